This design comes from an exercise in tuning for small area and a short achievable clock period on the open sky130 flow, not from production work.
At most, simulation tests tie the RTL to the original design; equivalence was not proved.
The runs stand in the order in which they began. Some may have run side by side, so a run need not build on the results above it, and the first need not be the original design.
Not every run is shown, and edits may drop behaviour that the tests do not exercise.
Only the layout flow was run in runs 1, 4 to 6, 8, 10, 13, 15 and 17; the RTL was not checked for function there.
No activity file was given, so power comes from the tool's default toggle rates.

`design.v`:
```
package defines;
localparam  XLEN                    = 32;
localparam  FLEN                    = 32;
localparam  NUM_REGS                = XLEN;
localparam  REG_WIDTH               = $clog2(NUM_REGS);
localparam  NUM_EXE_PIPES           = 4;  
localparam  NUM_IO_CORES            = 4;  
localparam  EXE_PIPE_ID_ALU         = 0;
localparam  EXE_PIPE_ID_LSU         = 1;
localparam  EXE_PIPE_ID_MUL         = 2;
localparam  EXE_PIPE_ID_DIV         = 3;
localparam  ICACHE_NUM_WAYS         = 4;
localparam  ICACHE_NUM_SETS         = 64;
localparam  ICACHE_CL_SIZE          = 64;  
localparam  ICACHE_NUM_BLOCK_BITS   = $clog2(ICACHE_CL_SIZE);
localparam  ICACHE_NUM_SET_BITS     = $clog2(ICACHE_NUM_SETS);
localparam  ICACHE_NUM_TAG_BITS     = 32 - (ICACHE_NUM_BLOCK_BITS + ICACHE_NUM_SET_BITS);
localparam  ICACHE_NUM_WAY_BITS     = $clog2(ICACHE_NUM_WAYS);
localparam  DCACHE_NUM_WAYS         = 4;
localparam  DCACHE_NUM_SETS         = 128;
localparam  DCACHE_CL_SIZE          = 64;  
localparam  DCACHE_NUM_BLOCK_BITS   = $clog2(DCACHE_CL_SIZE);
localparam  DCACHE_NUM_SET_BITS     = $clog2(DCACHE_NUM_SETS);
localparam  DCACHE_NUM_TAG_BITS     = 32 - (DCACHE_NUM_BLOCK_BITS + DCACHE_NUM_SET_BITS);
localparam  DCACHE_NUM_WAY_BITS     = $clog2(DCACHE_NUM_WAYS);
typedef struct packed {
    logic[ICACHE_NUM_TAG_BITS-1:0]      tag_idx;
    logic[ICACHE_NUM_SET_BITS-1:0]      set_idx;
    logic[ICACHE_NUM_BLOCK_BITS-1:0]    block_idx;
} ifu_address_t;
typedef struct packed {
    logic[DCACHE_NUM_TAG_BITS-1:0]      tag_idx;
    logic[DCACHE_NUM_SET_BITS-1:0]      set_idx;
    logic[DCACHE_NUM_BLOCK_BITS-1:0]    block_idx;
} lsu_address_t;
typedef logic[ICACHE_NUM_TAG_BITS-1:0]  icache_tag_t;
typedef logic[DCACHE_NUM_TAG_BITS-1:0]  dcache_tag_t;
typedef enum logic[NUM_EXE_PIPES-1:0] {
    EXE_PIPE_INVALID    = 0,
    EXE_PIPE_ALU        = 1 << EXE_PIPE_ID_ALU,
    EXE_PIPE_LSU        = 1 << EXE_PIPE_ID_LSU,
    EXE_PIPE_MUL        = 1 << EXE_PIPE_ID_MUL,
    EXE_PIPE_DIV        = 1 << EXE_PIPE_ID_DIV
} exe_pipe_e;
typedef enum logic[6:0] {
    INSTR_OPCODE_ALU_MUL_DIV_R  = 7'b0110011,    
    INSTR_OPCODE_ALU_BRANCH     = 7'b1100011,    
    INSTR_OPCODE_ALU_I          = 7'b0010011,    
    INSTR_OPCODE_ALU_JALR       = 7'b1100111,    
    INSTR_OPCODE_ALU_JAL        = 7'b1101111,    
    INSTR_OPCODE_ALU_LUI        = 7'b0110111,    
    INSTR_OPCODE_ALU_AUIPC      = 7'b0010111,    
    INSTR_OPCODE_LSU_LOAD       = 7'b0000011,    
    INSTR_OPCODE_LSU_STORE      = 7'b0100011,    
    INSTR_OPCODE_FENCE          = 7'b0001111,    
    INSTR_OPCODE_CSR            = 7'b1110011     
} instr_opcode_e;
typedef enum logic[3:0] {
    ALU_OP_ADD      = 4'b0000,
    ALU_OP_SUB      = 4'b1000,
    ALU_OP_SLL      = 4'b0001,
    ALU_OP_LT       = 4'b0010,
    ALU_OP_LTU      = 4'b0011,
    ALU_OP_XOR      = 4'b0100,
    ALU_OP_SRL      = 4'b0101,
    ALU_OP_SRA      = 4'b1101,
    ALU_OP_OR       = 4'b0110,
    ALU_OP_AND      = 4'b0111,
    ALU_OP_LUI      = 4'b1111,
    ALU_OP_AUIPC    = 4'b1110
} alu_op_e;
typedef enum logic[1:0] {
    MUL_OP_MUL      = 2'b00,
    MUL_OP_MULH     = 2'b01,
    MUL_OP_MULHSU   = 2'b10,
    MUL_OP_MULHU    = 2'b11
} mul_op_e;
typedef enum logic[1:0] {
    DIV_OP_DIV  = 2'b00,
    DIV_OP_DIVU = 2'b01,
    DIV_OP_REM  = 2'b10,
    DIV_OP_REMU = 2'b11
} div_op_e;
typedef enum logic[2:0] {
    IMM_TYPE_I  = 3'b000,
    IMM_TYPE_S  = 3'b001,
    IMM_TYPE_B  = 3'b010,
    IMM_TYPE_J  = 3'b011,
    IMM_TYPE_SH = 3'b100,
    IMM_TYPE_U  = 3'b101
} imm_type_e;
typedef enum logic[2:0] {
    BRANCH_OP_BEQ   = 3'b000,
    BRANCH_OP_BNE   = 3'b001,
    BRANCH_OP_BLT   = 3'b100,
    BRANCH_OP_BGE   = 3'b101,
    BRANCH_OP_BLTU  = 3'b110,
    BRANCH_OP_BGEU  = 3'b111
} branch_op_e;
typedef enum logic[2:0] {
    LOAD_OP_LB  = 3'b000,
    LOAD_OP_LH  = 3'b001,
    LOAD_OP_LW  = 3'b010,
    LOAD_OP_LBU = 3'b100,
    LOAD_OP_LHU = 3'b101
} load_op_e;
typedef enum logic[1:0] {
    STORE_OP_SB = 2'b00,
    STORE_OP_SH = 2'b01,
    STORE_OP_SW = 2'b10
} store_op_e;
typedef enum logic[2:0] {
    CSR_OP_RW   = 3'b001,
    CSR_OP_RS   = 3'b010,
    CSR_OP_RC   = 3'b011,
    CSR_OP_RWI  = 3'b101,
    CSR_OP_RSI  = 3'b110,
    CSR_OP_RCI  = 3'b111
} csr_op_e;
typedef enum logic[11:0] {
    CSR_REG_DCACHE_FLUSH    = 12'h3a0
} csr_reg_e;
typedef struct packed {
    logic       branch_taken;
    logic[29:0] branch_target;
} btp_info_t;
typedef struct packed {
    ifu_address_t                       fetched_pc;
    logic[ICACHE_NUM_WAYS-1:0]          valid_bits;
    icache_tag_t[ICACHE_NUM_WAYS-1:0]   tags_read;
} ift_ifd_inf_t;
typedef struct packed {
    logic                           cache_miss;
    logic                           resume_fetch;
    logic[ICACHE_NUM_WAYS-1:0]      update_tag_en;
    logic[ICACHE_NUM_SET_BITS-1:0]  update_tag_set;
    icache_tag_t                    update_tag;
} ifd_ift_inf_t;
typedef struct packed {
    logic[31:0] pc;
    logic[31:0] pc_inc;
    logic[31:0] instr;
} ifd_id_inf_t;
typedef struct packed {
    logic[REG_WIDTH-1:0]    a1;
    logic[REG_WIDTH-1:0]    a2;
    logic[REG_WIDTH-1:0]    rd;
    logic[31:0]             pc;
    logic[31:0]             pc_inc;
    logic[31:0]             imm_ext;
    logic                   register_write;
    logic                   branch, jal, jalr;
    branch_op_e             branch_op;
    btp_info_t              btp_info;
    logic                   result_src;
    logic                   mem_store;
    logic                   mem_load;
    logic                   icache_invalidate;
    logic                   dcache_flush;
    alu_op_e                alu_control;
    mul_op_e                mul_control;
    div_op_e                div_control;
    logic[2:0]              lsu_control;
    logic                   alu_src;
    exe_pipe_e              exe_pipe;
} id_ix_inf_t;
typedef struct packed {
    logic                   icache_invalidate;
    logic                   register_write;
    logic                   branch, jump;
    btp_info_t              btp_info;
    branch_op_e             branch_op;
    logic                   result_src;
    alu_op_e                alu_control;
    logic[REG_WIDTH-1:0]    rd;
    logic[31:0]             pc;
    logic[31:0]             pc_inc;
    logic[31:0]             pc_base;
    logic[31:0]             rs1;
    logic[31:0]             rs2;
    logic[31:0]             imm_ext;
} ix_alu_inf_t;
typedef struct packed {
    logic[REG_WIDTH-1:0]    rd;
    logic                   register_write;
    logic                   mem_store;
    logic                   mem_load;
    logic                   dcache_flush;
    logic[2:0]              lsu_control;
    logic[31:0]             write_data;
    logic[31:0]             rs1;
    logic[31:0]             imm_ext;
    logic[31:0]             pc;
} ix_lst_inf_t;
typedef struct packed {
    logic                               register_write;
    logic                               mem_store;
    logic                               mem_load;
    logic                               dcache_flush;
    logic                               cacheable_mem_access;
    logic                               unaligned_mem_access;
    logic[REG_WIDTH-1:0]                rd;
    lsu_address_t                       mem_addr;
    load_op_e                           mem_load_op;
    logic[3:0]                          write_strobe;
    logic[31:0]                         write_data;
    logic[31:0]                         pc;
    logic[31:0]                         dcache_flush_start_addr;
    logic[31:0]                         dcache_flush_end_addr;
    logic[DCACHE_NUM_WAYS-1:0]          valid_bits;
    dcache_tag_t[DCACHE_NUM_WAYS-1:0]   tags_read;
    logic                               io_rd_en;
    logic                               io_wr_en;
    logic[NUM_IO_CORES-1:0]             io_cs;
} lst_lsd_inf_t;
typedef struct packed {
    logic[DCACHE_NUM_WAYS-1:0]      update_tag_en;
    logic[DCACHE_NUM_SET_BITS-1:0]  update_tag_set;
    logic[DCACHE_NUM_SET_BITS-1:0]  evict_set;
    dcache_tag_t                    update_tag;
} lsd_lst_inf_t;
typedef struct packed {
    logic[REG_WIDTH-1:0]    rd;
    logic[31:0]             rs1;
    logic[31:0]             rs2;
    mul_op_e                mul_control;
} ix_mul_inf_t;
typedef struct packed {
    logic[REG_WIDTH-1:0]    rd;
    logic[31:0]             rs1;
    logic[31:0]             rs2;
    div_op_e                div_control;
} ix_div_inf_t;
typedef struct packed {
    logic                   do_branch;
    logic                   icache_invalidate;
    logic[31:0]             branch_target;
    logic[31:0]             control_flow_pc;
    logic                   register_write;
    logic[REG_WIDTH-1:0]    rd;
    logic[31:0]             exe_result;
} alu_wb_inf_t;
typedef struct packed {
    logic                   do_branch;
    logic[31:0]             control_flow_pc;
    logic                   register_write;
    logic                   unaligned_mem_access;
    logic[1:0]              load_selector;
    load_op_e               load_control;
    logic[REG_WIDTH-1:0]    rd;
    logic[31:0]             load_result;
    logic[31:0]             branch_target;
} lsd_wb_inf_t;
typedef struct packed {
    logic[4:0]  rd;
    logic[31:0] result;
} mul_wb_inf_t;
typedef struct packed {
    logic[4:0]  rd;
    logic[31:0] result;
} div_wb_inf_t;
typedef struct packed {
    logic                   wr_en;
    logic[REG_WIDTH-1:0]    rd;
    logic[31:0]             wr_data;
} wb_ix_inf_t;
endpackage
module shift_register
#
(
    parameter WIDTH         = 1,     
    parameter DELAY_COUNT   = 3      
)
(
    input logic             clk,
    input logic[WIDTH-1:0]  d,
    output logic[WIDTH-1:0] q 
);
    logic[WIDTH-1:0]   q_reg[DELAY_COUNT-1:0];
    always_ff @(posedge clk) begin
        for (integer i = 0; i < DELAY_COUNT-1; i=i+1)
            q_reg[i + 1] <= q_reg[i];
        q_reg[0] <= d;
    end
    assign q = q_reg[DELAY_COUNT-1];
endmodule
module pipelined_divider
(
    input logic         aclk,
    input logic         s_axis_divisor_tvalid,
    input logic[31:0]   s_axis_divisor_tdata,
    input logic         s_axis_dividend_tvalid,
    input logic[31:0]   s_axis_dividend_tdata,
    output logic        m_axis_dout_tvalid,
    output logic[63:0]  m_axis_dout_tdata
);
    localparam NUM_STAGES = 14;
    logic           valid_reg[NUM_STAGES];
    logic[31:0]     rem_reg[NUM_STAGES];
    logic[31:0]     nq_reg[NUM_STAGES];      
    logic[31:0]     divisor_reg[NUM_STAGES];
    function automatic integer stage_bits(input integer s);
        stage_bits = (s < 4) ? 3 : 2;
    endfunction
    genvar s;
    generate
        for (s = 0; s < NUM_STAGES; s = s + 1) begin : stage
            logic       v_in;
            logic[31:0] r_in, nq_in, d_in;
            logic[31:0] r_out, nq_out;
            if (s == 0) begin : first
                assign v_in = s_axis_divisor_tvalid & s_axis_dividend_tvalid;
                assign r_in = 32'd0;
                assign nq_in = s_axis_dividend_tdata;
                assign d_in = s_axis_divisor_tdata;
            end else begin : rest
                assign v_in = valid_reg[s-1];
                assign r_in = rem_reg[s-1];
                assign nq_in = nq_reg[s-1];
                assign d_in = divisor_reg[s-1];
            end
            always_comb begin
                logic[32:0] tmp;
                logic[31:0] r, nq;
                r = r_in;
                nq = nq_in;
                for (integer b = 0; b < stage_bits(s); b = b + 1) begin
                    tmp = {r, nq[31]};
                    nq = {nq[30:0], 1'b0};
                    if (tmp >= {1'b0, d_in}) begin
                        r = tmp[31:0] - d_in;
                        nq[0] = 1'b1;
                    end else begin
                        r = tmp[31:0];
                    end
                end
                r_out = r;
                nq_out = nq;
            end
            always_ff @(posedge aclk) begin
                valid_reg[s] <= v_in;
                rem_reg[s] <= r_out;
                nq_reg[s] <= nq_out;
                divisor_reg[s] <= d_in;
            end
        end
    endgenerate
    assign m_axis_dout_tvalid = valid_reg[NUM_STAGES-1];
    assign m_axis_dout_tdata = {nq_reg[NUM_STAGES-1], rem_reg[NUM_STAGES-1]};
endmodule
module exe_mul
(
    input logic         clk, rst,
    input logic         wb_do_branch,
    input logic         ix_mul_valid,
    input defines::ix_mul_inf_t  ix_mul_inf,
    output logic        mul_valid,
    output defines::mul_wb_inf_t mul_wb_inf
);
    logic       s1_valid_reg;
    logic       s1_output_lower_reg;
    logic[4:0]  s1_rd_reg;
    logic[32:0] s1_a_reg, s1_b_reg;
    logic       s2_valid_reg;
    logic       s2_output_lower_reg;
    logic[4:0]  s2_rd_reg;
    logic[65:0] s2_result_reg;
    always_ff @(posedge clk) begin
        if (rst || wb_do_branch)
            s1_valid_reg <= 1'b0;
        else
            s1_valid_reg <= ix_mul_valid;
    end
    always_ff @(posedge clk) begin
        s1_output_lower_reg <= ix_mul_inf.mul_control == defines::MUL_OP_MUL;
        s1_a_reg <= {((ix_mul_inf.mul_control == defines::MUL_OP_MUL) || (ix_mul_inf.mul_control == defines::MUL_OP_MULHU)) ? 1'b0 : ix_mul_inf.rs1[31], ix_mul_inf.rs1};;
        s1_b_reg <= {(ix_mul_inf.mul_control == defines::MUL_OP_MULH) ? ix_mul_inf.rs2[31] : 1'b0, ix_mul_inf.rs2};
        s1_rd_reg <= ix_mul_inf.rd[4:0];  
    end
    always_ff @(posedge clk) begin
        s2_valid_reg <= s1_valid_reg;
        s2_output_lower_reg <= s1_output_lower_reg;
        s2_rd_reg <= s1_rd_reg;
        s2_result_reg <= $signed(s1_a_reg) * $signed(s1_b_reg);
    end
    always_ff @(posedge clk) begin
        mul_valid <= s2_valid_reg;
        mul_wb_inf.rd <= s2_rd_reg;
        mul_wb_inf.result <= s2_output_lower_reg ? s2_result_reg[31:0] : s2_result_reg[63:32];
    end
endmodule
module exe_div
(
    input logic         clk, rst,
    input logic         wb_do_branch,
    input logic         ix_div_valid,
    input defines::ix_div_inf_t  ix_div_inf,
    output logic        div_valid,
    output defines::div_wb_inf_t div_wb_inf
);
    localparam  PIPE_DIV_LATENCY = 14;
    logic           flip_sign_rem, flip_sign_qout;
    logic           div_valid_tmp;
    logic[4:0]      rd_dly;
    logic[63:0]     div_result_tmp;
    logic           flip_quot_sign_dly, flip_rem_sign_dly, div_op_dly;
    logic           div_input_valid_reg, div_valid_reg;
    logic[4:0]      rd_reg;
    logic[31:0]     divisor_reg, dividend_reg, div_output_reg;
    always_ff @(posedge clk) begin
        div_input_valid_reg <= ix_div_valid && !wb_do_branch && !rst;
        divisor_reg <= {((~ix_div_inf.div_control[0]) & ix_div_inf.rs2[31]) ? -$signed(ix_div_inf.rs2) : ix_div_inf.rs2};
        dividend_reg <= {((~ix_div_inf.div_control[0]) & ix_div_inf.rs1[31]) ? -$signed(ix_div_inf.rs1) : ix_div_inf.rs1};
    end
    pipelined_divider divider(
        .aclk(clk),
        .s_axis_divisor_tvalid(div_input_valid_reg),
        .s_axis_divisor_tdata(divisor_reg),
        .s_axis_dividend_tvalid(div_input_valid_reg),
        .s_axis_dividend_tdata(dividend_reg),
        .m_axis_dout_tvalid(div_valid_tmp),
        .m_axis_dout_tdata(div_result_tmp));
    always_ff @(posedge clk) begin
        div_valid_reg <= div_valid_tmp;
        rd_reg <= rd_dly;
        div_output_reg <= div_op_dly ? (flip_quot_sign_dly ? -$signed(div_result_tmp[63:32]) : div_result_tmp[63:32]) :
                          (flip_rem_sign_dly ? -$signed(div_result_tmp[31:0]) : div_result_tmp[31:0]);
    end
    shift_register #(.WIDTH(5), .DELAY_COUNT(PIPE_DIV_LATENCY+1)) dly_rd(
    	.clk(clk),
        .d(ix_div_inf.rd),
        .q(rd_dly));
    shift_register #(.WIDTH(1), .DELAY_COUNT(PIPE_DIV_LATENCY+1)) dly_flip_sign_rem(
        .clk(clk),
        .d(flip_sign_rem),
        .q(flip_rem_sign_dly));
    shift_register #(.WIDTH(1), .DELAY_COUNT(PIPE_DIV_LATENCY+1)) dly_flip_sign_qout(
        .clk(clk),
        .d(flip_sign_qout),
        .q(flip_quot_sign_dly));
    shift_register #(.WIDTH(1), .DELAY_COUNT(PIPE_DIV_LATENCY+1)) dly_div_op(
        .clk(clk),
        .d(~ix_div_inf.div_control[1]),  
        .q(div_op_dly));
    assign flip_sign_qout = (ix_div_inf.rs1[31] ^ ix_div_inf.rs2[31]) &
                            (~ix_div_inf.div_control[0]) &  
                            (|ix_div_inf.rs2);  
    assign flip_sign_rem = ix_div_inf.rs1[31] &
                           (~ix_div_inf.div_control[0]);  
    assign div_valid = div_valid_reg;
    assign div_wb_inf.rd = rd_reg;
    assign div_wb_inf.result = div_output_reg;
endmodule
module exe_muldiv
(
    input logic         clk, rst,
    input logic         wb_do_branch,
    input logic         ix_mul_valid,
    input logic[4:0]    ix_mul_rd,
    input logic[31:0]   ix_mul_rs1,
    input logic[31:0]   ix_mul_rs2,
    input logic[1:0]    ix_mul_op,
    input logic         ix_div_valid,
    input logic[4:0]    ix_div_rd,
    input logic[31:0]   ix_div_rs1,
    input logic[31:0]   ix_div_rs2,
    input logic[1:0]    ix_div_op,
    output logic        mul_valid,
    output logic[4:0]   mul_rd,
    output logic[31:0]  mul_result,
    output logic        div_valid,
    output logic[4:0]   div_rd,
    output logic[31:0]  div_result
);
    defines::ix_mul_inf_t    ix_mul_inf;
    defines::ix_div_inf_t    ix_div_inf;
    defines::mul_wb_inf_t    mul_wb_inf;
    defines::div_wb_inf_t    div_wb_inf;
    assign ix_mul_inf.rd = ix_mul_rd;
    assign ix_mul_inf.rs1 = ix_mul_rs1;
    assign ix_mul_inf.rs2 = ix_mul_rs2;
    assign ix_mul_inf.mul_control = defines::mul_op_e'(ix_mul_op);
    assign ix_div_inf.rd = ix_div_rd;
    assign ix_div_inf.rs1 = ix_div_rs1;
    assign ix_div_inf.rs2 = ix_div_rs2;
    assign ix_div_inf.div_control = defines::div_op_e'(ix_div_op);
    exe_mul mul(
        .clk(clk),
        .rst(rst),
        .wb_do_branch(wb_do_branch),
        .ix_mul_valid(ix_mul_valid),
        .ix_mul_inf(ix_mul_inf),
        .mul_valid(mul_valid),
        .mul_wb_inf(mul_wb_inf));
    exe_div div(
        .clk(clk),
        .rst(rst),
        .wb_do_branch(wb_do_branch),
        .ix_div_valid(ix_div_valid),
        .ix_div_inf(ix_div_inf),
        .div_valid(div_valid),
        .div_wb_inf(div_wb_inf));
    assign mul_rd = mul_wb_inf.rd;
    assign mul_result = mul_wb_inf.result;
    assign div_rd = div_wb_inf.rd;
    assign div_result = div_wb_inf.result;
endmodule
```
`run.sh`:
```
#!/bin/bash
# synth_recipe.tcl (not shown) runs the flow's synth.tcl, then flattens the netlist and writes it again
# the make line also repeats each setting of config.mk as NAME=value (left out here)
make -C /OpenROAD-flow-scripts/flow DESIGN_CONFIG=/design/flow/config.mk WORK_HOME=/design/flow/orfs CLKGATE_MAP_FILE= SYNTH_SCRIPT=/design/flow/synth_recipe.tcl finish
```
`config.mk`:
```
export PLATFORM = sky130hd
export DESIGN_NAME = exe_muldiv
export DESIGN_NICKNAME = exe_muldiv
export VERILOG_FILES = /design/flow/design.v
export SDC_FILE = /design/flow/constraint.sdc
export NUM_CORES = 4
export LEC_CHECK = 0
export CAP_MARGIN = 20
export CORE_MARGIN = 2
export CORE_UTILIZATION = 40
export SLEW_MARGIN = 20
```
`constraint.sdc`:
```
create_clock -name core_clock -period 9.5 [get_ports {clk}]
set_input_delay 1.9000 -clock core_clock [delete_from_list [all_inputs] [get_ports {clk}]]
set_output_delay 1.9000 -clock core_clock [all_outputs]
set_load 0.01 [all_outputs]
```
==> flow_summary.yaml, run 1 <==
outcome:
  status: "complete, no violations"
route:
  drt-total-wl_um: 390000
  num_vias: 105485
  postRouteAntennaNets: 0
  drc: 0
  wl_per_cell_um: 19.8
  dr.pass1.iters: 6
  drt_iter0_drc: 7087
  post_drt_via_cell_ratio: 5.34
clock_network:
  cts_hold_buf: 0
  cts_inserted_buffers: 199
  cts_tree: "yes"
  clk_latency_ps: 910
  h-tree-depth: 4
  clk_pin_slew_ps: 60
  cts_sinks: 1731
  cts.root.buffer_cell: "clkbuf_16"
  cts_max_path_buffers: 4
synthesis:
  yosysTopAreaCell: "dfxtp_1"
  synth_area_um2: 135000
  ys.flop_type: "dfxtp_1"
  synth_cell_types: 100
  synth_area_leaders: "dfxtp_1 (26%), fa_1 (17%), ha_1 (11%), inv_1 (5.0%), nand2_1 (4.3%)"
  syn_avg_cell_area_um2: 9.01
  synth-async-reset-ratio: 0
  yosysMostFrequentCell: "inv_1"
  yosysWarningCount: 11
  syn_nets: 17468
  netlist_instances: 14953
  synth_top_area_frac: 0.257
  ys_ff_latch: 1731
  synth-edff-count: 0
  synth-seq-area-share: 0.257
  synth_commonest_cells: "inv_1 (1,802), dfxtp_1 (1,731), nand2_1 (1,539), ha_1 (1,212), fa_1 (1,156)"
timing:
  relSlewSlack: 0.247
  fin_crit_ps: 9120
  setup_viol: 0
  finClkSkew_ps: 111
  finalCritPeriodShare: 0.960
  worstMarginPinSlew_ps: 1120
  slew_viol_final: 0
  max_freq_ghz: 0.110
  timing_hold_violations_final: 0
floorplanning:
  die-height_um: 584
  die_w_um: 584
  num_rows: 213
  core_region_area_um2: 336000
  start_util: 0.401
  io_pins: 223
  die_area_um2: 341000
global_routing:
  grt_util_all_layers: 0.224
  grt_pass1_vias: 103132
  grt_antenna_before_repair: 21
  grt_pass1_wl_um: 602000
  overflow: 0
  met2_usage: 0.366
  gr-usage-met1: 0.304
  grt-busiest-layer: "met2"
  grt_max_degree: 65
  grtUsageMet3: 0.0286
setup_path:
  crit_arrival_ps: 9890
  crit_top_cell: "a21oi_1"
  start_kind: "register"
  cp_max_fo: 21
  slowest_delay_ps: 490
  critPathCaptureType: "register"
  required_ps: 10270
  slowest_stage: "a2111o_1"
  crit_type: "register to register"
  rrSetupSlack_ps: 380
layout:
  drive_gt1_frac: 0.0784
  fill_cells: 32747
  area_delta_synth_final_pct: 11.1
  final_area_um2: 150000
  finalNetCount: 17694
place:
  gp_congestion: 0.956
  place_hpwl_um: 323000
  place_area_um2: 143000
  portBuffers: 222
run:
  maxCapViolations: 0
min_path:
  hp-class: "register to register"
## worst max-delay path: cells and delay by family, from the launching register on
family                     cells  cell delay, ps
muxes                          3             960
DFF                            1             450
and+or+nand+nor                6             800
buffers and inverters          5             920
xor gates and xnor gates       1              80
AOI/OAI and AO/OA             20            4670
adders and majority gates      3            1160
## final timing paths
kind,startpoint,endpoint,depth (start not counted)
max,div.divider.divisor_reg[2][2]$_DFF_P_,div.divider.rem_reg[3][30]$_DFF_P_,38
min,div.divider.divisor_reg[7][12]$_DFF_P_,div.divider.divisor_reg[8][12]$_DFF_P_,0
max reg2reg,div.divider.divisor_reg[2][2]$_DFF_P_,div.divider.rem_reg[3][30]$_DFF_P_,38
min reg2reg,div.divider.divisor_reg[7][12]$_DFF_P_,div.divider.divisor_reg[8][12]$_DFF_P_,0
## area by class of cell
type	instances	area (um^2)	area share
diodes	13	32.5	0.000217
clock inverters	102	1210	0.00811
flip-flops and latches	1731	34700	0.232
well taps	4407	5510	0.0369
multi-input cells	10962	91700	0.613
inverters	1812	6800	0.0455
repair buffers	473	4210	0.0281
clock buffers	256	5430	0.0363
## layout by cell type (no fill, tap or decap), drive strengths merged, types with 30 or more instances in the layout
| cell | count |
|---|---|
| a21oi | 965 |
| and3 | 101 |
| or3 | 63 |
| o21a | 188 |
| inv | 1822 |
| buf | 251 |
| nand3 | 246 |
| clkbuf | 256 |
| o211ai | 54 |
| and2 | 341 |
| o21bai | 138 |
| dfxtp | 1731 |
| nand2b | 175 |
| nor4 | 67 |
| or2 | 38 |
| nor2b | 134 |
| clkinv | 61 |
| o21ai | 814 |
| o41ai | 30 |
| a21boi | 36 |
| xor2 | 338 |
| clkdlybuf4s50 | 222 |
| nand4 | 145 |
| a21o | 419 |
| xnor2 | 649 |
| o31ai | 96 |
| mux2i | 49 |
| o31a | 34 |
| and4 | 36 |
| ha | 1212 |
| a31oi | 94 |
| nor2 | 671 |
| nand2 | 1540 |
| a211oi | 85 |
| a211o | 34 |
| fa | 1156 |
| mux2 | 473 |
| nor3 | 172 |
| a2111oi | 43 |
## stage by stage
stage	setup WS [ps]	TNS [ps]	cells	hold slack [ps]	util
finish	385	0	19756	283	0.446
global route	-63.9	-119	19748	291	0.446
detailed placement	-48.7	-778	19381	312	0.425
floorplan	524	0	14953	310	-
CTS	9.86	0	19739	282	0.445
global placement	-191	-2010	19381	310	0.425
## per-layer routing
layer / routed length (um) / part of all wire
met5: 13 / 0.000033
met4: 15200 / 0.039
met3: 20400 / 0.052
met2: 178000 / 0.46
met1: 176000 / 0.45
## what timing repair did
item | 4_1_cts | 5_1_grt
resized for setup | 2 | 56
setup endpoints to repair | 29 | 105
cloned | 0 | 0
pin swaps | 0 | 4
buffers inserted | 0 | 4
## cell families after synthesis
group                      count (synthesis)  synth area share
and+or+nand+nor                         3822             0.135
DFF                                     1731             0.257
xor gates and xnor gates                 987            0.0642
AOI/OAI and AO/OA                       3263             0.153
muxes                                    522            0.0432
buffers and inverters                   2260            0.0634
adders and majority gates               2368             0.284
Power of run 1 is not shown: default switching activity piles up to over one toggle a cycle in this logic, so the estimate is an artifact.
==> run 2: too many edits to list; what changed since run 1 <==
design.v: 507 -> 2203 lines; modules unchanged: 0
  exe_mul: edited, 41 -> 1814 lines, shown in part
  exe_div: edited, 62 -> 357 lines
  exe_muldiv: edited, 54 -> 32 lines
  removed: shift_register, pipelined_divider
  code outside the modules changed too, not shown
==> module exe_mul, changes in run 2, first 41 of 1836 lines <==
@@ -3,39 +3,1812 @@
     input logic         clk, rst,
     input logic         wb_do_branch,
     input logic         ix_mul_valid,
-    input defines::ix_mul_inf_t  ix_mul_inf,
+    input logic[4:0]    ix_mul_rd,
+    input logic[31:0]   ix_mul_rs1,
+    input logic[31:0]   ix_mul_rs2,
+    input logic[1:0]    ix_mul_op,
     output logic        mul_valid,
-    output defines::mul_wb_inf_t mul_wb_inf
+    output logic[4:0]   mul_rd,
+    output logic[31:0]  mul_result
 );
-    logic       s1_valid_reg;
-    logic       s1_output_lower_reg;
+    wire sa_in = (ix_mul_op == 2'b01) || (ix_mul_op == 2'b10);
+    wire sb_in = (ix_mul_op == 2'b01);
+    wire[32:0] a_in = {sa_in & ix_mul_rs1[31], ix_mul_rs1};
+    wire[33:0] b_in = {{2{sb_in & ix_mul_rs2[31]}}, ix_mul_rs2};
+    logic       s1_valid_reg, s1_lo_reg;
     logic[4:0]  s1_rd_reg;
-    logic[32:0] s1_a_reg, s1_b_reg;
-    logic       s2_valid_reg;
-    logic       s2_output_lower_reg;
-    logic[4:0]  s2_rd_reg;
-    logic[65:0] s2_result_reg;
-    always_ff @(posedge clk) begin
-        if (rst || wb_do_branch)
-            s1_valid_reg <= 1'b0;
-        else
-            s1_valid_reg <= ix_mul_valid;
-    end
+    logic[32:0] s1_a_reg;
+    logic[16:0] s1_one_reg, s1_two_reg, s1_neg_reg;
     always_ff @(posedge clk) begin
-        s1_output_lower_reg <= ix_mul_inf.mul_control == defines::MUL_OP_MUL;
-        s1_a_reg <= {((ix_mul_inf.mul_control == defines::MUL_OP_MUL) || (ix_mul_inf.mul_control == defines::MUL_OP_MULHU)) ? 1'b0 : ix_mul_inf.rs1[31], ix_mul_inf.rs1};;
-        s1_b_reg <= {(ix_mul_inf.mul_control == defines::MUL_OP_MULH) ? ix_mul_inf.rs2[31] : 1'b0, ix_mul_inf.rs2};
-        s1_rd_reg <= ix_mul_inf.rd[4:0];  
+        s1_valid_reg <= ix_mul_valid && !wb_do_branch && !rst;
==> module exe_div as of run 2 <==
module exe_div
(
    input logic         clk, rst,
    input logic         wb_do_branch,
    input logic         ix_div_valid,
    input logic[4:0]    ix_div_rd,
    input logic[31:0]   ix_div_rs1,
    input logic[31:0]   ix_div_rs2,
    input logic[1:0]    ix_div_op,
    output logic        div_valid,
    output logic[4:0]   div_rd,
    output logic[31:0]  div_result
);
    wire sgn_in = ~ix_div_op[0];
    wire rem_in = ix_div_op[1];
    wire neg_in = sgn_in & (rem_in ? ix_div_rs1[31] : ((ix_div_rs1[31] ^ ix_div_rs2[31]) & (|ix_div_rs2)));
    logic       v0_reg, rem0_reg, neg0_reg;
    logic[4:0]  rd0_reg;
    logic[31:0] d0_reg;
    logic[31:0] rn0_reg;    
    logic       v1_reg, rem1_reg, neg1_reg;
    logic[4:0]  rd1_reg;
    logic[31:0] d1_reg;
    logic[31:0] rn1_reg;    
    logic[3:0] q1_reg;
    logic       v2_reg, rem2_reg, neg2_reg;
    logic[4:0]  rd2_reg;
    logic[31:0] d2_reg;
    logic[31:0] rn2_reg;    
    logic[6:0] q2_reg;
    logic       v3_reg, rem3_reg, neg3_reg;
    logic[4:0]  rd3_reg;
    logic[31:0] d3_reg;
    logic[31:0] rn3_reg;    
    logic[9:0] q3_reg;
    logic       v4_reg, rem4_reg, neg4_reg;
    logic[4:0]  rd4_reg;
    logic[31:0] d4_reg;
    logic[31:0] rn4_reg;    
    logic[12:0] q4_reg;
    logic       v5_reg, rem5_reg, neg5_reg;
    logic[4:0]  rd5_reg;
    logic[31:0] d5_reg;
    logic[31:0] rn5_reg;    
    logic[14:0] q5_reg;
    logic       v6_reg, rem6_reg, neg6_reg;
    logic[4:0]  rd6_reg;
    logic[31:0] d6_reg;
    logic[31:0] rn6_reg;    
    logic[16:0] q6_reg;
    logic       v7_reg, rem7_reg, neg7_reg;
    logic[4:0]  rd7_reg;
    logic[31:0] d7_reg;
    logic[31:0] rn7_reg;    
    logic[18:0] q7_reg;
    logic       v8_reg, rem8_reg, neg8_reg;
    logic[4:0]  rd8_reg;
    logic[31:0] d8_reg;
    logic[31:0] rn8_reg;    
    logic[20:0] q8_reg;
    logic       v9_reg, rem9_reg, neg9_reg;
    logic[4:0]  rd9_reg;
    logic[31:0] d9_reg;
    logic[31:0] rn9_reg;    
    logic[22:0] q9_reg;
    logic       v10_reg, rem10_reg, neg10_reg;
    logic[4:0]  rd10_reg;
    logic[31:0] d10_reg;
    logic[31:0] rn10_reg;    
    logic[24:0] q10_reg;
    logic       v11_reg, rem11_reg, neg11_reg;
    logic[4:0]  rd11_reg;
    logic[31:0] d11_reg;
    logic[31:0] rn11_reg;    
    logic[26:0] q11_reg;
    logic       v12_reg, rem12_reg, neg12_reg;
    logic[4:0]  rd12_reg;
    logic[31:0] d12_reg;
    logic[31:0] rn12_reg;    
    logic[28:0] q12_reg;
    logic       v13_reg, rem13_reg, neg13_reg;
    logic[4:0]  rd13_reg;
    logic[31:0] d13_reg;
    logic[31:0] rn13_reg;    
    logic[30:0] q13_reg;
    logic       v14_reg, rem14_reg, neg14_reg;
    logic[4:0]  rd14_reg;
    logic[31:0] x14_reg;     
    wire[31:0] ua_in = (sgn_in & ix_div_rs1[31]) ? -ix_div_rs1 : ix_div_rs1;
    wire[31:0] ud_in = (sgn_in & ix_div_rs2[31]) ? -ix_div_rs2 : ix_div_rs2;
    always_ff @(posedge clk) begin
        v0_reg <= ix_div_valid && !wb_do_branch && !rst;
        rem0_reg <= rem_in;
        neg0_reg <= neg_in;
        rd0_reg <= ix_div_rd;
        d0_reg <= ud_in;
        rn0_reg <= ua_in;
    end
    wire[0:0] s1_t = rn0_reg[31];
    wire[1:0] s1_diff = {1'b0, s1_t} - {1'b0, d0_reg[0:0]};
    wire s1_ge = ~s1_diff[1] & ~|d0_reg[31:1];
    wire[0:0] s1_r = s1_ge ? s1_diff[0:0] : s1_t;
    wire[1:0] s2_t = {s1_r, rn0_reg[30]};
    wire[2:0] s2_diff = {1'b0, s2_t} - {1'b0, d0_reg[1:0]};
    wire s2_ge = ~s2_diff[2] & ~|d0_reg[31:2];
    wire[1:0] s2_r = s2_ge ? s2_diff[1:0] : s2_t;
    wire[2:0] s3_t = {s2_r, rn0_reg[29]};
    wire[3:0] s3_diff = {1'b0, s3_t} - {1'b0, d0_reg[2:0]};
    wire s3_ge = ~s3_diff[3] & ~|d0_reg[31:3];
    wire[2:0] s3_r = s3_ge ? s3_diff[2:0] : s3_t;
    wire[3:0] s4_t = {s3_r, rn0_reg[28]};
    wire[4:0] s4_diff = {1'b0, s4_t} - {1'b0, d0_reg[3:0]};
    wire s4_ge = ~s4_diff[4] & ~|d0_reg[31:4];
    wire[3:0] s4_r = s4_ge ? s4_diff[3:0] : s4_t;
    always_ff @(posedge clk) begin
        v1_reg <= v0_reg;
        rem1_reg <= rem0_reg;
        neg1_reg <= neg0_reg;
        rd1_reg <= rd0_reg;
        d1_reg <= d0_reg;
        rn1_reg <= {s4_r, rn0_reg[27:0]};
        q1_reg <= {s1_ge, s2_ge, s3_ge, s4_ge};
    end
    wire[4:0] s5_t = {rn1_reg[31:28], rn1_reg[27]};
    wire[5:0] s5_diff = {1'b0, s5_t} - {1'b0, d1_reg[4:0]};
    wire s5_ge = ~s5_diff[5] & ~|d1_reg[31:5];
    wire[4:0] s5_r = s5_ge ? s5_diff[4:0] : s5_t;
    wire[5:0] s6_t = {s5_r, rn1_reg[26]};
    wire[6:0] s6_diff = {1'b0, s6_t} - {1'b0, d1_reg[5:0]};
    wire s6_ge = ~s6_diff[6] & ~|d1_reg[31:6];
    wire[5:0] s6_r = s6_ge ? s6_diff[5:0] : s6_t;
    wire[6:0] s7_t = {s6_r, rn1_reg[25]};
    wire[7:0] s7_diff = {1'b0, s7_t} - {1'b0, d1_reg[6:0]};
    wire s7_ge = ~s7_diff[7] & ~|d1_reg[31:7];
    wire[6:0] s7_r = s7_ge ? s7_diff[6:0] : s7_t;
    always_ff @(posedge clk) begin
        v2_reg <= v1_reg;
        rem2_reg <= rem1_reg;
        neg2_reg <= neg1_reg;
        rd2_reg <= rd1_reg;
        d2_reg <= d1_reg;
        rn2_reg <= {s7_r, rn1_reg[24:0]};
        q2_reg <= {q1_reg, s5_ge, s6_ge, s7_ge};
    end
    wire[7:0] s8_t = {rn2_reg[31:25], rn2_reg[24]};
    wire[8:0] s8_diff = {1'b0, s8_t} - {1'b0, d2_reg[7:0]};
    wire s8_ge = ~s8_diff[8] & ~|d2_reg[31:8];
    wire[7:0] s8_r = s8_ge ? s8_diff[7:0] : s8_t;
    wire[8:0] s9_t = {s8_r, rn2_reg[23]};
    wire[9:0] s9_diff = {1'b0, s9_t} - {1'b0, d2_reg[8:0]};
    wire s9_ge = ~s9_diff[9] & ~|d2_reg[31:9];
    wire[8:0] s9_r = s9_ge ? s9_diff[8:0] : s9_t;
    wire[9:0] s10_t = {s9_r, rn2_reg[22]};
    wire[10:0] s10_diff = {1'b0, s10_t} - {1'b0, d2_reg[9:0]};
    wire s10_ge = ~s10_diff[10] & ~|d2_reg[31:10];
    wire[9:0] s10_r = s10_ge ? s10_diff[9:0] : s10_t;
    always_ff @(posedge clk) begin
        v3_reg <= v2_reg;
        rem3_reg <= rem2_reg;
        neg3_reg <= neg2_reg;
        rd3_reg <= rd2_reg;
        d3_reg <= d2_reg;
        rn3_reg <= {s10_r, rn2_reg[21:0]};
        q3_reg <= {q2_reg, s8_ge, s9_ge, s10_ge};
    end
    wire[10:0] s11_t = {rn3_reg[31:22], rn3_reg[21]};
    wire[11:0] s11_diff = {1'b0, s11_t} - {1'b0, d3_reg[10:0]};
    wire s11_ge = ~s11_diff[11] & ~|d3_reg[31:11];
    wire[10:0] s11_r = s11_ge ? s11_diff[10:0] : s11_t;
    wire[11:0] s12_t = {s11_r, rn3_reg[20]};
    wire[12:0] s12_diff = {1'b0, s12_t} - {1'b0, d3_reg[11:0]};
    wire s12_ge = ~s12_diff[12] & ~|d3_reg[31:12];
    wire[11:0] s12_r = s12_ge ? s12_diff[11:0] : s12_t;
    wire[12:0] s13_t = {s12_r, rn3_reg[19]};
    wire[13:0] s13_diff = {1'b0, s13_t} - {1'b0, d3_reg[12:0]};
    wire s13_ge = ~s13_diff[13] & ~|d3_reg[31:13];
    wire[12:0] s13_r = s13_ge ? s13_diff[12:0] : s13_t;
    always_ff @(posedge clk) begin
        v4_reg <= v3_reg;
        rem4_reg <= rem3_reg;
        neg4_reg <= neg3_reg;
        rd4_reg <= rd3_reg;
        d4_reg <= d3_reg;
        rn4_reg <= {s13_r, rn3_reg[18:0]};
        q4_reg <= {q3_reg, s11_ge, s12_ge, s13_ge};
    end
    wire[13:0] s14_t = {rn4_reg[31:19], rn4_reg[18]};
    wire[14:0] s14_diff = {1'b0, s14_t} - {1'b0, d4_reg[13:0]};
    wire s14_ge = ~s14_diff[14] & ~|d4_reg[31:14];
    wire[13:0] s14_r = s14_ge ? s14_diff[13:0] : s14_t;
    wire[14:0] s15_t = {s14_r, rn4_reg[17]};
    wire[15:0] s15_diff = {1'b0, s15_t} - {1'b0, d4_reg[14:0]};
    wire s15_ge = ~s15_diff[15] & ~|d4_reg[31:15];
    wire[14:0] s15_r = s15_ge ? s15_diff[14:0] : s15_t;
    always_ff @(posedge clk) begin
        v5_reg <= v4_reg;
        rem5_reg <= rem4_reg;
        neg5_reg <= neg4_reg;
        rd5_reg <= rd4_reg;
        d5_reg <= d4_reg;
        rn5_reg <= {s15_r, rn4_reg[16:0]};
        q5_reg <= {q4_reg, s14_ge, s15_ge};
    end
    wire[15:0] s16_t = {rn5_reg[31:17], rn5_reg[16]};
    wire[16:0] s16_diff = {1'b0, s16_t} - {1'b0, d5_reg[15:0]};
    wire s16_ge = ~s16_diff[16] & ~|d5_reg[31:16];
    wire[15:0] s16_r = s16_ge ? s16_diff[15:0] : s16_t;
    wire[16:0] s17_t = {s16_r, rn5_reg[15]};
    wire[17:0] s17_diff = {1'b0, s17_t} - {1'b0, d5_reg[16:0]};
    wire s17_ge = ~s17_diff[17] & ~|d5_reg[31:17];
    wire[16:0] s17_r = s17_ge ? s17_diff[16:0] : s17_t;
    always_ff @(posedge clk) begin
        v6_reg <= v5_reg;
        rem6_reg <= rem5_reg;
        neg6_reg <= neg5_reg;
        rd6_reg <= rd5_reg;
        d6_reg <= d5_reg;
        rn6_reg <= {s17_r, rn5_reg[14:0]};
        q6_reg <= {q5_reg, s16_ge, s17_ge};
    end
    wire[17:0] s18_t = {rn6_reg[31:15], rn6_reg[14]};
    wire[18:0] s18_diff = {1'b0, s18_t} - {1'b0, d6_reg[17:0]};
    wire s18_ge = ~s18_diff[18] & ~|d6_reg[31:18];
    wire[17:0] s18_r = s18_ge ? s18_diff[17:0] : s18_t;
    wire[18:0] s19_t = {s18_r, rn6_reg[13]};
    wire[19:0] s19_diff = {1'b0, s19_t} - {1'b0, d6_reg[18:0]};
    wire s19_ge = ~s19_diff[19] & ~|d6_reg[31:19];
    wire[18:0] s19_r = s19_ge ? s19_diff[18:0] : s19_t;
    always_ff @(posedge clk) begin
        v7_reg <= v6_reg;
        rem7_reg <= rem6_reg;
        neg7_reg <= neg6_reg;
        rd7_reg <= rd6_reg;
        d7_reg <= d6_reg;
        rn7_reg <= {s19_r, rn6_reg[12:0]};
        q7_reg <= {q6_reg, s18_ge, s19_ge};
    end
    wire[19:0] s20_t = {rn7_reg[31:13], rn7_reg[12]};
    wire[20:0] s20_diff = {1'b0, s20_t} - {1'b0, d7_reg[19:0]};
    wire s20_ge = ~s20_diff[20] & ~|d7_reg[31:20];
    wire[19:0] s20_r = s20_ge ? s20_diff[19:0] : s20_t;
    wire[20:0] s21_t = {s20_r, rn7_reg[11]};
    wire[21:0] s21_diff = {1'b0, s21_t} - {1'b0, d7_reg[20:0]};
    wire s21_ge = ~s21_diff[21] & ~|d7_reg[31:21];
    wire[20:0] s21_r = s21_ge ? s21_diff[20:0] : s21_t;
    always_ff @(posedge clk) begin
        v8_reg <= v7_reg;
        rem8_reg <= rem7_reg;
        neg8_reg <= neg7_reg;
        rd8_reg <= rd7_reg;
        d8_reg <= d7_reg;
        rn8_reg <= {s21_r, rn7_reg[10:0]};
        q8_reg <= {q7_reg, s20_ge, s21_ge};
    end
    wire[21:0] s22_t = {rn8_reg[31:11], rn8_reg[10]};
    wire[22:0] s22_diff = {1'b0, s22_t} - {1'b0, d8_reg[21:0]};
    wire s22_ge = ~s22_diff[22] & ~|d8_reg[31:22];
    wire[21:0] s22_r = s22_ge ? s22_diff[21:0] : s22_t;
    wire[22:0] s23_t = {s22_r, rn8_reg[9]};
    wire[23:0] s23_diff = {1'b0, s23_t} - {1'b0, d8_reg[22:0]};
    wire s23_ge = ~s23_diff[23] & ~|d8_reg[31:23];
    wire[22:0] s23_r = s23_ge ? s23_diff[22:0] : s23_t;
    always_ff @(posedge clk) begin
        v9_reg <= v8_reg;
        rem9_reg <= rem8_reg;
        neg9_reg <= neg8_reg;
        rd9_reg <= rd8_reg;
        d9_reg <= d8_reg;
        rn9_reg <= {s23_r, rn8_reg[8:0]};
        q9_reg <= {q8_reg, s22_ge, s23_ge};
    end
    wire[23:0] s24_t = {rn9_reg[31:9], rn9_reg[8]};
    wire[24:0] s24_diff = {1'b0, s24_t} - {1'b0, d9_reg[23:0]};
    wire s24_ge = ~s24_diff[24] & ~|d9_reg[31:24];
    wire[23:0] s24_r = s24_ge ? s24_diff[23:0] : s24_t;
    wire[24:0] s25_t = {s24_r, rn9_reg[7]};
    wire[25:0] s25_diff = {1'b0, s25_t} - {1'b0, d9_reg[24:0]};
    wire s25_ge = ~s25_diff[25] & ~|d9_reg[31:25];
    wire[24:0] s25_r = s25_ge ? s25_diff[24:0] : s25_t;
    always_ff @(posedge clk) begin
        v10_reg <= v9_reg;
        rem10_reg <= rem9_reg;
        neg10_reg <= neg9_reg;
        rd10_reg <= rd9_reg;
        d10_reg <= d9_reg;
        rn10_reg <= {s25_r, rn9_reg[6:0]};
        q10_reg <= {q9_reg, s24_ge, s25_ge};
    end
    wire[25:0] s26_t = {rn10_reg[31:7], rn10_reg[6]};
    wire[26:0] s26_diff = {1'b0, s26_t} - {1'b0, d10_reg[25:0]};
    wire s26_ge = ~s26_diff[26] & ~|d10_reg[31:26];
    wire[25:0] s26_r = s26_ge ? s26_diff[25:0] : s26_t;
    wire[26:0] s27_t = {s26_r, rn10_reg[5]};
    wire[27:0] s27_diff = {1'b0, s27_t} - {1'b0, d10_reg[26:0]};
    wire s27_ge = ~s27_diff[27] & ~|d10_reg[31:27];
    wire[26:0] s27_r = s27_ge ? s27_diff[26:0] : s27_t;
    always_ff @(posedge clk) begin
        v11_reg <= v10_reg;
        rem11_reg <= rem10_reg;
        neg11_reg <= neg10_reg;
        rd11_reg <= rd10_reg;
        d11_reg <= d10_reg;
        rn11_reg <= {s27_r, rn10_reg[4:0]};
        q11_reg <= {q10_reg, s26_ge, s27_ge};
    end
    wire[27:0] s28_t = {rn11_reg[31:5], rn11_reg[4]};
    wire[28:0] s28_diff = {1'b0, s28_t} - {1'b0, d11_reg[27:0]};
    wire s28_ge = ~s28_diff[28] & ~|d11_reg[31:28];
    wire[27:0] s28_r = s28_ge ? s28_diff[27:0] : s28_t;
    wire[28:0] s29_t = {s28_r, rn11_reg[3]};
    wire[29:0] s29_diff = {1'b0, s29_t} - {1'b0, d11_reg[28:0]};
    wire s29_ge = ~s29_diff[29] & ~|d11_reg[31:29];
    wire[28:0] s29_r = s29_ge ? s29_diff[28:0] : s29_t;
    always_ff @(posedge clk) begin
        v12_reg <= v11_reg;
        rem12_reg <= rem11_reg;
        neg12_reg <= neg11_reg;
        rd12_reg <= rd11_reg;
        d12_reg <= d11_reg;
        rn12_reg <= {s29_r, rn11_reg[2:0]};
        q12_reg <= {q11_reg, s28_ge, s29_ge};
    end
    wire[29:0] s30_t = {rn12_reg[31:3], rn12_reg[2]};
    wire[30:0] s30_diff = {1'b0, s30_t} - {1'b0, d12_reg[29:0]};
    wire s30_ge = ~s30_diff[30] & ~|d12_reg[31:30];
    wire[29:0] s30_r = s30_ge ? s30_diff[29:0] : s30_t;
    wire[30:0] s31_t = {s30_r, rn12_reg[1]};
    wire[31:0] s31_diff = {1'b0, s31_t} - {1'b0, d12_reg[30:0]};
    wire s31_ge = ~s31_diff[31] & ~|d12_reg[31:31];
    wire[30:0] s31_r = s31_ge ? s31_diff[30:0] : s31_t;
    always_ff @(posedge clk) begin
        v13_reg <= v12_reg;
        rem13_reg <= rem12_reg;
        neg13_reg <= neg12_reg;
        rd13_reg <= rd12_reg;
        d13_reg <= d12_reg;
        rn13_reg <= {s31_r, rn12_reg[0:0]};
        q13_reg <= {q12_reg, s30_ge, s31_ge};
    end
    wire[31:0] s32_t = {rn13_reg[31:1], rn13_reg[0]};
    wire[32:0] s32_diff = {1'b0, s32_t} - {1'b0, d13_reg[31:0]};
    wire s32_ge = ~s32_diff[32];
    wire[31:0] s32_r = s32_ge ? s32_diff[31:0] : s32_t;
    always_ff @(posedge clk) begin
        v14_reg <= v13_reg;
        rem14_reg <= rem13_reg;
        neg14_reg <= neg13_reg;
        rd14_reg <= rd13_reg;
        x14_reg <= (rem13_reg ? s32_r : {q13_reg, s32_ge});
    end
    wire[31:0] xo = x14_reg;
    always_ff @(posedge clk) begin
        div_valid <= v14_reg;
        div_rd <= rd14_reg;
        div_result <= neg14_reg ? -xo : xo;
    end
endmodule
==> module exe_muldiv as of run 2 <==
module exe_muldiv
(
    input logic         clk, rst,
    input logic         wb_do_branch,
    input logic         ix_mul_valid,
    input logic[4:0]    ix_mul_rd,
    input logic[31:0]   ix_mul_rs1,
    input logic[31:0]   ix_mul_rs2,
    input logic[1:0]    ix_mul_op,
    input logic         ix_div_valid,
    input logic[4:0]    ix_div_rd,
    input logic[31:0]   ix_div_rs1,
    input logic[31:0]   ix_div_rs2,
    input logic[1:0]    ix_div_op,
    output logic        mul_valid,
    output logic[4:0]   mul_rd,
    output logic[31:0]  mul_result,
    output logic        div_valid,
    output logic[4:0]   div_rd,
    output logic[31:0]  div_result
);
    exe_mul mul(
        .clk(clk), .rst(rst), .wb_do_branch(wb_do_branch),
        .ix_mul_valid(ix_mul_valid), .ix_mul_rd(ix_mul_rd),
        .ix_mul_rs1(ix_mul_rs1), .ix_mul_rs2(ix_mul_rs2), .ix_mul_op(ix_mul_op),
        .mul_valid(mul_valid), .mul_rd(mul_rd), .mul_result(mul_result));
    exe_div div(
        .clk(clk), .rst(rst), .wb_do_branch(wb_do_branch),
        .ix_div_valid(ix_div_valid), .ix_div_rd(ix_div_rd),
        .ix_div_rs1(ix_div_rs1), .ix_div_rs2(ix_div_rs2), .ix_div_op(ix_div_op),
        .div_valid(div_valid), .div_rd(div_rd), .div_result(div_result));
endmodule
--- a/config.mk
+++ b/config.mk
@@ -5,6 +5,7 @@
 export SDC_FILE = /design/flow/constraint.sdc
 export NUM_CORES = 4
 export LEC_CHECK = 0
+export ABC_AREA = 1
 export CAP_MARGIN = 20
 export CORE_MARGIN = 2
 export CORE_UTILIZATION = 40
==> run 2 against run 1 <==
  * Wire length fell by 14%
  * Register-to-register slack improved by 2300 ps
  * Utilization is 0.31 points higher
  * First-iteration DRC count is 4.5% higher
  * Area after synthesis decreased by 23%
  * Critical path depth fell by 7
  * Die area down 23%
  * Sequential share of layout area grew 4.4 points
  * Critical path type unchanged
  * Highest routed layer unchanged
==> flow_summary.yaml, run 2 <==
clock_network:
  post-cts-setup-buffers: 0
  cts.root.buffer_cell: "clkbuf_16"
  cts_max_path_buffers: 4
  clk_latency_ps: 880
  clk_pin_slew_ps: 70
  cts_inserted_buffers: 182
  cts_tree: "yes"
  cts_sinks: 1588
  h-tree-depth: 4
  cts_hold_buf: 0
  cts_resized: 0
layout:
  fin_util: 0.449
  largest_reg_flops: 127
  area_delta_synth_final_pct: 11.6
  final_area_um2: 115000
  finalNetCount: 15483
  final_cell_mix: "nand2_1 (3,737), inv_1 (2,362), dfxtp_1 (1,585)"
  fill_cells: 26365
  register_area_um2: 31800
  final_common_cell: "nand2_1"
  multiInputGateArea_um2: 60900
  drive_gt1_frac: 0.0372
route:
  dr.pass1.iters: 6
  drt-total-wl_um: 335000
  postRouteAntennaNets: 0
  wl_per_cell_um: 18.9
  drc: 0
  drt_iter0_drc: 7403
  num_vias: 88899
  post_drt_via_cell_ratio: 5.01
synthesis:
  synth_area_leaders: "dfxtp_1 (31%), nand2_1 (14%), fa_1 (9.5%), inv_1 (8.6%), ha_1 (7.9%)"
  synth_compound_area_frac: 0.0886
  syn_nets: 15341
  ys.flop_type: "dfxtp_1"
  synth-simple-area-share: 0.243
  synth_cell_types: 60
  synth_top_area_frac: 0.308
  yosysWarningCount: 2
  synth_commonest_cells: "nand2_1 (3,737), inv_1 (2,368), dfxtp_1 (1,588), nor2_1 (811), xor2_1 (797)"
  synthMuxAreaShare: 0.00153
  yosysMostFrequentCell: "nand2_1"
  synth_top_family_by_area: "simple AND/OR/NAND/NOR gates"
  synth-seq-area-share: 0.308
  synth-edff-count: 0
  syn_avg_cell_area_um2: 7.35
  yosysTopAreaCell: "dfxtp_1"
  synth_area_um2: 103000
  synth-async-reset-ratio: 0
  ys_ff_latch: 1588
  synthXorXnorAreaFrac: 0.0820
  netlist_instances: 14051
  synthAdderAreaFrac: 0.174
global_routing:
  grt_max_degree: 42
  overflow: 0
  grt_util_all_layers: 0.250
  grt_pass1_wl_um: 510000
  grt_pass1_vias: 86260
  grt_antenna_before_repair: 19
setup_path:
  crit_arrival_ps: 7570
  crit_type: "register to register"
  slowest_delay_ps: 480
  cp_num_buf_inv: 5
  crit_top_cell: "nand2_1"
  critPathCaptureType: "register"
  required_ps: 10260
  rrSetupSlack_ps: 2690
  crit_family: "simple AND/OR/NAND/NOR gates"
  start_kind: "register"
  cp_max_fo: 16
  slowest_stage: "fa_1"
timing:
  finalCritPeriodShare: 0.717
  setup_viol: 0
  fin_crit_ps: 6810
  relSlewSlack: 0.216
  worst_slack_ps: 2690
  slew_viol_final: 0
  timing_hold_violations_final: 0
  fin_tns_setup_ps: 0
  worstMarginPinSlew_ps: 1180
  max_freq_ghz: 0.147
  finClkSkew_ps: 107
  rsz0062_at_grt: "false"
power:
  p_total_mw: 35.4
  power.leakage_nw: 59.0
  peakVddDrop_uv: 302
  power_density_nw_per_um2: 307
floorplanning:
  core_region_area_um2: 257000
  start_util: 0.402
  num_rows: 186
  io_pins: 223
  die_area_um2: 262000
  die-height_um: 512
  die_w_um: 512
min_path:
  hp-class: "register to register"
place:
  place_area_um2: 109000
  portBuffers: 222
  place_hpwl_um: 266000
  gp_congestion: 0.976
  pre_cts_ws_ps: 2660
run:
  maxCapViolations: 0
outcome:
  status: "complete, no violations"
==> run 2: logic make-up (layout without fill, tap and decap cells) <==
group,Yosys count,count (layout)
multiplexers,14,14
flip-flops,1588,1588
other,0,9
buffers and inverters,2756,3042
AND/OR/NAND/NOR,5983,5983
XOR/XNOR,968,968
adder cells (fa/ha/maj),1143,1143
AO/OA/AOI/OAI,1599,1599
==> run 2: metrics by stage <==
stage	instances	hold slack [ps]
after floorplan	14051	310
final	17730	301
after detailed placement	17393	312
after global routing	17722	301
after CTS	17721	291
after global placement	17393	310
==> run 2: where the power goes <==
part           switching (mW)  internal [mW]
Combinational            12.5           6.84
Clock                    2.90           4.45
Sequential              0.781           7.93
Total                    16.2           19.2
==> run 2: final cells by class <==
type,count,area share
clock buffers,232,0.0438
repair buffers,317,0.0255
inverters,2397,0.0781
clock inverters,96,0.0115
diodes,9,0.000195
flip-flops and latches,1588,0.276
well taps,3384,0.0367
multi-input cells,9707,0.529
==> run 2: worst reg2reg max path, delay by kind of cell (launching register included) <==
kind / cells / cell delay, ps
fa+ha+maj: 3 / 1150
buf+inv: 5 / 1440
compound gates: 3 / 690
simple gates: 20 / 3060
flops: 1 / 360
==> run 2: layer usage <==
layer | GRT usage | wire length [um]
met3 | 0.0487 | 26600
met5 | 0 | 27
met2 | 0.396 | 146000
met1 | 0.339 | 150000
met4 | 0.0804 | 12300
==> run 2: path summary, 6_finish.rpt <==
path,cells after the start,startpoint,end
hold reg to reg,0,div.rn11_reg[2]$_DFF_P_,div.rn12_reg[2]$_DFF_P_
setup / recovery,31,div.d3_reg[1]$_DFF_P_,div.rn4_reg[28]$_DFF_P_
hold / removal,0,div.rn11_reg[2]$_DFF_P_,div.rn12_reg[2]$_DFF_P_
setup reg to reg,31,div.d3_reg[1]$_DFF_P_,div.rn4_reg[28]$_DFF_P_
==> run 3, diff against run 2 <==
--- a/config.mk
+++ b/config.mk
@@ -9,4 +9,5 @@
 export CAP_MARGIN = 20
 export CORE_MARGIN = 2
 export CORE_UTILIZATION = 40
+export SETUP_SLACK_MARGIN = 5
 export SLEW_MARGIN = 20
==> run 3 against run 2 <==
  * Maximum frequency grew 51%
  * Sequential power is essentially flat
  * Combinational power grew 3%
  * Synthesized cell count is the same
  * Final area grew 3.8%
  * Global-route usage grew 0.41 points
  * Critical path depth is the same
  * Utilization grew 1.7 points
  * Wire length grew 3.1%
  * Critical endpoint is now div.rn4_reg[30]$_DFF_P_
  * Largest cell class unchanged
==> flow_summary.yaml, run 3 <==
outcome:
  status: "complete, no violations"
place:
  dp_cells: 17392
  portBuffers: 222
  gp_congestion: 0.972
  place_hpwl_um: 266000
  pre_cts_ws_ps: 3020
floorplanning:
  die-height_um: 512
  die_w_um: 512
  num_rows: 186
  start_util: 0.402
  io_pins: 223
  core_region_area_um2: 257000
  die_area_um2: 262000
setup_path:
  slowest_stage: "fa_2"
  critPathCaptureType: "register"
  crit_type: "register to register"
  start_kind: "register"
  reg2regPathDepth: 31
  cp_max_fo: 8
  required_ps: 10230
  crit_arrival_ps: 5240
  slowest_delay_ps: 440
  reg2reg_to: "div.rn4_reg[30]$_DFF_P_"
  rrSetupSlack_ps: 4990
  r2r-start: "div.rn3_reg[21]$_DFF_P_"
  crit_top_cell: "nand2_2"
power:
  power.leakage_nw: 60.3
  peakVddDrop_uv: 356
  seqPwrFrac: 0.243
  power_frac_comb: 0.553
  power_density_nw_per_um2: 300
  switching_share: 0.458
  p_total_mw: 35.9
  p_int_mw: 19.5
  switching_power_mw: 16.4
  clkPwrFrac: 0.204
clock_network:
  cts_inserted_buffers: 182
  cts_sinks: 1588
  clk_pin_slew_ps: 60
  h-tree-depth: 4
  cts_hold_buf: 0
  cts_tree: "yes"
  cts_max_path_buffers: 4
  clk_latency_ps: 860
  cts.root.buffer_cell: "clkbuf_16"
layout:
  final_common_cell: "nand2_1"
  final_cell_mix: "nand2_1 (3,636), inv_1 (2,307), dfxtp_1 (1,541)"
  drive_gt1_frac: 0.0802
  largest_reg_flops: 127
  finalNetCount: 15660
  area_delta_synth_final_pct: 15.8
  instances_no_fill: 17896
synthesis:
  synth-edff-count: 0
  yosysTopAreaCell: "dfxtp_1"
  synth_cell_types: 60
  yosysWarningCount: 2
  syn_avg_cell_area_um2: 7.35
  ys_ff_latch: 1588
  synth_commonest_cells: "nand2_1 (3,737), inv_1 (2,368), dfxtp_1 (1,588), nor2_1 (811), xor2_1 (797)"
  yosysMostFrequentCell: "nand2_1"
  synth-seq-area-share: 0.308
  synth_area_um2: 103000
  ys.flop_type: "dfxtp_1"
  synth_area_leaders: "dfxtp_1 (31%), nand2_1 (14%), fa_1 (9.5%), inv_1 (8.6%), ha_1 (7.9%)"
  syn_nets: 15341
  synth-async-reset-ratio: 0
  netlist_instances: 14051
  synth_top_area_frac: 0.308
route:
  postRouteAntennaNets: 0
  drt_iter0_drc: 7904
  drt-total-wl_um: 346000
  num_vias: 90872
  post_drt_via_cell_ratio: 5.08
  drc: 0
  dr.pass1.iters: 6
  wl_per_cell_um: 19.3
global_routing:
  grt_pass1_vias: 87254
  grt_antenna_before_repair: 20
  grt_pass1_wl_um: 517000
  grt_util_all_layers: 0.254
  overflow: 0
  grt_max_degree: 39
timing:
  fin_tns_setup_ps: 0
  hold_ws_ps: 281
  finClkSkew_ps: 78.9
  slew_viol_final: 0
  worst_slack_ps: 4990
  max_freq_ghz: 0.222
  worstMarginPinSlew_ps: 1430
  fin_crit_ps: 4510
  timing_hold_violations_final: 0
  rsz0062_at_grt: "true"
  finalCritPeriodShare: 0.475
  setup_viol: 0
  relSlewSlack: 0.0389
min_path:
  holdPathEnd: "div.q4_reg[10]$_DFF_P_"
  hp-class: "register to register"
  min_path_cells: 0
  hold_start: "div.q3_reg[7]$_DFF_P_"
run:
  maxCapViolations: 0
## run 3: cell counts after synthesis
No cell type changed its count.
## run 3: power by group through the flow
stage / Combinational (mW) / Clock [mW] / Sequential, mW
2_1_floorplan: 12.3 / 0 / 8.45
3_3_place_gp: 18.7 / 0 / 8.84
3_5_place_dp: 18.8 / 0 / 8.83
4_1_cts: 19.2 / 7.52 / 8.70
5_1_grt: 22.3 / 7.77 / 8.78
6_report: 19.9 / 7.33 / 8.71
## run 3: repair_timing
item,CTS,global route
pin swaps,36,124
setup buffers,62,80
cloned,19,16
setup endpoints to repair,302,291
resized for setup,284,468
## run 3: area by class of cell
type / count / area [um^2]
antenna: 5 / 12.5
clock buffer: 230 / 5030
clock inverter: 91 / 1240
fill: 25956 / 137000
inverter: 2397 / 9210
multi-input combinational: 9729 / 63500
sequential: 1588 / 31900
tap: 3384 / 4230
timing repair buffer: 465 / 4510
timing repair inverter: 7 / 58.8
## run 3: logic make-up (layout without fill, tap and decap cells)
| group | after synthesis | count (layout) | share of synthesized area |
|---|---|---|---|
| other | 0 | 5 | 0 |
| AO/OA/AOI/OAI | 1599 | 1601 | 0.0886 |
| multiplexers | 14 | 14 | 0.00153 |
| AND/OR/NAND/NOR | 5983 | 6003 | 0.243 |
| adder cells (fa/ha/maj) | 1143 | 1143 | 0.174 |
| flip-flops | 1588 | 1588 | 0.308 |
| buffers and inverters | 2756 | 3190 | 0.103 |
| XOR/XNOR | 968 | 968 | 0.0820 |
## run 3: critical path: cells and delay by family (launching register included)
family                   cells  cell delay (ps)
AND/OR/NAND/NOR             12             1180
adder cells (fa/ha/maj)      4             1120
AO/OA/AOI/OAI                6              860
buffers and inverters        8              760
flip-flops                   1              310
XOR/XNOR                     1              140
## run 3: through the flow
stage / area [um^2] / utilization
after global placement: 109000 / 0.424
after global routing: 120000 / 0.466
after detailed placement: 109000 / 0.424
final: 120000 / 0.466
after floorplan: 103000 / -
after CTS: 117000 / 0.455
## run 3: how the worst max path moves through the flow
| stage | from | end | slack (ps) | cells past startpoint |
|---|---|---|---|---|
| floorplan | mul.s1_neg_reg[7]$_DFF_P_ | mul.s2_t_reg[66]$_DFF_P_ | 5040 | 13 |
| global placement | div.d3_reg[2]$_DFF_P_ | div.rn4_reg[29]$_DFF_P_ | 3080 | 31 |
| detailed placement | div.d3_reg[2]$_DFF_P_ | div.rn4_reg[29]$_DFF_P_ | 3020 | 31 |
| CTS | div.d3_reg[5]$_DFF_P_ | div.rn4_reg[29]$_DFF_P_ | 4970 | 35 |
| global route | div.rn3_reg[21]$_DFF_P_ | div.rn4_reg[30]$_DFF_P_ | 4770 | 33 |
| finish | div.rn3_reg[21]$_DFF_P_ | div.rn4_reg[30]$_DFF_P_ | 4990 | 31 |
## run 3: layer usage
layer  routed length [um]  share of wire  up-vias  global-route usage
met4                12800          0.037       10              0.0818
met3                27100          0.078      645              0.0471
met5                   90        0.00026        -             0.00110
li1                     -              -    44765                   -
met1               153000           0.44    41926               0.346
met2               153000           0.44     3526               0.403
==> run 4, diff against run 3 <==
--- a/design.v
+++ b/design.v
@@ -1544,133 +1544,133 @@
     assign t_c463 = (t_c405 & ~pp[14][33]) | (t_c405 & pp[15][31]) | (~pp[14][33] & pp[15][31]);
     assign t_s464 = pp[15][32] ^ pp[16][30];
     assign t_c464 = pp[15][32] & pp[16][30];
-    assign t_s465 = pp[0][2] ^ pp[1][0];
-    assign t_c465 = pp[0][2] & pp[1][0];
-    assign t_s466 = pp[0][3] ^ pp[1][1];
-    assign t_c466 = pp[0][3] & pp[1][1];
-    assign t_s467 = t_s406 ^ pp[2][0] ^ neg[2];
-    assign t_c467 = (t_s406 & pp[2][0]) | (t_s406 & neg[2]) | (pp[2][0] & neg[2]);
-    assign t_s468 = t_c406 ^ t_s407 ^ pp[2][1];
-    assign t_c468 = (t_c406 & t_s407) | (t_c406 & pp[2][1]) | (t_s407 & pp[2][1]);
-    assign t_s469 = t_c407 ^ t_s408 ^ neg[3];
-    assign t_c469 = (t_c407 & t_s408) | (t_c407 & neg[3]) | (t_s408 & neg[3]);
-    assign t_s470 = t_c408 ^ t_s409 ^ pp[3][1];
-    assign t_c470 = (t_c408 & t_s409) | (t_c408 & pp[3][1]) | (t_s409 & pp[3][1]);
-    assign t_s471 = t_c409 ^ t_s410 ^ neg[4];
-    assign t_c471 = (t_c409 & t_s410) | (t_c409 & neg[4]) | (t_s410 & neg[4]);
-    assign t_s472 = t_c410 ^ t_s411 ^ t_s305;
-    assign t_c472 = (t_c410 & t_s411) | (t_c410 & t_s305) | (t_s411 & t_s305);
-    assign t_s473 = t_c411 ^ t_s412 ^ t_s307;
-    assign t_c473 = (t_c411 & t_s412) | (t_c411 & t_s307) | (t_s412 & t_s307);
-    assign t_s474 = t_c412 ^ t_s413 ^ t_s309;
-    assign t_c474 = (t_c412 & t_s413) | (t_c412 & t_s309) | (t_s413 & t_s309);
-    assign t_s475 = t_c413 ^ t_s414 ^ t_s311;
-    assign t_c475 = (t_c413 & t_s414) | (t_c413 & t_s311) | (t_s414 & t_s311);
-    assign t_s476 = t_c414 ^ t_s415 ^ t_s313;
-    assign t_c476 = (t_c414 & t_s415) | (t_c414 & t_s313) | (t_s415 & t_s313);
-    assign t_s477 = t_c415 ^ t_s416 ^ t_s315;
-    assign t_c477 = (t_c415 & t_s416) | (t_c415 & t_s315) | (t_s416 & t_s315);
-    assign t_s478 = t_c416 ^ t_s417 ^ t_s317;
-    assign t_c478 = (t_c416 & t_s417) | (t_c416 & t_s317) | (t_s417 & t_s317);
-    assign t_s479 = t_c417 ^ t_s418 ^ t_s319;
-    assign t_c479 = (t_c417 & t_s418) | (t_c417 & t_s319) | (t_s418 & t_s319);
-    assign t_s480 = t_c418 ^ t_s419 ^ t_s321;
-    assign t_c480 = (t_c418 & t_s419) | (t_c418 & t_s321) | (t_s419 & t_s321);
-    assign t_s481 = t_c419 ^ t_s420 ^ t_s323;
-    assign t_c481 = (t_c419 & t_s420) | (t_c419 & t_s323) | (t_s420 & t_s323);
-    assign t_s482 = t_c420 ^ t_s421 ^ t_s325;
-    assign t_c482 = (t_c420 & t_s421) | (t_c420 & t_s325) | (t_s421 & t_s325);
-    assign t_s483 = t_c421 ^ t_s422 ^ t_s327;
-    assign t_c483 = (t_c421 & t_s422) | (t_c421 & t_s327) | (t_s422 & t_s327);
-    assign t_s484 = t_c422 ^ t_s423 ^ t_s329;
-    assign t_c484 = (t_c422 & t_s423) | (t_c422 & t_s329) | (t_s423 & t_s329);
-    assign t_s485 = t_c423 ^ t_s424 ^ t_s331;
-    assign t_c485 = (t_c423 & t_s424) | (t_c423 & t_s331) | (t_s424 & t_s331);
-    assign t_s486 = t_c424 ^ t_s425 ^ t_s333;
-    assign t_c486 = (t_c424 & t_s425) | (t_c424 & t_s333) | (t_s425 & t_s333);
-    assign t_s487 = t_c425 ^ t_s426 ^ t_s335;
-    assign t_c487 = (t_c425 & t_s426) | (t_c425 & t_s335) | (t_s426 & t_s335);
-    assign t_s488 = t_c426 ^ t_s427 ^ t_s337;
-    assign t_c488 = (t_c426 & t_s427) | (t_c426 & t_s337) | (t_s427 & t_s337);
-    assign t_s489 = t_c427 ^ t_s428 ^ t_s339;
-    assign t_c489 = (t_c427 & t_s428) | (t_c427 & t_s339) | (t_s428 & t_s339);
-    assign t_s490 = t_c428 ^ t_s429 ^ t_s341;
-    assign t_c490 = (t_c428 & t_s429) | (t_c428 & t_s341) | (t_s429 & t_s341);
-    assign t_s491 = t_c429 ^ t_s430 ^ t_s343;
-    assign t_c491 = (t_c429 & t_s430) | (t_c429 & t_s343) | (t_s430 & t_s343);
-    assign t_s492 = t_c430 ^ t_s431 ^ t_s345;
-    assign t_c492 = (t_c430 & t_s431) | (t_c430 & t_s345) | (t_s431 & t_s345);
-    assign t_s493 = t_c431 ^ t_s432 ^ t_s347;
-    assign t_c493 = (t_c431 & t_s432) | (t_c431 & t_s347) | (t_s432 & t_s347);
-    assign t_s494 = t_c432 ^ t_s433 ^ t_s349;
-    assign t_c494 = (t_c432 & t_s433) | (t_c432 & t_s349) | (t_s433 & t_s349);
-    assign t_s495 = t_c433 ^ t_s434 ^ t_s351;
-    assign t_c495 = (t_c433 & t_s434) | (t_c433 & t_s351) | (t_s434 & t_s351);
-    assign t_s496 = t_c434 ^ t_s435 ^ t_s353;
-    assign t_c496 = (t_c434 & t_s435) | (t_c434 & t_s353) | (t_s435 & t_s353);
-    assign t_s497 = t_c435 ^ t_s436 ^ t_s355;
-    assign t_c497 = (t_c435 & t_s436) | (t_c435 & t_s355) | (t_s436 & t_s355);
-    assign t_s498 = t_c436 ^ t_s437 ^ t_s357;
-    assign t_c498 = (t_c436 & t_s437) | (t_c436 & t_s357) | (t_s437 & t_s357);
-    assign t_s499 = t_c437 ^ t_s438 ^ t_s359;
-    assign t_c499 = (t_c437 & t_s438) | (t_c437 & t_s359) | (t_s438 & t_s359);
-    assign t_s500 = t_c438 ^ t_s439 ^ t_s361;
-    assign t_c500 = (t_c438 & t_s439) | (t_c438 & t_s361) | (t_s439 & t_s361);
-    assign t_s501 = t_c439 ^ t_s440 ^ t_s363;
-    assign t_c501 = (t_c439 & t_s440) | (t_c439 & t_s363) | (t_s440 & t_s363);
-    assign t_s502 = t_c440 ^ t_s441 ^ t_s365;
-    assign t_c502 = (t_c440 & t_s441) | (t_c440 & t_s365) | (t_s441 & t_s365);
-    assign t_s503 = t_c441 ^ t_s442 ^ t_s367;
-    assign t_c503 = (t_c441 & t_s442) | (t_c441 & t_s367) | (t_s442 & t_s367);
-    assign t_s504 = t_c442 ^ t_s443 ^ t_s369;
-    assign t_c504 = (t_c442 & t_s443) | (t_c442 & t_s369) | (t_s443 & t_s369);
-    assign t_s505 = t_c443 ^ t_s444 ^ t_s371;
-    assign t_c505 = (t_c443 & t_s444) | (t_c443 & t_s371) | (t_s444 & t_s371);
-    assign t_s506 = t_c444 ^ t_s445 ^ t_s373;
-    assign t_c506 = (t_c444 & t_s445) | (t_c444 & t_s373) | (t_s445 & t_s373);
-    assign t_s507 = t_c445 ^ t_s446 ^ t_s375;
-    assign t_c507 = (t_c445 & t_s446) | (t_c445 & t_s375) | (t_s446 & t_s375);
-    assign t_s508 = t_c446 ^ t_s447 ^ t_s377;
-    assign t_c508 = (t_c446 & t_s447) | (t_c446 & t_s377) | (t_s447 & t_s377);
-    assign t_s509 = t_c447 ^ t_s448 ^ t_s379;
-    assign t_c509 = (t_c447 & t_s448) | (t_c447 & t_s379) | (t_s448 & t_s379);
-    assign t_s510 = t_c448 ^ t_s449 ^ t_s381;
-    assign t_c510 = (t_c448 & t_s449) | (t_c448 & t_s381) | (t_s449 & t_s381);
-    assign t_s511 = t_c449 ^ t_s450 ^ t_s383;
-    assign t_c511 = (t_c449 & t_s450) | (t_c449 & t_s383) | (t_s450 & t_s383);
-    assign t_s512 = t_c450 ^ t_s451 ^ t_s385;
-    assign t_c512 = (t_c450 & t_s451) | (t_c450 & t_s385) | (t_s451 & t_s385);
-    assign t_s513 = t_c451 ^ t_s452 ^ t_s387;
-    assign t_c513 = (t_c451 & t_s452) | (t_c451 & t_s387) | (t_s452 & t_s387);
-    assign t_s514 = t_c452 ^ t_s453 ^ t_s389;
-    assign t_c514 = (t_c452 & t_s453) | (t_c452 & t_s389) | (t_s453 & t_s389);
-    assign t_s515 = t_c453 ^ t_s454 ^ t_s391;
-    assign t_c515 = (t_c453 & t_s454) | (t_c453 & t_s391) | (t_s454 & t_s391);
-    assign t_s516 = t_c454 ^ t_s455 ^ t_s393;
-    assign t_c516 = (t_c454 & t_s455) | (t_c454 & t_s393) | (t_s455 & t_s393);
-    assign t_s517 = t_c455 ^ t_s456 ^ t_s395;
-    assign t_c517 = (t_c455 & t_s456) | (t_c455 & t_s395) | (t_s456 & t_s395);
-    assign t_s518 = t_c456 ^ t_s457 ^ t_s397;
-    assign t_c518 = (t_c456 & t_s457) | (t_c456 & t_s397) | (t_s457 & t_s397);
-    assign t_s519 = t_c457 ^ t_s458 ^ t_s399;
-    assign t_c519 = (t_c457 & t_s458) | (t_c457 & t_s399) | (t_s458 & t_s399);
-    assign t_s520 = t_c458 ^ t_s459 ^ t_s401;
-    assign t_c520 = (t_c458 & t_s459) | (t_c458 & t_s401) | (t_s459 & t_s401);
-    assign t_s521 = t_c459 ^ t_s460 ^ t_s403;
-    assign t_c521 = (t_c459 & t_s460) | (t_c459 & t_s403) | (t_s460 & t_s403);
-    assign t_s522 = t_c460 ^ t_s461 ^ pp[16][27];
-    assign t_c522 = (t_c460 & t_s461) | (t_c460 & pp[16][27]) | (t_s461 & pp[16][27]);
-    assign t_s523 = t_c461 ^ t_s462 ^ 1'b1;
-    assign t_c523 = (t_c461 & t_s462) | (t_c461 & 1'b1) | (t_s462 & 1'b1);
-    assign t_s524 = t_c462 ^ t_s463 ^ pp[16][29];
-    assign t_c524 = (t_c462 & t_s463) | (t_c462 & pp[16][29]) | (t_s463 & pp[16][29]);
-    assign t_s525 = t_c463 ^ t_s464 ^ 1'b1;
-    assign t_c525 = (t_c463 & t_s464) | (t_c463 & 1'b1) | (t_s464 & 1'b1);
-    assign t_s526 = t_c464 ^ ~pp[15][33] ^ pp[16][31];
-    assign t_c526 = (t_c464 & ~pp[15][33]) | (t_c464 & pp[16][31]) | (~pp[15][33] & pp[16][31]);
+    assign t_s465 = s2_t_reg[3] ^ s2_t_reg[4];
+    assign t_c465 = s2_t_reg[3] & s2_t_reg[4];
+    assign t_s466 = s2_t_reg[6] ^ s2_t_reg[7];
+    assign t_c466 = s2_t_reg[6] & s2_t_reg[7];
+    assign t_s467 = s2_t_reg[8] ^ s2_t_reg[9] ^ s2_t_reg[10];
+    assign t_c467 = (s2_t_reg[8] & s2_t_reg[9]) | (s2_t_reg[8] & s2_t_reg[10]) | (s2_t_reg[9] & s2_t_reg[10]);
+    assign t_s468 = s2_t_reg[11] ^ s2_t_reg[12] ^ s2_t_reg[13];
+    assign t_c468 = (s2_t_reg[11] & s2_t_reg[12]) | (s2_t_reg[11] & s2_t_reg[13]) | (s2_t_reg[12] & s2_t_reg[13]);
+    assign t_s469 = s2_t_reg[14] ^ s2_t_reg[15] ^ s2_t_reg[16];
+    assign t_c469 = (s2_t_reg[14] & s2_t_reg[15]) | (s2_t_reg[14] & s2_t_reg[16]) | (s2_t_reg[15] & s2_t_reg[16]);
+    assign t_s470 = s2_t_reg[17] ^ s2_t_reg[18] ^ s2_t_reg[19];
+    assign t_c470 = (s2_t_reg[17] & s2_t_reg[18]) | (s2_t_reg[17] & s2_t_reg[19]) | (s2_t_reg[18] & s2_t_reg[19]);
+    assign t_s471 = s2_t_reg[20] ^ s2_t_reg[21] ^ s2_t_reg[22];
+    assign t_c471 = (s2_t_reg[20] & s2_t_reg[21]) | (s2_t_reg[20] & s2_t_reg[22]) | (s2_t_reg[21] & s2_t_reg[22]);
+    assign t_s472 = s2_t_reg[23] ^ s2_t_reg[24] ^ s2_t_reg[25];
+    assign t_c472 = (s2_t_reg[23] & s2_t_reg[24]) | (s2_t_reg[23] & s2_t_reg[25]) | (s2_t_reg[24] & s2_t_reg[25]);
+    assign t_s473 = s2_t_reg[26] ^ s2_t_reg[27] ^ s2_t_reg[28];
+    assign t_c473 = (s2_t_reg[26] & s2_t_reg[27]) | (s2_t_reg[26] & s2_t_reg[28]) | (s2_t_reg[27] & s2_t_reg[28]);
+    assign t_s474 = s2_t_reg[29] ^ s2_t_reg[30] ^ s2_t_reg[31];
+    assign t_c474 = (s2_t_reg[29] & s2_t_reg[30]) | (s2_t_reg[29] & s2_t_reg[31]) | (s2_t_reg[30] & s2_t_reg[31]);
+    assign t_s475 = s2_t_reg[32] ^ s2_t_reg[33] ^ s2_t_reg[34];
+    assign t_c475 = (s2_t_reg[32] & s2_t_reg[33]) | (s2_t_reg[32] & s2_t_reg[34]) | (s2_t_reg[33] & s2_t_reg[34]);
+    assign t_s476 = s2_t_reg[35] ^ s2_t_reg[36] ^ s2_t_reg[37];
+    assign t_c476 = (s2_t_reg[35] & s2_t_reg[36]) | (s2_t_reg[35] & s2_t_reg[37]) | (s2_t_reg[36] & s2_t_reg[37]);
+    assign t_s477 = s2_t_reg[38] ^ s2_t_reg[39] ^ s2_t_reg[40];
+    assign t_c477 = (s2_t_reg[38] & s2_t_reg[39]) | (s2_t_reg[38] & s2_t_reg[40]) | (s2_t_reg[39] & s2_t_reg[40]);
+    assign t_s478 = s2_t_reg[41] ^ s2_t_reg[42] ^ s2_t_reg[43];
+    assign t_c478 = (s2_t_reg[41] & s2_t_reg[42]) | (s2_t_reg[41] & s2_t_reg[43]) | (s2_t_reg[42] & s2_t_reg[43]);
+    assign t_s479 = s2_t_reg[44] ^ s2_t_reg[45] ^ s2_t_reg[46];
+    assign t_c479 = (s2_t_reg[44] & s2_t_reg[45]) | (s2_t_reg[44] & s2_t_reg[46]) | (s2_t_reg[45] & s2_t_reg[46]);
+    assign t_s480 = s2_t_reg[47] ^ s2_t_reg[48] ^ s2_t_reg[49];
+    assign t_c480 = (s2_t_reg[47] & s2_t_reg[48]) | (s2_t_reg[47] & s2_t_reg[49]) | (s2_t_reg[48] & s2_t_reg[49]);
+    assign t_s481 = s2_t_reg[50] ^ s2_t_reg[51] ^ s2_t_reg[52];
+    assign t_c481 = (s2_t_reg[50] & s2_t_reg[51]) | (s2_t_reg[50] & s2_t_reg[52]) | (s2_t_reg[51] & s2_t_reg[52]);
+    assign t_s482 = s2_t_reg[53] ^ s2_t_reg[54] ^ s2_t_reg[55];
+    assign t_c482 = (s2_t_reg[53] & s2_t_reg[54]) | (s2_t_reg[53] & s2_t_reg[55]) | (s2_t_reg[54] & s2_t_reg[55]);
+    assign t_s483 = s2_t_reg[56] ^ s2_t_reg[57] ^ s2_t_reg[58];
+    assign t_c483 = (s2_t_reg[56] & s2_t_reg[57]) | (s2_t_reg[56] & s2_t_reg[58]) | (s2_t_reg[57] & s2_t_reg[58]);
+    assign t_s484 = s2_t_reg[59] ^ s2_t_reg[60] ^ s2_t_reg[61];
+    assign t_c484 = (s2_t_reg[59] & s2_t_reg[60]) | (s2_t_reg[59] & s2_t_reg[61]) | (s2_t_reg[60] & s2_t_reg[61]);
+    assign t_s485 = s2_t_reg[62] ^ s2_t_reg[63] ^ s2_t_reg[64];
+    assign t_c485 = (s2_t_reg[62] & s2_t_reg[63]) | (s2_t_reg[62] & s2_t_reg[64]) | (s2_t_reg[63] & s2_t_reg[64]);
+    assign t_s486 = s2_t_reg[65] ^ s2_t_reg[66] ^ s2_t_reg[67];
+    assign t_c486 = (s2_t_reg[65] & s2_t_reg[66]) | (s2_t_reg[65] & s2_t_reg[67]) | (s2_t_reg[66] & s2_t_reg[67]);
+    assign t_s487 = s2_t_reg[68] ^ s2_t_reg[69] ^ s2_t_reg[70];
+    assign t_c487 = (s2_t_reg[68] & s2_t_reg[69]) | (s2_t_reg[68] & s2_t_reg[70]) | (s2_t_reg[69] & s2_t_reg[70]);
+    assign t_s488 = s2_t_reg[71] ^ s2_t_reg[72] ^ s2_t_reg[73];
+    assign t_c488 = (s2_t_reg[71] & s2_t_reg[72]) | (s2_t_reg[71] & s2_t_reg[73]) | (s2_t_reg[72] & s2_t_reg[73]);
+    assign t_s489 = s2_t_reg[74] ^ s2_t_reg[75] ^ s2_t_reg[76];
+    assign t_c489 = (s2_t_reg[74] & s2_t_reg[75]) | (s2_t_reg[74] & s2_t_reg[76]) | (s2_t_reg[75] & s2_t_reg[76]);
+    assign t_s490 = s2_t_reg[77] ^ s2_t_reg[78] ^ s2_t_reg[79];
+    assign t_c490 = (s2_t_reg[77] & s2_t_reg[78]) | (s2_t_reg[77] & s2_t_reg[79]) | (s2_t_reg[78] & s2_t_reg[79]);
+    assign t_s491 = s2_t_reg[80] ^ s2_t_reg[81] ^ s2_t_reg[82];
+    assign t_c491 = (s2_t_reg[80] & s2_t_reg[81]) | (s2_t_reg[80] & s2_t_reg[82]) | (s2_t_reg[81] & s2_t_reg[82]);
+    assign t_s492 = s2_t_reg[83] ^ s2_t_reg[84] ^ s2_t_reg[85];
+    assign t_c492 = (s2_t_reg[83] & s2_t_reg[84]) | (s2_t_reg[83] & s2_t_reg[85]) | (s2_t_reg[84] & s2_t_reg[85]);
+    assign t_s493 = s2_t_reg[86] ^ s2_t_reg[87] ^ s2_t_reg[88];
+    assign t_c493 = (s2_t_reg[86] & s2_t_reg[87]) | (s2_t_reg[86] & s2_t_reg[88]) | (s2_t_reg[87] & s2_t_reg[88]);
+    assign t_s494 = s2_t_reg[89] ^ s2_t_reg[90] ^ s2_t_reg[91];
+    assign t_c494 = (s2_t_reg[89] & s2_t_reg[90]) | (s2_t_reg[89] & s2_t_reg[91]) | (s2_t_reg[90] & s2_t_reg[91]);
+    assign t_s495 = s2_t_reg[92] ^ s2_t_reg[93] ^ s2_t_reg[94];
+    assign t_c495 = (s2_t_reg[92] & s2_t_reg[93]) | (s2_t_reg[92] & s2_t_reg[94]) | (s2_t_reg[93] & s2_t_reg[94]);
+    assign t_s496 = s2_t_reg[95] ^ s2_t_reg[96] ^ s2_t_reg[97];
+    assign t_c496 = (s2_t_reg[95] & s2_t_reg[96]) | (s2_t_reg[95] & s2_t_reg[97]) | (s2_t_reg[96] & s2_t_reg[97]);
+    assign t_s497 = s2_t_reg[98] ^ s2_t_reg[99] ^ s2_t_reg[100];
+    assign t_c497 = (s2_t_reg[98] & s2_t_reg[99]) | (s2_t_reg[98] & s2_t_reg[100]) | (s2_t_reg[99] & s2_t_reg[100]);
+    assign t_s498 = s2_t_reg[101] ^ s2_t_reg[102] ^ s2_t_reg[103];
+    assign t_c498 = (s2_t_reg[101] & s2_t_reg[102]) | (s2_t_reg[101] & s2_t_reg[103]) | (s2_t_reg[102] & s2_t_reg[103]);
+    assign t_s499 = s2_t_reg[104] ^ s2_t_reg[105] ^ s2_t_reg[106];
+    assign t_c499 = (s2_t_reg[104] & s2_t_reg[105]) | (s2_t_reg[104] & s2_t_reg[106]) | (s2_t_reg[105] & s2_t_reg[106]);
+    assign t_s500 = s2_t_reg[107] ^ s2_t_reg[108] ^ s2_t_reg[109];
+    assign t_c500 = (s2_t_reg[107] & s2_t_reg[108]) | (s2_t_reg[107] & s2_t_reg[109]) | (s2_t_reg[108] & s2_t_reg[109]);
+    assign t_s501 = s2_t_reg[110] ^ s2_t_reg[111] ^ s2_t_reg[112];
+    assign t_c501 = (s2_t_reg[110] & s2_t_reg[111]) | (s2_t_reg[110] & s2_t_reg[112]) | (s2_t_reg[111] & s2_t_reg[112]);
+    assign t_s502 = s2_t_reg[113] ^ s2_t_reg[114] ^ s2_t_reg[115];
+    assign t_c502 = (s2_t_reg[113] & s2_t_reg[114]) | (s2_t_reg[113] & s2_t_reg[115]) | (s2_t_reg[114] & s2_t_reg[115]);
+    assign t_s503 = s2_t_reg[116] ^ s2_t_reg[117] ^ s2_t_reg[118];
+    assign t_c503 = (s2_t_reg[116] & s2_t_reg[117]) | (s2_t_reg[116] & s2_t_reg[118]) | (s2_t_reg[117] & s2_t_reg[118]);
+    assign t_s504 = s2_t_reg[119] ^ s2_t_reg[120] ^ s2_t_reg[121];
+    assign t_c504 = (s2_t_reg[119] & s2_t_reg[120]) | (s2_t_reg[119] & s2_t_reg[121]) | (s2_t_reg[120] & s2_t_reg[121]);
+    assign t_s505 = s2_t_reg[122] ^ s2_t_reg[123] ^ s2_t_reg[124];
+    assign t_c505 = (s2_t_reg[122] & s2_t_reg[123]) | (s2_t_reg[122] & s2_t_reg[124]) | (s2_t_reg[123] & s2_t_reg[124]);
+    assign t_s506 = s2_t_reg[125] ^ s2_t_reg[126] ^ s2_t_reg[127];
+    assign t_c506 = (s2_t_reg[125] & s2_t_reg[126]) | (s2_t_reg[125] & s2_t_reg[127]) | (s2_t_reg[126] & s2_t_reg[127]);
+    assign t_s507 = s2_t_reg[128] ^ s2_t_reg[129] ^ s2_t_reg[130];
+    assign t_c507 = (s2_t_reg[128] & s2_t_reg[129]) | (s2_t_reg[128] & s2_t_reg[130]) | (s2_t_reg[129] & s2_t_reg[130]);
+    assign t_s508 = s2_t_reg[131] ^ s2_t_reg[132] ^ s2_t_reg[133];
+    assign t_c508 = (s2_t_reg[131] & s2_t_reg[132]) | (s2_t_reg[131] & s2_t_reg[133]) | (s2_t_reg[132] & s2_t_reg[133]);
+    assign t_s509 = s2_t_reg[134] ^ s2_t_reg[135] ^ s2_t_reg[136];
+    assign t_c509 = (s2_t_reg[134] & s2_t_reg[135]) | (s2_t_reg[134] & s2_t_reg[136]) | (s2_t_reg[135] & s2_t_reg[136]);
+    assign t_s510 = s2_t_reg[137] ^ s2_t_reg[138] ^ s2_t_reg[139];
+    assign t_c510 = (s2_t_reg[137] & s2_t_reg[138]) | (s2_t_reg[137] & s2_t_reg[139]) | (s2_t_reg[138] & s2_t_reg[139]);
+    assign t_s511 = s2_t_reg[140] ^ s2_t_reg[141] ^ s2_t_reg[142];
+    assign t_c511 = (s2_t_reg[140] & s2_t_reg[141]) | (s2_t_reg[140] & s2_t_reg[142]) | (s2_t_reg[141] & s2_t_reg[142]);
+    assign t_s512 = s2_t_reg[143] ^ s2_t_reg[144] ^ s2_t_reg[145];
+    assign t_c512 = (s2_t_reg[143] & s2_t_reg[144]) | (s2_t_reg[143] & s2_t_reg[145]) | (s2_t_reg[144] & s2_t_reg[145]);
+    assign t_s513 = s2_t_reg[146] ^ s2_t_reg[147] ^ s2_t_reg[148];
+    assign t_c513 = (s2_t_reg[146] & s2_t_reg[147]) | (s2_t_reg[146] & s2_t_reg[148]) | (s2_t_reg[147] & s2_t_reg[148]);
+    assign t_s514 = s2_t_reg[149] ^ s2_t_reg[150] ^ s2_t_reg[151];
+    assign t_c514 = (s2_t_reg[149] & s2_t_reg[150]) | (s2_t_reg[149] & s2_t_reg[151]) | (s2_t_reg[150] & s2_t_reg[151]);
+    assign t_s515 = s2_t_reg[152] ^ s2_t_reg[153] ^ s2_t_reg[154];
+    assign t_c515 = (s2_t_reg[152] & s2_t_reg[153]) | (s2_t_reg[152] & s2_t_reg[154]) | (s2_t_reg[153] & s2_t_reg[154]);
+    assign t_s516 = s2_t_reg[155] ^ s2_t_reg[156] ^ s2_t_reg[157];
+    assign t_c516 = (s2_t_reg[155] & s2_t_reg[156]) | (s2_t_reg[155] & s2_t_reg[157]) | (s2_t_reg[156] & s2_t_reg[157]);
+    assign t_s517 = s2_t_reg[158] ^ s2_t_reg[159] ^ s2_t_reg[160];
+    assign t_c517 = (s2_t_reg[158] & s2_t_reg[159]) | (s2_t_reg[158] & s2_t_reg[160]) | (s2_t_reg[159] & s2_t_reg[160]);
+    assign t_s518 = s2_t_reg[161] ^ s2_t_reg[162] ^ s2_t_reg[163];
+    assign t_c518 = (s2_t_reg[161] & s2_t_reg[162]) | (s2_t_reg[161] & s2_t_reg[163]) | (s2_t_reg[162] & s2_t_reg[163]);
+    assign t_s519 = s2_t_reg[164] ^ s2_t_reg[165] ^ s2_t_reg[166];
+    assign t_c519 = (s2_t_reg[164] & s2_t_reg[165]) | (s2_t_reg[164] & s2_t_reg[166]) | (s2_t_reg[165] & s2_t_reg[166]);
+    assign t_s520 = s2_t_reg[167] ^ s2_t_reg[168] ^ s2_t_reg[169];
+    assign t_c520 = (s2_t_reg[167] & s2_t_reg[168]) | (s2_t_reg[167] & s2_t_reg[169]) | (s2_t_reg[168] & s2_t_reg[169]);
+    assign t_s521 = s2_t_reg[170] ^ s2_t_reg[171] ^ s2_t_reg[172];
+    assign t_c521 = (s2_t_reg[170] & s2_t_reg[171]) | (s2_t_reg[170] & s2_t_reg[172]) | (s2_t_reg[171] & s2_t_reg[172]);
+    assign t_s522 = s2_t_reg[173] ^ s2_t_reg[174] ^ s2_t_reg[175];
+    assign t_c522 = (s2_t_reg[173] & s2_t_reg[174]) | (s2_t_reg[173] & s2_t_reg[175]) | (s2_t_reg[174] & s2_t_reg[175]);
+    assign t_s523 = s2_t_reg[176] ^ s2_t_reg[177] ^ 1'b1;
+    assign t_c523 = (s2_t_reg[176] & s2_t_reg[177]) | (s2_t_reg[176] & 1'b1) | (s2_t_reg[177] & 1'b1);
+    assign t_s524 = s2_t_reg[178] ^ s2_t_reg[179] ^ s2_t_reg[180];
+    assign t_c524 = (s2_t_reg[178] & s2_t_reg[179]) | (s2_t_reg[178] & s2_t_reg[180]) | (s2_t_reg[179] & s2_t_reg[180]);
+    assign t_s525 = s2_t_reg[181] ^ s2_t_reg[182] ^ 1'b1;
+    assign t_c525 = (s2_t_reg[181] & s2_t_reg[182]) | (s2_t_reg[181] & 1'b1) | (s2_t_reg[182] & 1'b1);
+    assign t_s526 = s2_t_reg[183] ^ s2_t_reg[184] ^ s2_t_reg[185];
+    assign t_c526 = (s2_t_reg[183] & s2_t_reg[184]) | (s2_t_reg[183] & s2_t_reg[185]) | (s2_t_reg[184] & s2_t_reg[185]);
     logic       s2_valid_reg, s2_lo_reg;
     logic[4:0]  s2_rd_reg;
-    logic[126:0] s2_t_reg;
+    logic[185:0] s2_t_reg;
     always_ff @(posedge clk) begin
         s2_valid_reg <= s1_valid_reg;
         s2_lo_reg <= s1_lo_reg;
@@ -1678,133 +1678,192 @@
         s2_t_reg[0] <= pp[0][0];
         s2_t_reg[1] <= neg[0];
         s2_t_reg[2] <= pp[0][1];
-        s2_t_reg[3] <= t_s465;
-        s2_t_reg[4] <= neg[1];
-        s2_t_reg[5] <= t_c465;
-        s2_t_reg[6] <= t_s466;
-        s2_t_reg[7] <= t_c466;
-        s2_t_reg[8] <= t_s467;
-        s2_t_reg[9] <= t_c467;
-        s2_t_reg[10] <= t_s468;
-        s2_t_reg[11] <= t_c468;
-        s2_t_reg[12] <= t_s469;
-        s2_t_reg[13] <= t_c469;
-        s2_t_reg[14] <= t_s470;
-        s2_t_reg[15] <= t_c470;
-        s2_t_reg[16] <= t_s471;
-        s2_t_reg[17] <= t_c471;
-        s2_t_reg[18] <= t_s472;
-        s2_t_reg[19] <= t_c472;
-        s2_t_reg[20] <= t_s473;
-        s2_t_reg[21] <= t_c473;
-        s2_t_reg[22] <= t_s474;
-        s2_t_reg[23] <= t_c474;
-        s2_t_reg[24] <= t_s475;
-        s2_t_reg[25] <= t_c475;
-        s2_t_reg[26] <= t_s476;
-        s2_t_reg[27] <= t_c476;
-        s2_t_reg[28] <= t_s477;
-        s2_t_reg[29] <= t_c477;
-        s2_t_reg[30] <= t_s478;
-        s2_t_reg[31] <= t_c478;
-        s2_t_reg[32] <= t_s479;
-        s2_t_reg[33] <= t_c479;
-        s2_t_reg[34] <= t_s480;
-        s2_t_reg[35] <= t_c480;
-        s2_t_reg[36] <= t_s481;
-        s2_t_reg[37] <= t_c481;
-        s2_t_reg[38] <= t_s482;
-        s2_t_reg[39] <= t_c482;
-        s2_t_reg[40] <= t_s483;
-        s2_t_reg[41] <= t_c483;
-        s2_t_reg[42] <= t_s484;
-        s2_t_reg[43] <= t_c484;
-        s2_t_reg[44] <= t_s485;
-        s2_t_reg[45] <= t_c485;
-        s2_t_reg[46] <= t_s486;
-        s2_t_reg[47] <= t_c486;
-        s2_t_reg[48] <= t_s487;
-        s2_t_reg[49] <= t_c487;
-        s2_t_reg[50] <= t_s488;
-        s2_t_reg[51] <= t_c488;
-        s2_t_reg[52] <= t_s489;
-        s2_t_reg[53] <= t_c489;
-        s2_t_reg[54] <= t_s490;
-        s2_t_reg[55] <= t_c490;
-        s2_t_reg[56] <= t_s491;
-        s2_t_reg[57] <= t_c491;
-        s2_t_reg[58] <= t_s492;
-        s2_t_reg[59] <= t_c492;
-        s2_t_reg[60] <= t_s493;
-        s2_t_reg[61] <= t_c493;
-        s2_t_reg[62] <= t_s494;
-        s2_t_reg[63] <= t_c494;
-        s2_t_reg[64] <= t_s495;
-        s2_t_reg[65] <= t_c495;
-        s2_t_reg[66] <= t_s496;
-        s2_t_reg[67] <= t_c496;
-        s2_t_reg[68] <= t_s497;
-        s2_t_reg[69] <= t_c497;
-        s2_t_reg[70] <= t_s498;
-        s2_t_reg[71] <= t_c498;
-        s2_t_reg[72] <= t_s499;
-        s2_t_reg[73] <= t_c499;
-        s2_t_reg[74] <= t_s500;
-        s2_t_reg[75] <= t_c500;
-        s2_t_reg[76] <= t_s501;
-        s2_t_reg[77] <= t_c501;
-        s2_t_reg[78] <= t_s502;
-        s2_t_reg[79] <= t_c502;
-        s2_t_reg[80] <= t_s503;
-        s2_t_reg[81] <= t_c503;
-        s2_t_reg[82] <= t_s504;
-        s2_t_reg[83] <= t_c504;
-        s2_t_reg[84] <= t_s505;
-        s2_t_reg[85] <= t_c505;
-        s2_t_reg[86] <= t_s506;
-        s2_t_reg[87] <= t_c506;
-        s2_t_reg[88] <= t_s507;
-        s2_t_reg[89] <= t_c507;
-        s2_t_reg[90] <= t_s508;
-        s2_t_reg[91] <= t_c508;
-        s2_t_reg[92] <= t_s509;
-        s2_t_reg[93] <= t_c509;
-        s2_t_reg[94] <= t_s510;
-        s2_t_reg[95] <= t_c510;
-        s2_t_reg[96] <= t_s511;
-        s2_t_reg[97] <= t_c511;
-        s2_t_reg[98] <= t_s512;
-        s2_t_reg[99] <= t_c512;
-        s2_t_reg[100] <= t_s513;
-        s2_t_reg[101] <= t_c513;
-        s2_t_reg[102] <= t_s514;
-        s2_t_reg[103] <= t_c514;
-        s2_t_reg[104] <= t_s515;
-        s2_t_reg[105] <= t_c515;
-        s2_t_reg[106] <= t_s516;
-        s2_t_reg[107] <= t_c516;
-        s2_t_reg[108] <= t_s517;
-        s2_t_reg[109] <= t_c517;
-        s2_t_reg[110] <= t_s518;
-        s2_t_reg[111] <= t_c518;
-        s2_t_reg[112] <= t_s519;
-        s2_t_reg[113] <= t_c519;
-        s2_t_reg[114] <= t_s520;
-        s2_t_reg[115] <= t_c520;
-        s2_t_reg[116] <= t_s521;
-        s2_t_reg[117] <= t_c521;
-        s2_t_reg[118] <= t_s522;
-        s2_t_reg[119] <= t_c522;
-        s2_t_reg[120] <= t_s523;
-        s2_t_reg[121] <= t_c523;
-        s2_t_reg[122] <= t_s524;
-        s2_t_reg[123] <= t_c524;
-        s2_t_reg[124] <= t_s525;
-        s2_t_reg[125] <= t_c525;
-        s2_t_reg[126] <= t_s526;
+        s2_t_reg[3] <= pp[0][2];
+        s2_t_reg[4] <= pp[1][0];
+        s2_t_reg[5] <= neg[1];
+        s2_t_reg[6] <= pp[0][3];
+        s2_t_reg[7] <= pp[1][1];
+        s2_t_reg[8] <= t_s406;
+        s2_t_reg[9] <= pp[2][0];
+        s2_t_reg[10] <= neg[2];
+        s2_t_reg[11] <= t_c406;
+        s2_t_reg[12] <= t_s407;
+        s2_t_reg[13] <= pp[2][1];
+        s2_t_reg[14] <= t_c407;
+        s2_t_reg[15] <= t_s408;
+        s2_t_reg[16] <= neg[3];
+        s2_t_reg[17] <= t_c408;
+        s2_t_reg[18] <= t_s409;
+        s2_t_reg[19] <= pp[3][1];
+        s2_t_reg[20] <= t_c409;
+        s2_t_reg[21] <= t_s410;
+        s2_t_reg[22] <= neg[4];
+        s2_t_reg[23] <= t_c410;
+        s2_t_reg[24] <= t_s411;
+        s2_t_reg[25] <= t_s305;
+        s2_t_reg[26] <= t_c411;
+        s2_t_reg[27] <= t_s412;
+        s2_t_reg[28] <= t_s307;
+        s2_t_reg[29] <= t_c412;
+        s2_t_reg[30] <= t_s413;
+        s2_t_reg[31] <= t_s309;
+        s2_t_reg[32] <= t_c413;
+        s2_t_reg[33] <= t_s414;
+        s2_t_reg[34] <= t_s311;
+        s2_t_reg[35] <= t_c414;
+        s2_t_reg[36] <= t_s415;
+        s2_t_reg[37] <= t_s313;
+        s2_t_reg[38] <= t_c415;
+        s2_t_reg[39] <= t_s416;
+        s2_t_reg[40] <= t_s315;
+        s2_t_reg[41] <= t_c416;
+        s2_t_reg[42] <= t_s417;
+        s2_t_reg[43] <= t_s317;
+        s2_t_reg[44] <= t_c417;
+        s2_t_reg[45] <= t_s418;
+        s2_t_reg[46] <= t_s319;
+        s2_t_reg[47] <= t_c418;
+        s2_t_reg[48] <= t_s419;
+        s2_t_reg[49] <= t_s321;
+        s2_t_reg[50] <= t_c419;
+        s2_t_reg[51] <= t_s420;
+        s2_t_reg[52] <= t_s323;
+        s2_t_reg[53] <= t_c420;
+        s2_t_reg[54] <= t_s421;
+        s2_t_reg[55] <= t_s325;
+        s2_t_reg[56] <= t_c421;
+        s2_t_reg[57] <= t_s422;
+        s2_t_reg[58] <= t_s327;
+        s2_t_reg[59] <= t_c422;
+        s2_t_reg[60] <= t_s423;
+        s2_t_reg[61] <= t_s329;
+        s2_t_reg[62] <= t_c423;
+        s2_t_reg[63] <= t_s424;
+        s2_t_reg[64] <= t_s331;
+        s2_t_reg[65] <= t_c424;
+        s2_t_reg[66] <= t_s425;
+        s2_t_reg[67] <= t_s333;
+        s2_t_reg[68] <= t_c425;
+        s2_t_reg[69] <= t_s426;
+        s2_t_reg[70] <= t_s335;
+        s2_t_reg[71] <= t_c426;
+        s2_t_reg[72] <= t_s427;
+        s2_t_reg[73] <= t_s337;
+        s2_t_reg[74] <= t_c427;
+        s2_t_reg[75] <= t_s428;
+        s2_t_reg[76] <= t_s339;
+        s2_t_reg[77] <= t_c428;
+        s2_t_reg[78] <= t_s429;
+        s2_t_reg[79] <= t_s341;
+        s2_t_reg[80] <= t_c429;
+        s2_t_reg[81] <= t_s430;
+        s2_t_reg[82] <= t_s343;
+        s2_t_reg[83] <= t_c430;
+        s2_t_reg[84] <= t_s431;
+        s2_t_reg[85] <= t_s345;
+        s2_t_reg[86] <= t_c431;
+        s2_t_reg[87] <= t_s432;
+        s2_t_reg[88] <= t_s347;
+        s2_t_reg[89] <= t_c432;
+        s2_t_reg[90] <= t_s433;
+        s2_t_reg[91] <= t_s349;
+        s2_t_reg[92] <= t_c433;
+        s2_t_reg[93] <= t_s434;
+        s2_t_reg[94] <= t_s351;
+        s2_t_reg[95] <= t_c434;
+        s2_t_reg[96] <= t_s435;
+        s2_t_reg[97] <= t_s353;
+        s2_t_reg[98] <= t_c435;
+        s2_t_reg[99] <= t_s436;
+        s2_t_reg[100] <= t_s355;
+        s2_t_reg[101] <= t_c436;
+        s2_t_reg[102] <= t_s437;
+        s2_t_reg[103] <= t_s357;
+        s2_t_reg[104] <= t_c437;
+        s2_t_reg[105] <= t_s438;
+        s2_t_reg[106] <= t_s359;
+        s2_t_reg[107] <= t_c438;
+        s2_t_reg[108] <= t_s439;
+        s2_t_reg[109] <= t_s361;
+        s2_t_reg[110] <= t_c439;
+        s2_t_reg[111] <= t_s440;
+        s2_t_reg[112] <= t_s363;
+        s2_t_reg[113] <= t_c440;
+        s2_t_reg[114] <= t_s441;
+        s2_t_reg[115] <= t_s365;
+        s2_t_reg[116] <= t_c441;
+        s2_t_reg[117] <= t_s442;
+        s2_t_reg[118] <= t_s367;
+        s2_t_reg[119] <= t_c442;
+        s2_t_reg[120] <= t_s443;
+        s2_t_reg[121] <= t_s369;
+        s2_t_reg[122] <= t_c443;
+        s2_t_reg[123] <= t_s444;
+        s2_t_reg[124] <= t_s371;
+        s2_t_reg[125] <= t_c444;
+        s2_t_reg[126] <= t_s445;
+        s2_t_reg[127] <= t_s373;
+        s2_t_reg[128] <= t_c445;
+        s2_t_reg[129] <= t_s446;
+        s2_t_reg[130] <= t_s375;
+        s2_t_reg[131] <= t_c446;
+        s2_t_reg[132] <= t_s447;
+        s2_t_reg[133] <= t_s377;
+        s2_t_reg[134] <= t_c447;
+        s2_t_reg[135] <= t_s448;
+        s2_t_reg[136] <= t_s379;
+        s2_t_reg[137] <= t_c448;
+        s2_t_reg[138] <= t_s449;
+        s2_t_reg[139] <= t_s381;
+        s2_t_reg[140] <= t_c449;
+        s2_t_reg[141] <= t_s450;
+        s2_t_reg[142] <= t_s383;
+        s2_t_reg[143] <= t_c450;
+        s2_t_reg[144] <= t_s451;
+        s2_t_reg[145] <= t_s385;
+        s2_t_reg[146] <= t_c451;
+        s2_t_reg[147] <= t_s452;
+        s2_t_reg[148] <= t_s387;
+        s2_t_reg[149] <= t_c452;
+        s2_t_reg[150] <= t_s453;
+        s2_t_reg[151] <= t_s389;
+        s2_t_reg[152] <= t_c453;
+        s2_t_reg[153] <= t_s454;
+        s2_t_reg[154] <= t_s391;
+        s2_t_reg[155] <= t_c454;
+        s2_t_reg[156] <= t_s455;
+        s2_t_reg[157] <= t_s393;
+        s2_t_reg[158] <= t_c455;
+        s2_t_reg[159] <= t_s456;
+        s2_t_reg[160] <= t_s395;
+        s2_t_reg[161] <= t_c456;
+        s2_t_reg[162] <= t_s457;
+        s2_t_reg[163] <= t_s397;
+        s2_t_reg[164] <= t_c457;
+        s2_t_reg[165] <= t_s458;
+        s2_t_reg[166] <= t_s399;
+        s2_t_reg[167] <= t_c458;
+        s2_t_reg[168] <= t_s459;
+        s2_t_reg[169] <= t_s401;
+        s2_t_reg[170] <= t_c459;
+        s2_t_reg[171] <= t_s460;
+        s2_t_reg[172] <= t_s403;
+        s2_t_reg[173] <= t_c460;
+        s2_t_reg[174] <= t_s461;
+        s2_t_reg[175] <= pp[16][27];
+        s2_t_reg[176] <= t_c461;
+        s2_t_reg[177] <= t_s462;
+        s2_t_reg[178] <= t_c462;
+        s2_t_reg[179] <= t_s463;
+        s2_t_reg[180] <= pp[16][29];
+        s2_t_reg[181] <= t_c463;
+        s2_t_reg[182] <= t_s464;
+        s2_t_reg[183] <= t_c464;
+        s2_t_reg[184] <= ~pp[15][33];
+        s2_t_reg[185] <= pp[16][31];
     end
-    wire[63:0] row0 = {s2_t_reg[125], s2_t_reg[123], s2_t_reg[121], s2_t_reg[119], s2_t_reg[117], s2_t_reg[115], s2_t_reg[113], s2_t_reg[111], s2_t_reg[109], s2_t_reg[107], s2_t_reg[105], s2_t_reg[103], s2_t_reg[101], s2_t_reg[99], s2_t_reg[97], s2_t_reg[95], s2_t_reg[93], s2_t_reg[91], s2_t_reg[89], s2_t_reg[87], s2_t_reg[85], s2_t_reg[83], s2_t_reg[81], s2_t_reg[79], s2_t_reg[77], s2_t_reg[75], s2_t_reg[73], s2_t_reg[71], s2_t_reg[69], s2_t_reg[67], s2_t_reg[65], s2_t_reg[63], s2_t_reg[61], s2_t_reg[59], s2_t_reg[57], s2_t_reg[55], s2_t_reg[53], s2_t_reg[51], s2_t_reg[49], s2_t_reg[47], s2_t_reg[45], s2_t_reg[43], s2_t_reg[41], s2_t_reg[39], s2_t_reg[37], s2_t_reg[35], s2_t_reg[33], s2_t_reg[31], s2_t_reg[29], s2_t_reg[27], s2_t_reg[25], s2_t_reg[23], s2_t_reg[21], s2_t_reg[19], s2_t_reg[17], s2_t_reg[15], s2_t_reg[13], s2_t_reg[11], s2_t_reg[9], s2_t_reg[7], s2_t_reg[5], s2_t_reg[3], s2_t_reg[2], s2_t_reg[0]};
-    wire[63:0] row1 = {s2_t_reg[126], s2_t_reg[124], s2_t_reg[122], s2_t_reg[120], s2_t_reg[118], s2_t_reg[116], s2_t_reg[114], s2_t_reg[112], s2_t_reg[110], s2_t_reg[108], s2_t_reg[106], s2_t_reg[104], s2_t_reg[102], s2_t_reg[100], s2_t_reg[98], s2_t_reg[96], s2_t_reg[94], s2_t_reg[92], s2_t_reg[90], s2_t_reg[88], s2_t_reg[86], s2_t_reg[84], s2_t_reg[82], s2_t_reg[80], s2_t_reg[78], s2_t_reg[76], s2_t_reg[74], s2_t_reg[72], s2_t_reg[70], s2_t_reg[68], s2_t_reg[66], s2_t_reg[64], s2_t_reg[62], s2_t_reg[60], s2_t_reg[58], s2_t_reg[56], s2_t_reg[54], s2_t_reg[52], s2_t_reg[50], s2_t_reg[48], s2_t_reg[46], s2_t_reg[44], s2_t_reg[42], s2_t_reg[40], s2_t_reg[38], s2_t_reg[36], s2_t_reg[34], s2_t_reg[32], s2_t_reg[30], s2_t_reg[28], s2_t_reg[26], s2_t_reg[24], s2_t_reg[22], s2_t_reg[20], s2_t_reg[18], s2_t_reg[16], s2_t_reg[14], s2_t_reg[12], s2_t_reg[10], s2_t_reg[8], s2_t_reg[6], s2_t_reg[4], 1'b0, s2_t_reg[1]};
+    wire[63:0] row0 = {t_c525, t_c524, t_c523, t_c522, t_c521, t_c520, t_c519, t_c518, t_c517, t_c516, t_c515, t_c514, t_c513, t_c512, t_c511, t_c510, t_c509, t_c508, t_c507, t_c506, t_c505, t_c504, t_c503, t_c502, t_c501, t_c500, t_c499, t_c498, t_c497, t_c496, t_c495, t_c494, t_c493, t_c492, t_c491, t_c490, t_c489, t_c488, t_c487, t_c486, t_c485, t_c484, t_c483, t_c482, t_c481, t_c480, t_c479, t_c478, t_c477, t_c476, t_c475, t_c474, t_c473, t_c472, t_c471, t_c470, t_c469, t_c468, t_c467, t_c466, t_c465, t_s465, s2_t_reg[2], s2_t_reg[0]};
+    wire[63:0] row1 = {t_s526, t_s525, t_s524, t_s523, t_s522, t_s521, t_s520, t_s519, t_s518, t_s517, t_s516, t_s515, t_s514, t_s513, t_s512, t_s511, t_s510, t_s509, t_s508, t_s507, t_s506, t_s505, t_s504, t_s503, t_s502, t_s501, t_s500, t_s499, t_s498, t_s497, t_s496, t_s495, t_s494, t_s493, t_s492, t_s491, t_s490, t_s489, t_s488, t_s487, t_s486, t_s485, t_s484, t_s483, t_s482, t_s481, t_s480, t_s479, t_s478, t_s477, t_s476, t_s475, t_s474, t_s473, t_s472, t_s471, t_s470, t_s469, t_s468, t_s467, t_s466, s2_t_reg[5], 1'b0, s2_t_reg[1]};
     wire[63:0] prod = row0 + row1;
     always_ff @(posedge clk) begin
         mul_valid <= s2_valid_reg;
@@ -1836,70 +1895,72 @@
     logic[4:0]  rd1_reg;
     logic[31:0] d1_reg;
     logic[31:0] rn1_reg;    
-    logic[3:0] q1_reg;
+    logic[2:0] q1_reg;
     logic       v2_reg, rem2_reg, neg2_reg;
     logic[4:0]  rd2_reg;
     logic[31:0] d2_reg;
     logic[31:0] rn2_reg;    
-    logic[6:0] q2_reg;
+    logic[5:0] q2_reg;
     logic       v3_reg, rem3_reg, neg3_reg;
     logic[4:0]  rd3_reg;
     logic[31:0] d3_reg;
     logic[31:0] rn3_reg;    
-    logic[9:0] q3_reg;
+    logic[8:0] q3_reg;
     logic       v4_reg, rem4_reg, neg4_reg;
     logic[4:0]  rd4_reg;
     logic[31:0] d4_reg;
     logic[31:0] rn4_reg;    
-    logic[12:0] q4_reg;
+    logic[10:0] q4_reg;
     logic       v5_reg, rem5_reg, neg5_reg;
     logic[4:0]  rd5_reg;
     logic[31:0] d5_reg;
     logic[31:0] rn5_reg;    
-    logic[14:0] q5_reg;
+    logic[12:0] q5_reg;
     logic       v6_reg, rem6_reg, neg6_reg;
     logic[4:0]  rd6_reg;
     logic[31:0] d6_reg;
     logic[31:0] rn6_reg;    
-    logic[16:0] q6_reg;
+    logic[14:0] q6_reg;
     logic       v7_reg, rem7_reg, neg7_reg;
     logic[4:0]  rd7_reg;
     logic[31:0] d7_reg;
     logic[31:0] rn7_reg;    
-    logic[18:0] q7_reg;
+    logic[16:0] q7_reg;
     logic       v8_reg, rem8_reg, neg8_reg;
     logic[4:0]  rd8_reg;
     logic[31:0] d8_reg;
     logic[31:0] rn8_reg;    
-    logic[20:0] q8_reg;
+    logic[18:0] q8_reg;
     logic       v9_reg, rem9_reg, neg9_reg;
     logic[4:0]  rd9_reg;
     logic[31:0] d9_reg;
     logic[31:0] rn9_reg;    
-    logic[22:0] q9_reg;
+    logic[20:0] q9_reg;
     logic       v10_reg, rem10_reg, neg10_reg;
     logic[4:0]  rd10_reg;
     logic[31:0] d10_reg;
     logic[31:0] rn10_reg;    
-    logic[24:0] q10_reg;
+    logic[22:0] q10_reg;
     logic       v11_reg, rem11_reg, neg11_reg;
     logic[4:0]  rd11_reg;
     logic[31:0] d11_reg;
     logic[31:0] rn11_reg;    
-    logic[26:0] q11_reg;
+    logic[24:0] q11_reg;
     logic       v12_reg, rem12_reg, neg12_reg;
     logic[4:0]  rd12_reg;
     logic[31:0] d12_reg;
     logic[31:0] rn12_reg;    
-    logic[28:0] q12_reg;
+    logic[26:0] q12_reg;
     logic       v13_reg, rem13_reg, neg13_reg;
     logic[4:0]  rd13_reg;
     logic[31:0] d13_reg;
     logic[31:0] rn13_reg;    
-    logic[30:0] q13_reg;
+    logic[28:0] q13_reg;
     logic       v14_reg, rem14_reg, neg14_reg;
     logic[4:0]  rd14_reg;
-    logic[31:0] x14_reg;     
+    logic[31:0] d14_reg;
+    logic[31:0] rn14_reg;    
+    logic[30:0] q14_reg;
     wire[31:0] ua_in = (sgn_in & ix_div_rs1[31]) ? -ix_div_rs1 : ix_div_rs1;
     wire[31:0] ud_in = (sgn_in & ix_div_rs2[31]) ? -ix_div_rs2 : ix_div_rs2;
     always_ff @(posedge clk) begin
@@ -1922,20 +1983,20 @@
     wire[3:0] s3_diff = {1'b0, s3_t} - {1'b0, d0_reg[2:0]};
     wire s3_ge = ~s3_diff[3] & ~|d0_reg[31:3];
     wire[2:0] s3_r = s3_ge ? s3_diff[2:0] : s3_t;
-    wire[3:0] s4_t = {s3_r, rn0_reg[28]};
-    wire[4:0] s4_diff = {1'b0, s4_t} - {1'b0, d0_reg[3:0]};
-    wire s4_ge = ~s4_diff[4] & ~|d0_reg[31:4];
-    wire[3:0] s4_r = s4_ge ? s4_diff[3:0] : s4_t;
     always_ff @(posedge clk) begin
         v1_reg <= v0_reg;
         rem1_reg <= rem0_reg;
         neg1_reg <= neg0_reg;
         rd1_reg <= rd0_reg;
         d1_reg <= d0_reg;
-        rn1_reg <= {s4_r, rn0_reg[27:0]};
-        q1_reg <= {s1_ge, s2_ge, s3_ge, s4_ge};
+        rn1_reg <= {s3_r, rn0_reg[28:0]};
+        q1_reg <= {s1_ge, s2_ge, s3_ge};
     end
-    wire[4:0] s5_t = {rn1_reg[31:28], rn1_reg[27]};
+    wire[3:0] s4_t = {rn1_reg[31:29], rn1_reg[28]};
+    wire[4:0] s4_diff = {1'b0, s4_t} - {1'b0, d1_reg[3:0]};
+    wire s4_ge = ~s4_diff[4] & ~|d1_reg[31:4];
+    wire[3:0] s4_r = s4_ge ? s4_diff[3:0] : s4_t;
+    wire[4:0] s5_t = {s4_r, rn1_reg[27]};
     wire[5:0] s5_diff = {1'b0, s5_t} - {1'b0, d1_reg[4:0]};
     wire s5_ge = ~s5_diff[5] & ~|d1_reg[31:5];
     wire[4:0] s5_r = s5_ge ? s5_diff[4:0] : s5_t;
@@ -1943,20 +2004,20 @@
     wire[6:0] s6_diff = {1'b0, s6_t} - {1'b0, d1_reg[5:0]};
     wire s6_ge = ~s6_diff[6] & ~|d1_reg[31:6];
     wire[5:0] s6_r = s6_ge ? s6_diff[5:0] : s6_t;
-    wire[6:0] s7_t = {s6_r, rn1_reg[25]};
-    wire[7:0] s7_diff = {1'b0, s7_t} - {1'b0, d1_reg[6:0]};
-    wire s7_ge = ~s7_diff[7] & ~|d1_reg[31:7];
-    wire[6:0] s7_r = s7_ge ? s7_diff[6:0] : s7_t;
     always_ff @(posedge clk) begin
         v2_reg <= v1_reg;
         rem2_reg <= rem1_reg;
         neg2_reg <= neg1_reg;
         rd2_reg <= rd1_reg;
         d2_reg <= d1_reg;
-        rn2_reg <= {s7_r, rn1_reg[24:0]};
-        q2_reg <= {q1_reg, s5_ge, s6_ge, s7_ge};
+        rn2_reg <= {s6_r, rn1_reg[25:0]};
+        q2_reg <= {q1_reg, s4_ge, s5_ge, s6_ge};
     end
-    wire[7:0] s8_t = {rn2_reg[31:25], rn2_reg[24]};
+    wire[6:0] s7_t = {rn2_reg[31:26], rn2_reg[25]};
+    wire[7:0] s7_diff = {1'b0, s7_t} - {1'b0, d2_reg[6:0]};
+    wire s7_ge = ~s7_diff[7] & ~|d2_reg[31:7];
+    wire[6:0] s7_r = s7_ge ? s7_diff[6:0] : s7_t;
+    wire[7:0] s8_t = {s7_r, rn2_reg[24]};
     wire[8:0] s8_diff = {1'b0, s8_t} - {1'b0, d2_reg[7:0]};
     wire s8_ge = ~s8_diff[8] & ~|d2_reg[31:8];
     wire[7:0] s8_r = s8_ge ? s8_diff[7:0] : s8_t;
@@ -1964,205 +2025,207 @@
     wire[9:0] s9_diff = {1'b0, s9_t} - {1'b0, d2_reg[8:0]};
     wire s9_ge = ~s9_diff[9] & ~|d2_reg[31:9];
     wire[8:0] s9_r = s9_ge ? s9_diff[8:0] : s9_t;
-    wire[9:0] s10_t = {s9_r, rn2_reg[22]};
-    wire[10:0] s10_diff = {1'b0, s10_t} - {1'b0, d2_reg[9:0]};
-    wire s10_ge = ~s10_diff[10] & ~|d2_reg[31:10];
-    wire[9:0] s10_r = s10_ge ? s10_diff[9:0] : s10_t;
     always_ff @(posedge clk) begin
         v3_reg <= v2_reg;
         rem3_reg <= rem2_reg;
         neg3_reg <= neg2_reg;
         rd3_reg <= rd2_reg;
         d3_reg <= d2_reg;
-        rn3_reg <= {s10_r, rn2_reg[21:0]};
-        q3_reg <= {q2_reg, s8_ge, s9_ge, s10_ge};
+        rn3_reg <= {s9_r, rn2_reg[22:0]};
+        q3_reg <= {q2_reg, s7_ge, s8_ge, s9_ge};
     end
-    wire[10:0] s11_t = {rn3_reg[31:22], rn3_reg[21]};
+    wire[9:0] s10_t = {rn3_reg[31:23], rn3_reg[22]};
+    wire[10:0] s10_diff = {1'b0, s10_t} - {1'b0, d3_reg[9:0]};
+    wire s10_ge = ~s10_diff[10] & ~|d3_reg[31:10];
+    wire[9:0] s10_r = s10_ge ? s10_diff[9:0] : s10_t;
+    wire[10:0] s11_t = {s10_r, rn3_reg[21]};
     wire[11:0] s11_diff = {1'b0, s11_t} - {1'b0, d3_reg[10:0]};
     wire s11_ge = ~s11_diff[11] & ~|d3_reg[31:11];
     wire[10:0] s11_r = s11_ge ? s11_diff[10:0] : s11_t;
-    wire[11:0] s12_t = {s11_r, rn3_reg[20]};
-    wire[12:0] s12_diff = {1'b0, s12_t} - {1'b0, d3_reg[11:0]};
-    wire s12_ge = ~s12_diff[12] & ~|d3_reg[31:12];
-    wire[11:0] s12_r = s12_ge ? s12_diff[11:0] : s12_t;
-    wire[12:0] s13_t = {s12_r, rn3_reg[19]};
-    wire[13:0] s13_diff = {1'b0, s13_t} - {1'b0, d3_reg[12:0]};
-    wire s13_ge = ~s13_diff[13] & ~|d3_reg[31:13];
-    wire[12:0] s13_r = s13_ge ? s13_diff[12:0] : s13_t;
     always_ff @(posedge clk) begin
         v4_reg <= v3_reg;
         rem4_reg <= rem3_reg;
         neg4_reg <= neg3_reg;
         rd4_reg <= rd3_reg;
         d4_reg <= d3_reg;
-        rn4_reg <= {s13_r, rn3_reg[18:0]};
-        q4_reg <= {q3_reg, s11_ge, s12_ge, s13_ge};
+        rn4_reg <= {s11_r, rn3_reg[20:0]};
+        q4_reg <= {q3_reg, s10_ge, s11_ge};
     end
-    wire[13:0] s14_t = {rn4_reg[31:19], rn4_reg[18]};
-    wire[14:0] s14_diff = {1'b0, s14_t} - {1'b0, d4_reg[13:0]};
-    wire s14_ge = ~s14_diff[14] & ~|d4_reg[31:14];
-    wire[13:0] s14_r = s14_ge ? s14_diff[13:0] : s14_t;
-    wire[14:0] s15_t = {s14_r, rn4_reg[17]};
-    wire[15:0] s15_diff = {1'b0, s15_t} - {1'b0, d4_reg[14:0]};
-    wire s15_ge = ~s15_diff[15] & ~|d4_reg[31:15];
-    wire[14:0] s15_r = s15_ge ? s15_diff[14:0] : s15_t;
+    wire[11:0] s12_t = {rn4_reg[31:21], rn4_reg[20]};
+    wire[12:0] s12_diff = {1'b0, s12_t} - {1'b0, d4_reg[11:0]};
+    wire s12_ge = ~s12_diff[12] & ~|d4_reg[31:12];
+    wire[11:0] s12_r = s12_ge ? s12_diff[11:0] : s12_t;
+    wire[12:0] s13_t = {s12_r, rn4_reg[19]};
+    wire[13:0] s13_diff = {1'b0, s13_t} - {1'b0, d4_reg[12:0]};
+    wire s13_ge = ~s13_diff[13] & ~|d4_reg[31:13];
+    wire[12:0] s13_r = s13_ge ? s13_diff[12:0] : s13_t;
     always_ff @(posedge clk) begin
         v5_reg <= v4_reg;
         rem5_reg <= rem4_reg;
         neg5_reg <= neg4_reg;
         rd5_reg <= rd4_reg;
         d5_reg <= d4_reg;
-        rn5_reg <= {s15_r, rn4_reg[16:0]};
-        q5_reg <= {q4_reg, s14_ge, s15_ge};
+        rn5_reg <= {s13_r, rn4_reg[18:0]};
+        q5_reg <= {q4_reg, s12_ge, s13_ge};
     end
-    wire[15:0] s16_t = {rn5_reg[31:17], rn5_reg[16]};
-    wire[16:0] s16_diff = {1'b0, s16_t} - {1'b0, d5_reg[15:0]};
-    wire s16_ge = ~s16_diff[16] & ~|d5_reg[31:16];
-    wire[15:0] s16_r = s16_ge ? s16_diff[15:0] : s16_t;
-    wire[16:0] s17_t = {s16_r, rn5_reg[15]};
-    wire[17:0] s17_diff = {1'b0, s17_t} - {1'b0, d5_reg[16:0]};
-    wire s17_ge = ~s17_diff[17] & ~|d5_reg[31:17];
-    wire[16:0] s17_r = s17_ge ? s17_diff[16:0] : s17_t;
+    wire[13:0] s14_t = {rn5_reg[31:19], rn5_reg[18]};
+    wire[14:0] s14_diff = {1'b0, s14_t} - {1'b0, d5_reg[13:0]};
+    wire s14_ge = ~s14_diff[14] & ~|d5_reg[31:14];
+    wire[13:0] s14_r = s14_ge ? s14_diff[13:0] : s14_t;
+    wire[14:0] s15_t = {s14_r, rn5_reg[17]};
+    wire[15:0] s15_diff = {1'b0, s15_t} - {1'b0, d5_reg[14:0]};
+    wire s15_ge = ~s15_diff[15] & ~|d5_reg[31:15];
+    wire[14:0] s15_r = s15_ge ? s15_diff[14:0] : s15_t;
     always_ff @(posedge clk) begin
         v6_reg <= v5_reg;
         rem6_reg <= rem5_reg;
         neg6_reg <= neg5_reg;
         rd6_reg <= rd5_reg;
         d6_reg <= d5_reg;
-        rn6_reg <= {s17_r, rn5_reg[14:0]};
-        q6_reg <= {q5_reg, s16_ge, s17_ge};
+        rn6_reg <= {s15_r, rn5_reg[16:0]};
+        q6_reg <= {q5_reg, s14_ge, s15_ge};
     end
-    wire[17:0] s18_t = {rn6_reg[31:15], rn6_reg[14]};
-    wire[18:0] s18_diff = {1'b0, s18_t} - {1'b0, d6_reg[17:0]};
-    wire s18_ge = ~s18_diff[18] & ~|d6_reg[31:18];
-    wire[17:0] s18_r = s18_ge ? s18_diff[17:0] : s18_t;
-    wire[18:0] s19_t = {s18_r, rn6_reg[13]};
-    wire[19:0] s19_diff = {1'b0, s19_t} - {1'b0, d6_reg[18:0]};
-    wire s19_ge = ~s19_diff[19] & ~|d6_reg[31:19];
-    wire[18:0] s19_r = s19_ge ? s19_diff[18:0] : s19_t;
+    wire[15:0] s16_t = {rn6_reg[31:17], rn6_reg[16]};
+    wire[16:0] s16_diff = {1'b0, s16_t} - {1'b0, d6_reg[15:0]};
+    wire s16_ge = ~s16_diff[16] & ~|d6_reg[31:16];
+    wire[15:0] s16_r = s16_ge ? s16_diff[15:0] : s16_t;
+    wire[16:0] s17_t = {s16_r, rn6_reg[15]};
+    wire[17:0] s17_diff = {1'b0, s17_t} - {1'b0, d6_reg[16:0]};
+    wire s17_ge = ~s17_diff[17] & ~|d6_reg[31:17];
+    wire[16:0] s17_r = s17_ge ? s17_diff[16:0] : s17_t;
     always_ff @(posedge clk) begin
         v7_reg <= v6_reg;
         rem7_reg <= rem6_reg;
         neg7_reg <= neg6_reg;
         rd7_reg <= rd6_reg;
         d7_reg <= d6_reg;
-        rn7_reg <= {s19_r, rn6_reg[12:0]};
-        q7_reg <= {q6_reg, s18_ge, s19_ge};
+        rn7_reg <= {s17_r, rn6_reg[14:0]};
+        q7_reg <= {q6_reg, s16_ge, s17_ge};
     end
-    wire[19:0] s20_t = {rn7_reg[31:13], rn7_reg[12]};
-    wire[20:0] s20_diff = {1'b0, s20_t} - {1'b0, d7_reg[19:0]};
-    wire s20_ge = ~s20_diff[20] & ~|d7_reg[31:20];
-    wire[19:0] s20_r = s20_ge ? s20_diff[19:0] : s20_t;
-    wire[20:0] s21_t = {s20_r, rn7_reg[11]};
-    wire[21:0] s21_diff = {1'b0, s21_t} - {1'b0, d7_reg[20:0]};
-    wire s21_ge = ~s21_diff[21] & ~|d7_reg[31:21];
-    wire[20:0] s21_r = s21_ge ? s21_diff[20:0] : s21_t;
+    wire[17:0] s18_t = {rn7_reg[31:15], rn7_reg[14]};
+    wire[18:0] s18_diff = {1'b0, s18_t} - {1'b0, d7_reg[17:0]};
+    wire s18_ge = ~s18_diff[18] & ~|d7_reg[31:18];
+    wire[17:0] s18_r = s18_ge ? s18_diff[17:0] : s18_t;
+    wire[18:0] s19_t = {s18_r, rn7_reg[13]};
+    wire[19:0] s19_diff = {1'b0, s19_t} - {1'b0, d7_reg[18:0]};
+    wire s19_ge = ~s19_diff[19] & ~|d7_reg[31:19];
+    wire[18:0] s19_r = s19_ge ? s19_diff[18:0] : s19_t;
     always_ff @(posedge clk) begin
         v8_reg <= v7_reg;
         rem8_reg <= rem7_reg;
         neg8_reg <= neg7_reg;
         rd8_reg <= rd7_reg;
         d8_reg <= d7_reg;
-        rn8_reg <= {s21_r, rn7_reg[10:0]};
-        q8_reg <= {q7_reg, s20_ge, s21_ge};
+        rn8_reg <= {s19_r, rn7_reg[12:0]};
+        q8_reg <= {q7_reg, s18_ge, s19_ge};
     end
-    wire[21:0] s22_t = {rn8_reg[31:11], rn8_reg[10]};
-    wire[22:0] s22_diff = {1'b0, s22_t} - {1'b0, d8_reg[21:0]};
-    wire s22_ge = ~s22_diff[22] & ~|d8_reg[31:22];
-    wire[21:0] s22_r = s22_ge ? s22_diff[21:0] : s22_t;
-    wire[22:0] s23_t = {s22_r, rn8_reg[9]};
-    wire[23:0] s23_diff = {1'b0, s23_t} - {1'b0, d8_reg[22:0]};
-    wire s23_ge = ~s23_diff[23] & ~|d8_reg[31:23];
-    wire[22:0] s23_r = s23_ge ? s23_diff[22:0] : s23_t;
+    wire[19:0] s20_t = {rn8_reg[31:13], rn8_reg[12]};
+    wire[20:0] s20_diff = {1'b0, s20_t} - {1'b0, d8_reg[19:0]};
+    wire s20_ge = ~s20_diff[20] & ~|d8_reg[31:20];
+    wire[19:0] s20_r = s20_ge ? s20_diff[19:0] : s20_t;
+    wire[20:0] s21_t = {s20_r, rn8_reg[11]};
+    wire[21:0] s21_diff = {1'b0, s21_t} - {1'b0, d8_reg[20:0]};
+    wire s21_ge = ~s21_diff[21] & ~|d8_reg[31:21];
+    wire[20:0] s21_r = s21_ge ? s21_diff[20:0] : s21_t;
     always_ff @(posedge clk) begin
         v9_reg <= v8_reg;
         rem9_reg <= rem8_reg;
         neg9_reg <= neg8_reg;
         rd9_reg <= rd8_reg;
         d9_reg <= d8_reg;
-        rn9_reg <= {s23_r, rn8_reg[8:0]};
-        q9_reg <= {q8_reg, s22_ge, s23_ge};
+        rn9_reg <= {s21_r, rn8_reg[10:0]};
+        q9_reg <= {q8_reg, s20_ge, s21_ge};
     end
-    wire[23:0] s24_t = {rn9_reg[31:9], rn9_reg[8]};
-    wire[24:0] s24_diff = {1'b0, s24_t} - {1'b0, d9_reg[23:0]};
-    wire s24_ge = ~s24_diff[24] & ~|d9_reg[31:24];
-    wire[23:0] s24_r = s24_ge ? s24_diff[23:0] : s24_t;
-    wire[24:0] s25_t = {s24_r, rn9_reg[7]};
-    wire[25:0] s25_diff = {1'b0, s25_t} - {1'b0, d9_reg[24:0]};
-    wire s25_ge = ~s25_diff[25] & ~|d9_reg[31:25];
-    wire[24:0] s25_r = s25_ge ? s25_diff[24:0] : s25_t;
+    wire[21:0] s22_t = {rn9_reg[31:11], rn9_reg[10]};
+    wire[22:0] s22_diff = {1'b0, s22_t} - {1'b0, d9_reg[21:0]};
+    wire s22_ge = ~s22_diff[22] & ~|d9_reg[31:22];
+    wire[21:0] s22_r = s22_ge ? s22_diff[21:0] : s22_t;
+    wire[22:0] s23_t = {s22_r, rn9_reg[9]};
+    wire[23:0] s23_diff = {1'b0, s23_t} - {1'b0, d9_reg[22:0]};
+    wire s23_ge = ~s23_diff[23] & ~|d9_reg[31:23];
+    wire[22:0] s23_r = s23_ge ? s23_diff[22:0] : s23_t;
     always_ff @(posedge clk) begin
         v10_reg <= v9_reg;
         rem10_reg <= rem9_reg;
         neg10_reg <= neg9_reg;
         rd10_reg <= rd9_reg;
         d10_reg <= d9_reg;
-        rn10_reg <= {s25_r, rn9_reg[6:0]};
-        q10_reg <= {q9_reg, s24_ge, s25_ge};
+        rn10_reg <= {s23_r, rn9_reg[8:0]};
+        q10_reg <= {q9_reg, s22_ge, s23_ge};
     end
-    wire[25:0] s26_t = {rn10_reg[31:7], rn10_reg[6]};
-    wire[26:0] s26_diff = {1'b0, s26_t} - {1'b0, d10_reg[25:0]};
-    wire s26_ge = ~s26_diff[26] & ~|d10_reg[31:26];
-    wire[25:0] s26_r = s26_ge ? s26_diff[25:0] : s26_t;
-    wire[26:0] s27_t = {s26_r, rn10_reg[5]};
-    wire[27:0] s27_diff = {1'b0, s27_t} - {1'b0, d10_reg[26:0]};
-    wire s27_ge = ~s27_diff[27] & ~|d10_reg[31:27];
-    wire[26:0] s27_r = s27_ge ? s27_diff[26:0] : s27_t;
+    wire[23:0] s24_t = {rn10_reg[31:9], rn10_reg[8]};
+    wire[24:0] s24_diff = {1'b0, s24_t} - {1'b0, d10_reg[23:0]};
+    wire s24_ge = ~s24_diff[24] & ~|d10_reg[31:24];
+    wire[23:0] s24_r = s24_ge ? s24_diff[23:0] : s24_t;
+    wire[24:0] s25_t = {s24_r, rn10_reg[7]};
+    wire[25:0] s25_diff = {1'b0, s25_t} - {1'b0, d10_reg[24:0]};
+    wire s25_ge = ~s25_diff[25] & ~|d10_reg[31:25];
+    wire[24:0] s25_r = s25_ge ? s25_diff[24:0] : s25_t;
     always_ff @(posedge clk) begin
         v11_reg <= v10_reg;
         rem11_reg <= rem10_reg;
         neg11_reg <= neg10_reg;
         rd11_reg <= rd10_reg;
         d11_reg <= d10_reg;
-        rn11_reg <= {s27_r, rn10_reg[4:0]};
-        q11_reg <= {q10_reg, s26_ge, s27_ge};
+        rn11_reg <= {s25_r, rn10_reg[6:0]};
+        q11_reg <= {q10_reg, s24_ge, s25_ge};
     end
-    wire[27:0] s28_t = {rn11_reg[31:5], rn11_reg[4]};
-    wire[28:0] s28_diff = {1'b0, s28_t} - {1'b0, d11_reg[27:0]};
-    wire s28_ge = ~s28_diff[28] & ~|d11_reg[31:28];
-    wire[27:0] s28_r = s28_ge ? s28_diff[27:0] : s28_t;
-    wire[28:0] s29_t = {s28_r, rn11_reg[3]};
-    wire[29:0] s29_diff = {1'b0, s29_t} - {1'b0, d11_reg[28:0]};
-    wire s29_ge = ~s29_diff[29] & ~|d11_reg[31:29];
-    wire[28:0] s29_r = s29_ge ? s29_diff[28:0] : s29_t;
+    wire[25:0] s26_t = {rn11_reg[31:7], rn11_reg[6]};
+    wire[26:0] s26_diff = {1'b0, s26_t} - {1'b0, d11_reg[25:0]};
+    wire s26_ge = ~s26_diff[26] & ~|d11_reg[31:26];
+    wire[25:0] s26_r = s26_ge ? s26_diff[25:0] : s26_t;
+    wire[26:0] s27_t = {s26_r, rn11_reg[5]};
+    wire[27:0] s27_diff = {1'b0, s27_t} - {1'b0, d11_reg[26:0]};
+    wire s27_ge = ~s27_diff[27] & ~|d11_reg[31:27];
+    wire[26:0] s27_r = s27_ge ? s27_diff[26:0] : s27_t;
     always_ff @(posedge clk) begin
         v12_reg <= v11_reg;
         rem12_reg <= rem11_reg;
         neg12_reg <= neg11_reg;
         rd12_reg <= rd11_reg;
         d12_reg <= d11_reg;
-        rn12_reg <= {s29_r, rn11_reg[2:0]};
-        q12_reg <= {q11_reg, s28_ge, s29_ge};
+        rn12_reg <= {s27_r, rn11_reg[4:0]};
+        q12_reg <= {q11_reg, s26_ge, s27_ge};
     end
-    wire[29:0] s30_t = {rn12_reg[31:3], rn12_reg[2]};
-    wire[30:0] s30_diff = {1'b0, s30_t} - {1'b0, d12_reg[29:0]};
-    wire s30_ge = ~s30_diff[30] & ~|d12_reg[31:30];
-    wire[29:0] s30_r = s30_ge ? s30_diff[29:0] : s30_t;
-    wire[30:0] s31_t = {s30_r, rn12_reg[1]};
-    wire[31:0] s31_diff = {1'b0, s31_t} - {1'b0, d12_reg[30:0]};
-    wire s31_ge = ~s31_diff[31] & ~|d12_reg[31:31];
-    wire[30:0] s31_r = s31_ge ? s31_diff[30:0] : s31_t;
+    wire[27:0] s28_t = {rn12_reg[31:5], rn12_reg[4]};
+    wire[28:0] s28_diff = {1'b0, s28_t} - {1'b0, d12_reg[27:0]};
+    wire s28_ge = ~s28_diff[28] & ~|d12_reg[31:28];
+    wire[27:0] s28_r = s28_ge ? s28_diff[27:0] : s28_t;
+    wire[28:0] s29_t = {s28_r, rn12_reg[3]};
+    wire[29:0] s29_diff = {1'b0, s29_t} - {1'b0, d12_reg[28:0]};
+    wire s29_ge = ~s29_diff[29] & ~|d12_reg[31:29];
+    wire[28:0] s29_r = s29_ge ? s29_diff[28:0] : s29_t;
     always_ff @(posedge clk) begin
         v13_reg <= v12_reg;
         rem13_reg <= rem12_reg;
         neg13_reg <= neg12_reg;
         rd13_reg <= rd12_reg;
         d13_reg <= d12_reg;
-        rn13_reg <= {s31_r, rn12_reg[0:0]};
-        q13_reg <= {q12_reg, s30_ge, s31_ge};
+        rn13_reg <= {s29_r, rn12_reg[2:0]};
+        q13_reg <= {q12_reg, s28_ge, s29_ge};
     end
-    wire[31:0] s32_t = {rn13_reg[31:1], rn13_reg[0]};
-    wire[32:0] s32_diff = {1'b0, s32_t} - {1'b0, d13_reg[31:0]};
-    wire s32_ge = ~s32_diff[32];
-    wire[31:0] s32_r = s32_ge ? s32_diff[31:0] : s32_t;
+    wire[29:0] s30_t = {rn13_reg[31:3], rn13_reg[2]};
+    wire[30:0] s30_diff = {1'b0, s30_t} - {1'b0, d13_reg[29:0]};
+    wire s30_ge = ~s30_diff[30] & ~|d13_reg[31:30];
+    wire[29:0] s30_r = s30_ge ? s30_diff[29:0] : s30_t;
+    wire[30:0] s31_t = {s30_r, rn13_reg[1]};
+    wire[31:0] s31_diff = {1'b0, s31_t} - {1'b0, d13_reg[30:0]};
+    wire s31_ge = ~s31_diff[31] & ~|d13_reg[31:31];
+    wire[30:0] s31_r = s31_ge ? s31_diff[30:0] : s31_t;
     always_ff @(posedge clk) begin
         v14_reg <= v13_reg;
         rem14_reg <= rem13_reg;
         neg14_reg <= neg13_reg;
         rd14_reg <= rd13_reg;
-        x14_reg <= (rem13_reg ? s32_r : {q13_reg, s32_ge});
+        d14_reg <= d13_reg;
+        rn14_reg <= {s31_r, rn13_reg[0:0]};
+        q14_reg <= {q13_reg, s30_ge, s31_ge};
     end
-    wire[31:0] xo = x14_reg;
+    wire[31:0] s32_t = {rn14_reg[31:1], rn14_reg[0]};
+    wire[32:0] s32_diff = {1'b0, s32_t} - {1'b0, d14_reg[31:0]};
+    wire s32_ge = ~s32_diff[32];
+    wire[31:0] s32_r = s32_ge ? s32_diff[31:0] : s32_t;
+    wire[31:0] xo = (rem14_reg ? s32_r : {q14_reg, s32_ge});
     always_ff @(posedge clk) begin
         div_valid <= v14_reg;
         div_rd <= rd14_reg;
==> run 4 against run 3 <==
  * Non-clock buffer count is 261 higher
  * Count of clock-buffer cells in the layout is 14 higher
  * Synthesized cell count is 20% lower
  * Critical endpoint is now div.rn3_reg[28]$_DFF_P_
  * Highest routed layer unchanged
  * Worst setup slack worse by 350 ps
  * Critical path type unchanged
  * Sequential share of layout area is 2.6 points higher
  * Combinational power is 5% higher
==> flow_summary.yaml, run 4 <==
timing:
  finClkSkew_ps: 58.8
  finalCritPeriodShare: 0.511
  timing_hold_violations_final: 0
  max_freq_ghz: 0.206
  relSlewSlack: 0.296
  rsz0062_at_grt: "true"
  fin_crit_ps: 4860
  setup_viol: 0
  slew_viol_final: 0
  worstMarginPinSlew_ps: 1060
  fin_tns_setup_ps: 0
floorplanning:
  start_util: 0.401
  io_pins: 223
  num_rows: 178
  core_region_area_um2: 235000
  die_w_um: 489
  die_area_um2: 239000
  die-height_um: 489
clock_network:
  cts_tree: "yes"
  cts_sinks: 1688
  cts_max_path_buffers: 3
  h-tree-depth: 4
  cts.root.buffer_cell: "clkbuf_16"
  cts_inserted_buffers: 184
  clk_latency_ps: 860
  clk_pin_slew_ps: 60
  cts_hold_buf: 0
global_routing:
  grt_util_all_layers: 0.259
  grt_pass1_wl_um: 473000
  grt_max_degree: 42
  overflow: 0
  grt_antenna_before_repair: 23
  grt_pass1_vias: 80304
layout:
  multiInputGateArea_um2: 58500
  finalNetCount: 13034
  largest_reg_flops: 186
  instances_no_fill: 15061
  fill_cells: 21881
  area_delta_synth_final_pct: 23.0
  final_cell_mix: "nand2_1 (1,784), dfxtp_1 (1,625), inv_1 (1,396)"
  register_area_um2: 33900
  final_common_cell: "nand2_1"
  drive_gt1_frac: 0.160
place:
  portBuffers: 222
  gp_congestion: 0.981
  place_hpwl_um: 235000
  dp_cells: 14296
route:
  postRouteAntennaNets: 0
  num_vias: 79826
  wl_per_cell_um: 21.7
  drc: 0
  dr.pass1.iters: 6
  drt-total-wl_um: 327000
  post_drt_via_cell_ratio: 5.30
  drt_iter0_drc: 6820
synthesis:
  ys.flop_type: "dfxtp_1"
  synth-async-reset-ratio: 0
  synth_top_family_by_area: "adder cells"
  synth-seq-area-share: 0.359
  syn_avg_cell_area_um2: 8.43
  yosysWarningCount: 2
  yosysMostFrequentCell: "nand2_1"
  synth-edff-count: 0
  syn_nets: 12475
  synth_top_area_frac: 0.359
  synth_cell_types: 63
  yosysTopAreaCell: "dfxtp_1"
  synth_area_leaders: "dfxtp_1 (36%), fa_1 (10%), ha_1 (8.7%), xor2_1 (8.2%), nand2_1 (7.8%)"
  netlist_instances: 11184
  synth-simple-area-share: 0.137
  ys_ff_latch: 1688
  synthMuxAreaShare: 0.00178
  synthXorXnorAreaFrac: 0.102
  synthAdderAreaFrac: 0.191
  synth_commonest_cells: "nand2_1 (1,970), dfxtp_1 (1,688), inv_1 (1,507), xor2_1 (877), o21ai_0 (721)"
  synth_area_um2: 94200
  synth_compound_area_frac: 0.133
setup_path:
  start_kind: "register"
  crit_type: "register to register"
  crit_top_cell: "nand2_1"
  required_ps: 10230
  critPathCaptureType: "register"
  slowest_stage: "dfxtp_4"
  crit_arrival_ps: 5590
  cp_max_fo: 8
  slowest_delay_ps: 360
power:
  p_total_mw: 37.4
  peakVddDrop_uv: 245
  power_density_nw_per_um2: 323
  power.leakage_nw: 53.5
run:
  maxCapViolations: 0
outcome:
  status: "complete, no violations"
min_path:
  hp-class: "register to register"
==> run 4: per-layer routing <==
layer  vias to the layer above  global-route usage  wire length [um]  part of all wire
li1                      37595                   -                 -                 -
met1                     37838               0.320            132000              0.40
met2                      3414               0.411            145000              0.45
met3                       959              0.0752             29800             0.091
met4                        20               0.128             18900             0.058
met5                         -             0.00483               285           0.00087
==> run 4: repair_timing <==
action / CTS / global route
setup buffers: 156 / 207
pin swaps: 140 / 291
endpoints found under the setup margin: 295 / 291
cloned: 30 / 18
gates resized for setup: 586 / 923
==> run 4: final timing paths <==
kind | depth (start not counted) | slack [ps] | start | end
max | 36 | 4640 | div.d2_reg[2]$_DFF_P_ | div.rn3_reg[28]$_DFF_P_
min | 0 | 290 | div.rn0_reg[9]$_DFF_P_ | div.rn1_reg[9]$_DFF_P_
max reg2reg | 36 | 4640 | div.d2_reg[2]$_DFF_P_ | div.rn3_reg[28]$_DFF_P_
min reg2reg | 0 | 290 | div.rn0_reg[9]$_DFF_P_ | div.rn1_reg[9]$_DFF_P_
==> run 4: worst max-delay path: cells and delay by family, from the launching register on <==
family / cells / cell delay (ps)
DFF: 1 / 360
buffers and inverters: 4 / 520
AOI/OAI and AO/OA: 14 / 1840
and+or+nand+nor: 15 / 1240
adders and majority gates: 3 / 790
==> run 4: layout make-up <==
class                   instances  share of cell area
repair buffers                726              0.0617
clock inverters               101              0.0117
inverters                    1535              0.0507
flip-flops and latches       1688               0.292
repair inverters                3            0.000184
multi-input cells            7605               0.504
diodes                          9            0.000194
well taps                    3150              0.0340
clock buffers                 244              0.0446
==> run 4: report_power, final <==
group / leakage (nW) / switching [mW] / internal [mW] / total (mW)
combinational: 36.2 / 13.3 / 7.59 / 20.9
sequential: 14.1 / 0.690 / 8.33 / 9.02
clock: 3.17 / 3.12 / 4.39 / 7.50
==> run 4: logic make-up after synthesis <==
logic type,count (synthesis)
compound gates,2219
xor+xnor,1100
fa+ha+maj,1144
buf+inv,1902
flops,1688
mux,15
simple gates,3116
==> run 4: stage by stage <==
| step | instance area (um^2) | util | setup WS, ps | hold slack [ps] |
|---|---|---|---|---|
| 3_5_place_dp | 99900 | 0.425 | 3040 | 312 |
| 2_1_floorplan | 94300 | - | 4990 | 310 |
| 3_3_place_gp | 99900 | 0.425 | 3180 | 309 |
| 6_report | 116000 | 0.494 | 4640 | 292 |
| 5_1_grt | 116000 | 0.494 | 4300 | 304 |
| 4_1_cts | 110000 | 0.470 | 4830 | 291 |
==> run 5, diff against run 4 <==
--- a/design.v
+++ b/design.v
@@ -1895,12 +1895,12 @@
     logic[4:0]  rd1_reg;
     logic[31:0] d1_reg;
     logic[31:0] rn1_reg;    
-    logic[2:0] q1_reg;
+    logic[3:0] q1_reg;
     logic       v2_reg, rem2_reg, neg2_reg;
     logic[4:0]  rd2_reg;
     logic[31:0] d2_reg;
     logic[31:0] rn2_reg;    
-    logic[5:0] q2_reg;
+    logic[6:0] q2_reg;
     logic       v3_reg, rem3_reg, neg3_reg;
     logic[4:0]  rd3_reg;
     logic[31:0] d3_reg;
@@ -1983,20 +1983,20 @@
     wire[3:0] s3_diff = {1'b0, s3_t} - {1'b0, d0_reg[2:0]};
     wire s3_ge = ~s3_diff[3] & ~|d0_reg[31:3];
     wire[2:0] s3_r = s3_ge ? s3_diff[2:0] : s3_t;
+    wire[3:0] s4_t = {s3_r, rn0_reg[28]};
+    wire[4:0] s4_diff = {1'b0, s4_t} - {1'b0, d0_reg[3:0]};
+    wire s4_ge = ~s4_diff[4] & ~|d0_reg[31:4];
+    wire[3:0] s4_r = s4_ge ? s4_diff[3:0] : s4_t;
     always_ff @(posedge clk) begin
         v1_reg <= v0_reg;
         rem1_reg <= rem0_reg;
         neg1_reg <= neg0_reg;
         rd1_reg <= rd0_reg;
         d1_reg <= d0_reg;
-        rn1_reg <= {s3_r, rn0_reg[28:0]};
-        q1_reg <= {s1_ge, s2_ge, s3_ge};
+        rn1_reg <= {s4_r, rn0_reg[27:0]};
+        q1_reg <= {s1_ge, s2_ge, s3_ge, s4_ge};
     end
-    wire[3:0] s4_t = {rn1_reg[31:29], rn1_reg[28]};
-    wire[4:0] s4_diff = {1'b0, s4_t} - {1'b0, d1_reg[3:0]};
-    wire s4_ge = ~s4_diff[4] & ~|d1_reg[31:4];
-    wire[3:0] s4_r = s4_ge ? s4_diff[3:0] : s4_t;
-    wire[4:0] s5_t = {s4_r, rn1_reg[27]};
+    wire[4:0] s5_t = {rn1_reg[31:28], rn1_reg[27]};
     wire[5:0] s5_diff = {1'b0, s5_t} - {1'b0, d1_reg[4:0]};
     wire s5_ge = ~s5_diff[5] & ~|d1_reg[31:5];
     wire[4:0] s5_r = s5_ge ? s5_diff[4:0] : s5_t;
@@ -2004,20 +2004,20 @@
     wire[6:0] s6_diff = {1'b0, s6_t} - {1'b0, d1_reg[5:0]};
     wire s6_ge = ~s6_diff[6] & ~|d1_reg[31:6];
     wire[5:0] s6_r = s6_ge ? s6_diff[5:0] : s6_t;
+    wire[6:0] s7_t = {s6_r, rn1_reg[25]};
+    wire[7:0] s7_diff = {1'b0, s7_t} - {1'b0, d1_reg[6:0]};
+    wire s7_ge = ~s7_diff[7] & ~|d1_reg[31:7];
+    wire[6:0] s7_r = s7_ge ? s7_diff[6:0] : s7_t;
     always_ff @(posedge clk) begin
         v2_reg <= v1_reg;
         rem2_reg <= rem1_reg;
         neg2_reg <= neg1_reg;
         rd2_reg <= rd1_reg;
         d2_reg <= d1_reg;
-        rn2_reg <= {s6_r, rn1_reg[25:0]};
-        q2_reg <= {q1_reg, s4_ge, s5_ge, s6_ge};
+        rn2_reg <= {s7_r, rn1_reg[24:0]};
+        q2_reg <= {q1_reg, s5_ge, s6_ge, s7_ge};
     end
-    wire[6:0] s7_t = {rn2_reg[31:26], rn2_reg[25]};
-    wire[7:0] s7_diff = {1'b0, s7_t} - {1'b0, d2_reg[6:0]};
-    wire s7_ge = ~s7_diff[7] & ~|d2_reg[31:7];
-    wire[6:0] s7_r = s7_ge ? s7_diff[6:0] : s7_t;
-    wire[7:0] s8_t = {s7_r, rn2_reg[24]};
+    wire[7:0] s8_t = {rn2_reg[31:25], rn2_reg[24]};
     wire[8:0] s8_diff = {1'b0, s8_t} - {1'b0, d2_reg[7:0]};
     wire s8_ge = ~s8_diff[8] & ~|d2_reg[31:8];
     wire[7:0] s8_r = s8_ge ? s8_diff[7:0] : s8_t;
@@ -2032,7 +2032,7 @@
         rd3_reg <= rd2_reg;
         d3_reg <= d2_reg;
         rn3_reg <= {s9_r, rn2_reg[22:0]};
-        q3_reg <= {q2_reg, s7_ge, s8_ge, s9_ge};
+        q3_reg <= {q2_reg, s8_ge, s9_ge};
     end
     wire[9:0] s10_t = {rn3_reg[31:23], rn3_reg[22]};
     wire[10:0] s10_diff = {1'b0, s10_t} - {1'b0, d3_reg[9:0]};
--- a/config.mk
+++ b/config.mk
@@ -8,6 +8,6 @@
 export ABC_AREA = 1
 export CAP_MARGIN = 20
 export CORE_MARGIN = 2
-export CORE_UTILIZATION = 40
+export CORE_UTILIZATION = 50
 export SETUP_SLACK_MARGIN = 5
 export SLEW_MARGIN = 20
==> run 5 against run 4 <==
  * Still clean
  * Global-route usage up 6.2 points
  * First-iteration DRC count up 0.29%
  * Utilization up 13 points
  * Flip-flop and latch count up 2
  * Synthesized cell count up 0.56%
  * Clock skew up 16 ps
  * Area after synthesis up 0.49%
  * Sequential share of layout area down 0.17 points
  * Via count up 0.85%
  * Final cell count down 3.7%
==> flow_summary.yaml, run 5 <==
outcome:
  status: "complete, no violations"
route:
  postRouteAntennaNets: 0
  drc: 0
  dr.pass1.iters: 8
  num_vias: 80507
  wl_per_cell_um: 22.3
  post_drt_via_cell_ratio: 5.55
  drt-total-wl_um: 323000
  drt_iter0_drc: 6840
setup_path:
  required_ps: 10190
  crit_type: "register to register"
  start_kind: "register"
  cp_max_fo: 8
  slowest_stage: "ha_1"
  crit_top_cell: "nand2_1"
  critPathCaptureType: "register"
  slowest_delay_ps: 360
  crit_arrival_ps: 5470
  cp_num_buf_inv: 7
  crit_family: "compound AO/OA/AOI/OAI gates"
layout:
  final_cell_mix: "nand2_1 (1,719), dfxtp_1 (1,596), inv_1 (1,483)"
  largest_reg_flops: 186
  drive_gt1_frac: 0.169
  instances_no_fill: 14510
  final_common_cell: "nand2_1"
  area_delta_synth_final_pct: 23.5
  multiInputGateArea_um2: 59100
  register_area_um2: 34000
  fill_cells: 15984
  finalNetCount: 13145
power:
  power.leakage_nw: 54.1
  peakVddDrop_uv: 231
  power_density_nw_per_um2: 315
synthesis:
  synthAdderAreaFrac: 0.190
  yosysTopAreaCell: "dfxtp_1"
  synth-seq-area-share: 0.357
  synth_area_leaders: "dfxtp_1 (36%), fa_1 (10%), ha_1 (8.6%), xor2_1 (7.9%), nand2_1 (7.6%)"
  synth_commonest_cells: "nand2_1 (1,929), dfxtp_1 (1,690), inv_1 (1,568), xor2_1 (854), o21ai_0 (701)"
  syn_avg_cell_area_um2: 8.42
  synth_cell_types: 62
  ys.flop_type: "dfxtp_1"
  yosysMostFrequentCell: "nand2_1"
  syn_nets: 12538
  synth_area_um2: 94700
  synthMuxAreaShare: 0.00166
  synth-async-reset-ratio: 0
  ys_ff_latch: 1690
  yosysWarningCount: 2
  synthXorXnorAreaFrac: 0.102
  synth-edff-count: 0
  synth_top_family_by_area: "adder cells"
  synth-simple-area-share: 0.136
  synth_compound_area_frac: 0.135
  synth_top_area_frac: 0.357
  netlist_instances: 11247
global_routing:
  grt_util_all_layers: 0.321
  grt_antenna_before_repair: 7
  grt_pass1_vias: 80751
  grt_max_degree: 65
  overflow: 0
  grt_pass1_wl_um: 478000
place:
  gp_congestion: 0.995
  portBuffers: 222
  dp_cells: 13699
  place_hpwl_um: 232000
clock_network:
  cts_sinks: 1690
  cts.root.buffer_cell: "clkbuf_16"
  cts_hold_buf: 0
  clk_latency_ps: 860
  cts_tree: "yes"
  clk_pin_slew_ps: 70
  cts_inserted_buffers: 180
  cts_max_path_buffers: 3
  h-tree-depth: 4
timing:
  relSlewSlack: 0.206
  finalCritPeriodShare: 0.503
  max_freq_ghz: 0.209
  timing_hold_violations_final: 0
  worstMarginPinSlew_ps: 1180
  finClkSkew_ps: 75.2
  slew_viol_final: 0
  fin_crit_ps: 4780
  rsz0062_at_grt: "true"
  setup_viol: 0
  fin_tns_setup_ps: 0
floorplanning:
  die_w_um: 439
  num_rows: 159
  die-height_um: 439
  die_area_um2: 193000
  io_pins: 223
  core_region_area_um2: 188000
  start_util: 0.504
run:
  maxCapViolations: 0
min_path:
  hp-class: "register to register"
==> run 5: repair_timing <==
| action | 4_1_cts | 5_1_grt |
|---|---|---|
| cloned | 44 | 26 |
| endpoints found under the setup margin | 271 | 302 |
| setup buffers | 222 | 176 |
| pin swaps | 223 | 316 |
| resized for setup | 833 | 882 |
==> run 5: metrics by stage <==
step / worst slack, ps / instance area [um^2] / utilization / power (mW) / hold WS, ps
floorplan: 5000 / 94700 / - / 20.9 / 310
global placement: 2810 / 99400 / 0.529 / 27.1 / 309
detailed placement: 2770 / 99400 / 0.529 / 27.3 / 312
CTS: 4860 / 112000 / 0.594 / 35.7 / 268
global route: 4430 / 117000 / 0.622 / 39.4 / 267
finish: 4720 / 117000 / 0.622 / 36.9 / 269
==> run 5: worst paths after layout <==
| check | slack, ps | end | cells past startpoint | startpoint |
|---|---|---|---|---|
| min | 270 | div.rn5_reg[8]$_DFF_P_ | 0 | div.rn4_reg[8]$_DFF_P_ |
| max reg2reg | 4720 | div.rn14_reg[22]$_DFF_P_ | 33 | div.rn13_reg[2]$_DFF_P_ |
| min reg2reg | 270 | div.rn5_reg[8]$_DFF_P_ | 0 | div.rn4_reg[8]$_DFF_P_ |
| max | 4720 | div.rn14_reg[22]$_DFF_P_ | 33 | div.rn13_reg[2]$_DFF_P_ |
==> run 5: cells by family (layout without fill, tap and decap cells) <==
| logic type | after synthesis | count (layout) |
|---|---|---|
| mux | 14 | 14 |
| fa+ha+maj | 1144 | 1144 |
| flops | 1690 | 1690 |
| simple gates | 3095 | 3110 |
| other cells | 0 | 6 |
| xor+xnor | 1098 | 1098 |
| compound gates | 2242 | 2243 |
| buf+inv | 1964 | 2710 |
==> run 5: area by class of cell <==
class,count,area share
Multi-Input combinational cell,7609,0.506
Sequential cell,1690,0.291
Timing Repair Buffer,776,0.0676
Inverter,1594,0.0523
Clock buffer,237,0.0432
Tap cell,2495,0.0267
Clock inverter,100,0.0131
Timing Repair inverter,3,0.000460
Antenna cell,6,0.000128
==> run 5: per-layer routing <==
| metal | up-vias | wire [um] | GRT usage |
|---|---|---|---|
| li1 | 37884 | - | - |
| met2 | 3256 | 149000 | 0.532 |
| met1 | 38407 | 132000 | 0.402 |
| met4 | 6 | 18100 | 0.149 |
| met5 | - | 42 | 0 |
| met3 | 954 | 23700 | 0.0644 |
==> run 5: power breakdown <==
group,leakage [nW],internal [mW],total [mW],switching (mW)
logic,36.8,7.48,20.2,12.8
registers,14.2,8.34,9.07,0.729
clock network,3.15,4.44,7.56,3.11
total,54.1,20.3,36.9,16.6
--- run 6: outline of the changes from run 5 ---
design.v: 2266 -> 1785 lines; modules unchanged: 2
  exe_mul: edited, 1873 -> 1392 lines, shown in part
==> module exe_mul, changes in run 6, first 27 of 1538 lines <==
@@ -618,1056 +618,575 @@
     assign t_c0 = pp[0][24] & pp[1][22];
     assign t_s1 = pp[0][25] ^ pp[1][23];
     assign t_c1 = pp[0][25] & pp[1][23];
-    assign t_s2 = pp[0][26] ^ pp[1][24] ^ pp[2][22];
-    assign t_c2 = (pp[0][26] & pp[1][24]) | (pp[0][26] & pp[2][22]) | (pp[1][24] & pp[2][22]);
+    assign {t_c2, t_s2} = {1'b0, pp[0][26]} + {1'b0, pp[1][24]} + {1'b0, pp[2][22]};
     assign t_s3 = pp[3][20] ^ pp[4][18];
     assign t_c3 = pp[3][20] & pp[4][18];
-    assign t_s4 = pp[0][27] ^ pp[1][25] ^ pp[2][23];
-    assign t_c4 = (pp[0][27] & pp[1][25]) | (pp[0][27] & pp[2][23]) | (pp[1][25] & pp[2][23]);
+    assign {t_c4, t_s4} = {1'b0, pp[0][27]} + {1'b0, pp[1][25]} + {1'b0, pp[2][23]};
     assign t_s5 = pp[3][21] ^ pp[4][19];
     assign t_c5 = pp[3][21] & pp[4][19];
-    assign t_s6 = pp[0][28] ^ pp[1][26] ^ pp[2][24];
-    assign t_c6 = (pp[0][28] & pp[1][26]) | (pp[0][28] & pp[2][24]) | (pp[1][26] & pp[2][24]);
-    assign t_s7 = pp[3][22] ^ pp[4][20] ^ pp[5][18];
-    assign t_c7 = (pp[3][22] & pp[4][20]) | (pp[3][22] & pp[5][18]) | (pp[4][20] & pp[5][18]);
+    assign {t_c6, t_s6} = {1'b0, pp[0][28]} + {1'b0, pp[1][26]} + {1'b0, pp[2][24]};
+    assign {t_c7, t_s7} = {1'b0, pp[3][22]} + {1'b0, pp[4][20]} + {1'b0, pp[5][18]};
     assign t_s8 = pp[6][16] ^ pp[7][14];
     assign t_c8 = pp[6][16] & pp[7][14];
-    assign t_s9 = pp[0][29] ^ pp[1][27] ^ pp[2][25];
-    assign t_c9 = (pp[0][29] & pp[1][27]) | (pp[0][29] & pp[2][25]) | (pp[1][27] & pp[2][25]);
-    assign t_s10 = pp[3][23] ^ pp[4][21] ^ pp[5][19];
-    assign t_c10 = (pp[3][23] & pp[4][21]) | (pp[3][23] & pp[5][19]) | (pp[4][21] & pp[5][19]);
+    assign {t_c9, t_s9} = {1'b0, pp[0][29]} + {1'b0, pp[1][27]} + {1'b0, pp[2][25]};
==> run 6 against run 5 <==
  * Power is 0.58% higher
  * Final area is 0.73% lower
  * Worst setup slack better by 32 ps
  * Final cell count is 0.16% lower
  * Worst hold slack worse by 6.9 ps
  * Sequential share of layout area is 0.21 points higher
  * Largest cell class unchanged
==> flow_summary.yaml, run 6 <==
floorplanning:
  die-height_um: 439
  num_rows: 159
  core_region_area_um2: 188000
  io_pins: 223
  die_area_um2: 193000
  die_w_um: 439
  start_util: 0.504
global_routing:
  grt_pass1_vias: 79394
  grt_max_degree: 65
  overflow: 0
  grt_util_all_layers: 0.315
  grt_pass1_wl_um: 468000
  grt_antenna_before_repair: 17
synthesis:
  synth_commonest_cells: "nand2_1 (1,946), dfxtp_1 (1,690), inv_1 (1,562), xor2_1 (840), o21ai_0 (704)"
  syn_nets: 12533
  synth_area_um2: 94700
  yosysTopAreaCell: "dfxtp_1"
  synth-seq-area-share: 0.357
  synth_area_leaders: "dfxtp_1 (36%), fa_1 (10%), ha_1 (8.6%), xor2_1 (7.8%), nand2_1 (7.7%)"
  syn_avg_cell_area_um2: 8.42
  ys.flop_type: "dfxtp_1"
  synth-edff-count: 0
  synth_cell_types: 58
  netlist_instances: 11242
  yosysWarningCount: 2
  yosysMostFrequentCell: "nand2_1"
  ys_ff_latch: 1690
  synth_top_area_frac: 0.357
  synth-async-reset-ratio: 0
setup_path:
  slowest_stage: "dfxtp_2"
  critPathCaptureType: "register"
  required_ps: 10210
  crit_top_cell: "nand2_2"
  rrSetupSlack_ps: 4750
  crit_arrival_ps: 5460
  crit_type: "register to register"
  r2r-start: "div.d11_reg[3]$_DFF_P_"
  slowest_delay_ps: 430
  reg2regPathDepth: 31
  reg2reg_to: "div.rn12_reg[5]$_DFF_P_"
  cp_max_fo: 7
  start_kind: "register"
power:
  clkPwrFrac: 0.202
  power_frac_comb: 0.553
  power.leakage_nw: 53.9
  power_density_nw_per_um2: 320
  switching_share: 0.448
  seqPwrFrac: 0.245
  switching_power_mw: 16.6
  peakVddDrop_uv: 255
  p_int_mw: 20.5
clock_network:
  cts.root.buffer_cell: "clkbuf_16"
  clk_latency_ps: 870
  h-tree-depth: 4
  cts_hold_buf: 0
  cts_sinks: 1690
  cts_tree: "yes"
  clk_pin_slew_ps: 60
  cts_inserted_buffers: 178
  cts_max_path_buffers: 3
layout:
  drive_gt1_frac: 0.166
  fill_cells: 15959
  final_cell_mix: "nand2_1 (1,767), dfxtp_1 (1,612), inv_1 (1,436)"
  final_common_cell: "nand2_1"
  finalNetCount: 13128
  largest_reg_flops: 186
  register_area_um2: 34000
  area_delta_synth_final_pct: 22.6
  multiInputGateArea_um2: 58800
timing:
  max_freq_ghz: 0.211
  worst_slack_ps: 4750
  slew_viol_final: 0
  relSlewSlack: 0.150
  fin_tns_setup_ps: 0
  timing_hold_violations_final: 0
  finalCritPeriodShare: 0.500
  setup_viol: 0
  finClkSkew_ps: 70.5
  worstMarginPinSlew_ps: 1270
  rsz0062_at_grt: "true"
  fin_crit_ps: 4750
place:
  portBuffers: 222
  gp_congestion: 0.969
  pre_cts_ws_ps: 3010
  place_hpwl_um: 223000
min_path:
  hp-class: "register to register"
  min_path_cells: 0
  holdPathEnd: "div.q4_reg[6]$_DFF_P_"
  hold_start: "div.q3_reg[4]$_DFF_P_"
route:
  drt-total-wl_um: 318000
  drc: 0
  dr.pass1.iters: 18
  post_drt_via_cell_ratio: 5.56
  postRouteAntennaNets: 0
  drt_iter0_drc: 6994
  wl_per_cell_um: 21.9
  num_vias: 80486
run:
  maxCapViolations: 0
outcome:
  status: "complete, no violations"
-- run 6: cell type report --
type                    instances  share of cell area
inverters                    1591              0.0531
repair buffers                764              0.0643
multi-input cells            7608               0.506
clock inverters               103              0.0135
flip-flops and latches       1690               0.293
repair inverters                4            0.000442
clock buffers                 229              0.0426
well taps                    2495              0.0269
diodes                          3           0.0000647
-- run 6: worst max-delay path, delay by kind of cell, from the launching register on --
kind | cells | cell delay [ps]
AO/OA/AOI/OAI | 7 | 990
adder cells (fa/ha/maj) | 2 | 630
AND/OR/NAND/NOR | 13 | 1330
buffers and inverters | 9 | 1220
flip-flops | 1 | 430
-- run 6: cells by family after synthesis --
kind of cell,Yosys count,share of synthesized area
simple gates,3129,0.139
compound gates,2207,0.132
fa+ha+maj,1144,0.190
xor+xnor,1098,0.102
mux,15,0.00178
buf+inv,1959,0.0784
flops,1690,0.357
-- run 6: worst max path at each step --
stage | startpoint | to | slack, ps | cells past startpoint
final | div.d11_reg[3]$_DFF_P_ | div.rn12_reg[5]$_DFF_P_ | 4750 | 31
after floorplan | div.d1_reg[2]$_DFF_P_ | div.rn2_reg[29]$_DFF_P_ | 5010 | 30
after CTS | div.rn11_reg[6]$_DFF_P_ | div.rn12_reg[26]$_DFF_P_ | 4860 | 33
after detailed placement | div.d13_reg[0]$_DFF_P_ | div.rn14_reg[3]$_DFF_P_ | 3010 | 32
after global placement | div.d13_reg[0]$_DFF_P_ | div.rn14_reg[3]$_DFF_P_ | 3220 | 32
after global routing | div.d11_reg[3]$_DFF_P_ | div.rn12_reg[5]$_DFF_P_ | 4670 | 22
-- run 6: timing repair --
| item | 4_1_cts | 5_1_grt |
|---|---|---|
| endpoints found under the hold margin | 0 | 0 |
| cloned | 38 | 15 |
| pin swaps | 158 | 300 |
| buffers inserted | 206 | 210 |
| setup endpoints to repair | 317 | 277 |
| resized for setup | 742 | 878 |
-- run 6: metrics by stage --
step | util | std cells | total power [mW] | hold WS [ps] | cell area [um^2]
after global placement | 0.528 | 13683 | 27.3 | 310 | 99300
after detailed placement | 0.528 | 13683 | 27.5 | 312 | 99300
after global routing | 0.617 | 14486 | 39.8 | 255 | 116000
final | 0.617 | 14487 | 37.1 | 262 | 116000
after CTS | 0.590 | 14259 | 35.8 | 251 | 111000
after floorplan | - | 11242 | 21.2 | 310 | 94700
-- run 6: power groups by stage --
stage | Sequential [mW] | Combinational [mW] | Clock [mW]
2_1_floorplan | 8.95 | 12.3 | 0
3_3_place_gp | 9.19 | 18.1 | 0
3_5_place_dp | 9.21 | 18.2 | 0
4_1_cts | 9.08 | 19.1 | 7.64
5_1_grt | 9.18 | 22.7 | 7.92
6_report | 9.08 | 20.5 | 7.49
-- run 6: per-layer routing --
| metal | share of wire | GRT usage | vias to the layer above |
|---|---|---|---|
| li1 | - | - | 37789 |
| met1 | 0.41 | 0.402 | 37925 |
| met2 | 0.44 | 0.498 | 3729 |
| met3 | 0.088 | 0.0752 | 1027 |
| met4 | 0.060 | 0.158 | 16 |
| met5 | 0.00035 | 0.000496 | - |
==> run 7, diff against run 6 <==
==> design.v: back to that of run 2 <==
--- a/config.mk
+++ b/config.mk
@@ -6,8 +6,9 @@
 export NUM_CORES = 4
 export LEC_CHECK = 0
 export ABC_AREA = 1
+export ABC_CLOCK_PERIOD_IN_PS = 4000
 export CAP_MARGIN = 20
 export CORE_MARGIN = 2
-export CORE_UTILIZATION = 50
+export CORE_UTILIZATION = 40
 export SETUP_SLACK_MARGIN = 5
 export SLEW_MARGIN = 20
==> run 7 against run 6 <==
  * Still clean
  * Non-clock buffer count fell by 299
  * Count of clock-buffer cells in the layout rose by 1
  * Critical path depth unchanged
  * First-iteration DRC count up 13%
  * Global-route usage fell by 6.1 points
  * Utilization decreased by 15 points
  * Critical path type unchanged
==> flow_summary.yaml, run 7 <==
timing:
  setup_viol: 0
  fin_crit_ps: 4510
  rsz0062_at_grt: "true"
  fin_tns_setup_ps: 0
  timing_hold_violations_final: 0
  worst_slack_ps: 4990
  hold_ws_ps: 281
  finClkSkew_ps: 78.9
  max_freq_ghz: 0.222
  worstMarginPinSlew_ps: 1430
  slew_viol_final: 0
  finalCritPeriodShare: 0.475
  relSlewSlack: 0.0389
synthesis:
  ys_ff_latch: 1588
  syn_avg_cell_area_um2: 7.35
  synth_commonest_cells: "nand2_1 (3,737), inv_1 (2,368), dfxtp_1 (1,588), nor2_1 (811), xor2_1 (797)"
  yosysTopAreaCell: "dfxtp_1"
  synth_area_um2: 103000
  synth-async-reset-ratio: 0
  syn_nets: 15341
  synth_top_area_frac: 0.308
  synth_cell_types: 60
  yosysMostFrequentCell: "nand2_1"
  synth_area_leaders: "dfxtp_1 (31%), nand2_1 (14%), fa_1 (9.5%), inv_1 (8.6%), ha_1 (7.9%)"
  ys.flop_type: "dfxtp_1"
  synth-edff-count: 0
  synth-seq-area-share: 0.308
  yosysWarningCount: 2
  netlist_instances: 14051
floorplanning:
  start_util: 0.402
  core_region_area_um2: 257000
  die_w_um: 512
  num_rows: 186
  die-height_um: 512
  die_area_um2: 262000
  io_pins: 223
layout:
  area_delta_synth_final_pct: 15.8
  final_cell_mix: "nand2_1 (3,636), inv_1 (2,307), dfxtp_1 (1,541)"
  fin_util: 0.466
  finalNetCount: 15660
  final_common_cell: "nand2_1"
  drive_gt1_frac: 0.0802
  largest_reg_flops: 127
global_routing:
  grt_antenna_before_repair: 20
  overflow: 0
  grt_util_all_layers: 0.254
  grt_pass1_wl_um: 517000
  grt_max_degree: 39
  grt_pass1_vias: 87254
route:
  post_drt_via_cell_ratio: 5.08
  dr.pass1.iters: 6
  num_vias: 90872
  drt-total-wl_um: 346000
  wl_per_cell_um: 19.3
  drt_iter0_drc: 7904
  drc: 0
  postRouteAntennaNets: 0
power:
  p_total_mw: 35.9
  seqPwrFrac: 0.243
  switching_share: 0.458
  power_frac_comb: 0.553
  clkPwrFrac: 0.204
  power.leakage_nw: 60.3
  switching_power_mw: 16.4
  peakVddDrop_uv: 356
  p_int_mw: 19.5
  power_density_nw_per_um2: 300
setup_path:
  reg2regPathDepth: 31
  crit_top_cell: "nand2_2"
  cp-endpoint: "div.rn4_reg[30]$_DFF_P_"
  crit_family: "simple AND/OR/NAND/NOR gates"
  crit_start: "div.rn3_reg[21]$_DFF_P_"
  reg2reg_to: "div.rn4_reg[30]$_DFF_P_"
  required_ps: 10230
  slowest_delay_ps: 440
  cp_num_cells: 31
  critPathCaptureType: "register"
  rrSetupSlack_ps: 4990
  crit_type: "register to register"
  cp_num_buf_inv: 8
  crit_arrival_ps: 5240
  start_kind: "register"
  cp_max_fo: 8
  slowest_stage: "fa_2"
  r2r-start: "div.rn3_reg[21]$_DFF_P_"
place:
  portBuffers: 222
  place_hpwl_um: 266000
  pre_cts_ws_ps: 3020
  gp_congestion: 0.972
clock_network:
  h-tree-depth: 4
  cts_max_path_buffers: 4
  clk_pin_slew_ps: 60
  cts_hold_buf: 0
  cts.root.buffer_cell: "clkbuf_16"
  clk_latency_ps: 860
  cts_sinks: 1588
  cts_inserted_buffers: 182
  cts_tree: "yes"
min_path:
  hp-class: "register to register"
outcome:
  status: "complete, no violations"
run:
  maxCapViolations: 0
-- run 7: cell count changes in the layout (fill, tap and decap cells not counted), sizes merged, moves of 86 or more --
| cell | delta |
|---|---|
| inv | +824 |
| buf | -287 |
| and2 | +159 |
| nand2 | +1804 |
| o21ai | -383 |
| nand3 | +481 |
| nor2 | +336 |
| xnor2 | -86 |
| dfxtp | -102 |
-- run 7: kinds of logic (layout without fill, tap and decap cells) --
family,Yosys count,after routing,share of synthesized area
buf+inv,2756,3190,0.103
xor+xnor,968,968,0.0820
simple gates,5983,6003,0.243
mux,14,14,0.00153
other cells,0,5,0
fa+ha+maj,1143,1143,0.174
flops,1588,1588,0.308
compound gates,1599,1601,0.0886
-- run 7: final cells by class --
class / instances / area (um^2)
Antenna cell: 5 / 12.5
Sequential cell: 1588 / 31900
Multi-Input combinational cell: 9729 / 63500
Clock inverter: 91 / 1240
Inverter: 2397 / 9210
Fill cell: 25956 / 137000
Clock buffer: 230 / 5030
Timing Repair inverter: 7 / 58.8
Timing Repair Buffer: 465 / 4510
Tap cell: 3384 / 4230
-- run 7: power by group through the flow --
stage | Sequential, mW | Combinational (mW) | Clock, mW
finish | 8.71 | 19.9 | 7.33
global route | 8.78 | 22.3 | 7.77
CTS | 8.70 | 19.2 | 7.52
detailed placement | 8.83 | 18.8 | 0
global placement | 8.84 | 18.7 | 0
floorplan | 8.45 | 12.3 | 0
-- run 7: worst min path at each step --
stage / depth (start not counted) / endpoint / startpoint
2_1_floorplan: 0 / div.div_rd[0]$_DFF_P_ / div.rd14_reg[0]$_DFF_P_
3_3_place_gp: 0 / div.rn1_reg[18]$_DFF_P_ / div.rn0_reg[18]$_DFF_P_
3_5_place_dp: 0 / div.neg6_reg$_DFF_P_ / div.neg5_reg$_DFF_P_
6_report: 0 / div.q4_reg[10]$_DFF_P_ / div.q3_reg[7]$_DFF_P_
5_1_grt: 0 / div.q4_reg[8]$_DFF_P_ / div.q3_reg[5]$_DFF_P_
4_1_cts: 0 / div.q4_reg[9]$_DFF_P_ / div.q3_reg[6]$_DFF_P_
-- run 7: metrics by stage --
stage | std cells | cell area [um^2]
CTS | 17794 | 117000
detailed placement | 17392 | 109000
global route | 17892 | 120000
finish | 17896 | 120000
floorplan | 14051 | 103000
global placement | 17392 | 109000
-- run 7: what timing repair did --
action | CTS | global route
buffers inserted | 62 | 80
pin swaps | 36 | 124
resized for setup | 284 | 468
cloned | 19 | 16
endpoints found under the setup margin | 302 | 291
-- run 7: per-layer routing --
metal	vias up	part of all wire	track usage
met3	645	0.078	0.0471
met5	-	0.00026	0.00110
li1	44765	-	-
met2	3526	0.44	0.403
met4	10	0.037	0.0818
met1	41926	0.44	0.346
--- run 8: outline of the changes from run 7 ---
design.v: 2203 -> 5636 lines; modules unchanged: 1
  exe_mul: edited, 1814 -> 2265 lines, not shown
  exe_div: edited, 357 -> 3339 lines, shown in part
==> module exe_div, changes in run 8, first 38 of 3220 lines <==
@@ -86,8 +86,172 @@
     logic       v14_reg, rem14_reg, neg14_reg;
     logic[4:0]  rd14_reg;
     logic[31:0] x14_reg;     
-    wire[31:0] ua_in = (sgn_in & ix_div_rs1[31]) ? -ix_div_rs1 : ix_div_rs1;
-    wire[31:0] ud_in = (sgn_in & ix_div_rs2[31]) ? -ix_div_rs2 : ix_div_rs2;
+    wire[31:0] abs1_x = ix_div_rs1;
+    wire abs1_o1_1 = abs1_x[1] | abs1_x[0];
+    wire abs1_o1_3 = abs1_x[3] | abs1_x[2];
+    wire abs1_o1_5 = abs1_x[5] | abs1_x[4];
+    wire abs1_o1_7 = abs1_x[7] | abs1_x[6];
+    wire abs1_o1_9 = abs1_x[9] | abs1_x[8];
+    wire abs1_o1_11 = abs1_x[11] | abs1_x[10];
+    wire abs1_o1_13 = abs1_x[13] | abs1_x[12];
+    wire abs1_o1_15 = abs1_x[15] | abs1_x[14];
+    wire abs1_o1_17 = abs1_x[17] | abs1_x[16];
+    wire abs1_o1_19 = abs1_x[19] | abs1_x[18];
+    wire abs1_o1_21 = abs1_x[21] | abs1_x[20];
+    wire abs1_o1_23 = abs1_x[23] | abs1_x[22];
+    wire abs1_o1_25 = abs1_x[25] | abs1_x[24];
+    wire abs1_o1_27 = abs1_x[27] | abs1_x[26];
+    wire abs1_o1_29 = abs1_x[29] | abs1_x[28];
+    wire abs1_o1_31 = abs1_x[31] | abs1_x[30];
+    wire abs1_o2_2 = abs1_x[2] | abs1_o1_1;
+    wire abs1_o2_3 = abs1_o1_3 | abs1_o1_1;
+    wire abs1_o2_6 = abs1_x[6] | abs1_o1_5;
+    wire abs1_o2_7 = abs1_o1_7 | abs1_o1_5;
+    wire abs1_o2_10 = abs1_x[10] | abs1_o1_9;
+    wire abs1_o2_11 = abs1_o1_11 | abs1_o1_9;
+    wire abs1_o2_14 = abs1_x[14] | abs1_o1_13;
+    wire abs1_o2_15 = abs1_o1_15 | abs1_o1_13;
+    wire abs1_o2_18 = abs1_x[18] | abs1_o1_17;
+    wire abs1_o2_19 = abs1_o1_19 | abs1_o1_17;
+    wire abs1_o2_22 = abs1_x[22] | abs1_o1_21;
+    wire abs1_o2_23 = abs1_o1_23 | abs1_o1_21;
+    wire abs1_o2_26 = abs1_x[26] | abs1_o1_25;
+    wire abs1_o2_27 = abs1_o1_27 | abs1_o1_25;
+    wire abs1_o2_30 = abs1_x[30] | abs1_o1_29;
removed: run.sh
==> flow/run.sh (new file) <==
#!/bin/bash
# The standard layout (standard.sh, all steps), with one change to
# synthesis: no full/half-adder cell extraction (ADDER_MAP_FILE empty), so
# that ABC maps the adders into plain gates. Registers are unchanged.
set -euo pipefail
export ADDER_MAP_FILE=
bash standard.sh > standard.log 2>&1
==> standard.sh (new file) <==
#!/bin/bash
# synth_recipe.tcl (not shown) runs the flow's synth.tcl, then flattens the netlist and writes it again
# the make line also repeats each setting of config.mk as NAME=value (left out here)
make -C /OpenROAD-flow-scripts/flow DESIGN_CONFIG=/design/flow/config.mk WORK_HOME=/design/flow/orfs CLKGATE_MAP_FILE= SYNTH_SCRIPT=/design/flow/synth_recipe.tcl "${@:-finish}"
--- a/config.mk
+++ b/config.mk
@@ -6,7 +6,6 @@
 export NUM_CORES = 4
 export LEC_CHECK = 0
 export ABC_AREA = 1
-export ABC_CLOCK_PERIOD_IN_PS = 4000
 export CAP_MARGIN = 20
 export CORE_MARGIN = 2
 export CORE_UTILIZATION = 40
==> run 8 against run 7 <==
  * Still clean
  * Worst setup slack better by 26 ps
  * Count of clock-buffer cells in the layout down 9
  * Final area fell by 9.1%
  * Area after synthesis is 8.3% lower
  * Final cell count is 1.6% higher
  * Synthesized cell count is 4.0% higher
  * First-iteration DRC count is 16% lower
  * Utilization shrank 0.35 points
  * Maximum frequency up 0.59%
  * Die area shrank 8.3%
  * Non-clock buffer count shrank 48
  * Critical endpoint is now div.rn0_reg[5]$_DFF_P_
  * Largest power group unchanged
==> flow_summary.yaml, run 8 <==
global_routing:
  grt_util_all_layers: 0.217
  grt_antenna_before_repair: 24
  grt_pass1_wl_um: 420000
  overflow: 0
  grt_max_degree: 62
  grt_pass1_vias: 77899
setup_path:
  crit_arrival_ps: 5230
  crit_family: "buffers and inverters"
  cp_max_fo: 2
  cp_num_buf_inv: 23
  required_ps: 10240
  start_kind: "input port"
  slowest_stage: "o31ai_4"
  crit_top_cell: "buf_4"
  crit_type: "input port to register"
  critPathCaptureType: "register"
  slowest_delay_ps: 220
layout:
  fill_cells: 23920
  largest_reg_flops: 127
  final_common_cell: "nand2_1"
  final_cell_mix: "nand2_1 (4,468), inv_1 (2,009), dfxtp_1 (1,557)"
  drive_gt1_frac: 0.0845
  finalNetCount: 15024
  area_delta_synth_final_pct: 14.9
  instances_no_fill: 18183
route:
  drt_iter0_drc: 6618
  num_vias: 86534
  drc: 0
  wl_per_cell_um: 15.1
  drt-total-wl_um: 275000
  postRouteAntennaNets: 0
  post_drt_via_cell_ratio: 4.76
  dr.pass1.iters: 7
synthesis:
  syn_avg_cell_area_um2: 6.48
  yosysTopAreaCell: "dfxtp_1"
  yosysWarningCount: 2
  synth_commonest_cells: "nand2_1 (4,552), inv_1 (2,059), dfxtp_1 (1,588), nor2_1 (1,542), xor2_1 (1,179)"
  ys_ff_latch: 1588
  synth_top_area_frac: 0.336
  synth_area_leaders: "dfxtp_1 (34%), nand2_1 (18%), xor2_1 (11%), inv_1 (8.2%), nor2_1 (6.1%)"
  synth-seq-area-share: 0.336
  synth_cell_types: 72
  syn_nets: 14760
  synth-async-reset-ratio: 0
  ys.flop_type: "dfxtp_1"
  netlist_instances: 14613
  synth-edff-count: 0
  yosysMostFrequentCell: "nand2_1"
  synth_area_um2: 94700
power:
  p_int_mw: 17.6
  power_frac_comb: 0.496
  seqPwrFrac: 0.275
  switching_power_mw: 13.6
  peakVddDrop_uv: 250
  switching_share: 0.437
  power.leakage_nw: 57.3
  power_density_nw_per_um2: 287
  clkPwrFrac: 0.229
clock_network:
  clk_pin_slew_ps: 60
  cts_max_path_buffers: 3
  cts_hold_buf: 0
  cts.root.buffer_cell: "clkbuf_16"
  cts_inserted_buffers: 175
  cts_tree: "yes"
  cts_sinks: 1588
  clk_latency_ps: 840
  h-tree-depth: 4
timing:
  relSlewSlack: 0.253
  max_freq_ghz: 0.223
  timing_hold_violations_final: 0
  setup_viol: 0
  rsz0062_at_grt: "true"
  fin_crit_ps: 4490
  finClkSkew_ps: 42.3
  worstMarginPinSlew_ps: 1110
  slew_viol_final: 0
  fin_tns_setup_ps: 0
  finalCritPeriodShare: 0.472
  hold_ws_ps: 300
floorplanning:
  start_util: 0.402
  die_w_um: 491
  core_region_area_um2: 235000
  io_pins: 223
  die_area_um2: 241000
  die-height_um: 491
  num_rows: 178
outcome:
  status: "complete, no violations"
place:
  dp_cells: 17717
  gp_congestion: 0.946
  place_hpwl_um: 200000
  portBuffers: 222
min_path:
  hp-class: "register to register"
run:
  maxCapViolations: 0
[run 8: cell types whose count changed in the layout (fill, tap and decap cells not counted), moves of 298 or more]
cell and delta:
inv_1 -298, ha_1 -573, nor2_1 +714, fa_1 -476
nand2_1 +832, xor2_1 +385
[run 8: routing by layer]
metal | wire length (um) | part of all wire | global-route usage
met1 | 124000 | 0.45 | 0.296
met2 | 115000 | 0.42 | 0.333
met3 | 25500 | 0.093 | 0.0516
met4 | 10100 | 0.037 | 0.0776
met5 | 63 | 0.00023 | 0
[run 8: worst paths after layout]
path | from | cells after the start | to | slack (ps)
setup / recovery | ix_div_rs1[2] | 26 | div.rn0_reg[5]$_DFF_P_ | 5010
hold reg to reg | div.q12_reg[26]$_DFF_P_ | 0 | div.q13_reg[28]$_DFF_P_ | 300
hold / removal | div.q12_reg[26]$_DFF_P_ | 0 | div.q13_reg[28]$_DFF_P_ | 300
setup reg to reg | mul.s1_neg_reg[7]$_DFF_P_ | 21 | mul.s2_t_reg[64]$_DFF_P_ | 5120
[run 8: timing repair]
item                                    CTS  global route
endpoints found under the setup margin  282           355
pin swaps                                21            56
gates resized for setup                  95           317
buffers inserted                         27            66
hold endpoints to repair                  0             0
cloned                                    6            34
[run 8: power groups by stage]
stage               logic, mW  registers (mW)  clock network [mW]
floorplan                11.1            8.45                   0
global placement         14.5            8.71                   0
detailed placement       14.6            8.72                   0
CTS                      14.8            8.57                7.35
global route             17.4            8.70                7.62
finish                   15.5            8.58                7.14
[run 8: cell families (layout without fill, tap and decap cells)]
family | count (synthesis) | count (layout) | synth area share
flops | 1588 | 1588 | 0.336
compound gates | 1741 | 1743 | 0.108
xor+xnor | 1437 | 1437 | 0.133
buf+inv | 2486 | 2871 | 0.103
fa+ha+maj | 1 | 1 | 0.000106
simple gates | 7345 | 7371 | 0.318
mux | 15 | 15 | 0.00178
other cells | 0 | 7 | 0
[run 8: area by class of cell]
class                   instances  area [um^2]  area share
multi-input cells           10567        54700       0.502
flip-flops and latches       1588        31800       0.293
inverters                    2120         8140      0.0748
clock buffers                 221         4810      0.0442
well taps                    3150         3940      0.0362
repair buffers                417         3930      0.0361
clock inverters               105         1420      0.0130
repair inverters                8         76.3    0.000701
diodes                          7         17.5    0.000161
[run 8: metrics by stage]
stage                     total power, mW   util  area (um^2)  setup slack [ps]
after detailed placement             23.4  0.424        99900              3370
after global routing                 33.7  0.462       109000              4930
after CTS                            30.7  0.453       107000              5000
after global placement               23.2  0.424        99900              3360
after floorplan                      19.6      -        94700              5010
final                                31.2  0.462       109000              5010
==> run 9, diff against run 8 <==
==> design.v: back to that of run 2 <==
==> run 9 against run 8 <==
  * Die area up 9.3%
  * Clock power decreased by 0.6%
  * Utilization down 0.42 points
  * Register-to-register slack lost 40 ps
  * Maximum frequency rose by 1.6%
  * Worst setup slack improved by 71 ps
  * Worst hold slack improved by 1.7 ps
  * Flip-flop and latch count did not move
  * Synthesized cell count is 15% higher
  * Highest routed layer unchanged
==> flow_summary.yaml, run 9 <==
outcome:
  status: "complete, no violations"
clock_network:
  clk_latency_ps: 880
  clk_pin_slew_ps: 60
  h-tree-depth: 4
  cts_inserted_buffers: 180
  cts_tree: "yes"
  cts.root.buffer_cell: "clkbuf_16"
  cts_max_path_buffers: 4
  cts_sinks: 1588
timing:
  rsz0062_at_grt: "false"
  fin_tns_setup_ps: 0
  worst_slack_ps: 5080
  timing_hold_violations_final: 0
  finClkSkew_ps: 77.2
  worstMarginPinSlew_ps: 1140
  setup_viol: 0
  finalCritPeriodShare: 0.465
  relSlewSlack: 0.235
  max_freq_ghz: 0.226
  fin_crit_ps: 4420
  slew_viol_final: 0
  hold_ws_ps: 301
min_path:
  hp-class: "register to register"
layout:
  final_cell_mix: "nand2_1 (5,267), inv_1 (2,407), nor2_1 (1,841)"
  drive_gt1_frac: 0.0695
  area_delta_synth_final_pct: 13.7
  final_area_um2: 118000
  largest_reg_flops: 127
  final_common_cell: "nand2_1"
  finalNetCount: 17145
  fin_util: 0.458
synthesis:
  netlist_instances: 16753
  synth_commonest_cells: "nand2_1 (5,322), inv_1 (2,451), nor2_1 (1,909), dfxtp_1 (1,588), xor2_1 (1,219)"
  synth-edff-count: 0
  ys.flop_type: "dfxtp_1"
  synth_top_area_frac: 0.307
  syn_avg_cell_area_um2: 6.18
  synth_cell_types: 69
  yosysWarningCount: 2
  synth_area_leaders: "dfxtp_1 (31%), nand2_1 (19%), xor2_1 (10%), inv_1 (8.9%), nor2_1 (6.9%)"
  yosysMostFrequentCell: "nand2_1"
  ys_ff_latch: 1588
  synth_area_um2: 104000
  yosysTopAreaCell: "dfxtp_1"
  synth-async-reset-ratio: 0
  synth-seq-area-share: 0.307
  syn_nets: 16900
floorplanning:
  die-height_um: 513
  die_w_um: 513
  die_area_um2: 263000
  num_rows: 186
  start_util: 0.403
  core_region_area_um2: 257000
  io_pins: 223
route:
  wl_per_cell_um: 17.6
  drt-total-wl_um: 362000
  drc: 0
  dr.pass1.iters: 7
  num_vias: 102453
  post_drt_via_cell_ratio: 4.99
  postRouteAntennaNets: 0
  drt_iter0_drc: 7891
global_routing:
  grt_max_degree: 47
  grt_util_all_layers: 0.264
  grt_antenna_before_repair: 30
  grt_pass1_wl_um: 543000
  overflow: 0
  grt_pass1_vias: 94191
place:
  gp_congestion: 0.977
  place_hpwl_um: 280000
  portBuffers: 222
  place_area_um2: 109000
  pre_cts_ws_ps: 4000
power:
  peakVddDrop_uv: 318
  power.leakage_nw: 62.3
  power_density_nw_per_um2: 294
setup_path:
  critPathCaptureType: "register"
  start_kind: "register"
  cp_max_fo: 31
  required_ps: 10140
  crit_arrival_ps: 5060
  crit_type: "register to register"
run:
  maxCapViolations: 0
-- run 9: power breakdown --
part	leakage, nW	internal (mW)	switching, mW
clock	2.91	4.20	2.90
combinational	46.1	6.01	12.8
sequential	13.3	7.85	0.835
-- run 9: layer usage --
layer  track usage  wire [um]  part of all wire
met1         0.353     162000              0.45
met2         0.420     156000              0.43
met5             0        333           0.00092
met4        0.0937      14300             0.040
met3        0.0515      29500             0.081
-- run 9: per-stage QoR --
step / instances / power [mW]
3_3_place_gp: 20093 / 26.5
6_report: 20530 / 34.6
5_1_grt: 20520 / 37.1
2_1_floorplan: 16753 / 20.8
3_5_place_dp: 20093 / 26.6
4_1_cts: 20436 / 33.9
-- run 9: area by class of cell --
| class | count | area, um^2 |
|---|---|---|
| repair buffers | 423 | 4150 |
| clock buffers | 240 | 5030 |
| flip-flops and latches | 1588 | 31900 |
| well taps | 3384 | 4230 |
| clock inverters | 77 | 1000 |
| repair inverters | 3 | 20.0 |
| inverters | 2505 | 9530 |
| fillers | 26931 | 139000 |
| diodes | 13 | 32.5 |
| multi-input cells | 12297 | 61900 |
-- run 9: worst paths after layout --
check / start / end / slack, ps / cells past startpoint
max: mul.s1_one_reg[2]$_DFF_P_ / mul.s2_t_reg[72]$_DFF_P_ / 5080 / 21
min: div.rn10_reg[3]$_DFF_P_ / div.rn11_reg[3]$_DFF_P_ / 300 / 0
min reg2reg: div.rn10_reg[3]$_DFF_P_ / div.rn11_reg[3]$_DFF_P_ / 300 / 0
max reg2reg: mul.s1_one_reg[2]$_DFF_P_ / mul.s2_t_reg[72]$_DFF_P_ / 5080 / 21
-- run 9: logic make-up (layout without fill, tap and decap cells) --
logic type / Yosys count / count (layout) / synth area share
DFF: 1588 / 1588 / 0.307
other: 0 / 13 / 0
adders and majority gates: 5 / 5 / 0.000483
buffers and inverters: 2875 / 3248 / 0.107
AOI/OAI and AO/OA: 2148 / 2149 / 0.119
muxes: 15 / 15 / 0.00163
and+or+nand+nor: 8618 / 8624 / 0.338
xor gates and xnor gates: 1504 / 1504 / 0.127
-- run 9: worst max-delay path: stages (launching register included) --
cell and delay (ps):
dfxtp_1 350, clkinv_1 360, buf_4 440, o22ai_1 270, xor2_1 200, or2_2 160, nand2_1 60, xnor2_1 430
nand2_1 140, nand4_1 110, inv_1 50, o21ai_0 230, nor2_1 60, inv_1 100, nand2_1 70, xor2_1 210
nand2_1 130, nor2_1 160, nor2_1 80, nand2_1 80, nand2_1 60, xor2_1 430
-- run 9: repair_timing --
action,4_1_cts,5_1_grt
buffers inserted,22,65
cloned,4,16
pin swaps,8,45
hold buffers,0,0
gates resized for setup,121,373
endpoints found under the setup margin,263,335
==> run 10, diff against run 9 <==
==> design.v: back to that of run 8 <==
--- a/config.mk
+++ b/config.mk
@@ -8,6 +8,8 @@
 export ABC_AREA = 1
 export CAP_MARGIN = 20
 export CORE_MARGIN = 2
-export CORE_UTILIZATION = 40
+export CORE_UTILIZATION = 50
+export CTS_CLUSTER_DIAMETER = 100
+export CTS_CLUSTER_SIZE = 30
 export SETUP_SLACK_MARGIN = 5
 export SLEW_MARGIN = 20
==> run 10 against run 9 <==
  * Combinational power down 9.6%
  * First-iteration DRC count down 3.6%
  * Non-clock buffer count down 30
  * Critical endpoint is now mul.s2_t_reg[92]$_DFF_P_
  * Highest routed layer unchanged
==> flow_summary.yaml, run 10 <==
clock_network:
  h-tree-depth: 3
  cts_tree: "yes"
  cts_hold_buf: 0
  cts_inserted_buffers: 75
  cts_max_path_buffers: 3
  cts_sinks: 1588
  clk_pin_slew_ps: 110
  cts.root.buffer_cell: "clkbuf_16"
  clk_latency_ps: 780
synthesis:
  synthAdderAreaFrac: 0.000106
  synth-async-reset-ratio: 0
  synth_top_family_by_area: "simple AND/OR/NAND/NOR gates"
  ys.flop_type: "dfxtp_1"
  yosysTopAreaCell: "dfxtp_1"
  synthMuxAreaShare: 0.00178
  synthXorXnorAreaFrac: 0.133
  syn_avg_cell_area_um2: 6.48
  synth_area_leaders: "dfxtp_1 (34%), nand2_1 (18%), xor2_1 (11%), inv_1 (8.2%), nor2_1 (6.1%)"
  syn_nets: 14760
  synth_top_area_frac: 0.336
  ys_ff_latch: 1588
  synth_area_um2: 94700
  netlist_instances: 14613
  yosysWarningCount: 2
  yosysMostFrequentCell: "nand2_1"
  synth_commonest_cells: "nand2_1 (4,552), inv_1 (2,059), dfxtp_1 (1,588), nor2_1 (1,542), xor2_1 (1,179)"
  synth_cell_types: 72
  synth_compound_area_frac: 0.108
  synth-simple-area-share: 0.318
  synth-seq-area-share: 0.336
  synth-edff-count: 0
timing:
  finalCritPeriodShare: 0.471
  hold_ws_ps: 317
  max_freq_ghz: 0.224
  finClkSkew_ps: 38.9
  fin_crit_ps: 4470
  rsz0062_at_grt: "true"
  worst_slack_ps: 5030
  worstMarginPinSlew_ps: 1330
  fin_tns_setup_ps: 0
  slew_viol_final: 0
  timing_hold_violations_final: 0
  setup_viol: 0
  relSlewSlack: 0.108
floorplanning:
  core_region_area_um2: 188000
  num_rows: 159
  io_pins: 223
  die_w_um: 439
  die_area_um2: 193000
  die-height_um: 439
  start_util: 0.504
global_routing:
  overflow: 0
  grt_antenna_before_repair: 27
  grt_util_all_layers: 0.296
  grt_pass1_wl_um: 449000
  grt_max_degree: 62
  grt_pass1_vias: 81893
place:
  pre_cts_ws_ps: 3080
  portBuffers: 222
  gp_congestion: 0.968
  place_hpwl_um: 220000
layout:
  multiInputGateArea_um2: 55100
  final_cell_mix: "nand2_1 (4,462), inv_1 (2,003), dfxtp_1 (1,536)"
  drive_gt1_frac: 0.0766
  fill_cells: 18304
  finalNetCount: 14901
  fin_util: 0.557
  register_area_um2: 31900
  final_common_cell: "nand2_1"
  largest_reg_flops: 127
  area_delta_synth_final_pct: 10.6
setup_path:
  crit_arrival_ps: 5040
  crit_start: "mul.s1_two_reg[9]$_DFF_P_"
  crit_type: "register to register"
  required_ps: 10070
  cp_max_fo: 33
  r2r-start: "mul.s1_two_reg[9]$_DFF_P_"
  critPathCaptureType: "register"
  start_kind: "register"
power:
  power_frac_comb: 0.574
  switching_power_mw: 14.5
  power.leakage_nw: 55.6
  power_density_nw_per_um2: 283
  peakVddDrop_uv: 320
  seqPwrFrac: 0.291
  switching_share: 0.489
  clkPwrFrac: 0.136
  p_int_mw: 15.1
outcome:
  status: "complete, no violations"
route:
  drt-total-wl_um: 300000
  drc: 0
  dr.pass1.iters: 6
  postRouteAntennaNets: 0
  wl_per_cell_um: 17.4
  drt_iter0_drc: 7606
  post_drt_via_cell_ratio: 5.20
  num_vias: 89934
run:
  maxCapViolations: 0
min_path:
  hold_start: "div.q9_reg[7]$_DFF_P_"
  hp-class: "register to register"
==> run 10: through the flow <==
stage	total power, mW	instances	area (um^2)
finish	29.6	17294	105000
global route	31.8	17290	105000
CTS	28.6	17189	102000
detailed placement	24.4	17041	98900
global placement	24.1	17041	98900
floorplan	19.6	14613	94700
==> run 10: power by group through the flow <==
stage | logic [mW] | clock network [mW] | registers, mW
floorplan | 11.1 | 0 | 8.45
global placement | 15.4 | 0 | 8.73
detailed placement | 15.7 | 0 | 8.74
CTS | 15.9 | 4.14 | 8.59
global route | 18.7 | 4.38 | 8.71
finish | 17.0 | 4.02 | 8.60
==> run 10: per-layer routing <==
layer	wire (um)	vias up	GRT usage
met4	11800	8	0.110
met2	126000	3076	0.455
met1	134000	40748	0.404
met5	66	-	0
met3	27500	592	0.0652
li1	-	45510	-
==> run 10: path summary, 6_finish.rpt <==
kind | to | slack [ps] | cells past startpoint
hold / removal | div.q10_reg[9]$_DFF_P_ | 320 | 0
setup reg to reg | mul.s2_t_reg[92]$_DFF_P_ | 5030 | 16
setup / recovery | mul.s2_t_reg[92]$_DFF_P_ | 5030 | 16
hold reg to reg | div.q10_reg[9]$_DFF_P_ | 320 | 0
==> run 10: cells by family (layout without fill, tap and decap cells) <==
family,after synthesis,in the layout
adder cells (fa/ha/maj),1,1
buffers and inverters,2486,2636
AO/OA/AOI/OAI,1741,1743
flip-flops,1588,1588
XOR/XNOR,1437,1437
other,0,6
multiplexers,15,15
AND/OR/NAND/NOR,7345,7373
==> run 10: area by class of cell <==
| class | instances | share of cell area |
|---|---|---|
| Inverter | 2120 | 0.0784 |
| Antenna cell | 6 | 0.000143 |
| Timing Repair inverter | 7 | 0.000705 |
| Clock inverter | 35 | 0.00581 |
| Timing Repair Buffer | 393 | 0.0360 |
| Sequential cell | 1588 | 0.304 |
| Tap cell | 2495 | 0.0298 |
| Clock buffer | 81 | 0.0187 |
| Multi-Input combinational cell | 10569 | 0.526 |
==> run 10: repair_timing <==
action | CTS | global route
gates cloned | 11 | 30
pin swaps | 26 | 70
endpoints found under the setup margin | 317 | 354
gates resized for setup | 147 | 408
setup buffers | 21 | 68
==> run 10: critical path, cell delays in order, from the launching register on <==
cell	delay [ps]
dfxtp_1	320
inv_2	740
o22ai_1	230
xor2_1	230
o21ai_0	210
nand2_1	90
or2_2	310
nand2_1	80
xor2_1	80
or2_2	310
nand2_1	60
nand2_1	60
or2_2	280
nand2_1	80
xnor2_1	230
xnor2_1	140
xnor2_1	800
## Run 11: large edit since run 10, in outline
design.v: 5636 -> 5150 lines; modules unchanged: 1
  exe_mul: edited, 2265 -> 1843 lines, not shown
  exe_div: edited, 3339 -> 3275 lines, shown in part
==> module exe_div, changes in run 11, first 40 of 4915 lines <==
@@ -261,53 +261,45 @@
         rn0_reg <= ua_in;
     end
     wire[0:0] s1_t = rn0_reg[31];
-    wire[0:0] s1_a = s1_t, s1_b = ~d0_reg[0:0];
-    wire[0:0] s1_p = s1_a ^ s1_b;
-    wire s1_g0_0 = s1_a[0] | s1_b[0];
-    wire[1:0] s1_diff = {~s1_g0_0, s1_p[0] ^ 1'b1};
-    wire s1_ge = ~s1_diff[1] & ~|d0_reg[31:1];
-    wire[0:0] s1_r = s1_ge ? s1_diff[0:0] : s1_t;
+    wire[0:0] s1_a = s1_t, s1_d = d0_reg[0:0];
+    wire s1_g0_0 = s1_a[0] | ~s1_d[0];
+    wire s1_ge = s1_g0_0 & ~|d0_reg[31:1];
+    wire[0:0] s1_r = {s1_a[0] ^ (s1_ge & s1_d[0])};
     wire[1:0] s2_t = {s1_r, rn0_reg[30]};
-    wire[1:0] s2_a = s2_t, s2_b = ~d0_reg[1:0];
-    wire[1:0] s2_p = s2_a ^ s2_b;
-    wire s2_g0_0 = s2_a[0] | s2_b[0];
-    wire s2_g0_1 = s2_a[1] & s2_b[1];
-    wire s2_g1_1 = s2_g0_1 | (s2_p[1] & s2_g0_0);
-    wire s2_q1_1 = s2_p[1] & s2_p[0];
-    wire[2:0] s2_diff = {~s2_g1_1, s2_p[1] ^ s2_g0_0, s2_p[0] ^ 1'b1};
-    wire s2_ge = ~s2_diff[2] & ~|d0_reg[31:2];
-    wire[1:0] s2_r = s2_ge ? s2_diff[1:0] : s2_t;
+    wire[1:0] s2_a = s2_t, s2_d = d0_reg[1:0];
+    wire s2_g0_0 = s2_a[0] | ~s2_d[0];
+    wire s2_g0_1 = s2_a[1] & ~s2_d[1];
+    wire s2_p0_1 = s2_a[1] | ~s2_d[1];
+    wire s2_g1_1 = s2_g0_1 | (s2_p0_1 & s2_g0_0);
+    wire s2_ge = s2_g1_1 & ~|d0_reg[31:2];
+    wire[1:0] s2_r = {s2_a[1] ^ (s2_ge & ~(s2_d[1] ^ s2_g0_0)), s2_a[0] ^ (s2_ge & s2_d[0])};
     wire[2:0] s3_t = {s2_r, rn0_reg[29]};
-    wire[2:0] s3_a = s3_t, s3_b = ~d0_reg[2:0];
-    wire[2:0] s3_p = s3_a ^ s3_b;
-    wire s3_g0_0 = s3_a[0] | s3_b[0];
-    wire s3_g0_1 = s3_a[1] & s3_b[1];
-    wire s3_g0_2 = s3_a[2] & s3_b[2];
-    wire s3_g1_1 = s3_g0_1 | (s3_p[1] & s3_g0_0);
-    wire s3_q1_1 = s3_p[1] & s3_p[0];
-    wire s3_g2_2 = s3_g0_2 | (s3_p[2] & s3_g1_1);
removed: flow/run.sh
removed: standard.sh
==> run.sh (new file) <==
#!/bin/bash
# synth_recipe.tcl (not shown) runs the flow's synth.tcl, then flattens the netlist and writes it again
# the make line also repeats each setting of config.mk as NAME=value (left out here)
make -C /OpenROAD-flow-scripts/flow DESIGN_CONFIG=/design/flow/config.mk WORK_HOME=/design/flow/orfs CLKGATE_MAP_FILE= SYNTH_SCRIPT=/design/flow/synth_recipe.tcl finish
--- a/config.mk
+++ b/config.mk
@@ -8,8 +8,6 @@
 export ABC_AREA = 1
 export CAP_MARGIN = 20
 export CORE_MARGIN = 2
-export CORE_UTILIZATION = 50
-export CTS_CLUSTER_DIAMETER = 100
-export CTS_CLUSTER_SIZE = 30
+export CORE_UTILIZATION = 40
 export SETUP_SLACK_MARGIN = 5
 export SLEW_MARGIN = 20
==> run 11 against run 10 <==
  * Largest cell class unchanged
  * Die area up 21%
  * Critical endpoint is now mul.s2_t_reg[111]$_DFF_P_
  * Wire length down 9.9%
  * Largest power group unchanged
  * Critical path depth shrank 5
  * Power up 5.7%
  * Register-to-register slack improved by 70 ps
  * Clock power is 84% higher
  * Area after synthesis down 2.7%
  * Synthesized cell count decreased by 18%
  * Sequential power is 5.5% higher
==> flow_summary.yaml, run 11 <==
setup_path:
  crit_start: "mul.s1_neg_reg[7]$_DFF_P_"
  r2r-start: "mul.s1_neg_reg[7]$_DFF_P_"
  crit_arrival_ps: 5120
  critPathCaptureType: "register"
  required_ps: 10220
  start_kind: "register"
  crit_type: "register to register"
  cp_max_fo: 28
  reg2regPathDepth: 11
floorplanning:
  die_area_um2: 234000
  num_rows: 176
  core_region_area_um2: 229000
  die_w_um: 484
  io_pins: 223
  die-height_um: 484
  start_util: 0.402
synthesis:
  synth-async-reset-ratio: 0
  yosysTopAreaCell: "dfxtp_1"
  synth_commonest_cells: "nand2_1 (2,764), dfxtp_1 (1,647), inv_1 (1,647), xor2_1 (887), nor2_1 (856)"
  synth_area_um2: 92200
  synth_cell_types: 78
  ys_ff_latch: 1647
  synth_area_leaders: "dfxtp_1 (36%), nand2_1 (11%), fa_1 (10%), xor2_1 (8.4%), inv_1 (6.7%)"
  netlist_instances: 11929
  syn_avg_cell_area_um2: 7.73
  syn_nets: 12664
  synth-seq-area-share: 0.358
  synth_top_area_frac: 0.358
  yosysWarningCount: 2
  yosysMostFrequentCell: "nand2_1"
  synth-edff-count: 0
  ys.flop_type: "dfxtp_1"
timing:
  fin_tns_setup_ps: 0
  relSlewSlack: 0.225
  fin_crit_ps: 4410
  finalCritPeriodShare: 0.464
  worstMarginPinSlew_ps: 1150
  hold_ws_ps: 237
  timing_hold_violations_final: 0
  setup_viol: 0
  rsz0062_at_grt: "false"
  slew_viol_final: 0
  max_freq_ghz: 0.227
  finClkSkew_ps: 113
layout:
  register_area_um2: 33000
  finalNetCount: 12879
  multiInputGateArea_um2: 51900
  final_cell_mix: "nand2_1 (2,735), dfxtp_1 (1,632), inv_1 (1,622)"
  largest_reg_flops: 186
  fill_cells: 22252
  final_common_cell: "nand2_1"
  area_delta_synth_final_pct: 14.5
  drive_gt1_frac: 0.0802
  fin_util: 0.460
route:
  met2WireLength_um: 121000
  drc: 0
  dr.pass1.iters: 6
  top_layer: "met5"
  drt_iter0_drc: 6193
  post_drt_via_cell_ratio: 5.17
  drt-total-wl_um: 270000
  postRouteAntennaNets: 0
  wl_met1_um: 112000
  num_vias: 79316
  wl_met3_um: 22800
  wl_per_cell_um: 17.6
clock_network:
  cts_sinks: 1647
  cts_max_path_buffers: 3
  cts_inserted_buffers: 181
  h-tree-depth: 4
  clk_pin_slew_ps: 60
  clk_latency_ps: 900
  cts.root.buffer_cell: "clkbuf_16"
  cts_tree: "yes"
min_path:
  hp-class: "register to register"
  min_path_cells: 0
  hold_start: "div.q2_reg[4]$_DFF_P_"
run:
  maxCapViolations: 0
power:
  power_density_nw_per_um2: 296
  power.leakage_nw: 50.5
  peakVddDrop_uv: 263
place:
  portBuffers: 222
  gp_congestion: 0.946
  place_hpwl_um: 197000
global_routing:
  grt_util_all_layers: 0.225
  overflow: 0
  grt_max_degree: 47
  grt_antenna_before_repair: 29
  grt_pass1_wl_um: 421000
  grt_pass1_vias: 78027
outcome:
  status: "complete, no violations"
run 11: cell count changes after synthesis, sizes merged, moves of 134 or more:
cell,change
nand2,-1808
nor2,-666
fa,+465
inv,-413
xor2,-292
nand3,+228
nand4,+219
xnor2,-201
or2,-166
o21bai,+134
run 11: kinds of logic after synthesis:
| group | count (synthesis) | share of synthesized area |
|---|---|---|
| DFF | 1647 | 0.358 |
| adders and majority gates | 590 | 0.118 |
| buffers and inverters | 2085 | 0.0892 |
| AOI/OAI and AO/OA | 1583 | 0.106 |
| xor gates and xnor gates | 944 | 0.0897 |
| and+or+nand+nor | 5065 | 0.238 |
| muxes | 15 | 0.00183 |
run 11: what timing repair did:
action	in CTS	in global routing
setup buffers	16	59
pin swaps	13	49
setup endpoints to repair	204	318
gates resized for setup	62	173
gates cloned	6	8
hold buffers	0	0
run 11: worst paths after layout:
check | to | slack (ps)
max | mul.s2_t_reg[111]$_DFF_P_ | 5090
min | div.q3_reg[7]$_DFF_P_ | 240
max reg2reg | mul.s2_t_reg[111]$_DFF_P_ | 5090
min reg2reg | div.q3_reg[7]$_DFF_P_ | 240
run 11: cell type report:
class | instances | share of cell area
clock inverters | 97 | 0.0134
flip-flops and latches | 1647 | 0.313
clock buffers | 238 | 0.0483
repair buffers | 405 | 0.0368
diodes | 10 | 0.000237
multi-input cells | 8208 | 0.492
well taps | 3026 | 0.0359
inverters | 1701 | 0.0607
run 11: worst max-delay path, cell delays in order, from the launching register on:
cell and delay, ps:
dfxtp_1 890, inv_2 30, buf_4 370, xor2_1 270
fa_1 560, inv_1 60, fa_1 530, inv_1 60
fa_1 440, fa_1 490, fa_1 560, inv_1 40
run 11: per-stage QoR:
step	setup slack [ps]	cells	cell area, um^2	total power, mW
detailed placement	2870	14898	97100	23.3
CTS	5000	15255	104000	31.0
global route	4930	15328	106000	33.7
finish	5090	15332	106000	31.3
global placement	2650	14898	97100	22.9
floorplan	5040	11929	92200	18.5
run 11: layer usage:
metal | vias to the layer above | track usage
li1 | 38544 | -
met1 | 36939 | 0.278
met2 | 3030 | 0.366
met3 | 783 | 0.0545
met4 | 20 | 0.108
met5 | - | 0
run 11: power breakdown:
| group | internal, mW | switching [mW] | leakage [nW] | total, mW |
|---|---|---|---|---|
| Combinational | 5.47 | 9.35 | 33.6 | 14.8 |
| Sequential | 8.19 | 0.877 | 13.8 | 9.07 |
| Clock | 4.34 | 3.05 | 3.14 | 7.39 |
==> run 12, diff against run 11 <==
--- a/config.mk
+++ b/config.mk
@@ -8,6 +8,8 @@
 export ABC_AREA = 1
 export CAP_MARGIN = 20
 export CORE_MARGIN = 2
-export CORE_UTILIZATION = 40
+export CORE_UTILIZATION = 50
+export CTS_CLUSTER_DIAMETER = 100
+export CTS_CLUSTER_SIZE = 30
 export SETUP_SLACK_MARGIN = 5
 export SLEW_MARGIN = 20
==> run 12 against run 11 <==
  * Die area decreased by 20%
  * Sequential share of layout area up 1.5 points
  * Count of clock-buffer cells in the layout shrank 158
  * Critical path depth down 1
  * Utilization rose by 9.1 points
  * Critical path type unchanged
  * First-iteration DRC count decreased by 3.2%
  * Register-to-register slack got worse by 80 ps
  * Combinational power hardly changed
  * Sequential power about the same
  * Critical endpoint is now mul.s2_t_reg[114]$_DFF_P_
  * Largest cell class unchanged
==> flow_summary.yaml, run 12 <==
timing:
  setup_viol: 0
  fin_tns_setup_ps: 0
  relSlewSlack: 0.189
  worst_slack_ps: 5010
  worstMarginPinSlew_ps: 1200
  finalCritPeriodShare: 0.472
  fin_crit_ps: 4490
  timing_hold_violations_final: 0
  slew_viol_final: 0
  finClkSkew_ps: 40.9
  rsz0062_at_grt: "false"
  max_freq_ghz: 0.223
synthesis:
  syn_nets: 12664
  yosysWarningCount: 2
  ys.flop_type: "dfxtp_1"
  yosysMostFrequentCell: "nand2_1"
  yosysTopAreaCell: "dfxtp_1"
  netlist_instances: 11929
  synth_area_leaders: "dfxtp_1 (36%), nand2_1 (11%), fa_1 (10%), xor2_1 (8.4%), inv_1 (6.7%)"
  synth_cell_types: 78
  ys_ff_latch: 1647
  synth-seq-area-share: 0.358
  synth_commonest_cells: "nand2_1 (2,764), dfxtp_1 (1,647), inv_1 (1,647), xor2_1 (887), nor2_1 (856)"
  synth_top_area_frac: 0.358
  synth-edff-count: 0
  synth_area_um2: 92200
  synth-async-reset-ratio: 0
  syn_avg_cell_area_um2: 7.73
power:
  power_density_nw_per_um2: 278
  peakVddDrop_uv: 244
  power.leakage_nw: 48.5
  p_total_mw: 28.0
place:
  place_area_um2: 96400
  place_hpwl_um: 204000
  portBuffers: 222
  gp_congestion: 0.929
  pre_cts_ws_ps: 3230
layout:
  finalNetCount: 12774
  final_common_cell: "nand2_1"
  fill_cells: 17347
  drive_gt1_frac: 0.0662
  area_delta_synth_final_pct: 9.41
  largest_reg_flops: 186
  final_area_um2: 101000
  final_cell_mix: "nand2_1 (2,740), dfxtp_1 (1,619), inv_1 (1,601)"
setup_path:
  slowest_delay_ps: 610
  cp_max_fo: 24
  start_kind: "register"
  required_ps: 10190
  crit_path_cell_trace: "inv_1 > buf_4 > o22ai_1 > xor2_1 > fa_1 > fa_1 > fa_1 > fa_1 > fa_1 > inv_1"
  crit_top_cell: "fa_1"
  crit_type: "register to register"
  critPathCaptureType: "register"
  crit_arrival_ps: 5170
  cp_num_buf_inv: 3
  slowest_stage: "fa_1"
  crit_family: "adder cells"
route:
  post_drt_via_cell_ratio: 5.40
  drc: 0
  num_vias: 78586
  dr.pass1.iters: 8
  drt-total-wl_um: 282000
  drt_iter0_drc: 5992
  postRouteAntennaNets: 0
  wl_per_cell_um: 19.4
floorplanning:
  die-height_um: 433
  io_pins: 223
  core_region_area_um2: 183000
  num_rows: 157
  die_w_um: 433
  start_util: 0.503
  die_area_um2: 188000
clock_network:
  cts_inserted_buffers: 76
  cts_hold_buf: 0
  cts_tree: "yes"
  cts.root.buffer_cell: "clkbuf_16"
  cts_max_path_buffers: 3
  clk_latency_ps: 780
  clk_pin_slew_ps: 120
  h-tree-depth: 3
  cts_sinks: 1647
run:
  maxCapViolations: 0
global_routing:
  grt_pass1_wl_um: 427000
  overflow: 0
  grt_pass1_vias: 75265
  grt_util_all_layers: 0.293
  grt_max_degree: 47
  grt_antenna_before_repair: 13
outcome:
  status: "complete, no violations"
min_path:
  hp-class: "register to register"
run 12: cell counts after synthesis:
Identical to the previous run, type by type.
run 12: repair_timing:
item / 4_1_cts / 5_1_grt
setup endpoints to repair: 232 / 328
setup buffers: 14 / 71
pin swaps: 17 / 43
cloned: 7 / 9
resized for setup: 71 / 166
run 12: path summary, 6_finish.rpt:
kind | from | end | slack (ps) | cells after the start
worst max-delay path | mul.s1_one_reg[9]$_DFF_P_ | mul.s2_t_reg[114]$_DFF_P_ | 5010 | 10
worst min-delay path | div.q9_reg[19]$_DFF_P_ | div.q10_reg[21]$_DFF_P_ | 320 | 0
worst max register to register | mul.s1_one_reg[9]$_DFF_P_ | mul.s2_t_reg[114]$_DFF_P_ | 5010 | 10
worst min register to register | div.q9_reg[19]$_DFF_P_ | div.q10_reg[21]$_DFF_P_ | 320 | 0
run 12: metal layers:
layer  routed length, um  GRT usage  share of wire  vias up
met5                 197          0        0.00070        -
met4               14500      0.139          0.052       10
met3               24600     0.0755          0.088      749
met2              128000      0.485           0.45     2893
met1              114000      0.354           0.41    36693
li1                    -          -              -    38241
run 12: final cells by class:
cell class / instances / area [um^2] / share of cell area
well taps: 2464 / 3080 / 0.0306
clock inverters: 35 / 566 / 0.00561
repair buffers: 402 / 3880 / 0.0384
clock buffers: 80 / 1930 / 0.0191
repair inverters: 1 / 5.00 / 0.0000496
flip-flops and latches: 1647 / 33000 / 0.327
inverters: 1701 / 6410 / 0.0636
diodes: 11 / 27.5 / 0.000273
multi-input cells: 8210 / 51900 / 0.515
run 12: through the flow:
step	instances	hold WS, ps	utilization
final	14551	319	0.551
after global routing	14545	327	0.551
after detailed placement	14324	312	0.526
after CTS	14460	318	0.543
after floorplan	11929	310	-
after global placement	14324	310	0.526
run 12: power by group:
group	switching, mW	total [mW]	internal [mW]
Clock	2.42	4.03	1.61
Sequential	0.903	9.08	8.18
Combinational	9.46	14.9	5.46
Total	12.8	28.0	15.3
run 12: worst register-to-register path, cell delays in order (launching register included):
cell and delay, ps:
dfxtp_1 420, inv_1 360, buf_4 500, o22ai_1 190, xor2_1 270, fa_1 480, fa_1 530, fa_1 470
fa_1 610, fa_1 560, inv_1 40
run 12: cell families (layout without fill, tap and decap cells):
family / Yosys count / in the layout / share of synthesized area
AOI/OAI and AO/OA: 1583 / 1589 / 0.106
buffers and inverters: 2085 / 2219 / 0.0892
xor gates and xnor gates: 944 / 944 / 0.0897
and+or+nand+nor: 5065 / 5072 / 0.238
DFF: 1647 / 1647 / 0.358
other: 0 / 11 / 0
muxes: 15 / 15 / 0.00183
adders and majority gates: 590 / 590 / 0.118
==> run 13, diff against run 12 <==
--- a/design.v
+++ b/design.v
@@ -1061,135 +1061,135 @@
     assign {t_c404, t_s404} = {1'b0, ~pp[13][33]} + {1'b0, pp[14][31]} + {1'b0, pp[15][29]};
     assign t_s405 = pp[14][32] ^ pp[15][30];
     assign t_c405 = pp[14][32] & pp[15][30];
-    assign t_s406 = pp[0][4] ^ pp[1][2];
-    assign t_c406 = pp[0][4] & pp[1][2];
-    assign t_s407 = pp[0][5] ^ pp[1][3];
-    assign t_c407 = pp[0][5] & pp[1][3];
-    assign {t_c408, t_s408} = {1'b0, t_s300} + {1'b0, pp[2][2]} + {1'b0, pp[3][0]};
-    assign {t_c409, t_s409} = {1'b0, t_c300} + {1'b0, t_s301} + {1'b0, pp[2][3]};
-    assign {t_c410, t_s410} = {1'b0, t_c301} + {1'b0, t_s302} + {1'b0, t_s303};
-    assign {t_c411, t_s411} = {1'b0, t_c302} + {1'b0, t_c303} + {1'b0, t_s304};
-    assign {t_c412, t_s412} = {1'b0, t_c304} + {1'b0, t_c305} + {1'b0, t_s306};
-    assign {t_c413, t_s413} = {1'b0, t_c306} + {1'b0, t_c307} + {1'b0, t_s308};
-    assign {t_c414, t_s414} = {1'b0, t_c308} + {1'b0, t_c309} + {1'b0, t_s310};
-    assign {t_c415, t_s415} = {1'b0, t_c310} + {1'b0, t_c311} + {1'b0, t_s312};
-    assign {t_c416, t_s416} = {1'b0, t_c312} + {1'b0, t_c313} + {1'b0, t_s314};
-    assign {t_c417, t_s417} = {1'b0, t_c314} + {1'b0, t_c315} + {1'b0, t_s316};
-    assign {t_c418, t_s418} = {1'b0, t_c316} + {1'b0, t_c317} + {1'b0, t_s318};
-    assign {t_c419, t_s419} = {1'b0, t_c318} + {1'b0, t_c319} + {1'b0, t_s320};
-    assign {t_c420, t_s420} = {1'b0, t_c320} + {1'b0, t_c321} + {1'b0, t_s322};
-    assign {t_c421, t_s421} = {1'b0, t_c322} + {1'b0, t_c323} + {1'b0, t_s324};
-    assign {t_c422, t_s422} = {1'b0, t_c324} + {1'b0, t_c325} + {1'b0, t_s326};
-    assign {t_c423, t_s423} = {1'b0, t_c326} + {1'b0, t_c327} + {1'b0, t_s328};
-    assign {t_c424, t_s424} = {1'b0, t_c328} + {1'b0, t_c329} + {1'b0, t_s330};
-    assign {t_c425, t_s425} = {1'b0, t_c330} + {1'b0, t_c331} + {1'b0, t_s332};
-    assign {t_c426, t_s426} = {1'b0, t_c332} + {1'b0, t_c333} + {1'b0, t_s334};
-    assign {t_c427, t_s427} = {1'b0, t_c334} + {1'b0, t_c335} + {1'b0, t_s336};
-    assign {t_c428, t_s428} = {1'b0, t_c336} + {1'b0, t_c337} + {1'b0, t_s338};
-    assign {t_c429, t_s429} = {1'b0, t_c338} + {1'b0, t_c339} + {1'b0, t_s340};
-    assign {t_c430, t_s430} = {1'b0, t_c340} + {1'b0, t_c341} + {1'b0, t_s342};
-    assign {t_c431, t_s431} = {1'b0, t_c342} + {1'b0, t_c343} + {1'b0, t_s344};
-    assign {t_c432, t_s432} = {1'b0, t_c344} + {1'b0, t_c345} + {1'b0, t_s346};
-    assign {t_c433, t_s433} = {1'b0, t_c346} + {1'b0, t_c347} + {1'b0, t_s348};
-    assign {t_c434, t_s434} = {1'b0, t_c348} + {1'b0, t_c349} + {1'b0, t_s350};
-    assign {t_c435, t_s435} = {1'b0, t_c350} + {1'b0, t_c351} + {1'b0, t_s352};
-    assign {t_c436, t_s436} = {1'b0, t_c352} + {1'b0, t_c353} + {1'b0, t_s354};
-    assign {t_c437, t_s437} = {1'b0, t_c354} + {1'b0, t_c355} + {1'b0, t_s356};
-    assign {t_c438, t_s438} = {1'b0, t_c356} + {1'b0, t_c357} + {1'b0, t_s358};
-    assign {t_c439, t_s439} = {1'b0, t_c358} + {1'b0, t_c359} + {1'b0, t_s360};
-    assign {t_c440, t_s440} = {1'b0, t_c360} + {1'b0, t_c361} + {1'b0, t_s362};
-    assign {t_c441, t_s441} = {1'b0, t_c362} + {1'b0, t_c363} + {1'b0, t_s364};
-    assign {t_c442, t_s442} = {1'b0, t_c364} + {1'b0, t_c365} + {1'b0, t_s366};
-    assign {t_c443, t_s443} = {1'b0, t_c366} + {1'b0, t_c367} + {1'b0, t_s368};
-    assign {t_c444, t_s444} = {1'b0, t_c368} + {1'b0, t_c369} + {1'b0, t_s370};
-    assign {t_c445, t_s445} = {1'b0, t_c370} + {1'b0, t_c371} + {1'b0, t_s372};
-    assign {t_c446, t_s446} = {1'b0, t_c372} + {1'b0, t_c373} + {1'b0, t_s374};
-    assign {t_c447, t_s447} = {1'b0, t_c374} + {1'b0, t_c375} + {1'b0, t_s376};
-    assign {t_c448, t_s448} = {1'b0, t_c376} + {1'b0, t_c377} + {1'b0, t_s378};
-    assign {t_c449, t_s449} = {1'b0, t_c378} + {1'b0, t_c379} + {1'b0, t_s380};
-    assign {t_c450, t_s450} = {1'b0, t_c380} + {1'b0, t_c381} + {1'b0, t_s382};
-    assign {t_c451, t_s451} = {1'b0, t_c382} + {1'b0, t_c383} + {1'b0, t_s384};
-    assign {t_c452, t_s452} = {1'b0, t_c384} + {1'b0, t_c385} + {1'b0, t_s386};
-    assign {t_c453, t_s453} = {1'b0, t_c386} + {1'b0, t_c387} + {1'b0, t_s388};
-    assign {t_c454, t_s454} = {1'b0, t_c388} + {1'b0, t_c389} + {1'b0, t_s390};
-    assign {t_c455, t_s455} = {1'b0, t_c390} + {1'b0, t_c391} + {1'b0, t_s392};
-    assign {t_c456, t_s456} = {1'b0, t_c392} + {1'b0, t_c393} + {1'b0, t_s394};
-    assign {t_c457, t_s457} = {1'b0, t_c394} + {1'b0, t_c395} + {1'b0, t_s396};
-    assign {t_c458, t_s458} = {1'b0, t_c396} + {1'b0, t_c397} + {1'b0, t_s398};
-    assign {t_c459, t_s459} = {1'b0, t_c398} + {1'b0, t_c399} + {1'b0, t_s400};
-    assign {t_c460, t_s460} = {1'b0, t_c400} + {1'b0, t_c401} + {1'b0, t_s402};
-    assign {t_c461, t_s461} = {1'b0, t_c402} + {1'b0, t_c403} + {1'b0, t_s404};
-    assign {t_c462, t_s462} = {1'b0, t_c404} + {1'b0, t_s405} + {1'b0, pp[16][28]};
-    assign {t_c463, t_s463} = {1'b0, t_c405} + {1'b0, ~pp[14][33]} + {1'b0, pp[15][31]};
-    assign t_s464 = pp[15][32] ^ pp[16][30];
-    assign t_c464 = pp[15][32] & pp[16][30];
+    assign t_s406 = s2_t_reg[8] ^ s2_t_reg[9];
+    assign t_c406 = s2_t_reg[8] & s2_t_reg[9];
+    assign t_s407 = s2_t_reg[12] ^ s2_t_reg[13];
+    assign t_c407 = s2_t_reg[12] & s2_t_reg[13];
+    assign {t_c408, t_s408} = {1'b0, s2_t_reg[15]} + {1'b0, s2_t_reg[16]} + {1'b0, s2_t_reg[17]};
+    assign {t_c409, t_s409} = {1'b0, s2_t_reg[19]} + {1'b0, s2_t_reg[20]} + {1'b0, s2_t_reg[21]};
+    assign {t_c410, t_s410} = {1'b0, s2_t_reg[23]} + {1'b0, s2_t_reg[24]} + {1'b0, s2_t_reg[25]};
+    assign {t_c411, t_s411} = {1'b0, s2_t_reg[27]} + {1'b0, s2_t_reg[28]} + {1'b0, s2_t_reg[29]};
+    assign {t_c412, t_s412} = {1'b0, s2_t_reg[31]} + {1'b0, s2_t_reg[32]} + {1'b0, s2_t_reg[33]};
+    assign {t_c413, t_s413} = {1'b0, s2_t_reg[35]} + {1'b0, s2_t_reg[36]} + {1'b0, s2_t_reg[37]};
+    assign {t_c414, t_s414} = {1'b0, s2_t_reg[39]} + {1'b0, s2_t_reg[40]} + {1'b0, s2_t_reg[41]};
+    assign {t_c415, t_s415} = {1'b0, s2_t_reg[43]} + {1'b0, s2_t_reg[44]} + {1'b0, s2_t_reg[45]};
+    assign {t_c416, t_s416} = {1'b0, s2_t_reg[47]} + {1'b0, s2_t_reg[48]} + {1'b0, s2_t_reg[49]};
+    assign {t_c417, t_s417} = {1'b0, s2_t_reg[51]} + {1'b0, s2_t_reg[52]} + {1'b0, s2_t_reg[53]};
+    assign {t_c418, t_s418} = {1'b0, s2_t_reg[55]} + {1'b0, s2_t_reg[56]} + {1'b0, s2_t_reg[57]};
+    assign {t_c419, t_s419} = {1'b0, s2_t_reg[59]} + {1'b0, s2_t_reg[60]} + {1'b0, s2_t_reg[61]};
+    assign {t_c420, t_s420} = {1'b0, s2_t_reg[63]} + {1'b0, s2_t_reg[64]} + {1'b0, s2_t_reg[65]};
+    assign {t_c421, t_s421} = {1'b0, s2_t_reg[67]} + {1'b0, s2_t_reg[68]} + {1'b0, s2_t_reg[69]};
+    assign {t_c422, t_s422} = {1'b0, s2_t_reg[71]} + {1'b0, s2_t_reg[72]} + {1'b0, s2_t_reg[73]};
+    assign {t_c423, t_s423} = {1'b0, s2_t_reg[75]} + {1'b0, s2_t_reg[76]} + {1'b0, s2_t_reg[77]};
+    assign {t_c424, t_s424} = {1'b0, s2_t_reg[79]} + {1'b0, s2_t_reg[80]} + {1'b0, s2_t_reg[81]};
+    assign {t_c425, t_s425} = {1'b0, s2_t_reg[83]} + {1'b0, s2_t_reg[84]} + {1'b0, s2_t_reg[85]};
+    assign {t_c426, t_s426} = {1'b0, s2_t_reg[87]} + {1'b0, s2_t_reg[88]} + {1'b0, s2_t_reg[89]};
+    assign {t_c427, t_s427} = {1'b0, s2_t_reg[91]} + {1'b0, s2_t_reg[92]} + {1'b0, s2_t_reg[93]};
+    assign {t_c428, t_s428} = {1'b0, s2_t_reg[95]} + {1'b0, s2_t_reg[96]} + {1'b0, s2_t_reg[97]};
+    assign {t_c429, t_s429} = {1'b0, s2_t_reg[99]} + {1'b0, s2_t_reg[100]} + {1'b0, s2_t_reg[101]};
+    assign {t_c430, t_s430} = {1'b0, s2_t_reg[103]} + {1'b0, s2_t_reg[104]} + {1'b0, s2_t_reg[105]};
+    assign {t_c431, t_s431} = {1'b0, s2_t_reg[107]} + {1'b0, s2_t_reg[108]} + {1'b0, s2_t_reg[109]};
+    assign {t_c432, t_s432} = {1'b0, s2_t_reg[111]} + {1'b0, s2_t_reg[112]} + {1'b0, s2_t_reg[113]};
+    assign {t_c433, t_s433} = {1'b0, s2_t_reg[115]} + {1'b0, s2_t_reg[116]} + {1'b0, s2_t_reg[117]};
+    assign {t_c434, t_s434} = {1'b0, s2_t_reg[119]} + {1'b0, s2_t_reg[120]} + {1'b0, s2_t_reg[121]};
+    assign {t_c435, t_s435} = {1'b0, s2_t_reg[123]} + {1'b0, s2_t_reg[124]} + {1'b0, s2_t_reg[125]};
+    assign {t_c436, t_s436} = {1'b0, s2_t_reg[127]} + {1'b0, s2_t_reg[128]} + {1'b0, s2_t_reg[129]};
+    assign {t_c437, t_s437} = {1'b0, s2_t_reg[131]} + {1'b0, s2_t_reg[132]} + {1'b0, s2_t_reg[133]};
+    assign {t_c438, t_s438} = {1'b0, s2_t_reg[135]} + {1'b0, s2_t_reg[136]} + {1'b0, s2_t_reg[137]};
+    assign {t_c439, t_s439} = {1'b0, s2_t_reg[139]} + {1'b0, s2_t_reg[140]} + {1'b0, s2_t_reg[141]};
+    assign {t_c440, t_s440} = {1'b0, s2_t_reg[143]} + {1'b0, s2_t_reg[144]} + {1'b0, s2_t_reg[145]};
+    assign {t_c441, t_s441} = {1'b0, s2_t_reg[147]} + {1'b0, s2_t_reg[148]} + {1'b0, s2_t_reg[149]};
+    assign {t_c442, t_s442} = {1'b0, s2_t_reg[151]} + {1'b0, s2_t_reg[152]} + {1'b0, s2_t_reg[153]};
+    assign {t_c443, t_s443} = {1'b0, s2_t_reg[155]} + {1'b0, s2_t_reg[156]} + {1'b0, s2_t_reg[157]};
+    assign {t_c444, t_s444} = {1'b0, s2_t_reg[159]} + {1'b0, s2_t_reg[160]} + {1'b0, s2_t_reg[161]};
+    assign {t_c445, t_s445} = {1'b0, s2_t_reg[163]} + {1'b0, s2_t_reg[164]} + {1'b0, s2_t_reg[165]};
+    assign {t_c446, t_s446} = {1'b0, s2_t_reg[167]} + {1'b0, s2_t_reg[168]} + {1'b0, s2_t_reg[169]};
+    assign {t_c447, t_s447} = {1'b0, s2_t_reg[171]} + {1'b0, s2_t_reg[172]} + {1'b0, s2_t_reg[173]};
+    assign {t_c448, t_s448} = {1'b0, s2_t_reg[175]} + {1'b0, s2_t_reg[176]} + {1'b0, s2_t_reg[177]};
+    assign {t_c449, t_s449} = {1'b0, s2_t_reg[179]} + {1'b0, s2_t_reg[180]} + {1'b0, s2_t_reg[181]};
+    assign {t_c450, t_s450} = {1'b0, s2_t_reg[183]} + {1'b0, s2_t_reg[184]} + {1'b0, s2_t_reg[185]};
+    assign {t_c451, t_s451} = {1'b0, s2_t_reg[187]} + {1'b0, s2_t_reg[188]} + {1'b0, s2_t_reg[189]};
+    assign {t_c452, t_s452} = {1'b0, s2_t_reg[191]} + {1'b0, s2_t_reg[192]} + {1'b0, s2_t_reg[193]};
+    assign {t_c453, t_s453} = {1'b0, s2_t_reg[195]} + {1'b0, s2_t_reg[196]} + {1'b0, s2_t_reg[197]};
+    assign {t_c454, t_s454} = {1'b0, s2_t_reg[199]} + {1'b0, s2_t_reg[200]} + {1'b0, s2_t_reg[201]};
+    assign {t_c455, t_s455} = {1'b0, s2_t_reg[203]} + {1'b0, s2_t_reg[204]} + {1'b0, s2_t_reg[205]};
+    assign {t_c456, t_s456} = {1'b0, s2_t_reg[207]} + {1'b0, s2_t_reg[208]} + {1'b0, s2_t_reg[209]};
+    assign {t_c457, t_s457} = {1'b0, s2_t_reg[211]} + {1'b0, s2_t_reg[212]} + {1'b0, s2_t_reg[213]};
+    assign {t_c458, t_s458} = {1'b0, s2_t_reg[215]} + {1'b0, s2_t_reg[216]} + {1'b0, s2_t_reg[217]};
+    assign {t_c459, t_s459} = {1'b0, s2_t_reg[219]} + {1'b0, s2_t_reg[220]} + {1'b0, s2_t_reg[221]};
+    assign {t_c460, t_s460} = {1'b0, s2_t_reg[223]} + {1'b0, s2_t_reg[224]} + {1'b0, s2_t_reg[225]};
+    assign {t_c461, t_s461} = {1'b0, s2_t_reg[227]} + {1'b0, s2_t_reg[228]} + {1'b0, s2_t_reg[229]};
+    assign {t_c462, t_s462} = {1'b0, s2_t_reg[231]} + {1'b0, s2_t_reg[232]} + {1'b0, s2_t_reg[233]};
+    assign {t_c463, t_s463} = {1'b0, s2_t_reg[234]} + {1'b0, s2_t_reg[235]} + {1'b0, s2_t_reg[236]};
+    assign t_s464 = s2_t_reg[238] ^ s2_t_reg[239];
+    assign t_c464 = s2_t_reg[238] & s2_t_reg[239];
     assign t_s465 = s2_t_reg[3] ^ s2_t_reg[4];
     assign t_c465 = s2_t_reg[3] & s2_t_reg[4];
     assign t_s466 = s2_t_reg[6] ^ s2_t_reg[7];
     assign t_c466 = s2_t_reg[6] & s2_t_reg[7];
-    assign {t_c467, t_s467} = {1'b0, s2_t_reg[8]} + {1'b0, s2_t_reg[9]} + {1'b0, s2_t_reg[10]};
-    assign {t_c468, t_s468} = {1'b0, s2_t_reg[11]} + {1'b0, s2_t_reg[12]} + {1'b0, s2_t_reg[13]};
-    assign {t_c469, t_s469} = {1'b0, s2_t_reg[14]} + {1'b0, s2_t_reg[15]} + {1'b0, s2_t_reg[16]};
-    assign {t_c470, t_s470} = {1'b0, s2_t_reg[17]} + {1'b0, s2_t_reg[18]} + {1'b0, s2_t_reg[19]};
-    assign {t_c471, t_s471} = {1'b0, s2_t_reg[20]} + {1'b0, s2_t_reg[21]} + {1'b0, s2_t_reg[22]};
-    assign {t_c472, t_s472} = {1'b0, s2_t_reg[23]} + {1'b0, s2_t_reg[24]} + {1'b0, s2_t_reg[25]};
-    assign {t_c473, t_s473} = {1'b0, s2_t_reg[26]} + {1'b0, s2_t_reg[27]} + {1'b0, s2_t_reg[28]};
-    assign {t_c474, t_s474} = {1'b0, s2_t_reg[29]} + {1'b0, s2_t_reg[30]} + {1'b0, s2_t_reg[31]};
-    assign {t_c475, t_s475} = {1'b0, s2_t_reg[32]} + {1'b0, s2_t_reg[33]} + {1'b0, s2_t_reg[34]};
-    assign {t_c476, t_s476} = {1'b0, s2_t_reg[35]} + {1'b0, s2_t_reg[36]} + {1'b0, s2_t_reg[37]};
-    assign {t_c477, t_s477} = {1'b0, s2_t_reg[38]} + {1'b0, s2_t_reg[39]} + {1'b0, s2_t_reg[40]};
-    assign {t_c478, t_s478} = {1'b0, s2_t_reg[41]} + {1'b0, s2_t_reg[42]} + {1'b0, s2_t_reg[43]};
-    assign {t_c479, t_s479} = {1'b0, s2_t_reg[44]} + {1'b0, s2_t_reg[45]} + {1'b0, s2_t_reg[46]};
-    assign {t_c480, t_s480} = {1'b0, s2_t_reg[47]} + {1'b0, s2_t_reg[48]} + {1'b0, s2_t_reg[49]};
-    assign {t_c481, t_s481} = {1'b0, s2_t_reg[50]} + {1'b0, s2_t_reg[51]} + {1'b0, s2_t_reg[52]};
-    assign {t_c482, t_s482} = {1'b0, s2_t_reg[53]} + {1'b0, s2_t_reg[54]} + {1'b0, s2_t_reg[55]};
-    assign {t_c483, t_s483} = {1'b0, s2_t_reg[56]} + {1'b0, s2_t_reg[57]} + {1'b0, s2_t_reg[58]};
-    assign {t_c484, t_s484} = {1'b0, s2_t_reg[59]} + {1'b0, s2_t_reg[60]} + {1'b0, s2_t_reg[61]};
-    assign {t_c485, t_s485} = {1'b0, s2_t_reg[62]} + {1'b0, s2_t_reg[63]} + {1'b0, s2_t_reg[64]};
-    assign {t_c486, t_s486} = {1'b0, s2_t_reg[65]} + {1'b0, s2_t_reg[66]} + {1'b0, s2_t_reg[67]};
-    assign {t_c487, t_s487} = {1'b0, s2_t_reg[68]} + {1'b0, s2_t_reg[69]} + {1'b0, s2_t_reg[70]};
-    assign {t_c488, t_s488} = {1'b0, s2_t_reg[71]} + {1'b0, s2_t_reg[72]} + {1'b0, s2_t_reg[73]};
-    assign {t_c489, t_s489} = {1'b0, s2_t_reg[74]} + {1'b0, s2_t_reg[75]} + {1'b0, s2_t_reg[76]};
-    assign {t_c490, t_s490} = {1'b0, s2_t_reg[77]} + {1'b0, s2_t_reg[78]} + {1'b0, s2_t_reg[79]};
-    assign {t_c491, t_s491} = {1'b0, s2_t_reg[80]} + {1'b0, s2_t_reg[81]} + {1'b0, s2_t_reg[82]};
-    assign {t_c492, t_s492} = {1'b0, s2_t_reg[83]} + {1'b0, s2_t_reg[84]} + {1'b0, s2_t_reg[85]};
-    assign {t_c493, t_s493} = {1'b0, s2_t_reg[86]} + {1'b0, s2_t_reg[87]} + {1'b0, s2_t_reg[88]};
-    assign {t_c494, t_s494} = {1'b0, s2_t_reg[89]} + {1'b0, s2_t_reg[90]} + {1'b0, s2_t_reg[91]};
-    assign {t_c495, t_s495} = {1'b0, s2_t_reg[92]} + {1'b0, s2_t_reg[93]} + {1'b0, s2_t_reg[94]};
-    assign {t_c496, t_s496} = {1'b0, s2_t_reg[95]} + {1'b0, s2_t_reg[96]} + {1'b0, s2_t_reg[97]};
-    assign {t_c497, t_s497} = {1'b0, s2_t_reg[98]} + {1'b0, s2_t_reg[99]} + {1'b0, s2_t_reg[100]};
-    assign {t_c498, t_s498} = {1'b0, s2_t_reg[101]} + {1'b0, s2_t_reg[102]} + {1'b0, s2_t_reg[103]};
-    assign {t_c499, t_s499} = {1'b0, s2_t_reg[104]} + {1'b0, s2_t_reg[105]} + {1'b0, s2_t_reg[106]};
-    assign {t_c500, t_s500} = {1'b0, s2_t_reg[107]} + {1'b0, s2_t_reg[108]} + {1'b0, s2_t_reg[109]};
-    assign {t_c501, t_s501} = {1'b0, s2_t_reg[110]} + {1'b0, s2_t_reg[111]} + {1'b0, s2_t_reg[112]};
-    assign {t_c502, t_s502} = {1'b0, s2_t_reg[113]} + {1'b0, s2_t_reg[114]} + {1'b0, s2_t_reg[115]};
-    assign {t_c503, t_s503} = {1'b0, s2_t_reg[116]} + {1'b0, s2_t_reg[117]} + {1'b0, s2_t_reg[118]};
-    assign {t_c504, t_s504} = {1'b0, s2_t_reg[119]} + {1'b0, s2_t_reg[120]} + {1'b0, s2_t_reg[121]};
-    assign {t_c505, t_s505} = {1'b0, s2_t_reg[122]} + {1'b0, s2_t_reg[123]} + {1'b0, s2_t_reg[124]};
-    assign {t_c506, t_s506} = {1'b0, s2_t_reg[125]} + {1'b0, s2_t_reg[126]} + {1'b0, s2_t_reg[127]};
-    assign {t_c507, t_s507} = {1'b0, s2_t_reg[128]} + {1'b0, s2_t_reg[129]} + {1'b0, s2_t_reg[130]};
-    assign {t_c508, t_s508} = {1'b0, s2_t_reg[131]} + {1'b0, s2_t_reg[132]} + {1'b0, s2_t_reg[133]};
-    assign {t_c509, t_s509} = {1'b0, s2_t_reg[134]} + {1'b0, s2_t_reg[135]} + {1'b0, s2_t_reg[136]};
-    assign {t_c510, t_s510} = {1'b0, s2_t_reg[137]} + {1'b0, s2_t_reg[138]} + {1'b0, s2_t_reg[139]};
-    assign {t_c511, t_s511} = {1'b0, s2_t_reg[140]} + {1'b0, s2_t_reg[141]} + {1'b0, s2_t_reg[142]};
-    assign {t_c512, t_s512} = {1'b0, s2_t_reg[143]} + {1'b0, s2_t_reg[144]} + {1'b0, s2_t_reg[145]};
-    assign {t_c513, t_s513} = {1'b0, s2_t_reg[146]} + {1'b0, s2_t_reg[147]} + {1'b0, s2_t_reg[148]};
-    assign {t_c514, t_s514} = {1'b0, s2_t_reg[149]} + {1'b0, s2_t_reg[150]} + {1'b0, s2_t_reg[151]};
-    assign {t_c515, t_s515} = {1'b0, s2_t_reg[152]} + {1'b0, s2_t_reg[153]} + {1'b0, s2_t_reg[154]};
-    assign {t_c516, t_s516} = {1'b0, s2_t_reg[155]} + {1'b0, s2_t_reg[156]} + {1'b0, s2_t_reg[157]};
-    assign {t_c517, t_s517} = {1'b0, s2_t_reg[158]} + {1'b0, s2_t_reg[159]} + {1'b0, s2_t_reg[160]};
-    assign {t_c518, t_s518} = {1'b0, s2_t_reg[161]} + {1'b0, s2_t_reg[162]} + {1'b0, s2_t_reg[163]};
-    assign {t_c519, t_s519} = {1'b0, s2_t_reg[164]} + {1'b0, s2_t_reg[165]} + {1'b0, s2_t_reg[166]};
-    assign {t_c520, t_s520} = {1'b0, s2_t_reg[167]} + {1'b0, s2_t_reg[168]} + {1'b0, s2_t_reg[169]};
-    assign {t_c521, t_s521} = {1'b0, s2_t_reg[170]} + {1'b0, s2_t_reg[171]} + {1'b0, s2_t_reg[172]};
-    assign {t_c522, t_s522} = {1'b0, s2_t_reg[173]} + {1'b0, s2_t_reg[174]} + {1'b0, s2_t_reg[175]};
-    assign {t_c523, t_s523} = {1'b0, s2_t_reg[176]} + {1'b0, s2_t_reg[177]} + {1'b0, 1'b1};
-    assign {t_c524, t_s524} = {1'b0, s2_t_reg[178]} + {1'b0, s2_t_reg[179]} + {1'b0, s2_t_reg[180]};
-    assign {t_c525, t_s525} = {1'b0, s2_t_reg[181]} + {1'b0, s2_t_reg[182]} + {1'b0, 1'b1};
-    assign {t_c526, t_s526} = {1'b0, s2_t_reg[183]} + {1'b0, s2_t_reg[184]} + {1'b0, s2_t_reg[185]};
+    assign {t_c467, t_s467} = {1'b0, t_s406} + {1'b0, s2_t_reg[10]} + {1'b0, s2_t_reg[11]};
+    assign {t_c468, t_s468} = {1'b0, t_c406} + {1'b0, t_s407} + {1'b0, s2_t_reg[14]};
+    assign {t_c469, t_s469} = {1'b0, t_c407} + {1'b0, t_s408} + {1'b0, s2_t_reg[18]};
+    assign {t_c470, t_s470} = {1'b0, t_c408} + {1'b0, t_s409} + {1'b0, s2_t_reg[22]};
+    assign {t_c471, t_s471} = {1'b0, t_c409} + {1'b0, t_s410} + {1'b0, s2_t_reg[26]};
+    assign {t_c472, t_s472} = {1'b0, t_c410} + {1'b0, t_s411} + {1'b0, s2_t_reg[30]};
+    assign {t_c473, t_s473} = {1'b0, t_c411} + {1'b0, t_s412} + {1'b0, s2_t_reg[34]};
+    assign {t_c474, t_s474} = {1'b0, t_c412} + {1'b0, t_s413} + {1'b0, s2_t_reg[38]};
+    assign {t_c475, t_s475} = {1'b0, t_c413} + {1'b0, t_s414} + {1'b0, s2_t_reg[42]};
+    assign {t_c476, t_s476} = {1'b0, t_c414} + {1'b0, t_s415} + {1'b0, s2_t_reg[46]};
+    assign {t_c477, t_s477} = {1'b0, t_c415} + {1'b0, t_s416} + {1'b0, s2_t_reg[50]};
+    assign {t_c478, t_s478} = {1'b0, t_c416} + {1'b0, t_s417} + {1'b0, s2_t_reg[54]};
+    assign {t_c479, t_s479} = {1'b0, t_c417} + {1'b0, t_s418} + {1'b0, s2_t_reg[58]};
+    assign {t_c480, t_s480} = {1'b0, t_c418} + {1'b0, t_s419} + {1'b0, s2_t_reg[62]};
+    assign {t_c481, t_s481} = {1'b0, t_c419} + {1'b0, t_s420} + {1'b0, s2_t_reg[66]};
+    assign {t_c482, t_s482} = {1'b0, t_c420} + {1'b0, t_s421} + {1'b0, s2_t_reg[70]};
+    assign {t_c483, t_s483} = {1'b0, t_c421} + {1'b0, t_s422} + {1'b0, s2_t_reg[74]};
+    assign {t_c484, t_s484} = {1'b0, t_c422} + {1'b0, t_s423} + {1'b0, s2_t_reg[78]};
+    assign {t_c485, t_s485} = {1'b0, t_c423} + {1'b0, t_s424} + {1'b0, s2_t_reg[82]};
+    assign {t_c486, t_s486} = {1'b0, t_c424} + {1'b0, t_s425} + {1'b0, s2_t_reg[86]};
+    assign {t_c487, t_s487} = {1'b0, t_c425} + {1'b0, t_s426} + {1'b0, s2_t_reg[90]};
+    assign {t_c488, t_s488} = {1'b0, t_c426} + {1'b0, t_s427} + {1'b0, s2_t_reg[94]};
+    assign {t_c489, t_s489} = {1'b0, t_c427} + {1'b0, t_s428} + {1'b0, s2_t_reg[98]};
+    assign {t_c490, t_s490} = {1'b0, t_c428} + {1'b0, t_s429} + {1'b0, s2_t_reg[102]};
+    assign {t_c491, t_s491} = {1'b0, t_c429} + {1'b0, t_s430} + {1'b0, s2_t_reg[106]};
+    assign {t_c492, t_s492} = {1'b0, t_c430} + {1'b0, t_s431} + {1'b0, s2_t_reg[110]};
+    assign {t_c493, t_s493} = {1'b0, t_c431} + {1'b0, t_s432} + {1'b0, s2_t_reg[114]};
+    assign {t_c494, t_s494} = {1'b0, t_c432} + {1'b0, t_s433} + {1'b0, s2_t_reg[118]};
+    assign {t_c495, t_s495} = {1'b0, t_c433} + {1'b0, t_s434} + {1'b0, s2_t_reg[122]};
+    assign {t_c496, t_s496} = {1'b0, t_c434} + {1'b0, t_s435} + {1'b0, s2_t_reg[126]};
+    assign {t_c497, t_s497} = {1'b0, t_c435} + {1'b0, t_s436} + {1'b0, s2_t_reg[130]};
+    assign {t_c498, t_s498} = {1'b0, t_c436} + {1'b0, t_s437} + {1'b0, s2_t_reg[134]};
+    assign {t_c499, t_s499} = {1'b0, t_c437} + {1'b0, t_s438} + {1'b0, s2_t_reg[138]};
+    assign {t_c500, t_s500} = {1'b0, t_c438} + {1'b0, t_s439} + {1'b0, s2_t_reg[142]};
+    assign {t_c501, t_s501} = {1'b0, t_c439} + {1'b0, t_s440} + {1'b0, s2_t_reg[146]};
+    assign {t_c502, t_s502} = {1'b0, t_c440} + {1'b0, t_s441} + {1'b0, s2_t_reg[150]};
+    assign {t_c503, t_s503} = {1'b0, t_c441} + {1'b0, t_s442} + {1'b0, s2_t_reg[154]};
+    assign {t_c504, t_s504} = {1'b0, t_c442} + {1'b0, t_s443} + {1'b0, s2_t_reg[158]};
+    assign {t_c505, t_s505} = {1'b0, t_c443} + {1'b0, t_s444} + {1'b0, s2_t_reg[162]};
+    assign {t_c506, t_s506} = {1'b0, t_c444} + {1'b0, t_s445} + {1'b0, s2_t_reg[166]};
+    assign {t_c507, t_s507} = {1'b0, t_c445} + {1'b0, t_s446} + {1'b0, s2_t_reg[170]};
+    assign {t_c508, t_s508} = {1'b0, t_c446} + {1'b0, t_s447} + {1'b0, s2_t_reg[174]};
+    assign {t_c509, t_s509} = {1'b0, t_c447} + {1'b0, t_s448} + {1'b0, s2_t_reg[178]};
+    assign {t_c510, t_s510} = {1'b0, t_c448} + {1'b0, t_s449} + {1'b0, s2_t_reg[182]};
+    assign {t_c511, t_s511} = {1'b0, t_c449} + {1'b0, t_s450} + {1'b0, s2_t_reg[186]};
+    assign {t_c512, t_s512} = {1'b0, t_c450} + {1'b0, t_s451} + {1'b0, s2_t_reg[190]};
+    assign {t_c513, t_s513} = {1'b0, t_c451} + {1'b0, t_s452} + {1'b0, s2_t_reg[194]};
+    assign {t_c514, t_s514} = {1'b0, t_c452} + {1'b0, t_s453} + {1'b0, s2_t_reg[198]};
+    assign {t_c515, t_s515} = {1'b0, t_c453} + {1'b0, t_s454} + {1'b0, s2_t_reg[202]};
+    assign {t_c516, t_s516} = {1'b0, t_c454} + {1'b0, t_s455} + {1'b0, s2_t_reg[206]};
+    assign {t_c517, t_s517} = {1'b0, t_c455} + {1'b0, t_s456} + {1'b0, s2_t_reg[210]};
+    assign {t_c518, t_s518} = {1'b0, t_c456} + {1'b0, t_s457} + {1'b0, s2_t_reg[214]};
+    assign {t_c519, t_s519} = {1'b0, t_c457} + {1'b0, t_s458} + {1'b0, s2_t_reg[218]};
+    assign {t_c520, t_s520} = {1'b0, t_c458} + {1'b0, t_s459} + {1'b0, s2_t_reg[222]};
+    assign {t_c521, t_s521} = {1'b0, t_c459} + {1'b0, t_s460} + {1'b0, s2_t_reg[226]};
+    assign {t_c522, t_s522} = {1'b0, t_c460} + {1'b0, t_s461} + {1'b0, s2_t_reg[230]};
+    assign {t_c523, t_s523} = {1'b0, t_c461} + {1'b0, t_s462} + {1'b0, 1'b1};
+    assign {t_c524, t_s524} = {1'b0, t_c462} + {1'b0, t_s463} + {1'b0, s2_t_reg[237]};
+    assign {t_c525, t_s525} = {1'b0, t_c463} + {1'b0, t_s464} + {1'b0, 1'b1};
+    assign {t_c526, t_s526} = {1'b0, t_c464} + {1'b0, s2_t_reg[240]} + {1'b0, s2_t_reg[241]};
     logic       s2_valid_reg, s2_lo_reg;
     logic[4:0]  s2_rd_reg;
-    logic[185:0] s2_t_reg;
+    logic[241:0] s2_t_reg;
     always_ff @(posedge clk) begin
         s2_valid_reg <= s1_valid_reg;
         s2_lo_reg <= s1_lo_reg;
@@ -1202,447 +1202,566 @@
         s2_t_reg[5] <= neg[1];
         s2_t_reg[6] <= pp[0][3];
         s2_t_reg[7] <= pp[1][1];
-        s2_t_reg[8] <= t_s406;
-        s2_t_reg[9] <= pp[2][0];
-        s2_t_reg[10] <= neg[2];
-        s2_t_reg[11] <= t_c406;
-        s2_t_reg[12] <= t_s407;
-        s2_t_reg[13] <= pp[2][1];
-        s2_t_reg[14] <= t_c407;
-        s2_t_reg[15] <= t_s408;
-        s2_t_reg[16] <= neg[3];
-        s2_t_reg[17] <= t_c408;
-        s2_t_reg[18] <= t_s409;
-        s2_t_reg[19] <= pp[3][1];
-        s2_t_reg[20] <= t_c409;
-        s2_t_reg[21] <= t_s410;
-        s2_t_reg[22] <= neg[4];
-        s2_t_reg[23] <= t_c410;
-        s2_t_reg[24] <= t_s411;
-        s2_t_reg[25] <= t_s305;
-        s2_t_reg[26] <= t_c411;
-        s2_t_reg[27] <= t_s412;
-        s2_t_reg[28] <= t_s307;
-        s2_t_reg[29] <= t_c412;
-        s2_t_reg[30] <= t_s413;
-        s2_t_reg[31] <= t_s309;
-        s2_t_reg[32] <= t_c413;
-        s2_t_reg[33] <= t_s414;
-        s2_t_reg[34] <= t_s311;
-        s2_t_reg[35] <= t_c414;
-        s2_t_reg[36] <= t_s415;
-        s2_t_reg[37] <= t_s313;
-        s2_t_reg[38] <= t_c415;
-        s2_t_reg[39] <= t_s416;
-        s2_t_reg[40] <= t_s315;
-        s2_t_reg[41] <= t_c416;
-        s2_t_reg[42] <= t_s417;
-        s2_t_reg[43] <= t_s317;
-        s2_t_reg[44] <= t_c417;
-        s2_t_reg[45] <= t_s418;
-        s2_t_reg[46] <= t_s319;
-        s2_t_reg[47] <= t_c418;
-        s2_t_reg[48] <= t_s419;
-        s2_t_reg[49] <= t_s321;
-        s2_t_reg[50] <= t_c419;
-        s2_t_reg[51] <= t_s420;
-        s2_t_reg[52] <= t_s323;
-        s2_t_reg[53] <= t_c420;
-        s2_t_reg[54] <= t_s421;
-        s2_t_reg[55] <= t_s325;
-        s2_t_reg[56] <= t_c421;
-        s2_t_reg[57] <= t_s422;
-        s2_t_reg[58] <= t_s327;
-        s2_t_reg[59] <= t_c422;
-        s2_t_reg[60] <= t_s423;
-        s2_t_reg[61] <= t_s329;
-        s2_t_reg[62] <= t_c423;
-        s2_t_reg[63] <= t_s424;
-        s2_t_reg[64] <= t_s331;
-        s2_t_reg[65] <= t_c424;
-        s2_t_reg[66] <= t_s425;
-        s2_t_reg[67] <= t_s333;
-        s2_t_reg[68] <= t_c425;
-        s2_t_reg[69] <= t_s426;
-        s2_t_reg[70] <= t_s335;
-        s2_t_reg[71] <= t_c426;
-        s2_t_reg[72] <= t_s427;
-        s2_t_reg[73] <= t_s337;
-        s2_t_reg[74] <= t_c427;
-        s2_t_reg[75] <= t_s428;
-        s2_t_reg[76] <= t_s339;
-        s2_t_reg[77] <= t_c428;
-        s2_t_reg[78] <= t_s429;
-        s2_t_reg[79] <= t_s341;
-        s2_t_reg[80] <= t_c429;
-        s2_t_reg[81] <= t_s430;
-        s2_t_reg[82] <= t_s343;
-        s2_t_reg[83] <= t_c430;
-        s2_t_reg[84] <= t_s431;
-        s2_t_reg[85] <= t_s345;
-        s2_t_reg[86] <= t_c431;
-        s2_t_reg[87] <= t_s432;
-        s2_t_reg[88] <= t_s347;
-        s2_t_reg[89] <= t_c432;
-        s2_t_reg[90] <= t_s433;
-        s2_t_reg[91] <= t_s349;
-        s2_t_reg[92] <= t_c433;
-        s2_t_reg[93] <= t_s434;
-        s2_t_reg[94] <= t_s351;
-        s2_t_reg[95] <= t_c434;
-        s2_t_reg[96] <= t_s435;
-        s2_t_reg[97] <= t_s353;
-        s2_t_reg[98] <= t_c435;
-        s2_t_reg[99] <= t_s436;
-        s2_t_reg[100] <= t_s355;
-        s2_t_reg[101] <= t_c436;
-        s2_t_reg[102] <= t_s437;
-        s2_t_reg[103] <= t_s357;
-        s2_t_reg[104] <= t_c437;
-        s2_t_reg[105] <= t_s438;
-        s2_t_reg[106] <= t_s359;
-        s2_t_reg[107] <= t_c438;
-        s2_t_reg[108] <= t_s439;
-        s2_t_reg[109] <= t_s361;
-        s2_t_reg[110] <= t_c439;
-        s2_t_reg[111] <= t_s440;
-        s2_t_reg[112] <= t_s363;
-        s2_t_reg[113] <= t_c440;
-        s2_t_reg[114] <= t_s441;
-        s2_t_reg[115] <= t_s365;
-        s2_t_reg[116] <= t_c441;
-        s2_t_reg[117] <= t_s442;
-        s2_t_reg[118] <= t_s367;
-        s2_t_reg[119] <= t_c442;
-        s2_t_reg[120] <= t_s443;
-        s2_t_reg[121] <= t_s369;
-        s2_t_reg[122] <= t_c443;
-        s2_t_reg[123] <= t_s444;
-        s2_t_reg[124] <= t_s371;
-        s2_t_reg[125] <= t_c444;
-        s2_t_reg[126] <= t_s445;
-        s2_t_reg[127] <= t_s373;
-        s2_t_reg[128] <= t_c445;
-        s2_t_reg[129] <= t_s446;
-        s2_t_reg[130] <= t_s375;
-        s2_t_reg[131] <= t_c446;
-        s2_t_reg[132] <= t_s447;
-        s2_t_reg[133] <= t_s377;
-        s2_t_reg[134] <= t_c447;
-        s2_t_reg[135] <= t_s448;
-        s2_t_reg[136] <= t_s379;
-        s2_t_reg[137] <= t_c448;
-        s2_t_reg[138] <= t_s449;
-        s2_t_reg[139] <= t_s381;
-        s2_t_reg[140] <= t_c449;
-        s2_t_reg[141] <= t_s450;
-        s2_t_reg[142] <= t_s383;
-        s2_t_reg[143] <= t_c450;
-        s2_t_reg[144] <= t_s451;
-        s2_t_reg[145] <= t_s385;
-        s2_t_reg[146] <= t_c451;
-        s2_t_reg[147] <= t_s452;
-        s2_t_reg[148] <= t_s387;
-        s2_t_reg[149] <= t_c452;
-        s2_t_reg[150] <= t_s453;
-        s2_t_reg[151] <= t_s389;
-        s2_t_reg[152] <= t_c453;
-        s2_t_reg[153] <= t_s454;
-        s2_t_reg[154] <= t_s391;
-        s2_t_reg[155] <= t_c454;
-        s2_t_reg[156] <= t_s455;
-        s2_t_reg[157] <= t_s393;
-        s2_t_reg[158] <= t_c455;
-        s2_t_reg[159] <= t_s456;
-        s2_t_reg[160] <= t_s395;
-        s2_t_reg[161] <= t_c456;
-        s2_t_reg[162] <= t_s457;
-        s2_t_reg[163] <= t_s397;
-        s2_t_reg[164] <= t_c457;
-        s2_t_reg[165] <= t_s458;
-        s2_t_reg[166] <= t_s399;
-        s2_t_reg[167] <= t_c458;
-        s2_t_reg[168] <= t_s459;
-        s2_t_reg[169] <= t_s401;
-        s2_t_reg[170] <= t_c459;
-        s2_t_reg[171] <= t_s460;
-        s2_t_reg[172] <= t_s403;
-        s2_t_reg[173] <= t_c460;
-        s2_t_reg[174] <= t_s461;
-        s2_t_reg[175] <= pp[16][27];
-        s2_t_reg[176] <= t_c461;
-        s2_t_reg[177] <= t_s462;
-        s2_t_reg[178] <= t_c462;
-        s2_t_reg[179] <= t_s463;
-        s2_t_reg[180] <= pp[16][29];
-        s2_t_reg[181] <= t_c463;
-        s2_t_reg[182] <= t_s464;
-        s2_t_reg[183] <= t_c464;
-        s2_t_reg[184] <= ~pp[15][33];
-        s2_t_reg[185] <= pp[16][31];
+        s2_t_reg[8] <= pp[0][4];
+        s2_t_reg[9] <= pp[1][2];
+        s2_t_reg[10] <= pp[2][0];
+        s2_t_reg[11] <= neg[2];
+        s2_t_reg[12] <= pp[0][5];
+        s2_t_reg[13] <= pp[1][3];
+        s2_t_reg[14] <= pp[2][1];
+        s2_t_reg[15] <= t_s300;
+        s2_t_reg[16] <= pp[2][2];
+        s2_t_reg[17] <= pp[3][0];
+        s2_t_reg[18] <= neg[3];
+        s2_t_reg[19] <= t_c300;
+        s2_t_reg[20] <= t_s301;
+        s2_t_reg[21] <= pp[2][3];
+        s2_t_reg[22] <= pp[3][1];
+        s2_t_reg[23] <= t_c301;
+        s2_t_reg[24] <= t_s302;
+        s2_t_reg[25] <= t_s303;
+        s2_t_reg[26] <= neg[4];
+        s2_t_reg[27] <= t_c302;
+        s2_t_reg[28] <= t_c303;
+        s2_t_reg[29] <= t_s304;
+        s2_t_reg[30] <= t_s305;
+        s2_t_reg[31] <= t_c304;
+        s2_t_reg[32] <= t_c305;
+        s2_t_reg[33] <= t_s306;
+        s2_t_reg[34] <= t_s307;
+        s2_t_reg[35] <= t_c306;
+        s2_t_reg[36] <= t_c307;
+        s2_t_reg[37] <= t_s308;
+        s2_t_reg[38] <= t_s309;
+        s2_t_reg[39] <= t_c308;
+        s2_t_reg[40] <= t_c309;
+        s2_t_reg[41] <= t_s310;
+        s2_t_reg[42] <= t_s311;
+        s2_t_reg[43] <= t_c310;
+        s2_t_reg[44] <= t_c311;
+        s2_t_reg[45] <= t_s312;
+        s2_t_reg[46] <= t_s313;
+        s2_t_reg[47] <= t_c312;
+        s2_t_reg[48] <= t_c313;
+        s2_t_reg[49] <= t_s314;
+        s2_t_reg[50] <= t_s315;
+        s2_t_reg[51] <= t_c314;
+        s2_t_reg[52] <= t_c315;
+        s2_t_reg[53] <= t_s316;
+        s2_t_reg[54] <= t_s317;
+        s2_t_reg[55] <= t_c316;
+        s2_t_reg[56] <= t_c317;
+        s2_t_reg[57] <= t_s318;
+        s2_t_reg[58] <= t_s319;
+        s2_t_reg[59] <= t_c318;
+        s2_t_reg[60] <= t_c319;
+        s2_t_reg[61] <= t_s320;
+        s2_t_reg[62] <= t_s321;
+        s2_t_reg[63] <= t_c320;
+        s2_t_reg[64] <= t_c321;
+        s2_t_reg[65] <= t_s322;
+        s2_t_reg[66] <= t_s323;
+        s2_t_reg[67] <= t_c322;
+        s2_t_reg[68] <= t_c323;
+        s2_t_reg[69] <= t_s324;
+        s2_t_reg[70] <= t_s325;
+        s2_t_reg[71] <= t_c324;
+        s2_t_reg[72] <= t_c325;
+        s2_t_reg[73] <= t_s326;
+        s2_t_reg[74] <= t_s327;
+        s2_t_reg[75] <= t_c326;
+        s2_t_reg[76] <= t_c327;
+        s2_t_reg[77] <= t_s328;
+        s2_t_reg[78] <= t_s329;
+        s2_t_reg[79] <= t_c328;
+        s2_t_reg[80] <= t_c329;
+        s2_t_reg[81] <= t_s330;
+        s2_t_reg[82] <= t_s331;
+        s2_t_reg[83] <= t_c330;
+        s2_t_reg[84] <= t_c331;
+        s2_t_reg[85] <= t_s332;
+        s2_t_reg[86] <= t_s333;
+        s2_t_reg[87] <= t_c332;
+        s2_t_reg[88] <= t_c333;
+        s2_t_reg[89] <= t_s334;
+        s2_t_reg[90] <= t_s335;
+        s2_t_reg[91] <= t_c334;
+        s2_t_reg[92] <= t_c335;
+        s2_t_reg[93] <= t_s336;
+        s2_t_reg[94] <= t_s337;
+        s2_t_reg[95] <= t_c336;
+        s2_t_reg[96] <= t_c337;
+        s2_t_reg[97] <= t_s338;
+        s2_t_reg[98] <= t_s339;
+        s2_t_reg[99] <= t_c338;
+        s2_t_reg[100] <= t_c339;
+        s2_t_reg[101] <= t_s340;
+        s2_t_reg[102] <= t_s341;
+        s2_t_reg[103] <= t_c340;
+        s2_t_reg[104] <= t_c341;
+        s2_t_reg[105] <= t_s342;
+        s2_t_reg[106] <= t_s343;
+        s2_t_reg[107] <= t_c342;
+        s2_t_reg[108] <= t_c343;
+        s2_t_reg[109] <= t_s344;
+        s2_t_reg[110] <= t_s345;
+        s2_t_reg[111] <= t_c344;
+        s2_t_reg[112] <= t_c345;
+        s2_t_reg[113] <= t_s346;
+        s2_t_reg[114] <= t_s347;
+        s2_t_reg[115] <= t_c346;
+        s2_t_reg[116] <= t_c347;
+        s2_t_reg[117] <= t_s348;
+        s2_t_reg[118] <= t_s349;
+        s2_t_reg[119] <= t_c348;
+        s2_t_reg[120] <= t_c349;
+        s2_t_reg[121] <= t_s350;
+        s2_t_reg[122] <= t_s351;
+        s2_t_reg[123] <= t_c350;
+        s2_t_reg[124] <= t_c351;
+        s2_t_reg[125] <= t_s352;
+        s2_t_reg[126] <= t_s353;
+        s2_t_reg[127] <= t_c352;
+        s2_t_reg[128] <= t_c353;
+        s2_t_reg[129] <= t_s354;
+        s2_t_reg[130] <= t_s355;
+        s2_t_reg[131] <= t_c354;
+        s2_t_reg[132] <= t_c355;
+        s2_t_reg[133] <= t_s356;
+        s2_t_reg[134] <= t_s357;
+        s2_t_reg[135] <= t_c356;
+        s2_t_reg[136] <= t_c357;
+        s2_t_reg[137] <= t_s358;
+        s2_t_reg[138] <= t_s359;
+        s2_t_reg[139] <= t_c358;
+        s2_t_reg[140] <= t_c359;
+        s2_t_reg[141] <= t_s360;
+        s2_t_reg[142] <= t_s361;
+        s2_t_reg[143] <= t_c360;
+        s2_t_reg[144] <= t_c361;
+        s2_t_reg[145] <= t_s362;
+        s2_t_reg[146] <= t_s363;
+        s2_t_reg[147] <= t_c362;
+        s2_t_reg[148] <= t_c363;
+        s2_t_reg[149] <= t_s364;
+        s2_t_reg[150] <= t_s365;
+        s2_t_reg[151] <= t_c364;
+        s2_t_reg[152] <= t_c365;
+        s2_t_reg[153] <= t_s366;
+        s2_t_reg[154] <= t_s367;
+        s2_t_reg[155] <= t_c366;
+        s2_t_reg[156] <= t_c367;
+        s2_t_reg[157] <= t_s368;
+        s2_t_reg[158] <= t_s369;
+        s2_t_reg[159] <= t_c368;
+        s2_t_reg[160] <= t_c369;
+        s2_t_reg[161] <= t_s370;
+        s2_t_reg[162] <= t_s371;
+        s2_t_reg[163] <= t_c370;
+        s2_t_reg[164] <= t_c371;
+        s2_t_reg[165] <= t_s372;
+        s2_t_reg[166] <= t_s373;
+        s2_t_reg[167] <= t_c372;
+        s2_t_reg[168] <= t_c373;
+        s2_t_reg[169] <= t_s374;
+        s2_t_reg[170] <= t_s375;
+        s2_t_reg[171] <= t_c374;
+        s2_t_reg[172] <= t_c375;
+        s2_t_reg[173] <= t_s376;
+        s2_t_reg[174] <= t_s377;
+        s2_t_reg[175] <= t_c376;
+        s2_t_reg[176] <= t_c377;
+        s2_t_reg[177] <= t_s378;
+        s2_t_reg[178] <= t_s379;
+        s2_t_reg[179] <= t_c378;
+        s2_t_reg[180] <= t_c379;
+        s2_t_reg[181] <= t_s380;
+        s2_t_reg[182] <= t_s381;
+        s2_t_reg[183] <= t_c380;
+        s2_t_reg[184] <= t_c381;
+        s2_t_reg[185] <= t_s382;
+        s2_t_reg[186] <= t_s383;
+        s2_t_reg[187] <= t_c382;
+        s2_t_reg[188] <= t_c383;
+        s2_t_reg[189] <= t_s384;
+        s2_t_reg[190] <= t_s385;
+        s2_t_reg[191] <= t_c384;
+        s2_t_reg[192] <= t_c385;
+        s2_t_reg[193] <= t_s386;
+        s2_t_reg[194] <= t_s387;
+        s2_t_reg[195] <= t_c386;
+        s2_t_reg[196] <= t_c387;
+        s2_t_reg[197] <= t_s388;
+        s2_t_reg[198] <= t_s389;
+        s2_t_reg[199] <= t_c388;
+        s2_t_reg[200] <= t_c389;
+        s2_t_reg[201] <= t_s390;
+        s2_t_reg[202] <= t_s391;
+        s2_t_reg[203] <= t_c390;
+        s2_t_reg[204] <= t_c391;
+        s2_t_reg[205] <= t_s392;
+        s2_t_reg[206] <= t_s393;
+        s2_t_reg[207] <= t_c392;
+        s2_t_reg[208] <= t_c393;
+        s2_t_reg[209] <= t_s394;
+        s2_t_reg[210] <= t_s395;
+        s2_t_reg[211] <= t_c394;
+        s2_t_reg[212] <= t_c395;
+        s2_t_reg[213] <= t_s396;
+        s2_t_reg[214] <= t_s397;
+        s2_t_reg[215] <= t_c396;
+        s2_t_reg[216] <= t_c397;
+        s2_t_reg[217] <= t_s398;
+        s2_t_reg[218] <= t_s399;
+        s2_t_reg[219] <= t_c398;
+        s2_t_reg[220] <= t_c399;
+        s2_t_reg[221] <= t_s400;
+        s2_t_reg[222] <= t_s401;
+        s2_t_reg[223] <= t_c400;
+        s2_t_reg[224] <= t_c401;
+        s2_t_reg[225] <= t_s402;
+        s2_t_reg[226] <= t_s403;
+        s2_t_reg[227] <= t_c402;
+        s2_t_reg[228] <= t_c403;
+        s2_t_reg[229] <= t_s404;
+        s2_t_reg[230] <= pp[16][27];
+        s2_t_reg[231] <= t_c404;
+        s2_t_reg[232] <= t_s405;
+        s2_t_reg[233] <= pp[16][28];
+        s2_t_reg[234] <= t_c405;
+        s2_t_reg[235] <= ~pp[14][33];
+        s2_t_reg[236] <= pp[15][31];
+        s2_t_reg[237] <= pp[16][29];
+        s2_t_reg[238] <= pp[15][32];
+        s2_t_reg[239] <= pp[16][30];
+        s2_t_reg[240] <= ~pp[15][33];
+        s2_t_reg[241] <= pp[16][31];
     end
     wire[63:0] row0 = {t_c525, t_c524, t_c523, t_c522, t_c521, t_c520, t_c519, t_c518, t_c517, t_c516, t_c515, t_c514, t_c513, t_c512, t_c511, t_c510, t_c509, t_c508, t_c507, t_c506, t_c505, t_c504, t_c503, t_c502, t_c501, t_c500, t_c499, t_c498, t_c497, t_c496, t_c495, t_c494, t_c493, t_c492, t_c491, t_c490, t_c489, t_c488, t_c487, t_c486, t_c485, t_c484, t_c483, t_c482, t_c481, t_c480, t_c479, t_c478, t_c477, t_c476, t_c475, t_c474, t_c473, t_c472, t_c471, t_c470, t_c469, t_c468, t_c467, t_c466, t_c465, t_s465, s2_t_reg[2], s2_t_reg[0]};
     wire[63:0] row1 = {t_s526, t_s525, t_s524, t_s523, t_s522, t_s521, t_s520, t_s519, t_s518, t_s517, t_s516, t_s515, t_s514, t_s513, t_s512, t_s511, t_s510, t_s509, t_s508, t_s507, t_s506, t_s505, t_s504, t_s503, t_s502, t_s501, t_s500, t_s499, t_s498, t_s497, t_s496, t_s495, t_s494, t_s493, t_s492, t_s491, t_s490, t_s489, t_s488, t_s487, t_s486, t_s485, t_s484, t_s483, t_s482, t_s481, t_s480, t_s479, t_s478, t_s477, t_s476, t_s475, t_s474, t_s473, t_s472, t_s471, t_s470, t_s469, t_s468, t_s467, t_s466, s2_t_reg[5], 1'b0, s2_t_reg[1]};
     wire[63:0] fin_a = row0, fin_b = row1;
-    wire[63:0] fin_p = fin_a ^ fin_b;
     wire fin_g0_0 = fin_a[0] & fin_b[0];
+    wire fin_p0_0 = fin_a[0] | fin_b[0];
     wire fin_g0_1 = fin_a[1] & fin_b[1];
+    wire fin_p0_1 = fin_a[1] | fin_b[1];
     wire fin_g0_2 = fin_a[2] & fin_b[2];
+    wire fin_p0_2 = fin_a[2] | fin_b[2];
     wire fin_g0_3 = fin_a[3] & fin_b[3];
+    wire fin_p0_3 = fin_a[3] | fin_b[3];
     wire fin_g0_4 = fin_a[4] & fin_b[4];
+    wire fin_p0_4 = fin_a[4] | fin_b[4];
     wire fin_g0_5 = fin_a[5] & fin_b[5];
+    wire fin_p0_5 = fin_a[5] | fin_b[5];
     wire fin_g0_6 = fin_a[6] & fin_b[6];
+    wire fin_p0_6 = fin_a[6] | fin_b[6];
     wire fin_g0_7 = fin_a[7] & fin_b[7];
+    wire fin_p0_7 = fin_a[7] | fin_b[7];
     wire fin_g0_8 = fin_a[8] & fin_b[8];
+    wire fin_p0_8 = fin_a[8] | fin_b[8];
     wire fin_g0_9 = fin_a[9] & fin_b[9];
+    wire fin_p0_9 = fin_a[9] | fin_b[9];
     wire fin_g0_10 = fin_a[10] & fin_b[10];
+    wire fin_p0_10 = fin_a[10] | fin_b[10];
     wire fin_g0_11 = fin_a[11] & fin_b[11];
+    wire fin_p0_11 = fin_a[11] | fin_b[11];
     wire fin_g0_12 = fin_a[12] & fin_b[12];
+    wire fin_p0_12 = fin_a[12] | fin_b[12];
     wire fin_g0_13 = fin_a[13] & fin_b[13];
+    wire fin_p0_13 = fin_a[13] | fin_b[13];
     wire fin_g0_14 = fin_a[14] & fin_b[14];
+    wire fin_p0_14 = fin_a[14] | fin_b[14];
     wire fin_g0_15 = fin_a[15] & fin_b[15];
+    wire fin_p0_15 = fin_a[15] | fin_b[15];
     wire fin_g0_16 = fin_a[16] & fin_b[16];
+    wire fin_p0_16 = fin_a[16] | fin_b[16];
     wire fin_g0_17 = fin_a[17] & fin_b[17];
+    wire fin_p0_17 = fin_a[17] | fin_b[17];
     wire fin_g0_18 = fin_a[18] & fin_b[18];
+    wire fin_p0_18 = fin_a[18] | fin_b[18];
     wire fin_g0_19 = fin_a[19] & fin_b[19];
+    wire fin_p0_19 = fin_a[19] | fin_b[19];
     wire fin_g0_20 = fin_a[20] & fin_b[20];
+    wire fin_p0_20 = fin_a[20] | fin_b[20];
     wire fin_g0_21 = fin_a[21] & fin_b[21];
+    wire fin_p0_21 = fin_a[21] | fin_b[21];
     wire fin_g0_22 = fin_a[22] & fin_b[22];
+    wire fin_p0_22 = fin_a[22] | fin_b[22];
     wire fin_g0_23 = fin_a[23] & fin_b[23];
+    wire fin_p0_23 = fin_a[23] | fin_b[23];
     wire fin_g0_24 = fin_a[24] & fin_b[24];
+    wire fin_p0_24 = fin_a[24] | fin_b[24];
     wire fin_g0_25 = fin_a[25] & fin_b[25];
+    wire fin_p0_25 = fin_a[25] | fin_b[25];
     wire fin_g0_26 = fin_a[26] & fin_b[26];
+    wire fin_p0_26 = fin_a[26] | fin_b[26];
     wire fin_g0_27 = fin_a[27] & fin_b[27];
+    wire fin_p0_27 = fin_a[27] | fin_b[27];
     wire fin_g0_28 = fin_a[28] & fin_b[28];
+    wire fin_p0_28 = fin_a[28] | fin_b[28];
     wire fin_g0_29 = fin_a[29] & fin_b[29];
+    wire fin_p0_29 = fin_a[29] | fin_b[29];
     wire fin_g0_30 = fin_a[30] & fin_b[30];
+    wire fin_p0_30 = fin_a[30] | fin_b[30];
     wire fin_g0_31 = fin_a[31] & fin_b[31];
+    wire fin_p0_31 = fin_a[31] | fin_b[31];
     wire fin_g0_32 = fin_a[32] & fin_b[32];
+    wire fin_p0_32 = fin_a[32] | fin_b[32];
     wire fin_g0_33 = fin_a[33] & fin_b[33];
+    wire fin_p0_33 = fin_a[33] | fin_b[33];
     wire fin_g0_34 = fin_a[34] & fin_b[34];
+    wire fin_p0_34 = fin_a[34] | fin_b[34];
     wire fin_g0_35 = fin_a[35] & fin_b[35];
+    wire fin_p0_35 = fin_a[35] | fin_b[35];
     wire fin_g0_36 = fin_a[36] & fin_b[36];
+    wire fin_p0_36 = fin_a[36] | fin_b[36];
     wire fin_g0_37 = fin_a[37] & fin_b[37];
+    wire fin_p0_37 = fin_a[37] | fin_b[37];
     wire fin_g0_38 = fin_a[38] & fin_b[38];
+    wire fin_p0_38 = fin_a[38] | fin_b[38];
     wire fin_g0_39 = fin_a[39] & fin_b[39];
+    wire fin_p0_39 = fin_a[39] | fin_b[39];
     wire fin_g0_40 = fin_a[40] & fin_b[40];
+    wire fin_p0_40 = fin_a[40] | fin_b[40];
     wire fin_g0_41 = fin_a[41] & fin_b[41];
+    wire fin_p0_41 = fin_a[41] | fin_b[41];
     wire fin_g0_42 = fin_a[42] & fin_b[42];
+    wire fin_p0_42 = fin_a[42] | fin_b[42];
     wire fin_g0_43 = fin_a[43] & fin_b[43];
+    wire fin_p0_43 = fin_a[43] | fin_b[43];
     wire fin_g0_44 = fin_a[44] & fin_b[44];
+    wire fin_p0_44 = fin_a[44] | fin_b[44];
     wire fin_g0_45 = fin_a[45] & fin_b[45];
+    wire fin_p0_45 = fin_a[45] | fin_b[45];
     wire fin_g0_46 = fin_a[46] & fin_b[46];
+    wire fin_p0_46 = fin_a[46] | fin_b[46];
     wire fin_g0_47 = fin_a[47] & fin_b[47];
+    wire fin_p0_47 = fin_a[47] | fin_b[47];
     wire fin_g0_48 = fin_a[48] & fin_b[48];
+    wire fin_p0_48 = fin_a[48] | fin_b[48];
     wire fin_g0_49 = fin_a[49] & fin_b[49];
+    wire fin_p0_49 = fin_a[49] | fin_b[49];
     wire fin_g0_50 = fin_a[50] & fin_b[50];
+    wire fin_p0_50 = fin_a[50] | fin_b[50];
     wire fin_g0_51 = fin_a[51] & fin_b[51];
+    wire fin_p0_51 = fin_a[51] | fin_b[51];
     wire fin_g0_52 = fin_a[52] & fin_b[52];
+    wire fin_p0_52 = fin_a[52] | fin_b[52];
     wire fin_g0_53 = fin_a[53] & fin_b[53];
+    wire fin_p0_53 = fin_a[53] | fin_b[53];
     wire fin_g0_54 = fin_a[54] & fin_b[54];
+    wire fin_p0_54 = fin_a[54] | fin_b[54];
     wire fin_g0_55 = fin_a[55] & fin_b[55];
+    wire fin_p0_55 = fin_a[55] | fin_b[55];
     wire fin_g0_56 = fin_a[56] & fin_b[56];
+    wire fin_p0_56 = fin_a[56] | fin_b[56];
     wire fin_g0_57 = fin_a[57] & fin_b[57];
+    wire fin_p0_57 = fin_a[57] | fin_b[57];
     wire fin_g0_58 = fin_a[58] & fin_b[58];
+    wire fin_p0_58 = fin_a[58] | fin_b[58];
     wire fin_g0_59 = fin_a[59] & fin_b[59];
+    wire fin_p0_59 = fin_a[59] | fin_b[59];
     wire fin_g0_60 = fin_a[60] & fin_b[60];
+    wire fin_p0_60 = fin_a[60] | fin_b[60];
     wire fin_g0_61 = fin_a[61] & fin_b[61];
+    wire fin_p0_61 = fin_a[61] | fin_b[61];
     wire fin_g0_62 = fin_a[62] & fin_b[62];
+    wire fin_p0_62 = fin_a[62] | fin_b[62];
     wire fin_g0_63 = fin_a[63] & fin_b[63];
-    wire fin_g1_1 = fin_g0_1 | (fin_p[1] & fin_g0_0);
-    wire fin_q1_1 = fin_p[1] & fin_p[0];
-    wire fin_g1_3 = fin_g0_3 | (fin_p[3] & fin_g0_2);
-    wire fin_q1_3 = fin_p[3] & fin_p[2];
-    wire fin_g1_5 = fin_g0_5 | (fin_p[5] & fin_g0_4);
-    wire fin_q1_5 = fin_p[5] & fin_p[4];
-    wire fin_g1_7 = fin_g0_7 | (fin_p[7] & fin_g0_6);
-    wire fin_q1_7 = fin_p[7] & fin_p[6];
-    wire fin_g1_9 = fin_g0_9 | (fin_p[9] & fin_g0_8);
-    wire fin_q1_9 = fin_p[9] & fin_p[8];
-    wire fin_g1_11 = fin_g0_11 | (fin_p[11] & fin_g0_10);
-    wire fin_q1_11 = fin_p[11] & fin_p[10];
-    wire fin_g1_13 = fin_g0_13 | (fin_p[13] & fin_g0_12);
-    wire fin_q1_13 = fin_p[13] & fin_p[12];
-    wire fin_g1_15 = fin_g0_15 | (fin_p[15] & fin_g0_14);
-    wire fin_q1_15 = fin_p[15] & fin_p[14];
-    wire fin_g1_17 = fin_g0_17 | (fin_p[17] & fin_g0_16);
-    wire fin_q1_17 = fin_p[17] & fin_p[16];
-    wire fin_g1_19 = fin_g0_19 | (fin_p[19] & fin_g0_18);
-    wire fin_q1_19 = fin_p[19] & fin_p[18];
-    wire fin_g1_21 = fin_g0_21 | (fin_p[21] & fin_g0_20);
-    wire fin_q1_21 = fin_p[21] & fin_p[20];
-    wire fin_g1_23 = fin_g0_23 | (fin_p[23] & fin_g0_22);
-    wire fin_q1_23 = fin_p[23] & fin_p[22];
-    wire fin_g1_25 = fin_g0_25 | (fin_p[25] & fin_g0_24);
-    wire fin_q1_25 = fin_p[25] & fin_p[24];
-    wire fin_g1_27 = fin_g0_27 | (fin_p[27] & fin_g0_26);
-    wire fin_q1_27 = fin_p[27] & fin_p[26];
-    wire fin_g1_29 = fin_g0_29 | (fin_p[29] & fin_g0_28);
-    wire fin_q1_29 = fin_p[29] & fin_p[28];
-    wire fin_g1_31 = fin_g0_31 | (fin_p[31] & fin_g0_30);
-    wire fin_q1_31 = fin_p[31] & fin_p[30];
-    wire fin_g1_33 = fin_g0_33 | (fin_p[33] & fin_g0_32);
-    wire fin_q1_33 = fin_p[33] & fin_p[32];
-    wire fin_g1_35 = fin_g0_35 | (fin_p[35] & fin_g0_34);
-    wire fin_q1_35 = fin_p[35] & fin_p[34];
-    wire fin_g1_37 = fin_g0_37 | (fin_p[37] & fin_g0_36);
-    wire fin_q1_37 = fin_p[37] & fin_p[36];
-    wire fin_g1_39 = fin_g0_39 | (fin_p[39] & fin_g0_38);
-    wire fin_q1_39 = fin_p[39] & fin_p[38];
-    wire fin_g1_41 = fin_g0_41 | (fin_p[41] & fin_g0_40);
-    wire fin_q1_41 = fin_p[41] & fin_p[40];
-    wire fin_g1_43 = fin_g0_43 | (fin_p[43] & fin_g0_42);
-    wire fin_q1_43 = fin_p[43] & fin_p[42];
-    wire fin_g1_45 = fin_g0_45 | (fin_p[45] & fin_g0_44);
-    wire fin_q1_45 = fin_p[45] & fin_p[44];
-    wire fin_g1_47 = fin_g0_47 | (fin_p[47] & fin_g0_46);
-    wire fin_q1_47 = fin_p[47] & fin_p[46];
-    wire fin_g1_49 = fin_g0_49 | (fin_p[49] & fin_g0_48);
-    wire fin_q1_49 = fin_p[49] & fin_p[48];
-    wire fin_g1_51 = fin_g0_51 | (fin_p[51] & fin_g0_50);
-    wire fin_q1_51 = fin_p[51] & fin_p[50];
-    wire fin_g1_53 = fin_g0_53 | (fin_p[53] & fin_g0_52);
-    wire fin_q1_53 = fin_p[53] & fin_p[52];
-    wire fin_g1_55 = fin_g0_55 | (fin_p[55] & fin_g0_54);
-    wire fin_q1_55 = fin_p[55] & fin_p[54];
-    wire fin_g1_57 = fin_g0_57 | (fin_p[57] & fin_g0_56);
-    wire fin_q1_57 = fin_p[57] & fin_p[56];
-    wire fin_g1_59 = fin_g0_59 | (fin_p[59] & fin_g0_58);
-    wire fin_q1_59 = fin_p[59] & fin_p[58];
-    wire fin_g1_61 = fin_g0_61 | (fin_p[61] & fin_g0_60);
-    wire fin_q1_61 = fin_p[61] & fin_p[60];
-    wire fin_g1_63 = fin_g0_63 | (fin_p[63] & fin_g0_62);
-    wire fin_q1_63 = fin_p[63] & fin_p[62];
-    wire fin_g2_2 = fin_g0_2 | (fin_p[2] & fin_g1_1);
-    wire fin_q2_2 = fin_p[2] & fin_q1_1;
+    wire fin_p0_63 = fin_a[63] | fin_b[63];
+    wire fin_g1_1 = fin_g0_1 | (fin_p0_1 & fin_g0_0);
+    wire fin_q1_1 = fin_p0_1 & fin_p0_0;
+    wire fin_g1_3 = fin_g0_3 | (fin_p0_3 & fin_g0_2);
+    wire fin_q1_3 = fin_p0_3 & fin_p0_2;
+    wire fin_g1_5 = fin_g0_5 | (fin_p0_5 & fin_g0_4);
+    wire fin_q1_5 = fin_p0_5 & fin_p0_4;
+    wire fin_g1_7 = fin_g0_7 | (fin_p0_7 & fin_g0_6);
+    wire fin_q1_7 = fin_p0_7 & fin_p0_6;
+    wire fin_g1_9 = fin_g0_9 | (fin_p0_9 & fin_g0_8);
+    wire fin_q1_9 = fin_p0_9 & fin_p0_8;
+    wire fin_g1_11 = fin_g0_11 | (fin_p0_11 & fin_g0_10);
+    wire fin_q1_11 = fin_p0_11 & fin_p0_10;
+    wire fin_g1_13 = fin_g0_13 | (fin_p0_13 & fin_g0_12);
+    wire fin_q1_13 = fin_p0_13 & fin_p0_12;
+    wire fin_g1_15 = fin_g0_15 | (fin_p0_15 & fin_g0_14);
+    wire fin_q1_15 = fin_p0_15 & fin_p0_14;
+    wire fin_g1_17 = fin_g0_17 | (fin_p0_17 & fin_g0_16);
+    wire fin_q1_17 = fin_p0_17 & fin_p0_16;
+    wire fin_g1_19 = fin_g0_19 | (fin_p0_19 & fin_g0_18);
+    wire fin_q1_19 = fin_p0_19 & fin_p0_18;
+    wire fin_g1_21 = fin_g0_21 | (fin_p0_21 & fin_g0_20);
+    wire fin_q1_21 = fin_p0_21 & fin_p0_20;
+    wire fin_g1_23 = fin_g0_23 | (fin_p0_23 & fin_g0_22);
+    wire fin_q1_23 = fin_p0_23 & fin_p0_22;
+    wire fin_g1_25 = fin_g0_25 | (fin_p0_25 & fin_g0_24);
+    wire fin_q1_25 = fin_p0_25 & fin_p0_24;
+    wire fin_g1_27 = fin_g0_27 | (fin_p0_27 & fin_g0_26);
+    wire fin_q1_27 = fin_p0_27 & fin_p0_26;
+    wire fin_g1_29 = fin_g0_29 | (fin_p0_29 & fin_g0_28);
+    wire fin_q1_29 = fin_p0_29 & fin_p0_28;
+    wire fin_g1_31 = fin_g0_31 | (fin_p0_31 & fin_g0_30);
+    wire fin_q1_31 = fin_p0_31 & fin_p0_30;
+    wire fin_g1_33 = fin_g0_33 | (fin_p0_33 & fin_g0_32);
+    wire fin_q1_33 = fin_p0_33 & fin_p0_32;
+    wire fin_g1_35 = fin_g0_35 | (fin_p0_35 & fin_g0_34);
+    wire fin_q1_35 = fin_p0_35 & fin_p0_34;
+    wire fin_g1_37 = fin_g0_37 | (fin_p0_37 & fin_g0_36);
+    wire fin_q1_37 = fin_p0_37 & fin_p0_36;
+    wire fin_g1_39 = fin_g0_39 | (fin_p0_39 & fin_g0_38);
+    wire fin_q1_39 = fin_p0_39 & fin_p0_38;
+    wire fin_g1_41 = fin_g0_41 | (fin_p0_41 & fin_g0_40);
+    wire fin_q1_41 = fin_p0_41 & fin_p0_40;
+    wire fin_g1_43 = fin_g0_43 | (fin_p0_43 & fin_g0_42);
+    wire fin_q1_43 = fin_p0_43 & fin_p0_42;
+    wire fin_g1_45 = fin_g0_45 | (fin_p0_45 & fin_g0_44);
+    wire fin_q1_45 = fin_p0_45 & fin_p0_44;
+    wire fin_g1_47 = fin_g0_47 | (fin_p0_47 & fin_g0_46);
+    wire fin_q1_47 = fin_p0_47 & fin_p0_46;
+    wire fin_g1_49 = fin_g0_49 | (fin_p0_49 & fin_g0_48);
+    wire fin_q1_49 = fin_p0_49 & fin_p0_48;
+    wire fin_g1_51 = fin_g0_51 | (fin_p0_51 & fin_g0_50);
+    wire fin_q1_51 = fin_p0_51 & fin_p0_50;
+    wire fin_g1_53 = fin_g0_53 | (fin_p0_53 & fin_g0_52);
+    wire fin_q1_53 = fin_p0_53 & fin_p0_52;
+    wire fin_g1_55 = fin_g0_55 | (fin_p0_55 & fin_g0_54);
+    wire fin_q1_55 = fin_p0_55 & fin_p0_54;
+    wire fin_g1_57 = fin_g0_57 | (fin_p0_57 & fin_g0_56);
+    wire fin_q1_57 = fin_p0_57 & fin_p0_56;
+    wire fin_g1_59 = fin_g0_59 | (fin_p0_59 & fin_g0_58);
+    wire fin_q1_59 = fin_p0_59 & fin_p0_58;
+    wire fin_g1_61 = fin_g0_61 | (fin_p0_61 & fin_g0_60);
+    wire fin_q1_61 = fin_p0_61 & fin_p0_60;
+    wire fin_g1_63 = fin_g0_63 | (fin_p0_63 & fin_g0_62);
+    wire fin_q1_63 = fin_p0_63 & fin_p0_62;
+    wire fin_g2_2 = fin_g0_2 | (fin_p0_2 & fin_g1_1);
+    wire fin_q2_2 = fin_p0_2 & fin_q1_1;
     wire fin_g2_3 = fin_g1_3 | (fin_q1_3 & fin_g1_1);
     wire fin_q2_3 = fin_q1_3 & fin_q1_1;
-    wire fin_g2_6 = fin_g0_6 | (fin_p[6] & fin_g1_5);
-    wire fin_q2_6 = fin_p[6] & fin_q1_5;
+    wire fin_g2_6 = fin_g0_6 | (fin_p0_6 & fin_g1_5);
+    wire fin_q2_6 = fin_p0_6 & fin_q1_5;
     wire fin_g2_7 = fin_g1_7 | (fin_q1_7 & fin_g1_5);
     wire fin_q2_7 = fin_q1_7 & fin_q1_5;
-    wire fin_g2_10 = fin_g0_10 | (fin_p[10] & fin_g1_9);
-    wire fin_q2_10 = fin_p[10] & fin_q1_9;
+    wire fin_g2_10 = fin_g0_10 | (fin_p0_10 & fin_g1_9);
+    wire fin_q2_10 = fin_p0_10 & fin_q1_9;
     wire fin_g2_11 = fin_g1_11 | (fin_q1_11 & fin_g1_9);
     wire fin_q2_11 = fin_q1_11 & fin_q1_9;
-    wire fin_g2_14 = fin_g0_14 | (fin_p[14] & fin_g1_13);
-    wire fin_q2_14 = fin_p[14] & fin_q1_13;
+    wire fin_g2_14 = fin_g0_14 | (fin_p0_14 & fin_g1_13);
+    wire fin_q2_14 = fin_p0_14 & fin_q1_13;
     wire fin_g2_15 = fin_g1_15 | (fin_q1_15 & fin_g1_13);
     wire fin_q2_15 = fin_q1_15 & fin_q1_13;
-    wire fin_g2_18 = fin_g0_18 | (fin_p[18] & fin_g1_17);
-    wire fin_q2_18 = fin_p[18] & fin_q1_17;
+    wire fin_g2_18 = fin_g0_18 | (fin_p0_18 & fin_g1_17);
+    wire fin_q2_18 = fin_p0_18 & fin_q1_17;
     wire fin_g2_19 = fin_g1_19 | (fin_q1_19 & fin_g1_17);
     wire fin_q2_19 = fin_q1_19 & fin_q1_17;
-    wire fin_g2_22 = fin_g0_22 | (fin_p[22] & fin_g1_21);
-    wire fin_q2_22 = fin_p[22] & fin_q1_21;
+    wire fin_g2_22 = fin_g0_22 | (fin_p0_22 & fin_g1_21);
+    wire fin_q2_22 = fin_p0_22 & fin_q1_21;
     wire fin_g2_23 = fin_g1_23 | (fin_q1_23 & fin_g1_21);
     wire fin_q2_23 = fin_q1_23 & fin_q1_21;
-    wire fin_g2_26 = fin_g0_26 | (fin_p[26] & fin_g1_25);
-    wire fin_q2_26 = fin_p[26] & fin_q1_25;
+    wire fin_g2_26 = fin_g0_26 | (fin_p0_26 & fin_g1_25);
+    wire fin_q2_26 = fin_p0_26 & fin_q1_25;
     wire fin_g2_27 = fin_g1_27 | (fin_q1_27 & fin_g1_25);
     wire fin_q2_27 = fin_q1_27 & fin_q1_25;
-    wire fin_g2_30 = fin_g0_30 | (fin_p[30] & fin_g1_29);
-    wire fin_q2_30 = fin_p[30] & fin_q1_29;
+    wire fin_g2_30 = fin_g0_30 | (fin_p0_30 & fin_g1_29);
+    wire fin_q2_30 = fin_p0_30 & fin_q1_29;
     wire fin_g2_31 = fin_g1_31 | (fin_q1_31 & fin_g1_29);
     wire fin_q2_31 = fin_q1_31 & fin_q1_29;
-    wire fin_g2_34 = fin_g0_34 | (fin_p[34] & fin_g1_33);
-    wire fin_q2_34 = fin_p[34] & fin_q1_33;
+    wire fin_g2_34 = fin_g0_34 | (fin_p0_34 & fin_g1_33);
+    wire fin_q2_34 = fin_p0_34 & fin_q1_33;
     wire fin_g2_35 = fin_g1_35 | (fin_q1_35 & fin_g1_33);
     wire fin_q2_35 = fin_q1_35 & fin_q1_33;
-    wire fin_g2_38 = fin_g0_38 | (fin_p[38] & fin_g1_37);
-    wire fin_q2_38 = fin_p[38] & fin_q1_37;
+    wire fin_g2_38 = fin_g0_38 | (fin_p0_38 & fin_g1_37);
+    wire fin_q2_38 = fin_p0_38 & fin_q1_37;
     wire fin_g2_39 = fin_g1_39 | (fin_q1_39 & fin_g1_37);
     wire fin_q2_39 = fin_q1_39 & fin_q1_37;
-    wire fin_g2_42 = fin_g0_42 | (fin_p[42] & fin_g1_41);
-    wire fin_q2_42 = fin_p[42] & fin_q1_41;
+    wire fin_g2_42 = fin_g0_42 | (fin_p0_42 & fin_g1_41);
+    wire fin_q2_42 = fin_p0_42 & fin_q1_41;
     wire fin_g2_43 = fin_g1_43 | (fin_q1_43 & fin_g1_41);
     wire fin_q2_43 = fin_q1_43 & fin_q1_41;
-    wire fin_g2_46 = fin_g0_46 | (fin_p[46] & fin_g1_45);
-    wire fin_q2_46 = fin_p[46] & fin_q1_45;
+    wire fin_g2_46 = fin_g0_46 | (fin_p0_46 & fin_g1_45);
+    wire fin_q2_46 = fin_p0_46 & fin_q1_45;
     wire fin_g2_47 = fin_g1_47 | (fin_q1_47 & fin_g1_45);
     wire fin_q2_47 = fin_q1_47 & fin_q1_45;
-    wire fin_g2_50 = fin_g0_50 | (fin_p[50] & fin_g1_49);
-    wire fin_q2_50 = fin_p[50] & fin_q1_49;
+    wire fin_g2_50 = fin_g0_50 | (fin_p0_50 & fin_g1_49);
+    wire fin_q2_50 = fin_p0_50 & fin_q1_49;
     wire fin_g2_51 = fin_g1_51 | (fin_q1_51 & fin_g1_49);
     wire fin_q2_51 = fin_q1_51 & fin_q1_49;
-    wire fin_g2_54 = fin_g0_54 | (fin_p[54] & fin_g1_53);
-    wire fin_q2_54 = fin_p[54] & fin_q1_53;
+    wire fin_g2_54 = fin_g0_54 | (fin_p0_54 & fin_g1_53);
+    wire fin_q2_54 = fin_p0_54 & fin_q1_53;
     wire fin_g2_55 = fin_g1_55 | (fin_q1_55 & fin_g1_53);
     wire fin_q2_55 = fin_q1_55 & fin_q1_53;
-    wire fin_g2_58 = fin_g0_58 | (fin_p[58] & fin_g1_57);
-    wire fin_q2_58 = fin_p[58] & fin_q1_57;
+    wire fin_g2_58 = fin_g0_58 | (fin_p0_58 & fin_g1_57);
+    wire fin_q2_58 = fin_p0_58 & fin_q1_57;
     wire fin_g2_59 = fin_g1_59 | (fin_q1_59 & fin_g1_57);
     wire fin_q2_59 = fin_q1_59 & fin_q1_57;
-    wire fin_g2_62 = fin_g0_62 | (fin_p[62] & fin_g1_61);
-    wire fin_q2_62 = fin_p[62] & fin_q1_61;
+    wire fin_g2_62 = fin_g0_62 | (fin_p0_62 & fin_g1_61);
+    wire fin_q2_62 = fin_p0_62 & fin_q1_61;
     wire fin_g2_63 = fin_g1_63 | (fin_q1_63 & fin_g1_61);
     wire fin_q2_63 = fin_q1_63 & fin_q1_61;
-    wire fin_g3_4 = fin_g0_4 | (fin_p[4] & fin_g2_3);
-    wire fin_q3_4 = fin_p[4] & fin_q2_3;
+    wire fin_g3_4 = fin_g0_4 | (fin_p0_4 & fin_g2_3);
+    wire fin_q3_4 = fin_p0_4 & fin_q2_3;
     wire fin_g3_5 = fin_g1_5 | (fin_q1_5 & fin_g2_3);
     wire fin_q3_5 = fin_q1_5 & fin_q2_3;
     wire fin_g3_6 = fin_g2_6 | (fin_q2_6 & fin_g2_3);
     wire fin_q3_6 = fin_q2_6 & fin_q2_3;
     wire fin_g3_7 = fin_g2_7 | (fin_q2_7 & fin_g2_3);
     wire fin_q3_7 = fin_q2_7 & fin_q2_3;
-    wire fin_g3_12 = fin_g0_12 | (fin_p[12] & fin_g2_11);
-    wire fin_q3_12 = fin_p[12] & fin_q2_11;
+    wire fin_g3_12 = fin_g0_12 | (fin_p0_12 & fin_g2_11);
+    wire fin_q3_12 = fin_p0_12 & fin_q2_11;
     wire fin_g3_13 = fin_g1_13 | (fin_q1_13 & fin_g2_11);
     wire fin_q3_13 = fin_q1_13 & fin_q2_11;
     wire fin_g3_14 = fin_g2_14 | (fin_q2_14 & fin_g2_11);
     wire fin_q3_14 = fin_q2_14 & fin_q2_11;
     wire fin_g3_15 = fin_g2_15 | (fin_q2_15 & fin_g2_11);
     wire fin_q3_15 = fin_q2_15 & fin_q2_11;
-    wire fin_g3_20 = fin_g0_20 | (fin_p[20] & fin_g2_19);
-    wire fin_q3_20 = fin_p[20] & fin_q2_19;
+    wire fin_g3_20 = fin_g0_20 | (fin_p0_20 & fin_g2_19);
+    wire fin_q3_20 = fin_p0_20 & fin_q2_19;
     wire fin_g3_21 = fin_g1_21 | (fin_q1_21 & fin_g2_19);
     wire fin_q3_21 = fin_q1_21 & fin_q2_19;
     wire fin_g3_22 = fin_g2_22 | (fin_q2_22 & fin_g2_19);
     wire fin_q3_22 = fin_q2_22 & fin_q2_19;
     wire fin_g3_23 = fin_g2_23 | (fin_q2_23 & fin_g2_19);
     wire fin_q3_23 = fin_q2_23 & fin_q2_19;
-    wire fin_g3_28 = fin_g0_28 | (fin_p[28] & fin_g2_27);
-    wire fin_q3_28 = fin_p[28] & fin_q2_27;
+    wire fin_g3_28 = fin_g0_28 | (fin_p0_28 & fin_g2_27);
+    wire fin_q3_28 = fin_p0_28 & fin_q2_27;
     wire fin_g3_29 = fin_g1_29 | (fin_q1_29 & fin_g2_27);
     wire fin_q3_29 = fin_q1_29 & fin_q2_27;
     wire fin_g3_30 = fin_g2_30 | (fin_q2_30 & fin_g2_27);
     wire fin_q3_30 = fin_q2_30 & fin_q2_27;
     wire fin_g3_31 = fin_g2_31 | (fin_q2_31 & fin_g2_27);
     wire fin_q3_31 = fin_q2_31 & fin_q2_27;
-    wire fin_g3_36 = fin_g0_36 | (fin_p[36] & fin_g2_35);
-    wire fin_q3_36 = fin_p[36] & fin_q2_35;
+    wire fin_g3_36 = fin_g0_36 | (fin_p0_36 & fin_g2_35);
+    wire fin_q3_36 = fin_p0_36 & fin_q2_35;
     wire fin_g3_37 = fin_g1_37 | (fin_q1_37 & fin_g2_35);
     wire fin_q3_37 = fin_q1_37 & fin_q2_35;
     wire fin_g3_38 = fin_g2_38 | (fin_q2_38 & fin_g2_35);
     wire fin_q3_38 = fin_q2_38 & fin_q2_35;
     wire fin_g3_39 = fin_g2_39 | (fin_q2_39 & fin_g2_35);
     wire fin_q3_39 = fin_q2_39 & fin_q2_35;
-    wire fin_g3_44 = fin_g0_44 | (fin_p[44] & fin_g2_43);
-    wire fin_q3_44 = fin_p[44] & fin_q2_43;
+    wire fin_g3_44 = fin_g0_44 | (fin_p0_44 & fin_g2_43);
+    wire fin_q3_44 = fin_p0_44 & fin_q2_43;
     wire fin_g3_45 = fin_g1_45 | (fin_q1_45 & fin_g2_43);
     wire fin_q3_45 = fin_q1_45 & fin_q2_43;
     wire fin_g3_46 = fin_g2_46 | (fin_q2_46 & fin_g2_43);
     wire fin_q3_46 = fin_q2_46 & fin_q2_43;
     wire fin_g3_47 = fin_g2_47 | (fin_q2_47 & fin_g2_43);
     wire fin_q3_47 = fin_q2_47 & fin_q2_43;
-    wire fin_g3_52 = fin_g0_52 | (fin_p[52] & fin_g2_51);
-    wire fin_q3_52 = fin_p[52] & fin_q2_51;
+    wire fin_g3_52 = fin_g0_52 | (fin_p0_52 & fin_g2_51);
+    wire fin_q3_52 = fin_p0_52 & fin_q2_51;
     wire fin_g3_53 = fin_g1_53 | (fin_q1_53 & fin_g2_51);
     wire fin_q3_53 = fin_q1_53 & fin_q2_51;
     wire fin_g3_54 = fin_g2_54 | (fin_q2_54 & fin_g2_51);
     wire fin_q3_54 = fin_q2_54 & fin_q2_51;
     wire fin_g3_55 = fin_g2_55 | (fin_q2_55 & fin_g2_51);
     wire fin_q3_55 = fin_q2_55 & fin_q2_51;
-    wire fin_g3_60 = fin_g0_60 | (fin_p[60] & fin_g2_59);
-    wire fin_q3_60 = fin_p[60] & fin_q2_59;
+    wire fin_g3_60 = fin_g0_60 | (fin_p0_60 & fin_g2_59);
+    wire fin_q3_60 = fin_p0_60 & fin_q2_59;
     wire fin_g3_61 = fin_g1_61 | (fin_q1_61 & fin_g2_59);
     wire fin_q3_61 = fin_q1_61 & fin_q2_59;
     wire fin_g3_62 = fin_g2_62 | (fin_q2_62 & fin_g2_59);
     wire fin_q3_62 = fin_q2_62 & fin_q2_59;
     wire fin_g3_63 = fin_g2_63 | (fin_q2_63 & fin_g2_59);
     wire fin_q3_63 = fin_q2_63 & fin_q2_59;
-    wire fin_g4_8 = fin_g0_8 | (fin_p[8] & fin_g3_7);
-    wire fin_q4_8 = fin_p[8] & fin_q3_7;
+    wire fin_g4_8 = fin_g0_8 | (fin_p0_8 & fin_g3_7);
+    wire fin_q4_8 = fin_p0_8 & fin_q3_7;
     wire fin_g4_9 = fin_g1_9 | (fin_q1_9 & fin_g3_7);
     wire fin_q4_9 = fin_q1_9 & fin_q3_7;
     wire fin_g4_10 = fin_g2_10 | (fin_q2_10 & fin_g3_7);
@@ -1657,8 +1776,8 @@
     wire fin_q4_14 = fin_q3_14 & fin_q3_7;
     wire fin_g4_15 = fin_g3_15 | (fin_q3_15 & fin_g3_7);
     wire fin_q4_15 = fin_q3_15 & fin_q3_7;
-    wire fin_g4_24 = fin_g0_24 | (fin_p[24] & fin_g3_23);
-    wire fin_q4_24 = fin_p[24] & fin_q3_23;
+    wire fin_g4_24 = fin_g0_24 | (fin_p0_24 & fin_g3_23);
+    wire fin_q4_24 = fin_p0_24 & fin_q3_23;
     wire fin_g4_25 = fin_g1_25 | (fin_q1_25 & fin_g3_23);
     wire fin_q4_25 = fin_q1_25 & fin_q3_23;
     wire fin_g4_26 = fin_g2_26 | (fin_q2_26 & fin_g3_23);
@@ -1673,8 +1792,8 @@
     wire fin_q4_30 = fin_q3_30 & fin_q3_23;
     wire fin_g4_31 = fin_g3_31 | (fin_q3_31 & fin_g3_23);
     wire fin_q4_31 = fin_q3_31 & fin_q3_23;
-    wire fin_g4_40 = fin_g0_40 | (fin_p[40] & fin_g3_39);
-    wire fin_q4_40 = fin_p[40] & fin_q3_39;
+    wire fin_g4_40 = fin_g0_40 | (fin_p0_40 & fin_g3_39);
+    wire fin_q4_40 = fin_p0_40 & fin_q3_39;
     wire fin_g4_41 = fin_g1_41 | (fin_q1_41 & fin_g3_39);
     wire fin_q4_41 = fin_q1_41 & fin_q3_39;
     wire fin_g4_42 = fin_g2_42 | (fin_q2_42 & fin_g3_39);
@@ -1689,8 +1808,8 @@
     wire fin_q4_46 = fin_q3_46 & fin_q3_39;
     wire fin_g4_47 = fin_g3_47 | (fin_q3_47 & fin_g3_39);
     wire fin_q4_47 = fin_q3_47 & fin_q3_39;
-    wire fin_g4_56 = fin_g0_56 | (fin_p[56] & fin_g3_55);
-    wire fin_q4_56 = fin_p[56] & fin_q3_55;
+    wire fin_g4_56 = fin_g0_56 | (fin_p0_56 & fin_g3_55);
+    wire fin_q4_56 = fin_p0_56 & fin_q3_55;
     wire fin_g4_57 = fin_g1_57 | (fin_q1_57 & fin_g3_55);
     wire fin_q4_57 = fin_q1_57 & fin_q3_55;
     wire fin_g4_58 = fin_g2_58 | (fin_q2_58 & fin_g3_55);
@@ -1705,8 +1824,8 @@
     wire fin_q4_62 = fin_q3_62 & fin_q3_55;
     wire fin_g4_63 = fin_g3_63 | (fin_q3_63 & fin_g3_55);
     wire fin_q4_63 = fin_q3_63 & fin_q3_55;
-    wire fin_g5_16 = fin_g0_16 | (fin_p[16] & fin_g4_15);
-    wire fin_q5_16 = fin_p[16] & fin_q4_15;
+    wire fin_g5_16 = fin_g0_16 | (fin_p0_16 & fin_g4_15);
+    wire fin_q5_16 = fin_p0_16 & fin_q4_15;
     wire fin_g5_17 = fin_g1_17 | (fin_q1_17 & fin_g4_15);
     wire fin_q5_17 = fin_q1_17 & fin_q4_15;
     wire fin_g5_18 = fin_g2_18 | (fin_q2_18 & fin_g4_15);
@@ -1737,8 +1856,8 @@
     wire fin_q5_30 = fin_q4_30 & fin_q4_15;
     wire fin_g5_31 = fin_g4_31 | (fin_q4_31 & fin_g4_15);
     wire fin_q5_31 = fin_q4_31 & fin_q4_15;
-    wire fin_g5_48 = fin_g0_48 | (fin_p[48] & fin_g4_47);
-    wire fin_q5_48 = fin_p[48] & fin_q4_47;
+    wire fin_g5_48 = fin_g0_48 | (fin_p0_48 & fin_g4_47);
+    wire fin_q5_48 = fin_p0_48 & fin_q4_47;
     wire fin_g5_49 = fin_g1_49 | (fin_q1_49 & fin_g4_47);
     wire fin_q5_49 = fin_q1_49 & fin_q4_47;
     wire fin_g5_50 = fin_g2_50 | (fin_q2_50 & fin_g4_47);
@@ -1769,8 +1888,8 @@
     wire fin_q5_62 = fin_q4_62 & fin_q4_47;
     wire fin_g5_63 = fin_g4_63 | (fin_q4_63 & fin_g4_47);
     wire fin_q5_63 = fin_q4_63 & fin_q4_47;
-    wire fin_g6_32 = fin_g0_32 | (fin_p[32] & fin_g5_31);
-    wire fin_q6_32 = fin_p[32] & fin_q5_31;
+    wire fin_g6_32 = fin_g0_32 | (fin_p0_32 & fin_g5_31);
+    wire fin_q6_32 = fin_p0_32 & fin_q5_31;
     wire fin_g6_33 = fin_g1_33 | (fin_q1_33 & fin_g5_31);
     wire fin_q6_33 = fin_q1_33 & fin_q5_31;
     wire fin_g6_34 = fin_g2_34 | (fin_q2_34 & fin_g5_31);
@@ -1833,7 +1952,7 @@
     wire fin_q6_62 = fin_q5_62 & fin_q5_31;
     wire fin_g6_63 = fin_g5_63 | (fin_q5_63 & fin_g5_31);
     wire fin_q6_63 = fin_q5_63 & fin_q5_31;
-    wire[63:0] fin_s = {fin_p[63] ^ fin_g6_62, fin_p[62] ^ fin_g6_61, fin_p[61] ^ fin_g6_60, fin_p[60] ^ fin_g6_59, fin_p[59] ^ fin_g6_58, fin_p[58] ^ fin_g6_57, fin_p[57] ^ fin_g6_56, fin_p[56] ^ fin_g6_55, fin_p[55] ^ fin_g6_54, fin_p[54] ^ fin_g6_53, fin_p[53] ^ fin_g6_52, fin_p[52] ^ fin_g6_51, fin_p[51] ^ fin_g6_50, fin_p[50] ^ fin_g6_49, fin_p[49] ^ fin_g6_48, fin_p[48] ^ fin_g6_47, fin_p[47] ^ fin_g6_46, fin_p[46] ^ fin_g6_45, fin_p[45] ^ fin_g6_44, fin_p[44] ^ fin_g6_43, fin_p[43] ^ fin_g6_42, fin_p[42] ^ fin_g6_41, fin_p[41] ^ fin_g6_40, fin_p[40] ^ fin_g6_39, fin_p[39] ^ fin_g6_38, fin_p[38] ^ fin_g6_37, fin_p[37] ^ fin_g6_36, fin_p[36] ^ fin_g6_35, fin_p[35] ^ fin_g6_34, fin_p[34] ^ fin_g6_33, fin_p[33] ^ fin_g6_32, fin_p[32] ^ fin_g5_31, fin_p[31] ^ fin_g5_30, fin_p[30] ^ fin_g5_29, fin_p[29] ^ fin_g5_28, fin_p[28] ^ fin_g5_27, fin_p[27] ^ fin_g5_26, fin_p[26] ^ fin_g5_25, fin_p[25] ^ fin_g5_24, fin_p[24] ^ fin_g5_23, fin_p[23] ^ fin_g5_22, fin_p[22] ^ fin_g5_21, fin_p[21] ^ fin_g5_20, fin_p[20] ^ fin_g5_19, fin_p[19] ^ fin_g5_18, fin_p[18] ^ fin_g5_17, fin_p[17] ^ fin_g5_16, fin_p[16] ^ fin_g4_15, fin_p[15] ^ fin_g4_14, fin_p[14] ^ fin_g4_13, fin_p[13] ^ fin_g4_12, fin_p[12] ^ fin_g4_11, fin_p[11] ^ fin_g4_10, fin_p[10] ^ fin_g4_9, fin_p[9] ^ fin_g4_8, fin_p[8] ^ fin_g3_7, fin_p[7] ^ fin_g3_6, fin_p[6] ^ fin_g3_5, fin_p[5] ^ fin_g3_4, fin_p[4] ^ fin_g2_3, fin_p[3] ^ fin_g2_2, fin_p[2] ^ fin_g1_1, fin_p[1] ^ fin_g0_0, fin_p[0]};
+    wire[63:0] fin_s = {fin_a[63] ^ (fin_b[63] ^ fin_g6_62), fin_a[62] ^ (fin_b[62] ^ fin_g6_61), fin_a[61] ^ (fin_b[61] ^ fin_g6_60), fin_a[60] ^ (fin_b[60] ^ fin_g6_59), fin_a[59] ^ (fin_b[59] ^ fin_g6_58), fin_a[58] ^ (fin_b[58] ^ fin_g6_57), fin_a[57] ^ (fin_b[57] ^ fin_g6_56), fin_a[56] ^ (fin_b[56] ^ fin_g6_55), fin_a[55] ^ (fin_b[55] ^ fin_g6_54), fin_a[54] ^ (fin_b[54] ^ fin_g6_53), fin_a[53] ^ (fin_b[53] ^ fin_g6_52), fin_a[52] ^ (fin_b[52] ^ fin_g6_51), fin_a[51] ^ (fin_b[51] ^ fin_g6_50), fin_a[50] ^ (fin_b[50] ^ fin_g6_49), fin_a[49] ^ (fin_b[49] ^ fin_g6_48), fin_a[48] ^ (fin_b[48] ^ fin_g6_47), fin_a[47] ^ (fin_b[47] ^ fin_g6_46), fin_a[46] ^ (fin_b[46] ^ fin_g6_45), fin_a[45] ^ (fin_b[45] ^ fin_g6_44), fin_a[44] ^ (fin_b[44] ^ fin_g6_43), fin_a[43] ^ (fin_b[43] ^ fin_g6_42), fin_a[42] ^ (fin_b[42] ^ fin_g6_41), fin_a[41] ^ (fin_b[41] ^ fin_g6_40), fin_a[40] ^ (fin_b[40] ^ fin_g6_39), fin_a[39] ^ (fin_b[39] ^ fin_g6_38), fin_a[38] ^ (fin_b[38] ^ fin_g6_37), fin_a[37] ^ (fin_b[37] ^ fin_g6_36), fin_a[36] ^ (fin_b[36] ^ fin_g6_35), fin_a[35] ^ (fin_b[35] ^ fin_g6_34), fin_a[34] ^ (fin_b[34] ^ fin_g6_33), fin_a[33] ^ (fin_b[33] ^ fin_g6_32), fin_a[32] ^ (fin_b[32] ^ fin_g5_31), fin_a[31] ^ (fin_b[31] ^ fin_g5_30), fin_a[30] ^ (fin_b[30] ^ fin_g5_29), fin_a[29] ^ (fin_b[29] ^ fin_g5_28), fin_a[28] ^ (fin_b[28] ^ fin_g5_27), fin_a[27] ^ (fin_b[27] ^ fin_g5_26), fin_a[26] ^ (fin_b[26] ^ fin_g5_25), fin_a[25] ^ (fin_b[25] ^ fin_g5_24), fin_a[24] ^ (fin_b[24] ^ fin_g5_23), fin_a[23] ^ (fin_b[23] ^ fin_g5_22), fin_a[22] ^ (fin_b[22] ^ fin_g5_21), fin_a[21] ^ (fin_b[21] ^ fin_g5_20), fin_a[20] ^ (fin_b[20] ^ fin_g5_19), fin_a[19] ^ (fin_b[19] ^ fin_g5_18), fin_a[18] ^ (fin_b[18] ^ fin_g5_17), fin_a[17] ^ (fin_b[17] ^ fin_g5_16), fin_a[16] ^ (fin_b[16] ^ fin_g4_15), fin_a[15] ^ (fin_b[15] ^ fin_g4_14), fin_a[14] ^ (fin_b[14] ^ fin_g4_13), fin_a[13] ^ (fin_b[13] ^ fin_g4_12), fin_a[12] ^ (fin_b[12] ^ fin_g4_11), fin_a[11] ^ (fin_b[11] ^ fin_g4_10), fin_a[10] ^ (fin_b[10] ^ fin_g4_9), fin_a[9] ^ (fin_b[9] ^ fin_g4_8), fin_a[8] ^ (fin_b[8] ^ fin_g3_7), fin_a[7] ^ (fin_b[7] ^ fin_g3_6), fin_a[6] ^ (fin_b[6] ^ fin_g3_5), fin_a[5] ^ (fin_b[5] ^ fin_g3_4), fin_a[4] ^ (fin_b[4] ^ fin_g2_3), fin_a[3] ^ (fin_b[3] ^ fin_g2_2), fin_a[2] ^ (fin_b[2] ^ fin_g1_1), fin_a[1] ^ (fin_b[1] ^ fin_g0_0), fin_a[0] ^ fin_b[0]};
     wire[63:0] prod = fin_s;
     always_ff @(posedge clk) begin
         mul_valid <= s2_valid_reg;
--- a/config.mk
+++ b/config.mk
@@ -9,7 +9,5 @@
 export CAP_MARGIN = 20
 export CORE_MARGIN = 2
 export CORE_UTILIZATION = 50
-export CTS_CLUSTER_DIAMETER = 100
-export CTS_CLUSTER_SIZE = 30
 export SETUP_SLACK_MARGIN = 5
 export SLEW_MARGIN = 20
==> run 13 against run 12 <==
  * Wire length up 0.28%
  * Maximum frequency up 1.5%
  * Critical path depth unchanged
  * Count of clock-buffer cells in the layout is 140 higher
  * Flip-flop and latch count rose by 56
  * Critical endpoint is now mul.s2_t_reg[134]$_DFF_P_
  * Non-clock buffer count rose by 21
==> flow_summary.yaml, run 13 <==
global_routing:
  grtUsageMet3: 0.0658
  met2_usage: 0.476
  overflow: 0
  grt_max_degree: 44
  grt_antenna_before_repair: 13
  grt-busiest-layer: "met2"
  grt_pass1_vias: 78499
  grt_util_all_layers: 0.290
  grt_pass1_wl_um: 435000
  gr-usage-met1: 0.355
synthesis:
  yosysWarningCount: 2
  synth_area_um2: 93100
  synth-seq-area-share: 0.366
  syn_avg_cell_area_um2: 7.67
  synthMuxAreaShare: 0.00206
  synthXorXnorAreaFrac: 0.0888
  synth-edff-count: 0
  synth_commonest_cells: "nand2_1 (2,789), inv_1 (1,738), dfxtp_1 (1,703), nor2_1 (963), xor2_1 (879)"
  synth_cell_types: 75
  netlist_instances: 12127
  synth-simple-area-share: 0.235
  synth_top_area_frac: 0.366
  yosysTopAreaCell: "dfxtp_1"
  synth_top_family_by_area: "simple AND/OR/NAND/NOR gates"
  yosysMostFrequentCell: "nand2_1"
  syn_nets: 12801
  synth-async-reset-ratio: 0
  synthAdderAreaFrac: 0.109
  ys.flop_type: "dfxtp_1"
  ys_ff_latch: 1703
  synth_area_leaders: "dfxtp_1 (37%), nand2_1 (11%), fa_1 (10%), xor2_1 (8.3%), inv_1 (7.0%)"
  synth_compound_area_frac: 0.109
route:
  num_vias: 81145
  wl_per_cell_um: 18.8
  dr.pass1.iters: 7
  drt-total-wl_um: 282000
  post_drt_via_cell_ratio: 5.41
  postRouteAntennaNets: 0
  drt_iter0_drc: 6448
  drc: 0
clock_network:
  h-tree-depth: 4
  cts_sinks: 1703
  clk_pin_slew_ps: 60
  cts_tree: "yes"
  cts_max_path_buffers: 3
  cts.root.buffer_cell: "clkbuf_16"
  clk_latency_ps: 870
  cts_inserted_buffers: 178
  cts_hold_buf: 0
floorplanning:
  core_region_area_um2: 185000
  die-height_um: 435
  die_area_um2: 190000
  die_w_um: 435
  start_util: 0.502
  num_rows: 158
  io_pins: 223
power:
  power_density_nw_per_um2: 326
  power.leakage_nw: 51.2
  peakVddDrop_uv: 408
  p_total_mw: 34.5
layout:
  final_common_cell: "nand2_1"
  drive_gt1_frac: 0.0750
  final_area_um2: 106000
  largest_reg_flops: 242
  area_delta_synth_final_pct: 13.8
  fill_cells: 16894
  fin_util: 0.572
  final_cell_mix: "nand2_1 (2,766), inv_1 (1,694), dfxtp_1 (1,681)"
  finalNetCount: 13034
timing:
  setup_viol: 0
  finClkSkew_ps: 71.8
  finalCritPeriodShare: 0.465
  fin_crit_ps: 4420
  timing_hold_violations_final: 0
  slew_viol_final: 0
  fin_tns_setup_ps: 0
  relSlewSlack: 0.214
  max_freq_ghz: 0.226
  worstMarginPinSlew_ps: 1170
  rsz0062_at_grt: "true"
run:
  maxCapViolations: 0
setup_path:
  critPathCaptureType: "register"
  start_kind: "register"
  crit_type: "register to register"
  cp_max_fo: 20
  required_ps: 10230
  crit_arrival_ps: 5150
  reg2regPathDepth: 10
place:
  place_hpwl_um: 201000
  place_area_um2: 97400
  portBuffers: 222
  gp_congestion: 0.931
min_path:
  hp-class: "register to register"
  min_path_cells: 0
outcome:
  status: "complete, no violations"
[run 13: logic make-up (layout without fill, tap and decap cells)]
kind of cell / count (synthesis) / after routing
mux: 17 / 17
buf+inv: 2152 / 2527
other cells: 0 / 8
xor+xnor: 943 / 943
simple gates: 5135 / 5141
compound gates: 1644 / 1649
flops: 1703 / 1703
fa+ha+maj: 533 / 533
[run 13: layout make-up]
cell class,instances,area (um^2),share of cell area
clock buffer,220,4800,0.0453
antenna,8,20.0,0.000189
tap,2480,3100,0.0293
inverter,1770,6670,0.0630
sequential,1703,34100,0.322
multi-input combinational,8283,51600,0.487
timing repair buffer,423,4070,0.0384
clock inverter,113,1530,0.0145
timing repair inverter,1,5.00,0.0000472
[run 13: per-stage QoR]
step / instances / hold WS, ps / worst slack, ps
floorplan: 12127 / 310 / 5030
global placement: 14550 / 309 / 3120
detailed placement: 14551 / 312 / 3230
CTS: 14921 / 291 / 5000
global route: 14995 / 290 / 4930
finish: 15001 / 286 / 5080
[run 13: routing by layer]
layer	vias to the layer above	wire length (um)
met4	4	17500
met3	901	23800
met5	-	30
met1	37940	114000
li1	39078	-
met2	3222	127000
[run 13: repair_timing]
action	CTS	global route
pin swaps	21	38
setup endpoints to repair	246	307
resized for setup	85	179
cloned	7	6
setup buffers	30	64
[run 13: path summary, 6_finish.rpt]
path / startpoint / end / slack [ps]
hold reg to reg: div.rn2_reg[4]$_DFF_P_ / div.rn3_reg[4]$_DFF_P_ / 290
hold / removal: div.rn2_reg[4]$_DFF_P_ / div.rn3_reg[4]$_DFF_P_ / 290
setup / recovery: mul.s1_a_reg[23]$_DFF_P_ / mul.s2_t_reg[134]$_DFF_P_ / 5080
setup reg to reg: mul.s1_a_reg[23]$_DFF_P_ / mul.s2_t_reg[134]$_DFF_P_ / 5080
[run 13: report_power, final]
group	switching (mW)	leakage [nW]	total [mW]	internal, mW
Sequential	0.891	14.3	9.36	8.47
Combinational	11.4	33.9	17.9	6.43
Clock	3.10	3.05	7.29	4.19
[run 13: worst max-delay path: stages (launching register included)]
cell      delay [ps]
dfxtp_1          600
clkinv_1         820
o22ai_1          450
xor2_1           240
fa_1             460
fa_1             540
inv_1             60
fa_1             490
inv_1             50
fa_1             540
inv_1             40
==> run 14, diff against run 13 <==
==> design.v: back to that of run 11 <==
==> run 14 against run 13 <==
  * Maximum frequency down 2.5%
  * Largest cell class unchanged
  * Worst setup slack worse by 120 ps
  * Final area down 1.5%
  * Combinational power down 17%
  * Utilization down 0.19 points
==> flow_summary.yaml, run 14 <==
synthesis:
  syn_avg_cell_area_um2: 7.73
  ys.flop_type: "dfxtp_1"
  yosysWarningCount: 2
  syn_nets: 12664
  netlist_instances: 11929
  synth_cell_types: 78
  yosysMostFrequentCell: "nand2_1"
  synth-seq-area-share: 0.358
  yosysTopAreaCell: "dfxtp_1"
  synth_area_leaders: "dfxtp_1 (36%), nand2_1 (11%), fa_1 (10%), xor2_1 (8.4%), inv_1 (6.7%)"
  synth_commonest_cells: "nand2_1 (2,764), dfxtp_1 (1,647), inv_1 (1,647), xor2_1 (887), nor2_1 (856)"
  synth-edff-count: 0
  ys_ff_latch: 1647
  synth_area_um2: 92200
  synth-async-reset-ratio: 0
  synth_top_area_frac: 0.358
power:
  peakVddDrop_uv: 323
  power.leakage_nw: 50.2
  power_density_nw_per_um2: 298
run:
  maxCapViolations: 0
route:
  drt_iter0_drc: 6096
  num_vias: 79473
  postRouteAntennaNets: 0
  wl_per_cell_um: 19.2
  drt-total-wl_um: 283000
  dr.pass1.iters: 8
  drc: 0
  post_drt_via_cell_ratio: 5.39
setup_path:
  r2r-start: "mul.s1_neg_reg[12]$_DFF_P_"
  slowest_delay_ps: 740
  crit_type: "register to register"
  cp_max_fo: 28
  crit_top_cell: "fa_1"
  crit_path_cell_trace: "inv_2 > xor2_1 > fa_1 > fa_1 > fa_1 > fa_1 > fa_1 > inv_1"
  crit_arrival_ps: 5260
  required_ps: 10230
  reg2regPathDepth: 8
  rrSetupSlack_ps: 4970
  slowest_stage: "dfxtp_2"
  start_kind: "register"
  reg2reg_to: "mul.s2_t_reg[105]$_DFF_P_"
  critPathCaptureType: "register"
timing:
  timing_hold_violations_final: 0
  worst_slack_ps: 4970
  finalCritPeriodShare: 0.477
  hold_ws_ps: 298
  setup_viol: 0
  worstMarginPinSlew_ps: 1280
  relSlewSlack: 0.133
  max_freq_ghz: 0.221
  finClkSkew_ps: 40.0
  fin_crit_ps: 4530
  slew_viol_final: 0
  rsz0062_at_grt: "true"
  fin_tns_setup_ps: 0
global_routing:
  grt_pass1_wl_um: 432000
  grt_antenna_before_repair: 10
  grt_max_degree: 47
  overflow: 0
  grt_pass1_vias: 76303
  grt_util_all_layers: 0.296
layout:
  fill_cells: 16980
  largest_reg_flops: 186
  finalNetCount: 12868
  final_cell_mix: "nand2_1 (2,741), dfxtp_1 (1,622), inv_1 (1,602)"
  area_delta_synth_final_pct: 13.2
  fin_util: 0.570
  drive_gt1_frac: 0.0801
  final_common_cell: "nand2_1"
  instances_no_fill: 14756
place:
  pre_cts_ws_ps: 3230
  gp_congestion: 0.929
  portBuffers: 222
  place_hpwl_um: 204000
  dp_cells: 14324
clock_network:
  clk_pin_slew_ps: 70
  cts.root.buffer_cell: "clkbuf_16"
  cts_max_path_buffers: 3
  cts_tree: "yes"
  cts_sinks: 1647
  h-tree-depth: 4
  cts_hold_buf: 0
  clk_latency_ps: 830
  cts_inserted_buffers: 174
min_path:
  min_path_cells: 0
  hp-class: "register to register"
  hold_start: "div.q2_reg[4]$_DFF_P_"
  holdPathEnd: "div.q3_reg[7]$_DFF_P_"
floorplanning:
  num_rows: 157
  die_area_um2: 188000
  core_region_area_um2: 183000
  io_pins: 223
  start_util: 0.503
  die_w_um: 433
  die-height_um: 433
outcome:
  status: "complete, no violations"
==> run 14: layer usage <==
layer  GRT usage  share of wire  wire (um)
met5           0       0.000060         17
met4       0.141          0.053      14900
met3      0.0805          0.089      25100
met2       0.488           0.46     129000
met1       0.357           0.40     114000
==> run 14: final cells by class <==
class | count | area [um^2] | area share
Inverter | 1701 | 6410 | 0.0615
Clock inverter | 103 | 1330 | 0.0128
Timing Repair inverter | 1 | 5.00 | 0.0000480
Antenna cell | 12 | 30.0 | 0.000288
Multi-Input combinational cell | 8208 | 51800 | 0.497
Sequential cell | 1647 | 33000 | 0.316
Timing Repair Buffer | 400 | 3830 | 0.0367
Clock buffer | 220 | 4810 | 0.0461
Tap cell | 2464 | 3080 | 0.0295
==> run 14: worst max-delay path, delay by kind of cell (launching register included) <==
family,cells,cell delay (ps)
xor+xnor,1,350
fa+ha+maj,5,2640
buf+inv,2,680
flops,1,740
==> run 14: kinds of logic after synthesis <==
family,share of synthesized area
AO/OA/AOI/OAI,0.106
XOR/XNOR,0.0897
adder cells (fa/ha/maj),0.118
buffers and inverters,0.0892
flip-flops,0.358
multiplexers,0.00183
AND/OR/NAND/NOR,0.238
==> run 14: where the power goes <==
part | internal, mW | switching, mW
Combinational | 5.48 | 9.46
Clock | 4.14 | 2.97
Sequential | 8.19 | 0.903
Total | 17.8 | 13.3
==> run 14: metrics by stage <==
| step | power (mW) | instance area [um^2] |
|---|---|---|
| final | 31.1 | 104000 |
| after global routing | 33.5 | 104000 |
| after CTS | 30.8 | 103000 |
| after detailed placement | 23.4 | 96400 |
| after global placement | 23.2 | 96400 |
| after floorplan | 18.5 | 92200 |
==> run 14: worst max-delay path by stage <==
stage | startpoint | to | slack, ps | cells after the start
CTS | mul.s2_t_reg[11]$_DFF_P_ | mul.mul_result[26]$_DFF_P_ | 5000 | 29
detailed placement | ix_div_rs1[0] | div.rn0_reg[30]$_DFF_P_ | 3230 | 19
finish | mul.s1_neg_reg[12]$_DFF_P_ | mul.s2_t_reg[105]$_DFF_P_ | 4970 | 8
global placement | ix_div_rs1[0] | div.rn0_reg[30]$_DFF_P_ | 3150 | 19
floorplan | ix_div_rs1[0] | div.rn0_reg[30]$_DFF_P_ | 5040 | 18
global route | div.d10_reg[13]$_DFF_P_ | div.rn11_reg[5]$_DFF_P_ | 4940 | 27
==> run 14: repair_timing <==
action	in CTS	in global routing
endpoints found under the setup margin	224	322
resized for setup	72	159
cloned	7	7
buffers inserted	14	67
pin swaps	17	38
==> run 15, diff against run 14 <==
==> design.v: back to that of run 13 <==
--- a/config.mk
+++ b/config.mk
@@ -9,5 +9,7 @@
 export CAP_MARGIN = 20
 export CORE_MARGIN = 2
 export CORE_UTILIZATION = 50
+export CTS_CLUSTER_DIAMETER = 100
+export CTS_CLUSTER_SIZE = 30
 export SETUP_SLACK_MARGIN = 5
 export SLEW_MARGIN = 20
==> run 15 against run 14 <==
  * Combinational power up 18%
  * Final cell count grew 0.22%
  * Worst hold slack better by 12 ps
  * Die area grew 0.96%
  * Critical path depth rose by 2
  * Sequential share of layout area up 1.8 points
  * Maximum frequency grew 2.7%
  * Final area is 2.1% lower
  * Clock skew grew 21 ps
  * Global-route usage decreased by 1.0 points
  * Count of clock-buffer cells in the layout shrank 140
==> flow_summary.yaml, run 15 <==
setup_path:
  cp_max_fo: 18
  required_ps: 10190
  critPathCaptureType: "register"
  crit_type: "register to register"
  crit_arrival_ps: 5110
  start_kind: "register"
global_routing:
  grt_antenna_before_repair: 11
  grt_max_degree: 44
  grt_util_all_layers: 0.286
  grt_pass1_wl_um: 429000
  overflow: 0
  grt_pass1_vias: 77287
synthesis:
  synth-async-reset-ratio: 0
  syn_nets: 12801
  yosysTopAreaCell: "dfxtp_1"
  synth_area_leaders: "dfxtp_1 (37%), nand2_1 (11%), fa_1 (10%), xor2_1 (8.3%), inv_1 (7.0%)"
  synthXorXnorAreaFrac: 0.0888
  synthMuxAreaShare: 0.00206
  synth_commonest_cells: "nand2_1 (2,789), inv_1 (1,738), dfxtp_1 (1,703), nor2_1 (963), xor2_1 (879)"
  synth_area_um2: 93100
  netlist_instances: 12127
  yosysMostFrequentCell: "nand2_1"
  ys.flop_type: "dfxtp_1"
  yosysWarningCount: 2
  synthAdderAreaFrac: 0.109
  synth-simple-area-share: 0.235
  ys_ff_latch: 1703
  synth-seq-area-share: 0.366
  synth-edff-count: 0
  synth_top_family_by_area: "simple AND/OR/NAND/NOR gates"
  synth_top_area_frac: 0.366
  syn_avg_cell_area_um2: 7.67
  synth_compound_area_frac: 0.109
  synth_cell_types: 75
power:
  power.leakage_nw: 49.4
  peakVddDrop_uv: 400
  p_total_mw: 31.1
  power_density_nw_per_um2: 304
timing:
  worstMarginPinSlew_ps: 1240
  finalCritPeriodShare: 0.465
  hold_ws_ps: 310
  max_freq_ghz: 0.227
  relSlewSlack: 0.171
  finClkSkew_ps: 61.3
  setup_viol: 0
  rsz0062_at_grt: "false"
  timing_hold_violations_final: 0
  slew_viol_final: 0
  fin_crit_ps: 4410
  fin_tns_setup_ps: 0
floorplanning:
  die_w_um: 435
  io_pins: 223
  die-height_um: 435
  start_util: 0.502
  num_rows: 158
  core_region_area_um2: 185000
  die_area_um2: 190000
place:
  gp_congestion: 0.931
  place_hpwl_um: 201000
  place_area_um2: 97400
  portBuffers: 222
min_path:
  hp-class: "register to register"
layout:
  finalNetCount: 12942
  drive_gt1_frac: 0.0626
  largest_reg_flops: 242
  final_common_cell: "nand2_1"
  final_area_um2: 102000
  final_cell_mix: "nand2_1 (2,763), inv_1 (1,693), dfxtp_1 (1,671)"
  fin_util: 0.551
  area_delta_synth_final_pct: 9.74
clock_network:
  cts_max_path_buffers: 3
  h-tree-depth: 3
  cts_hold_buf: 0
  cts.root.buffer_cell: "clkbuf_16"
  clk_latency_ps: 810
  cts_sinks: 1703
  cts_inserted_buffers: 76
  clk_pin_slew_ps: 110
  cts_tree: "yes"
route:
  wl_per_cell_um: 18.9
  post_drt_via_cell_ratio: 5.43
  drt_iter0_drc: 6397
  drt-total-wl_um: 279000
  num_vias: 80258
  drc: 0
  dr.pass1.iters: 9
  postRouteAntennaNets: 0
run:
  maxCapViolations: 0
outcome:
  status: "complete, no violations"
-- run 15: routing by layer --
layer / vias up / wire length, um / track usage
met5: - / 0 / 0
met4: 0 / 17300 / 0.147
met3: 780 / 22700 / 0.0567
met2: 3129 / 126000 / 0.472
met1: 37608 / 113000 / 0.354
li1: 38741 / - / -
-- run 15: what timing repair did --
item,CTS,global route
pin swaps,19,51
cloned,7,7
setup endpoints to repair,249,308
gates resized for setup,82,200
buffers inserted,30,73
-- run 15: path summary, 6_finish.rpt --
path | from | to | slack, ps | depth (start not counted)
hold / removal | div.q10_reg[16]$_DFF_P_ | div.q11_reg[18]$_DFF_P_ | 310 | 0
setup reg to reg | mul.s1_a_reg[21]$_DFF_P_ | mul.s2_t_reg[142]$_DFF_P_ | 5090 | 10
setup / recovery | mul.s1_a_reg[21]$_DFF_P_ | mul.s2_t_reg[142]$_DFF_P_ | 5090 | 10
hold reg to reg | div.q10_reg[16]$_DFF_P_ | div.q11_reg[18]$_DFF_P_ | 310 | 0
-- run 15: layout make-up --
type                       count  area [um^2]
inverter                    1770         6670
antenna                        4         10.0
tap                         2480         3100
timing repair buffer         432         4040
multi-input combinational   8285        51700
fill                       17285        83100
clock buffer                  80         1950
clock inverter                34          543
sequential                  1703        34100
-- run 15: power breakdown --
part | total, mW | leakage (nW) | internal (mW) | switching, mW
Combinational | 17.6 | 33.9 | 6.29 | 11.4
Sequential | 9.34 | 14.3 | 8.46 | 0.885
Clock | 4.09 | 1.20 | 1.62 | 2.47
Total | 31.1 | 49.4 | 16.4 | 14.7
-- run 15: through the flow --
stage          cells  worst slack [ps]
2_1_floorplan  12127              5030
3_3_place_gp   14550              3120
3_5_place_dp   14551              3230
4_1_cts        14702              5000
5_1_grt        14785              4940
6_report       14788              5090
-- run 15: worst max-delay path: stages (launching register included) --
cell,delay (ps)
dfxtp_1,580
clkinv_1,780
o22ai_1,450
xor2_1,220
fa_1,470
fa_1,580
inv_1,70
fa_1,500
inv_1,50
fa_1,530
inv_1,40
-- run 15: cell families after synthesis --
group | Yosys count
buf+inv | 2152
mux | 17
xor+xnor | 943
simple gates | 5135
fa+ha+maj | 533
compound gates | 1644
flops | 1703
==> run 16, diff against run 15 <==
==> design.v: back to that of run 11 <==
--- a/config.mk
+++ b/config.mk
@@ -8,7 +8,7 @@
 export ABC_AREA = 1
 export CAP_MARGIN = 20
 export CORE_MARGIN = 2
-export CORE_UTILIZATION = 50
+export CORE_UTILIZATION = 40
 export CTS_CLUSTER_DIAMETER = 100
 export CTS_CLUSTER_SIZE = 30
 export SETUP_SLACK_MARGIN = 5
==> run 16 against run 15 <==
  * Worst hold slack better by 13 ps
  * Final cell count is 2.3% higher
  * Worst setup slack gained 19 ps
  * Sequential share of layout area is 1.0 points lower
  * Non-clock buffer count decreased by 33
  * Sequential power fell by 3.1%
  * Maximum frequency up 0.44%
  * Combinational power down 16%
  * Clock skew fell by 0.56 ps
  * Global-route usage shrank 6.4 points
  * Synthesized cell count is 1.6% lower
  * Flip-flop and latch count down 56
  * Critical path type unchanged
==> flow_summary.yaml, run 16 <==
floorplanning:
  io_pins: 223
  num_rows: 176
  die-height_um: 484
  start_util: 0.402
  die_w_um: 484
  core_region_area_um2: 229000
  die_area_um2: 234000
timing:
  setup_viol: 0
  slew_viol_final: 0
  fin_tns_setup_ps: 0
  timing_hold_violations_final: 0
  relSlewSlack: 0.216
  fin_crit_ps: 4390
  rsz0062_at_grt: "true"
  finalCritPeriodShare: 0.463
  worstMarginPinSlew_ps: 1170
  max_freq_ghz: 0.228
  finClkSkew_ps: 60.7
route:
  drt_iter0_drc: 6157
  drt-total-wl_um: 267000
  wl_per_cell_um: 17.7
  drc: 0
  num_vias: 78492
  postRouteAntennaNets: 0
  post_drt_via_cell_ratio: 5.19
  dr.pass1.iters: 7
layout:
  largest_reg_flops: 186
  final_cell_mix: "nand2_1 (2,741), dfxtp_1 (1,629), inv_1 (1,622)"
  finalNetCount: 12776
  final_area_um2: 102000
  area_delta_synth_final_pct: 10.5
  drive_gt1_frac: 0.0663
  final_common_cell: "nand2_1"
global_routing:
  met2_usage: 0.364
  grt_util_all_layers: 0.222
  overflow: 0
  grtUsageMet3: 0.0487
  grt-busiest-layer: "met2"
  gr-usage-met1: 0.277
  grt_pass1_vias: 76851
  grt_max_degree: 47
  grt_pass1_wl_um: 417000
  grt_antenna_before_repair: 26
power:
  power.leakage_nw: 48.7
  p_int_mw: 15.5
  seqPwrFrac: 0.320
  power_frac_comb: 0.524
  peakVddDrop_uv: 262
  switching_share: 0.452
  switching_power_mw: 12.8
  power_density_nw_per_um2: 278
  clkPwrFrac: 0.156
setup_path:
  slowest_stage: "dfxtp_1"
  r2r-start: "mul.s1_neg_reg[2]$_DFF_P_"
  start_kind: "register"
  slowest_delay_ps: 830
  crit_type: "register to register"
  crit_path_cell_trace: "inv_4 > xor2_2 > fa_1 > inv_1 > fa_1 > inv_1 > fa_1 > fa_1 > fa_1 > inv_1"
  crit_arrival_ps: 5080
  crit_start: "mul.s1_neg_reg[2]$_DFF_P_"
  cp_max_fo: 27
  crit_family: "adder cells"
  required_ps: 10190
  reg2regPathDepth: 10
  reg2reg_to: "mul.s2_t_reg[111]$_DFF_P_"
  cp_num_buf_inv: 4
  crit_top_cell: "fa_1"
  critPathCaptureType: "register"
  rrSetupSlack_ps: 5110
synthesis:
  yosysTopAreaCell: "dfxtp_1"
  ys_ff_latch: 1647
  synth_commonest_cells: "nand2_1 (2,764), dfxtp_1 (1,647), inv_1 (1,647), xor2_1 (887), nor2_1 (856)"
  yosysWarningCount: 2
  synth_area_um2: 92200
  syn_avg_cell_area_um2: 7.73
  synth-edff-count: 0
  netlist_instances: 11929
  yosysMostFrequentCell: "nand2_1"
  synth_cell_types: 78
  synth-seq-area-share: 0.358
  synth_area_leaders: "dfxtp_1 (36%), nand2_1 (11%), fa_1 (10%), xor2_1 (8.4%), inv_1 (6.7%)"
  synth_top_area_frac: 0.358
  synth-async-reset-ratio: 0
  ys.flop_type: "dfxtp_1"
  syn_nets: 12664
place:
  gp_congestion: 0.946
  place_area_um2: 97100
  portBuffers: 222
  place_hpwl_um: 197000
clock_network:
  cts_sinks: 1647
  cts_tree: "yes"
  h-tree-depth: 3
  cts_inserted_buffers: 84
  cts_max_path_buffers: 3
  clk_latency_ps: 780
  cts_hold_buf: 0
  clk_pin_slew_ps: 110
  cts.root.buffer_cell: "clkbuf_16"
min_path:
  holdPathEnd: "div.q12_reg[8]$_DFF_P_"
  hold_start: "div.q11_reg[6]$_DFF_P_"
  min_path_cells: 0
  hp-class: "register to register"
outcome:
  status: "complete, no violations"
run:
  maxCapViolations: 0
## run 16: cells by family after synthesis
kind of cell | synth area share
AND/OR/NAND/NOR | 0.238
buffers and inverters | 0.0892
flip-flops | 0.358
AO/OA/AOI/OAI | 0.106
XOR/XNOR | 0.0897
adder cells (fa/ha/maj) | 0.118
multiplexers | 0.00183
## run 16: worst max path at each step
stage	endpoint	slack (ps)	cells past startpoint
2_1_floorplan	div.rn0_reg[30]$_DFF_P_	5040	18
3_3_place_gp	div.rn0_reg[30]$_DFF_P_	2650	19
3_5_place_dp	div.rn0_reg[30]$_DFF_P_	2870	19
4_1_cts	div.rn0_reg[30]$_DFF_P_	5000	20
5_1_grt	mul.mul_result[15]$_DFF_P_	4900	31
6_report	mul.s2_t_reg[111]$_DFF_P_	5110	10
## run 16: cell type report
cell class	count	area, um^2
Multi-Input combinational cell	8208	51800
Clock inverter	53	850
Timing Repair Buffer	399	3760
Clock buffer	88	2150
Inverter	1701	6410
Sequential cell	1647	33000
Fill cell	22520	128000
Tap cell	3026	3790
Antenna cell	8	20.0
## run 16: metrics by stage
| step | instances | power (mW) | setup slack (ps) | utilization | hold WS, ps |
|---|---|---|---|---|---|
| floorplan | 11929 | 18.5 | 5040 | - | 310 |
| global placement | 14898 | 22.9 | 2650 | 0.423 | 309 |
| detailed placement | 14898 | 23.3 | 2870 | 0.423 | 312 |
| CTS | 15064 | 28.0 | 5000 | 0.439 | 319 |
| global route | 15128 | 30.7 | 4900 | 0.444 | 327 |
| finish | 15130 | 28.3 | 5110 | 0.444 | 324 |
## run 16: what timing repair did
action	4_1_cts	5_1_grt
pin swaps	13	41
gates resized for setup	63	159
gates cloned	6	6
setup endpoints to repair	205	317
setup buffers	19	52
## run 16: worst register-to-register path: stages, from the launching register on
cell	delay, ps
dfxtp_1	830
inv_4	410
xor2_2	360
fa_1	600
inv_1	60
fa_1	480
inv_1	60
fa_1	440
fa_1	480
fa_1	560
inv_1	40
## run 16: power by group through the flow
stage	combinational [mW]	sequential (mW)	clock, mW
6_report	14.8	9.05	4.42
4_1_cts	14.3	9.06	4.60
3_5_place_dp	14.0	9.23	0
3_3_place_gp	13.7	9.20	0
2_1_floorplan	9.57	8.91	0
5_1_grt	16.7	9.19	4.84
## run 16: routing by layer
metal	vias up	share of wire	wire length (um)
met5	-	0.00042	111
met4	20	0.049	13000
met3	673	0.085	22600
met2	2924	0.45	120000
met1	36647	0.42	111000
li1	38228	-	-
==> run 17: too many edits to list; what changed since run 16 <==
design.v: 5150 -> 4814 lines; modules unchanged: 2
  exe_mul: edited, 1843 -> 1507 lines, shown in part
==> module exe_mul, changes in run 17, first 30 of 2154 lines <==
@@ -15,75 +15,105 @@
     wire sb_in = (ix_mul_op == 2'b01);
     wire[32:0] a_in = {sa_in & ix_mul_rs1[31], ix_mul_rs1};
     wire[33:0] b_in = {{2{sb_in & ix_mul_rs2[31]}}, ix_mul_rs2};
+    wire[34:0] a3_in = {{2{a_in[32]}}, a_in} + {a_in[32], a_in, 1'b0};
     logic       s1_valid_reg, s1_lo_reg;
     logic[4:0]  s1_rd_reg;
     logic[32:0] s1_a_reg;
-    logic[16:0] s1_one_reg, s1_two_reg, s1_neg_reg;
+    logic[34:0] s1_a3_reg;
+    logic[10:0] s1_m1_reg, s1_m2_reg, s1_m3_reg, s1_m4_reg, s1_neg_reg;
+    wire[2:0] bs0 = {1'b0, b_in[1], 1'b0} + {2'b0, b_in[0]} + {2'b0, 1'b0};
+    wire[2:0] bm0 = b_in[2] ? 3'd4 - bs0 : bs0;
+    wire[2:0] bs1 = {1'b0, b_in[4], 1'b0} + {2'b0, b_in[3]} + {2'b0, b_in[2]};
+    wire[2:0] bm1 = b_in[5] ? 3'd4 - bs1 : bs1;
+    wire[2:0] bs2 = {1'b0, b_in[7], 1'b0} + {2'b0, b_in[6]} + {2'b0, b_in[5]};
+    wire[2:0] bm2 = b_in[8] ? 3'd4 - bs2 : bs2;
+    wire[2:0] bs3 = {1'b0, b_in[10], 1'b0} + {2'b0, b_in[9]} + {2'b0, b_in[8]};
+    wire[2:0] bm3 = b_in[11] ? 3'd4 - bs3 : bs3;
+    wire[2:0] bs4 = {1'b0, b_in[13], 1'b0} + {2'b0, b_in[12]} + {2'b0, b_in[11]};
+    wire[2:0] bm4 = b_in[14] ? 3'd4 - bs4 : bs4;
+    wire[2:0] bs5 = {1'b0, b_in[16], 1'b0} + {2'b0, b_in[15]} + {2'b0, b_in[14]};
+    wire[2:0] bm5 = b_in[17] ? 3'd4 - bs5 : bs5;
+    wire[2:0] bs6 = {1'b0, b_in[19], 1'b0} + {2'b0, b_in[18]} + {2'b0, b_in[17]};
+    wire[2:0] bm6 = b_in[20] ? 3'd4 - bs6 : bs6;
+    wire[2:0] bs7 = {1'b0, b_in[22], 1'b0} + {2'b0, b_in[21]} + {2'b0, b_in[20]};
+    wire[2:0] bm7 = b_in[23] ? 3'd4 - bs7 : bs7;
+    wire[2:0] bs8 = {1'b0, b_in[25], 1'b0} + {2'b0, b_in[24]} + {2'b0, b_in[23]};
+    wire[2:0] bm8 = b_in[26] ? 3'd4 - bs8 : bs8;
+    wire[2:0] bs9 = {1'b0, b_in[28], 1'b0} + {2'b0, b_in[27]} + {2'b0, b_in[26]};
==> run 17 against run 16 <==
  * First-iteration DRC count grew 33%
  * Clock skew is 8.3 ps higher
  * Final cell count up 0.50%
  * Maximum frequency fell by 4.4%
  * Sequential power grew 0.6%
  * Power is 0.75% higher
  * Via count is 4.5% higher
  * Register-to-register slack worse by 200 ps
  * Area after synthesis shrank 2.3%
  * Combinational power up 3%
  * Largest power group unchanged
==> flow_summary.yaml, run 17 <==
outcome:
  status: "complete, no violations"
route:
  num_vias: 82039
  drt-total-wl_um: 294000
  postRouteAntennaNets: 0
  wl_per_cell_um: 19.3
  post_drt_via_cell_ratio: 5.40
  drt_iter0_drc: 8185
  dr.pass1.iters: 10
  drc: 0
floorplanning:
  die-height_um: 478
  start_util: 0.401
  die_w_um: 478
  io_pins: 223
  core_region_area_um2: 224000
  num_rows: 174
  die_area_um2: 229000
global_routing:
  gr-usage-met1: 0.305
  grt_util_all_layers: 0.245
  grt_max_degree: 45
  grtUsageMet3: 0.0712
  grt_pass1_vias: 78717
  grt_pass1_wl_um: 444000
  grt_antenna_before_repair: 14
  overflow: 0
  grt-busiest-layer: "met2"
  met2_usage: 0.395
min_path:
  min_path_cells: 0
  hold_start: "div.rn0_reg[27]$_DFF_P_"
  holdPathEnd: "div.rn1_reg[27]$_DFF_P_"
  hp-class: "register to register"
setup_path:
  crit_start: "mul.s1_a_reg[22]$_DFF_P_"
  crit_arrival_ps: 5230
  cp_max_fo: 13
  slowest_stage: "clkinvlp_2"
  critPathCaptureType: "register"
  cp_num_buf_inv: 2
  r2r-start: "mul.s1_a_reg[22]$_DFF_P_"
  rrSetupSlack_ps: 4900
  reg2reg_to: "mul.s2_t_reg[87]$_DFF_P_"
  required_ps: 10130
  start_kind: "register"
  crit_family: "adder cells"
  slowest_delay_ps: 790
  crit_path_cell_trace: "clkinvlp_2 > o22ai_1 > a221oi_1 > xor2_1 > fa_1 > fa_1 > inv_1 > fa_1 > fa_1"
  reg2regPathDepth: 9
  crit_type: "register to register"
  crit_top_cell: "fa_1"
synthesis:
  syn_avg_cell_area_um2: 7.46
  synth_top_area_frac: 0.361
  synth_cell_types: 76
  synth_area_um2: 90000
  synth_area_leaders: "dfxtp_1 (36%), nand2_1 (12%), xor2_1 (7.0%), inv_1 (6.4%), fa_1 (6.1%)"
  yosysWarningCount: 2
  netlist_instances: 12059
  synth-async-reset-ratio: 0
  syn_nets: 12606
  ys.flop_type: "dfxtp_1"
  synth-seq-area-share: 0.361
  ys_ff_latch: 1625
  synth-edff-count: 0
  synth_commonest_cells: "nand2_1 (2,852), dfxtp_1 (1,625), inv_1 (1,540), nor2_1 (973), nand3_1 (866)"
  yosysMostFrequentCell: "nand2_1"
  yosysTopAreaCell: "dfxtp_1"
layout:
  final_common_cell: "nand2_1"
  fin_util: 0.447
  final_cell_mix: "nand2_1 (2,827), dfxtp_1 (1,548), inv_1 (1,510)"
  area_delta_synth_final_pct: 11.3
  finalNetCount: 12714
  drive_gt1_frac: 0.0756
  fill_cells: 22285
  largest_reg_flops: 126
  final_area_um2: 100000
  instances_no_fill: 15206
power:
  peakVddDrop_uv: 286
  power.leakage_nw: 46.7
  power_density_nw_per_um2: 285
clock_network:
  cts.root.buffer_cell: "clkbuf_16"
  cts_inserted_buffers: 79
  cts_max_path_buffers: 3
  clk_pin_slew_ps: 110
  cts_sinks: 1625
  cts_tree: "yes"
  clk_latency_ps: 800
  cts_hold_buf: 0
  h-tree-depth: 3
place:
  place_hpwl_um: 213000
  place_area_um2: 94800
  gp_congestion: 0.963
  portBuffers: 222
  dp_cells: 14931
timing:
  finClkSkew_ps: 69.0
  rsz0062_at_grt: "true"
  setup_viol: 0
  fin_crit_ps: 4600
  max_freq_ghz: 0.218
  worstMarginPinSlew_ps: 1140
  finalCritPeriodShare: 0.484
  relSlewSlack: 0.236
  timing_hold_violations_final: 0
  fin_tns_setup_ps: 0
  hold_ws_ps: 302
  slew_viol_final: 0
run:
  maxCapViolations: 0
[run 17: cell types whose count changed in the layout (fill, tap and decap cells not counted), sizes merged, moves of 54 or more]
cell	change
o22ai	-173
a221oi	+347
inv	-128
nand2	+94
buf	+54
xor2	-171
fa	-192
a21oi	+77
nor2	+115
[run 17: stage by stage]
| stage | total power, mW | setup slack [ps] |
|---|---|---|
| 2_1_floorplan | 17.7 | 4980 |
| 3_3_place_gp | 23.3 | 2870 |
| 3_5_place_dp | 23.6 | 3010 |
| 4_1_cts | 28.0 | 4930 |
| 5_1_grt | 30.5 | 4950 |
| 6_report | 28.5 | 4900 |
[run 17: layer usage]
metal  wire, um  vias up
met5         98        -
met4      14000       11
met3      28100      907
met2     129000     3456
met1     123000    38183
li1           -    39482
[run 17: power by group]
group / switching [mW] / leakage (nW) / internal, mW / total, mW
clock network: 2.49 / 1.32 / 1.71 / 4.21
registers: 1.04 / 13.6 / 8.06 / 9.10
logic: 9.72 / 31.7 / 5.50 / 15.2
total: 13.3 / 46.7 / 15.3 / 28.5
[run 17: cell families after synthesis]
family	synth area share
AO/OA/AOI/OAI	0.136
flip-flops	0.361
AND/OR/NAND/NOR	0.255
multiplexers	0.000111
adder cells (fa/ha/maj)	0.0787
XOR/XNOR	0.0791
buffers and inverters	0.0895
[run 17: repair_timing]
action,4_1_cts,5_1_grt
buffers inserted,45,73
pin swaps,33,53
cloned,15,14
gates resized for setup,136,231
setup endpoints to repair,285,341
[run 17: area by class of cell]
| class | count | area, um^2 | share of cell area |
|---|---|---|---|
| clock inverter | 44 | 761 | 0.00759 |
| timing repair buffer | 450 | 4270 | 0.0426 |
| antenna | 2 | 5.00 | 0.0000500 |
| multi-input combinational | 8404 | 50600 | 0.505 |
| timing repair inverter | 15 | 92.6 | 0.000924 |
| sequential | 1625 | 32600 | 0.326 |
| clock buffer | 82 | 2000 | 0.0199 |
| tap | 2992 | 3740 | 0.0374 |
| inverter | 1592 | 6110 | 0.0610 |
[run 17: worst register-to-register path, stage by stage (launching register included)]
cell and delay, ps:
dfxtp_2 690, clkinvlp_2 790, o22ai_1 370, a221oi_1 80, xor2_1 230, fa_1 480, fa_1 490, inv_1 50
fa_1 510, fa_1 770
[run 17: worst max path at each step]
| stage | to | depth (start not counted) | slack, ps |
|---|---|---|---|
| 6_report | mul.s2_t_reg[87]$_DFF_P_ | 9 | 4900 |
| 3_5_place_dp | div.rn0_reg[30]$_DFF_P_ | 23 | 3010 |
| 2_1_floorplan | div.rn0_reg[30]$_DFF_P_ | 21 | 4980 |
| 4_1_cts | div.rn0_reg[30]$_DFF_P_ | 23 | 4930 |
| 3_3_place_gp | div.rn0_reg[30]$_DFF_P_ | 23 | 2870 |
| 5_1_grt | div.rn8_reg[11]$_DFF_P_ | 29 | 4950 |
==> run 18, diff against run 17 <==
--- a/design.v
+++ b/design.v
@@ -782,75 +782,75 @@
     assign t_c277 = pp[9][32] & pp[10][29];
     assign t_s278 = pp[9][33] ^ pp[10][30];
     assign t_c278 = pp[9][33] & pp[10][30];
-    assign t_s279 = pp[0][3] ^ pp[1][0];
-    assign t_c279 = pp[0][3] & pp[1][0];
-    assign t_s280 = pp[0][4] ^ pp[1][1];
-    assign t_c280 = pp[0][4] & pp[1][1];
-    assign t_s281 = pp[0][5] ^ pp[1][2];
-    assign t_c281 = pp[0][5] & pp[1][2];
-    assign {t_c282, t_s282} = {1'b0, t_s224} + {1'b0, pp[2][0]} + {1'b0, neg[2]};
-    assign {t_c283, t_s283} = {1'b0, t_c224} + {1'b0, t_s225} + {1'b0, pp[2][1]};
-    assign {t_c284, t_s284} = {1'b0, t_c225} + {1'b0, t_s226} + {1'b0, pp[2][2]};
-    assign {t_c285, t_s285} = {1'b0, t_c226} + {1'b0, t_s227} + {1'b0, neg[3]};
-    assign {t_c286, t_s286} = {1'b0, t_c227} + {1'b0, t_s228} + {1'b0, pp[3][1]};
-    assign {t_c287, t_s287} = {1'b0, t_c228} + {1'b0, t_s229} + {1'b0, pp[3][2]};
-    assign {t_c288, t_s288} = {1'b0, t_c229} + {1'b0, t_s230} + {1'b0, neg[4]};
-    assign {t_c289, t_s289} = {1'b0, t_c230} + {1'b0, t_s231} + {1'b0, t_s138};
-    assign {t_c290, t_s290} = {1'b0, t_c231} + {1'b0, t_s232} + {1'b0, t_s140};
-    assign {t_c291, t_s291} = {1'b0, t_c232} + {1'b0, t_s233} + {1'b0, t_s142};
-    assign {t_c292, t_s292} = {1'b0, t_c233} + {1'b0, t_s234} + {1'b0, t_s144};
-    assign {t_c293, t_s293} = {1'b0, t_c234} + {1'b0, t_s235} + {1'b0, t_s146};
-    assign {t_c294, t_s294} = {1'b0, t_c235} + {1'b0, t_s236} + {1'b0, t_s148};
-    assign {t_c295, t_s295} = {1'b0, t_c236} + {1'b0, t_s237} + {1'b0, t_s150};
-    assign {t_c296, t_s296} = {1'b0, t_c237} + {1'b0, t_s238} + {1'b0, t_s152};
-    assign {t_c297, t_s297} = {1'b0, t_c238} + {1'b0, t_s239} + {1'b0, t_s154};
-    assign {t_c298, t_s298} = {1'b0, t_c239} + {1'b0, t_s240} + {1'b0, t_s156};
-    assign {t_c299, t_s299} = {1'b0, t_c240} + {1'b0, t_s241} + {1'b0, t_s158};
-    assign {t_c300, t_s300} = {1'b0, t_c241} + {1'b0, t_s242} + {1'b0, t_s160};
-    assign {t_c301, t_s301} = {1'b0, t_c242} + {1'b0, t_s243} + {1'b0, t_s162};
-    assign {t_c302, t_s302} = {1'b0, t_c243} + {1'b0, t_s244} + {1'b0, t_s164};
-    assign {t_c303, t_s303} = {1'b0, t_c244} + {1'b0, t_s245} + {1'b0, t_s166};
-    assign {t_c304, t_s304} = {1'b0, t_c245} + {1'b0, t_s246} + {1'b0, t_s168};
-    assign {t_c305, t_s305} = {1'b0, t_c246} + {1'b0, t_s247} + {1'b0, t_s170};
-    assign {t_c306, t_s306} = {1'b0, t_c247} + {1'b0, t_s248} + {1'b0, t_s172};
-    assign {t_c307, t_s307} = {1'b0, t_c248} + {1'b0, t_s249} + {1'b0, t_s174};
-    assign {t_c308, t_s308} = {1'b0, t_c249} + {1'b0, t_s250} + {1'b0, t_s176};
-    assign {t_c309, t_s309} = {1'b0, t_c250} + {1'b0, t_s251} + {1'b0, t_s178};
-    assign {t_c310, t_s310} = {1'b0, t_c251} + {1'b0, t_s252} + {1'b0, t_s180};
-    assign {t_c311, t_s311} = {1'b0, t_c252} + {1'b0, t_s253} + {1'b0, t_s182};
-    assign {t_c312, t_s312} = {1'b0, t_c253} + {1'b0, t_s254} + {1'b0, t_s184};
-    assign {t_c313, t_s313} = {1'b0, t_c254} + {1'b0, t_s255} + {1'b0, t_s186};
-    assign {t_c314, t_s314} = {1'b0, t_c255} + {1'b0, t_s256} + {1'b0, t_s188};
-    assign {t_c315, t_s315} = {1'b0, t_c256} + {1'b0, t_s257} + {1'b0, t_s190};
-    assign {t_c316, t_s316} = {1'b0, t_c257} + {1'b0, t_s258} + {1'b0, t_s192};
-    assign {t_c317, t_s317} = {1'b0, t_c258} + {1'b0, t_s259} + {1'b0, t_s194};
-    assign {t_c318, t_s318} = {1'b0, t_c259} + {1'b0, t_s260} + {1'b0, t_s196};
-    assign {t_c319, t_s319} = {1'b0, t_c260} + {1'b0, t_s261} + {1'b0, t_s198};
-    assign {t_c320, t_s320} = {1'b0, t_c261} + {1'b0, t_s262} + {1'b0, t_s200};
-    assign {t_c321, t_s321} = {1'b0, t_c262} + {1'b0, t_s263} + {1'b0, t_s202};
-    assign {t_c322, t_s322} = {1'b0, t_c263} + {1'b0, t_s264} + {1'b0, t_s204};
-    assign {t_c323, t_s323} = {1'b0, t_c264} + {1'b0, t_s265} + {1'b0, t_s206};
-    assign {t_c324, t_s324} = {1'b0, t_c265} + {1'b0, t_s266} + {1'b0, t_s208};
-    assign {t_c325, t_s325} = {1'b0, t_c266} + {1'b0, t_s267} + {1'b0, t_s210};
-    assign {t_c326, t_s326} = {1'b0, t_c267} + {1'b0, t_s268} + {1'b0, t_s212};
-    assign {t_c327, t_s327} = {1'b0, t_c268} + {1'b0, t_s269} + {1'b0, t_s214};
-    assign {t_c328, t_s328} = {1'b0, t_c269} + {1'b0, t_s270} + {1'b0, t_s216};
-    assign {t_c329, t_s329} = {1'b0, t_c270} + {1'b0, t_s271} + {1'b0, t_s218};
-    assign {t_c330, t_s330} = {1'b0, t_c271} + {1'b0, t_s272} + {1'b0, t_s220};
-    assign {t_c331, t_s331} = {1'b0, t_c272} + {1'b0, t_s273} + {1'b0, pp[10][25]};
-    assign {t_c332, t_s332} = {1'b0, t_c273} + {1'b0, t_s274} + {1'b0, 1'b1};
-    assign {t_c333, t_s333} = {1'b0, t_c274} + {1'b0, t_s275} + {1'b0, 1'b1};
-    assign {t_c334, t_s334} = {1'b0, t_c275} + {1'b0, t_s276} + {1'b0, pp[10][28]};
-    assign {t_c335, t_s335} = {1'b0, t_c276} + {1'b0, t_s277} + {1'b0, 1'b1};
-    assign {t_c336, t_s336} = {1'b0, t_c277} + {1'b0, t_s278} + {1'b0, 1'b1};
-    assign {t_c337, t_s337} = {1'b0, t_c278} + {1'b0, ~pp[9][34]} + {1'b0, pp[10][31]};
-    assign t_s338 = pp[10][32] ^ 1'b1;
-    assign t_c338 = pp[10][32] & 1'b1;
-    assign t_s339 = pp[10][33] ^ 1'b1;
-    assign t_c339 = pp[10][33] & 1'b1;
+    assign t_s279 = s2_t_reg[4] ^ s2_t_reg[5];
+    assign t_c279 = s2_t_reg[4] & s2_t_reg[5];
+    assign t_s280 = s2_t_reg[7] ^ s2_t_reg[8];
+    assign t_c280 = s2_t_reg[7] & s2_t_reg[8];
+    assign t_s281 = s2_t_reg[9] ^ s2_t_reg[10];
+    assign t_c281 = s2_t_reg[9] & s2_t_reg[10];
+    assign {t_c282, t_s282} = {1'b0, s2_t_reg[11]} + {1'b0, s2_t_reg[12]} + {1'b0, s2_t_reg[13]};
+    assign {t_c283, t_s283} = {1'b0, s2_t_reg[14]} + {1'b0, s2_t_reg[15]} + {1'b0, s2_t_reg[16]};
+    assign {t_c284, t_s284} = {1'b0, s2_t_reg[17]} + {1'b0, s2_t_reg[18]} + {1'b0, s2_t_reg[19]};
+    assign {t_c285, t_s285} = {1'b0, s2_t_reg[20]} + {1'b0, s2_t_reg[21]} + {1'b0, s2_t_reg[22]};
+    assign {t_c286, t_s286} = {1'b0, s2_t_reg[23]} + {1'b0, s2_t_reg[24]} + {1'b0, s2_t_reg[25]};
+    assign {t_c287, t_s287} = {1'b0, s2_t_reg[26]} + {1'b0, s2_t_reg[27]} + {1'b0, s2_t_reg[28]};
+    assign {t_c288, t_s288} = {1'b0, s2_t_reg[29]} + {1'b0, s2_t_reg[30]} + {1'b0, s2_t_reg[31]};
+    assign {t_c289, t_s289} = {1'b0, s2_t_reg[32]} + {1'b0, s2_t_reg[33]} + {1'b0, s2_t_reg[34]};
+    assign {t_c290, t_s290} = {1'b0, s2_t_reg[35]} + {1'b0, s2_t_reg[36]} + {1'b0, s2_t_reg[37]};
+    assign {t_c291, t_s291} = {1'b0, s2_t_reg[38]} + {1'b0, s2_t_reg[39]} + {1'b0, s2_t_reg[40]};
+    assign {t_c292, t_s292} = {1'b0, s2_t_reg[41]} + {1'b0, s2_t_reg[42]} + {1'b0, s2_t_reg[43]};
+    assign {t_c293, t_s293} = {1'b0, s2_t_reg[44]} + {1'b0, s2_t_reg[45]} + {1'b0, s2_t_reg[46]};
+    assign {t_c294, t_s294} = {1'b0, s2_t_reg[47]} + {1'b0, s2_t_reg[48]} + {1'b0, s2_t_reg[49]};
+    assign {t_c295, t_s295} = {1'b0, s2_t_reg[50]} + {1'b0, s2_t_reg[51]} + {1'b0, s2_t_reg[52]};
+    assign {t_c296, t_s296} = {1'b0, s2_t_reg[53]} + {1'b0, s2_t_reg[54]} + {1'b0, s2_t_reg[55]};
+    assign {t_c297, t_s297} = {1'b0, s2_t_reg[56]} + {1'b0, s2_t_reg[57]} + {1'b0, s2_t_reg[58]};
+    assign {t_c298, t_s298} = {1'b0, s2_t_reg[59]} + {1'b0, s2_t_reg[60]} + {1'b0, s2_t_reg[61]};
+    assign {t_c299, t_s299} = {1'b0, s2_t_reg[62]} + {1'b0, s2_t_reg[63]} + {1'b0, s2_t_reg[64]};
+    assign {t_c300, t_s300} = {1'b0, s2_t_reg[65]} + {1'b0, s2_t_reg[66]} + {1'b0, s2_t_reg[67]};
+    assign {t_c301, t_s301} = {1'b0, s2_t_reg[68]} + {1'b0, s2_t_reg[69]} + {1'b0, s2_t_reg[70]};
+    assign {t_c302, t_s302} = {1'b0, s2_t_reg[71]} + {1'b0, s2_t_reg[72]} + {1'b0, s2_t_reg[73]};
+    assign {t_c303, t_s303} = {1'b0, s2_t_reg[74]} + {1'b0, s2_t_reg[75]} + {1'b0, s2_t_reg[76]};
+    assign {t_c304, t_s304} = {1'b0, s2_t_reg[77]} + {1'b0, s2_t_reg[78]} + {1'b0, s2_t_reg[79]};
+    assign {t_c305, t_s305} = {1'b0, s2_t_reg[80]} + {1'b0, s2_t_reg[81]} + {1'b0, s2_t_reg[82]};
+    assign {t_c306, t_s306} = {1'b0, s2_t_reg[83]} + {1'b0, s2_t_reg[84]} + {1'b0, s2_t_reg[85]};
+    assign {t_c307, t_s307} = {1'b0, s2_t_reg[86]} + {1'b0, s2_t_reg[87]} + {1'b0, s2_t_reg[88]};
+    assign {t_c308, t_s308} = {1'b0, s2_t_reg[89]} + {1'b0, s2_t_reg[90]} + {1'b0, s2_t_reg[91]};
+    assign {t_c309, t_s309} = {1'b0, s2_t_reg[92]} + {1'b0, s2_t_reg[93]} + {1'b0, s2_t_reg[94]};
+    assign {t_c310, t_s310} = {1'b0, s2_t_reg[95]} + {1'b0, s2_t_reg[96]} + {1'b0, s2_t_reg[97]};
+    assign {t_c311, t_s311} = {1'b0, s2_t_reg[98]} + {1'b0, s2_t_reg[99]} + {1'b0, s2_t_reg[100]};
+    assign {t_c312, t_s312} = {1'b0, s2_t_reg[101]} + {1'b0, s2_t_reg[102]} + {1'b0, s2_t_reg[103]};
+    assign {t_c313, t_s313} = {1'b0, s2_t_reg[104]} + {1'b0, s2_t_reg[105]} + {1'b0, s2_t_reg[106]};
+    assign {t_c314, t_s314} = {1'b0, s2_t_reg[107]} + {1'b0, s2_t_reg[108]} + {1'b0, s2_t_reg[109]};
+    assign {t_c315, t_s315} = {1'b0, s2_t_reg[110]} + {1'b0, s2_t_reg[111]} + {1'b0, s2_t_reg[112]};
+    assign {t_c316, t_s316} = {1'b0, s2_t_reg[113]} + {1'b0, s2_t_reg[114]} + {1'b0, s2_t_reg[115]};
+    assign {t_c317, t_s317} = {1'b0, s2_t_reg[116]} + {1'b0, s2_t_reg[117]} + {1'b0, s2_t_reg[118]};
+    assign {t_c318, t_s318} = {1'b0, s2_t_reg[119]} + {1'b0, s2_t_reg[120]} + {1'b0, s2_t_reg[121]};
+    assign {t_c319, t_s319} = {1'b0, s2_t_reg[122]} + {1'b0, s2_t_reg[123]} + {1'b0, s2_t_reg[124]};
+    assign {t_c320, t_s320} = {1'b0, s2_t_reg[125]} + {1'b0, s2_t_reg[126]} + {1'b0, s2_t_reg[127]};
+    assign {t_c321, t_s321} = {1'b0, s2_t_reg[128]} + {1'b0, s2_t_reg[129]} + {1'b0, s2_t_reg[130]};
+    assign {t_c322, t_s322} = {1'b0, s2_t_reg[131]} + {1'b0, s2_t_reg[132]} + {1'b0, s2_t_reg[133]};
+    assign {t_c323, t_s323} = {1'b0, s2_t_reg[134]} + {1'b0, s2_t_reg[135]} + {1'b0, s2_t_reg[136]};
+    assign {t_c324, t_s324} = {1'b0, s2_t_reg[137]} + {1'b0, s2_t_reg[138]} + {1'b0, s2_t_reg[139]};
+    assign {t_c325, t_s325} = {1'b0, s2_t_reg[140]} + {1'b0, s2_t_reg[141]} + {1'b0, s2_t_reg[142]};
+    assign {t_c326, t_s326} = {1'b0, s2_t_reg[143]} + {1'b0, s2_t_reg[144]} + {1'b0, s2_t_reg[145]};
+    assign {t_c327, t_s327} = {1'b0, s2_t_reg[146]} + {1'b0, s2_t_reg[147]} + {1'b0, s2_t_reg[148]};
+    assign {t_c328, t_s328} = {1'b0, s2_t_reg[149]} + {1'b0, s2_t_reg[150]} + {1'b0, s2_t_reg[151]};
+    assign {t_c329, t_s329} = {1'b0, s2_t_reg[152]} + {1'b0, s2_t_reg[153]} + {1'b0, s2_t_reg[154]};
+    assign {t_c330, t_s330} = {1'b0, s2_t_reg[155]} + {1'b0, s2_t_reg[156]} + {1'b0, s2_t_reg[157]};
+    assign {t_c331, t_s331} = {1'b0, s2_t_reg[158]} + {1'b0, s2_t_reg[159]} + {1'b0, s2_t_reg[160]};
+    assign {t_c332, t_s332} = {1'b0, s2_t_reg[161]} + {1'b0, s2_t_reg[162]} + {1'b0, 1'b1};
+    assign {t_c333, t_s333} = {1'b0, s2_t_reg[163]} + {1'b0, s2_t_reg[164]} + {1'b0, 1'b1};
+    assign {t_c334, t_s334} = {1'b0, s2_t_reg[165]} + {1'b0, s2_t_reg[166]} + {1'b0, s2_t_reg[167]};
+    assign {t_c335, t_s335} = {1'b0, s2_t_reg[168]} + {1'b0, s2_t_reg[169]} + {1'b0, 1'b1};
+    assign {t_c336, t_s336} = {1'b0, s2_t_reg[170]} + {1'b0, s2_t_reg[171]} + {1'b0, 1'b1};
+    assign {t_c337, t_s337} = {1'b0, s2_t_reg[172]} + {1'b0, s2_t_reg[173]} + {1'b0, s2_t_reg[174]};
+    assign t_s338 = s2_t_reg[175] ^ 1'b1;
+    assign t_c338 = s2_t_reg[175] & 1'b1;
+    assign t_s339 = s2_t_reg[176] ^ 1'b1;
+    assign t_c339 = s2_t_reg[176] & 1'b1;
     logic       s2_valid_reg, s2_lo_reg;
     logic[4:0]  s2_rd_reg;
-    logic[125:0] s2_t_reg;
+    logic[176:0] s2_t_reg;
     always_ff @(posedge clk) begin
         s2_valid_reg <= s1_valid_reg;
         s2_lo_reg <= s1_lo_reg;
@@ -859,131 +859,182 @@
         s2_t_reg[1] <= neg[0];
         s2_t_reg[2] <= pp[0][1];
         s2_t_reg[3] <= pp[0][2];
-        s2_t_reg[4] <= t_s279;
-        s2_t_reg[5] <= neg[1];
-        s2_t_reg[6] <= t_c279;
-        s2_t_reg[7] <= t_s280;
-        s2_t_reg[8] <= t_c280;
-        s2_t_reg[9] <= t_s281;
-        s2_t_reg[10] <= t_c281;
-        s2_t_reg[11] <= t_s282;
-        s2_t_reg[12] <= t_c282;
-        s2_t_reg[13] <= t_s283;
-        s2_t_reg[14] <= t_c283;
-        s2_t_reg[15] <= t_s284;
-        s2_t_reg[16] <= t_c284;
-        s2_t_reg[17] <= t_s285;
-        s2_t_reg[18] <= t_c285;
-        s2_t_reg[19] <= t_s286;
-        s2_t_reg[20] <= t_c286;
-        s2_t_reg[21] <= t_s287;
-        s2_t_reg[22] <= t_c287;
-        s2_t_reg[23] <= t_s288;
-        s2_t_reg[24] <= t_c288;
-        s2_t_reg[25] <= t_s289;
-        s2_t_reg[26] <= t_c289;
-        s2_t_reg[27] <= t_s290;
-        s2_t_reg[28] <= t_c290;
-        s2_t_reg[29] <= t_s291;
-        s2_t_reg[30] <= t_c291;
-        s2_t_reg[31] <= t_s292;
-        s2_t_reg[32] <= t_c292;
-        s2_t_reg[33] <= t_s293;
-        s2_t_reg[34] <= t_c293;
-        s2_t_reg[35] <= t_s294;
-        s2_t_reg[36] <= t_c294;
-        s2_t_reg[37] <= t_s295;
-        s2_t_reg[38] <= t_c295;
-        s2_t_reg[39] <= t_s296;
-        s2_t_reg[40] <= t_c296;
-        s2_t_reg[41] <= t_s297;
-        s2_t_reg[42] <= t_c297;
-        s2_t_reg[43] <= t_s298;
-        s2_t_reg[44] <= t_c298;
-        s2_t_reg[45] <= t_s299;
-        s2_t_reg[46] <= t_c299;
-        s2_t_reg[47] <= t_s300;
-        s2_t_reg[48] <= t_c300;
-        s2_t_reg[49] <= t_s301;
-        s2_t_reg[50] <= t_c301;
-        s2_t_reg[51] <= t_s302;
-        s2_t_reg[52] <= t_c302;
-        s2_t_reg[53] <= t_s303;
-        s2_t_reg[54] <= t_c303;
-        s2_t_reg[55] <= t_s304;
-        s2_t_reg[56] <= t_c304;
-        s2_t_reg[57] <= t_s305;
-        s2_t_reg[58] <= t_c305;
-        s2_t_reg[59] <= t_s306;
-        s2_t_reg[60] <= t_c306;
-        s2_t_reg[61] <= t_s307;
-        s2_t_reg[62] <= t_c307;
-        s2_t_reg[63] <= t_s308;
-        s2_t_reg[64] <= t_c308;
-        s2_t_reg[65] <= t_s309;
-        s2_t_reg[66] <= t_c309;
-        s2_t_reg[67] <= t_s310;
-        s2_t_reg[68] <= t_c310;
-        s2_t_reg[69] <= t_s311;
-        s2_t_reg[70] <= t_c311;
-        s2_t_reg[71] <= t_s312;
-        s2_t_reg[72] <= t_c312;
-        s2_t_reg[73] <= t_s313;
-        s2_t_reg[74] <= t_c313;
-        s2_t_reg[75] <= t_s314;
-        s2_t_reg[76] <= t_c314;
-        s2_t_reg[77] <= t_s315;
-        s2_t_reg[78] <= t_c315;
-        s2_t_reg[79] <= t_s316;
-        s2_t_reg[80] <= t_c316;
-        s2_t_reg[81] <= t_s317;
-        s2_t_reg[82] <= t_c317;
-        s2_t_reg[83] <= t_s318;
-        s2_t_reg[84] <= t_c318;
-        s2_t_reg[85] <= t_s319;
-        s2_t_reg[86] <= t_c319;
-        s2_t_reg[87] <= t_s320;
-        s2_t_reg[88] <= t_c320;
-        s2_t_reg[89] <= t_s321;
-        s2_t_reg[90] <= t_c321;
-        s2_t_reg[91] <= t_s322;
-        s2_t_reg[92] <= t_c322;
-        s2_t_reg[93] <= t_s323;
-        s2_t_reg[94] <= t_c323;
-        s2_t_reg[95] <= t_s324;
-        s2_t_reg[96] <= t_c324;
-        s2_t_reg[97] <= t_s325;
-        s2_t_reg[98] <= t_c325;
-        s2_t_reg[99] <= t_s326;
-        s2_t_reg[100] <= t_c326;
-        s2_t_reg[101] <= t_s327;
-        s2_t_reg[102] <= t_c327;
-        s2_t_reg[103] <= t_s328;
-        s2_t_reg[104] <= t_c328;
-        s2_t_reg[105] <= t_s329;
-        s2_t_reg[106] <= t_c329;
-        s2_t_reg[107] <= t_s330;
-        s2_t_reg[108] <= t_c330;
-        s2_t_reg[109] <= t_s331;
-        s2_t_reg[110] <= t_c331;
-        s2_t_reg[111] <= t_s332;
-        s2_t_reg[112] <= t_c332;
-        s2_t_reg[113] <= t_s333;
-        s2_t_reg[114] <= t_c333;
-        s2_t_reg[115] <= t_s334;
-        s2_t_reg[116] <= t_c334;
-        s2_t_reg[117] <= t_s335;
-        s2_t_reg[118] <= t_c335;
-        s2_t_reg[119] <= t_s336;
-        s2_t_reg[120] <= t_c336;
-        s2_t_reg[121] <= t_s337;
-        s2_t_reg[122] <= t_c337;
-        s2_t_reg[123] <= t_s338;
-        s2_t_reg[124] <= t_c338;
-        s2_t_reg[125] <= t_s339;
+        s2_t_reg[4] <= pp[0][3];
+        s2_t_reg[5] <= pp[1][0];
+        s2_t_reg[6] <= neg[1];
+        s2_t_reg[7] <= pp[0][4];
+        s2_t_reg[8] <= pp[1][1];
+        s2_t_reg[9] <= pp[0][5];
+        s2_t_reg[10] <= pp[1][2];
+        s2_t_reg[11] <= t_s224;
+        s2_t_reg[12] <= pp[2][0];
+        s2_t_reg[13] <= neg[2];
+        s2_t_reg[14] <= t_c224;
+        s2_t_reg[15] <= t_s225;
+        s2_t_reg[16] <= pp[2][1];
+        s2_t_reg[17] <= t_c225;
+        s2_t_reg[18] <= t_s226;
+        s2_t_reg[19] <= pp[2][2];
+        s2_t_reg[20] <= t_c226;
+        s2_t_reg[21] <= t_s227;
+        s2_t_reg[22] <= neg[3];
+        s2_t_reg[23] <= t_c227;
+        s2_t_reg[24] <= t_s228;
+        s2_t_reg[25] <= pp[3][1];
+        s2_t_reg[26] <= t_c228;
+        s2_t_reg[27] <= t_s229;
+        s2_t_reg[28] <= pp[3][2];
+        s2_t_reg[29] <= t_c229;
+        s2_t_reg[30] <= t_s230;
+        s2_t_reg[31] <= neg[4];
+        s2_t_reg[32] <= t_c230;
+        s2_t_reg[33] <= t_s231;
+        s2_t_reg[34] <= t_s138;
+        s2_t_reg[35] <= t_c231;
+        s2_t_reg[36] <= t_s232;
+        s2_t_reg[37] <= t_s140;
+        s2_t_reg[38] <= t_c232;
+        s2_t_reg[39] <= t_s233;
+        s2_t_reg[40] <= t_s142;
+        s2_t_reg[41] <= t_c233;
+        s2_t_reg[42] <= t_s234;
+        s2_t_reg[43] <= t_s144;
+        s2_t_reg[44] <= t_c234;
+        s2_t_reg[45] <= t_s235;
+        s2_t_reg[46] <= t_s146;
+        s2_t_reg[47] <= t_c235;
+        s2_t_reg[48] <= t_s236;
+        s2_t_reg[49] <= t_s148;
+        s2_t_reg[50] <= t_c236;
+        s2_t_reg[51] <= t_s237;
+        s2_t_reg[52] <= t_s150;
+        s2_t_reg[53] <= t_c237;
+        s2_t_reg[54] <= t_s238;
+        s2_t_reg[55] <= t_s152;
+        s2_t_reg[56] <= t_c238;
+        s2_t_reg[57] <= t_s239;
+        s2_t_reg[58] <= t_s154;
+        s2_t_reg[59] <= t_c239;
+        s2_t_reg[60] <= t_s240;
+        s2_t_reg[61] <= t_s156;
+        s2_t_reg[62] <= t_c240;
+        s2_t_reg[63] <= t_s241;
+        s2_t_reg[64] <= t_s158;
+        s2_t_reg[65] <= t_c241;
+        s2_t_reg[66] <= t_s242;
+        s2_t_reg[67] <= t_s160;
+        s2_t_reg[68] <= t_c242;
+        s2_t_reg[69] <= t_s243;
+        s2_t_reg[70] <= t_s162;
+        s2_t_reg[71] <= t_c243;
+        s2_t_reg[72] <= t_s244;
+        s2_t_reg[73] <= t_s164;
+        s2_t_reg[74] <= t_c244;
+        s2_t_reg[75] <= t_s245;
+        s2_t_reg[76] <= t_s166;
+        s2_t_reg[77] <= t_c245;
+        s2_t_reg[78] <= t_s246;
+        s2_t_reg[79] <= t_s168;
+        s2_t_reg[80] <= t_c246;
+        s2_t_reg[81] <= t_s247;
+        s2_t_reg[82] <= t_s170;
+        s2_t_reg[83] <= t_c247;
+        s2_t_reg[84] <= t_s248;
+        s2_t_reg[85] <= t_s172;
+        s2_t_reg[86] <= t_c248;
+        s2_t_reg[87] <= t_s249;
+        s2_t_reg[88] <= t_s174;
+        s2_t_reg[89] <= t_c249;
+        s2_t_reg[90] <= t_s250;
+        s2_t_reg[91] <= t_s176;
+        s2_t_reg[92] <= t_c250;
+        s2_t_reg[93] <= t_s251;
+        s2_t_reg[94] <= t_s178;
+        s2_t_reg[95] <= t_c251;
+        s2_t_reg[96] <= t_s252;
+        s2_t_reg[97] <= t_s180;
+        s2_t_reg[98] <= t_c252;
+        s2_t_reg[99] <= t_s253;
+        s2_t_reg[100] <= t_s182;
+        s2_t_reg[101] <= t_c253;
+        s2_t_reg[102] <= t_s254;
+        s2_t_reg[103] <= t_s184;
+        s2_t_reg[104] <= t_c254;
+        s2_t_reg[105] <= t_s255;
+        s2_t_reg[106] <= t_s186;
+        s2_t_reg[107] <= t_c255;
+        s2_t_reg[108] <= t_s256;
+        s2_t_reg[109] <= t_s188;
+        s2_t_reg[110] <= t_c256;
+        s2_t_reg[111] <= t_s257;
+        s2_t_reg[112] <= t_s190;
+        s2_t_reg[113] <= t_c257;
+        s2_t_reg[114] <= t_s258;
+        s2_t_reg[115] <= t_s192;
+        s2_t_reg[116] <= t_c258;
+        s2_t_reg[117] <= t_s259;
+        s2_t_reg[118] <= t_s194;
+        s2_t_reg[119] <= t_c259;
+        s2_t_reg[120] <= t_s260;
+        s2_t_reg[121] <= t_s196;
+        s2_t_reg[122] <= t_c260;
+        s2_t_reg[123] <= t_s261;
+        s2_t_reg[124] <= t_s198;
+        s2_t_reg[125] <= t_c261;
+        s2_t_reg[126] <= t_s262;
+        s2_t_reg[127] <= t_s200;
+        s2_t_reg[128] <= t_c262;
+        s2_t_reg[129] <= t_s263;
+        s2_t_reg[130] <= t_s202;
+        s2_t_reg[131] <= t_c263;
+        s2_t_reg[132] <= t_s264;
+        s2_t_reg[133] <= t_s204;
+        s2_t_reg[134] <= t_c264;
+        s2_t_reg[135] <= t_s265;
+        s2_t_reg[136] <= t_s206;
+        s2_t_reg[137] <= t_c265;
+        s2_t_reg[138] <= t_s266;
+        s2_t_reg[139] <= t_s208;
+        s2_t_reg[140] <= t_c266;
+        s2_t_reg[141] <= t_s267;
+        s2_t_reg[142] <= t_s210;
+        s2_t_reg[143] <= t_c267;
+        s2_t_reg[144] <= t_s268;
+        s2_t_reg[145] <= t_s212;
+        s2_t_reg[146] <= t_c268;
+        s2_t_reg[147] <= t_s269;
+        s2_t_reg[148] <= t_s214;
+        s2_t_reg[149] <= t_c269;
+        s2_t_reg[150] <= t_s270;
+        s2_t_reg[151] <= t_s216;
+        s2_t_reg[152] <= t_c270;
+        s2_t_reg[153] <= t_s271;
+        s2_t_reg[154] <= t_s218;
+        s2_t_reg[155] <= t_c271;
+        s2_t_reg[156] <= t_s272;
+        s2_t_reg[157] <= t_s220;
+        s2_t_reg[158] <= t_c272;
+        s2_t_reg[159] <= t_s273;
+        s2_t_reg[160] <= pp[10][25];
+        s2_t_reg[161] <= t_c273;
+        s2_t_reg[162] <= t_s274;
+        s2_t_reg[163] <= t_c274;
+        s2_t_reg[164] <= t_s275;
+        s2_t_reg[165] <= t_c275;
+        s2_t_reg[166] <= t_s276;
+        s2_t_reg[167] <= pp[10][28];
+        s2_t_reg[168] <= t_c276;
+        s2_t_reg[169] <= t_s277;
+        s2_t_reg[170] <= t_c277;
+        s2_t_reg[171] <= t_s278;
+        s2_t_reg[172] <= t_c278;
+        s2_t_reg[173] <= ~pp[9][34];
+        s2_t_reg[174] <= pp[10][31];
+        s2_t_reg[175] <= pp[10][32];
+        s2_t_reg[176] <= pp[10][33];
     end
-    wire[63:0] row0 = {s2_t_reg[124], s2_t_reg[122], s2_t_reg[120], s2_t_reg[118], s2_t_reg[116], s2_t_reg[114], s2_t_reg[112], s2_t_reg[110], s2_t_reg[108], s2_t_reg[106], s2_t_reg[104], s2_t_reg[102], s2_t_reg[100], s2_t_reg[98], s2_t_reg[96], s2_t_reg[94], s2_t_reg[92], s2_t_reg[90], s2_t_reg[88], s2_t_reg[86], s2_t_reg[84], s2_t_reg[82], s2_t_reg[80], s2_t_reg[78], s2_t_reg[76], s2_t_reg[74], s2_t_reg[72], s2_t_reg[70], s2_t_reg[68], s2_t_reg[66], s2_t_reg[64], s2_t_reg[62], s2_t_reg[60], s2_t_reg[58], s2_t_reg[56], s2_t_reg[54], s2_t_reg[52], s2_t_reg[50], s2_t_reg[48], s2_t_reg[46], s2_t_reg[44], s2_t_reg[42], s2_t_reg[40], s2_t_reg[38], s2_t_reg[36], s2_t_reg[34], s2_t_reg[32], s2_t_reg[30], s2_t_reg[28], s2_t_reg[26], s2_t_reg[24], s2_t_reg[22], s2_t_reg[20], s2_t_reg[18], s2_t_reg[16], s2_t_reg[14], s2_t_reg[12], s2_t_reg[10], s2_t_reg[8], s2_t_reg[6], s2_t_reg[4], s2_t_reg[3], s2_t_reg[2], s2_t_reg[0]};
-    wire[63:0] row1 = {s2_t_reg[125], s2_t_reg[123], s2_t_reg[121], s2_t_reg[119], s2_t_reg[117], s2_t_reg[115], s2_t_reg[113], s2_t_reg[111], s2_t_reg[109], s2_t_reg[107], s2_t_reg[105], s2_t_reg[103], s2_t_reg[101], s2_t_reg[99], s2_t_reg[97], s2_t_reg[95], s2_t_reg[93], s2_t_reg[91], s2_t_reg[89], s2_t_reg[87], s2_t_reg[85], s2_t_reg[83], s2_t_reg[81], s2_t_reg[79], s2_t_reg[77], s2_t_reg[75], s2_t_reg[73], s2_t_reg[71], s2_t_reg[69], s2_t_reg[67], s2_t_reg[65], s2_t_reg[63], s2_t_reg[61], s2_t_reg[59], s2_t_reg[57], s2_t_reg[55], s2_t_reg[53], s2_t_reg[51], s2_t_reg[49], s2_t_reg[47], s2_t_reg[45], s2_t_reg[43], s2_t_reg[41], s2_t_reg[39], s2_t_reg[37], s2_t_reg[35], s2_t_reg[33], s2_t_reg[31], s2_t_reg[29], s2_t_reg[27], s2_t_reg[25], s2_t_reg[23], s2_t_reg[21], s2_t_reg[19], s2_t_reg[17], s2_t_reg[15], s2_t_reg[13], s2_t_reg[11], s2_t_reg[9], s2_t_reg[7], s2_t_reg[5], 1'b0, 1'b0, s2_t_reg[1]};
+    wire[63:0] row0 = {t_c338, t_c337, t_c336, t_c335, t_c334, t_c333, t_c332, t_c331, t_c330, t_c329, t_c328, t_c327, t_c326, t_c325, t_c324, t_c323, t_c322, t_c321, t_c320, t_c319, t_c318, t_c317, t_c316, t_c315, t_c314, t_c313, t_c312, t_c311, t_c310, t_c309, t_c308, t_c307, t_c306, t_c305, t_c304, t_c303, t_c302, t_c301, t_c300, t_c299, t_c298, t_c297, t_c296, t_c295, t_c294, t_c293, t_c292, t_c291, t_c290, t_c289, t_c288, t_c287, t_c286, t_c285, t_c284, t_c283, t_c282, t_c281, t_c280, t_c279, t_s279, s2_t_reg[3], s2_t_reg[2], s2_t_reg[0]};
+    wire[63:0] row1 = {t_s339, t_s338, t_s337, t_s336, t_s335, t_s334, t_s333, t_s332, t_s331, t_s330, t_s329, t_s328, t_s327, t_s326, t_s325, t_s324, t_s323, t_s322, t_s321, t_s320, t_s319, t_s318, t_s317, t_s316, t_s315, t_s314, t_s313, t_s312, t_s311, t_s310, t_s309, t_s308, t_s307, t_s306, t_s305, t_s304, t_s303, t_s302, t_s301, t_s300, t_s299, t_s298, t_s297, t_s296, t_s295, t_s294, t_s293, t_s292, t_s291, t_s290, t_s289, t_s288, t_s287, t_s286, t_s285, t_s284, t_s283, t_s282, t_s281, t_s280, s2_t_reg[6], 1'b0, 1'b0, s2_t_reg[1]};
     wire[63:0] fin_a = row0, fin_b = row1;
     wire fin_g0_0 = fin_a[0] & fin_b[0];
     wire fin_p0_0 = fin_a[0] | fin_b[0];
==> run 18 against run 17 <==
  * Clock power decreased by 2%
  * Synthesized cell count up 0.65%
  * Still clean
  * Flip-flop and latch count grew 51
  * First-iteration DRC count fell by 2.5%
==> flow_summary.yaml, run 18 <==
timing:
  timing_hold_violations_final: 0
  finalCritPeriodShare: 0.481
  rsz0062_at_grt: "true"
  fin_crit_ps: 4570
  max_freq_ghz: 0.219
  finClkSkew_ps: 44.4
  setup_viol: 0
  slew_viol_final: 0
  worstMarginPinSlew_ps: 1320
  hold_ws_ps: 306
  relSlewSlack: 0.118
  fin_tns_setup_ps: 0
synthesis:
  synthXorXnorAreaFrac: 0.0761
  synth_cell_types: 72
  synth_top_family_by_area: "simple AND/OR/NAND/NOR gates"
  synth-edff-count: 0
  synth-seq-area-share: 0.369
  yosysTopAreaCell: "dfxtp_1"
  yosysMostFrequentCell: "nand2_1"
  syn_nets: 12685
  ys_ff_latch: 1676
  synth_area_leaders: "dfxtp_1 (37%), nand2_1 (12%), xor2_1 (6.9%), inv_1 (6.6%), fa_1 (6.0%)"
  synth_top_area_frac: 0.369
  synth_commonest_cells: "nand2_1 (2,808), dfxtp_1 (1,676), inv_1 (1,595), nor2_1 (976), nand3_1 (880)"
  synthMuxAreaShare: 0.000220
  yosysWarningCount: 2
  synth_area_um2: 90800
  synth-simple-area-share: 0.249
  ys.flop_type: "dfxtp_1"
  synthAdderAreaFrac: 0.0785
  synth-async-reset-ratio: 0
  syn_avg_cell_area_um2: 7.48
  netlist_instances: 12137
  synth_compound_area_frac: 0.136
layout:
  final_common_cell: "nand2_1"
  largest_reg_flops: 177
  final_area_um2: 101000
  finalNetCount: 12761
  area_delta_synth_final_pct: 11.0
  final_cell_mix: "nand2_1 (2,783), dfxtp_1 (1,617), inv_1 (1,586)"
  drive_gt1_frac: 0.0689
  fill_cells: 22222
setup_path:
  cp_num_buf_inv: 4
  crit_top_cell: "fa_1"
  crit_family: "adder cells"
  crit_arrival_ps: 5240
  required_ps: 10170
  start_kind: "register"
  critPathCaptureType: "register"
  cp_max_fo: 23
  crit_type: "register to register"
  slowest_stage: "clkinv_1"
  crit_path_cell_trace: "buf_4 > clkinv_1 > xor2_1 > ha_1 > inv_1 > fa_1 > fa_1 > fa_1 > inv_1"
  slowest_delay_ps: 930
floorplanning:
  die-height_um: 481
  io_pins: 223
  start_util: 0.403
  die_area_um2: 231000
  num_rows: 174
  core_region_area_um2: 225000
  die_w_um: 481
global_routing:
  grt_antenna_before_repair: 12
  grt_pass1_vias: 78407
  grt_max_degree: 47
  overflow: 0
  grt_util_all_layers: 0.248
  grt_pass1_wl_um: 451000
clock_network:
  clk_latency_ps: 800
  cts_sinks: 1676
  cts_tree: "yes"
  h-tree-depth: 3
  cts_inserted_buffers: 77
  cts_hold_buf: 0
  cts_max_path_buffers: 3
  cts.root.buffer_cell: "clkbuf_16"
  clk_pin_slew_ps: 110
route:
  postRouteAntennaNets: 0
  dr.pass1.iters: 12
  wl_per_cell_um: 19.6
  drc: 0
  wl_met1_um: 127000
  num_vias: 82040
  drt_iter0_drc: 7980
  wl_met3_um: 27800
  top_layer: "met5"
  met2WireLength_um: 130000
  drt-total-wl_um: 299000
  post_drt_via_cell_ratio: 5.38
power:
  power_density_nw_per_um2: 283
  power.leakage_nw: 47.1
  peakVddDrop_uv: 245
place:
  place_area_um2: 95600
  portBuffers: 222
  place_hpwl_um: 218000
  gp_congestion: 0.975
outcome:
  status: "complete, no violations"
min_path:
  hp-class: "register to register"
run:
  maxCapViolations: 0
run 18: cell count changes after synthesis, sizes merged, moves of 23 or more:
cell and change:
nand2 -55, buf -27, dfxtp +51, xnor2 -23, clkbuf +39, inv +54
run 18: final cells by class:
cell class              instances  area, um^2  area share
diodes                          7        17.5    0.000174
repair buffers                434        4180      0.0415
well taps                    2992        3740      0.0371
clock buffers                  81        1970      0.0195
inverters                    1645        6220      0.0617
clock inverters                37         647     0.00641
repair inverters                6        36.3    0.000360
flip-flops and latches       1676       33600       0.333
multi-input cells            8373       50400       0.500
run 18: worst paths after layout:
path,from,end,slack [ps],depth (start not counted)
setup / recovery,mul.s1_neg_reg[6]$_DFF_P_,mul.s2_t_reg[90]$_DFF_P_,4930,9
hold / removal,div.v7_reg$_DFF_P_,div.v8_reg$_DFF_P_,310,0
setup reg to reg,mul.s1_neg_reg[6]$_DFF_P_,mul.s2_t_reg[90]$_DFF_P_,4930,9
hold reg to reg,div.v7_reg$_DFF_P_,div.v8_reg$_DFF_P_,310,0
run 18: through the flow:
| stage | utilization | worst slack [ps] | total power [mW] | cells |
|---|---|---|---|---|
| final | 0.448 | 4930 | 28.5 | 15251 |
| after global routing | 0.448 | 4960 | 30.7 | 15246 |
| after CTS | 0.440 | 4910 | 28.1 | 15157 |
| after detailed placement | 0.424 | 2680 | 23.7 | 14994 |
| after global placement | 0.424 | 2460 | 23.4 | 14994 |
| after floorplan | - | 5020 | 18.4 | 12137 |
run 18: cell families after synthesis:
kind of cell	count (synthesis)
multiplexers	2
adder cells (fa/ha/maj)	407
flip-flops	1676
buffers and inverters	2106
AND/OR/NAND/NOR	5278
AO/OA/AOI/OAI	1879
XOR/XNOR	789
run 18: where the power goes:
group | leakage [nW] | internal (mW) | total [mW] | switching, mW
logic | 31.8 | 5.24 | 15.0 | 9.77
registers | 14.0 | 8.30 | 9.38 | 1.09
clock network | 1.25 | 1.66 | 4.14 | 2.48
run 18: repair_timing:
| item | in CTS | in global routing |
|---|---|---|
| gates cloned | 7 | 19 |
| endpoints found under the setup margin | 282 | 310 |
| pin swaps | 26 | 61 |
| setup buffers | 38 | 68 |
| resized for setup | 91 | 230 |
run 18: routing by layer:
layer | up-vias | track usage
li1 | 39638 | -
met1 | 38104 | 0.319
met2 | 3461 | 0.391
met3 | 827 | 0.0681
met4 | 10 | 0.100
met5 | - | 0.00601

-- static timing again, ports no longer ideal --
In the flow no input, the clock included, has a driving cell. The finished layouts below were timed again as built, in two steps. Step 1 assumes that a clkbuf_16 drives the clock port and a buf_2 every other input. Step 2 adds t to the input delays and takes it off the output delays; t is the mean of the earliest and latest rising clock arrival at the registers after step 1. Input paths then give back, and output paths get back, about the clock's delay inside the block. a / b / c = ideal ports / drivers / drivers and shift; a / b = the first two.
run | shift t [ns] | setup WS [ns] | worst register clock-pin slew, ns | worst data-port slew with drivers (ns) | pins driven straight from the clock port
run 1 | 0.956 | 0.385 / 0.385 / 0.385 | 0.07 / 0.07 | 0.13 | 1
run 2 | 0.916 | 2.690 / 2.690 / 2.690 | 0.07 / 0.07 | 0.07 | 1
run 3 | 0.930 | 4.987 / 4.987 / 4.987 | 0.07 / 0.07 | 0.06 | 1
run 4 | 0.920 | 4.641 / 4.641 / 4.485 | 0.07 / 0.07 | 0.11 | 1
run 5 | 0.911 | 4.720 / 4.720 / 4.386 | 0.07 / 0.07 | 0.06 | 1
run 6 | 0.922 | 4.753 / 4.753 / 4.474 | 0.07 / 0.07 | 0.14 | 1
run 7 | 0.930 | 4.987 / 4.987 / 4.987 | 0.07 / 0.07 | 0.06 | 1
run 8 | 0.918 | 5.014 / 5.084 / 4.166 | 0.07 / 0.07 | 0.11 | 1
run 9 | 0.933 | 5.084 / 5.084 / 4.422 | 0.07 / 0.07 | 0.11 | 1
run 10 | 0.845 | 5.026 / 5.026 / 4.379 | 0.12 / 0.12 | 0.14 | 1
run 11 | 0.927 | 5.091 / 5.091 / 4.426 | 0.07 / 0.07 | 0.15 | 1
run 12 | 0.849 | 5.012 / 5.012 / 4.477 | 0.12 / 0.12 | 0.15 | 1
run 13 | 0.925 | 5.081 / 5.081 / 4.363 | 0.07 / 0.07 | 0.10 | 1
run 14 | 0.899 | 4.965 / 4.965 / 4.344 | 0.07 / 0.07 | 0.15 | 1
run 15 | 0.863 | 5.087 / 5.087 / 4.390 | 0.12 / 0.12 | 0.10 | 1
run 16 | 0.835 | 5.106 / 5.106 / 4.435 | 0.11 / 0.11 | 0.14 | 1
run 17 | 0.846 | 4.904 / 4.904 / 4.358 | 0.11 / 0.11 | 0.06 | 1
run 18 | 0.865 | 4.933 / 4.933 / 4.408 | 0.12 / 0.12 | 0.08 | 1
After both steps setup and hold are still met in every run listed. For run 8, which loses most, drivers alone change the setup slack by +0.070 ns; drivers and shift together by -0.848 ns.
